From an optimization exercise on the open Yosys and OpenROAD flow, aimed at small area, a short achievable clock period and few clock cycles; shortcuts taken in it are not production practice.
Where RTL was checked, it was by simulation tests only, not by an equivalence proof against the original.
Runs are listed by start time; runs that overlapped did not see each other's results, and the first one shown may already differ from the original design.
The series may have gaps, and a smaller design here may also do less where the tests do not look.
Only the layout flow was run in runs 2 to 11, 13, 16, 31 to 34, 48, 61 to 63, 67 and 70; the RTL was not checked for function there.

[run.sh]
#!/bin/bash
# synth_recipe.tcl (not shown) runs the flow's synth.tcl, then flattens the netlist and writes it again
# the make line also repeats each setting of config.mk as NAME=value (left out here)
make -C /OpenROAD-flow-scripts/flow DESIGN_CONFIG=/design/flow/config.mk WORK_HOME=/design/flow/orfs CLKGATE_MAP_FILE= SYNTH_SCRIPT=/design/flow/synth_recipe.tcl finish
[config.mk]
export PLATFORM = sky130hd
export DESIGN_NAME = bas
export DESIGN_NICKNAME = bas
export VERILOG_FILES = /design/flow/design.v
export SDC_FILE = /design/flow/constraint.sdc
export NUM_CORES = 8
export LEC_CHECK = 0
export CAP_MARGIN = 20
export CORE_MARGIN = 2
export CORE_UTILIZATION = 45
export SLEW_MARGIN = 20
[constraint.sdc]
create_clock -name core_clock -period 27.0 [get_ports {clock}]
set_input_delay 5.4000 -clock core_clock [delete_from_list [all_inputs] [get_ports {clock}]]
set_output_delay 5.4000 -clock core_clock [all_outputs]
set_load 0.01 [all_outputs]
[design.v]
`timescale 1ns / 1ps
module lfsr(clock,reset,load,seed_x,seed_y,dir_x,dir_y);
input clock,reset,load;
input [8:0] seed_x,seed_y;
output reg [8:0] dir_x,dir_y;
always@(posedge clock)
begin
    if(reset)
    begin
        dir_x<=9'b0;
        dir_y<=9'b0;
    end
    else if(load)
    begin
        dir_x<=seed_x;
        dir_y<=seed_y;
    end
    else
    begin
        dir_x[8:1]<=dir_x[7:0];
        dir_x[0]<= (dir_x[1] ^ dir_x[2]) ^ (dir_x[3] ^ dir_x[7]);
        dir_y[8:1]<=dir_y[8:0];
        dir_y[0]<= (dir_y[1] ^ dir_y[2]) ^ (dir_y[3] ^ dir_y[7]);
    end
 end
 endmodule
`timescale 1ns / 1ps
module beetle_left_antenna(dir_x,dir_y,x,y,sense,x_l,y_l);
input signed [8:0] dir_x,dir_y;
input signed [15:0] x,y;
input signed [13:0] sense;  
output signed [15:0] x_l,y_l; 
wire  signed [22:0] temp_x,temp_y;
assign temp_x=dir_x*sense;
assign temp_y=dir_y*sense;
assign x_l= x + (temp_x>>>8);
assign y_l= y + (temp_y>>>8);
endmodule
`timescale 1ns / 1ps
module beetle_right_antenna(dir_x,dir_y,x,y,sense,x_r,y_r);
input signed [8:0] dir_x,dir_y;
input signed [15:0] x,y;
input  signed [13:0] sense;  
output signed [15:0] x_r,y_r;
wire  signed [22:0] temp_x,temp_y;
assign temp_x=dir_x*sense;
assign temp_y=dir_y*sense;
assign x_r= x - (temp_x>>>8);
assign y_r= y - (temp_y>>>8);
endmodule
`timescale 1ns / 1ps
module beetle_position(move,dir_x,dir_y,odour_left,odour_right,updated_x,updated_y,x,y);
input signed [13:0] move;  
input signed [8:0] dir_x,dir_y;
input signed [15:0] x,y;
input signed [31:0] odour_left,odour_right;
output signed [15:0] updated_x,updated_y;
wire signed [13:0] move_x,move_y;
wire signed [22:0] temp_x,temp_y;
assign temp_x= move*dir_x;
assign temp_y= move*dir_y;
assign move_x= (temp_x>>> 8);
assign move_y=(temp_y >>> 8);
assign updated_x= (odour_left>odour_right)?(x-move_x):(x+move_x);
assign updated_y= (odour_left>odour_right)?(y-move_y):(y+move_y);
endmodule
`timescale 1ns / 1ps
module bas(clock,reset,load, seed_x,seed_y,iterations,x,y,x_extreme,y_extreme,out_value,done );
    input clock,reset,load;
    input [8:0] seed_x,seed_y;
    input [8:0] iterations;
    input [15:0] x,y;
    output signed [15:0] x_extreme,y_extreme;
    output signed [39:0] out_value;
    output reg done;
    wire signed [15:0] x_l,y_l,x_r,y_r;
    wire signed [8:0] dir_x,dir_y;
    reg signed [13:0] sense,move;
    reg  [9:0] count;
    wire signed [8:0] sense_c,move_c;
    wire signed [39:0] odour_left;
    wire signed [39:0] odour_right;
    wire signed [39:0] value;
    reg signed [39:0] value_best;
    reg signed [15:0] x_curr,y_curr,x_best,y_best;
    wire signed[15:0] x_updated,y_updated;
    wire signed [22:0] temp_sense,temp_move;
    assign sense_c=9'h0FF;  
    assign move_c=9'h0FF;   
    assign temp_sense= (sense*sense_c);
    assign temp_move= (move*move_c);
    wire [39:0] temp_value_left1,temp_value_left2,temp_value_left4,temp_value_left5 ;
    wire [39:0] temp_value_left3,temp_value_left6 ;
    assign temp_value_left1=16'sh0200 * y_l;
    assign temp_value_left2=(x_l + (temp_value_left1 >>> 8)-16'sh0700) ;
    assign temp_value_left3= temp_value_left2 * temp_value_left2;
    assign temp_value_left4= 16'sh0200*x_l;
    assign temp_value_left5= ((temp_value_left4>>>8) + y_l -16'sh0500) ;
    assign temp_value_left6= temp_value_left5*temp_value_left5;
    assign odour_left= (temp_value_left3>>>8)  + (temp_value_left6>>>8);
    wire [39:0] temp_value_right1,temp_value_right2,temp_value_right4,temp_value_right5 ;
    wire [39:0] temp_value_right3,temp_value_right6 ;
    assign temp_value_right1=16'sh0200 * y_r;
    assign temp_value_right2=(x_r + (temp_value_right1 >>> 8)-16'sh0700) ;
    assign temp_value_right3= temp_value_right2 * temp_value_right2;
    assign temp_value_right4= 16'sh0200*x_r;
    assign temp_value_right5= ((temp_value_right4>>>8) + y_r -16'sh0500) ; 
    assign temp_value_right6= temp_value_right5*temp_value_right5;
    assign odour_right= (temp_value_right3>>>8)  + (temp_value_right6>>>8);
    wire [39:0] temp_value1,temp_value2,temp_value4,temp_value5;
    wire [39:0] temp_value3,temp_value6 ;
    assign temp_value1= 16'sh0200 * y_curr;
    assign temp_value2= (x_curr + (temp_value1 >>> 8)-16'sh0700) ;
    assign temp_value3= temp_value2*temp_value2;
    assign temp_value4= 16'sh0200*x_curr;
    assign temp_value5= ((temp_value4>>>8) + y_curr -16'sh0500) ;
    assign temp_value6= temp_value5*temp_value5;
    assign value= (temp_value3>>>8)  + (temp_value6>>>8);
    assign x_extreme=x_best;
    assign y_extreme=y_best;
    assign out_value=value_best;
    always@(posedge clock)
    begin
        if(reset)
        begin
            sense<=14'b0;
            move<=14'b0;
            count<=10'b0;
            value_best<=39'h0FFFFFFFFF;
            x_curr<=x; 
            y_curr<=y; 
            x_best<=0;
            y_best<=0;
            done<=0;
        end
        else if(load)
        begin
            sense<=14'h1900;  
            move<=14'h1900;   
            count<=10'b0;
            value_best<=39'h0FFFFFFFFF;  
        end
        else
        begin
            if(count<iterations)
            begin
                sense <= (temp_sense >>>8);
                move <= (temp_move >>> 8);
                count<=count+1;
                x_curr<=x_updated;
                y_curr<=y_updated;
                if(value<value_best)
                begin
                    value_best<=value;
                    x_best<=x_curr;
                    y_best<=y_curr;
                end
            end
            else
            begin
                sense<=14'b0;
                move<=14'b0;
                done<=1'b1;
            end
        end
    end    
    lfsr lfsr1(clock,reset,load,seed_x,seed_y,dir_x,dir_y);
    beetle_left_antenna bla1(dir_x,dir_y,x_curr,y_curr,sense,x_l,y_l);
    beetle_right_antenna bra1(dir_x,dir_y,x_curr,y_curr,sense,x_r,y_r);
    beetle_position bp1 (move,dir_x,dir_y,odour_left,odour_right,x_updated,y_updated,x_curr,y_curr);
endmodule
==> impl_summary.txt, run 1 <==
----------------------------------------------------
[Run status]
  Run status ... finished clean

[Synth]
  Dominant register cell in the synthesized netlist ... dfxtp_1
  Number of instances in the synthesized netlist ... ~18000
  Number of synthesized flops with an enable pin ... 32
  Area contributors post-synth ... fa_1 51%, ha_1 13%, inv_1 13%, xnor2_1 2.9%, nand2_1 2.7%
  Number of flip-flops and latches in the synthesized netlist ... 155
  Average footprint of a synthesized cell ... between 9 and 10 sq um
  Synthesized cell area ... around 160000 sq um
  Cell taking the most area after synthesis ... fa_1
  Library cells used by synthesis ... 95
  Synth warnings ... 4
  Register area share after synthesis ... roughly 2.1%
  Async set-reset flop share out of synthesis ... 0%
  Proportion of netlist area held by the largest area contributor ... around 51%

[Setup path]
  Critical Path Start Type ... flip-flop
  Crit path max-delay cell type ... dfxtp_1
  Critical path launch point ... sense[5]
  CP Capture Type ... flip-flop
  Worst reg-to-reg path cell count ... about 90
  Signal arrival time at the worst endpoint ... 25.63 ns
  Critical setup path kind ... flip-flop to flip-flop
  Largest stage delay on the critical path ... 0.98 ns
  Required time of the critical path ... between 20 and 30 ns
  Highest fanout seen on the critical path ... 52
  FF-to-FF Start ... sense[5]
  CP most frequent cell ... fa_1

[Detailed routing]
  Average wire per cell in the routed design ... 21.5 microns
  Antenna Violating Nets Remaining ... 0
  Drt initial violations ... 8531
  Total routed wirelength ... around 490000 microns
  Per-cell via count in the routed design ... between 5 and 6
  Count of vias placed by the detailed router ... between 100k and 150k
  Number of optimization iterations in the first detailed-route pass ... 6
  DRC violations left ... 0

[Layout]
  Area delta synth->final ... 5.07%
  Ratio of cells with drive above 1 in the final layout ... 2.74%
  Net count reported at finish ... approximately 24000
  Cell area after layout ... between 150000 and 200000 sq um
  Most common cell after layout, fill and taps aside ... inv_1
  Most frequent cells in the layout ... 5504 x inv_1, 4162 x fa_1, 1710 x ha_1

[Floorplan]
  Cell row count ... 222
  Starting Density ... between 40% and 50%
  Top Ports ... around 140
  Full die area ... between 300000 and 400000 sq um
  Floorplan die width ... 609 microns
  Die Y-Extent ... around 610 microns
  Area of the core ... around 360000 sq um

[Clocking]
  Clk latency of the worst-skew pair ... roughly 0.55 ns
  Bufs on Longest Clock Path ... 2
  Clock Tree Root ... clkbuf_16
  Post-cts resize count ... 0
  Number of sinks driven by the clock tree ... approximately 160
  TritonCTS clock tree ... done
  Hold-fix buffer count after cts ... 0
  Register clock-pin slew on the reported worst setup and hold paths ... roughly 0.09 ns
  Post-CTS Setup Bufs ... 0
  Number of levels in the clock H-tree ... 4
  Number of clock buffers inserted by TritonCTS ... 17

[Worst hold path]
  Critical hold path startpoint ... y_best[15]
  Worst Hold Class ... flip-flop to flip-flop
  Worst Hold Path Cells ... 2

[GRT]
  Gr usage total ... between 20% and 30%
  Maximum number of pins on one net before global-route repair ... a little over 70
  Vias in the first global route ... approximately 130k
  Overflow left after global routing ... 0
  First-pass GRT wire length ... 763000 microns
  Antenna violations before repair ... 13

[Timing]
  Unrepaired setup endpoints after global routing ... no
  Achievable Freq ... approximately 39 MHz
  Pins Over Slew Limit ... 0
  Tightest slew margin relative to the limit ... a little under a quarter
  Fin crit period ... about 25 ns
  Final Hold Viols ... 0
  Setup Viol. Count Final ... 0
  Worst path setup slack after routing ... 1.64 ns
  Total negative setup slack ... 0 ns
  Least-Margin Pin Slew ... between 1 and 1.5 ns
  Post-route clock skew ... between 0.03 and 0.04 ns
  Tcrit/Tclk final ... 93.9%

[Placement]
  Dpl ws ... approximately 1.7 ns
  Placed standard-cell area ... between 150000 and 200000 sq um
  Count of buffers inserted at the top-level ports ... 130
  Detailed placement HPWL ... slightly above 400000 microns
  Routability congestion estimate ... 0.960

[Flow run]
  Max Cap Violations ... 0

----------------------------------------------------
## cells in the mapped netlist, types with 33 or more instances
library cell,number
nand3_1,332
nor2_1,1141
nand2b_1,158
o21a_1,110
or3_1,55
nand4_1,49
nor2b_1,85
a21o_1,208
inv_1,5505
or2_2,44
o21bai_1,44
and3_1,92
a31oi_1,33
dfxtp_1,123
clkbuf_1,566
xnor2_1,547
o21ai_0,211
mux2i_1,92
and2_1,343
a21oi_1,313
fa_1,4163
nor3_1,412
ha_1,1712
buf_1,44
xor2_1,188
nand2_1,1183
## flip-flops by register name, indices dropped and copies added, names as in the netlist
name	cells
x_best	16
value_best	34
move	14
count	10
lfsr1.dir_y	9
x_curr	16
y_curr	16
y_best	16
sense	14
done	1
lfsr1.dir_x	9
## final cells by class
| type | instances | area [sq um] |
|---|---|---|
| multi-input combinational | 11800 | 139000 |
| sequential | 155 | 3430 |
| tap | 4816 | 6030 |
| fill | 35400 | 192000 |
| clock inverter | 15 | 168 |
| inverter | 5531 | 20800 |
| antenna | 8 | 20.0 |
| clock buffer | 17 | 425 |
| timing repair buffer | 419 | 3470 |
## routing by layer
metal | share of wire (%) | up-vias | global-route usage (%)
met3 | 8.7 | 828 | 5.21
met2 | 45 | 4387 | 42.4
met1 | 42 | 59700 | 37.6
met5 | 0.020 | - | 0
met4 | 4.4 | 14 | 9.74
li1 | - | 52600 | -
## stage by stage
stage          utilization [%]  std cells  hold slack (ns)
2_1_floorplan                -      18100            0.438
3_5_place_dp              47.2      22800            0.488
4_1_cts                   47.4      22800            0.503
6_report                  47.4      22800            0.500
3_3_place_gp              47.2      22800            0.476
5_1_grt                   47.4      22800            0.536
## worst paths after layout
kind,slack [ns],endpoint
setup reg to reg,1.64,y_curr[14]
hold reg to reg,0.50,y_best[15]
hold / removal,0.50,y_best[15]
setup / recovery,1.64,y_curr[14]
## worst max-delay path: cells and delay by family, from the launching register on
kind                     cells  cell delay (ns)
XOR/XNOR                     7             2.37
buffers and inverters       11             1.75
AO/OA/AOI/OAI               34             6.83
adder cells (fa/ha/maj)     20             9.12
flip-flops                   1             0.98
AND/OR/NAND/NOR             16             3.99
## kinds of logic (layout without fill, tap and decap cells)
group | Yosys count | in the layout | share of synthesized area (%)
buffers and inverters | 6151 | 5982 | 14.0
adder cells (fa/ha/maj) | 5875 | 5875 | 63.7
XOR/XNOR | 740 | 740 | 3.98
AO/OA/AOI/OAI | 1157 | 1157 | 4.61
AND/OR/NAND/NOR | 3962 | 3962 | 11.0
other | 1 | 12 | 0.00228
multiplexers | 96 | 96 | 0.587
flip-flops | 155 | 155 | 2.08
Testbench counts, summed over its fixed seeds: cycles 49,176.
Power of run 1 is left out: the tool's default activity adds up to more than one toggle a clock period on the data nets, which glitch-free logic cannot reach.
==> inputs of run 2 (changes only) <==
==> design.v (replaced) <==
module lfsr(d, n);
input  [8:0] d;
output [8:0] n;
assign n = {d[7:0], d[1] ^ d[2] ^ d[3] ^ d[7]};
endmodule
module beetle_left_antenna(x, y, odour);
input  [15:0] x, y;
output [32:0] odour;
wire signed [17:0] d1 = {2'b00, x} + {y[15], y, 1'b0} - 18'sd1792;
wire signed [17:0] d2 = {x[15], x, 1'b0} + {2'b00, y} - 18'sd1280;
wire [35:0] s1 = d1 * d1;
wire [35:0] s2 = d2 * d2;
wire [31:0] t1 = {6'b0, s1[33:8]} + {(y[15] ? d1[6:0] : 7'd0), 25'd0};
wire [31:0] t2 = {6'b0, s2[33:8]} + {(x[15] ? d2[6:0] : 7'd0), 25'd0};
assign odour = {1'b0, t1} + {1'b0, t2};
endmodule
module beetle_right_antenna(dir, sense, step);
input  signed [8:0]  dir;
input         [12:0] sense;
output signed [13:0] step;
wire signed [22:0] p = dir * $signed({1'b0, sense});
assign step = p[21:8];
endmodule
module beetle_position(x, y, sx, sy, xl, yl, xr, yr, ol, or_, go_right);
input  [15:0] x, y;
input  signed [13:0] sx, sy;
output [15:0] xl, yl, xr, yr;
input  [32:0] ol, or_;
output go_right;
assign xl = x + {{2{sx[13]}}, sx};
assign yl = y + {{2{sy[13]}}, sy};
assign xr = x - {{2{sx[13]}}, sx};
assign yr = y - {{2{sy[13]}}, sy};
assign go_right = $signed(ol[31:0]) > $signed(or_[31:0]);
endmodule
module bas(clock,reset,load, seed_x,seed_y,iterations,x,y,x_extreme,y_extreme,out_value,done );
    input clock,reset,load;
    input [8:0] seed_x,seed_y;
    input [8:0] iterations;
    input [15:0] x,y;
    output signed [15:0] x_extreme,y_extreme;
    output signed [39:0] out_value;
    output reg done;
    reg [15:0] x_curr, y_curr;        
    reg signed [13:0] step_x, step_y;  
    reg [8:0] dir_x, dir_y;           
    reg [12:0] sense;                 
    reg [8:0] remain;                 
    reg run;
    reg [15:0] x_best, y_best;
    reg [32:0] value_best;
    reg value_init;                   
    wire [15:0] x_l, y_l, x_r, y_r;
    wire [32:0] odour_l, odour_r;
    wire go_right;
    beetle_position bp(x_curr, y_curr, step_x, step_y, x_l, y_l, x_r, y_r, odour_l, odour_r, go_right);
    beetle_left_antenna ol(x_l, y_l, odour_l);
    beetle_left_antenna or_(x_r, y_r, odour_r);
    wire [15:0] x_next = go_right ? x_r : x_l;
    wire [15:0] y_next = go_right ? y_r : y_l;
    wire [32:0] v_next = go_right ? odour_r : odour_l;
    wire better = go_right ? (odour_r < value_best) : (odour_l < value_best);
    wire [8:0] dir_x_n, dir_y_n, seed_x_n, seed_y_n;
    lfsr lx(dir_x, dir_x_n);
    lfsr ly(dir_y, dir_y_n);
    lfsr lsx(seed_x, seed_x_n);
    lfsr lsy(seed_y, seed_y_n);
    wire signed [13:0] step_x_n, step_y_n;
    beetle_right_antenna sxn(dir_x, sense, step_x_n);
    beetle_right_antenna syn(dir_y, sense, step_y_n);
    wire first = iterations != 9'd0;
    wire record = load ? first : run;
    assign x_extreme = x_best;
    assign y_extreme = y_best;
    assign out_value = {4'b0, {3{value_init}}, value_best};
    always @(posedge clock) begin
        if (reset) begin
            x_curr <= x;
            y_curr <= y;
            step_x <= 14'd0;
            step_y <= 14'd0;
            run <= 1'b0;
            done <= 1'b0;
            x_best <= 16'd0;
            y_best <= 16'd0;
            value_best <= {33{1'b1}};
            value_init <= 1'b1;
        end else begin
            if (load) begin
                step_x <= $signed(seed_x) * 14'sd25;
                step_y <= $signed(seed_y) * 14'sd25;
                dir_x <= seed_x_n;
                dir_y <= seed_y_n;
                sense <= 13'd6375;
                remain <= iterations - 9'd1;
                run <= iterations > 9'd1;
                done <= iterations <= 9'd1;
            end else if (run) begin
                step_x <= step_x_n;
                step_y <= step_y_n;
                dir_x <= dir_x_n;
                dir_y <= dir_y_n;
                sense <= sense - {8'd0, sense[12:8]} - {12'd0, sense[7:0] != 8'd0};
                remain <= remain - 9'd1;
                if (remain == 9'd1) begin
                    run <= 1'b0;
                    done <= 1'b1;
                end
            end
            if (load | run) begin
                x_curr <= x_next;
                y_curr <= y_next;
            end
            if (record & better) begin
                x_best <= x_next;
                y_best <= y_next;
                value_best <= v_next;
                value_init <= 1'b0;
            end
        end
    end
endmodule
==> run 2 against run 1 <==
Register-to-register slack better by 6.8 ns. First-iteration DRC count down 58%. Count of clock-buffer cells in the layout unchanged. Die area down 59%. Final area down 59%. Critical path depth down 21. Highest routed layer unchanged. Largest cell class unchanged. Synthesized area down 59%. Fmax up 37%. Synthesized cell count down 58%. Clock skew down 0.010 ns. Still clean on timing, DRC and antenna.
==> impl_summary.txt, run 2 <==
----------------------------------------------------
[Run status]
  Run status ... finished clean

[Layout]
  Fillers ... 14400 (-59%)
  Final cell count without fillers ... 9592 (-58%)
  Share of the core filled with cells in the final layout ... 48.1% (+0.68 points)
  Reg with most FFs ... value_best
  Most frequent cells in the layout ... 2000 x inv_1, 1304 x fa_1, 880 x ha_1

[Synth]
  Number of flip-flops and latches in the synthesized netlist ... 168 (+8.4%)
  Largest family of logic cells by synthesized area ... adder cells
  Register area share after synthesis ... 6.06% (+4.0 points)
  Library cells used by synthesis ... 99 (+4.2%)
  Async set-reset flop share out of synthesis ... 0% (unchanged)
  Simple-gate share of the synthesized area ... 11.2% (+0.21 points)
  Number of instances in the synthesized netlist ... 7597 (-58%)
  Compound-Gate Fraction of Synth Area ... 8.80% (+4.2 points)
  Synth warnings ... 1 (-3)
  Area contributors post-synth ... fa_1 39%, ha_1 16%, inv_1 11%, xnor2_1 3.9%, nand2_1 3.4%

[GRT]
  Overflow left after global routing ... 0 (unchanged)
  Gr usage total ... 27.1% (-0.076 points)
  Maximum number of pins on one net before global-route repair ... 61 (-15%)

[Setup path]
  Required time of the critical path ... 27.44 ns (+0.17 ns)
  Signal arrival time at the worst endpoint ... 18.97 ns (-6.66 ns)
  Critical Path Start Type ... flip-flop
  Critical setup path kind ... flip-flop to flip-flop
  FF-to-FF Start ... step_y[1]
  Critical path buffers and inverters ... 9 (-2)
  R2r setup slk ... 8.47 ns (+6.82 ns)
  Crit path max-delay cell type ... a21boi_4

[Clocking]
  Post-cts resize count ... 0 (unchanged)
  Number of clock buffers inserted by TritonCTS ... 17 (unchanged)
  TritonCTS clock tree ... done
  Hold-fix buffer count after cts ... 0 (unchanged)
  Post-CTS Setup Bufs ... 0 (unchanged)

[Detailed routing]
  Count of vias placed by the detailed router ... 51100 (-57%)
  Drt initial violations ... 3604 (-58%)
  Antenna Violating Nets Remaining ... 0 (unchanged)
  Per-cell via count in the routed design ... 5.32 (+3.2%)
  Number of optimization iterations in the first detailed-route pass ... 9 (+3)
  Average wire per cell in the routed design ... 20.8 microns (-2.9%)
  Total routed wirelength ... 200000 microns (-59%)

[Timing]
  Final Hold Viols ... 0 (unchanged)
  Fin crit period ... 18.53 ns (-6.82 ns)
  Tcrit/Tclk final ... 68.6% (-25 points)
  Tightest slew margin relative to the limit ... 24.2% (+0.86 points)

[Placement]
  Routability congestion estimate ... 0.955 (-0.54%)

[Flow run]
  Max Cap Violations ... 0 (unchanged)

[Worst hold path]
  Worst Hold Class ... flip-flop to flip-flop
  Critical hold path startpoint ... x_best[8]

[Floorplan]
  Cell row count ... 142 (-36%)
  Die Y-Extent ... 391 microns (-36%)

----------------------------------------------------
run 2: logic make-up after synthesis:
kind of cell | count (synthesis)
simple gates | 1682
fa+ha+maj | 2184
xor+xnor | 422
flops | 168
buf+inv | 2219
mux | 54
compound gates | 867
other cells | 1
run 2: worst max-delay path by stage:
stage          startpoint             end  slack, ns  cells after the start
2_1_floorplan   x_curr[0]       x_curr[7]      12.34                     67
3_3_place_gp    x_curr[1]  value_best[10]       9.14                     67
3_5_place_dp    x_curr[1]       y_best[8]       8.79                     69
4_1_cts         step_x[1]       y_best[1]       8.72                     70
5_1_grt         step_x[1]       y_best[1]       7.57                     70
6_report        step_y[1]       x_best[1]       8.47                     67
run 2: layout make-up:
class | instances | area, sq um | share of cell area, %
tap | 1944 | 2430 | 3.39
timing repair buffer | 217 | 1960 | 2.73
sequential | 168 | 4080 | 5.69
multi-input combinational | 5213 | 55100 | 76.8
inverter | 2016 | 7570 | 10.6
clock inverter | 15 | 189 | 0.263
clock buffer | 17 | 425 | 0.593
antenna | 2 | 5.00 | 0.00698
run 2: per-layer routing:
layer  wire [microns]  vias to the layer above  global-route usage (%)  share of wire (%)
met4             7520                        4                    9.33                3.8
met1            82800                    25900                    35.4                 41
met2            98200                     1537                    46.6                 49
li1                 -                    23300                       -                  -
met3            11300                      285                    2.77                5.6
met5               17                        -                       0             0.0085
run 2: metrics by stage:
stage	area [sq um]	setup slack (ns)	hold WS, ns
4_1_cts	71700	8.72	0.496
2_1_floorplan	67400	12.34	0.475
3_5_place_dp	71100	8.79	0.475
5_1_grt	71700	7.57	0.506
3_3_place_gp	71100	9.14	0.456
6_report	71700	8.47	0.497
Power of run 2 is left out for the same reason.
## Run 3: large edit since run 2, in outline
design.v: 122 -> 749 lines; modules unchanged: 2
  beetle_left_antenna: edited, 11 -> 615 lines, shown in part
  beetle_position: edited, 12 -> 23 lines
  bas: edited, 87 -> 99 lines, not shown
==> module beetle_left_antenna, changes in run 3, first 37 of 626 lines <==
@@ -1,11 +1,615 @@
-module beetle_left_antenna(x, y, odour);
-input  [15:0] x, y;
-output [32:0] odour;
-wire signed [17:0] d1 = {2'b00, x} + {y[15], y, 1'b0} - 18'sd1792;
-wire signed [17:0] d2 = {x[15], x, 1'b0} + {2'b00, y} - 18'sd1280;
-wire [35:0] s1 = d1 * d1;
-wire [35:0] s2 = d2 * d2;
-wire [31:0] t1 = {6'b0, s1[33:8]} + {(y[15] ? d1[6:0] : 7'd0), 25'd0};
-wire [31:0] t2 = {6'b0, s2[33:8]} + {(x[15] ? d2[6:0] : 7'd0), 25'd0};
-assign odour = {1'b0, t1} + {1'b0, t2};
+module beetle_left_antenna(d1, d2, q1, q2, f);
+input [17:0] d1, d2;
+input q1, q2;
+output [32:0] f;
+wire hs0 = d1[3] ^ (d1[0] & d1[5]);
+wire hk0 = d1[3] & (d1[0] & d1[5]);
+wire hs1 = (d1[0] & d1[6]) ^ (d1[1] & d1[5]);
+wire hk1 = (d1[0] & d1[6]) & (d1[1] & d1[5]);
+wire hs2 = d1[2] ^ (d1[0] & d1[3]);
+wire hk2 = d1[2] & (d1[0] & d1[3]);
+wire hs3 = (d1[0] & d1[4]) ^ (d1[1] & d1[3]);
+wire hk3 = (d1[0] & d1[4]) & (d1[1] & d1[3]);
+wire s0 = (d1[1] & d1[4]) ^ (d1[2] & d1[3]) ^ hs0;
+wire k0 = ((d1[1] & d1[4]) & (d1[2] & d1[3])) | ((d1[1] & d1[4]) & hs0) | ((d1[2] & d1[3]) & hs0);
+wire s1 = (d1[2] & d1[4]) ^ hk0 ^ hs1;
+wire k1 = ((d1[2] & d1[4]) & hk0) | ((d1[2] & d1[4]) & hs1) | (hk0 & hs1);
+wire [8:0] Alo = {1'b0, k0, hk3, hk2, hs2, (d1[0] & d1[2]), d1[1], 1'b0, d1[0]} + {1'b0, s1, s0, hs3, (d1[1] & d1[2]), 1'b0, (d1[0] & d1[1]), 1'b0, 1'b0};
+wire hs4 = d2[3] ^ (d2[0] & d2[5]);
+wire hk4 = d2[3] & (d2[0] & d2[5]);
+wire hs5 = (d2[0] & d2[6]) ^ (d2[1] & d2[5]);
+wire hk5 = (d2[0] & d2[6]) & (d2[1] & d2[5]);
+wire hs6 = d2[2] ^ (d2[0] & d2[3]);
+wire hk6 = d2[2] & (d2[0] & d2[3]);
+wire hs7 = (d2[0] & d2[4]) ^ (d2[1] & d2[3]);
+wire hk7 = (d2[0] & d2[4]) & (d2[1] & d2[3]);
+wire s2 = (d2[1] & d2[4]) ^ (d2[2] & d2[3]) ^ hs4;
==> module beetle_position as of run 3 <==
module beetle_position(x, y, sx, sy, b1, b2, g1, g2, xa, ya, d1, d2);
parameter SUB = 0;    
input  [15:0] x, y;
input  signed [13:0] sx, sy;
input  [17:0] b1, b2;
input  signed [15:0] g1, g2;
output [15:0] xa, ya;
output [17:0] d1, d2;
wire signed [17:0] ux = SUB ? $signed({2'b00, x}) - sx : $signed({2'b00, x}) + sx;   
wire signed [17:0] uy = SUB ? $signed({2'b00, y}) - sy : $signed({2'b00, y}) + sy;
wire signed [17:0] vx = SUB ? $signed({{2{x[15]}}, x}) - sx : $signed({{2{x[15]}}, x}) + sx;   
wire signed [17:0] vy = SUB ? $signed({{2{y[15]}}, y}) - sy : $signed({{2{y[15]}}, y}) + sy;
assign xa = ux[15:0];
assign ya = uy[15:0];
wire [1:0] cux = ux[17] ? 2'd1 : (ux[16] ? 2'd3 : 2'd0);
wire [1:0] cuy = uy[17] ? 2'd1 : (uy[16] ? 2'd3 : 2'd0);
wire ovx = vx[16] != vx[15];
wire ovy = vy[16] != vy[15];
wire [17:0] e1 = SUB ? b1 - {{2{g1[15]}}, g1} : b1 + {{2{g1[15]}}, g1};
wire [17:0] e2 = SUB ? b2 - {{2{g2[15]}}, g2} : b2 + {{2{g2[15]}}, g2};
assign d1 = {e1[17:16] + cux + {ovy, 1'b0}, e1[15:0]};
assign d2 = {e2[17:16] + cuy + {ovx, 1'b0}, e2[15:0]};
endmodule
==> run 3 against run 2 <==
Clock skew rose by 0.019 ns. Fmax rose by 31%. Critical path depth fell by 12. Worst hold slack got worse by 0.035 ns. Count of clock-buffer cells in the layout rose by 35. Worst setup slack improved by 4.4 ns. Flip-flop and latch count rose by 99. Non-clock buffer count fell by 12. Register-to-register slack improved by 4.4 ns. Still clean on timing, DRC and antenna. Global-route usage rose by 0.15 points.
==> impl_summary.txt, run 3 <==
----------------------------------------------------
[Floorplan]
  Tap cell count ... 1403 (-28%)
  Die Y-Extent ... 332 microns (-15%)
  Cell row count ... 120 (-15%)

[Layout]
  Most frequent cells in the layout ... 997 x inv_1, 724 x fa_1, 630 x nor2_1
  Number of clock buffers in the layout ... 52 (+35)
  Data-path buffer share of cell area in the final layout ... 3.58% (+0.85 points)
  Multi-input logic cell count ... 4189 (-20%)
  Num sequential ... 267 (+59%)
  Non-clock inverter total of the final layout ... 1031 (-49%)
  Share of the final layout cell area in sequential cells ... 10.4% (+4.7 points)
  Total of plain and repair buffers excluding clock buffers ... 205 (-5.5%)
  Antenna diode instance count ... 1 (-1)
  Cell type taking the most area ... multi-input gates
  Clock buf/inv share ... 2.33% (+1.5 points)
  Area taken by flip-flops and latches ... 5440 sq um (+33%)

[Setup path]
  Worst setup path end ... x_curr[13]
  Critical setup path kind ... flip-flop to flip-flop
  Critical Path Start Type ... flip-flop
  Signal arrival time at the worst endpoint ... 14.57 ns (-4.40 ns)
  R2r setup slk ... 12.90 ns (+4.43 ns)
  Critical path launch point ... step_x[0]
  FF-to-FF Start ... step_x[0]
  Crit path max-delay cell type ... buf_4
  Required time of the critical path ... 27.47 ns (+0.03 ns)

[Clocking]
  TritonCTS clock tree ... done
  Post-CTS Setup Bufs ... 0 (unchanged)
  Hold-fix buffer count after cts ... 0 (unchanged)
  Number of clock buffers inserted by TritonCTS ... 37 (+20)

[Worst hold path]
  Worst Hold Class ... flip-flop to flip-flop

[Detailed routing]
  Count of vias placed by the detailed router ... 38800 (-24%)
  Number of optimization iterations in the first detailed-route pass ... 5 (-4)
  Average wire per cell in the routed design ... 20.7 microns (-0.49%)
  Total routed wirelength ... 148000 microns (-26%)
  Antenna Violating Nets Remaining ... 0 (unchanged)
  Wire length on met2 ... 66300 microns (-32%)
  WL met1 ... 64000 microns (-23%)

[GRT]
  Busiest layer in global routing ... met2
  Maximum number of pins on one net before global-route repair ... 138 (+130%)
  Met2 usage ... 43.9% (-2.7 points)
  Global routing usage on met3 ... 4.83% (+2.1 points)

[Synth]
  Area contributors post-synth ... fa_1 30%, ha_1 15%, dfxtp_1 11%, inv_1 7.8%, nor2_1 4.9%
  Number of flip-flops and latches in the synthesized netlist ... 267 (+59%)
  Number of instances in the synthesized netlist ... 5703 (-25%)
  Library cells used by synthesis ... 82 (-17%)
  Synth warnings ... 1 (unchanged)

[Timing]
  Tightest slew margin relative to the limit ... 20.0% (-4.2 points)

[Flow run]
  Max Cap Violations ... 0 (unchanged)

[Run status]
  Run status ... finished clean

[Placement]
  Routability congestion estimate ... 0.967 (+1.3%)

----------------------------------------------------
==> run 3: cell types whose count changed in the layout (fill, tap and decap cells not counted), moves of 46 or more <==
| cell | before | now |
|---|---|---|
| nor2_1 | 531 | 630 |
| inv_1 | 2000 | 997 |
| xnor2_1 | 288 | 202 |
| nand2_1 | 617 | 516 |
| o21ai_0 | 147 | 193 |
| fa_1 | 1304 | 724 |
| edfxtp_1 | 72 | 9 |
| xor2_1 | 118 | 67 |
| a21o_1 | 125 | 75 |
| ha_1 | 880 | 597 |
| dfxtp_1 | 96 | 258 |
==> run 3: kinds of logic after synthesis <==
| kind of cell | count (synthesis) | share of synthesized area (%) |
|---|---|---|
| DFF | 267 | 11.3 |
| adders and majority gates | 1321 | 45.5 |
| and+or+nand+nor | 1683 | 15.7 |
| muxes | 74 | 1.60 |
| buffers and inverters | 1250 | 9.85 |
| AOI/OAI and AO/OA | 822 | 10.8 |
| xor gates and xnor gates | 285 | 5.21 |
| other | 1 | 0.00777 |
==> run 3: through the flow <==
step	cells	cell area, sq um	hold WS, ns	worst slack, ns	util (%)
final	7159	52400	0.462	12.90	49.1
after global routing	7158	52400	0.480	12.04	49.1
after CTS	7158	52400	0.467	13.09	49.1
after detailed placement	7095	51200	0.451	13.13	47.9
after global placement	7095	51100	0.452	13.26	47.9
after floorplan	5706	48300	0.426	15.16	-
==> run 3: worst max-delay path: cells and delay by family (launching register included) <==
kind                       cells  cell delay (ns)
AOI/OAI and AO/OA             15             3.73
buffers and inverters          9             2.06
muxes                          3             0.61
and+or+nand+nor               10             1.52
xor gates and xnor gates       7             1.43
DFF                            1             0.37
adders and majority gates     11             4.13
Power of run 3 is left out for the same reason.
--- run 4: outline of the changes from run 3 ---
design.v: 749 -> 920 lines; modules unchanged: 2
  beetle_left_antenna: edited, 615 -> 613 lines, shown in part
  beetle_compare: new, 142 lines, not shown
  beetle_position: edited, 23 -> 17 lines
  bas: edited, 99 -> 136 lines, not shown
==> module beetle_left_antenna as of run 4, first 33 of 613 lines <==
module beetle_left_antenna(d1, d2, q1, q2, ra, rb);
input [17:0] d1, d2;
input q1, q2;
output [32:0] ra, rb;
wire hs0, hk0;
assign {hk0, hs0} = {1'b0, (d1[0] & d1[6])} + {1'b0, (d1[1] & d1[5])};
wire hs1, hk1;
assign {hk1, hs1} = {1'b0, (d1[0] & d1[4])} + {1'b0, (d1[1] & d1[3])};
wire s0, k0;
assign {k0, s0} = {1'b0, (d1[0] & d1[5])} + {1'b0, (d1[1] & d1[4])} + {1'b0, (d1[3] & ~d1[2])};
wire s1, k1;
assign {k1, s1} = {1'b0, (d1[2] & d1[4])} + {1'b0, (d1[3] & d1[2])} + {1'b0, hs0};
wire [8:0] Alo = {1'b0, k0, hk1, hs1, (d1[0] & d1[3]), (d1[0] & d1[2]), (d1[1] & ~d1[0]), 1'b0, d1[0]} + {1'b0, s1, s0, (d1[2] & d1[1]), (d1[2] & ~d1[1]), (d1[1] & d1[0]), 1'b0, 1'b0, 1'b0};
wire hs2, hk2;
assign {hk2, hs2} = {1'b0, (d2[0] & d2[6])} + {1'b0, (d2[1] & d2[5])};
wire hs3, hk3;
assign {hk3, hs3} = {1'b0, (d2[0] & d2[4])} + {1'b0, (d2[1] & d2[3])};
wire s2, k2;
assign {k2, s2} = {1'b0, (d2[0] & d2[5])} + {1'b0, (d2[1] & d2[4])} + {1'b0, (d2[3] & ~d2[2])};
wire s3, k3;
assign {k3, s3} = {1'b0, (d2[2] & d2[4])} + {1'b0, (d2[3] & d2[2])} + {1'b0, hs2};
wire [8:0] Blo = {1'b0, k2, hk3, hs3, (d2[0] & d2[3]), (d2[0] & d2[2]), (d2[1] & ~d2[0]), 1'b0, d2[0]} + {1'b0, s3, s2, (d2[2] & d2[1]), (d2[2] & ~d2[1]), (d2[1] & d2[0]), 1'b0, 1'b0, 1'b0};
wire hs4, hk4;
assign {hk4, hs4} = {1'b0, (d1[0] & d1[7])} + {1'b0, (d1[1] & d1[6])};
wire hs5, hk5;
assign {hk5, hs5} = {1'b0, (d1[0] & d1[12])} + {1'b0, (d1[1] & d1[11])};
wire s4, k4;
assign {k4, s4} = {1'b0, (d1[0] & d1[13])} + {1'b0, (d1[1] & d1[12])} + {1'b0, (d1[2] & d1[11])};
wire s5, k5;
assign {k5, s5} = {1'b0, (d1[0] & d1[14])} + {1'b0, (d1[1] & d1[13])} + {1'b0, (d1[2] & d1[12])};
wire s6, k6;
assign {k6, s6} = {1'b0, (d1[3] & d1[11])} + {1'b0, (d1[4] & d1[10])} + {1'b0, (d1[5] & d1[9])};
wire s7, k7;
==> module beetle_position as of run 4 <==
module beetle_position(x, y, sx, sy, c1, c2, s1, s2);
parameter SUB = 0;
input  [15:0] x, y;
input  signed [13:0] sx, sy;
output [1:0] c1, c2;
output s1, s2;
wire signed [17:0] ux = SUB ? $signed({2'b00, x}) - sx : $signed({2'b00, x}) + sx;
wire signed [17:0] uy = SUB ? $signed({2'b00, y}) - sy : $signed({2'b00, y}) + sy;
wire [1:0] cux = ux[17] ? 2'd1 : (ux[16] ? 2'd3 : 2'd0);
wire [1:0] cuy = uy[17] ? 2'd1 : (uy[16] ? 2'd3 : 2'd0);
wire ovx = SUB ? (x[15] != sx[13]) && (ux[15] != x[15]) : (x[15] == sx[13]) && (ux[15] != x[15]);
wire ovy = SUB ? (y[15] != sy[13]) && (uy[15] != y[15]) : (y[15] == sy[13]) && (uy[15] != y[15]);
assign c1 = cux + {ovy, 1'b0};
assign c2 = cuy + {ovx, 1'b0};
assign s1 = uy[15];
assign s2 = ux[15];
endmodule
==> run 4 against run 3 <==
Fmax increased by 10%. Synthesized area increased by 8.6%. Worst setup slack improved by 1.3 ns. Wire length increased by 12%. Global-route usage increased by 0.91 points. Critical path depth decreased by 15. Die area increased by 8.5%. Count of clock-buffer cells in the layout decreased by 3. First-iteration DRC count decreased by 10%. Via count increased by 7.8%. Synthesized cell count increased by 7.2%.
==> impl_summary.txt, run 4 <==
----------------------------------------------------
[Run status]
  Run status ... finished clean

[Synth]
  Library cells used by synthesis ... 91 (+11%)
  Synth warnings ... 1 (unchanged)
  Number of flip-flops and latches in the synthesized netlist ... 275 (+3.0%)
  Number of instances in the synthesized netlist ... 6116 (+7.2%)
  Average footprint of a synthesized cell ... around 8.6 sq um
  Area contributors post-synth ... fa_1 30%, ha_1 16%, dfxtp_1 10%, inv_1 6.7%, nor2_1 5.6%

[Setup path]
  Critical setup path kind ... flip-flop to flip-flop
  Worst setup path end ... br1[15]
  Required time of the critical path ... 27.53 ns (+0.06 ns)
  Critical Path Start Type ... flip-flop
  Crit path max-delay cell type ... buf_4
  FF-to-FF Start ... br2[0]
  Critical path launch point ... br2[0]
  R2r setup slk ... 14.19 ns (+1.29 ns)
  Signal arrival time at the worst endpoint ... 13.34 ns (-1.23 ns)

[GRT]
  Busiest layer in global routing ... met2
  Global routing usage on met3 ... 3.96% (-0.87 points)
  Vias in the first global route ... ~43000
  Met2 usage ... 47.1% (+3.2 points)
  Maximum number of pins on one net before global-route repair ... 80 (-42%)

[Timing]
  Tcrit/Tclk final ... 47.4%
  Tightest slew margin relative to the limit ... 17.6% (-2.4 points)
  Hold_ws ... 0.455 ns (-0.00676 ns)
  Worst path setup slack after routing ... 14.19 ns (+1.29 ns)
  Total negative setup slack ... 0 ns

[Clocking]
  Hold-fix buffer count after cts ... 0 (unchanged)
  TritonCTS clock tree ... done
  Clk latency of the worst-skew pair ... 0.64 ns
  Post-CTS Setup Bufs ... 0 (unchanged)

[Floorplan]
  Die Y-Extent ... 345 microns (+4.2%)
  Cell row count ... 125 (+4.2%)

[Flow run]
  Max Cap Violations ... 0 (unchanged)

[Detailed routing]
  Average wire per cell in the routed design ... 21.6 microns (+4.0%)
  WL met1 ... 68100 microns (+6.5%)
  Wire length on met2 ... 77300 microns (+17%)
  Total routed wirelength ... 166000 microns (+12%)
  Count of vias placed by the detailed router ... 41900 (+7.8%)
  Number of optimization iterations in the first detailed-route pass ... 5 (unchanged)

[Placement]
  Routability congestion estimate ... 0.980 (+1.4%)
  Placed Instances ... 7638 (+7.7%)
  Placed standard-cell area ... 55700 sq um (+8.9%)
  Count of buffers inserted at the top-level ports ... 130

[Layout]
  Ratio of cells with drive above 1 in the final layout ... roughly 4.8%
  Final cell count without fillers ... 7708 (+7.7%)
  Cell area after layout ... 57100 sq um (+8.9%)
  Most frequent cells in the layout ... 939 x inv_1, 776 x nor2_1, 775 x fa_1
  Share of the core filled with cells in the final layout ... 49.2% (+0.16 points)

[Worst hold path]
  Worst Hold Class ... flip-flop to flip-flop

----------------------------------------------------
==> run 4: critical path: cells and delay by family, from the launching register on <==
| kind | cells | cell delay (ns) |
|---|---|---|
| xor gates and xnor gates | 1 | 0.16 |
| muxes | 3 | 1.02 |
| and+or+nand+nor | 5 | 1.49 |
| AOI/OAI and AO/OA | 15 | 3.41 |
| buffers and inverters | 5 | 1.37 |
| DFF | 1 | 0.34 |
| adders and majority gates | 11 | 4.88 |
==> run 4: worst min path at each step <==
stage | startpoint | to | depth (start not counted)
after floorplan | x_curr[15] | x_best[15] | 2
after CTS | y_best[15] | y_best[15] | 2
final | x_best[14] | x_best[14] | 2
after global routing | x_best[2] | x_best[2] | 2
after detailed placement | x_best[0] | x_best[0] | 2
after global placement | y_best[7] | y_best[7] | 2
==> run 4: cell families after synthesis <==
kind of cell | after synthesis | share of synthesized area [%]
compound gates | 854 | 10.3
xor+xnor | 311 | 5.34
fa+ha+maj | 1442 | 45.5
buf+inv | 1182 | 8.62
flops | 275 | 10.7
mux | 182 | 3.53
other cells | 1 | 0.00715
simple gates | 1869 | 16.1
==> run 4: final cells by class <==
cell class / count / area [sq um] / share of cell area, %
Sequential cell: 275 / 5600 / 9.81
Clock buffer: 49 / 1050 / 1.84
Clock inverter: 20 / 290 / 0.509
Timing Repair Buffer: 234 / 2080 / 3.64
Multi-Input combinational cell: 4662 / 42600 / 74.6
Tap cell: 1524 / 1910 / 3.34
Inverter: 943 / 3550 / 6.22
Antenna cell: 1 / 2.50 / 0.00439
Power of run 4 is left out for the same reason.
==> inputs of run 5 (changes only) <==
==> flow/run.sh (new file) <==
#!/bin/bash
# The standard layout, with timing repair aiming for 17 ns of setup slack
# at the design's clock period (over-fixing, as SETUP_SLACK_MARGIN does).
set -euo pipefail
bash standard.sh SETUP_SLACK_MARGIN=17 finish > orfs_make.log 2>&1
==> standard.sh (new file) <==
#!/bin/bash
# synth_recipe.tcl (not shown) runs the flow's synth.tcl, then flattens the netlist and writes it again
# the make line also repeats each setting of config.mk as NAME=value (left out here)
make -C /OpenROAD-flow-scripts/flow DESIGN_CONFIG=/design/flow/config.mk WORK_HOME=/design/flow/orfs CLKGATE_MAP_FILE= SYNTH_SCRIPT=/design/flow/synth_recipe.tcl "${@:-finish}"
removed: run.sh
==> run 5 against run 4 <==
Non-clock buffer count is 113 higher. Via count increased by 2.4%. Clock skew down 0.021 ns. Cell count increased by 1.5%. Final area is 4.3% higher. Worst hold slack worse by 0.0029 ns. Count of clock-buffer cells in the layout increased by 2. First-iteration DRC count increased by 15%. Die area did not move. Synthesized cell count is the same. Global-route usage is 0.50 points higher. Critical path type unchanged.
==> impl_summary.txt, run 5 <==
----------------------------------------------------
[Setup path]
  Critical Path Start Type ... flip-flop
  Crit path max-delay cell type ... fa_1
  Signal arrival time at the worst endpoint ... 10.61 ns (-2.73 ns)
  Critical setup path kind ... flip-flop to flip-flop
  R2r setup slk ... 16.94 ns (+2.75 ns)
  FF-to-FF Start ... br1[0]

[Layout]
  Num sequential ... 275 (unchanged)
  Share of the final layout cell area in sequential cells ... 9.45% (-0.36 points)
  Most frequent cells in the layout ... 920 x inv_1, 766 x nor2_1, 702 x fa_1
  Cell type taking the most area ... multi-input gates
  Antenna diode instance count ... 0 (-1)
  Share of the core filled with cells in the final layout ... 51.4% (+2.1 points)
  Area taken by flip-flops and latches ... 5630 sq um (+0.54%)
  Cell area after layout ... 59500 sq um (+4.3%)
  Number of clock buffers in the layout ... 51 (+4.1%)
  Ratio of cells with drive above 1 in the final layout ... 10.3% (+5.6 points)
  Clock buf/inv share ... 2.24% (-0.11 points)
  Fraction of standard cell area in multi-input logic ... 73.5% (-1.1 points)
  Total of plain and repair buffers excluding clock buffers ... 347 (+48%)
  Fillers ... 11000
  Data-path buffer share of cell area in the final layout ... 5.62% (+2.0 points)
  Final cell count without fillers ... 7821 (+1.5%)

[GRT]
  Maximum number of pins on one net before global-route repair ... 67 (-16%)
  Vias in the first global route ... 44300 (+1.9%)

[Run status]
  Run status ... finished clean

[Worst hold path]
  Critical hold path startpoint ... y_best[12]
  Worst Hold Class ... flip-flop to flip-flop
  Worst Hold Path Cells ... 2 (unchanged)
  Worst Hold Path EP ... y_best[12]

[Detailed routing]
  Number of optimization iterations in the first detailed-route pass ... 9 (+4)

[Timing]
  Final Hold Viols ... 0
  Total negative setup slack ... 0 ns (unchanged)
  Worst path setup slack after routing ... 16.94 ns (+2.75 ns)
  Tightest slew margin relative to the limit ... 20.5% (+2.8 points)
  Hold_ws ... 0.452 ns (-0.00291 ns)
  Tcrit/Tclk final ... 37.3% (-10 points)

[Floorplan]
  Die Y-Extent ... 345 microns (unchanged)
  Tap cell count ... 1524 (unchanged)

[Placement]
  Placed standard-cell area ... 55700 sq um (about the same)
  Routability congestion estimate ... 0.946 (-3.4%)
  Count of buffers inserted at the top-level ports ... 130 (unchanged)
  Placed Instances ... 7635 (-0.039%)

[Clocking]
  Clk latency of the worst-skew pair ... 0.63 ns (about the same)
  TritonCTS clock tree ... done

[Synth]
  Number of instances in the synthesized netlist ... 6116 (unchanged)
  Area contributors post-synth ... fa_1 30%, ha_1 16%, dfxtp_1 10%, inv_1 6.7%, nor2_1 5.6%
  Library cells used by synthesis ... 91 (unchanged)
  Synth warnings ... 1 (unchanged)

[Flow run]
  Max Cap Violations ... 0 (unchanged)

----------------------------------------------------
## run 5: cell counts after synthesis
Identical to the previous run, type by type.
## run 5: repair_timing
| item | CTS | global route |
|---|---|---|
| endpoints found under the hold margin | 0 | 0 |
| pin swaps | 145 | 157 |
| gates resized for setup | 217 | 156 |
| gates cloned | 7 | 4 |
| setup buffers | 70 | 35 |
| setup endpoints to repair | 105 | 105 |
## run 5: how the worst max path moves through the flow
| stage | start | end | cells past startpoint |
|---|---|---|---|
| after CTS | step_x[0] | br1[15] | 43 |
| after detailed placement | g1[2] | br1[7] | 39 |
| after floorplan | step_y[0] | value_curr[0] | 41 |
| after global routing | br1[0] | br1[15] | 43 |
| after global placement | g1[2] | br1[7] | 39 |
| final | br1[0] | br2[13] | 41 |
## run 5: cell families after synthesis
| group | share of synthesized area (%) |
|---|---|
| other cells | 0.00715 |
| simple gates | 16.1 |
| flops | 10.7 |
| mux | 3.53 |
| xor+xnor | 5.34 |
| compound gates | 10.3 |
| fa+ha+maj | 45.5 |
| buf+inv | 8.62 |
## run 5: worst max-delay path, delay by kind of cell, from the launching register on
kind / cells / cell delay [ns]
mux: 2 / 0.44
fa+ha+maj: 11 / 4.60
simple gates: 6 / 1.27
flops: 1 / 0.35
compound gates: 13 / 2.17
xor+xnor: 1 / 0.18
buf+inv: 8 / 0.97
## run 5: metal layers
layer / up-vias / GRT usage, % / share of wire (%)
met5: - / 0 / 0
met4: 0 / 17.0 / 7.1
met3: 430 / 3.89 / 6.4
met2: 1518 / 47.4 / 47
met1: 21100 / 35.7 / 40
li1: 19800 / - / -
Power of run 5 is left out for the same reason.
==> inputs of run 6 (changes only) <==
==> flow/run.sh (replaced) <==
#!/bin/bash
# The standard layout, with timing repair aiming for 20 ns of setup slack
# at the design's clock period (over-fixing, as SETUP_SLACK_MARGIN does).
set -euo pipefail
bash standard.sh SETUP_SLACK_MARGIN=20 finish > orfs_make.log 2>&1
==> run 6 against run 5 <==
Final area rose by 2.7%. Non-clock buffer count increased by 91. Critical path depth is 2 higher. Fmax shrank 0.57%. Highest routed layer unchanged. Largest cell class unchanged. Critical path type unchanged. Register-to-register slack worse by 0.06 ns. Sequential share of layout area down 0.13 points. Synthesized cell count is the same. Via count increased by 1.7%.
==> impl_summary.txt, run 6 <==
----------------------------------------------------
[Run status]
  Run status ... finished clean

[GRT]
  Vias in the first global route ... 45700 (+3.2%)
  Maximum number of pins on one net before global-route repair ... 70 (+4.5%)
  Busiest layer in global routing ... met2
  Met1 capacity usage during global routing ... 35.8% (+0.039 points)
  Met2 usage ... 47.6% (+0.29 points)
  Global routing usage on met3 ... 4.33% (+0.44 points)

[Layout]
  Fraction of standard cell area in multi-input logic ... 72.3% (-1.2 points)
  Antenna diode instance count ... 1 (+1)
  Data-path buffer share of cell area in the final layout ... 7.13% (+1.5 points)
  Total of plain and repair buffers excluding clock buffers ... 438 (+26%)
  Fillers ... 10700 (-2.7%)
  Cell type taking the most area ... multi-input gates
  Clock buf/inv share ... 2.23% (-0.012 points)
  Share of the final layout cell area in sequential cells ... 9.32% (-0.13 points)
  Ratio of cells with drive above 1 in the final layout ... 13.1% (+2.8 points)
  Number of clock buffers in the layout ... 54 (+5.9%)
  Most frequent cells in the layout ... 904 x inv_1, 765 x nor2_1, 698 x fa_1
  Area taken by flip-flops and latches ... 5700 sq um (+1.3%)
  Most common cell after layout, fill and taps aside ... inv_1

[Setup path]
  Critical path launch point ... step_x[0]
  Signal arrival time at the worst endpoint ... 10.64 ns (+0.03 ns)
  FF-to-FF Start ... step_x[0]
  Top Family by Delay on Critical Path ... adder cells
  Critical Path Start Type ... flip-flop
  Worst setup path end ... br1[15]
  Cell count along the critical path ... 43 (+4.9%)
  Crit path max-delay cell type ... fa_2
  R2r setup slk ... 16.88 ns (-0.06 ns)
  Critical path buffers and inverters ... 8 (unchanged)
  Critical setup path kind ... flip-flop to flip-flop

[Clocking]
  Clk latency of the worst-skew pair ... 0.64 ns (about the same)
  TritonCTS clock tree ... done
  Number of levels in the clock H-tree ... 2

[Placement]
  Count of buffers inserted at the top-level ports ... 130 (unchanged)
  Routability congestion estimate ... 0.954 (+0.80%)

[Timing]
  Final Hold Viols ... 0 (unchanged)
  Tcrit/Tclk final ... 37.5% (+0.21 points)
  Worst path setup slack after routing ... 16.88 ns (-0.0579 ns)
  Tightest slew margin relative to the limit ... 14.1% (-6.3 points)
  Least-Margin Pin Slew ... about 1.3 ns
  Total negative setup slack ... 0 ns (unchanged)

[Synth]
  Synth warnings ... 1 (unchanged)
  Number of instances in the synthesized netlist ... 6116 (unchanged)
  Library cells used by synthesis ... 91 (unchanged)
  Area contributors post-synth ... fa_1 30%, ha_1 16%, dfxtp_1 10%, inv_1 6.7%, nor2_1 5.6%

[Floorplan]
  Die Y-Extent ... 345 microns (unchanged)
  Full die area ... between 100000 and 150000 sq um

[Worst hold path]
  Worst Hold Class ... flip-flop to flip-flop

----------------------------------------------------
run 6: worst min-delay path by stage:
stage	startpoint	to	slack, ns	depth (start not counted)
CTS	y_best[2]	y_best[2]	0.46	2
global placement	x_best[2]	x_best[2]	0.45	2
floorplan	x_curr[15]	x_best[15]	0.45	2
detailed placement	x_best[13]	x_best[13]	0.45	2
finish	y_best[2]	y_best[2]	0.46	2
global route	x_best[15]	x_best[15]	0.48	2
run 6: per-stage QoR:
step | cells | utilization (%) | hold slack [ns] | instance area, sq um
after global placement | 7618 | 48.1 | 0.446 | 55700
final | 7914 | 52.8 | 0.457 | 61200
after global routing | 7913 | 52.8 | 0.476 | 61200
after CTS | 7865 | 51.9 | 0.460 | 60200
after detailed placement | 7618 | 48.1 | 0.446 | 55700
after floorplan | 6119 | - | 0.450 | 52800
run 6: cells by family after synthesis:
family / share of synthesized area, %
other: 0.00715
adder cells (fa/ha/maj): 45.5
flip-flops: 10.7
XOR/XNOR: 5.34
multiplexers: 3.53
AO/OA/AOI/OAI: 10.3
AND/OR/NAND/NOR: 16.1
buffers and inverters: 8.62
run 6: layer usage:
| metal | vias up | routed length [microns] |
|---|---|---|
| li1 | 20000 | - |
| met5 | - | 0 |
| met1 | 21600 | 68500 |
| met4 | 0 | 14400 |
| met3 | 516 | 11600 |
| met2 | 1459 | 79900 |
run 6: repair_timing:
item | in CTS | in global routing
gates resized for setup | 359 | 153
endpoints found under the setup margin | 208 | 170
pin swaps | 201 | 170
endpoints found under the hold margin | 0 | 0
setup buffers | 162 | 44
cloned | 14 | 4
Power of run 6 is left out for the same reason.
==> inputs of run 7 (changes only) <==
--- a/design.v
+++ b/design.v
@@ -765,22 +765,37 @@
 wire signed [22:0] p = dir * $signed({1'b0, sense});
 assign step = p[21:8];
 endmodule
-module beetle_position(x, y, sx, sy, c1, c2, s1, s2);
-parameter SUB = 0;
+module beetle_position(x, y, mx, my, sx, sy, nx, ny, d1, d2, e1, e2, q1, q2);
+parameter MA = 0;
+parameter NB = 0;
 input  [15:0] x, y;
-input  signed [13:0] sx, sy;
-output [1:0] c1, c2;
-output s1, s2;
-wire signed [17:0] ux = SUB ? $signed({2'b00, x}) - sx : $signed({2'b00, x}) + sx;
-wire signed [17:0] uy = SUB ? $signed({2'b00, y}) - sy : $signed({2'b00, y}) + sy;
-wire [1:0] cux = ux[17] ? 2'd1 : (ux[16] ? 2'd3 : 2'd0);
-wire [1:0] cuy = uy[17] ? 2'd1 : (uy[16] ? 2'd3 : 2'd0);
-wire ovx = SUB ? (x[15] != sx[13]) && (ux[15] != x[15]) : (x[15] == sx[13]) && (ux[15] != x[15]);
-wire ovy = SUB ? (y[15] != sy[13]) && (uy[15] != y[15]) : (y[15] == sy[13]) && (uy[15] != y[15]);
-assign c1 = cux + {ovy, 1'b0};
-assign c2 = cuy + {ovx, 1'b0};
-assign s1 = uy[15];
-assign s2 = ux[15];
+input  signed [13:0] sx, sy, nx, ny;
+input  signed [17:0] mx, my;    
+input  [17:0] d1, d2;
+output [17:0] e1, e2;
+output q1, q2;
+wire signed [17:0] rx = NB ? (MA ? $signed({2'b00, x}) - sx - nx : $signed({2'b00, x}) + sx - nx)
+                           : (MA ? $signed({2'b00, x}) - sx + nx : $signed({2'b00, x}) + sx + nx);
+wire signed [17:0] ry = NB ? (MA ? $signed({2'b00, y}) - sy - ny : $signed({2'b00, y}) + sy - ny)
+                           : (MA ? $signed({2'b00, y}) - sy + ny : $signed({2'b00, y}) + sy + ny);
+wire [1:0] wmx = mx[17] ? 2'b11 : (mx[16] ? 2'b01 : 2'b00);
+wire [1:0] wmy = my[17] ? 2'b11 : (my[16] ? 2'b01 : 2'b00);
+wire [2:0] tx = {rx[17:16] - wmx, rx[15]};
+wire [2:0] ty = {ry[17:16] - wmy, ry[15]};
+wire [2:0] ux = {tx[2:1] - {1'b0, mx[15]}, tx[0]};
+wire [2:0] uy = {ty[2:1] - {1'b0, my[15]}, ty[0]};
+wire [1:0] cux = tx[2] ? 2'd1 : (tx[1] ? 2'd3 : 2'd0);
+wire [1:0] cuy = ty[2] ? 2'd1 : (ty[1] ? 2'd3 : 2'd0);
+wire ovx = !(ux == 3'b000 || ux == 3'b111);
+wire ovy = !(uy == 3'b000 || uy == 3'b111);
+wire [17:0] f1 = NB ? d1 - {{4{nx[13]}}, nx} - {{3{ny[13]}}, ny, 1'b0}
+                    : d1 + {{4{nx[13]}}, nx} + {{3{ny[13]}}, ny, 1'b0};
+wire [17:0] f2 = NB ? d2 - {{3{nx[13]}}, nx, 1'b0} - {{4{ny[13]}}, ny}
+                    : d2 + {{3{nx[13]}}, nx, 1'b0} + {{4{ny[13]}}, ny};
+assign e1 = {f1[17:16] + cux + {ovy, 1'b0}, f1[15:0]};
+assign e2 = {f2[17:16] + cuy + {ovx, 1'b0}, f2[15:0]};
+assign q1 = ry[15];
+assign q2 = rx[15];
 endmodule
 module bas(clock,reset,load, seed_x,seed_y,iterations,x,y,x_extreme,y_extreme,out_value,done );
     input clock,reset,load;
@@ -790,46 +805,46 @@
     output signed [15:0] x_extreme,y_extreme;
     output signed [39:0] out_value;
     output reg done;
-    reg [15:0] x_curr, y_curr;         
-    reg [17:0] bl1, bl2, br1, br2;     
-    reg ql1, ql2, qr1, qr2;            
-    reg signed [13:0] step_x, step_y;  
-    reg signed [15:0] g1, g2;          
-    reg [32:0] value_curr;             
-    reg [8:0] dir_x, dir_y;            
-    reg [12:0] sense;                  
-    reg [8:0] remain;
+    reg [15:0] x_curr, y_curr;           
+    reg signed [13:0] step_x, step_y;    
+    reg signed [13:0] step_nx, step_ny;  
+    reg [17:0] dl1, dl2, dr1, dr2;       
+    reg ql1, ql2, qr1, qr2;              
+    reg [32:0] value_curr;               
+    reg [8:0] dir_x, dir_y;              
+    reg [12:0] sense;                    
+    reg [9:0] remain;
     reg run;
     reg [15:0] x_best, y_best;
     reg [32:0] value_best;
-    reg value_init;                    
-    wire [15:0] x_l = x_curr + {{2{step_x[13]}}, step_x};
-    wire [15:0] y_l = y_curr + {{2{step_y[13]}}, step_y};
-    wire [15:0] x_r = x_curr - {{2{step_x[13]}}, step_x};
-    wire [15:0] y_r = y_curr - {{2{step_y[13]}}, step_y};
-    wire [17:0] d1_l = bl1 + {{2{g1[15]}}, g1};
-    wire [17:0] d2_l = bl2 + {{2{g2[15]}}, g2};
-    wire [17:0] d1_r = br1 - {{2{g1[15]}}, g1};
-    wire [17:0] d2_r = br2 - {{2{g2[15]}}, g2};
+    reg value_init;                      
     wire [32:0] al, bl, ar, br;
-    beetle_left_antenna ol(d1_l, d2_l, ql1, ql2, al, bl);
-    beetle_left_antenna or_(d1_r, d2_r, qr1, qr2, ar, br);
+    beetle_left_antenna ol(dl1, dl2, ql1, ql2, al, bl);
+    beetle_left_antenna or_(dr1, dr2, qr1, qr2, ar, br);
     wire go_right;
     beetle_compare cmp(al, bl, ar, br, go_right);
     wire [32:0] odour_l = al + bl;
     wire [32:0] odour_r = ar + br;
-    wire signed [13:0] nstep_x, nstep_y;
-    beetle_right_antenna mulx(dir_x, sense, nstep_x);
-    beetle_right_antenna muly(dir_y, sense, nstep_y);
+    wire signed [17:0] mx_l = $signed({2'b00, x_curr}) + step_x;
+    wire signed [17:0] my_l = $signed({2'b00, y_curr}) + step_y;
+    wire signed [17:0] mx_r = $signed({2'b00, x_curr}) - step_x;
+    wire signed [17:0] my_r = $signed({2'b00, y_curr}) - step_y;
+    wire [15:0] x_l = mx_l[15:0];
+    wire [15:0] y_l = my_l[15:0];
+    wire [15:0] x_r = mx_r[15:0];
+    wire [15:0] y_r = my_r[15:0];
+    wire [17:0] ell1, ell2, elr1, elr2, erl1, erl2, err1, err2;
+    wire qll1, qll2, qlr1, qlr2, qrl1, qrl2, qrr1, qrr2;
+    beetle_position #(0, 0) pll(x_curr, y_curr, mx_l, my_l, step_x, step_y, step_nx, step_ny, dl1, dl2, ell1, ell2, qll1, qll2);
+    beetle_position #(0, 1) plr(x_curr, y_curr, mx_l, my_l, step_x, step_y, step_nx, step_ny, dl1, dl2, elr1, elr2, qlr1, qlr2);
+    beetle_position #(1, 0) prl(x_curr, y_curr, mx_r, my_r, step_x, step_y, step_nx, step_ny, dr1, dr2, erl1, erl2, qrl1, qrl2);
+    beetle_position #(1, 1) prr(x_curr, y_curr, mx_r, my_r, step_x, step_y, step_nx, step_ny, dr1, dr2, err1, err2, qrr1, qrr2);
+    wire signed [13:0] mul_x, mul_y;
+    beetle_right_antenna mulx(dir_x, sense, mul_x);
+    beetle_right_antenna muly(dir_y, sense, mul_y);
     wire [8:0] dir_x_n, dir_y_n;
     lfsr lx(dir_x, dir_x_n);
     lfsr ly(dir_y, dir_y_n);
-    wire [1:0] cll1, cll2, clr1, clr2, crl1, crl2, crr1, crr2;
-    wire sll1, sll2, slr1, slr2, srl1, srl2, srr1, srr2;
-    beetle_position #(0) wll(x_l, y_l, nstep_x, nstep_y, cll1, cll2, sll1, sll2);
-    beetle_position #(1) wlr(x_l, y_l, nstep_x, nstep_y, clr1, clr2, slr1, slr2);
-    beetle_position #(0) wrl(x_r, y_r, nstep_x, nstep_y, crl1, crl2, srl1, srl2);
-    beetle_position #(1) wrr(x_r, y_r, nstep_x, nstep_y, crr1, crr2, srr1, srr2);
     assign x_extreme = x_best;
     assign y_extreme = y_best;
     assign out_value = {4'b0, {3{value_init}}, value_best};
@@ -837,48 +852,48 @@
         if (reset) begin
             x_curr <= x;
             y_curr <= y;
-            bl1 <= {2'b00, x} + {y[15], y, 1'b0} - 18'd1792;
-            bl2 <= {x[15], x, 1'b0} + {2'b00, y} - 18'd1280;
-            br1 <= {2'b00, x} + {y[15], y, 1'b0} - 18'd1792;
-            br2 <= {x[15], x, 1'b0} + {2'b00, y} - 18'd1280;
+            dl1 <= {2'b00, x} + {y[15], y, 1'b0} - 18'd1792;
+            dl2 <= {x[15], x, 1'b0} + {2'b00, y} - 18'd1280;
+            dr1 <= {2'b00, x} + {y[15], y, 1'b0} - 18'd1792;
+            dr2 <= {x[15], x, 1'b0} + {2'b00, y} - 18'd1280;
             ql1 <= y[15];
             ql2 <= x[15];
             qr1 <= y[15];
             qr2 <= x[15];
             step_x <= 14'd0;
             step_y <= 14'd0;
-            g1 <= 16'd0;
-            g2 <= 16'd0;
+            step_nx <= 14'd0;
+            step_ny <= 14'd0;
             dir_x <= 9'd0;
             dir_y <= 9'd0;
         end else begin
             if (go_right) begin
                 x_curr <= x_r;
                 y_curr <= y_r;
-                bl1 <= {d1_r[17:16] + crl1, d1_r[15:0]};
-                bl2 <= {d2_r[17:16] + crl2, d2_r[15:0]};
-                br1 <= {d1_r[17:16] + crr1, d1_r[15:0]};
-                br2 <= {d2_r[17:16] + crr2, d2_r[15:0]};
-                ql1 <= srl1;
-                ql2 <= srl2;
-                qr1 <= srr1;
-                qr2 <= srr2;
+                dl1 <= erl1;
+                dl2 <= erl2;
+                dr1 <= err1;
+                dr2 <= err2;
+                ql1 <= qrl1;
+                ql2 <= qrl2;
+                qr1 <= qrr1;
+                qr2 <= qrr2;
             end else begin
                 x_curr <= x_l;
                 y_curr <= y_l;
-                bl1 <= {d1_l[17:16] + cll1, d1_l[15:0]};
-                bl2 <= {d2_l[17:16] + cll2, d2_l[15:0]};
-                br1 <= {d1_l[17:16] + clr1, d1_l[15:0]};
-                br2 <= {d2_l[17:16] + clr2, d2_l[15:0]};
-                ql1 <= sll1;
-                ql2 <= sll2;
-                qr1 <= slr1;
-                qr2 <= slr2;
+                dl1 <= ell1;
+                dl2 <= ell2;
+                dr1 <= elr1;
+                dr2 <= elr2;
+                ql1 <= qll1;
+                ql2 <= qll2;
+                qr1 <= qlr1;
+                qr2 <= qlr2;
             end
-            step_x <= nstep_x;
-            step_y <= nstep_y;
-            g1 <= {{2{nstep_x[13]}}, nstep_x} + {nstep_y[13], nstep_y, 1'b0};
-            g2 <= {nstep_x[13], nstep_x, 1'b0} + {{2{nstep_y[13]}}, nstep_y};
+            step_x <= step_nx;
+            step_y <= step_ny;
+            step_nx <= mul_x;
+            step_ny <= mul_y;
             if (load) begin
                 dir_x <= seed_x;
                 dir_y <= seed_y;
@@ -900,12 +915,12 @@
             value_best <= {33{1'b1}};
             value_init <= 1'b1;
         end else if (load) begin
-            remain <= iterations;
+            remain <= {1'b0, iterations} + 10'd1;
             run <= iterations != 9'd0;
             done <= iterations == 9'd0;
         end else if (run) begin
-            remain <= remain - 9'd1;
-            if (remain == 9'd0) begin
+            remain <= remain - 10'd1;
+            if (remain == 10'd0) begin
                 run <= 1'b0;
                 done <= 1'b1;
             end
==> flow/run.sh (replaced) <==
#!/bin/bash
# The standard layout, with timing repair aiming for 18 ns of setup slack
# at the design's clock period (over-fixing, as SETUP_SLACK_MARGIN does).
set -euo pipefail
bash standard.sh SETUP_SLACK_MARGIN=18 finish > orfs_make.log 2>&1
==> run 7 against run 6 <==
Flip-flop and latch count rose by 31. Global-route usage fell by 3.0 points. Die area rose by 13%. Worst setup slack improved by 1.3 ns. Synthesized area rose by 13%. Worst hold slack improved by 0.00093 ns. Count of clock-buffer cells in the layout fell by 1. Cell count rose by 6.4%. Synthesized cell count rose by 8.0%. Core utilization fell by 4.0 points.
==> impl_summary.txt, run 7 <==
----------------------------------------------------
[Placement]
  Placed Instances ... 8335 (+9.4%)
  Routability congestion estimate ... 0.944 (-1.0%)
  Count of buffers inserted at the top-level ports ... 130 (unchanged)

[Synth]
  Area share of xor/xnor cells in the synthesized design ... 5.79% (+0.45 points)
  Compound-Gate Fraction of Synth Area ... 11.0% (+0.73 points)
  Simple-gate share of the synthesized area ... 16.4% (+0.29 points)
  Library cells used by synthesis ... 80 (-12%)
  Synth warnings ... 1 (unchanged)
  Adder and majority gate portion of the synthesized area ... 46.3% (+0.78 points)
  Number of instances in the synthesized netlist ... 6607 (+8.0%)
  Largest family of logic cells by synthesized area ... adder cells
  Area contributors post-synth ... fa_1 30%, ha_1 16%, dfxtp_1 10%, inv_1 5.8%, and2_1 5.6%

[Floorplan]
  Full die area ... 134000 sq um (+13%)
  Die Y-Extent ... 367 microns (+6.1%)

[Layout]
  Data-path buffer share of cell area in the final layout ... 3.20% (-3.9 points)
  Clock buf/inv share ... 2.26% (+0.035 points)
  Most frequent cells in the layout ... 913 x inv_1, 901 x fa_1, 745 x ha_1
  Ratio of cells with drive above 1 in the final layout ... 3.47% (-9.6 points)
  Number of clock buffers in the layout ... 53 (-1.9%)
  Share of the core filled with cells in the final layout ... 48.8% (-4.0 points)
  Final cell count without fillers ... 8420 (+6.4%)
  Fraction of standard cell area in multi-input logic ... 76.0% (+3.6 points)
  Antenna diode instance count ... 3 (+2)
  Share of the final layout cell area in sequential cells ... 9.75% (+0.43 points)
  Cell area after layout ... 63900 sq um (+4.5%)

[Timing]
  Tcrit/Tclk final ... 32.6% (-4.8 points)
  Total negative setup slack ... 0 ns (unchanged)
  Hold_ws ... 0.457 ns (+0.000933 ns)
  Worst path setup slack after routing ... 18.19 ns (+1.30 ns)
  Tightest slew margin relative to the limit ... 26.5% (+12 points)
  Final Hold Viols ... 0 (unchanged)

[Setup path]
  Critical Path Start Type ... input port
  Signal arrival time at the worst endpoint ... 9.37 ns (-1.27 ns)
  Critical setup path kind ... input port to flip-flop

[GRT]
  Global routing usage on met3 ... 3.82% (-0.51 points)
  Busiest layer in global routing ... met2
  Vias in the first global route ... 48600 (+6.4%)
  Met2 usage ... 44.4% (-3.2 points)
  Maximum number of pins on one net before global-route repair ... 106 (+51%)
  Met1 capacity usage during global routing ... 34.5% (-1.2 points)

[Detailed routing]
  WL met1 ... 77300 microns (+13%)
  Per-cell via count in the routed design ... between 5 and 6
  Top Metal Used ... met4
  Met3 wire len ... 10600 microns (-8.5%)
  Wire length on met2 ... 82400 microns (+3.1%)

[Clocking]
  TritonCTS clock tree ... done
  Clk latency of the worst-skew pair ... 0.67 ns (+0.03 ns)
  Number of levels in the clock H-tree ... 2 (unchanged)

[Run status]
  Run status ... finished clean

----------------------------------------------------
[run 7: cell types whose count changed after synthesis, moves of 26 or more]
cell     before  now
nor2_1      779  377
ha_1        667  745
inv_1       939  913
nand2_1     505  589
o21ai_1      18   84
dfxtp_1     266  296
xnor2_1     212  250
fa_1        775  901
o21ai_0     171  130
a21oi_1     280  342
and2_1       96  528
or2_2        54   18
nor2b_1      66  101
[run 7: cell families after synthesis]
| group | after synthesis |
|---|---|
| buffers and inverters | 1162 |
| adders and majority gates | 1646 |
| AOI/OAI and AO/OA | 1023 |
| muxes | 146 |
| other | 1 |
| DFF | 306 |
| xor gates and xnor gates | 375 |
| and+or+nand+nor | 1948 |
[run 7: what timing repair did]
item,CTS,global route
setup endpoints to repair,48,106
cloned,2,1
resized for setup,6,4
hold buffers,0,0
endpoints found under the hold margin,0,0
setup buffers,0,3
[run 7: worst paths after layout]
check	from	end	slack, ns	cells after the start
setup / recovery	y[1]	dl1[14]	18.19	15
setup reg to reg	dl1[9]	x_curr[14]	18.49	25
hold / removal	x_best[9]	x_best[9]	0.46	2
hold reg to reg	x_best[9]	x_best[9]	0.46	2
[run 7: worst max-delay path: stages]
cell and delay [ns]:
clkdlybuf4s50_1 0.47, ha_1 0.33, ha_1 0.23, fa_1 0.41, a21o_1 0.21, a21oi_1 0.22
o21bai_1 0.11, a21oi_2 0.30, o21bai_1 0.17, a211o_1 0.36, a2111oi_2 0.46, nor2_1 0.12
xnor2_1 0.26, nor2_1 0.08, a211o_1 0.25
Power of run 7 is left out for the same reason.
==> inputs of run 8 (changes only) <==
==> flow/run.sh (replaced) <==
#!/bin/bash
# The standard layout, with timing repair aiming for 20 ns of setup slack
# at the design's clock period (over-fixing, as SETUP_SLACK_MARGIN does).
set -euo pipefail
bash standard.sh SETUP_SLACK_MARGIN=20 finish > orfs_make.log 2>&1
==> run 8 against run 7 <==
Still clean. Worst setup slack better by 0.88 ns. Final area up 5.1%. Wire length up 7.7%. Clock skew down 0.024 ns. Register-to-register slack better by 0.84 ns. First-iteration DRC count up 11%. Critical path type unchanged. Critical endpoint unchanged.
==> impl_summary.txt, run 8 <==
----------------------------------------------------
[Setup path]
  Largest stage delay on the critical path ... 0.41 ns (-0.06 ns)
  Crit path max-delay cell type ... a2111oi_4
  Critical setup path kind ... input port to flip-flop
  Critical Path, Cell by Cell ... buf_8, ha_4, ha_4, fa_2, a21o_1, a21oi_2, o21bai_2, a21oi_4, o21bai_4, a211o_1, a2111oi_4, nor2_1, xnor2_1, nor2_1, a211o_1
  Signal arrival time at the worst endpoint ... 8.45 ns (-0.92 ns)
  CP Capture Type ... flip-flop
  Critical Path Start Type ... input port

[Placement]
  Routability congestion estimate ... 0.936 (-0.79%)
  Count of buffers inserted at the top-level ports ... 130 (unchanged)
  Detailed placement HPWL ... 144000 microns

[Clocking]
  Clock Tree Root ... clkbuf_16
  Number of levels in the clock H-tree ... 2 (unchanged)
  Post-cts resize count ... 330 (+324)
  Register clock-pin slew on the reported worst setup and hold paths ... roughly 0.060 ns
  Hold-fix buffer count after cts ... 0 (unchanged)
  Post-CTS Setup Bufs ... 36 (+36)
  TritonCTS clock tree ... done
  Clk latency of the worst-skew pair ... 0.65 ns (-0.02 ns)

[Floorplan]
  Area of the core ... roughly 130000 sq um
  Floorplan die width ... ~370 microns
  Full die area ... 134000 sq um (unchanged)
  Die Y-Extent ... 367 microns (unchanged)
  Top Ports ... 135

[Synth]
  Area share of xor/xnor cells in the synthesized design ... 5.79% (unchanged)
  Largest family of logic cells by synthesized area ... adder cells
  Synth warnings ... 1 (unchanged)
  Number of instances in the synthesized netlist ... 6607 (unchanged)
  Compound-Gate Fraction of Synth Area ... 11.0% (unchanged)
  Library cells used by synthesis ... 80 (unchanged)
  Synthesized cell area ... about 59000 sq um
  Adder and majority gate portion of the synthesized area ... 46.3% (unchanged)
  Simple-gate share of the synthesized area ... 16.4% (unchanged)
  Number of flip-flops and latches in the synthesized netlist ... about 310
  Area contributors post-synth ... fa_1 30%, ha_1 16%, dfxtp_1 10%, inv_1 5.8%, and2_1 5.6%

[GRT]
  Gr usage total ... 27.3%
  Maximum number of pins on one net before global-route repair ... 77 (-27%)
  Vias in the first global route ... 48200 (-0.84%)

[Timing]
  Total negative setup slack ... 0 ns (unchanged)
  Tcrit/Tclk final ... 29.4% (-3.3 points)
  Pins Over Slew Limit ... 0
  Setup Viol. Count Final ... 0
  Final Hold Viols ... 0 (unchanged)
  Tightest slew margin relative to the limit ... 22.0% (-4.5 points)

[Detailed routing]
  Per-cell via count in the routed design ... 5.52 (+1.0%)
  Drt initial violations ... 3200
  Total routed wirelength ... roughly 190000 microns

[Layout]
  Ratio of cells with drive above 1 in the final layout ... 8.94% (+5.5 points)
  Most frequent cells in the layout ... 905 x inv_1, 872 x fa_1, 725 x ha_1

[Run status]
  Run status ... finished clean

----------------------------------------------------
run 8: cell counts after synthesis:
Identical to the previous run, type by type.
run 8: worst paths after layout:
| path | startpoint | endpoint | slack, ns | cells past startpoint |
|---|---|---|---|---|
| max reg2reg | dl1[12] | dr2[2] | 19.33 | 27 |
| min | x_best[11] | x_best[11] | 0.46 | 2 |
| max | y[1] | dl1[14] | 19.07 | 15 |
| min reg2reg | x_best[11] | x_best[11] | 0.46 | 2 |
run 8: final cells by class:
cell class,instances,share of cell area [%]
Tap cell,1755,3.27
Clock inverter,22,0.499
Antenna cell,1,0.00373
Multi-Input combinational cell,5142,74.2
Inverter,914,5.12
Timing Repair Buffer,306,5.52
Sequential cell,306,9.51
Clock buffer,58,1.86
run 8: layer usage:
metal	up-vias	track usage [%]	routed length, microns
met5	-	0	0
met4	0	8.90	7360
met3	331	3.24	11900
met2	1563	45.8	88800
met1	23600	36.5	81500
li1	21500	-	-
run 8: through the flow:
step / util [%] / hold WS (ns) / area [sq um] / instances / setup slack (ns)
5_1_grt: 51.3 / 0.473 / 67200 / 8503 / 18.98
3_3_place_gp: 47.7 / 0.444 / 62400 / 8321 / 17.61
6_report: 51.3 / 0.458 / 67200 / 8504 / 19.07
3_5_place_dp: 47.7 / 0.446 / 62400 / 8321 / 17.63
2_1_floorplan: - / 0.455 / 59400 / 6610 / 18.91
4_1_cts: 50.2 / 0.461 / 65700 / 8454 / 19.04
run 8: worst max-delay path: cells and delay by family:
family | cells | cell delay, ns
AOI/OAI and AO/OA | 8 | 1.78
adders and majority gates | 3 | 0.74
xor gates and xnor gates | 1 | 0.27
and+or+nand+nor | 2 | 0.15
buffers and inverters | 1 | 0.10
Power of run 8 is left out for the same reason.
==> inputs of run 9 (changes only) <==
--- a/design.v
+++ b/design.v
@@ -765,37 +765,20 @@
 wire signed [22:0] p = dir * $signed({1'b0, sense});
 assign step = p[21:8];
 endmodule
-module beetle_position(x, y, mx, my, sx, sy, nx, ny, d1, d2, e1, e2, q1, q2);
-parameter MA = 0;
+module beetle_position(mx, my, nx, ny, d1, d2, q1, q2);
 parameter NB = 0;
-input  [15:0] x, y;
-input  signed [13:0] sx, sy, nx, ny;
-input  signed [17:0] mx, my;    
-input  [17:0] d1, d2;
-output [17:0] e1, e2;
+input  [15:0] mx, my;
+input  signed [13:0] nx, ny;
+output [17:0] d1, d2;
 output q1, q2;
-wire signed [17:0] rx = NB ? (MA ? $signed({2'b00, x}) - sx - nx : $signed({2'b00, x}) + sx - nx)
-                           : (MA ? $signed({2'b00, x}) - sx + nx : $signed({2'b00, x}) + sx + nx);
-wire signed [17:0] ry = NB ? (MA ? $signed({2'b00, y}) - sy - ny : $signed({2'b00, y}) + sy - ny)
-                           : (MA ? $signed({2'b00, y}) - sy + ny : $signed({2'b00, y}) + sy + ny);
-wire [1:0] wmx = mx[17] ? 2'b11 : (mx[16] ? 2'b01 : 2'b00);
-wire [1:0] wmy = my[17] ? 2'b11 : (my[16] ? 2'b01 : 2'b00);
-wire [2:0] tx = {rx[17:16] - wmx, rx[15]};
-wire [2:0] ty = {ry[17:16] - wmy, ry[15]};
-wire [2:0] ux = {tx[2:1] - {1'b0, mx[15]}, tx[0]};
-wire [2:0] uy = {ty[2:1] - {1'b0, my[15]}, ty[0]};
-wire [1:0] cux = tx[2] ? 2'd1 : (tx[1] ? 2'd3 : 2'd0);
-wire [1:0] cuy = ty[2] ? 2'd1 : (ty[1] ? 2'd3 : 2'd0);
-wire ovx = !(ux == 3'b000 || ux == 3'b111);
-wire ovy = !(uy == 3'b000 || uy == 3'b111);
-wire [17:0] f1 = NB ? d1 - {{4{nx[13]}}, nx} - {{3{ny[13]}}, ny, 1'b0}
-                    : d1 + {{4{nx[13]}}, nx} + {{3{ny[13]}}, ny, 1'b0};
-wire [17:0] f2 = NB ? d2 - {{3{nx[13]}}, nx, 1'b0} - {{4{ny[13]}}, ny}
-                    : d2 + {{3{nx[13]}}, nx, 1'b0} + {{4{ny[13]}}, ny};
-assign e1 = {f1[17:16] + cux + {ovy, 1'b0}, f1[15:0]};
-assign e2 = {f2[17:16] + cuy + {ovx, 1'b0}, f2[15:0]};
-assign q1 = ry[15];
-assign q2 = rx[15];
+wire [15:0] fx = {{2{nx[13]}}, nx};
+wire [15:0] fy = {{2{ny[13]}}, ny};
+wire [15:0] ax = NB ? mx - fx : mx + fx;
+wire [15:0] ay = NB ? my - fy : my + fy;
+assign d1 = {2'b00, ax} + {ay[15], ay, 1'b0} - 18'd1792;
+assign d2 = {ax[15], ax, 1'b0} + {2'b00, ay} - 18'd1280;
+assign q1 = ay[15];
+assign q2 = ax[15];
 endmodule
 module bas(clock,reset,load, seed_x,seed_y,iterations,x,y,x_extreme,y_extreme,out_value,done );
     input clock,reset,load;
@@ -815,6 +798,7 @@
     reg [12:0] sense;                    
     reg [9:0] remain;
     reg run;
+    reg first;                           
     reg [15:0] x_best, y_best;
     reg [32:0] value_best;
     reg value_init;                      
@@ -825,20 +809,16 @@
     beetle_compare cmp(al, bl, ar, br, go_right);
     wire [32:0] odour_l = al + bl;
     wire [32:0] odour_r = ar + br;
-    wire signed [17:0] mx_l = $signed({2'b00, x_curr}) + step_x;
-    wire signed [17:0] my_l = $signed({2'b00, y_curr}) + step_y;
-    wire signed [17:0] mx_r = $signed({2'b00, x_curr}) - step_x;
-    wire signed [17:0] my_r = $signed({2'b00, y_curr}) - step_y;
-    wire [15:0] x_l = mx_l[15:0];
-    wire [15:0] y_l = my_l[15:0];
-    wire [15:0] x_r = mx_r[15:0];
-    wire [15:0] y_r = my_r[15:0];
+    wire [15:0] x_l = x_curr + {{2{step_x[13]}}, step_x};
+    wire [15:0] y_l = y_curr + {{2{step_y[13]}}, step_y};
+    wire [15:0] x_r = x_curr - {{2{step_x[13]}}, step_x};
+    wire [15:0] y_r = y_curr - {{2{step_y[13]}}, step_y};
     wire [17:0] ell1, ell2, elr1, elr2, erl1, erl2, err1, err2;
     wire qll1, qll2, qlr1, qlr2, qrl1, qrl2, qrr1, qrr2;
-    beetle_position #(0, 0) pll(x_curr, y_curr, mx_l, my_l, step_x, step_y, step_nx, step_ny, dl1, dl2, ell1, ell2, qll1, qll2);
-    beetle_position #(0, 1) plr(x_curr, y_curr, mx_l, my_l, step_x, step_y, step_nx, step_ny, dl1, dl2, elr1, elr2, qlr1, qlr2);
-    beetle_position #(1, 0) prl(x_curr, y_curr, mx_r, my_r, step_x, step_y, step_nx, step_ny, dr1, dr2, erl1, erl2, qrl1, qrl2);
-    beetle_position #(1, 1) prr(x_curr, y_curr, mx_r, my_r, step_x, step_y, step_nx, step_ny, dr1, dr2, err1, err2, qrr1, qrr2);
+    beetle_position #(0) pll(x_l, y_l, step_nx, step_ny, ell1, ell2, qll1, qll2);
+    beetle_position #(1) plr(x_l, y_l, step_nx, step_ny, elr1, elr2, qlr1, qlr2);
+    beetle_position #(0) prl(x_r, y_r, step_nx, step_ny, erl1, erl2, qrl1, qrl2);
+    beetle_position #(1) prr(x_r, y_r, step_nx, step_ny, err1, err2, qrr1, qrr2);
     wire signed [13:0] mul_x, mul_y;
     beetle_right_antenna mulx(dir_x, sense, mul_x);
     beetle_right_antenna muly(dir_y, sense, mul_y);
@@ -852,14 +832,14 @@
         if (reset) begin
             x_curr <= x;
             y_curr <= y;
-            dl1 <= {2'b00, x} + {y[15], y, 1'b0} - 18'd1792;
-            dl2 <= {x[15], x, 1'b0} + {2'b00, y} - 18'd1280;
-            dr1 <= {2'b00, x} + {y[15], y, 1'b0} - 18'd1792;
-            dr2 <= {x[15], x, 1'b0} + {2'b00, y} - 18'd1280;
-            ql1 <= y[15];
-            ql2 <= x[15];
-            qr1 <= y[15];
-            qr2 <= x[15];
+            dl1 <= 18'd0;
+            dl2 <= 18'd0;
+            dr1 <= 18'd0;
+            dr2 <= 18'd0;
+            ql1 <= 1'b0;
+            ql2 <= 1'b0;
+            qr1 <= 1'b0;
+            qr2 <= 1'b0;
             step_x <= 14'd0;
             step_y <= 14'd0;
             step_nx <= 14'd0;
@@ -916,15 +896,17 @@
             value_init <= 1'b1;
         end else if (load) begin
             remain <= {1'b0, iterations} + 10'd1;
+            first <= 1'b1;
             run <= iterations != 9'd0;
             done <= iterations == 9'd0;
         end else if (run) begin
             remain <= remain - 10'd1;
+            first <= 1'b0;
             if (remain == 10'd0) begin
                 run <= 1'b0;
                 done <= 1'b1;
             end
-            if (value_curr < value_best) begin
+            if (!first && value_curr < value_best) begin
                 x_best <= x_curr;
                 y_best <= y_curr;
                 value_best <= value_curr;
==> flow/run.sh (replaced) <==
#!/bin/bash
# The standard layout, with timing repair aiming for 18 ns of setup slack
# at the design's clock period (over-fixing, as SETUP_SLACK_MARGIN does).
set -euo pipefail
bash standard.sh SETUP_SLACK_MARGIN=18 finish > orfs_make.log 2>&1
==> run 9 against run 8 <==
Non-clock buffer count fell by 145. Sequential share of layout area rose by 1.1 points. Synthesized area fell by 6.4%. Core utilization fell by 2.4 points. Worst setup slack got worse by 0.57 ns. Worst hold slack improved by 0.0060 ns. Cell count fell by 5.9%. Wire length fell by 13%. Critical path type is now flip-flop to flip-flop. Fmax fell by 6.7%. Count of clock-buffer cells in the layout fell by 6.
==> impl_summary.txt, run 9 <==
----------------------------------------------------
[Setup path]
  FF-to-FF Start ... dr2[1]
  Critical Path, Cell by Cell ... and2_1, fa_1, inv_1, fa_1, fa_1, fa_1, fa_1, fa_1, fa_1, fa_1, ha_1, a21o_1, a211o_1, nor2_1, nor4b_1, o31ai_1, a21oi_1, xnor2_1, xnor2_2, xor2_4, buf_8, buf_8, mux2i_1, o21ai_1
  Top Family by Delay on Critical Path ... adder cells
  Crit path max-delay cell type ... dfxtp_1
  Signal arrival time at the worst endpoint ... 8.99 ns (+0.54 ns)
  R2r setup slk ... 18.50 ns (-0.83 ns)
  Critical path buffers and inverters ... 3 (+2)
  Critical path launch point ... dr2[1]
  Critical setup path kind ... flip-flop to flip-flop
  R2r endpoint ... y_curr[9]
  Worst reg-to-reg path cell count ... 24 (-11%)
  Largest stage delay on the critical path ... 0.81 ns (+0.40 ns)
  Worst setup path end ... y_curr[9]

[Clocking]
  Post-CTS Setup Bufs ... 0 (-100%)
  Hold-fix buffer count after cts ... 0 (unchanged)
  Clk latency of the worst-skew pair ... 0.65 ns (about the same)
  Clock Tree Root ... clkbuf_16
  TritonCTS clock tree ... done
  Register clock-pin slew on the reported worst setup and hold paths ... 0.07 ns (about the same)

[Synth]
  Simple-gate share of the synthesized area ... 17.1% (+0.66 points)
  Synth warnings ... 1 (unchanged)
  Adder and majority gate portion of the synthesized area ... 44.9% (-1.3 points)
  Area share of xor/xnor cells in the synthesized design ... 5.88% (+0.087 points)
  Compound-Gate Fraction of Synth Area ... 10.9% (-0.12 points)
  Number of flip-flops and latches in the synthesized netlist ... 307 (+0.33%)
  Synthesized cell area ... 55400 sq um (-6.4%)

[Run status]
  Run status ... finished clean

[Layout]
  Ratio of cells with drive above 1 in the final layout ... 3.45% (-5.5 points)
  Most frequent cells in the layout ... 984 x inv_1, 783 x fa_1, 736 x ha_1

[Placement]
  Dpl ws ... 17.63 ns (+0.00560 ns)
  Routability congestion estimate ... 0.913 (-2.5%)
  Detailed placement HPWL ... 134000 microns (-6.8%)

[GRT]
  Gr usage total ... 26.3% (-1.0 points)
  Vias in the first global route ... 43600 (-9.4%)
  Maximum number of pins on one net before global-route repair ... 149 (+94%)

[Detailed routing]
  Per-cell via count in the routed design ... 5.30 (-4.0%)
  Total routed wirelength ... 164000 microns (-13%)
  Drt initial violations ... 2578 (-19%)
  Antenna Violating Nets Remaining ... 0

[Worst hold path]
  Critical hold path startpoint ... value_curr[11]

[Floorplan]
  Area of the core ... 122000 sq um (-6.9%)
  Die Y-Extent ... 355 microns (-3.2%)
  Floorplan die width ... 355 microns (-3.2%)
  Top Ports ... 135 (unchanged)

[Timing]
  Total negative setup slack ... 0 ns (unchanged)
  Final Hold Viols ... 0 (unchanged)
  Setup Viol. Count Final ... 0 (unchanged)
  Hold_ws ... 0.464 ns (+0.00598 ns)
  Worst path setup slack after routing ... 18.50 ns (-0.566 ns)

----------------------------------------------------
run 9: metal layers:
layer  GRT usage (%)  up-vias  routed length (microns)
met2            44.7     1008                    78100
met1            34.8    20900                    71900
met3            2.85      232                     7760
li1                -    20300                        -
met4            8.78        2                     6180
met5               0        -                       19
run 9: worst min path at each step:
stage,end,slack [ns],depth (start not counted)
2_1_floorplan,value_best[10],0.44,1
5_1_grt,value_best[7],0.49,1
4_1_cts,value_best[18],0.47,1
3_3_place_gp,value_best[17],0.45,1
3_5_place_dp,value_best[18],0.46,1
6_report,value_best[11],0.46,1
run 9: area by class of cell:
type	instances	share of cell area, %
clock inverters	23	0.429
repair buffers	161	2.63
diodes	1	0.00420
clock buffers	52	1.95
flip-flops and latches	307	10.6
inverters	984	6.20
well taps	1625	3.41
multi-input cells	4848	74.8
run 9: cell families after synthesis:
kind of cell             Yosys count
AO/OA/AOI/OAI                    955
multiplexers                      86
adder cells (fa/ha/maj)         1519
XOR/XNOR                         369
flip-flops                       307
buffers and inverters           1225
AND/OR/NAND/NOR                 1915
other                              1
run 9: stage by stage:
| stage | std cells | util, % | area [sq um] |
|---|---|---|---|
| floorplan | 6380 | - | 55400 |
| finish | 8001 | 48.9 | 59600 |
| CTS | 8000 | 48.8 | 59500 |
| global placement | 7925 | 47.6 | 58000 |
| global route | 8000 | 48.9 | 59500 |
| detailed placement | 7925 | 47.6 | 58000 |
run 9: timing repair:
action,in CTS,in global routing
endpoints found under the setup margin,44,95
gates resized for setup,3,56
hold endpoints to repair,0,0
Power of run 9 is left out for the same reason.
==> inputs of run 10 (changes only) <==
==> flow/run.sh (replaced) <==
#!/bin/bash
# The standard layout, with timing repair aiming for 21 ns of setup slack
# at the design's clock period (over-fixing, as SETUP_SLACK_MARGIN does).
set -euo pipefail
bash standard.sh SETUP_SLACK_MARGIN=21 finish > orfs_make.log 2>&1
==> run 10 against run 9 <==
Still clean on timing, DRC and antenna. Final area grew 9.0%. Worst setup slack better by 0.84 ns. Synthesized area unchanged. Worst hold slack improved by 0.0047 ns. Core utilization grew 4.4 points. Wire length rose by 5.9%. Global-route usage increased by 0.69 points. Synthesized cell count unchanged.
==> impl_summary.txt, run 10 <==
----------------------------------------------------
[Run status]
  Run status ... finished clean

[Detailed routing]
  Total routed wirelength ... 174000 microns (+5.9%)
  Drt initial violations ... 3080 (+19%)
  Per-cell via count in the routed design ... 5.40 (+1.9%)
  Antenna Violating Nets Remaining ... 0 (unchanged)

[Timing]
  Tightest slew margin relative to the limit ... a little under two fifths
  Worst path setup slack after routing ... 19.34 ns (+0.842 ns)
  Final Hold Viols ... 0 (unchanged)
  Hold_ws ... 0.469 ns (+0.00475 ns)
  Post-route clock skew ... between 0.07 and 0.08 ns
  Total negative setup slack ... 0 ns (unchanged)

[Placement]
  Placed Instances ... 7931 (+0.076%)
  Routability congestion estimate ... 0.958 (+5.0%)
  Placed standard-cell area ... 58400 sq um (+0.55%)
  Detailed placement HPWL ... 126000 microns (-6.1%)

[Setup path]
  Worst reg-to-reg path cell count ... 28 (+17%)
  R2r setup slk ... 19.34 ns (+0.84 ns)
  Largest stage delay on the critical path ... 0.59 ns (-0.22 ns)
  Worst setup path end ... dl2[0]
  Critical path launch point ... dl2[6]
  R2r endpoint ... dl2[0]
  FF-to-FF Start ... dl2[6]
  Signal arrival time at the worst endpoint ... 8.20 ns (-0.79 ns)
  Critical setup path kind ... flip-flop to flip-flop

[GRT]
  Vias in the first global route ... 44900 (+3.0%)
  Maximum number of pins on one net before global-route repair ... 69 (-54%)
  Gr usage total ... 27.0% (+0.69 points)

[Floorplan]
  Die Y-Extent ... 355 microns (unchanged)
  Top Ports ... 135 (unchanged)
  Floorplan die width ... 355 microns (unchanged)

[Clocking]
  Hold-fix buffer count after cts ... 0 (unchanged)
  Clk latency of the worst-skew pair ... 0.66 ns (about the same)
  Clock Tree Root ... clkbuf_16
  TritonCTS clock tree ... done
  Register clock-pin slew on the reported worst setup and hold paths ... 0.06 ns (about the same)

[Synth]
  Area contributors post-synth ... fa_1 28%, ha_1 17%, dfxtp_1 11%, inv_1 6.7%, and2_1 5.8%
  Synth warnings ... 1 (unchanged)
  Most frequent cell after synthesis ... inv_1
  Number of flip-flops and latches in the synthesized netlist ... 307 (unchanged)
  Synthesized cell area ... 55400 sq um (unchanged)

[Worst hold path]
  Critical hold path startpoint ... value_curr[6]
  Worst Hold Path Cells ... 1 (unchanged)
  Worst Hold Path EP ... value_best[6]

[Layout]
  Share of the core filled with cells in the final layout ... 53.3% (+4.4 points)
  Ratio of cells with drive above 1 in the final layout ... 13.7% (+10 points)
  Final cell count without fillers ... 8208 (+2.6%)
  Cell area after layout ... 64900 sq um (+9.0%)
  Antenna diode instance count ... 0 (-1)
  Most frequent cells in the layout ... 971 x inv_1, 733 x fa_1, 732 x ha_1

----------------------------------------------------
[run 10: changes by cell type in the layout (fill, tap and decap cells not counted), moves of 36 or more]
cell	delta
a21oi_1	-70
a21oi_2	+58
buf_4	+75
buf_6	+99
clkdlybuf4s50_1	-77
dfxtp_1	-98
dfxtp_4	+67
fa_1	-50
fa_2	+50
nor2_1	-36
[run 10: cell families after synthesis]
kind of cell | synth area share, %
adder cells (fa/ha/maj) | 44.9
AO/OA/AOI/OAI | 10.9
other | 0.00677
buffers and inverters | 8.40
AND/OR/NAND/NOR | 17.1
multiplexers | 1.56
flip-flops | 11.3
XOR/XNOR | 5.88
[run 10: area by class of cell]
class | count | area [sq um]
Tap cell | 1625 | 2030
Sequential cell | 307 | 6610
Fill cell | 11100 | 57000
Timing Repair Buffer | 363 | 4830
Inverter | 984 | 3710
Multi-Input combinational cell | 4849 | 46200
Clock buffer | 51 | 1160
Clock inverter | 29 | 389
[run 10: critical path, delay by kind of cell, from the launching register on]
family / cells / cell delay [ns]
adder cells (fa/ha/maj): 9 / 4.21
XOR/XNOR: 3 / 0.61
flip-flops: 1 / 0.37
AND/OR/NAND/NOR: 4 / 0.43
buffers and inverters: 7 / 0.98
AO/OA/AOI/OAI: 5 / 0.94
[run 10: timing repair]
action,in CTS,in global routing
buffers inserted,92,55
gates cloned,33,17
endpoints found under the setup margin,345,297
pin swaps,38,79
resized for setup,804,249
[run 10: metal layers]
layer	vias up	GRT usage (%)	part of all wire, %
li1	20700	-	-
met1	21900	36.1	43
met2	1357	45.2	47
met3	329	3.26	5.7
met4	0	8.94	4.5
met5	-	0	0
Power of run 10 is left out for the same reason.
==> inputs of run 11 (changes only) <==
==> flow/run.sh (replaced) <==
#!/bin/bash
# The standard layout, with timing repair aiming for 20 ns of setup slack
# at the design's clock period (over-fixing, as SETUP_SLACK_MARGIN does).
set -euo pipefail
bash standard.sh SETUP_SLACK_MARGIN=20 finish > orfs_make.log 2>&1
==> run 11 against run 10 <==
Flip-flop and latch count unchanged. Worst hold slack worse by 0.0056 ns. Sequential share of layout area about the same. Global-route usage up 0.091 points. Die area unchanged. Via count down 1.4%. Critical path depth down 1. Critical endpoint is now dl2[5]. Register-to-register slack about the same. Wire length down 1.0%. Core utilization down 1.0 points.
==> impl_summary.txt, run 11 <==
----------------------------------------------------
[Run status]
  Run status ... finished clean

[Detailed routing]
  Drt initial violations ... 3018 (-2.0%)
  Antenna Violating Nets Remaining ... 0 (unchanged)
  Total routed wirelength ... 172000 microns (-1.0%)
  Per-cell via count in the routed design ... 5.34 (-1.1%)

[Setup path]
  Critical setup path kind ... flip-flop to flip-flop
  Top Family by Delay on Critical Path ... adder cells
  Largest stage delay on the critical path ... 0.60 ns (about the same)
  Cell count along the critical path ... 27 (-3.6%)
  FF-to-FF Start ... dr2[2]
  Critical path launch point ... dr2[2]
  Worst setup path end ... dl2[5]
  Critical path buffers and inverters ... 8 (+1)
  Signal arrival time at the worst endpoint ... 8.16 ns (-0.04 ns)
  Worst reg-to-reg path cell count ... 27 (-3.6%)
  CP Capture Type ... flip-flop
  R2r endpoint ... dl2[5]
  R2r setup slk ... 19.36 ns (about the same)

[Floorplan]
  Top Ports ... 135 (unchanged)
  Floorplan die width ... 355 microns (unchanged)
  Die Y-Extent ... 355 microns (unchanged)
  Tap cell count ... 1625 (unchanged)

[Synth]
  Synthesized cell area ... 55400 sq um (unchanged)
  Synth warnings ... 1 (unchanged)
  Number of flip-flops and latches in the synthesized netlist ... 307 (unchanged)
  Most frequent cell after synthesis ... inv_1
  Area contributors post-synth ... fa_1 28%, ha_1 17%, dfxtp_1 11%, inv_1 6.7%, and2_1 5.8%

[GRT]
  Gr usage total ... 27.0% (+0.091 points)
  Vias in the first global route ... 44700 (-0.43%)

[Clocking]
  Register clock-pin slew on the reported worst setup and hold paths ... 0.07 ns (about the same)
  Clock Tree Root ... clkbuf_16
  TritonCTS clock tree ... done
  Hold-fix buffer count after cts ... 0 (unchanged)
  Clk latency of the worst-skew pair ... 0.65 ns (about the same)

[Layout]
  Area taken by flip-flops and latches ... 6480 sq um (-2.0%)
  Clock buf/inv share ... 2.01% (-0.37 points)
  Most frequent cells in the layout ... 966 x inv_1, 730 x fa_1, 730 x ha_1
  Data-path buffer share of cell area in the final layout ... 6.61% (-0.82 points)
  Num sequential ... 307 (unchanged)
  Area of the multi-input gates ... 46000 sq um (-0.51%)
  Fillers ... 11300 (+1.9%)
  Ratio of cells with drive above 1 in the final layout ... 10.5% (-3.2 points)
  Total of plain and repair buffers excluding clock buffers ... 353 (-2.8%)
  Final cell count without fillers ... 8187 (-0.26%)

[Worst hold path]
  Critical hold path startpoint ... value_curr[2]
  Worst Hold Path Cells ... 1 (unchanged)

[Timing]
  Final Hold Viols ... 0 (unchanged)
  Post-route clock skew ... 0.0619 ns (-0.0111 ns)

[Placement]
  Count of buffers inserted at the top-level ports ... 130

----------------------------------------------------
[run 11: cell count changes in the layout (fill, tap and decap cells not counted), sizes merged, moves of 2 or more]
| cell | change |
|---|---|
| clkdlybuf4s50 | +67 |
| inv | -7 |
| bufbuf | -5 |
| buf | -69 |
| bufinv | -3 |
| clkbuf | -9 |
| dlygate4sd2 | +7 |
| clkdlybuf4s15 | -2 |
[run 11: repair_timing]
item / in CTS / in global routing
cloned: 24 / 6
buffers inserted: 129 / 27
endpoints found under the hold margin: 0 / 0
pin swaps: 106 / 94
setup endpoints to repair: 215 / 207
gates resized for setup: 406 / 192
[run 11: metrics by stage]
stage | hold WS, ns | setup WS [ns] | instance area, sq um | utilization (%)
after floorplan | 0.440 | 20.00 | 55700 | -
after global placement | 0.452 | 17.66 | 58100 | 47.7
after detailed placement | 0.451 | 17.53 | 58100 | 47.7
after CTS | 0.468 | 19.51 | 62600 | 51.3
after global routing | 0.477 | 19.24 | 63700 | 52.2
final | 0.463 | 19.36 | 63700 | 52.2
[run 11: layer usage]
layer / GRT usage (%) / share of wire, %
met1: 35.7 / 43
met2: 44.8 / 46
met3: 3.37 / 5.6
met4: 11.6 / 5.2
met5: 0 / 0.0076
[run 11: cells by family after synthesis]
logic type	count (synthesis)	synth area share, %
multiplexers	86	1.56
buffers and inverters	1225	8.40
AND/OR/NAND/NOR	1915	17.1
other	1	0.00677
XOR/XNOR	369	5.88
flip-flops	307	11.3
AO/OA/AOI/OAI	955	10.9
adder cells (fa/ha/maj)	1519	44.9
Power of run 11 is left out for the same reason.
==> inputs of run 12 (changes only) <==
--- a/design.v
+++ b/design.v
@@ -762,7 +762,8 @@
 input  signed [8:0]  dir;
 input         [12:0] sense;
 output signed [13:0] step;
-wire signed [22:0] p = dir * $signed({1'b0, sense});
+wire signed [13:0] s = {1'b0, sense};
+wire signed [22:0] p = dir * s;
 assign step = p[21:8];
 endmodule
 module beetle_position(mx, my, nx, ny, d1, d2, q1, q2);
==> flow/run.sh (replaced) <==
#!/bin/bash
# The standard layout, with timing repair aiming for 21 ns of setup slack
# at the design's clock period (over-fixing, as SETUP_SLACK_MARGIN does).
set -euo pipefail
bash standard.sh SETUP_SLACK_MARGIN=21 finish > orfs_make.log 2>&1
==> run 12 against run 11 <==
Highest routed layer is now met4. Worst hold slack better by 0.0056 ns. Synthesized area unchanged. Register-to-register slack is essentially flat. Largest cell class unchanged. Fmax fell by 0.16%. Sequential share of layout area barely moved. Flip-flop and latch count stayed put.
==> impl_summary.txt, run 12 <==
----------------------------------------------------
[Clocking]
  Register clock-pin slew on the reported worst setup and hold paths ... 0.06 ns (about the same)
  Post-cts resize count ... 804 (+98%)
  Clk latency of the worst-skew pair ... 0.66 ns (about the same)
  Hold-fix buffer count after cts ... 0 (unchanged)
  TritonCTS clock tree ... done
  Post-CTS Setup Bufs ... 92 (-29%)
  Clock Tree Root ... clkbuf_16

[Setup path]
  Largest stage delay on the critical path ... 0.59 ns (about the same)
  Top Family by Delay on Critical Path ... adder cells
  Critical Path Start Type ... flip-flop
  CP Capture Type ... flip-flop
  Critical path buffers and inverters ... 7 (-1)
  Critical setup path kind ... flip-flop to flip-flop

[Synth]
  Area share of xor/xnor cells in the synthesized design ... 5.88% (unchanged)
  Adder and majority gate portion of the synthesized area ... 44.9% (unchanged)
  Simple-gate share of the synthesized area ... 17.1% (unchanged)
  Most frequent cell after synthesis ... inv_1
  Mux cell area share after synthesis ... 1.56% (unchanged)
  Synth warnings ... 1 (unchanged)
  Area contributors post-synth ... fa_1 28%, ha_1 17%, dfxtp_1 11%, inv_1 6.7%, and2_1 5.8%
  Largest family of logic cells by synthesized area ... adder cells

[Layout]
  Area delta synth->final ... 17.3%
  Ratio of cells with drive above 1 in the final layout ... 13.7% (+3.2 points)
  Most frequent cells in the layout ... 971 x inv_1, 733 x fa_1, 732 x ha_1

[Detailed routing]
  WL met1 ... 74500 microns (+0.81%)
  Met3 wire len ... 9920 microns (+2.3%)
  Top Metal Used ... met4
  Total routed wirelength ... 174000 microns (+1.0%)
  Wire length on met2 ... 81400 microns (+2.6%)
  Per-cell via count in the routed design ... 5.40 (+1.1%)
  Drt initial violations ... 3080 (+2.1%)

[Timing]
  Pins Over Slew Limit ... 0
  Post-route clock skew ... 0.0730 ns (+0.0111 ns)
  Total negative setup slack ... 0 ns
  Final Hold Viols ... 0 (unchanged)
  Fin crit period ... 7.66 ns

[GRT]
  Antenna violations before repair ... 1
  First-pass GRT wire length ... between 200000 and 300000 microns
  Met2 usage ... 45.2% (+0.43 points)
  Busiest layer in global routing ... met2
  Vias in the first global route ... 44900 (+0.43%)
  Met1 capacity usage during global routing ... 36.1% (+0.47 points)
  Global routing usage on met3 ... 3.26% (-0.12 points)
  Gr usage total ... 27.0% (-0.091 points)

[Floorplan]
  Floorplan die width ... 355 microns (unchanged)
  Top Ports ... 135 (unchanged)
  Die Y-Extent ... 355 microns (unchanged)

[Run status]
  Run status ... finished clean

[Placement]
  Count of buffers inserted at the top-level ports ... 130 (unchanged)

----------------------------------------------------
[run 12: changes by cell type in the layout (fill, tap and decap cells not counted), moves of 19 or more]
cell	before	now
buf_4	121	102
buf_6	26	100
clkdlybuf4s50_1	118	51
dfxtp_1	227	147
dfxtp_2	15	82
nor2_1	332	306
[run 12: cell type report]
type | instances | area (sq um) | share of cell area, %
inverter | 984 | 3710 | 5.72
sequential | 307 | 6610 | 10.2
tap | 1625 | 2030 | 3.13
multi-input combinational | 4849 | 46200 | 71.1
clock buffer | 51 | 1160 | 1.78
clock inverter | 29 | 389 | 0.599
timing repair buffer | 363 | 4830 | 7.44
[run 12: path summary, 6_finish.rpt]
kind | startpoint | end | slack [ns] | cells after the start
hold / removal | value_curr[6] | value_best[6] | 0.47 | 1
setup reg to reg | dl2[6] | dl2[0] | 19.34 | 28
setup / recovery | dl2[6] | dl2[0] | 19.34 | 28
hold reg to reg | value_curr[6] | value_best[6] | 0.47 | 1
[run 12: worst reg2reg max path: cells and delay by family, from the launching register on]
family	cells	cell delay (ns)
fa+ha+maj	9	4.21
simple gates	4	0.44
xor+xnor	3	0.62
compound gates	5	0.95
buf+inv	7	0.98
flops	1	0.37
[run 12: stage by stage]
stage          hold slack [ns]  instances  cell area, sq um  setup slack (ns)
6_report                 0.469       8208             64900             19.34
5_1_grt                  0.481       8208             64900             19.16
4_1_cts                  0.469       8136             63000             19.45
3_5_place_dp             0.456       7931             58400             17.53
3_3_place_gp             0.447       7931             58400             17.66
2_1_floorplan            0.440       6380             56400             20.17
Testbench counts for the RTL of run 12, summed over its fixed seeds: cycles 49,368.
Power of run 12 is left out for the same reason.
==> inputs of run 13 (changes only) <==
--- a/design.v
+++ b/design.v
@@ -625,138 +625,20 @@
 wire [31:0] e = ~br[31:0];
 wire [32:0] tl = {1'b0, a} + {1'b0, b};
 wire [32:0] tr = {1'b0, ~c} + {1'b0, br[31:0]};
-wire xs0, xk0;
-assign {xk0, xs0} = {1'b0, a[0]} + {1'b0, b[0]} + {1'b0, c[0]};
-wire xs1, xk1;
-assign {xk1, xs1} = {1'b0, a[1]} + {1'b0, b[1]} + {1'b0, c[1]};
-wire xs2, xk2;
-assign {xk2, xs2} = {1'b0, a[2]} + {1'b0, b[2]} + {1'b0, c[2]};
-wire xs3, xk3;
-assign {xk3, xs3} = {1'b0, a[3]} + {1'b0, b[3]} + {1'b0, c[3]};
-wire xs4, xk4;
-assign {xk4, xs4} = {1'b0, a[4]} + {1'b0, b[4]} + {1'b0, c[4]};
-wire xs5, xk5;
-assign {xk5, xs5} = {1'b0, a[5]} + {1'b0, b[5]} + {1'b0, c[5]};
-wire xs6, xk6;
-assign {xk6, xs6} = {1'b0, a[6]} + {1'b0, b[6]} + {1'b0, c[6]};
-wire xs7, xk7;
-assign {xk7, xs7} = {1'b0, a[7]} + {1'b0, b[7]} + {1'b0, c[7]};
-wire xs8, xk8;
-assign {xk8, xs8} = {1'b0, a[8]} + {1'b0, b[8]} + {1'b0, c[8]};
-wire xs9, xk9;
-assign {xk9, xs9} = {1'b0, a[9]} + {1'b0, b[9]} + {1'b0, c[9]};
-wire xs10, xk10;
-assign {xk10, xs10} = {1'b0, a[10]} + {1'b0, b[10]} + {1'b0, c[10]};
-wire xs11, xk11;
-assign {xk11, xs11} = {1'b0, a[11]} + {1'b0, b[11]} + {1'b0, c[11]};
-wire xs12, xk12;
-assign {xk12, xs12} = {1'b0, a[12]} + {1'b0, b[12]} + {1'b0, c[12]};
-wire xs13, xk13;
-assign {xk13, xs13} = {1'b0, a[13]} + {1'b0, b[13]} + {1'b0, c[13]};
-wire xs14, xk14;
-assign {xk14, xs14} = {1'b0, a[14]} + {1'b0, b[14]} + {1'b0, c[14]};
-wire xs15, xk15;
-assign {xk15, xs15} = {1'b0, a[15]} + {1'b0, b[15]} + {1'b0, c[15]};
-wire xs16, xk16;
-assign {xk16, xs16} = {1'b0, a[16]} + {1'b0, b[16]} + {1'b0, c[16]};
-wire xs17, xk17;
-assign {xk17, xs17} = {1'b0, a[17]} + {1'b0, b[17]} + {1'b0, c[17]};
-wire xs18, xk18;
-assign {xk18, xs18} = {1'b0, a[18]} + {1'b0, b[18]} + {1'b0, c[18]};
-wire xs19, xk19;
-assign {xk19, xs19} = {1'b0, a[19]} + {1'b0, b[19]} + {1'b0, c[19]};
-wire xs20, xk20;
-assign {xk20, xs20} = {1'b0, a[20]} + {1'b0, b[20]} + {1'b0, c[20]};
-wire xs21, xk21;
-assign {xk21, xs21} = {1'b0, a[21]} + {1'b0, b[21]} + {1'b0, c[21]};
-wire xs22, xk22;
-assign {xk22, xs22} = {1'b0, a[22]} + {1'b0, b[22]} + {1'b0, c[22]};
-wire xs23, xk23;
-assign {xk23, xs23} = {1'b0, a[23]} + {1'b0, b[23]} + {1'b0, c[23]};
-wire xs24, xk24;
-assign {xk24, xs24} = {1'b0, a[24]} + {1'b0, b[24]} + {1'b0, c[24]};
-wire xs25, xk25;
-assign {xk25, xs25} = {1'b0, a[25]} + {1'b0, b[25]} + {1'b0, c[25]};
-wire xs26, xk26;
-assign {xk26, xs26} = {1'b0, a[26]} + {1'b0, b[26]} + {1'b0, c[26]};
-wire xs27, xk27;
-assign {xk27, xs27} = {1'b0, a[27]} + {1'b0, b[27]} + {1'b0, c[27]};
-wire xs28, xk28;
-assign {xk28, xs28} = {1'b0, a[28]} + {1'b0, b[28]} + {1'b0, c[28]};
-wire xs29, xk29;
-assign {xk29, xs29} = {1'b0, a[29]} + {1'b0, b[29]} + {1'b0, c[29]};
-wire xs30, xk30;
-assign {xk30, xs30} = {1'b0, a[30]} + {1'b0, b[30]} + {1'b0, c[30]};
-wire xs31, xk31;
-assign {xk31, xs31} = {1'b0, a[31]} + {1'b0, b[31]} + {1'b0, c[31]};
-wire ys32, yk32;
-assign {yk32, ys32} = {1'b0, xs0} + {1'b0, e[0]} + {1'b0, 1'b1};
-wire ys33, yk33;
-assign {yk33, ys33} = {1'b0, xs1} + {1'b0, e[1]} + {1'b0, xk0};
-wire ys34, yk34;
-assign {yk34, ys34} = {1'b0, xs2} + {1'b0, e[2]} + {1'b0, xk1};
-wire ys35, yk35;
-assign {yk35, ys35} = {1'b0, xs3} + {1'b0, e[3]} + {1'b0, xk2};
-wire ys36, yk36;
-assign {yk36, ys36} = {1'b0, xs4} + {1'b0, e[4]} + {1'b0, xk3};
-wire ys37, yk37;
-assign {yk37, ys37} = {1'b0, xs5} + {1'b0, e[5]} + {1'b0, xk4};
-wire ys38, yk38;
-assign {yk38, ys38} = {1'b0, xs6} + {1'b0, e[6]} + {1'b0, xk5};
-wire ys39, yk39;
-assign {yk39, ys39} = {1'b0, xs7} + {1'b0, e[7]} + {1'b0, xk6};
-wire ys40, yk40;
-assign {yk40, ys40} = {1'b0, xs8} + {1'b0, e[8]} + {1'b0, xk7};
-wire ys41, yk41;
-assign {yk41, ys41} = {1'b0, xs9} + {1'b0, e[9]} + {1'b0, xk8};
-wire ys42, yk42;
-assign {yk42, ys42} = {1'b0, xs10} + {1'b0, e[10]} + {1'b0, xk9};
-wire ys43, yk43;
-assign {yk43, ys43} = {1'b0, xs11} + {1'b0, e[11]} + {1'b0, xk10};
-wire ys44, yk44;
-assign {yk44, ys44} = {1'b0, xs12} + {1'b0, e[12]} + {1'b0, xk11};
-wire ys45, yk45;
-assign {yk45, ys45} = {1'b0, xs13} + {1'b0, e[13]} + {1'b0, xk12};
-wire ys46, yk46;
-assign {yk46, ys46} = {1'b0, xs14} + {1'b0, e[14]} + {1'b0, xk13};
-wire ys47, yk47;
-assign {yk47, ys47} = {1'b0, xs15} + {1'b0, e[15]} + {1'b0, xk14};
-wire ys48, yk48;
-assign {yk48, ys48} = {1'b0, xs16} + {1'b0, e[16]} + {1'b0, xk15};
-wire ys49, yk49;
-assign {yk49, ys49} = {1'b0, xs17} + {1'b0, e[17]} + {1'b0, xk16};
-wire ys50, yk50;
-assign {yk50, ys50} = {1'b0, xs18} + {1'b0, e[18]} + {1'b0, xk17};
-wire ys51, yk51;
-assign {yk51, ys51} = {1'b0, xs19} + {1'b0, e[19]} + {1'b0, xk18};
-wire ys52, yk52;
-assign {yk52, ys52} = {1'b0, xs20} + {1'b0, e[20]} + {1'b0, xk19};
-wire ys53, yk53;
-assign {yk53, ys53} = {1'b0, xs21} + {1'b0, e[21]} + {1'b0, xk20};
-wire ys54, yk54;
-assign {yk54, ys54} = {1'b0, xs22} + {1'b0, e[22]} + {1'b0, xk21};
-wire ys55, yk55;
-assign {yk55, ys55} = {1'b0, xs23} + {1'b0, e[23]} + {1'b0, xk22};
-wire ys56, yk56;
-assign {yk56, ys56} = {1'b0, xs24} + {1'b0, e[24]} + {1'b0, xk23};
-wire ys57, yk57;
-assign {yk57, ys57} = {1'b0, xs25} + {1'b0, e[25]} + {1'b0, xk24};
-wire ys58, yk58;
-assign {yk58, ys58} = {1'b0, xs26} + {1'b0, e[26]} + {1'b0, xk25};
-wire ys59, yk59;
-assign {yk59, ys59} = {1'b0, xs27} + {1'b0, e[27]} + {1'b0, xk26};
-wire ys60, yk60;
-assign {yk60, ys60} = {1'b0, xs28} + {1'b0, e[28]} + {1'b0, xk27};
-wire ys61, yk61;
-assign {yk61, ys61} = {1'b0, xs29} + {1'b0, e[29]} + {1'b0, xk28};
-wire ys62, yk62;
-assign {yk62, ys62} = {1'b0, xs30} + {1'b0, e[30]} + {1'b0, xk29};
-wire ys63, yk63;
-assign {yk63, ys63} = {1'b0, xs31} + {1'b0, e[31]} + {1'b0, xk30};
-wire [31:0] xs = {ys63, ys62, ys61, ys60, ys59, ys58, ys57, ys56, ys55, ys54, ys53, ys52, ys51, ys50, ys49, ys48, ys47, ys46, ys45, ys44, ys43, ys42, ys41, ys40, ys39, ys38, ys37, ys36, ys35, ys34, ys33, ys32};
-wire [31:0] xk = {yk62, yk61, yk60, yk59, yk58, yk57, yk56, yk55, yk54, yk53, yk52, yk51, yk50, yk49, yk48, yk47, yk46, yk45, yk44, yk43, yk42, yk41, yk40, yk39, yk38, yk37, yk36, yk35, yk34, yk33, yk32, 1'b0};
+wire [31:0] x1 = a ^ b;
+wire [31:0] x2 = c ^ e;
+wire [31:0] x = x1 ^ x2;
+wire [31:0] co;
+wire [31:0] ci = {co[30:0], 1'b1};
+genvar i;
+generate for (i = 0; i < 32; i = i + 1) begin : cmp4
+  assign co[i] = x1[i] ? c[i] : a[i];
+end endgenerate
+wire [31:0] xs = x ^ ci;
+wire [31:0] xk = {x[30:0] & ci[30:0] | ~x[30:0] & e[30:0], 1'b0};
+wire k31 = x[31] ? ci[31] : e[31];
 wire [32:0] ts = {1'b0, xs} + {1'b0, xk};
-assign gt = ~(ts[32] ^ xk31 ^ yk63 ^ tl[32] ^ tr[32]);
+assign gt = ~(ts[32] ^ k31 ^ co[31] ^ tl[32] ^ tr[32]);
 endmodule
 module beetle_right_antenna(dir, sense, step);
 input  signed [8:0]  dir;
==> flow/run.sh (replaced) <==
#!/bin/bash
# The standard layout, with timing repair aiming for 20 ns of setup slack
# at the design's clock period (over-fixing, as SETUP_SLACK_MARGIN does).
set -euo pipefail
bash standard.sh SETUP_SLACK_MARGIN=20 finish > orfs_make.log 2>&1
==> run 13 against run 12 <==
First-iteration DRC count grew 5.7%. Worst setup slack gained 0.045 ns. Register-to-register slack gained 0.05 ns. Cell count grew 1.4%. Global-route usage grew 0.27 points. Still clean.
==> impl_summary.txt, run 13 <==
----------------------------------------------------
[Synth]
  Simple-gate share of the synthesized area ... 17.5% (+0.41 points)
  Mux cell area share after synthesis ... 2.82% (+1.3 points)
  Area share of xor/xnor cells in the synthesized design ... 6.87% (+1.0 points)
  Most frequent cell after synthesis ... inv_1
  Largest family of logic cells by synthesized area ... adder cells
  Adder and majority gate portion of the synthesized area ... 42.2% (-2.7 points)
  Synth warnings ... 1 (unchanged)
  Area contributors post-synth ... fa_1 26%, ha_1 16%, dfxtp_1 11%, inv_1 6.6%, and2_1 5.8%

[Setup path]
  Critical setup path kind ... flip-flop to flip-flop
  Largest stage delay on the critical path ... 0.61 ns (+0.02 ns)
  Critical path buffers and inverters ... 9 (+2)
  R2r setup slk ... 19.39 ns (+0.05 ns)
  Worst reg-to-reg path cell count ... 30 (+7.1%)
  Critical Path Start Type ... flip-flop
  FF-to-FF Start ... dr2[5]

[Timing]
  Final Hold Viols ... 0 (unchanged)
  Pins Over Slew Limit ... 0 (unchanged)
  Fin crit period ... 7.61 ns (-0.0452 ns)
  Post-route clock skew ... 0.0620 ns (-0.0110 ns)
  Total negative setup slack ... 0 ns (unchanged)

[Detailed routing]
  Met3 wire len ... 11400 microns (+15%)
  Per-cell via count in the routed design ... 5.40 (about the same)
  Wire length on met2 ... 82400 microns (+1.2%)
  Top Metal Used ... met5
  Drt initial violations ... 3255 (+5.7%)
  Total routed wirelength ... 177000 microns (+2.1%)

[Layout]
  Area of the multi-input gates ... 46900 sq um (+1.6%)
  Multi-input logic cell count ... 4959 (+2.3%)
  Num sequential ... 307 (unchanged)
  Fraction of standard cell area in multi-input logic ... 72.2% (+1.0 points)
  Data-path buffer share of cell area in the final layout ... 6.67% (-0.77 points)
  Ratio of cells with drive above 1 in the final layout ... 11.3% (-2.4 points)
  Share of the final layout cell area in sequential cells ... 9.95% (-0.23 points)
  Area taken by flip-flops and latches ... 6470 sq um (-2.1%)
  Non-clock inverter total of the final layout ... 980 (-0.41%)
  Area delta synth->final ... 16.3%

[Clocking]
  Post-CTS Setup Bufs ... 70 (-24%)
  Post-cts resize count ... 332 (-59%)
  TritonCTS clock tree ... done
  Register clock-pin slew on the reported worst setup and hold paths ... 0.06 ns (about the same)

[GRT]
  Met2 usage ... 45.9% (+0.67 points)
  Met1 capacity usage during global routing ... 36.0% (-0.13 points)
  Antenna violations before repair ... 8 (+7)
  Gr usage total ... 27.2% (+0.27 points)

[Placement]
  Count of buffers inserted at the top-level ports ... 130 (unchanged)

[Run status]
  Run status ... finished clean

[Floorplan]
  Top Ports ... 135 (unchanged)
  Tap cell count ... 1637 (+0.74%)
  Die Y-Extent ... 356 microns (+0.48%)

----------------------------------------------------
-- run 13: changes by cell type in the layout (fill, tap and decap cells not counted), sizes merged, moves of 26 or more --
cell	change
a211o	-26
buf	-67
clkdlybuf4s50	+39
fa	-63
mux2i	+59
nand2b	+58
o21ai	-29
xnor2	+69
-- run 13: through the flow --
| step | setup slack (ns) | util [%] | cells | area, sq um | hold WS, ns |
|---|---|---|---|---|---|
| floorplan | 19.93 | - | 6537 | 56700 | 0.464 |
| detailed placement | 17.49 | 47.7 | 8052 | 58800 | 0.461 |
| global placement | 17.54 | 47.7 | 8052 | 58800 | 0.461 |
| global route | 19.16 | 52.7 | 8325 | 65000 | 0.491 |
| CTS | 19.39 | 50.8 | 8227 | 62700 | 0.475 |
| finish | 19.39 | 52.7 | 8327 | 65000 | 0.471 |
-- run 13: kinds of logic after synthesis --
kind of cell	Yosys count
AOI/OAI and AO/OA	955
xor gates and xnor gates	434
adders and majority gates	1454
buffers and inverters	1271
DFF	307
muxes	156
other	1
and+or+nand+nor	1956
-- run 13: tightest hold or removal path, delay by kind of cell, from the launching register on --
kind	cells	cell delay (ns)
DFF	1	0.31
muxes	1	0.05
and+or+nand+nor	1	0.06
-- run 13: worst max path at each step --
stage                endpoint  cells after the start  slack (ns)  startpoint
6_report       value_curr[24]                     30       19.39      dr2[5]
5_1_grt            x_curr[15]                     30       19.16     dr1[11]
4_1_cts            x_curr[15]                     28       19.39     dr1[13]
3_5_place_dp           dr2[0]                     26       17.49      dl2[6]
3_3_place_gp           dl2[1]                     26       17.54      dl2[6]
2_1_floorplan  value_best[23]                      8       19.93        load
Power of run 13 is left out for the same reason.
==> inputs of run 14 (changes only) <==
==> design.v: back to that of run 12 <==
--- a/config.mk
+++ b/config.mk
@@ -7,5 +7,5 @@
 export LEC_CHECK = 0
 export CAP_MARGIN = 20
 export CORE_MARGIN = 2
-export CORE_UTILIZATION = 45
+export CORE_UTILIZATION = 60
 export SLEW_MARGIN = 20
==> run 14 against run 13 <==
Via count fell by 1.6%. Synthesized area fell by 0.97%. Critical endpoint is now dl1[4]. Still clean. Critical path type unchanged. Final area fell by 3.5%. Core utilization increased by 16 points.
==> impl_summary.txt, run 14 <==
----------------------------------------------------
[Synth]
  Most frequent cell after synthesis ... inv_1
  Area contributors post-synth ... fa_1 28%, ha_1 17%, dfxtp_1 11%, inv_1 6.7%, and2_1 5.8%
  Synth warnings ... 1 (unchanged)
  Synth top cells by count ... 984 x inv_1, 783 x fa_1, 736 x ha_1, 626 x nand2_1, 513 x and2_1
  Register area share after synthesis ... 11.3%
  Library cells used by synthesis ... 83
  Cell taking the most area after synthesis ... fa_1
  Synthesized cell area ... 55400 sq um

[Detailed routing]
  Met3 wire len ... 12000 microns (+5.2%)
  Total routed wirelength ... 171000 microns (-3.5%)
  Top Metal Used ... met4
  Wire length on met2 ... 77300 microns (-6.2%)
  Per-cell via count in the routed design ... 5.73 (+6.1%)

[Floorplan]
  Die Y-Extent ... 308 microns (-14%)
  Top Ports ... 135 (unchanged)

[GRT]
  Met2 usage ... 58.5% (+13 points)
  Gr usage total ... 36.4% (+9.2 points)
  Global routing usage on met3 ... under 10%
  Maximum number of pins on one net before global-route repair ... approximately 110
  Antenna violations before repair ... 3 (-5)
  Met1 capacity usage during global routing ... 46.7% (+11 points)

[Clocking]
  Register clock-pin slew on the reported worst setup and hold paths ... 0.07 ns (about the same)
  Post-cts resize count ... 323 (-2.7%)
  TritonCTS clock tree ... done
  Post-CTS Setup Bufs ... 88 (+26%)

[Setup path]
  Critical setup path kind ... flip-flop to flip-flop
  Critical Path Start Type ... flip-flop
  Largest stage delay on the critical path ... 0.61 ns (about the same)

[Layout]
  Area delta synth->final ... 13.3%
  Cell area after layout ... 62800 sq um (-3.5%)
  Share of the core filled with cells in the final layout ... 68.6% (+16 points)
  Ratio of cells with drive above 1 in the final layout ... 9.29% (-2.0 points)
  Final cell count without fillers ... 7719 (-7.3%)

[Placement]
  Routability congestion estimate ... between 0.9 and 1
  Placed Instances ... 7484 (-7.1%)
  Placed standard-cell area ... 57500 sq um (-2.3%)
  Dpl ws ... 17.80 ns (+0.316 ns)

[Timing]
  Least-Margin Pin Slew ... roughly 0.96 ns
  Final Hold Viols ... 0 (unchanged)
  Total negative setup slack ... 0 ns (unchanged)
  Tcrit/Tclk final ... approximately 29%
  Worst path setup slack after routing ... 19.23 ns (-0.155 ns)
  Fin crit period ... 7.77 ns (+0.155 ns)
  Pins Over Slew Limit ... 0 (unchanged)
  Post-route clock skew ... 0.0449 ns (-0.0171 ns)
  Hold_ws ... 0.463 ns (-0.00772 ns)
  Achievable Freq ... 129 MHz

[Run status]
  Run status ... finished clean

[Flow run]
  Max Cap Violations ... 0

----------------------------------------------------
[run 14: cell count changes after synthesis, sizes merged, moves of 12 or more]
cell / delta
o21a: -12
nor3: +22
xnor2: -70
nand2: +15
o21ai: +29
a211oi: +21
fa: +63
a211o: +26
clkbuf: -39
mux2i: -59
a21o: -22
nand2b: -58
[run 14: final timing paths]
| check | from | end | slack (ns) | depth (start not counted) |
|---|---|---|---|---|
| setup reg to reg | dl1[15] | dl1[4] | 19.23 | 30 |
| hold / removal | value_curr[8] | value_best[8] | 0.46 | 1 |
| hold reg to reg | value_curr[8] | value_best[8] | 0.46 | 1 |
| setup / recovery | dl1[15] | dl1[4] | 19.23 | 30 |
[run 14: cell families after synthesis]
family | count (synthesis) | share of synthesized area, %
DFF | 307 | 11.3
muxes | 86 | 1.56
adders and majority gates | 1519 | 44.9
xor gates and xnor gates | 369 | 5.88
AOI/OAI and AO/OA | 955 | 10.9
other | 1 | 0.00677
and+or+nand+nor | 1915 | 17.1
buffers and inverters | 1225 | 8.40
[run 14: cell type report]
cell class	instances	area, sq um	share of cell area [%]
clock buffer	47	1060	1.69
inverter	984	3700	5.89
timing repair buffer	322	3980	6.34
tap	1186	1480	2.36
clock inverter	24	285	0.455
multi-input combinational	4848	45800	72.9
sequential	307	6480	10.3
antenna	1	2.50	0.00399
[run 14: critical path: cells and delay by family (launching register included)]
family	cells	cell delay (ns)
AOI/OAI and AO/OA	5	0.92
xor gates and xnor gates	3	0.61
adders and majority gates	9	4.28
buffers and inverters	9	0.96
DFF	1	0.37
and+or+nand+nor	4	0.46
Testbench counts for the RTL of run 14, summed over its fixed seeds: cycles 49,368.
Power of run 14 is left out for the same reason.
==> inputs of run 15 (changes only) <==
--- a/config.mk
+++ b/config.mk
@@ -7,5 +7,5 @@
 export LEC_CHECK = 0
 export CAP_MARGIN = 20
 export CORE_MARGIN = 2
-export CORE_UTILIZATION = 60
+export CORE_UTILIZATION = 70
 export SLEW_MARGIN = 20
==> run 15 against run 14 <==
Core utilization up 10 points. Worst hold slack improved by 0.0023 ns. Largest cell class unchanged. Worst setup slack improved by 0.080 ns. Cell count down 1.9%. Flip-flop and latch count did not move. First-iteration DRC count increased by 19%. Via count rose by 2.6%. Sequential share of layout area rose by 0.13 points. Synthesized area unchanged. Wire length decreased by 1.2%.
==> impl_summary.txt, run 15 <==
----------------------------------------------------
[Clocking]
  Post-CTS Setup Bufs ... 97 (+10%)
  Register clock-pin slew on the reported worst setup and hold paths ... 0.08 ns (about the same)
  Post-cts resize count ... 305 (-5.6%)
  TritonCTS clock tree ... done

[GRT]
  Gr usage total ... 41.0% (+4.6 points)
  Antenna violations before repair ... 3 (unchanged)
  Maximum number of pins on one net before global-route repair ... 109 (-1.8%)

[Synth]
  Synth warnings ... 1 (unchanged)
  Most frequent cell after synthesis ... inv_1
  Cell taking the most area after synthesis ... fa_1
  Synthesized cell area ... 55400 sq um (unchanged)
  Register area share after synthesis ... 11.3% (unchanged)
  Area contributors post-synth ... fa_1 28%, ha_1 17%, dfxtp_1 11%, inv_1 6.7%, and2_1 5.8%
  Library cells used by synthesis ... 83 (unchanged)
  Synth top cells by count ... 984 x inv_1, 783 x fa_1, 736 x ha_1, 626 x nand2_1, 513 x and2_1

[Setup path]
  Critical Path Start Type ... flip-flop
  Critical path buffers and inverters ... 8 (-1)
  Largest stage delay on the critical path ... 0.57 ns (-0.04 ns)
  Critical setup path kind ... flip-flop to flip-flop
  Top Family by Delay on Critical Path ... adder cells

[Timing]
  Total negative setup slack ... 0 ns (unchanged)
  Least-Margin Pin Slew ... 0.945 ns (-0.0197 ns)
  Final Hold Viols ... 0 (unchanged)
  Fin crit period ... 7.69 ns (-0.0800 ns)
  Tcrit/Tclk final ... 28.5% (-0.30 points)
  Post-route clock skew ... 0.0438 ns (-0.00109 ns)
  Achievable Freq ... 130 MHz (+1.0%)
  Pins Over Slew Limit ... 0 (unchanged)

[Floorplan]
  Die Y-Extent ... 285 microns (-7.3%)
  Top Ports ... 135 (unchanged)

[Detailed routing]
  Met3 wire len ... 15100 microns (+26%)
  Total routed wirelength ... 169000 microns (-1.2%)
  Top Metal Used ... met5
  Wire length on met2 ... 76400 microns (-1.3%)
  DRC violations left ... 0
  Antenna Violating Nets Remaining ... 0
  Per-cell via count in the routed design ... 5.99 (+4.6%)

[Placement]
  Routability congestion estimate ... 1.02 (+2.5%)
  Count of buffers inserted at the top-level ports ... 130

[Layout]
  Final cell count without fillers ... 7576 (-1.9%)
  Ratio of cells with drive above 1 in the final layout ... 8.87% (-0.42 points)
  Registers with the highest flip-flop counts ... value_best: 33 flops, value_curr: 33 flops
  Area delta synth->final ... 12.0%
  Area taken by flip-flops and latches ... 6480 sq um (about the same)
  Net count reported at finish ... between 8000 and 9000
  Area of the multi-input gates ... 45600 sq um (-0.34%)
  Cell area after layout ... 62000 sq um (-1.2%)

[Run status]
  Run status ... finished clean

[Flow run]
  Max Cap Violations ... 0 (unchanged)

----------------------------------------------------
## run 15: cell count changes in the layout (fill, tap and decap cells not counted), sizes merged
cell           previous run  this run
buf                     181       173
clkdlybuf4s50           119       120
clkinvlp                  6         5
dlygate4sd2               1         2
dlymetal6s2s              8         6
inv                     990       989
xnor2                   260       263
## run 15: final cells by class
class                   count  area share [%]
diodes                      1         0.00403
clock buffers              50            1.79
clock inverters            22           0.470
inverters                 984            5.96
multi-input cells        4851            73.5
well taps                1050            2.12
repair buffers            311            5.67
flip-flops and latches    307            10.5
## run 15: kinds of logic (layout without fill, tap and decap cells)
group           after synthesis  after routing  synth area share (%)
compound gates              955            955                  10.9
other cells                   1              5               0.00677
xor+xnor                    369            372                  5.88
buf+inv                    1225           1367                  8.40
simple gates               1915           1915                  17.1
fa+ha+maj                  1519           1519                  44.9
flops                       307            307                  11.3
mux                          86             86                  1.56
## run 15: through the flow
stage          hold WS (ns)  util (%)  setup slack [ns]
2_1_floorplan         0.440         -             20.00
3_3_place_gp          0.447      72.9             17.71
3_5_place_dp          0.452      72.9             17.57
4_1_cts               0.466      77.5             19.47
5_1_grt               0.475      78.9             19.15
6_report              0.465      78.9             19.31
## run 15: final timing paths
path / depth (start not counted) / slack (ns) / from / to
setup / recovery: 29 / 19.31 / dl1[8] / dl1[13]
hold / removal: 1 / 0.47 / value_curr[11] / value_best[11]
setup reg to reg: 29 / 19.31 / dl1[8] / dl1[13]
hold reg to reg: 1 / 0.47 / value_curr[11] / value_best[11]
## run 15: metal layers
layer	up-vias	GRT usage (%)
met3	632	7.92
li1	20600	-
met4	4	27.1
met2	2107	65.8
met5	-	0
met1	22000	50.6
Power of run 15 is left out for the same reason.
==> inputs of run 16 (changes only) <==
--- a/design.v
+++ b/design.v
@@ -797,7 +797,7 @@
     reg [32:0] value_curr;               
     reg [8:0] dir_x, dir_y;              
     reg [12:0] sense;                    
-    reg [9:0] remain;
+    reg [8:0] remain;
     reg run;
     reg first;                           
     reg [15:0] x_best, y_best;
@@ -823,9 +823,11 @@
     wire signed [13:0] mul_x, mul_y;
     beetle_right_antenna mulx(dir_x, sense, mul_x);
     beetle_right_antenna muly(dir_y, sense, mul_y);
-    wire [8:0] dir_x_n, dir_y_n;
+    wire [8:0] dir_x_n, dir_y_n, seed_x_n, seed_y_n;
     lfsr lx(dir_x, dir_x_n);
     lfsr ly(dir_y, dir_y_n);
+    lfsr lsx(seed_x, seed_x_n);
+    lfsr lsy(seed_y, seed_y_n);
     assign x_extreme = x_best;
     assign y_extreme = y_best;
     assign out_value = {4'b0, {3{value_init}}, value_best};
@@ -873,19 +875,23 @@
             end
             step_x <= step_nx;
             step_y <= step_ny;
-            step_nx <= mul_x;
-            step_ny <= mul_y;
             if (load) begin
-                dir_x <= seed_x;
-                dir_y <= seed_y;
+                step_nx <= {{5{seed_x[8]}}, seed_x} + {{2{seed_x[8]}}, seed_x, 3'b000} + {seed_x[8], seed_x, 4'b0000};
+                step_ny <= {{5{seed_y[8]}}, seed_y} + {{2{seed_y[8]}}, seed_y, 3'b000} + {seed_y[8], seed_y, 4'b0000};
+                dir_x <= seed_x_n;
+                dir_y <= seed_y_n;
             end else begin
+                step_nx <= mul_x;
+                step_ny <= mul_y;
                 dir_x <= dir_x_n;
                 dir_y <= dir_y_n;
             end
         end
         value_curr <= go_right ? odour_r : odour_l;
-        if (reset | load)
+        if (reset)
             sense <= 13'd6400;
+        else if (load)
+            sense <= 13'd6375;
         else
             sense <= sense - {8'd0, sense[12:8]} - {12'd0, sense[7:0] != 8'd0};
         if (reset) begin
@@ -896,14 +902,14 @@
             value_best <= {33{1'b1}};
             value_init <= 1'b1;
         end else if (load) begin
-            remain <= {1'b0, iterations} + 10'd1;
+            remain <= iterations;
             first <= 1'b1;
             run <= iterations != 9'd0;
             done <= iterations == 9'd0;
         end else if (run) begin
-            remain <= remain - 10'd1;
+            remain <= remain - 9'd1;
             first <= 1'b0;
-            if (remain == 10'd0) begin
+            if (remain == 9'd0) begin
                 run <= 1'b0;
                 done <= 1'b1;
             end
--- a/config.mk
+++ b/config.mk
@@ -7,5 +7,5 @@
 export LEC_CHECK = 0
 export CAP_MARGIN = 20
 export CORE_MARGIN = 2
-export CORE_UTILIZATION = 70
+export CORE_UTILIZATION = 45
 export SLEW_MARGIN = 20
==> run 16 against run 15 <==
Fmax increased by 2.9%. Non-clock buffer count up 37. Synthesized cell count rose by 5.7%. Core utilization is 26 points lower.
==> impl_summary.txt, run 16 <==
----------------------------------------------------
[GRT]
  Global routing usage on met3 ... 3.66% (-4.3 points)
  Gr usage total ... 28.5% (-13 points)
  Busiest layer in global routing ... met2
  Antenna violations before repair ... 3 (unchanged)

[Layout]
  Area of the multi-input gates ... 49200 sq um (+7.9%)
  Clock buf/inv share ... 2.33% (+0.070 points)
  Share of the core filled with cells in the final layout ... 52.5% (-26 points)
  Area delta synth->final ... 15.7%
  Total of plain and repair buffers excluding clock buffers ... 348 (+12%)
  Registers with the highest flip-flop counts ... value_best: 33 flops, value_curr: 33 flops
  Fraction of standard cell area in multi-input logic ... 73.4% (-0.14 points)
  Final cell count without fillers ... 8554 (+13%)
  Number of clock buffers in the layout ... 58 (+16%)
  Cell type taking the most area ... multi-input gates
  Ratio of cells with drive above 1 in the final layout ... 11.5% (+2.7 points)
  Data-path buffer share of cell area in the final layout ... 6.05% (+0.38 points)
  Share of the final layout cell area in sequential cells ... 9.58% (-0.88 points)
  Non-clock inverter total of the final layout ... 988 (+0.41%)
  Area taken by flip-flops and latches ... 6420 sq um (-0.97%)

[Floorplan]
  Tap cell count ... 1662 (+58%)
  Die Y-Extent ... 363 microns (+27%)

[Synth]
  Most frequent cell after synthesis ... inv_1
  Area contributors post-synth ... fa_1 28%, ha_1 16%, dfxtp_1 10%, inv_1 6.4%, and2_1 5.4%
  Synth top cells by count ... 987 x inv_1, 799 x fa_1, 754 x ha_1, 654 x nand2_1, 498 x and2_1
  Synth warnings ... 1 (unchanged)
  Register area share after synthesis ... 10.7% (-0.55 points)
  Synthesized cell area ... 57900 sq um (+4.6%)

[Placement]
  Routability congestion estimate ... 0.913 (-11%)
  Count of buffers inserted at the top-level ports ... 130 (unchanged)

[Run status]
  Run status ... finished clean

[Setup path]
  R2r setup slk ... 19.53 ns (+0.22 ns)
  Worst reg-to-reg path cell count ... 25 (-14%)
  Critical path buffers and inverters ... 7 (-1)
  Critical Path Start Type ... flip-flop
  Top Family by Delay on Critical Path ... adder cells
  FF-to-FF Start ... dl1[12]

[Timing]
  Total negative setup slack ... 0 ns (unchanged)
  Post-route clock skew ... 0.0519 ns (+0.00808 ns)
  Hold_ws ... 0.505 ns (+0.0399 ns)
  Least-Margin Pin Slew ... 1.01 ns (+0.0659 ns)
  Final Hold Viols ... 0 (unchanged)

[Clocking]
  Register clock-pin slew on the reported worst setup and hold paths ... 0.06 ns (-0.02 ns)

[Worst hold path]
  Worst Hold Path EP ... run
  Worst Hold Path Cells ... 2 (+1)
  Critical hold path startpoint ... run

[Detailed routing]
  Antenna Violating Nets Remaining ... 0 (unchanged)
  Per-cell via count in the routed design ... 5.56 (-7.2%)
  Total routed wirelength ... 188000 microns (+11%)

[Flow run]
  Max Cap Violations ... 0 (unchanged)

----------------------------------------------------
## run 16: routing by layer
layer  up-vias  wire (microns)
met2      1453           88100
met5         -              13
met3       288           11800
met4         2            6740
met1     23700           81000
li1      22100               -
## run 16: cell families (layout without fill, tap and decap cells)
group	after synthesis	after routing	synth area share [%]
compound gates	1146	1148	12.9
xor+xnor	382	391	5.82
fa+ha+maj	1553	1553	43.9
buf+inv	1278	1416	8.47
flops	306	306	10.7
mux	60	60	1.05
other cells	1	4	0.00647
simple gates	2014	2014	17.1
## run 16: repair_timing
action,in CTS,in global routing
setup buffers,110,33
setup endpoints to repair,201,210
gates resized for setup,635,235
pin swaps,173,114
gates cloned,27,8
endpoints found under the hold margin,0,0
## run 16: worst max-delay path by stage
stage	slack (ns)	startpoint	cells after the start	to
2_1_floorplan	19.45	seed_x[0]	13	step_nx[12]
3_3_place_gp	18.05	dr1[11]	23	dl2[16]
3_5_place_dp	17.95	dl1[6]	25	dl2[16]
4_1_cts	19.75	dl2[6]	26	dl2[16]
5_1_grt	19.36	dl1[12]	25	dl2[16]
6_report	19.53	dl1[12]	25	dl1[16]
## run 16: tightest hold or removal path, stage by stage (launching register included)
cell	delay, ns
dfxtp_1	0.34
nand2_1	0.07
a21oi_1	0.05
## run 16: metrics by stage
| step | worst slack, ns | area (sq um) |
|---|---|---|
| after floorplan | 19.45 | 58000 |
| after global placement | 18.05 | 60600 |
| after detailed placement | 17.95 | 60600 |
| after CTS | 19.75 | 65700 |
| after global routing | 19.36 | 67000 |
| final | 19.53 | 67000 |
Power of run 16 is left out for the same reason.
## Run 17: large edit since run 16, in outline
design.v: 924 -> 834 lines; modules unchanged: 2
  beetle_left_antenna: edited, 613 -> 613 lines, shown in part
  beetle_compare: edited, 142 -> 24 lines
  beetle_right_antenna: edited, 8 -> 21 lines
  beetle_booth_row: new, 14 lines
  bas: edited, 141 -> 142 lines
==> module beetle_left_antenna, changes in run 17, first 30 of 948 lines <==
@@ -2,612 +2,612 @@
 input [17:0] d1, d2;
 input q1, q2;
 output [32:0] ra, rb;
-wire hs0, hk0;
-assign {hk0, hs0} = {1'b0, (d1[0] & d1[6])} + {1'b0, (d1[1] & d1[5])};
-wire hs1, hk1;
-assign {hk1, hs1} = {1'b0, (d1[0] & d1[4])} + {1'b0, (d1[1] & d1[3])};
 wire s0, k0;
-assign {k0, s0} = {1'b0, (d1[0] & d1[5])} + {1'b0, (d1[1] & d1[4])} + {1'b0, (d1[3] & ~d1[2])};
+assign {k0, s0} = {1'b0, ~(d1[0] & d1[6])} + {1'b0, ~(d1[1] & d1[5])} + {1'b0, 1'b1};
 wire s1, k1;
-assign {k1, s1} = {1'b0, (d1[2] & d1[4])} + {1'b0, (d1[3] & d1[2])} + {1'b0, hs0};
-wire [8:0] Alo = {1'b0, k0, hk1, hs1, (d1[0] & d1[3]), (d1[0] & d1[2]), (d1[1] & ~d1[0]), 1'b0, d1[0]} + {1'b0, s1, s0, (d1[2] & d1[1]), (d1[2] & ~d1[1]), (d1[1] & d1[0]), 1'b0, 1'b0, 1'b0};
-wire hs2, hk2;
-assign {hk2, hs2} = {1'b0, (d2[0] & d2[6])} + {1'b0, (d2[1] & d2[5])};
-wire hs3, hk3;
-assign {hk3, hs3} = {1'b0, (d2[0] & d2[4])} + {1'b0, (d2[1] & d2[3])};
+assign {k1, s1} = {1'b0, ~(d1[0] & d1[4])} + {1'b0, ~(d1[1] & d1[3])} + {1'b0, 1'b1};
 wire s2, k2;
-assign {k2, s2} = {1'b0, (d2[0] & d2[5])} + {1'b0, (d2[1] & d2[4])} + {1'b0, (d2[3] & ~d2[2])};
+assign {k2, s2} = {1'b0, ~(d1[0] & d1[5])} + {1'b0, ~(d1[1] & d1[4])} + {1'b0, ~(d1[3] & ~d1[2])};
 wire s3, k3;
-assign {k3, s3} = {1'b0, (d2[2] & d2[4])} + {1'b0, (d2[3] & d2[2])} + {1'b0, hs2};
-wire [8:0] Blo = {1'b0, k2, hk3, hs3, (d2[0] & d2[3]), (d2[0] & d2[2]), (d2[1] & ~d2[0]), 1'b0, d2[0]} + {1'b0, s3, s2, (d2[2] & d2[1]), (d2[2] & ~d2[1]), (d2[1] & d2[0]), 1'b0, 1'b0, 1'b0};
-wire hs4, hk4;
-assign {hk4, hs4} = {1'b0, (d1[0] & d1[7])} + {1'b0, (d1[1] & d1[6])};
-wire hs5, hk5;
-assign {hk5, hs5} = {1'b0, (d1[0] & d1[12])} + {1'b0, (d1[1] & d1[11])};
+assign {k3, s3} = {1'b0, ~(d1[2] & d1[4])} + {1'b0, ~(d1[3] & d1[2])} + {1'b0, s0};
==> module beetle_compare as of run 17 <==
module beetle_compare(al, bl, ar, br, gt);
input [32:0] al, bl, ar, br;
output gt;
wire [31:0] a = {~al[31], al[30:0]};
wire [31:0] b = bl[31:0];
wire [31:0] c = ~{~ar[31], ar[30:0]};
wire [31:0] e = ~br[31:0];
wire [32:0] tl = {1'b0, a} + {1'b0, b};
wire [32:0] tr = {1'b0, ~c} + {1'b0, br[31:0]};
wire [31:0] x1 = a ^ b;
wire [31:0] x2 = c ^ e;
wire [31:0] x = x1 ^ x2;
wire [31:0] co;
wire [31:0] ci = {co[30:0], 1'b1};
genvar i;
generate for (i = 0; i < 32; i = i + 1) begin : cmp4
  assign co[i] = x1[i] ? c[i] : a[i];
end endgenerate
wire [31:0] xs = x ^ ci;
wire [31:0] xk = {x[30:0] & ci[30:0] | ~x[30:0] & e[30:0], 1'b0};
wire k31 = x[31] ? ci[31] : e[31];
wire [32:0] ts = {1'b0, xs} + {1'b0, xk};
assign gt = ~(ts[32] ^ k31 ^ co[31] ^ tl[32] ^ tr[32]);
endmodule
==> module beetle_right_antenna as of run 17 <==
module beetle_right_antenna(dir, sense, s3, step);
input  [8:0]  dir;
input  [12:0] sense;
input  [14:0] s3;
output [13:0] step;
wire [15:0] s1 = {3'b000, sense};
wire [15:0] s2 = {2'b00, sense, 1'b0};
wire [15:0] t3 = {1'b0, s3};
wire [15:0] s4 = {1'b0, sense, 2'b00};
wire [3:0] g0 = {dir[2:0], 1'b0};
wire [3:0] g1 = dir[5:2];
wire [3:0] g2 = dir[8:5];
wire [15:0] r0, r1, r2;
wire n0, n1, n2;
beetle_booth_row b0(g0, s1, s2, t3, s4, r0, n0);
beetle_booth_row b1(g1, s1, s2, t3, s4, r1, n1);
beetle_booth_row b2(g2, s1, s2, t3, s4, r2, n2);
wire [21:0] p = {{6{n0}}, r0} + {{3{n1}}, r1, 3'd0} + {r2, 6'd0}
              + {15'd0, n2, 2'b00, n1, 2'b00, n0};
assign step = p[21:8];
endmodule
==> module beetle_booth_row as of run 17 <==
module beetle_booth_row(g, s1, s2, s3, s4, r, n);
input  [3:0]  g;
input  [15:0] s1, s2, s3, s4;
output [15:0] r;
output n;
wire [2:0] a = g[3] ? ~g[2:0] : g[2:0];
wire m1 = ~a[2] & (a[1] ^ a[0]);
wire m2 = ~a[2] & a[1] & a[0] | a[2] & ~a[1] & ~a[0];
wire m3 = a[2] & (a[1] ^ a[0]);
wire m4 = a[2] & a[1] & a[0];
wire [15:0] mag = {16{m1}} & s1 | {16{m2}} & s2 | {16{m3}} & s3 | {16{m4}} & s4;
assign r = g[3] ? ~mag : mag;
assign n = g[3];
endmodule
==> module bas, changes in run 17 <==
@@ -38,8 +38,9 @@
     beetle_position #(0) prl(x_r, y_r, step_nx, step_ny, erl1, erl2, qrl1, qrl2);
     beetle_position #(1) prr(x_r, y_r, step_nx, step_ny, err1, err2, qrr1, qrr2);
     wire signed [13:0] mul_x, mul_y;
-    beetle_right_antenna mulx(dir_x, sense, mul_x);
-    beetle_right_antenna muly(dir_y, sense, mul_y);
+    wire [14:0] sense3 = {2'b00, sense} + {1'b0, sense, 1'b0};
+    beetle_right_antenna mulx(dir_x, sense, sense3, mul_x);
+    beetle_right_antenna muly(dir_y, sense, sense3, mul_y);
     wire [8:0] dir_x_n, dir_y_n, seed_x_n, seed_y_n;
     lfsr lx(dir_x, dir_x_n);
     lfsr ly(dir_y, dir_y_n);
==> run 17 against run 16 <==
Clock skew is essentially flat. Critical path depth grew 3. Final area shrank 3.3%. Worst hold slack lost 0.033 ns. Still clean. Core utilization grew 0.55 points. Global-route usage grew 0.42 points. Synthesized cell count shrank 3.9%.
==> impl_summary.txt, run 17 <==
----------------------------------------------------
[GRT]
  Vias in the first global route ... between 40000 and 50000
  Antenna violations before repair ... 3 (unchanged)
  Gr usage total ... 28.9% (+0.42 points)

[Clocking]
  Register clock-pin slew on the reported worst setup and hold paths ... 0.06 ns (about the same)
  Number of clock buffers inserted by TritonCTS ... 43
  Hold-fix buffer count after cts ... 0

[Detailed routing]
  Wire length on met2 ... 86300 microns (-2.1%)
  Met3 wire len ... 11600 microns (-1.5%)
  Per-cell via count in the routed design ... 5.60 (+0.85%)
  Antenna Violating Nets Remaining ... 0 (unchanged)
  Top Metal Used ... met5
  Drt initial violations ... between 3000 and 4000
  Total routed wirelength ... 183000 microns (-2.2%)
  WL met1 ... 75200 microns (-7.3%)

[Floorplan]
  Die Y-Extent ... 355 microns (-2.0%)
  Full die area ... 126000 sq um
  Starting Density ... between 40% and 50%

[Timing]
  Hold_ws ... 0.472 ns (-0.0335 ns)
  Least-Margin Pin Slew ... 1.03 ns (+0.0196 ns)
  Post-route clock skew ... 0.0518 ns (-0.000105 ns)
  Unrepaired setup endpoints after global routing ... yes
  Final Hold Viols ... 0 (unchanged)
  Total negative setup slack ... 0 ns (unchanged)
  Tcrit/Tclk final ... approximately 29%

[Layout]
  Final cell count without fillers ... 8274 (-3.3%)
  Registers with the highest flip-flop counts ... value_best: 33 flops, value_curr: 33 flops
  Ratio of cells with drive above 1 in the final layout ... 12.7% (+1.2 points)
  Area delta synth->final ... 16.6%

[Setup path]
  Largest stage delay on the critical path ... just over 0.6 ns
  Required time of the critical path ... 27.49 ns
  Top Family by Delay on Critical Path ... adder cells
  Crit path max-delay cell type ... ha_1
  Critical Path Start Type ... flip-flop
  CP Capture Type ... flip-flop
  Critical path buffers and inverters ... 9 (+2)

[Placement]
  Detailed placement HPWL ... roughly 140000 microns
  Count of buffers inserted at the top-level ports ... 130 (unchanged)
  Routability congestion estimate ... 0.924 (+1.2%)
  Placed Instances ... roughly 8000

[Run status]
  Run status ... finished clean

[Synth]
  Cell taking the most area after synthesis ... fa_1
  Synth top cells by count ... 758 x ha_1, 662 x inv_1, 585 x fa_1, 545 x and2_1, 432 x nand2_1
  Number of flip-flops and latches in the synthesized netlist ... between 300 and 400
  Synthesized cell area ... 55600 sq um (-4.1%)
  Most frequent cell after synthesis ... ha_1
  Area contributors post-synth ... fa_1 21%, ha_1 17%, dfxtp_1 11%, and2_1 6.1%, xnor2_1 5.8%
  Synth warnings ... 1 (unchanged)
  Register area share after synthesis ... 11.2% (+0.46 points)

[Flow run]
  Max Cap Violations ... 0 (unchanged)

----------------------------------------------------
run 17: routing by layer:
metal,vias up,track usage (%)
met2,1402,48.7
met5,-,0
met4,6,14.3
li1,21900,-
met3,340,4.64
met1,22800,35.9
run 17: area by class of cell:
class | instances | area [sq um]
tap | 1625 | 2030
multi-input combinational | 5198 | 47800
timing repair buffer | 400 | 4510
clock inverter | 26 | 328
inverter | 663 | 2500
sequential | 306 | 6460
antenna | 2 | 5.00
clock buffer | 54 | 1190
fill | 11200 | 57400
run 17: kinds of logic after synthesis:
family          synth area share, %
simple gates                   16.5
fa+ha+maj                      38.1
compound gates                 14.7
buf+inv                        6.73
xor+xnor                       9.01
flops                          11.2
mux                            3.74
other cells                 0.00675
run 17: final timing paths:
kind	from	endpoint	slack (ns)	depth (start not counted)
setup / recovery	dl1[15]	dl2[4]	19.28	28
hold / removal	value_curr[0]	value_best[0]	0.47	2
setup reg to reg	dl1[15]	dl2[4]	19.28	28
hold reg to reg	value_curr[0]	value_best[0]	0.47	2
run 17: stage by stage:
stage	util [%]	cell area [sq um]	setup WS [ns]
after floorplan	-	55800	19.52
after global placement	47.6	58200	16.53
after detailed placement	47.6	58200	16.45
after CTS	52.1	63700	19.32
after global routing	53.1	64800	19.06
final	53.1	64800	19.28
run 17: timing repair:
| item | CTS | global route |
|---|---|---|
| resized for setup | 656 | 181 |
| buffers inserted | 161 | 38 |
| pin swaps | 166 | 101 |
| setup endpoints to repair | 235 | 179 |
| gates cloned | 24 | 1 |
Testbench counts for the RTL of run 17, summed over its fixed seeds: cycles 49,176.
Power of run 17 is left out for the same reason.
==> inputs of run 18 (changes only) <==
==> flow/run.sh (replaced) <==
#!/bin/bash
# The standard layout, with timing repair aiming for 21 ns of setup slack
# at the design's clock period (over-fixing, as SETUP_SLACK_MARGIN does).
set -euo pipefail
bash standard.sh SETUP_SLACK_MARGIN=21 finish > orfs_make.log 2>&1
==> run 18 against run 17 <==
Still clean on timing, DRC and antenna. Flip-flop and latch count did not move. Die area did not move. Cell count rose by 1.5%. Worst setup slack improved by 0.24 ns. Worst hold slack improved by 0.0049 ns. First-iteration DRC count rose by 15%. Critical path type unchanged.
==> impl_summary.txt, run 18 <==
----------------------------------------------------
[Worst hold path]
  Worst Hold Path EP ... value_best[8]
  Worst Hold Path Cells ... 2 (unchanged)
  Critical hold path startpoint ... value_curr[8]

[Synth]
  Synthesized cell area ... 55600 sq um (unchanged)
  Cell taking the most area after synthesis ... fa_1
  Synth top cells by count ... 758 x ha_1, 662 x inv_1, 585 x fa_1, 545 x and2_1, 432 x nand2_1
  Register area share after synthesis ... 11.2% (unchanged)
  Number of flip-flops and latches in the synthesized netlist ... 306 (unchanged)
  Area contributors post-synth ... fa_1 21%, ha_1 17%, dfxtp_1 11%, and2_1 6.1%, xnor2_1 5.8%

[Setup path]
  Worst setup path end ... dr2[2]
  Critical path launch point ... dr2[4]
  Required time of the critical path ... 27.43 ns (-0.06 ns)
  Top Family by Delay on Critical Path ... adder cells
  Critical path buffers and inverters ... 7 (-2)
  CP Capture Type ... flip-flop
  FF-to-FF Start ... dr2[4]
  R2r setup slk ... 19.52 ns (+0.24 ns)
  Crit path max-delay cell type ... fa_2
  R2r endpoint ... dr2[2]
  Largest stage delay on the critical path ... 0.62 ns (about the same)

[Timing]
  Tcrit/Tclk final ... 27.7% (-0.89 points)
  Hold_ws ... 0.476 ns (+0.00487 ns)
  Least-Margin Pin Slew ... 0.908 ns (-0.122 ns)
  Total negative setup slack ... 0 ns (unchanged)
  Worst path setup slack after routing ... 19.52 ns (+0.239 ns)
  Final Hold Viols ... 0 (unchanged)

[Detailed routing]
  Antenna Violating Nets Remaining ... 0 (unchanged)
  Per-cell via count in the routed design ... 5.61 (about the same)
  Total routed wirelength ... 190000 microns (+3.6%)

[Layout]
  Area delta synth->final ... 19.9%
  Ratio of cells with drive above 1 in the final layout ... 17.4% (+4.7 points)
  Cell area after layout ... 66700 sq um (+2.8%)
  Share of the core filled with cells in the final layout ... 54.6% (+1.5 points)

[GRT]
  Busiest layer in global routing ... met2
  Met2 usage ... 48.6% (-0.10 points)
  Antenna violations before repair ... 3 (unchanged)
  Global routing usage on met3 ... 3.90% (-0.74 points)
  Gr usage total ... 29.2% (+0.22 points)
  Met1 capacity usage during global routing ... 38.2% (+2.2 points)
  Vias in the first global route ... 47100 (-0.85%)

[Clocking]
  Register clock-pin slew on the reported worst setup and hold paths ... 0.06 ns (about the same)
  Hold-fix buffer count after cts ... 0 (unchanged)

[Placement]
  Detailed placement HPWL ... 136000 microns (-1.5%)
  Placed Instances ... 7961 (-0.088%)
  Dpl ws ... 17.70 ns (+1.25 ns)
  Placed standard-cell area ... 58600 sq um (+0.79%)

[Run status]
  Run status ... finished clean

[Flow run]
  Max Cap Violations ... 0 (unchanged)

[Floorplan]
  Die Y-Extent ... 355 microns (unchanged)

----------------------------------------------------
## run 18: cell count changes in the layout (fill, tap and decap cells not counted), moves of 20 or more
cell	delta
buf_4	+90
buf_6	+93
clkdlybuf4s50_1	-60
dfxtp_1	-75
dfxtp_2	+54
dfxtp_4	+21
ha_1	-20
mux2i_1	+26
mux2i_4	-21
## run 18: cell families (layout without fill, tap and decap cells)
| family | Yosys count | after routing | synth area share [%] |
|---|---|---|---|
| AOI/OAI and AO/OA | 1259 | 1259 | 14.7 |
| xor gates and xnor gates | 566 | 566 | 9.01 |
| adders and majority gates | 1344 | 1344 | 38.1 |
| buffers and inverters | 978 | 1266 | 6.73 |
| DFF | 306 | 306 | 11.2 |
| muxes | 205 | 205 | 3.74 |
| other | 1 | 6 | 0.00675 |
| and+or+nand+nor | 1819 | 1819 | 16.5 |
## run 18: area by class of cell
| class | instances | area, sq um |
|---|---|---|
| antenna | 2 | 5.00 |
| sequential | 306 | 6600 |
| clock inverter | 16 | 216 |
| tap | 1625 | 2030 |
| clock buffer | 55 | 1140 |
| timing repair buffer | 531 | 6030 |
| timing repair inverter | 1 | 8.76 |
| multi-input combinational | 5197 | 48100 |
| inverter | 663 | 2530 |
| fill | 11100 | 55500 |
## run 18: layer usage
metal | share of wire (%) | routed length (microns)
met4 | 4.7 | 8850
met2 | 46 | 88300
met3 | 6.1 | 11600
met5 | 0.0068 | 13
met1 | 43 | 81300
## run 18: repair_timing
action | 4_1_cts | 5_1_grt
gates resized for setup | 1018 | 252
pin swaps | 157 | 138
cloned | 30 | 9
endpoints found under the setup margin | 361 | 317
buffers inserted | 243 | 80
Power of run 18 is left out for the same reason.
==> inputs of run 19 (changes only) <==
==> flow/run.sh (replaced) <==
#!/bin/bash
# The standard layout, with timing repair aiming for 20 ns of setup slack
# at the design's clock period (over-fixing, as SETUP_SLACK_MARGIN does),
# on the worst 20% of endpoints.
set -euo pipefail
bash standard.sh SETUP_SLACK_MARGIN=20 TNS_END_PERCENT=20 finish > orfs_make.log 2>&1
==> run 19 against run 18 <==
Still clean. Via count shrank 1.3%. Worst hold slack got worse by 0.0040 ns. Global-route usage shrank 0.41 points. Die area did not move. Fmax barely moved. Synthesized area unchanged. Critical path depth decreased by 1. Register-to-register slack barely moved. Non-clock buffer count down 122. Core utilization decreased by 2.2 points. Critical endpoint is now dr2[0]. Highest routed layer unchanged.
==> impl_summary.txt, run 19 <==
----------------------------------------------------
[Synth]
  Cell taking the most area after synthesis ... fa_1
  Synth top cells by count ... 758 x ha_1, 662 x inv_1, 585 x fa_1, 545 x and2_1, 432 x nand2_1
  Area share of xor/xnor cells in the synthesized design ... 9.01% (unchanged)
  Number of flip-flops and latches in the synthesized netlist ... 306 (unchanged)
  Register area share after synthesis ... 11.2% (unchanged)
  Mux cell area share after synthesis ... 3.74% (unchanged)
  Area contributors post-synth ... fa_1 21%, ha_1 17%, dfxtp_1 11%, and2_1 6.1%, xnor2_1 5.8%
  Adder and majority gate portion of the synthesized area ... 38.1% (unchanged)
  Compound-Gate Fraction of Synth Area ... 14.7% (unchanged)
  Simple-gate share of the synthesized area ... 16.5% (unchanged)
  Largest family of logic cells by synthesized area ... adder cells
  Dominant register cell in the synthesized netlist ... dfxtp_1
  Synthesized cell area ... 55600 sq um (unchanged)

[GRT]
  Antenna violations before repair ... 3 (unchanged)
  Vias in the first global route ... 46900 (-0.26%)
  Gr usage total ... 28.7% (-0.41 points)

[Setup path]
  Largest stage delay on the critical path ... 0.58 ns (-0.04 ns)
  Worst setup path end ... dr2[0]
  Top Family by Delay on Critical Path ... adder cells
  CP Capture Type ... flip-flop
  FF-to-FF Start ... dr1[11]
  R2r endpoint ... dr2[0]
  Crit path max-delay cell type ... fa_2
  Critical path buffers and inverters ... 6 (-1)
  Required time of the critical path ... 27.54 ns (+0.11 ns)
  Critical path launch point ... dr1[11]
  R2r setup slk ... 19.52 ns (about the same)

[Run status]
  Run status ... finished clean

[Clocking]
  Hold-fix buffer count after cts ... 0 (unchanged)
  Register clock-pin slew on the reported worst setup and hold paths ... 0.06 ns (about the same)
  Post-cts resize count ... 449 (-56%)
  Post-CTS Setup Bufs ... 170 (-30%)

[Timing]
  Unrepaired setup endpoints after global routing ... yes
  Tcrit/Tclk final ... 27.7% (about the same)
  Setup Viol. Count Final ... 0
  Least-Margin Pin Slew ... 1.07 ns (+0.166 ns)
  Final Hold Viols ... 0 (unchanged)
  Total negative setup slack ... 0 ns (unchanged)

[Placement]
  Detailed placement HPWL ... 140000 microns (+3.3%)

[Layout]
  Ratio of cells with drive above 1 in the final layout ... 11.5% (-5.9 points)
  Net count reported at finish ... roughly 8000

[Worst hold path]
  Worst Hold Path Cells ... 2 (unchanged)
  Worst Hold Path EP ... value_best[11]
  Critical hold path startpoint ... value_curr[11]

[Detailed routing]
  Antenna Violating Nets Remaining ... 0 (unchanged)
  Per-cell via count in the routed design ... 5.62 (+0.16%)
  Total routed wirelength ... 186000 microns (-2.3%)

[Flow run]
  Max Cap Violations ... 0 (unchanged)

[Floorplan]
  Die Y-Extent ... 355 microns (unchanged)

----------------------------------------------------
==> run 19: changes by cell type in the layout (fill, tap and decap cells not counted), moves of 35 or more <==
| cell | previous run | this run |
|---|---|---|
| clkdlybuf4s50_1 | 35 | 111 |
| nand2_1 | 396 | 431 |
| o21ai_0 | 196 | 241 |
| buf_4 | 256 | 210 |
| dfxtp_1 | 154 | 230 |
| dfxtp_2 | 62 | 6 |
| buf_6 | 131 | 21 |
==> run 19: metal layers <==
layer  global-route usage [%]  wire, microns  up-vias
met1                     35.8          76400    22700
met5                        0             12        -
met3                     3.97          11700      394
li1                         -              -    21900
met4                     12.6           9690        2
met2                     49.5          88000     1499
==> run 19: area by class of cell <==
class	instances	area (sq um)
Fill cell	11300	58200
Multi-Input combinational cell	5197	47300
Sequential cell	306	6460
Timing Repair Buffer	409	4240
Inverter	663	2490
Tap cell	1625	2030
Clock buffer	52	1190
Clock inverter	24	269
Antenna cell	1	2.50
==> run 19: per-stage QoR <==
| step | instance area [sq um] | worst slack [ns] | util (%) | hold slack (ns) | instances |
|---|---|---|---|---|---|
| 3_3_place_gp | 58100 | 17.53 | 47.6 | 0.466 | 7971 |
| 2_1_floorplan | 55700 | 19.52 | - | 0.436 | 6481 |
| 4_1_cts | 63000 | 19.43 | 51.5 | 0.470 | 8233 |
| 6_report | 64000 | 19.52 | 52.3 | 0.472 | 8277 |
| 5_1_grt | 64000 | 19.39 | 52.3 | 0.472 | 8277 |
| 3_5_place_dp | 58100 | 17.44 | 47.6 | 0.475 | 7971 |
Power of run 19 is left out for the same reason.
==> inputs of run 20 (changes only) <==
==> flow/run.sh (replaced) <==
#!/bin/bash
# The standard layout, with timing repair aiming for 21 ns of setup slack
# at the design's clock period (over-fixing, as SETUP_SLACK_MARGIN does),
# on the worst 20% of endpoints.
set -euo pipefail
bash standard.sh SETUP_SLACK_MARGIN=21 TNS_END_PERCENT=20 finish > orfs_make.log 2>&1
==> run 20 against run 19 <==
Cell count barely moved. Worst setup slack worse by 0.090 ns. Register-to-register slack worse by 0.09 ns. Core utilization increased by 0.17 points. Clock skew is 0.00050 ns lower. Critical path type unchanged. Die area did not move. Sequential share of layout area barely moved. Critical endpoint is now value_curr[30]. Wire length down 0.64%. Synthesized cell count stayed put. Fmax decreased by 1.2%.
==> impl_summary.txt, run 20 <==
----------------------------------------------------
[Placement]
  Placed standard-cell area ... 58400 sq um (+0.45%)
  Dpl ws ... 17.75 ns (+0.303 ns)
  Detailed placement HPWL ... 137000 microns (-2.6%)
  Placed Instances ... 7957 (-0.18%)

[Timing]
  Unrepaired setup endpoints after global routing ... yes
  Least-Margin Pin Slew ... 1.06 ns (-0.0156 ns)
  Tcrit/Tclk final ... 28.0% (+0.33 points)
  Hold_ws ... 0.485 ns (+0.0128 ns)
  Total negative setup slack ... 0 ns (unchanged)
  Setup Viol. Count Final ... 0 (unchanged)
  Final Hold Viols ... 0 (unchanged)
  Worst path setup slack after routing ... 19.43 ns (-0.0899 ns)
  Pins Over Slew Limit ... 0

[Floorplan]
  Full die area ... between 100000 and 150000 sq um
  Die Y-Extent ... 355 microns (unchanged)
  Area of the core ... around 120000 sq um

[Layout]
  Ratio of cells with drive above 1 in the final layout ... 11.9% (+0.35 points)
  Most frequent cells in the layout ... 712 x ha_1, 649 x inv_1, 540 x and2_1
  Antenna diode instance count ... 0 (-1)
  Net count reported at finish ... 8030 (+0.062%)
  Cell area after layout ... 64200 sq um (+0.32%)
  Share of the core filled with cells in the final layout ... 52.5% (+0.17 points)
  Final cell count without fillers ... 8282 (+0.060%)

[GRT]
  Vias in the first global route ... 47100 (+0.38%)
  Gr usage total ... 28.5% (-0.23 points)
  Antenna violations before repair ... 2 (-1)

[Synth]
  Dominant register cell in the synthesized netlist ... dfxtp_1
  Cell taking the most area after synthesis ... fa_1
  Area contributors post-synth ... fa_1 21%, ha_1 17%, dfxtp_1 11%, and2_1 6.1%, xnor2_1 5.8%
  Register area share after synthesis ... 11.2% (unchanged)
  Proportion of netlist area held by the largest area contributor ... 21.1%
  Synth top cells by count ... 758 x ha_1, 662 x inv_1, 585 x fa_1, 545 x and2_1, 432 x nand2_1
  Synthesized cell area ... 55600 sq um (unchanged)
  Number of flip-flops and latches in the synthesized netlist ... 306 (unchanged)

[Clocking]
  Bufs on Longest Clock Path ... 3
  Hold-fix buffer count after cts ... 0 (unchanged)
  TritonCTS clock tree ... done
  Register clock-pin slew on the reported worst setup and hold paths ... 0.06 ns (about the same)

[Setup path]
  R2r setup slk ... 19.43 ns (-0.09 ns)
  CP Capture Type ... flip-flop
  Required time of the critical path ... 27.53 ns (about the same)
  Largest stage delay on the critical path ... 0.61 ns (+0.03 ns)
  Crit path max-delay cell type ... fa_2

[Detailed routing]
  Per-cell via count in the routed design ... 5.63 (+0.13%)
  Antenna Violating Nets Remaining ... 0 (unchanged)
  DRC violations left ... 0
  Total routed wirelength ... 185000 microns (-0.64%)

[Run status]
  Run status ... finished clean

[Flow run]
  Max Cap Violations ... 0 (unchanged)

----------------------------------------------------
==> run 20: logic make-up after synthesis <==
logic type | after synthesis | share of synthesized area [%]
simple gates | 1819 | 16.5
fa+ha+maj | 1344 | 38.1
compound gates | 1259 | 14.7
buf+inv | 978 | 6.73
xor+xnor | 566 | 9.01
flops | 306 | 11.2
mux | 205 | 3.74
other cells | 1 | 0.00675
==> run 20: per-layer routing <==
layer / GRT usage, % / routed length [microns]
met1: 35.3 / 75300
met2: 49.2 / 88500
met3: 3.97 / 11000
met5: 0 / 14
met4: 12.8 / 9780
==> run 20: cell type report <==
type | instances | area [sq um]
Clock buffer | 56 | 1170
Clock inverter | 21 | 274
Fill cell | 11300 | 58000
Inverter | 663 | 2490
Multi-Input combinational cell | 5197 | 47400
Sequential cell | 306 | 6490
Tap cell | 1625 | 2030
Timing Repair Buffer | 414 | 4260
==> run 20: worst paths after layout <==
path	from	end	depth (start not counted)
worst max-delay path	dl1[10]	value_curr[30]	29
worst min-delay path	value_curr[32]	value_best[32]	2
worst max register to register	dl1[10]	value_curr[30]	29
worst min register to register	value_curr[32]	value_best[32]	2
==> run 20: critical path: cells and delay by family (launching register included) <==
family / cells / cell delay (ns)
adder cells (fa/ha/maj): 8 / 3.57
buffers and inverters: 9 / 1.12
AO/OA/AOI/OAI: 4 / 1.05
XOR/XNOR: 4 / 0.76
flip-flops: 1 / 0.41
multiplexers: 1 / 0.33
AND/OR/NAND/NOR: 3 / 0.21
==> run 20: what timing repair did <==
item	in CTS	in global routing
pin swaps	60	116
setup buffers	148	78
gates cloned	13	9
resized for setup	314	238
endpoints found under the setup margin	358	381
Power of run 20 is left out for the same reason.
==> inputs of run 21 (changes only) <==
==> flow/run.sh (replaced) <==
#!/bin/bash
# The standard layout, with timing repair aiming for 20 ns of setup slack
# at the design's clock period (over-fixing, as SETUP_SLACK_MARGIN does),
# on the worst 50% of endpoints.
set -euo pipefail
bash standard.sh SETUP_SLACK_MARGIN=20 TNS_END_PERCENT=50 finish > orfs_make.log 2>&1
==> run 21 against run 20 <==
Synthesized cell count stayed put. Synthesized area stayed put. Non-clock buffer count shrank 18. First-iteration DRC count grew 1.6%. Cell count decreased by 0.16%. Wire length increased by 0.42%. Count of clock-buffer cells in the layout up 1. Global-route usage up 0.47 points. Fmax increased by 0.24%. Still clean on timing, DRC and antenna. Register-to-register slack improved by 0.02 ns.
==> impl_summary.txt, run 21 <==
----------------------------------------------------
[Synth]
  Area contributors post-synth ... fa_1 21%, ha_1 17%, dfxtp_1 11%, and2_1 6.1%, xnor2_1 5.8%
  Synthesized cell area ... 55600 sq um (unchanged)
  Register area share after synthesis ... 11.2% (unchanged)
  Number of flip-flops and latches in the synthesized netlist ... 306 (unchanged)
  Proportion of netlist area held by the largest area contributor ... 21.1% (unchanged)
  Dominant register cell in the synthesized netlist ... dfxtp_1
  Cell taking the most area after synthesis ... fa_1

[Layout]
  Fillers ... 11300 (+0.50%)
  Ratio of cells with drive above 1 in the final layout ... 12.6% (+0.69 points)
  Most frequent cells in the layout ... 718 x ha_1, 644 x inv_1, 534 x and2_1
  Area taken by flip-flops and latches ... 6450 sq um (-0.60%)
  Antenna diode instance count ... 0 (unchanged)
  Final cell count without fillers ... 8269 (-0.16%)
  Share of the core filled with cells in the final layout ... 52.8% (+0.31 points)
  Area of the multi-input gates ... 47600 sq um (+0.33%)

[Timing]
  Least-Margin Pin Slew ... 1.08 ns (+0.0186 ns)
  Pins Over Slew Limit ... 0 (unchanged)
  Total negative setup slack ... 0 ns (unchanged)
  Setup Viol. Count Final ... 0 (unchanged)
  Unrepaired setup endpoints after global routing ... yes

[GRT]
  Global routing usage on met3 ... 4.05% (+0.077 points)
  Gr usage total ... 29.0% (+0.47 points)
  Vias in the first global route ... 47300 (+0.51%)
  Met1 capacity usage during global routing ... 36.0% (+0.68 points)
  Busiest layer in global routing ... met2
  Met2 usage ... 50.3% (+1.1 points)

[Run status]
  Run status ... finished clean

[Clocking]
  Register clock-pin slew on the reported worst setup and hold paths ... 0.06 ns (about the same)
  Hold-fix buffer count after cts ... 0 (unchanged)
  Bufs on Longest Clock Path ... 3 (unchanged)
  TritonCTS clock tree ... done

[Setup path]
  Crit path max-delay cell type ... fa_2
  Worst reg-to-reg path cell count ... 25 (-14%)
  Required time of the critical path ... 27.49 ns (-0.04 ns)
  CP Capture Type ... flip-flop
  Largest stage delay on the critical path ... 0.69 ns (+0.08 ns)

[Worst hold path]
  Worst Hold Path Cells ... 2 (unchanged)

[Detailed routing]
  Antenna Violating Nets Remaining ... 0 (unchanged)
  Met3 wire len ... 11300 microns (+2.6%)
  Top Metal Used ... met4
  Per-cell via count in the routed design ... 5.64 (+0.31%)
  WL met1 ... 75900 microns (+0.81%)
  Total routed wirelength ... 185000 microns (+0.42%)
  DRC violations left ... 0 (unchanged)

[Floorplan]
  Area of the core ... 122000 sq um (unchanged)
  Full die area ... 126000 sq um (unchanged)
  Die Y-Extent ... 355 microns (unchanged)

[Placement]
  Dpl ws ... 17.39 ns (-0.360 ns)
  Detailed placement HPWL ... 136000 microns (-0.11%)

----------------------------------------------------
[run 21: cell counts after synthesis]
Identical to the previous run, type by type.
[run 21: final cells by class]
class                   count  share of cell area (%)
clock buffers              57                    1.91
clock inverters            25                   0.485
inverters                 663                    3.86
multi-input cells        5197                    73.7
flip-flops and latches    306                    10.0
well taps                1625                    3.15
repair buffers            396                    6.86
[run 21: final timing paths]
| check | start | endpoint | slack [ns] |
|---|---|---|---|
| worst min register to register | value_curr[0] | value_best[0] | 0.48 |
| worst max register to register | dr1[12] | y_curr[13] | 19.45 |
| worst min-delay path | value_curr[0] | value_best[0] | 0.48 |
| worst max-delay path | dr1[12] | y_curr[13] | 19.45 |
[run 21: timing repair]
item                       4_1_cts  5_1_grt
setup buffers                  135       48
cloned                          30        1
pin swaps                      146      124
setup endpoints to repair      241      245
resized for setup              478      263
[run 21: critical path, delay by kind of cell, from the launching register on]
family / cells / cell delay (ns)
AOI/OAI and AO/OA: 4 / 0.91
xor gates and xnor gates: 5 / 0.96
adders and majority gates: 8 / 3.72
buffers and inverters: 4 / 0.71
DFF: 1 / 0.42
muxes: 1 / 0.24
and+or+nand+nor: 3 / 0.46
[run 21: cell families after synthesis]
logic type	share of synthesized area (%)
other	0.00675
multiplexers	3.74
adder cells (fa/ha/maj)	38.1
buffers and inverters	6.73
flip-flops	11.2
AO/OA/AOI/OAI	14.7
XOR/XNOR	9.01
AND/OR/NAND/NOR	16.5
[run 21: through the flow]
stage          hold slack, ns  area [sq um]
2_1_floorplan           0.436         55800
3_3_place_gp            0.468         58200
3_5_place_dp            0.473         58200
4_1_cts                 0.489         63300
5_1_grt                 0.514         64500
6_report                0.484         64500
Power of run 21 is left out for the same reason.
==> inputs of run 22 (changes only) <==
==> flow/run.sh (replaced) <==
#!/bin/bash
# The standard layout, with timing repair aiming for 22 ns of setup slack
# at the design's clock period (over-fixing, as SETUP_SLACK_MARGIN does),
# on the worst 10% of endpoints.
set -euo pipefail
bash standard.sh SETUP_SLACK_MARGIN=22 TNS_END_PERCENT=10 finish > orfs_make.log 2>&1
==> run 22 against run 21 <==
Critical path type unchanged. Non-clock buffer count decreased by 62. Flip-flop and latch count unchanged. Register-to-register slack got worse by 0.10 ns.
==> impl_summary.txt, run 22 <==
----------------------------------------------------
[Run status]
  Run status ... finished clean

[Layout]
  Most frequent cells in the layout ... 724 x ha_1, 652 x inv_1, 543 x and2_1
  Area taken by flip-flops and latches ... 6470 sq um (+0.23%)
  Area of the multi-input gates ... 47100 sq um (-1.1%)
  Ratio of cells with drive above 1 in the final layout ... 9.99% (-2.6 points)
  Fillers ... 11500 (+1.3%)

[Setup path]
  Required time of the critical path ... 27.47 ns (-0.02 ns)
  Crit path max-delay cell type ... fa_2
  FF-to-FF Start ... dr1[9]
  Top Family by Delay on Critical Path ... adder cells
  Cell count along the critical path ... 25 (unchanged)
  Worst setup path end ... y_curr[6]
  R2r endpoint ... y_curr[6]
  Critical path launch point ... dr1[9]
  CP Capture Type ... flip-flop
  R2r setup slk ... 19.34 ns (-0.10 ns)
  Largest stage delay on the critical path ... 0.61 ns (-0.08 ns)

[Synth]
  Area share of xor/xnor cells in the synthesized design ... 9.01% (unchanged)
  Number of flip-flops and latches in the synthesized netlist ... 306 (unchanged)
  Adder and majority gate portion of the synthesized area ... 38.1% (unchanged)
  Mux cell area share after synthesis ... 3.74% (unchanged)
  Cell taking the most area after synthesis ... fa_1
  Largest family of logic cells by synthesized area ... adder cells
  Simple-gate share of the synthesized area ... 16.5% (unchanged)
  Register area share after synthesis ... 11.2% (unchanged)
  Synthesized cell area ... 55600 sq um (unchanged)
  Proportion of netlist area held by the largest area contributor ... 21.1% (unchanged)
  Area contributors post-synth ... fa_1 21%, ha_1 17%, dfxtp_1 11%, and2_1 6.1%, xnor2_1 5.8%
  Dominant register cell in the synthesized netlist ... dfxtp_1

[Placement]
  Dpl ws ... 17.65 ns (+0.267 ns)
  Detailed placement HPWL ... 136000 microns (-0.54%)

[Detailed routing]
  Antenna Violating Nets Remaining ... 0 (unchanged)
  Total routed wirelength ... 177000 microns (-4.3%)
  Per-cell via count in the routed design ... 5.59 (-1.0%)
  DRC violations left ... 0 (unchanged)

[GRT]
  Vias in the first global route ... 46500 (-1.8%)

[Clocking]
  TritonCTS clock tree ... done
  Register clock-pin slew on the reported worst setup and hold paths ... 0.06 ns (about the same)
  Hold-fix buffer count after cts ... 0 (unchanged)

[Worst hold path]
  Worst Hold Path EP ... value_best[6]
  Worst Hold Path Cells ... 2 (unchanged)
  Critical hold path startpoint ... value_curr[6]

[Floorplan]
  Floorplan die width ... between 300 and 400 microns
  Full die area ... 126000 sq um (unchanged)
  Area of the core ... 122000 sq um (unchanged)
  Die Y-Extent ... 355 microns (unchanged)

[Timing]
  Setup Viol. Count Final ... 0 (unchanged)
  Total negative setup slack ... 0 ns (unchanged)
  Least-Margin Pin Slew ... 1.02 ns (-0.0564 ns)

----------------------------------------------------
run 22: cell counts after synthesis:
No cell type changed its count.
run 22: final cells by class:
class	count	share of cell area (%)
Clock buffer	52	1.83
Timing Repair Buffer	334	5.54
Tap cell	1625	3.23
Sequential cell	306	10.3
Multi-Input combinational cell	5197	74.7
Inverter	663	3.96
Clock inverter	27	0.449
Antenna cell	1	0.00397
run 22: cell families after synthesis:
logic type               after synthesis
adder cells (fa/ha/maj)             1344
multiplexers                         205
AND/OR/NAND/NOR                     1819
other                                  1
buffers and inverters                978
flip-flops                           306
AO/OA/AOI/OAI                       1259
XOR/XNOR                             566
run 22: metal layers:
metal / up-vias / GRT usage (%) / part of all wire [%]
li1: 21700 / - / -
met1: 22500 / 34.4 / 42
met2: 1261 / 49.2 / 49
met3: 306 / 3.23 / 4.7
met4: 0 / 9.11 / 3.7
met5: - / 0 / 0
run 22: per-stage QoR:
| stage | hold slack [ns] | instances | area (sq um) | utilization, % |
|---|---|---|---|---|
| global route | 0.514 | 8204 | 63000 | 51.5 |
| floorplan | 0.436 | 6481 | 56400 | - |
| detailed placement | 0.481 | 7971 | 58500 | 47.8 |
| finish | 0.467 | 8205 | 63000 | 51.5 |
| CTS | 0.477 | 8147 | 61800 | 50.6 |
| global placement | 0.473 | 7971 | 58500 | 47.8 |
run 22: timing repair:
item	4_1_cts	5_1_grt
setup endpoints to repair	385	385
buffers inserted	86	51
resized for setup	272	168
pin swaps	59	86
cloned	11	6
Power of run 22 is left out for the same reason.
==> inputs of run 23 (changes only) <==
==> flow/run.sh (replaced) <==
#!/bin/bash
# The standard layout, with timing repair aiming for 20 ns of setup slack
# at the design's clock period (over-fixing, as SETUP_SLACK_MARGIN does),
# on the worst 20% of endpoints.
set -euo pipefail
bash standard.sh SETUP_SLACK_MARGIN=20 TNS_END_PERCENT=20 finish > orfs_make.log 2>&1
--- a/config.mk
+++ b/config.mk
@@ -5,6 +5,7 @@
 export SDC_FILE = /design/flow/constraint.sdc
 export NUM_CORES = 8
 export LEC_CHECK = 0
+export ABC_CLOCK_PERIOD_IN_PS = 2000
 export CAP_MARGIN = 20
 export CORE_MARGIN = 2
 export CORE_UTILIZATION = 45
==> run 23 against run 22 <==
Still clean. Sequential share of layout area shrank 0.17 points. Register-to-register slack improved by 0.17 ns. Worst setup slack better by 0.17 ns. Final area increased by 1.5%. Critical path depth increased by 2. Cell count is 0.88% higher. Global-route usage up 1.2 points. Die area unchanged. Count of clock-buffer cells in the layout stayed put. Flip-flop and latch count unchanged.
==> impl_summary.txt, run 23 <==
----------------------------------------------------
[Setup path]
  CP Capture Type ... flip-flop
  Crit path max-delay cell type ... fa_2
  Critical Path Start Type ... flip-flop
  Critical path launch point ... dr1[11]
  Largest stage delay on the critical path ... 0.58 ns (-0.03 ns)
  Top Family by Delay on Critical Path ... adder cells
  Cell count along the critical path ... 27 (+8.0%)
  Required time of the critical path ... 27.54 ns (+0.07 ns)
  FF-to-FF Start ... dr1[11]

[Synth]
  Register area share after synthesis ... 11.2% (unchanged)
  Synthesized cell area ... 55600 sq um (unchanged)
  Area contributors post-synth ... fa_1 21%, ha_1 17%, dfxtp_1 11%, and2_1 6.1%, xnor2_1 5.8%
  Cell taking the most area after synthesis ... fa_1
  Number of flip-flops and latches in the synthesized netlist ... 306 (unchanged)
  Proportion of netlist area held by the largest area contributor ... 21.1% (unchanged)
  Dominant register cell in the synthesized netlist ... dfxtp_1

[Floorplan]
  Full die area ... 126000 sq um (unchanged)
  Starting Density ... between 40% and 50%
  Area of the core ... 122000 sq um (unchanged)
  Die Y-Extent ... 355 microns (unchanged)
  Cell row count ... ~130
  Floorplan die width ... 355 microns (unchanged)

[Worst hold path]
  Worst Hold Path Cells ... 2 (unchanged)
  Critical hold path startpoint ... value_curr[11]

[Detailed routing]
  WL met1 ... 76400 microns (+2.5%)
  Per-cell via count in the routed design ... 5.62 (+0.58%)
  DRC violations left ... 0 (unchanged)
  Total routed wirelength ... 186000 microns (+4.8%)
  Antenna Violating Nets Remaining ... 0 (unchanged)
  Wire length on met2 ... 88000 microns (+0.31%)
  Met3 wire len ... 11700 microns (+38%)
  Top Metal Used ... met5

[Layout]
  Cell area after layout ... 64000 sq um (+1.5%)
  Ratio of cells with drive above 1 in the final layout ... 11.5% (+1.6 points)
  Most frequent cells in the layout ... 716 x ha_1, 649 x inv_1, 539 x and2_1
  Fillers ... 11300 (-1.3%)

[Timing]
  Total negative setup slack ... 0 ns (unchanged)
  Least-Margin Pin Slew ... 1.07 ns (+0.0534 ns)
  Hold_ws ... 0.472 ns (+0.00544 ns)
  Final Hold Viols ... 0
  Setup Viol. Count Final ... 0 (unchanged)

[GRT]
  Vias in the first global route ... 46900 (+0.92%)

[Clocking]
  TritonCTS clock tree ... done
  Post-CTS Setup Bufs ... 170 (+98%)
  Post-cts resize count ... 449 (+65%)
  Register clock-pin slew on the reported worst setup and hold paths ... 0.06 ns (about the same)

[Placement]
  Placed standard-cell area ... 58100 sq um (-0.57%)
  Detailed placement HPWL ... 140000 microns (+3.4%)

[Run status]
  Run status ... finished clean

----------------------------------------------------
==> run 23: changes by cell type in the layout (fill, tap and decap cells not counted), moves of 6 or more <==
cell / previous run / this run
buf_12: 16 / 22
buf_16: 9 / 15
buf_4: 150 / 210
buf_8: 1 / 8
fa_1: 518 / 499
fa_2: 67 / 86
ha_1: 724 / 716
ha_4: 28 / 35
inv_6: 11 / 1
o21ai_1: 14 / 8
==> run 23: layer usage <==
layer | GRT usage, % | vias up
li1 | - | 21900
met1 | 35.8 | 22700
met2 | 49.5 | 1499
met3 | 3.97 | 394
met4 | 12.6 | 2
met5 | 0 | -
==> run 23: path summary, 6_finish.rpt <==
check	to	slack, ns
min	value_best[11]	0.47
max	dr2[0]	19.52
max reg2reg	dr2[0]	19.52
min reg2reg	value_best[11]	0.47
==> run 23: cell type report <==
cell class,count,area [sq um],share of cell area (%)
repair buffers,409,4240,6.63
multi-input cells,5197,47300,73.9
clock inverters,24,269,0.421
clock buffers,52,1190,1.86
flip-flops and latches,306,6460,10.1
well taps,1625,2030,3.18
diodes,1,2.50,0.00391
inverters,663,2490,3.89
==> run 23: through the flow <==
stage,setup WS (ns),util [%],std cells
after floorplan,19.52,-,6481
after global placement,17.53,47.6,7971
after detailed placement,17.44,47.6,7971
after CTS,19.43,51.5,8233
after global routing,19.39,52.3,8277
final,19.52,52.3,8277
==> run 23: logic make-up after synthesis <==
family                     count (synthesis)  share of synthesized area, %
adders and majority gates               1344                          38.1
and+or+nand+nor                         1819                          16.5
buffers and inverters                    978                          6.73
DFF                                      306                          11.2
AOI/OAI and AO/OA                       1259                          14.7
other                                      1                       0.00675
xor gates and xnor gates                 566                          9.01
muxes                                    205                          3.74
Power of run 23 is left out for the same reason.
==> inputs of run 24 (changes only) <==
==> flow/run.sh (replaced) <==
#!/bin/bash
# The standard layout, with timing repair aiming for 19 ns of setup slack
# at the design's clock period (over-fixing, as SETUP_SLACK_MARGIN does),
# on the worst 20% of endpoints.
set -euo pipefail
bash standard.sh SETUP_SLACK_MARGIN=19 TNS_END_PERCENT=20 finish > orfs_make.log 2>&1
--- a/config.mk
+++ b/config.mk
@@ -5,7 +5,7 @@
 export SDC_FILE = /design/flow/constraint.sdc
 export NUM_CORES = 8
 export LEC_CHECK = 0
-export ABC_CLOCK_PERIOD_IN_PS = 2000
+export ABC_AREA = 1
 export CAP_MARGIN = 20
 export CORE_MARGIN = 2
 export CORE_UTILIZATION = 45
==> run 24 against run 23 <==
Still clean on timing, DRC and antenna. Global-route usage is 2.2 points higher. Worst hold slack improved by 0.0028 ns. Wire length grew 11%. Flip-flop and latch count unchanged. Core utilization decreased by 3.9 points. Synthesized area increased by 4.9%. Highest routed layer is now met4.
==> impl_summary.txt, run 24 <==
----------------------------------------------------
[Setup path]
  Critical path launch point ... seed_x[4]
  Required time of the critical path ... 27.55 ns (about the same)
  CP Capture Type ... flip-flop
  FF-to-FF Start ... dl1[13]
  Crit path max-delay cell type ... clkdlybuf4s50_1
  Top Family by Delay on Critical Path ... adder cells
  Largest stage delay on the critical path ... 0.62 ns (+0.04 ns)
  R2r setup slk ... 19.26 ns (-0.26 ns)
  Critical Path Start Type ... input port
  Cell count along the critical path ... 14 (-48%)
  Worst setup path end ... step_nx[12]
  R2r endpoint ... dr1[0]

[Synth]
  Number of flip-flops and latches in the synthesized netlist ... 306 (unchanged)
  Register area share after synthesis ... 10.7% (-0.52 points)
  Area contributors post-synth ... fa_1 20%, ha_1 16%, inv_1 11%, nand2_1 11%, dfxtp_1 10%
  Synthesized cell area ... 58300 sq um (+4.9%)
  Proportion of netlist area held by the largest area contributor ... 20.1% (-0.98 points)
  Dominant register cell in the synthesized netlist ... dfxtp_1
  Cell taking the most area after synthesis ... fa_1

[Timing]
  Least-Margin Pin Slew ... 1.20 ns (+0.129 ns)
  Setup Viol. Count Final ... 0 (unchanged)
  Final Hold Viols ... 0 (unchanged)
  Total negative setup slack ... 0 ns (unchanged)

[Layout]
  Area taken by flip-flops and latches ... 6330 sq um (-2.1%)
  Fillers ... 13200 (+17%)
  Ratio of cells with drive above 1 in the final layout ... 3.07% (-8.5 points)
  Antenna diode instance count ... 0 (-1)
  Area of the multi-input gates ... 44500 sq um (-6.0%)
  Most frequent cells in the layout ... 1680 x inv_1, 1673 x nand2_1, 757 x ha_1
  Final cell count without fillers ... 9892 (+20%)

[Floorplan]
  Area of the core ... 129000 sq um (+5.6%)
  Full die area ... 132000 sq um (+4.8%)
  Die Y-Extent ... 364 microns (+2.4%)
  Starting Density ... 45.2% (-0.29 points)
  Cell row count ... 132 (+3.1%)
  Floorplan die width ... 364 microns (+2.4%)

[Detailed routing]
  DRC violations left ... 0 (unchanged)
  Antenna Violating Nets Remaining ... 0 (unchanged)

[Worst hold path]
  Critical hold path startpoint ... value_init
  Worst Hold Path Cells ... 2 (unchanged)
  Worst Hold Path EP ... value_init

[Placement]
  Detailed placement HPWL ... 167000 microns (+19%)
  Count of buffers inserted at the top-level ports ... between 100 and 150

[Clocking]
  Post-CTS Setup Bufs ... 0 (-100%)
  Post-cts resize count ... 53 (-88%)
  TritonCTS clock tree ... done
  Register clock-pin slew on the reported worst setup and hold paths ... 0.06 ns (about the same)

[GRT]
  Vias in the first global route ... 53500 (+14%)

[Run status]
  Run status ... finished clean

----------------------------------------------------
run 24: changes by cell type after synthesis, sizes merged, moves of 227 or more:
cell | previous run | this run
nand2 | 432 | 1679
inv | 662 | 1691
and2 | 545 | 2
xnor2 | 370 | 113
nand3 | 62 | 293
a21oi | 404 | 631
run 24: stage by stage:
stage	instance area, sq um	worst slack, ns	util, %	hold slack [ns]
2_1_floorplan	58300	19.53	-	0.444
3_3_place_gp	60700	18.30	47.0	0.464
3_5_place_dp	60700	18.17	47.0	0.469
4_1_cts	62200	18.95	48.3	0.481
5_1_grt	62500	18.94	48.5	0.499
6_report	62500	19.14	48.5	0.475
run 24: worst min-delay path, stage by stage (launching register included):
cell and delay, ns:
dfxtp_1 0.33, nand2_1 0.07, nand2_1 0.04
run 24: layout make-up:
class	count	share of cell area [%]
multi-input cells	5897	71.1
inverters	1698	10.2
flip-flops and latches	306	10.1
well taps	1742	3.49
repair buffers	173	2.75
clock buffers	52	1.88
clock inverters	24	0.442
run 24: cell families after synthesis:
family,share of synthesized area [%]
AND/OR/NAND/NOR,18.2
buffers and inverters,13.4
AO/OA/AOI/OAI,13.5
adder cells (fa/ha/maj),36.4
XOR/XNOR,7.69
flip-flops,10.7
multiplexers,0.152
other,0.00643
run 24: metal layers:
layer | vias to the layer above | wire (microns) | share of wire [%] | global-route usage (%)
li1 | 25500 | - | - | -
met1 | 25400 | 85000 | 41 | 38.7
met4 | 0 | 11500 | 5.6 | 14.5
met2 | 1782 | 98900 | 48 | 54.0
met3 | 420 | 11700 | 5.6 | 2.65
met5 | - | 0 | 0 | 0
Power of run 24 is left out for the same reason.
==> inputs of run 25 (changes only) <==
==> flow/run.sh (replaced) <==
#!/bin/bash
# The standard layout, with timing repair aiming for 21 ns of setup slack
# at the design's clock period (over-fixing, as SETUP_SLACK_MARGIN does),
# on the worst 20% of endpoints.
set -euo pipefail
bash standard.sh SETUP_SLACK_MARGIN=21 TNS_END_PERCENT=20 finish > orfs_make.log 2>&1
==> run 25 against run 24 <==
Register-to-register slack gained 0.83 ns. Clock skew shrank 0.00081 ns. Core utilization grew 5.1 points. Global-route usage grew 2.2 points. Worst setup slack gained 0.78 ns. First-iteration DRC count grew 2.7%. Synthesized cell count is the same. Sequential share of layout area shrank 0.70 points. Synthesized area is the same. Wire length grew 8.4%. Non-clock buffer count grew 319. Fmax grew 11%. Critical path type unchanged. Highest routed layer is now met5.
==> impl_summary.txt, run 25 <==
----------------------------------------------------
[Run status]
  Run status ... finished clean

[Setup path]
  R2r setup slk ... 20.09 ns (+0.83 ns)
  Critical Path Start Type ... input port
  Crit path max-delay cell type ... fa_1
  Largest stage delay on the critical path ... 0.50 ns (-0.12 ns)
  CP Capture Type ... flip-flop
  Required time of the critical path ... 27.56 ns (about the same)
  R2r endpoint ... y_curr[8]

[Worst hold path]
  Worst Hold Path Cells ... 2 (unchanged)
  Critical hold path startpoint ... value_init

[Clocking]
  TritonCTS clock tree ... done
  Register clock-pin slew on the reported worst setup and hold paths ... 0.06 ns (about the same)

[Synth]
  Number of flip-flops and latches in the synthesized netlist ... 306 (unchanged)
  Dominant register cell in the synthesized netlist ... dfxtp_1
  Cell taking the most area after synthesis ... fa_1
  Adder and majority gate portion of the synthesized area ... 36.4% (unchanged)
  Area contributors post-synth ... fa_1 20%, ha_1 16%, inv_1 11%, nand2_1 11%, dfxtp_1 10%
  Simple-gate share of the synthesized area ... 18.2% (unchanged)
  Register area share after synthesis ... 10.7% (unchanged)
  Mux cell area share after synthesis ... 0.152% (unchanged)
  Proportion of netlist area held by the largest area contributor ... 20.1% (unchanged)
  Area share of xor/xnor cells in the synthesized design ... 7.69% (unchanged)

[Detailed routing]
  WL met1 ... 90500 microns (+6.5%)
  Top Metal Used ... met5
  Wire length on met2 ... 105000 microns (+6.3%)
  Met3 wire len ... 15400 microns (+32%)
  DRC violations left ... 0 (unchanged)
  Antenna Violating Nets Remaining ... 0 (unchanged)

[Floorplan]
  Floorplan die width ... 364 microns (unchanged)
  Area of the core ... 129000 sq um (unchanged)
  Die Y-Extent ... 364 microns (unchanged)
  Full die area ... 132000 sq um (unchanged)
  Starting Density ... 45.2% (unchanged)

[GRT]
  Met1 capacity usage during global routing ... 40.9% (+2.3 points)
  Busiest layer in global routing ... met2
  Global routing usage on met3 ... 4.90% (+2.3 points)

[Timing]
  Hold_ws ... 0.476 ns (+0.000523 ns)
  Setup Viol. Count Final ... 0 (unchanged)
  Final Hold Viols ... 0 (unchanged)
  Total negative setup slack ... 0 ns (unchanged)
  Least-Margin Pin Slew ... 0.971 ns (-0.233 ns)

[Layout]
  Fillers ... 12500 (-5.6%)
  Most frequent cells in the layout ... 1636 x inv_1, 1586 x nand2_1, 697 x ha_1
  Ratio of cells with drive above 1 in the final layout ... 12.8% (+9.7 points)
  Antenna diode instance count ... 0 (unchanged)
  Share of the core filled with cells in the final layout ... 53.6% (+5.1 points)
  Cell area after layout ... 69100 sq um (+11%)

[Placement]
  Count of buffers inserted at the top-level ports ... 130 (unchanged)
  Placed standard-cell area ... 61000 sq um (+0.52%)

----------------------------------------------------
-- run 25: cell counts after synthesis --
No cell type changed its count.
-- run 25: timing repair --
item / in CTS / in global routing
setup buffers: 201 / 96
hold buffers: 0 / 0
setup endpoints to repair: 354 / 365
gates cloned: 24 / 10
pin swaps: 168 / 185
gates resized for setup: 624 / 392
-- run 25: logic make-up (layout without fill, tap and decap cells) --
family | Yosys count | in the layout
compound gates | 1400 | 1400
xor+xnor | 512 | 512
fa+ha+maj | 1343 | 1343
buf+inv | 2041 | 2277
flops | 306 | 306
mux | 8 | 8
other cells | 1 | 4
simple gates | 2625 | 2628
-- run 25: final cells by class --
class                      count  area, sq um  area share (%)
multi-input combinational   5895        47000            68.0
clock inverter                22          309           0.447
timing repair buffer         492         5320            7.69
timing repair inverter         5         81.3           0.118
clock buffer                  60         1240            1.80
tap                         1742         2180            3.15
inverter                    1698         6460            9.35
sequential                   306         6510            9.42
-- run 25: worst max-delay path by stage --
stage	endpoint	cells past startpoint	from	slack [ns]
floorplan	step_nx[12]	13	seed_x[0]	19.69
global placement	value_curr[2]	32	dl2[4]	18.18
detailed placement	dr2[3]	32	dl2[4]	18.16
CTS	step_nx[11]	16	seed_x[2]	19.96
global route	step_ny[11]	16	seed_y[1]	19.80
finish	step_ny[11]	16	seed_y[1]	19.92
-- run 25: worst max-delay path, delay by kind of cell --
family / cells / cell delay (ns)
AOI/OAI and AO/OA: 7 / 0.96
adders and majority gates: 2 / 0.81
and+or+nand+nor: 4 / 0.29
buffers and inverters: 3 / 0.20
Power of run 25 is left out for the same reason.
==> inputs of run 26 (changes only) <==
==> flow/run.sh (replaced) <==
#!/bin/bash
# The standard layout, with timing repair aiming for 20 ns of setup slack
# at the design's clock period (over-fixing, as SETUP_SLACK_MARGIN does),
# on the worst 20% of endpoints.
set -euo pipefail
bash standard.sh SETUP_SLACK_MARGIN=20 TNS_END_PERCENT=20 finish > orfs_make.log 2>&1
==> run 26 against run 25 <==
Sequential share of layout area up 0.32 points. Die area unchanged. Worst setup slack worse by 0.043 ns. Wire length down 2.2%. Register-to-register slack worse by 0.05 ns. Synthesized cell count unchanged. Core utilization down 2.1 points. Cell count down 0.92%. Non-clock buffer count down 96. Critical endpoint is now step_ny[1]. Largest cell class unchanged.
==> impl_summary.txt, run 26 <==
----------------------------------------------------
[Run status]
  Run status ... finished clean

[Layout]
  Clock buf/inv share ... 2.24% (-0.0047 points)
  Data-path buffer share of cell area in the final layout ... 6.22% (-1.5 points)
  Non-clock inverter total of the final layout ... 1701 (-0.12%)
  Fraction of standard cell area in multi-input logic ... 68.8% (+0.73 points)
  Area taken by flip-flops and latches ... 6460 sq um (-0.69%)
  Cell type taking the most area ... multi-input gates
  Antenna diode instance count ... 0 (unchanged)
  Num sequential ... 306 (unchanged)
  Cell area after layout ... 66300 sq um (-4.0%)
  Total of plain and repair buffers excluding clock buffers ... 396 (-20%)
  Share of the core filled with cells in the final layout ... 51.4% (-2.1 points)
  Multi-input logic cell count ... 5900 (+0.085%)
  Area of the multi-input gates ... 45600 sq um (-3.0%)
  Ratio of cells with drive above 1 in the final layout ... 8.46% (-4.4 points)
  Number of clock buffers in the layout ... 61 (+1.7%)

[Timing]
  Total negative setup slack ... 0 ns (unchanged)
  Least-Margin Pin Slew ... 1.17 ns (+0.195 ns)
  Setup Viol. Count Final ... 0 (unchanged)
  Final Hold Viols ... 0 (unchanged)
  Hold_ws ... 0.478 ns (+0.00170 ns)

[Floorplan]
  Full die area ... 132000 sq um (unchanged)
  Tap cell count ... 1742 (unchanged)
  Area of the core ... 129000 sq um (unchanged)
  Starting Density ... 45.2% (unchanged)
  Die Y-Extent ... 364 microns (unchanged)
  Floorplan die width ... 364 microns (unchanged)

[Detailed routing]
  Antenna Violating Nets Remaining ... 0 (unchanged)
  Count of vias placed by the detailed router ... 54500
  DRC violations left ... 0 (unchanged)

[GRT]
  Global routing usage on met3 ... 3.78% (-1.1 points)
  Busiest layer in global routing ... met2

[Clocking]
  Hold-fix buffer count after cts ... 0 (unchanged)
  Register clock-pin slew on the reported worst setup and hold paths ... 0.06 ns (about the same)
  TritonCTS clock tree ... done

[Setup path]
  Critical path launch point ... load
  FF-to-FF Start ... dl1[9]
  CP Capture Type ... flip-flop
  Critical Path Start Type ... input port
  Required time of the critical path ... 27.52 ns (-0.04 ns)
  Worst setup path end ... step_ny[1]

[Synth]
  Register area share after synthesis ... 10.7% (unchanged)
  Cell taking the most area after synthesis ... fa_1
  Proportion of netlist area held by the largest area contributor ... 20.1% (unchanged)
  Area contributors post-synth ... fa_1 20%, ha_1 16%, inv_1 11%, nand2_1 11%, dfxtp_1 10%
  Number of flip-flops and latches in the synthesized netlist ... 306 (unchanged)
  Dominant register cell in the synthesized netlist ... dfxtp_1

[Placement]
  Count of buffers inserted at the top-level ports ... 130 (unchanged)
  Placed standard-cell area ... 60700 sq um (-0.47%)

----------------------------------------------------
## run 26: cell counts after synthesis
No cell type changed its count.
## run 26: layer usage
| metal | vias to the layer above | share of wire (%) | wire length, microns |
|---|---|---|---|
| li1 | 26000 | - | - |
| met4 | 0 | 6.2 | 13600 |
| met5 | - | 0 | 0 |
| met1 | 26100 | 40 | 87900 |
| met3 | 540 | 6.0 | 13200 |
| met2 | 1896 | 48 | 105000 |
## run 26: cells by family after synthesis
family	after synthesis	share of synthesized area, %
multiplexers	8	0.152
other	1	0.00643
AO/OA/AOI/OAI	1400	13.5
XOR/XNOR	512	7.69
flip-flops	306	10.7
AND/OR/NAND/NOR	2625	18.2
adder cells (fa/ha/maj)	1343	36.4
buffers and inverters	2041	13.4
## run 26: critical path, cell delays in order
cell and delay, ns:
clkdlybuf4s50_1 0.51, buf_12 0.25, clkinvlp_4 0.19, buf_4 0.25, nor2_1 0.15, buf_6 0.26
clkinvlp_4 0.13, buf_4 0.19, o22ai_1 0.28
## run 26: how the worst min path moves through the flow
stage	start	endpoint	slack (ns)	cells after the start
2_1_floorplan	value_curr[0]	value_best[0]	0.44	2
3_3_place_gp	value_curr[1]	value_best[1]	0.46	2
3_5_place_dp	value_curr[7]	value_best[7]	0.46	2
4_1_cts	value_curr[7]	value_best[7]	0.48	2
5_1_grt	y_best[2]	y_best[2]	0.50	2
6_report	value_curr[7]	value_best[7]	0.48	2
## run 26: timing repair
action	in CTS	in global routing
resized for setup	358	247
gates cloned	13	15
setup endpoints to repair	243	233
pin swaps	38	130
setup buffers	110	101
Power of run 26 is left out for the same reason.
==> inputs of run 27 (changes only) <==
==> flow/run.sh (replaced) <==
#!/bin/bash
# The standard layout, with timing repair aiming for 20 ns of setup slack
# at the design's clock period (over-fixing, as SETUP_SLACK_MARGIN does),
# on the worst 10% of endpoints.
set -euo pipefail
bash standard.sh SETUP_SLACK_MARGIN=20 TNS_END_PERCENT=10 finish > orfs_make.log 2>&1
==> run 27 against run 26 <==
Highest routed layer unchanged. Sequential share of layout area is essentially flat. Still clean. Wire length barely moved. Cell count barely moved. Via count hardly changed. Clock skew shrank 0.0041 ns. Register-to-register slack hardly changed. Die area stayed put. Worst hold slack better by 0.0016 ns. Final area is essentially flat.
==> impl_summary.txt, run 27 <==
----------------------------------------------------
[Synth]
  Register area share after synthesis ... 10.7% (unchanged)
  Largest family of logic cells by synthesized area ... adder cells
  Area share of xor/xnor cells in the synthesized design ... 7.69% (unchanged)
  Mux cell area share after synthesis ... 0.152% (unchanged)
  Number of flip-flops and latches in the synthesized netlist ... 306 (unchanged)
  Adder and majority gate portion of the synthesized area ... 36.4% (unchanged)
  Compound-Gate Fraction of Synth Area ... 13.5% (unchanged)
  Simple-gate share of the synthesized area ... 18.2% (unchanged)
  Dominant register cell in the synthesized netlist ... dfxtp_1
  Proportion of netlist area held by the largest area contributor ... 20.1% (unchanged)
  Cell taking the most area after synthesis ... fa_1
  Area contributors post-synth ... fa_1 20%, ha_1 16%, inv_1 11%, nand2_1 11%, dfxtp_1 10%

[Detailed routing]
  WL met1 ... 87200 microns (-0.80%)
  DRC violations left ... 0 (unchanged)
  Wire length on met2 ... 104000 microns (-0.38%)
  Top Metal Used ... met4
  Met3 wire len ... 13800 microns (+4.8%)
  Count of vias placed by the detailed router ... 54500 (-0.028%)
  Antenna Violating Nets Remaining ... 0 (unchanged)

[Floorplan]
  Die Y-Extent ... 364 microns (unchanged)
  Floorplan die width ... 364 microns (unchanged)
  Full die area ... 132000 sq um (unchanged)
  Starting Density ... 45.2% (unchanged)
  Area of the core ... 129000 sq um (unchanged)

[Setup path]
  Critical path buffers and inverters ... 7 (unchanged)
  CP Capture Type ... flip-flop
  Critical Path Start Type ... input port
  Critical Path, Cell by Cell ... clkdlybuf4s50_1, buf_12, clkinvlp_4, buf_4, nor2_1, buf_6, clkinvlp_4, buf_4, o22ai_1
  Required time of the critical path ... 27.51 ns (about the same)
  Largest stage delay on the critical path ... 0.51 ns (about the same)
  Crit path max-delay cell type ... clkdlybuf4s50_1

[Timing]
  Setup Viol. Count Final ... 0 (unchanged)
  Least-Margin Pin Slew ... 1.15 ns (-0.0135 ns)
  Final Hold Viols ... 0 (unchanged)
  Achievable Freq ... between 100 and 150 MHz
  Fin crit period ... 7.14 ns

[Layout]
  Area of the multi-input gates ... 45600 sq um (about the same)
  Area taken by flip-flops and latches ... 6460 sq um (unchanged)
  Ratio of cells with drive above 1 in the final layout ... 8.36% (-0.093 points)

[Clocking]
  Post-CTS Setup Bufs ... 110 (unchanged)
  Register clock-pin slew on the reported worst setup and hold paths ... 0.05 ns (about the same)
  Number of levels in the clock H-tree ... 2
  Post-cts resize count ... 358 (unchanged)
  Hold-fix buffer count after cts ... 0 (unchanged)
  TritonCTS clock tree ... done

[Placement]
  Routability congestion estimate ... just under 1
  Count of buffers inserted at the top-level ports ... 130 (unchanged)

[Run status]
  Run status ... finished clean

[GRT]
  Busiest layer in global routing ... met2

----------------------------------------------------
run 27: cell count changes in the layout (fill, tap and decap cells not counted), moves of 2 or more:
cell	delta
nand2_4	+2
nand2_8	-2
fa_2	-3
fa_1	+3
run 27: path summary, 6_finish.rpt:
kind	startpoint	slack [ns]	cells past startpoint	end
worst max register to register	dl1[11]	20.03	29	value_curr[8]
worst min-delay path	value_curr[3]	0.48	2	value_best[3]
worst min register to register	value_curr[3]	0.48	2	value_best[3]
worst max-delay path	load	19.86	9	step_ny[1]
run 27: kinds of logic after synthesis:
logic type               count (synthesis)
adder cells (fa/ha/maj)               1343
AO/OA/AOI/OAI                         1400
XOR/XNOR                               512
other                                    1
buffers and inverters                 2041
flip-flops                             306
AND/OR/NAND/NOR                       2625
multiplexers                             8
run 27: through the flow:
step                      cells  cell area [sq um]  utilization, %  setup WS [ns]
after floorplan            8239              58300               -          19.69
after global placement     9806              60700            47.1          18.12
after detailed placement   9806              60700            47.1          18.15
after CTS                 10000              64400            49.9          19.90
after global routing      10100              66300            51.4          19.81
final                     10100              66300            51.4          19.86
run 27: area by class of cell:
type / instances / area share, %
sequential: 306 / 9.75
timing repair buffer: 394 / 6.20
clock inverter: 20 / 0.379
antenna: 1 / 0.00378
inverter: 1698 / 9.72
tap: 1742 / 3.29
multi-input combinational: 5900 / 68.8
clock buffer: 61 / 1.86
timing repair inverter: 3 / 0.0396
run 27: worst min-delay path, stage by stage (launching register included):
cell and delay, ns:
dfxtp_1 0.33, a21oi_1 0.06, o21ai_0 0.06
Power of run 27 is left out for the same reason.
==> inputs of run 28 (changes only) <==
==> flow/run.sh (replaced) <==
#!/bin/bash
# The standard layout, with timing repair aiming for 20 ns of setup slack
# at the design's clock period (over-fixing, as SETUP_SLACK_MARGIN does),
# on the worst 20% of endpoints.
set -euo pipefail
bash standard.sh SETUP_SLACK_MARGIN=20 TNS_END_PERCENT=20 finish > orfs_make.log 2>&1
--- a/config.mk
+++ b/config.mk
@@ -8,5 +8,5 @@
 export ABC_AREA = 1
 export CAP_MARGIN = 20
 export CORE_MARGIN = 2
-export CORE_UTILIZATION = 45
+export CORE_UTILIZATION = 60
 export SLEW_MARGIN = 20
==> run 28 against run 27 <==
Still clean on timing, DRC and antenna. Clock skew is 0.016 ns higher. Cell count fell by 4.8%. Global-route usage grew 8.3 points. Flip-flop and latch count stayed put. Critical path type unchanged.
==> impl_summary.txt, run 28 <==
----------------------------------------------------
[Detailed routing]
  Top Metal Used ... met5
  Total routed wirelength ... between 200000 and 250000 microns
  Antenna Violating Nets Remaining ... 0 (unchanged)
  WL met1 ... 81300 microns (-6.7%)
  Met3 wire len ... 21400 microns (+55%)
  DRC violations left ... 0 (unchanged)
  Count of vias placed by the detailed router ... 56000 (+2.9%)
  Wire length on met2 ... 89800 microns (-14%)

[Clocking]
  Post-CTS Setup Bufs ... 56 (-49%)
  Post-cts resize count ... 300 (-16%)
  Number of levels in the clock H-tree ... 2 (unchanged)
  Hold-fix buffer count after cts ... 0 (unchanged)
  Number of clock buffers inserted by TritonCTS ... 39
  Clk latency of the worst-skew pair ... around 0.65 ns
  Register clock-pin slew on the reported worst setup and hold paths ... 0.06 ns (about the same)

[Worst hold path]
  Critical hold path startpoint ... value_init

[Setup path]
  CP Capture Type ... flip-flop
  Critical Path, Cell by Cell ... clkdlybuf4s50_1, buf_4, nor2_1, nand2_1, buf_4, clkinv_2, buf_6, a21oi_1, o21ai_0
  Required time of the critical path ... 27.47 ns (-0.04 ns)
  Largest stage delay on the critical path ... 0.46 ns (-0.05 ns)
  Crit path max-delay cell type ... clkdlybuf4s50_1
  Critical path buffers and inverters ... 5 (-2)
  FF-to-FF Start ... dr1[10]
  Critical path launch point ... load

[Placement]
  Routability congestion estimate ... 1.02 (+4.1%)
  Placed standard-cell area ... 60200 sq um (-0.90%)
  Placed Instances ... 9345 (-4.7%)
  Dpl ws ... 17.70 ns (-0.457 ns)
  Count of buffers inserted at the top-level ports ... 130 (unchanged)

[Layout]
  Ratio of cells with drive above 1 in the final layout ... 8.60% (+0.23 points)
  Cell area after layout ... 65600 sq um (-0.96%)
  Net count reported at finish ... 9739
  Share of the core filled with cells in the final layout ... 68.0% (+17 points)

[Run status]
  Run status ... finished clean

[Synth]
  Area contributors post-synth ... fa_1 20%, ha_1 16%, inv_1 11%, nand2_1 11%, dfxtp_1 10%
  Dominant register cell in the synthesized netlist ... dfxtp_1
  Proportion of netlist area held by the largest area contributor ... 20.1% (unchanged)
  Number of flip-flops and latches in the synthesized netlist ... 306 (unchanged)
  Cell taking the most area after synthesis ... fa_1
  Register area share after synthesis ... 10.7% (unchanged)

[Timing]
  Achievable Freq ... 139 MHz (-0.59%)
  Setup Viol. Count Final ... 0 (unchanged)
  Final Hold Viols ... 0 (unchanged)
  Worst path setup slack after routing ... 19.82 ns (-0.0426 ns)
  Least-Margin Pin Slew ... 1.22 ns (+0.0717 ns)
  Fin crit period ... 7.18 ns (+0.0426 ns)

[GRT]
  Busiest layer in global routing ... met2

[Floorplan]
  Starting Density ... 60.4% (+15 points)
  Full die area ... 99700 sq um (-25%)

----------------------------------------------------
[run 28: cell counts after synthesis]
No cell type changed its count.
[run 28: path summary, 6_finish.rpt]
check                         to  slack (ns)  depth (start not counted)
hold reg to reg       value_init        0.48                          2
setup / recovery  value_best[10]       19.82                          9
hold / removal        value_init        0.48                          2
setup reg to reg  value_curr[21]       20.06                         28
[run 28: logic make-up after synthesis]
kind of cell             count (synthesis)  share of synthesized area, %
XOR/XNOR                               512                          7.69
AO/OA/AOI/OAI                         1400                          13.5
AND/OR/NAND/NOR                       2625                          18.2
adder cells (fa/ha/maj)               1343                          36.4
buffers and inverters                 2041                          13.4
flip-flops                             306                          10.7
other                                    1                       0.00643
multiplexers                             8                         0.152
[run 28: worst reg2reg max path, delay by kind of cell, from the launching register on]
| kind | cells | cell delay (ns) |
|---|---|---|
| muxes | 1 | 0.36 |
| buffers and inverters | 4 | 0.40 |
| AOI/OAI and AO/OA | 4 | 0.92 |
| DFF | 1 | 0.39 |
| adders and majority gates | 8 | 3.46 |
| and+or+nand+nor | 10 | 1.03 |
| xor gates and xnor gates | 1 | 0.20 |
[run 28: area by class of cell]
type / instances / area, sq um / share of cell area, %
multi-input combinational: 5898 / 45800 / 69.7
sequential: 306 / 6450 / 9.82
inverter: 1698 / 6430 / 9.80
timing repair buffer: 391 / 4020 / 6.13
tap: 1276 / 1600 / 2.43
clock buffer: 47 / 1080 / 1.64
clock inverter: 24 / 308 / 0.469
antenna: 2 / 5.00 / 0.00762
Power of run 28 is left out for the same reason.
==> inputs of run 29 (changes only) <==
--- a/config.mk
+++ b/config.mk
@@ -8,5 +8,6 @@
 export ABC_AREA = 1
 export CAP_MARGIN = 20
 export CORE_MARGIN = 2
-export CORE_UTILIZATION = 60
+export CORE_UTILIZATION = 45
+export PLACE_DENSITY = 0.75
 export SLEW_MARGIN = 20
==> run 29 against run 28 <==
Still clean on timing, DRC and antenna. Register-to-register slack improved by 0.04 ns. Wire length increased by 0.85%. Worst hold slack improved by 0.0033 ns. Count of clock-buffer cells in the layout grew 3. Fmax grew 0.60%. Flip-flop and latch count did not move. Synthesized area stayed put. Final area up 0.54%. Worst setup slack improved by 0.043 ns. Sequential share of layout area about the same. Global-route usage fell by 9.9 points. Core utilization fell by 17 points.
==> impl_summary.txt, run 29 <==
----------------------------------------------------
[Setup path]
  Critical path launch point ... seed_x[1]
  Required time of the critical path ... 27.59 ns (+0.12 ns)
  R2r setup slk ... 20.10 ns (+0.04 ns)
  Critical Path, Cell by Cell ... buf_4, fa_1, ha_1, nand2_1, nand2_1, a21oi_2, inv_1, a21oi_1, o21ai_1, nand2_1, inv_1, o21ai_1, nand2_1, a21oi_1, o21ai_1, a21oi_2
  FF-to-FF Start ... dr1[11]
  CP Capture Type ... flip-flop

[Synth]
  Area share of xor/xnor cells in the synthesized design ... 7.69% (unchanged)
  Adder and majority gate portion of the synthesized area ... 36.4% (unchanged)
  Largest family of logic cells by synthesized area ... adder cells
  Simple-gate share of the synthesized area ... 18.2% (unchanged)
  Register area share after synthesis ... 10.7% (unchanged)

[Placement]
  Routability congestion estimate ... 0.994 (-2.3%)
  Placed standard-cell area ... 60600 sq um (+0.80%)

[Layout]
  Antenna diode instance count ... 3 (+1)
  Number of clock buffers in the layout ... 50 (+6.4%)
  Area taken by flip-flops and latches ... 6460 sq um (+0.25%)
  Non-clock inverter total of the final layout ... 1698 (unchanged)
  Multi-input logic cell count ... 5904 (+0.10%)
  Clock buf/inv share ... 2.14% (+0.032 points)
  Area of the multi-input gates ... 45800 sq um (+0.18%)
  Total of plain and repair buffers excluding clock buffers ... 359 (-8.2%)

[Detailed routing]
  Count of vias placed by the detailed router ... 55300 (-1.2%)
  Antenna Violating Nets Remaining ... 0 (unchanged)
  DRC violations left ... 0 (unchanged)

[Floorplan]
  Full die area ... 132000 sq um (+33%)
  Starting Density ... 45.2% (-15 points)
  Tap cell count ... 1742 (+37%)

[Clocking]
  Number of levels in the clock H-tree ... 2 (unchanged)
  Hold-fix buffer count after cts ... 0 (unchanged)

[Run status]
  Run status ... finished clean

[Worst hold path]
  Critical hold path startpoint ... value_curr[29]

[Timing]
  Setup Viol. Count Final ... 0 (unchanged)
  Fin crit period ... 7.14 ns (-0.0427 ns)
  Final Hold Viols ... 0 (unchanged)

----------------------------------------------------
==> run 29: per-layer routing <==
| layer | track usage [%] | vias to the layer above | wire length [microns] |
|---|---|---|---|
| li1 | - | 25900 | - |
| met1 | 37.0 | 26200 | 80900 |
| met2 | 51.0 | 2533 | 96300 |
| met3 | 4.42 | 695 | 17100 |
| met4 | 18.0 | 0 | 15300 |
| met5 | 0 | - | 0 |
==> run 29: through the flow <==
step | utilization, % | cells | setup slack [ns] | hold slack (ns)
3_5_place_dp | 47.0 | 9797 | 17.36 | 0.468
4_1_cts | 49.4 | 9962 | 19.92 | 0.489
6_report | 51.2 | 10100 | 19.86 | 0.482
5_1_grt | 51.2 | 10100 | 19.70 | 0.498
3_3_place_gp | 47.0 | 9797 | 17.41 | 0.462
2_1_floorplan | - | 8239 | 19.69 | 0.444
==> run 29: kinds of logic after synthesis <==
| kind of cell | Yosys count |
|---|---|
| AO/OA/AOI/OAI | 1400 |
| flip-flops | 306 |
| AND/OR/NAND/NOR | 2625 |
| multiplexers | 8 |
| XOR/XNOR | 512 |
| other | 1 |
| adder cells (fa/ha/maj) | 1343 |
| buffers and inverters | 2041 |
==> run 29: timing repair <==
item,in CTS,in global routing
gates cloned,14,12
setup buffers,75,111
pin swaps,22,158
resized for setup,280,344
setup endpoints to repair,232,219
endpoints found under the hold margin,0,0
==> run 29: worst paths after layout <==
kind	cells past startpoint	endpoint
worst max-delay path	16	step_nx[11]
worst min-delay path	2	value_best[29]
worst max register to register	32	dl2[16]
worst min register to register	2	value_best[29]
==> run 29: tightest hold or removal path, stage by stage, from the launching register on <==
cell	delay, ns
dfxtp_1	0.33
a21oi_1	0.06
o21ai_0	0.06
Power of run 29 is left out for the same reason.
==> inputs of run 30 (changes only) <==
==> flow/run.sh (replaced) <==
#!/bin/bash
# The standard layout, with timing repair aiming for 20 ns of setup slack
# at the design's clock period (over-fixing, as SETUP_SLACK_MARGIN does),
# on the worst 20% of endpoints, and buf_4 cells as the port buffers.
set -euo pipefail
bash standard.sh SETUP_SLACK_MARGIN=20 TNS_END_PERCENT=20 "BUFFER_PORTS_ARGS=-buffer_cell sky130_fd_sc_hd__buf_4" finish > orfs_make.log 2>&1
--- a/config.mk
+++ b/config.mk
@@ -9,5 +9,4 @@
 export CAP_MARGIN = 20
 export CORE_MARGIN = 2
 export CORE_UTILIZATION = 45
-export PLACE_DENSITY = 0.75
 export SLEW_MARGIN = 20
==> run 30 against run 29 <==
Still clean on timing, DRC and antenna. Synthesized cell count is the same. Cell count rose by 0.16%. Global-route usage up 1.1 points. Fmax up 0.52%. Register-to-register slack lost 0.04 ns. Worst setup slack better by 0.037 ns. Count of clock-buffer cells in the layout grew 7. Wire length up 3.0%. Critical path depth fell by 2. Core utilization is 0.068 points higher. Sequential share of layout area hardly changed. Clock skew up 0.020 ns.
==> impl_summary.txt, run 30 <==
----------------------------------------------------
[Run status]
  Run status ... finished clean

[Synth]
  Register area share after synthesis ... 10.7% (unchanged)
  Number of synthesized flops with an enable pin ... 10
  Cell taking the most area after synthesis ... fa_1
  Synth top cells by count ... 1680 x inv_1, 1674 x nand2_1, 758 x ha_1, 629 x a21oi_1, 585 x fa_1
  Library cells used by synthesis ... 70

[Layout]
  Ratio of cells with drive above 1 in the final layout ... 9.88%
  Area of the multi-input gates ... 45800 sq um (about the same)
  Share of the core filled with cells in the final layout ... 51.2% (+0.068 points)
  Final cell count without fillers ... 10100 (+0.16%)
  Most frequent cells in the layout ... 1662 x nand2_1, 1662 x inv_1, 710 x ha_1
  Area taken by flip-flops and latches ... 6460 sq um (about the same)

[Floorplan]
  Full die area ... 132000 sq um (unchanged)
  Starting Density ... 45.2% (unchanged)
  Floorplan die width ... about 360 microns

[Timing]
  Setup Viol. Count Final ... 0 (unchanged)
  Worst path setup slack after routing ... 19.90 ns (+0.0370 ns)
  Final Hold Viols ... 0 (unchanged)
  Fin crit period ... 7.10 ns (-0.0370 ns)
  Hold_ws ... 0.480 ns (-0.00244 ns)
  Tcrit/Tclk final ... 26.3%

[Detailed routing]
  Total routed wirelength ... between 200000 and 250000 microns
  Count of vias placed by the detailed router ... 54700 (-1.1%)
  Drt initial violations ... 4497
  Top Metal Used ... met4
  WL met1 ... 86200 microns (+6.6%)
  Wire length on met2 ... 102000 microns (+5.4%)
  Antenna Violating Nets Remaining ... 0 (unchanged)
  DRC violations left ... 0 (unchanged)
  Met3 wire len ... 15000 microns (-12%)

[GRT]
  Vias in the first global route ... between 50000 and 60000

[Setup path]
  Critical Path, Cell by Cell ... buf_12, fa_1, ha_2, inv_2, fa_2, o21ai_2, nand2_1, nand2_2, a21oi_2, nor2_2, o21a_1, o31ai_2, o21bai_4, inv_2
  Largest stage delay on the critical path ... 0.53 ns
  CP Capture Type ... flip-flop
  Critical path launch point ... seed_x[1]
  Critical setup path kind ... input port to flip-flop
  Required time of the critical path ... 27.57 ns (-0.02 ns)
  FF-to-FF Start ... dr1[12]

[Placement]
  Routability congestion estimate ... 0.976 (-1.8%)
  Placed standard-cell area ... 60400 sq um (-0.42%)
  Placed Instances ... 9806 (+0.092%)
  Dpl ws ... 17.96 ns (+0.601 ns)

[Clocking]
  Post-cts resize count ... 250 (-11%)
  Bufs on Longest Clock Path ... 3
  Hold-fix buffer count after cts ... 0 (unchanged)
  Number of levels in the clock H-tree ... 2 (unchanged)
  Post-CTS Setup Bufs ... 83 (+11%)

[Worst hold path]
  Critical hold path startpoint ... value_curr[23]
  Worst Hold Class ... flip-flop to flip-flop

----------------------------------------------------
## run 30: layer usage
layer,GRT usage (%),vias up
li1,-,26000
met1,38.8,26000
met2,54.1,2233
met3,3.72,574
met4,16.2,0
met5,0,-
## run 30: worst register-to-register path, delay by kind of cell (launching register included)
family	cells	cell delay [ns]
XOR/XNOR	1	0.17
AO/OA/AOI/OAI	3	0.45
buffers and inverters	10	1.06
adder cells (fa/ha/maj)	7	3.17
AND/OR/NAND/NOR	13	1.64
flip-flops	1	0.39
## run 30: layout make-up
| type | count | area share [%] |
|---|---|---|
| Multi-Input combinational cell | 5905 | 69.3 |
| Sequential cell | 306 | 9.77 |
| Inverter | 1698 | 9.72 |
| Timing Repair Buffer | 369 | 5.31 |
| Tap cell | 1742 | 3.30 |
| Clock buffer | 57 | 1.88 |
| Clock inverter | 25 | 0.691 |
| Timing Repair inverter | 1 | 0.0133 |
| Antenna cell | 1 | 0.00379 |
## run 30: final timing paths
kind / endpoint / slack [ns] / cells past startpoint
hold / removal: value_best[23] / 0.48 / 2
setup reg to reg: dr1[1] / 20.06 / 34
hold reg to reg: value_best[23] / 0.48 / 2
setup / recovery: step_nx[12] / 19.90 / 14
## run 30: cell families (layout without fill, tap and decap cells)
| family | Yosys count | count (layout) | synth area share (%) |
|---|---|---|---|
| and+or+nand+nor | 2625 | 2638 | 18.2 |
| buffers and inverters | 2041 | 2150 | 13.4 |
| AOI/OAI and AO/OA | 1400 | 1400 | 13.5 |
| adders and majority gates | 1343 | 1343 | 36.4 |
| xor gates and xnor gates | 512 | 512 | 7.69 |
| DFF | 306 | 306 | 10.7 |
| muxes | 8 | 8 | 0.152 |
| other | 1 | 5 | 0.00643 |
Power of run 30 is left out for the same reason.
==> inputs of run 31 (changes only) <==
--- a/design.v
+++ b/design.v
@@ -800,8 +800,6 @@
         value_curr <= go_right ? odour_r : odour_l;
         if (reset)
             sense <= 13'd6400;
-        else if (load)
-            sense <= 13'd6375;
         else
             sense <= sense - {8'd0, sense[12:8]} - {12'd0, sense[7:0] != 8'd0};
         if (reset) begin
==> run 31 against run 30 <==
Via count shrank 1.1%. Register-to-register slack better by 0.08 ns. Global-route usage decreased by 0.44 points. Worst setup slack better by 0.0076 ns. Die area decreased by 0.10%. Cell count decreased by 0.15%. Worst hold slack got worse by 0.0032 ns. Critical path depth fell by 10. Wire length is 2.1% lower. Core utilization up 0.25 points. Highest routed layer unchanged. Clock skew decreased by 0.027 ns. Flip-flop and latch count unchanged.
==> impl_summary.txt, run 31 <==
----------------------------------------------------
[Timing]
  Pins Over Slew Limit ... 0
  Final Hold Viols ... 0 (unchanged)
  Least-Margin Pin Slew ... about 1.2 ns
  Hold_ws ... 0.477 ns (-0.00320 ns)
  Tcrit/Tclk final ... 26.3% (-0.028 points)
  Fin crit period ... 7.10 ns (-0.00760 ns)
  Worst path setup slack after routing ... 19.90 ns (+0.00760 ns)

[Worst hold path]
  Worst Hold Path Cells ... 2 (unchanged)
  Critical hold path startpoint ... value_init
  Worst Hold Class ... flip-flop to flip-flop

[Layout]
  Most frequent cells in the layout ... 1649 x nand2_1, 1642 x inv_1, 717 x ha_1
  Ratio of cells with drive above 1 in the final layout ... 9.40% (-0.48 points)
  Net count reported at finish ... between 9000 and 10000
  Share of the core filled with cells in the final layout ... 51.5% (+0.25 points)
  Final cell count without fillers ... 10100 (-0.15%)
  Registers with the highest flip-flop counts ... value_best: 33 flops, value_curr: 33 flops

[Setup path]
  Critical Path, Cell by Cell ... buf_6, buf_4, buf_4, a21oi_1
  FF-to-FF Start ... dr1[9]
  Critical Path Start Type ... input port
  Critical path launch point ... reset
  Critical setup path kind ... input port to flip-flop
  Worst reg-to-reg path cell count ... 33 (-2.9%)
  CP Capture Type ... flip-flop

[Detailed routing]
  Total routed wirelength ... 211000 microns (-2.1%)
  Count of vias placed by the detailed router ... 54100 (-1.1%)
  DRC violations left ... 0 (unchanged)
  Per-cell via count in the routed design ... 5.37
  Antenna Violating Nets Remaining ... 0 (unchanged)
  Drt initial violations ... 4611 (+2.5%)

[Synth]
  Library cells used by synthesis ... 66 (-5.7%)
  Synth top cells by count ... 1670 x inv_1, 1662 x nand2_1, 758 x ha_1, 655 x a21oi_1, 585 x fa_1
  Number of synthesized flops with an enable pin ... 10 (unchanged)
  Register area share after synthesis ... 10.7% (+0.011 points)
  Cell taking the most area after synthesis ... fa_1

[Placement]
  Placed standard-cell area ... 60300 sq um (about the same)
  Dpl ws ... 17.67 ns (-0.290 ns)
  Placed Instances ... 9811 (+0.051%)
  Routability congestion estimate ... 0.964 (-1.3%)

[Clocking]
  Hold-fix buffer count after cts ... 0 (unchanged)
  Number of clock buffers inserted by TritonCTS ... 44
  Bufs on Longest Clock Path ... 3 (unchanged)
  Post-cts resize count ... 268 (+7.2%)
  Post-CTS Setup Bufs ... 49 (-41%)
  Number of levels in the clock H-tree ... 2 (unchanged)

[Floorplan]
  Floorplan die width ... 364 microns (about the same)
  Full die area ... 132000 sq um (-0.10%)
  Starting Density ... 45.5% (+0.30 points)

[Run status]
  Run status ... finished clean

[GRT]
  Vias in the first global route ... 53800 (-1.3%)

----------------------------------------------------
[run 31: changes by cell type in the layout (fill, tap and decap cells not counted), sizes merged, moves of 7 or more]
cell and delta:
o22ai -18, nand4 -15, o21ai +50, o21bai -24, nor2 +38, inv -20, a22o -7, nor3 +7
a21oi +30, nand3 -36, nand2 -21
[run 31: area by class of cell]
cell class	instances	area, sq um
clock inverters	20	283
well taps	1729	2160
flip-flops and latches	306	6410
inverters	1685	6380
clock buffers	57	1180
multi-input cells	5914	45500
repair inverters	1	5.00
fillers	12600	62100
diodes	1	2.50
repair buffers	376	3960
[run 31: worst max-delay path, delay by kind of cell]
| family | cells | cell delay [ns] |
|---|---|---|
| AOI/OAI and AO/OA | 1 | 0.39 |
| buffers and inverters | 3 | 1.41 |
[run 31: cell families (layout without fill, tap and decap cells)]
logic type,Yosys count,in the layout,synth area share (%)
AND/OR/NAND/NOR,2610,2616,18.0
flip-flops,306,306,10.7
adder cells (fa/ha/maj),1343,1343,36.4
XOR/XNOR,506,506,7.61
other,1,5,0.00644
buffers and inverters,2030,2139,13.4
multiplexers,8,8,0.153
AO/OA/AOI/OAI,1437,1437,13.7
[run 31: worst paths after layout]
| path | slack (ns) | endpoint |
|---|---|---|
| worst max register to register | 20.14 | dr1[1] |
| worst max-delay path | 19.90 | remain[2] |
| worst min-delay path | 0.48 | value_init |
| worst min register to register | 0.48 | value_init |
[run 31: routing by layer]
| layer | track usage (%) | wire length [microns] |
|---|---|---|
| met5 | 0 | 0 |
| met4 | 13.0 | 11000 |
| met3 | 2.94 | 13000 |
| met2 | 54.9 | 101000 |
| met1 | 38.6 | 86000 |
Power of run 31 is left out for the same reason.
==> inputs of run 32 (changes only) <==
--- a/design.v
+++ b/design.v
@@ -725,19 +725,21 @@
     wire [15:0] y_r = y_curr - {{2{step_y[13]}}, step_y};
     wire [17:0] ell1, ell2, elr1, elr2, erl1, erl2, err1, err2;
     wire qll1, qll2, qlr1, qlr2, qrl1, qrl2, qrr1, qrr2;
-    beetle_position #(0) pll(x_l, y_l, step_nx, step_ny, ell1, ell2, qll1, qll2);
-    beetle_position #(1) plr(x_l, y_l, step_nx, step_ny, elr1, elr2, qlr1, qlr2);
-    beetle_position #(0) prl(x_r, y_r, step_nx, step_ny, erl1, erl2, qrl1, qrl2);
-    beetle_position #(1) prr(x_r, y_r, step_nx, step_ny, err1, err2, qrr1, qrr2);
+    wire signed [13:0] first_x = {{5{dir_x[8]}}, dir_x} + {{2{dir_x[8]}}, dir_x, 3'b000} + {dir_x[8], dir_x, 4'b0000};
+    wire signed [13:0] first_y = {{5{dir_y[8]}}, dir_y} + {{2{dir_y[8]}}, dir_y, 3'b000} + {dir_y[8], dir_y, 4'b0000};
+    wire signed [13:0] next_x = first ? first_x : step_nx;
+    wire signed [13:0] next_y = first ? first_y : step_ny;
+    beetle_position #(0) pll(x_l, y_l, next_x, next_y, ell1, ell2, qll1, qll2);
+    beetle_position #(1) plr(x_l, y_l, next_x, next_y, elr1, elr2, qlr1, qlr2);
+    beetle_position #(0) prl(x_r, y_r, next_x, next_y, erl1, erl2, qrl1, qrl2);
+    beetle_position #(1) prr(x_r, y_r, next_x, next_y, err1, err2, qrr1, qrr2);
     wire signed [13:0] mul_x, mul_y;
     wire [14:0] sense3 = {2'b00, sense} + {1'b0, sense, 1'b0};
-    beetle_right_antenna mulx(dir_x, sense, sense3, mul_x);
-    beetle_right_antenna muly(dir_y, sense, sense3, mul_y);
-    wire [8:0] dir_x_n, dir_y_n, seed_x_n, seed_y_n;
+    wire [8:0] dir_x_n, dir_y_n;
     lfsr lx(dir_x, dir_x_n);
     lfsr ly(dir_y, dir_y_n);
-    lfsr lsx(seed_x, seed_x_n);
-    lfsr lsy(seed_y, seed_y_n);
+    beetle_right_antenna mulx(dir_x_n, sense, sense3, mul_x);
+    beetle_right_antenna muly(dir_y_n, sense, sense3, mul_y);
     assign x_extreme = x_best;
     assign y_extreme = y_best;
     assign out_value = {4'b0, {3{value_init}}, value_best};
@@ -783,16 +785,14 @@
                 qr1 <= qlr1;
                 qr2 <= qlr2;
             end
-            step_x <= step_nx;
-            step_y <= step_ny;
+            step_x <= next_x;
+            step_y <= next_y;
+            step_nx <= mul_x;
+            step_ny <= mul_y;
             if (load) begin
-                step_nx <= {{5{seed_x[8]}}, seed_x} + {{2{seed_x[8]}}, seed_x, 3'b000} + {seed_x[8], seed_x, 4'b0000};
-                step_ny <= {{5{seed_y[8]}}, seed_y} + {{2{seed_y[8]}}, seed_y, 3'b000} + {seed_y[8], seed_y, 4'b0000};
-                dir_x <= seed_x_n;
-                dir_y <= seed_y_n;
+                dir_x <= seed_x;
+                dir_y <= seed_y;
             end else begin
-                step_nx <= mul_x;
-                step_ny <= mul_y;
                 dir_x <= dir_x_n;
                 dir_y <= dir_y_n;
             end
@@ -805,6 +805,7 @@
         if (reset) begin
             run <= 1'b0;
             done <= 1'b0;
+            first <= 1'b0;
             x_best <= 16'd0;
             y_best <= 16'd0;
             value_best <= {33{1'b1}};
==> run 32 against run 31 <==
Global-route usage rose by 0.41 points. Die area rose by 0.31%. Clock skew fell by 0.028 ns. Worst hold slack got worse by 0.018 ns. Core utilization rose by 0.39 points. Critical endpoint is now y_best[10]. Critical path type unchanged.
==> impl_summary.txt, run 32 <==
----------------------------------------------------
[Synth]
  Number of synthesized flops with an enable pin ... 9 (-1)
  Register area share after synthesis ... 10.6% (-0.12 points)
  Library cells used by synthesis ... 66 (unchanged)
  Cell taking the most area after synthesis ... fa_1

[Floorplan]
  Starting Density ... 45.2% (-0.26 points)
  Full die area ... 133000 sq um (+0.31%)
  Floorplan die width ... 364 microns (+0.16%)
  Tap cell count ... 1742 (+0.75%)

[Layout]
  Fillers ... 12700 (+0.73%)
  Data-path buffer share of cell area in the final layout ... 6.32% (+0.31 points)
  Share of the final layout cell area in sequential cells ... 9.57% (-0.15 points)
  Area taken by flip-flops and latches ... 6410 sq um (about the same)
  Total of plain and repair buffers excluding clock buffers ... 428 (+14%)
  Antenna diode instance count ... 2 (+1)
  Cell type taking the most area ... multi-input gates
  Ratio of cells with drive above 1 in the final layout ... 11.3% (+1.9 points)
  Number of clock buffers in the layout ... 49 (-14%)
  Most frequent cells in the layout ... 1725 x nand2_1, 1649 x inv_1, 713 x ha_1
  Net count reported at finish ... 9832 (+1.0%)
  Num sequential ... 304 (-0.65%)
  Non-clock inverter total of the final layout ... 1706 (+1.2%)

[Setup path]
  Worst reg-to-reg path cell count ... 31 (-6.1%)
  R2r setup slk ... 20.04 ns (-0.10 ns)
  Signal arrival time at the worst endpoint ... about 7.6 ns
  R2r endpoint ... dr2[3]
  Cell count along the critical path ... 8 (+4)
  CP Capture Type ... flip-flop
  Critical Path Start Type ... input port
  Top Family by Delay on Critical Path ... buffers and inverters
  Critical path launch point ... load
  Critical Path, Cell by Cell ... buf_4, nor2_2, nand2_8, buf_4, clkinv_2, buf_12, nor2_1, nor2_1
  Critical setup path kind ... input port to flip-flop
  FF-to-FF Start ... dr1[14]

[Placement]
  Routability congestion estimate ... 0.997 (+3.5%)

[Detailed routing]
  Per-cell via count in the routed design ... 5.34 (-0.41%)
  Antenna Violating Nets Remaining ... 0 (unchanged)
  Count of vias placed by the detailed router ... 54500 (+0.66%)
  DRC violations left ... 0 (unchanged)
  Total routed wirelength ... 215000 microns (+1.8%)

[Worst hold path]
  Worst Hold Class ... flip-flop to flip-flop

[GRT]
  Vias in the first global route ... 54400 (+1.1%)

[Clocking]
  Number of clock buffers inserted by TritonCTS ... 42 (-4.5%)
  Number of levels in the clock H-tree ... 2 (unchanged)

[Timing]
  Fin crit period ... 6.98 ns (-0.112 ns)
  Pins Over Slew Limit ... 0 (unchanged)
  Hold_ws ... 0.459 ns (-0.0182 ns)
  Tcrit/Tclk final ... 25.9% (-0.42 points)
  Final Hold Viols ... 0 (unchanged)

[Run status]
  Run status ... finished clean

----------------------------------------------------
[run 32: how the worst min path moves through the flow]
stage | cells past startpoint | startpoint | to | slack, ns
after CTS | 2 | value_curr[12] | value_best[12] | 0.46
after global routing | 2 | value_curr[7] | value_best[7] | 0.48
after floorplan | 2 | value_curr[0] | value_best[0] | 0.43
final | 2 | value_curr[12] | value_best[12] | 0.46
after global placement | 2 | value_curr[11] | value_best[11] | 0.44
after detailed placement | 2 | value_curr[12] | value_best[12] | 0.45
[run 32: kinds of logic (layout without fill, tap and decap cells)]
kind of cell,Yosys count,count (layout),synth area share [%]
buf+inv,2052,2212,13.5
other cells,1,6,0.00642
mux,10,10,0.191
xor+xnor,497,497,7.45
flops,304,304,10.6
compound gates,1326,1326,12.9
fa+ha+maj,1351,1351,36.5
simple gates,2743,2749,18.9
[run 32: per-layer routing]
layer	wire length (microns)	share of wire, %	vias up	GRT usage [%]
li1	-	-	26000	-
met5	13	0.0060	-	0
met4	14500	6.7	2	17.8
met1	84900	39	26100	37.1
met3	12500	5.8	516	3.94
met2	103000	48	1824	55.1
[run 32: stage by stage]
| step | setup WS (ns) | instance area, sq um | instances |
|---|---|---|---|
| after floorplan | 20.09 | 58400 | 8287 |
| after CTS | 19.98 | 64800 | 10100 |
| after global placement | 17.40 | 60500 | 9858 |
| after global routing | 19.70 | 67000 | 10200 |
| after detailed placement | 17.34 | 60500 | 9859 |
| final | 20.02 | 67000 | 10200 |
[run 32: what timing repair did]
action	in CTS	in global routing
resized for setup	345	295
endpoints found under the setup margin	205	199
hold buffers	0	0
pin swaps	76	151
gates cloned	15	11
setup buffers	131	101
Power of run 32 is left out for the same reason.
==> inputs of run 33 (changes only) <==
--- a/config.mk
+++ b/config.mk
@@ -8,5 +8,5 @@
 export ABC_AREA = 1
 export CAP_MARGIN = 20
 export CORE_MARGIN = 2
-export CORE_UTILIZATION = 45
+export CORE_UTILIZATION = 65
 export SLEW_MARGIN = 20
==> run 33 against run 32 <==
Sequential share of layout area up 0.27 points. Clock skew rose by 0.028 ns. Cell count down 6.1%. Die area decreased by 30%. Register-to-register slack worse by 0.15 ns. Wire length decreased by 3.5%. Worst setup slack got worse by 0.13 ns. Synthesized area unchanged. Core utilization up 21 points.
==> impl_summary.txt, run 33 <==
----------------------------------------------------
[Setup path]
  Signal arrival time at the worst endpoint ... 7.64 ns (+0.09 ns)
  Worst reg-to-reg path cell count ... 31 (unchanged)
  R2r setup slk ... 19.89 ns (-0.15 ns)
  Critical setup path kind ... flip-flop to flip-flop
  Critical path launch point ... dl1[6]

[Synth]
  Adder and majority gate portion of the synthesized area ... 36.5% (unchanged)
  Compound-Gate Fraction of Synth Area ... 12.9% (unchanged)
  Number of synthesized flops with an enable pin ... 9 (unchanged)
  Largest family of logic cells by synthesized area ... adder cells
  Library cells used by synthesis ... 66 (unchanged)
  Number of flip-flops and latches in the synthesized netlist ... roughly 300
  Register area share after synthesis ... 10.6% (unchanged)
  Area share of xor/xnor cells in the synthesized design ... 7.45% (unchanged)
  Cell taking the most area after synthesis ... fa_1

[GRT]
  Global routing usage on met3 ... 7.63% (+3.7 points)
  Vias in the first global route ... 56100 (+3.1%)
  Met2 usage ... 72.0% (+17 points)
  Met1 capacity usage during global routing ... 47.6% (+10 points)
  Busiest layer in global routing ... met2

[Layout]
  Most frequent cells in the layout ... 1741 x nand2_1, 1668 x inv_1, 720 x ha_1
  Fillers ... 7096 (-44%)
  Registers with the highest flip-flop counts ... value_best: 33 flops, value_curr: 33 flops
  Ratio of cells with drive above 1 in the final layout ... 9.63% (-1.7 points)
  Net count reported at finish ... 9789 (-0.44%)
  Area taken by flip-flops and latches ... 6400 sq um (-0.14%)
  Final cell count without fillers ... 9572 (-6.1%)

[Worst hold path]
  Worst Hold Path Cells ... 2 (unchanged)
  Worst Hold Class ... flip-flop to flip-flop
  Critical hold path startpoint ... value_curr[16]

[Placement]
  Routability congestion estimate ... 1.06 (+5.8%)
  Placed Instances ... 9279 (-5.9%)

[Timing]
  Pins Over Slew Limit ... 0 (unchanged)
  Tcrit/Tclk final ... 26.3% (+0.48 points)
  Final Hold Viols ... 0 (unchanged)
  Fin crit period ... 7.11 ns (+0.129 ns)

[Detailed routing]
  Wire length on met2 ... 94600 microns (-8.4%)
  WL met1 ... 71200 microns (-16%)
  Drt initial violations ... 6005
  Per-cell via count in the routed design ... 5.94 (+11%)
  Total routed wirelength ... 208000 microns (-3.5%)
  Top Metal Used ... met5
  Met3 wire len ... 19400 microns (+56%)
  Antenna Violating Nets Remaining ... 0 (unchanged)
  Count of vias placed by the detailed router ... 56900 (+4.4%)

[Clocking]
  Number of levels in the clock H-tree ... 2 (unchanged)
  Hold-fix buffer count after cts ... 0 (unchanged)

[Run status]
  Run status ... finished clean

[Floorplan]
  Cell row count ... about 110
  Starting Density ... 65.8% (+21 points)

----------------------------------------------------
## run 33: changes by cell type in the layout (fill, tap and decap cells not counted), sizes merged
cell,before,now
inv,1699,1698
nand3,272,275
nand2,1765,1766
bufbuf,4,2
buf,416,372
clkinvlp,13,12
bufinv,7,2
clkbuf,57,58
## run 33: cell families after synthesis
| kind of cell | after synthesis |
|---|---|
| adders and majority gates | 1351 |
| DFF | 304 |
| muxes | 10 |
| other | 1 |
| xor gates and xnor gates | 497 |
| and+or+nand+nor | 2743 |
| buffers and inverters | 2052 |
| AOI/OAI and AO/OA | 1326 |
## run 33: critical path, delay by kind of cell, from the launching register on
family | cells | cell delay, ns
AOI/OAI and AO/OA | 1 | 0.10
and+or+nand+nor | 13 | 2.04
buffers and inverters | 8 | 0.84
xor gates and xnor gates | 1 | 0.16
DFF | 1 | 0.37
adders and majority gates | 8 | 3.41
## run 33: timing repair
action | in CTS | in global routing
cloned | 16 | 9
endpoints found under the hold margin | 0 | 0
endpoints found under the setup margin | 196 | 201
buffers inserted | 92 | 102
pin swaps | 22 | 113
resized for setup | 257 | 245
## run 33: final cells by class
class                      count  area share (%)
clock inverter                22           0.348
antenna                        2         0.00769
tap                         1165            2.24
clock buffer                  50            1.72
inverter                    1705            9.90
timing repair buffer         382            5.52
sequential                   304            9.84
multi-input combinational   5941            70.4
timing repair inverter         1          0.0135
## run 33: through the flow
step / instance area (sq um) / worst slack (ns) / hold WS, ns
final: 65100 / 19.89 / 0.460
after floorplan: 58400 / 20.09 / 0.430
after global routing: 65100 / 19.79 / 0.474
after detailed placement: 59700 / 17.85 / 0.448
after global placement: 59700 / 17.83 / 0.443
after CTS: 63100 / 19.97 / 0.448
Power of run 33 is left out for the same reason.
==> inputs of run 34 (changes only) <==
==> flow/run.sh (replaced) <==
#!/bin/bash
# The standard layout, with timing repair aiming for 20.5 ns of setup slack
# at the design's clock period (over-fixing, as SETUP_SLACK_MARGIN does),
# on the worst 20% of endpoints, and buf_4 cells as the port buffers.
set -euo pipefail
bash standard.sh SETUP_SLACK_MARGIN=20.5 TNS_END_PERCENT=20 "BUFFER_PORTS_ARGS=-buffer_cell sky130_fd_sc_hd__buf_4" finish > orfs_make.log 2>&1
--- a/config.mk
+++ b/config.mk
@@ -8,5 +8,5 @@
 export ABC_AREA = 1
 export CAP_MARGIN = 20
 export CORE_MARGIN = 2
-export CORE_UTILIZATION = 65
+export CORE_UTILIZATION = 45
 export SLEW_MARGIN = 20
==> run 34 against run 33 <==
Critical path depth decreased by 1. Synthesized cell count is the same. Die area is 44% higher. Fmax rose by 4.1%. Count of clock-buffer cells in the layout rose by 4. Worst hold slack gained 0.0022 ns. Final area is 4.6% higher. Critical endpoint is now ql2.
==> impl_summary.txt, run 34 <==
----------------------------------------------------
[Synth]
  Number of flip-flops and latches in the synthesized netlist ... 304 (unchanged)
  Async set-reset flop share out of synthesis ... 0%
  Register area share after synthesis ... 10.6% (unchanged)
  Cell taking the most area after synthesis ... fa_1
  Number of synthesized flops with an enable pin ... 9 (unchanged)
  Library cells used by synthesis ... 66 (unchanged)

[Placement]
  Placed standard-cell area ... 60600 sq um (+1.4%)
  Routability congestion estimate ... 0.997 (-5.5%)

[Run status]
  Run status ... finished clean

[Clocking]
  Number of levels in the clock H-tree ... 2 (unchanged)

[Setup path]
  Signal arrival time at the worst endpoint ... 7.39 ns (-0.25 ns)
  Critical path buffers and inverters ... 8 (unchanged)
  Worst reg-to-reg path cell count ... 30 (-3.2%)
  Top Family by Delay on Critical Path ... adder cells
  Critical setup path kind ... flip-flop to flip-flop
  R2r setup slk ... 20.17 ns (+0.28 ns)
  Crit path max-delay cell type ... fa_2

[Layout]
  Ratio of cells with drive above 1 in the final layout ... 12.5% (+2.9 points)
  Cell area after layout ... 68100 sq um (+4.6%)
  Net count reported at finish ... 9878 (+0.91%)
  Registers with the highest flip-flop counts ... value_best: 33 flops, value_curr: 33 flops

[GRT]
  Met1 capacity usage during global routing ... 36.4% (-11 points)
  Met2 usage ... 55.7% (-16 points)
  Busiest layer in global routing ... met2
  Vias in the first global route ... 55700 (-0.73%)
  Global routing usage on met3 ... 4.65% (-3.0 points)

[Detailed routing]
  Antenna Violating Nets Remaining ... 0 (unchanged)
  Top Metal Used ... met4
  Drt initial violations ... 4579 (-24%)
  Average wire per cell in the routed design ... 21.2 microns
  Wire length on met2 ... 103000 microns (+9.2%)
  Total routed wirelength ... 217000 microns (+4.5%)
  Per-cell via count in the routed design ... 5.40 (-9.2%)
  Count of vias placed by the detailed router ... 55300 (-2.8%)
  Met3 wire len ... 14000 microns (-28%)
  WL met1 ... 82200 microns (+15%)

[Timing]
  Pins Over Slew Limit ... 0 (unchanged)
  Unrepaired setup endpoints after global routing ... yes
  Fin crit period ... 6.83 ns (-0.279 ns)
  Final Hold Viols ... 0 (unchanged)
  Tightest slew margin relative to the limit ... 34.3%
  Tcrit/Tclk final ... 25.3% (-1.0 points)

[Worst hold path]
  Worst Hold Path Cells ... 2 (unchanged)
  Critical hold path startpoint ... value_curr[11]
  Worst Hold Class ... flip-flop to flip-flop

[Floorplan]
  Floorplan die width ... between 300 and 400 microns
  Full die area ... between 100000 and 150000 sq um
  Starting Density ... 45.2% (-21 points)
  Cell row count ... 132 (+21%)

----------------------------------------------------
[run 34: logic make-up after synthesis]
group,after synthesis,share of synthesized area [%]
and+or+nand+nor,2743,18.9
buffers and inverters,2052,13.5
adders and majority gates,1351,36.5
AOI/OAI and AO/OA,1326,12.9
xor gates and xnor gates,497,7.45
DFF,304,10.6
muxes,10,0.191
other,1,0.00642
[run 34: how the worst max path moves through the flow]
stage          startpoint    endpoint  cells past startpoint
2_1_floorplan        load   x_best[0]                      8
6_report          dr1[12]         ql2                     30
4_1_cts           dl1[12]      dr1[1]                     34
5_1_grt           dr1[14]     dl1[15]                     31
3_3_place_gp       dr2[4]   x_curr[6]                     33
3_5_place_dp       dr2[4]  x_curr[10]                     32
[run 34: area by class of cell]
cell class              count  area (sq um)
flip-flops and latches    304          6400
clock inverters            23           265
clock buffers              54          1200
repair buffers            462          4740
inverters                1705          6460
well taps                1742          2180
repair inverters            1          16.3
multi-input cells        5949         46800
diodes                      1          2.50
fillers                 12600         61100
[run 34: what timing repair did]
action | in CTS | in global routing
hold endpoints to repair | 0 | 0
setup buffers | 190 | 70
pin swaps | 133 | 137
gates resized for setup | 498 | 280
cloned | 30 | 10
setup endpoints to repair | 298 | 296
hold buffers | 0 | 0
[run 34: through the flow]
stage	utilization (%)	instances	setup slack (ns)
2_1_floorplan	-	8287	20.35
3_3_place_gp	46.9	9863	17.44
3_5_place_dp	46.9	9863	17.51
4_1_cts	51.3	10200	20.29
5_1_grt	52.7	10200	19.95
6_report	52.7	10200	20.17
Power of run 34 is left out for the same reason.
## Run 35: large edit since run 34, in outline
design.v: 833 -> 833 lines; modules unchanged: 5
  beetle_left_antenna: edited, 613 -> 613 lines, shown in part
  beetle_position: edited, 15 -> 15 lines
==> module beetle_left_antenna, changes in run 35, first 28 of 951 lines <==
@@ -1,613 +1,613 @@
-module beetle_left_antenna(d1, d2, q1, q2, ra, rb);
-input [17:0] d1, d2;
+module beetle_left_antenna(nd1, nd2, q1, q2, ra, rb);
+input [17:0] nd1, nd2;    
 input q1, q2;
 output [32:0] ra, rb;
+wire hs0, hk0;
+assign {hk0, hs0} = {1'b0, (~nd1[0] & ~nd1[6])} + {1'b0, (~nd1[1] & ~nd1[5])};
+wire hs1, hk1;
+assign {hk1, hs1} = {1'b0, (~nd1[0] & ~nd1[4])} + {1'b0, (~nd1[1] & ~nd1[3])};
 wire s0, k0;
-assign {k0, s0} = {1'b0, ~(d1[0] & d1[6])} + {1'b0, ~(d1[1] & d1[5])} + {1'b0, 1'b1};
+assign {k0, s0} = {1'b0, (~nd1[0] & ~nd1[5])} + {1'b0, (~nd1[1] & ~nd1[4])} + {1'b0, (~nd1[3] & nd1[2])};
 wire s1, k1;
-assign {k1, s1} = {1'b0, ~(d1[0] & d1[4])} + {1'b0, ~(d1[1] & d1[3])} + {1'b0, 1'b1};
+assign {k1, s1} = {1'b0, (~nd1[2] & ~nd1[4])} + {1'b0, (~nd1[3] & ~nd1[2])} + {1'b0, hs0};
+wire [8:0] Alo = {1'b0, k0, hk1, hs1, (~nd1[0] & ~nd1[3]), (~nd1[0] & ~nd1[2]), (~nd1[1] & nd1[0]), 1'b0, ~nd1[0]} + {1'b0, s1, s0, (~nd1[2] & ~nd1[1]), (~nd1[2] & nd1[1]), (~nd1[1] & ~nd1[0]), 1'b0, 1'b0, 1'b0};
+wire hs2, hk2;
+assign {hk2, hs2} = {1'b0, (~nd2[0] & ~nd2[6])} + {1'b0, (~nd2[1] & ~nd2[5])};
+wire hs3, hk3;
+assign {hk3, hs3} = {1'b0, (~nd2[0] & ~nd2[4])} + {1'b0, (~nd2[1] & ~nd2[3])};
 wire s2, k2;
-assign {k2, s2} = {1'b0, ~(d1[0] & d1[5])} + {1'b0, ~(d1[1] & d1[4])} + {1'b0, ~(d1[3] & ~d1[2])};
+assign {k2, s2} = {1'b0, (~nd2[0] & ~nd2[5])} + {1'b0, (~nd2[1] & ~nd2[4])} + {1'b0, (~nd2[3] & nd2[2])};
 wire s3, k3;
-assign {k3, s3} = {1'b0, ~(d1[2] & d1[4])} + {1'b0, ~(d1[3] & d1[2])} + {1'b0, s0};
-wire [8:0] Alo = {1'b0, k2, k1, s1, ~(d1[0] & d1[3]), ~(d1[0] & d1[2]), ~(d1[1] & ~d1[0]), 1'b1, ~d1[0]} + {1'b0, s3, s2, ~(d1[2] & d1[1]), ~(d1[2] & ~d1[1]), ~(d1[1] & d1[0]), 1'b1, 1'b1, 1'b1} + 9'd1;
==> module beetle_position as of run 35 <==
module beetle_position(mx, my, nx, ny, d1, d2, q1, q2);
parameter NB = 0;
input  [15:0] mx, my;
input  signed [13:0] nx, ny;
output [17:0] d1, d2;
output q1, q2;
wire [15:0] fx = {{2{nx[13]}}, nx};
wire [15:0] fy = {{2{ny[13]}}, ny};
wire [15:0] ax = NB ? mx - fx : mx + fx;
wire [15:0] ay = NB ? my - fy : my + fy;
assign d1 = 18'd1791 - {2'b00, ax} - {ay[15], ay, 1'b0};
assign d2 = 18'd1279 - {ax[15], ax, 1'b0} - {2'b00, ay};
assign q1 = ay[15];
assign q2 = ax[15];
endmodule
==> run 35 against run 34 <==
Flip-flop and latch count unchanged. Wire length increased by 0.60%. Non-clock buffer count increased by 44. Fmax decreased by 1.9%. First-iteration DRC count increased by 18%. Die area decreased by 3.3%. Synthesized area decreased by 3.3%. Global-route usage increased by 0.82 points. Still clean. Count of clock-buffer cells in the layout decreased by 5.
==> impl_summary.txt, run 35 <==
----------------------------------------------------
[Layout]
  Data-path buffer share of cell area in the final layout ... 7.53% (+0.56 points)
  Num sequential ... 304 (unchanged)
  Ratio of cells with drive above 1 in the final layout ... 14.7% (+2.1 points)
  Share of the final layout cell area in sequential cells ... 9.58% (+0.17 points)
  Cell type taking the most area ... multi-input gates
  Total of plain and repair buffers excluding clock buffers ... 506 (+9.5%)
  Clock buf/inv share ... 2.25% (+0.10 points)
  Area of the multi-input gates ... 46500 sq um (-0.76%)
  Multi-input logic cell count ... 5973 (+0.40%)
  Registers with the highest flip-flop counts ... value_best: 33 flops, value_curr: 33 flops
  Fraction of standard cell area in multi-input logic ... 70.0% (+1.2 points)
  Fillers ... 12000 (-4.8%)
  Non-clock inverter total of the final layout ... 1286 (-25%)
  Antenna diode instance count ... 0 (-1)

[Detailed routing]
  Per-cell via count in the routed design ... 5.58 (+3.3%)
  Count of vias placed by the detailed router ... 54600 (-1.3%)
  Average wire per cell in the routed design ... 22.3 microns (+5.3%)
  Antenna Violating Nets Remaining ... 0 (unchanged)
  Total routed wirelength ... 219000 microns (+0.60%)
  Drt initial violations ... 5414 (+18%)

[Synth]
  Number of synthesized flops with an enable pin ... 9 (unchanged)
  Library cells used by synthesis ... 70 (+6.1%)
  Cell taking the most area after synthesis ... fa_1
  Register area share after synthesis ... 10.9% (+0.36 points)
  Async set-reset flop share out of synthesis ... 0% (unchanged)

[Timing]
  Fin crit period ... 6.97 ns (+0.132 ns)
  Final Hold Viols ... 0 (unchanged)
  Tightest slew margin relative to the limit ... 21.1% (-13 points)
  Tcrit/Tclk final ... 25.8% (+0.49 points)
  Pins Over Slew Limit ... 0 (unchanged)

[Run status]
  Run status ... finished clean

[Setup path]
  Critical path launch point ... load
  Worst reg-to-reg path cell count ... 30 (unchanged)
  Signal arrival time at the worst endpoint ... 7.44 ns (+0.05 ns)
  Critical setup path kind ... input port to flip-flop
  R2r setup slk ... 20.14 ns (-0.03 ns)

[GRT]
  Met1 capacity usage during global routing ... 42.9% (+6.5 points)
  Vias in the first global route ... 53200 (-4.4%)
  Met2 usage ... 52.6% (-3.1 points)
  Busiest layer in global routing ... met2

[Floorplan]
  Full die area ... 128000 sq um (-3.3%)
  Starting Density ... 45.5% (+0.27 points)
  Floorplan die width ... 358 microns (-1.7%)
  Cell row count ... 129 (-2.3%)
  Tap cell count ... 1637 (-6.0%)

[Worst hold path]
  Worst Hold Class ... flip-flop to flip-flop

[Placement]
  Routability congestion estimate ... 1.03 (+3.4%)
  Count of buffers inserted at the top-level ports ... 130

[Clocking]
  Hold-fix buffer count after cts ... 0 (unchanged)

----------------------------------------------------
run 35: critical path, stage by stage:
cell	delay [ns]
buf_4	0.18
nor2_1	0.38
nand2_1	0.32
clkinv_2	0.29
buf_6	0.49
o21ai_0	0.19
run 35: timing repair:
item / 4_1_cts / 5_1_grt
gates resized for setup: 309 / 557
gates cloned: 10 / 25
buffers inserted: 139 / 151
setup endpoints to repair: 314 / 320
pin swaps: 43 / 188
run 35: worst min path at each step:
stage                              start              to  slack (ns)  cells past startpoint
after floorplan            value_curr[0]   value_best[0]        0.44                      2
final                          y_best[9]       y_best[9]        0.49                      2
after CTS                 value_curr[17]  value_best[17]        0.48                      2
after global placement    value_curr[17]  value_best[17]        0.47                      2
after detailed placement  value_curr[17]  value_best[17]        0.47                      2
after global routing           x_best[2]       x_best[2]        0.51                      2
run 35: kinds of logic after synthesis:
family / share of synthesized area (%)
simple gates: 19.3
buf+inv: 10.8
compound gates: 14.1
fa+ha+maj: 36.4
xor+xnor: 8.21
flops: 10.9
mux: 0.124
other cells: 0.00664
run 35: through the flow:
stage                     cell area (sq um)  setup slack [ns]  std cells  utilization (%)  hold slack [ns]
after floorplan                       56600             20.48       7842                -            0.444
after global placement                58700             18.17       9381             47.3            0.469
after detailed placement              58700             18.07       9381             47.3            0.473
after CTS                             62700             20.00       9607             50.5            0.483
after global routing                  66400             19.90       9783             53.5            0.511
final                                 66400             20.03       9783             53.5            0.487
run 35: routing by layer:
layer	up-vias	wire length, microns
met3	561	17700
met1	26000	89900
met4	2	13900
met5	-	14
li1	25500	-
met2	2515	97000
Testbench counts for the RTL of run 35, summed over its fixed seeds: cycles 49,176.
Power of run 35 is left out for the same reason.
==> inputs of run 36 (changes only) <==
--- a/config.mk
+++ b/config.mk
@@ -8,5 +8,5 @@
 export ABC_AREA = 1
 export CAP_MARGIN = 20
 export CORE_MARGIN = 2
-export CORE_UTILIZATION = 45
+export CORE_UTILIZATION = 65
 export SLEW_MARGIN = 20
==> run 36 against run 35 <==
Still clean. Final area fell by 0.79%. Via count grew 7.7%. Wire length up 4.9%. First-iteration DRC count up 43%. Synthesized cell count unchanged. Worst setup slack got worse by 0.96 ns. Critical path type is now flip-flop to flip-flop. Critical endpoint is now dr2[13]. Largest cell class unchanged. Highest routed layer unchanged.
==> impl_summary.txt, run 36 <==
----------------------------------------------------
[GRT]
  Vias in the first global route ... 56200 (+5.6%)
  Antenna violations before repair ... 12

[Layout]
  Area of the multi-input gates ... 46400 sq um (-0.14%)
  Ratio of cells with drive above 1 in the final layout ... 14.7% (+0.065 points)
  Fillers ... 6359 (-47%)
  Final cell count without fillers ... 9296 (-5.0%)
  Registers with the highest flip-flop counts ... value_best: 33 flops, value_curr: 33 flops

[Worst hold path]
  Worst Hold Class ... flip-flop to flip-flop
  Critical hold path startpoint ... value_init

[Setup path]
  Signal arrival time at the worst endpoint ... 8.45 ns (+1.01 ns)
  CP most frequent cell ... ha_1
  Largest stage delay on the critical path ... 0.90 ns (+0.41 ns)
  Critical Path, Cell by Cell ... buf_4, fa_1, ha_1, fa_1, nand2_1, o21ai_0, ha_1, o21ai_0, a221oi_1, nand2_1, xor2_1, ha_1, inv_1, ha_1, nand2_1, inv_1, nand3_1, o211ai_1, a21oi_1, o21ai_0, xor2_1, o21ai_2, nor2_1
  Critical path launch point ... dir_y[4]
  Critical setup path kind ... flip-flop to flip-flop

[Detailed routing]
  Drt initial violations ... 7761 (+43%)
  Total routed wirelength ... 229000 microns (+4.9%)
  Per-cell via count in the routed design ... 6.32 (+13%)
  Count of vias placed by the detailed router ... 58700 (+7.7%)
  Average wire per cell in the routed design ... 24.7 microns (+10%)

[Clocking]
  Register clock-pin slew on the reported worst setup and hold paths ... 0.06 ns
  Number of clock buffers inserted by TritonCTS ... 38
  Hold-fix buffer count after cts ... 0 (unchanged)
  Post-CTS Setup Bufs ... 157 (+13%)
  Post-cts resize count ... 464 (+50%)

[Synth]
  Mux cell area share after synthesis ... 0.124% (unchanged)
  Most frequent cell after synthesis ... nand2_1
  Area contributors post-synth ... fa_1 21%, ha_1 16%, dfxtp_1 10%, nand2_1 8.8%, inv_1 8.4%
  Number of synthesized flops with an enable pin ... 9 (unchanged)
  Compound-Gate Fraction of Synth Area ... 14.1% (unchanged)
  Adder and majority gate portion of the synthesized area ... 36.4% (unchanged)
  Largest family of logic cells by synthesized area ... adder cells
  Area share of xor/xnor cells in the synthesized design ... 8.21% (unchanged)
  Async set-reset flop share out of synthesis ... 0% (unchanged)
  Simple-gate share of the synthesized area ... 19.3% (unchanged)

[Run status]
  Run status ... finished clean

[Timing]
  Pins Over Slew Limit ... 0 (unchanged)
  Fin crit period ... 7.92 ns (+0.955 ns)
  Tightest slew margin relative to the limit ... 13.2% (-7.8 points)
  Tcrit/Tclk final ... 29.3% (+3.5 points)
  Worst path setup slack after routing ... 19.08 ns (-0.955 ns)

[Placement]
  Placed Instances ... 8896 (-5.2%)
  Count of buffers inserted at the top-level ports ... 130 (unchanged)
  Routability congestion estimate ... 1.11 (+7.3%)
  Dpl ws ... 17.97 ns (-0.0998 ns)

[Floorplan]
  Area of the core ... 86500 sq um
  Starting Density ... 65.3% (+20 points)
  Full die area ... 89300 sq um (-30%)
  Cell row count ... 108 (-16%)

----------------------------------------------------
run 36: worst paths after layout:
check	endpoint	slack [ns]	cells past startpoint
setup reg to reg	dr2[13]	19.08	23
hold reg to reg	value_init	0.48	2
hold / removal	value_init	0.48	2
setup / recovery	dr2[13]	19.08	23
run 36: per-layer routing:
metal  routed length [microns]  vias to the layer above  track usage (%)
li1                          -                    25500                -
met3                     31400                     1548             15.3
met4                     23700                       16             35.8
met5                       101                        -                0
met1                     79300                    27200             56.7
met2                     94700                     4424             73.5
run 36: layout make-up:
class                      count  area share, %
clock inverter                19          0.372
antenna                        4         0.0152
inverter                    1286           7.70
timing repair buffer         512           7.92
tap                         1155           2.19
clock buffer                  50           1.75
sequential                   304           9.64
multi-input combinational   5966           70.4
run 36: worst reg2reg max path: stages, from the launching register on:
cell and delay [ns]:
dfxtp_1 0.30, buf_4 0.30, fa_1 0.49, ha_1 0.24, fa_1 0.44, nand2_1 0.08
o21ai_0 0.36, ha_1 0.64, o21ai_0 0.18, a221oi_1 0.26, nand2_1 0.13, xor2_1 0.62
ha_1 0.25, inv_1 0.05, ha_1 0.44, nand2_1 0.16, inv_1 0.18, nand3_1 0.43
o211ai_1 0.56, a21oi_1 0.19, o21ai_0 0.34, xor2_1 0.90, o21ai_2 0.14, nor2_1 0.16
run 36: per-stage QoR:
step                util [%]  area (sq um)
floorplan                  -         56600
global placement        67.2         58100
detailed placement      67.2         58100
CTS                     73.1         63200
global route            76.2         65900
finish                  76.2         65900
Power of run 36 is left out for the same reason.
==> inputs of run 37 (changes only) <==
==> flow/run.sh (replaced) <==
#!/bin/bash
# The standard layout, with timing repair aiming for 21 ns of setup slack
# at the design's clock period (over-fixing, as SETUP_SLACK_MARGIN does),
# on the worst 20% of endpoints, and buf_4 cells as the port buffers.
set -euo pipefail
bash standard.sh SETUP_SLACK_MARGIN=21 TNS_END_PERCENT=20 "BUFFER_PORTS_ARGS=-buffer_cell sky130_fd_sc_hd__buf_4" finish > orfs_make.log 2>&1
--- a/config.mk
+++ b/config.mk
@@ -8,5 +8,5 @@
 export ABC_AREA = 1
 export CAP_MARGIN = 20
 export CORE_MARGIN = 2
-export CORE_UTILIZATION = 65
+export CORE_UTILIZATION = 45
 export SLEW_MARGIN = 20
==> run 37 against run 36 <==
Wire length is 6.2% lower. Count of clock-buffer cells in the layout is 3 higher. Core utilization is 22 points lower. Non-clock buffer count is 23 higher. Fmax is 16% higher. Sequential share of layout area is 0.11 points lower. Critical path type unchanged. Synthesized cell count stayed put. Worst setup slack better by 1.1 ns. First-iteration DRC count is 31% lower. Critical path depth is 6 higher. Worst hold slack better by 0.0015 ns. Flip-flop and latch count stayed put.
==> impl_summary.txt, run 37 <==
----------------------------------------------------
[Floorplan]
  Cell row count ... 129 (+19%)
  Full die area ... 128000 sq um (+44%)
  Area of the core ... 124000 sq um (+44%)
  Floorplan die width ... 358 microns
  Starting Density ... 45.5% (-20 points)

[Layout]
  Fillers ... 11900 (+87%)
  Area of the multi-input gates ... 46800 sq um (+0.95%)
  Ratio of cells with drive above 1 in the final layout ... 15.6% (+0.92 points)
  Cell area after layout ... 67200 sq um (+2.0%)

[Run status]
  Run status ... finished clean

[Timing]
  Pins Over Slew Limit ... 0 (unchanged)
  Tcrit/Tclk final ... 25.3% (-4.0 points)
  Fin crit period ... 6.83 ns (-1.09 ns)

[Setup path]
  Required time of the critical path ... about 28 ns
  CP most frequent cell ... nand2_4
  Cell count along the critical path ... 29 (+26%)
  Signal arrival time at the worst endpoint ... 7.36 ns (-1.09 ns)
  Critical setup path kind ... flip-flop to flip-flop
  Critical path buffers and inverters ... 6
  Largest stage delay on the critical path ... 0.68 ns (-0.22 ns)
  Worst reg-to-reg path cell count ... 29 (+26%)

[Detailed routing]
  Per-cell via count in the routed design ... 5.58 (-12%)
  Top Metal Used ... met4
  WL met1 ... 87800 microns (+11%)
  Drt initial violations ... 5379 (-31%)
  Met3 wire len ... 16800 microns (-46%)
  Average wire per cell in the routed design ... 21.9 microns (-11%)
  Total routed wirelength ... 215000 microns (-6.2%)

[Synth]
  Most frequent cell after synthesis ... nand2_1
  Async set-reset flop share out of synthesis ... 0% (unchanged)
  Average footprint of a synthesized cell ... between 7 and 8 sq um
  Synthesized cell area ... ~56000 sq um
  Number of synthesized flops with an enable pin ... 9 (unchanged)
  Area contributors post-synth ... fa_1 21%, ha_1 16%, dfxtp_1 10%, nand2_1 8.8%, inv_1 8.4%

[GRT]
  Global routing usage on met3 ... 4.48% (-11 points)
  Busiest layer in global routing ... met2
  Met2 usage ... 52.7% (-21 points)
  Antenna violations before repair ... 1 (-11)
  Met1 capacity usage during global routing ... 41.9% (-15 points)
  First-pass GRT wire length ... ~320000 microns
  Vias in the first global route ... 53700 (-4.5%)

[Placement]
  Routability congestion estimate ... 1.02 (-7.5%)
  Placed standard-cell area ... 59000 sq um (+1.5%)
  Count of buffers inserted at the top-level ports ... 130 (unchanged)

[Worst hold path]
  Worst Hold Class ... flip-flop to flip-flop
  Worst Hold Path Cells ... 2 (unchanged)

[Clocking]
  Register clock-pin slew on the reported worst setup and hold paths ... 0.06 ns (about the same)
  Number of clock buffers inserted by TritonCTS ... 42 (+11%)
  Hold-fix buffer count after cts ... 0 (unchanged)

----------------------------------------------------
run 37: per-stage QoR:
step | hold WS [ns] | worst slack (ns) | cells | util [%]
finish | 0.481 | 20.17 | 9803 | 54.1
global route | 0.499 | 20.00 | 9802 | 54.1
CTS | 0.488 | 20.20 | 9644 | 51.5
detailed placement | 0.476 | 18.13 | 9368 | 47.5
global placement | 0.470 | 18.31 | 9368 | 47.5
floorplan | 0.444 | 20.64 | 7842 | -
run 37: cells by family (layout without fill, tap and decap cells):
logic type / Yosys count / in the layout / share of synthesized area [%]
adder cells (fa/ha/maj): 1294 / 1294 / 36.4
AO/OA/AOI/OAI: 1421 / 1421 / 14.1
flip-flops: 304 / 304 / 10.9
AND/OR/NAND/NOR: 2710 / 2714 / 19.3
buffers and inverters: 1576 / 1895 / 10.8
XOR/XNOR: 527 / 527 / 8.21
multiplexers: 6 / 6 / 0.124
other: 1 / 5 / 0.00664
run 37: final timing paths:
kind / from / end / slack, ns
worst max-delay path: dr2[7] / dr1[4] / 20.17
worst min-delay path: value_curr[4] / value_best[4] / 0.48
worst max register to register: dr2[7] / dr1[4] / 20.17
worst min register to register: value_curr[4] / value_best[4] / 0.48
run 37: layout make-up:
type                       instances  area share, %
sequential                       304           9.53
timing repair buffer             535           8.05
multi-input combinational       5966           69.7
inverter                        1286           7.62
clock inverter                    20          0.320
clock buffer                      53           1.72
antenna                            1        0.00372
timing repair inverter             1         0.0112
tap                             1637           3.05
run 37: timing repair:
item / 4_1_cts / 5_1_grt
buffers inserted: 179 / 149
cloned: 24 / 9
pin swaps: 68 / 106
endpoints found under the setup margin: 370 / 378
resized for setup: 422 / 487
Power of run 37 is left out for the same reason.
==> inputs of run 38 (changes only) <==
==> flow/run.sh (replaced) <==
#!/bin/bash
# The standard layout, with timing repair aiming for 20 ns of setup slack
# at the design's clock period (over-fixing, as SETUP_SLACK_MARGIN does),
# on the worst 20% of endpoints, and buf_4 cells as the port buffers.
set -euo pipefail
bash standard.sh SETUP_SLACK_MARGIN=20 TNS_END_PERCENT=20 "BUFFER_PORTS_ARGS=-buffer_cell sky130_fd_sc_hd__buf_4" finish > orfs_make.log 2>&1
==> run 38 against run 37 <==
Synthesized cell count unchanged. Global-route usage down 0.11 points. Fmax down 1.6%. Die area unchanged. Worst hold slack better by 0.0083 ns. Non-clock buffer count down 89. Wire length down 0.92%. Register-to-register slack worse by 0.11 ns. Via count down 1.8%. Sequential share of layout area up 0.27 points. Critical path type unchanged.
==> impl_summary.txt, run 38 <==
----------------------------------------------------
[Clocking]
  Hold-fix buffer count after cts ... 0 (unchanged)
  Register clock-pin slew on the reported worst setup and hold paths ... 0.06 ns (about the same)
  Number of clock buffers inserted by TritonCTS ... 43 (+2.4%)

[Floorplan]
  Starting Density ... 45.5% (unchanged)
  Full die area ... 128000 sq um (unchanged)
  Cell row count ... 129 (unchanged)
  Area of the core ... 124000 sq um (unchanged)
  Floorplan die width ... 358 microns (unchanged)

[Setup path]
  Critical setup path kind ... flip-flop to flip-flop
  R2r setup slk ... 20.05 ns (-0.11 ns)
  R2r endpoint ... y_curr[13]
  Worst reg-to-reg path cell count ... 25 (-14%)
  Cell count along the critical path ... 25 (-14%)
  Critical path launch point ... dr2[2]
  Signal arrival time at the worst endpoint ... 7.44 ns (+0.08 ns)
  Required time of the critical path ... 27.49 ns (-0.04 ns)
  Top Family by Delay on Critical Path ... adder cells
  Critical path buffers and inverters ... 8 (+2)
  FF-to-FF Start ... dr2[2]

[Layout]
  Final cell count without fillers ... 9717 (-0.88%)
  Cell area after layout ... 64800 sq um (-3.6%)
  Share of the core filled with cells in the final layout ... 52.2% (-2.0 points)

[GRT]
  Gr usage total ... around 32%
  Vias in the first global route ... 52400 (-2.3%)
  Antenna violations before repair ... 1 (unchanged)
  First-pass GRT wire length ... 317000 microns (-0.39%)

[Detailed routing]
  Drt initial violations ... 4937 (-8.2%)
  Per-cell via count in the routed design ... 5.53 (-0.92%)
  Count of vias placed by the detailed router ... ~54000
  Average wire per cell in the routed design ... 21.9 microns (about the same)
  Total routed wirelength ... 213000 microns (-0.92%)

[Synth]
  Area contributors post-synth ... fa_1 21%, ha_1 16%, dfxtp_1 10%, nand2_1 8.8%, inv_1 8.4%
  Average footprint of a synthesized cell ... 7.21 sq um (unchanged)
  Number of synthesized flops with an enable pin ... 9 (unchanged)
  Number of flip-flops and latches in the synthesized netlist ... between 300 and 400
  Synthesized cell area ... 56500 sq um (unchanged)
  Most frequent cell after synthesis ... nand2_1
  Async set-reset flop share out of synthesis ... 0% (unchanged)

[Timing]
  Tcrit/Tclk final ... 25.7% (+0.42 points)
  Pins Over Slew Limit ... 0 (unchanged)
  Fin crit period ... 6.95 ns (+0.113 ns)

[Worst hold path]
  Critical hold path startpoint ... y_best[12]
  Worst Hold Path Cells ... 2 (unchanged)
  Worst Hold Class ... flip-flop to flip-flop
  Worst Hold Path EP ... y_best[12]

[Placement]
  Routability congestion estimate ... 0.985 (-3.7%)
  Placed standard-cell area ... 58700 sq um (-0.50%)
  Placed Instances ... 9375 (+0.075%)

[Run status]
  Run status ... finished clean

----------------------------------------------------
run 38: timing repair:
action / 4_1_cts / 5_1_grt
cloned: 9 / 8
buffers inserted: 124 / 123
pin swaps: 28 / 116
endpoints found under the setup margin: 171 / 174
gates resized for setup: 295 / 287
run 38: kinds of logic (layout without fill, tap and decap cells):
family                     count (synthesis)  count (layout)  synth area share [%]
adders and majority gates               1294            1294                  36.4
and+or+nand+nor                         2710            2714                  19.3
DFF                                      304             304                  10.9
other                                      1               6               0.00664
xor gates and xnor gates                 527             527                  8.21
muxes                                      6               6                 0.124
AOI/OAI and AO/OA                       1421            1421                  14.1
buffers and inverters                   1576            1808                  10.8
run 38: stage by stage:
step | hold WS [ns] | setup WS [ns]
6_report | 0.490 | 20.05
5_1_grt | 0.510 | 19.94
4_1_cts | 0.493 | 19.95
3_5_place_dp | 0.478 | 18.09
3_3_place_gp | 0.468 | 18.24
2_1_floorplan | 0.444 | 20.14
run 38: area by class of cell:
type                            count  area [sq um]
Fill cell                       12300         59400
Sequential cell                   304          6350
Timing Repair Buffer              446          4120
Clock inverter                     24           310
Tap cell                         1637          2050
Multi-Input combinational cell   5966         45700
Inverter                         1286          5050
Antenna cell                        2          5.00
Clock buffer                       52          1170
run 38: layer usage:
layer | part of all wire, % | wire length [microns] | GRT usage, % | vias to the layer above
li1 | - | - | - | 25400
met1 | 42 | 89400 | 42.5 | 25600
met2 | 45 | 95100 | 52.8 | 2259
met3 | 7.4 | 15700 | 4.38 | 547
met4 | 6.0 | 12800 | 15.5 | 0
met5 | 0 | 0 | 0 | -
Power of run 38 is left out for the same reason.
==> inputs of run 39 (changes only) <==
==> flow/run.sh (replaced) <==
#!/bin/bash
# The standard layout, with timing repair aiming for 20 ns of setup slack
# at the design's clock period (over-fixing, as SETUP_SLACK_MARGIN does),
# on the worst 10% of endpoints, and sky130_fd_sc_hd__buf_4 cells as the port buffers.
set -euo pipefail
bash standard.sh SETUP_SLACK_MARGIN=20 TNS_END_PERCENT=10 "BUFFER_PORTS_ARGS=-buffer_cell sky130_fd_sc_hd__buf_4" finish > orfs_make.log 2>&1
==> run 39 against run 38 <==
Critical path depth fell by 17. Sequential share of layout area barely moved. Synthesized cell count did not move. Final area fell by 0.41%. Flip-flop and latch count did not move. Count of clock-buffer cells in the layout did not move. Via count fell by 0.38%. Register-to-register slack improved by 0.02 ns. Worst hold slack barely moved. Die area did not move.
==> impl_summary.txt, run 39 <==
----------------------------------------------------
[Detailed routing]
  Per-cell via count in the routed design ... 5.52 (-0.28%)
  WL met1 ... 89600 microns (+0.17%)
  Met3 wire len ... 15500 microns (-1.7%)
  Count of vias placed by the detailed router ... 53600 (-0.38%)
  Wire length on met2 ... 95700 microns (+0.63%)
  Drt initial violations ... 5068 (+2.7%)

[Worst hold path]
  Worst Hold Class ... flip-flop to flip-flop
  Worst Hold Path EP ... y_best[12]
  Worst Hold Path Cells ... 2 (unchanged)
  Critical hold path startpoint ... y_best[12]

[Synth]
  Async set-reset flop share out of synthesis ... 0% (unchanged)
  Number of flip-flops and latches in the synthesized netlist ... 304 (unchanged)
  Area contributors post-synth ... fa_1 21%, ha_1 16%, dfxtp_1 10%, nand2_1 8.8%, inv_1 8.4%
  Synthesized cell area ... 56500 sq um (unchanged)
  Number of synthesized flops with an enable pin ... 9 (unchanged)
  Most frequent cell after synthesis ... nand2_1
  Synth top cells by count ... 1330 x nand2_1, 1267 x inv_1, 959 x nor2_1, 709 x ha_1, 609 x a21oi_1

[Floorplan]
  Starting Density ... 45.5% (unchanged)
  Area of the core ... 124000 sq um (unchanged)
  Cell row count ... 129 (unchanged)
  Floorplan die width ... 358 microns (unchanged)
  Full die area ... 128000 sq um (unchanged)

[Timing]
  Fin crit period ... 6.98 ns (+0.0335 ns)
  Post-route clock skew ... about 0.047 ns
  Pins Over Slew Limit ... 0 (unchanged)
  Hold_ws ... 0.490 ns (-0.0000530 ns)
  Total negative setup slack ... 0 ns

[Run status]
  Run status ... finished clean

[Setup path]
  R2r endpoint ... y_curr[12]
  Critical setup path kind ... input port to flip-flop
  Required time of the critical path ... 27.54 ns (+0.05 ns)
  Worst reg-to-reg path cell count ... 31 (+24%)
  FF-to-FF Start ... dr2[16]
  R2r setup slk ... 20.07 ns (+0.02 ns)
  Signal arrival time at the worst endpoint ... 7.52 ns (+0.08 ns)
  Top Family by Delay on Critical Path ... buffers and inverters
  Critical path launch point ... load

[Placement]
  Placed standard-cell area ... 58700 sq um (unchanged)
  Routability congestion estimate ... 0.985 (unchanged)

[Layout]
  Share of the core filled with cells in the final layout ... 52.0% (-0.21 points)
  Final cell count without fillers ... 9707 (-0.10%)
  Fillers ... 12400 (+0.41%)

[GRT]
  Vias in the first global route ... 52400 (-0.013%)
  Met2 usage ... 52.8% (unchanged)
  First-pass GRT wire length ... 316000 microns (-0.15%)
  Met1 capacity usage during global routing ... 42.5% (about the same)
  Gr usage total ... 32.4% (-0.062 points)
  Busiest layer in global routing ... met2

[Clocking]
  Register clock-pin slew on the reported worst setup and hold paths ... 0.06 ns (about the same)

----------------------------------------------------
[run 39: cell counts after synthesis]
No cell type changed its count.
[run 39: kinds of logic (layout without fill, tap and decap cells)]
kind of cell | after synthesis | count (layout) | share of synthesized area, %
compound gates | 1421 | 1421 | 14.1
xor+xnor | 527 | 527 | 8.21
mux | 6 | 6 | 0.124
flops | 304 | 304 | 10.9
simple gates | 2710 | 2715 | 19.3
other cells | 1 | 7 | 0.00664
fa+ha+maj | 1294 | 1294 | 36.4
buf+inv | 1576 | 1796 | 10.8
[run 39: final cells by class]
| class | instances | area, sq um | area share, % |
|---|---|---|---|
| diodes | 3 | 7.51 | 0.0116 |
| clock buffers | 52 | 1170 | 1.82 |
| flip-flops and latches | 304 | 6340 | 9.84 |
| clock inverters | 24 | 310 | 0.481 |
| inverters | 1286 | 5040 | 7.81 |
| well taps | 1637 | 2050 | 3.18 |
| multi-input cells | 5967 | 45600 | 70.7 |
| repair buffers | 434 | 3950 | 6.13 |
[run 39: timing repair]
| action | in CTS | in global routing |
|---|---|---|
| endpoints found under the setup margin | 171 | 174 |
| hold buffers | 0 | 0 |
| gates cloned | 8 | 8 |
| resized for setup | 285 | 265 |
| pin swaps | 25 | 100 |
| setup buffers | 124 | 113 |
| hold endpoints to repair | 0 | 0 |
[run 39: worst max path at each step]
| stage | to | cells after the start |
|---|---|---|
| floorplan | remain[0] | 4 |
| global placement | y_curr[1] | 29 |
| finish | value_best[4] | 8 |
| global route | y_curr[12] | 34 |
| CTS | dr2[6] | 30 |
| detailed placement | dr1[3] | 29 |
Power of run 39 is left out for the same reason.
==> inputs of run 40 (changes only) <==
==> flow/run.sh (replaced) <==
#!/bin/bash
# The standard layout, with timing repair aiming for 19.5 ns of setup slack
# at the design's clock period (over-fixing, as SETUP_SLACK_MARGIN does),
# on the worst 20% of endpoints, and sky130_fd_sc_hd__buf_4 cells as the port buffers.
set -euo pipefail
bash standard.sh SETUP_SLACK_MARGIN=19.5 TNS_END_PERCENT=20 "BUFFER_PORTS_ARGS=-buffer_cell sky130_fd_sc_hd__buf_4" finish > orfs_make.log 2>&1
==> run 40 against run 39 <==
Non-clock buffer count down 117. Still clean. Die area unchanged. Critical path depth rose by 21. Global-route usage decreased by 0.57 points. Register-to-register slack worse by 0.40 ns. Fmax shrank 4.8%. Synthesized area unchanged. Worst setup slack got worse by 0.35 ns. Largest cell class unchanged.
==> impl_summary.txt, run 40 <==
----------------------------------------------------
[Run status]
  Run status ... finished clean

[Worst hold path]
  Critical hold path startpoint ... y_best[14]
  Worst Hold Path Cells ... 2 (unchanged)
  Worst Hold Path EP ... y_best[14]
  Worst Hold Class ... flip-flop to flip-flop

[Setup path]
  Worst reg-to-reg path cell count ... 29 (-6.5%)
  Worst setup path end ... y_curr[11]
  Critical Path Start Type ... flip-flop
  R2r endpoint ... y_curr[11]
  Highest fanout seen on the critical path ... 14
  Critical setup path kind ... flip-flop to flip-flop
  Signal arrival time at the worst endpoint ... 7.87 ns (+0.35 ns)
  Critical path launch point ... dr2[5]
  Required time of the critical path ... 27.54 ns (about the same)
  R2r setup slk ... 19.67 ns (-0.40 ns)
  FF-to-FF Start ... dr2[5]
  Largest stage delay on the critical path ... ~0.70 ns

[Synth]
  Synth top cells by count ... 1330 x nand2_1, 1267 x inv_1, 959 x nor2_1, 709 x ha_1, 609 x a21oi_1
  Area contributors post-synth ... fa_1 21%, ha_1 16%, dfxtp_1 10%, nand2_1 8.8%, inv_1 8.4%
  Number of instances in the synthesized netlist ... 7839
  Most frequent cell after synthesis ... nand2_1
  Async set-reset flop share out of synthesis ... 0% (unchanged)
  Number of flip-flops and latches in the synthesized netlist ... 304 (unchanged)
  Synthesized cell area ... 56500 sq um (unchanged)
  Number of synthesized flops with an enable pin ... 9 (unchanged)

[Layout]
  Fillers ... 12600 (+1.8%)

[Timing]
  Post-route clock skew ... 0.0527 ns (+0.00576 ns)
  Unrepaired setup endpoints after global routing ... yes
  Total negative setup slack ... 0 ns (unchanged)
  Fin crit period ... 7.33 ns (+0.352 ns)
  Pins Over Slew Limit ... 0 (unchanged)

[GRT]
  Gr usage total ... 31.8% (-0.57 points)
  Vias in the first global route ... 51800 (-1.2%)
  Maximum number of pins on one net before global-route repair ... 76
  First-pass GRT wire length ... 311000 microns (-1.7%)

[Clocking]
  Hold-fix buffer count after cts ... 0 (unchanged)
  Clock Tree Root ... clkbuf_16
  Number of clock buffers inserted by TritonCTS ... 43
  Register clock-pin slew on the reported worst setup and hold paths ... 0.07 ns (about the same)

[Detailed routing]
  Drt initial violations ... 4712 (-7.0%)
  Count of vias placed by the detailed router ... 52800 (-1.3%)
  Per-cell via count in the routed design ... 5.51 (-0.10%)

[Floorplan]
  Area of the core ... 124000 sq um (unchanged)
  Full die area ... 128000 sq um (unchanged)
  Starting Density ... 45.5% (unchanged)
  Cell row count ... 129 (unchanged)
  Floorplan die width ... 358 microns (unchanged)

[Placement]
  Count of buffers inserted at the top-level ports ... 130
  Routability congestion estimate ... 0.985 (unchanged)

----------------------------------------------------
-- run 40: logic make-up after synthesis --
logic type	share of synthesized area, %
other cells	0.00664
simple gates	19.3
xor+xnor	8.21
flops	10.9
fa+ha+maj	36.4
compound gates	14.1
mux	0.124
buf+inv	10.8
-- run 40: critical path, delay by kind of cell (launching register included) --
kind                     cells  cell delay, ns
flip-flops                   1            0.32
AND/OR/NAND/NOR             11            1.21
adder cells (fa/ha/maj)      8            3.72
multiplexers                 1            0.36
XOR/XNOR                     1            0.15
AO/OA/AOI/OAI                3            0.55
buffers and inverters        5            0.91
-- run 40: per-stage QoR --
stage	area [sq um]	util [%]	hold WS, ns	instances	setup WS, ns
4_1_cts	60600	48.8	0.493	9479	19.43
2_1_floorplan	56500	-	0.444	7842	20.14
6_report	62000	50.0	0.488	9588	19.67
3_3_place_gp	58700	47.3	0.468	9375	18.24
5_1_grt	62000	50.0	0.510	9587	19.45
3_5_place_dp	58700	47.3	0.478	9375	18.09
-- run 40: per-layer routing --
metal	vias to the layer above	global-route usage, %	part of all wire (%)
met2	2105	52.2	45
li1	25100	-	-
met4	2	14.5	5.6
met1	25100	41.9	42
met5	-	0	0.0063
met3	465	3.89	6.9
-- run 40: what timing repair did --
item / CTS / global route
pin swaps: 2 / 12
cloned: 5 / 5
gates resized for setup: 75 / 129
buffers inserted: 23 / 103
endpoints found under the setup margin: 136 / 170
-- run 40: layout make-up --
class	instances	area [sq um]	area share, %
timing repair buffer	317	2650	4.28
clock buffer	52	1170	1.89
tap	1637	2050	3.30
inverter	1286	4990	8.05
clock inverter	24	310	0.500
sequential	304	6300	10.2
multi-input combinational	5967	44500	71.8
antenna	1	2.50	0.00403
Power of run 40 is left out for the same reason.
==> inputs of run 41 (changes only) <==
==> flow/run.sh (replaced) <==
#!/bin/bash
# The standard layout, with timing repair aiming for 20 ns of setup slack
# at the design's clock period (over-fixing, as SETUP_SLACK_MARGIN does),
# on the worst 5% of endpoints, and sky130_fd_sc_hd__buf_4 cells as the port buffers.
set -euo pipefail
bash standard.sh SETUP_SLACK_MARGIN=20 TNS_END_PERCENT=5 "BUFFER_PORTS_ARGS=-buffer_cell sky130_fd_sc_hd__buf_4" finish > orfs_make.log 2>&1
==> run 41 against run 40 <==
Still clean. Critical path depth shrank 21. Fmax rose by 5.1%. Die area is the same. Largest cell class unchanged.
==> impl_summary.txt, run 41 <==
----------------------------------------------------
[Setup path]
  Critical setup path kind ... input port to flip-flop
  Largest stage delay on the critical path ... 0.45 ns (-0.25 ns)
  Highest fanout seen on the critical path ... 66 (+52)
  Critical path buffers and inverters ... 4 (-1)
  Required time of the critical path ... 27.54 ns (about the same)
  Signal arrival time at the worst endpoint ... 7.52 ns (-0.35 ns)
  R2r setup slk ... 20.09 ns (+0.42 ns)
  Top Family by Delay on Critical Path ... buffers and inverters

[Synth]
  Number of synthesized flops with an enable pin ... 9 (unchanged)
  Number of flip-flops and latches in the synthesized netlist ... 304 (unchanged)
  Synthesized cell area ... 56500 sq um (unchanged)
  Most frequent cell after synthesis ... nand2_1
  Synth top cells by count ... 1330 x nand2_1, 1267 x inv_1, 959 x nor2_1, 709 x ha_1, 609 x a21oi_1
  Area contributors post-synth ... fa_1 21%, ha_1 16%, dfxtp_1 10%, nand2_1 8.8%, inv_1 8.4%
  Number of instances in the synthesized netlist ... 7839 (unchanged)
  Proportion of netlist area held by the largest area contributor ... around 21%
  Async set-reset flop share out of synthesis ... 0% (unchanged)

[Timing]
  Fin crit period ... 6.98 ns (-0.354 ns)
  Unrepaired setup endpoints after global routing ... yes
  Post-route clock skew ... 0.0504 ns (-0.00234 ns)
  Pins Over Slew Limit ... 0 (unchanged)
  Total negative setup slack ... 0 ns (unchanged)
  Hold_ws ... 0.490 ns (+0.00162 ns)
  Worst path setup slack after routing ... 20.02 ns (+0.354 ns)

[Floorplan]
  Area of the core ... 124000 sq um (unchanged)
  Cell row count ... 129 (unchanged)
  Starting Density ... 45.5% (unchanged)
  Floorplan die width ... 358 microns (unchanged)

[Detailed routing]
  Drt initial violations ... 5028 (+6.7%)
  Antenna Violating Nets Remaining ... 0
  Per-cell via count in the routed design ... 5.53 (+0.40%)

[GRT]
  Vias in the first global route ... 52400 (+1.2%)
  First-pass GRT wire length ... 316000 microns (+1.7%)
  Maximum number of pins on one net before global-route repair ... 76 (unchanged)
  Gr usage total ... 32.4% (+0.57 points)

[Clocking]
  Number of clock buffers inserted by TritonCTS ... 43 (unchanged)
  Hold-fix buffer count after cts ... 0 (unchanged)
  Register clock-pin slew on the reported worst setup and hold paths ... 0.06 ns (about the same)
  Clock Tree Root ... clkbuf_16

[Worst hold path]
  Worst Hold Class ... flip-flop to flip-flop

[Layout]
  Cell area after layout ... 64500 sq um (+4.0%)
  Area taken by flip-flops and latches ... 6340 sq um (+0.66%)
  Area of the multi-input gates ... 45600 sq um (+2.4%)

[Flow run]
  Max Cap Violations ... 0

[Run status]
  Run status ... finished clean

[Placement]
  Routability congestion estimate ... 0.985 (unchanged)
  Count of buffers inserted at the top-level ports ... 130 (unchanged)
  Placed standard-cell area ... 58700 sq um (unchanged)
  Dpl ws ... 18.09 ns (unchanged)

----------------------------------------------------
run 41: final cells by class:
cell class	count	area share [%]
timing repair buffer	433	6.11
antenna	2	0.00776
clock inverter	24	0.481
sequential	304	9.84
inverter	1286	7.82
clock buffer	52	1.82
multi-input combinational	5967	70.7
tap	1637	3.18
run 41: cells by family (layout without fill, tap and decap cells):
kind of cell	after synthesis	after routing	synth area share, %
and+or+nand+nor	2710	2715	19.3
buffers and inverters	1576	1795	10.8
AOI/OAI and AO/OA	1421	1421	14.1
adders and majority gates	1294	1294	36.4
xor gates and xnor gates	527	527	8.21
DFF	304	304	10.9
muxes	6	6	0.124
other	1	6	0.00664
run 41: per-stage QoR:
step / cells / utilization [%]
CTS: 9583 / 50.2
finish: 9705 / 51.9
global placement: 9375 / 47.3
floorplan: 7842 / -
detailed placement: 9375 / 47.3
global route: 9703 / 51.9
run 41: routing by layer:
metal / vias to the layer above / wire (microns) / GRT usage, %
li1: 25400 / - / -
met1: 25600 / 89800 / 42.5
met2: 2228 / 95800 / 52.8
met3: 480 / 15300 / 4.24
met4: 0 / 12100 / 15.3
met5: - / 0 / 0
run 41: worst paths after layout:
kind | cells past startpoint | start | endpoint
setup / recovery | 8 | load | value_best[4]
hold reg to reg | 2 | y_best[12] | y_best[12]
setup reg to reg | 32 | dr1[10] | y_curr[12]
hold / removal | 2 | y_best[12] | y_best[12]
run 41: repair_timing:
item | in CTS | in global routing
setup endpoints to repair | 171 | 174
endpoints found under the hold margin | 0 | 0
cloned | 8 | 8
gates resized for setup | 285 | 260
pin swaps | 25 | 98
buffers inserted | 124 | 112
Power of run 41 is left out for the same reason.
==> inputs of run 42 (changes only) <==
==> flow/run.sh (replaced) <==
#!/bin/bash
# The standard layout, with timing repair aiming for 20 ns of setup slack
# at the design's clock period (over-fixing, as SETUP_SLACK_MARGIN does),
# on the worst 10% of endpoints, and sky130_fd_sc_hd__buf_2 cells as the port buffers.
set -euo pipefail
bash standard.sh SETUP_SLACK_MARGIN=20 TNS_END_PERCENT=10 "BUFFER_PORTS_ARGS=-buffer_cell sky130_fd_sc_hd__buf_2" finish > orfs_make.log 2>&1
==> run 42 against run 41 <==
Fmax increased by 0.36%. Flip-flop and latch count stayed put. Cell count rose by 0.11%. Largest cell class unchanged. Critical path depth is 4 lower. Sequential share of layout area about the same. Core utilization hardly changed. Worst hold slack worse by 0.010 ns. Wire length up 0.15%. Synthesized area is the same. Worst setup slack better by 0.025 ns. Synthesized cell count is the same.
==> impl_summary.txt, run 42 <==
----------------------------------------------------
[Run status]
  Run status ... finished clean

[Synth]
  Largest family of logic cells by synthesized area ... adder cells
  Number of instances in the synthesized netlist ... 7839 (unchanged)
  Area contributors post-synth ... fa_1 21%, ha_1 16%, dfxtp_1 10%, nand2_1 8.8%, inv_1 8.4%
  Synth top cells by count ... 1330 x nand2_1, 1267 x inv_1, 959 x nor2_1, 709 x ha_1, 609 x a21oi_1
  Mux cell area share after synthesis ... 0.124% (unchanged)
  Adder and majority gate portion of the synthesized area ... 36.4% (unchanged)
  Number of flip-flops and latches in the synthesized netlist ... 304 (unchanged)
  Area share of xor/xnor cells in the synthesized design ... 8.21% (unchanged)
  Proportion of netlist area held by the largest area contributor ... 20.7% (unchanged)

[Floorplan]
  Starting Density ... 45.5% (unchanged)
  Cell row count ... 129 (unchanged)
  Area of the core ... 124000 sq um (unchanged)
  Floorplan die width ... 358 microns (unchanged)

[Detailed routing]
  Per-cell via count in the routed design ... 5.56 (+0.39%)
  WL met1 ... 88800 microns (-1.0%)
  Met3 wire len ... 15600 microns (+2.1%)
  Top Metal Used ... met5
  Antenna Violating Nets Remaining ... 0 (unchanged)
  Drt initial violations ... 5094 (+1.3%)

[Setup path]
  Signal arrival time at the worst endpoint ... 7.40 ns (-0.12 ns)
  Required time of the critical path ... 27.45 ns (-0.09 ns)
  Critical setup path kind ... input port to flip-flop

[Timing]
  Hold_ws ... 0.480 ns (-0.0101 ns)
  Total negative setup slack ... 0 ns (unchanged)
  Pins Over Slew Limit ... 0 (unchanged)
  Fin crit period ... 6.95 ns (-0.0248 ns)
  Unrepaired setup endpoints after global routing ... yes
  Post-route clock skew ... 0.0471 ns (-0.00323 ns)

[Layout]
  Area taken by flip-flops and latches ... 6350 sq um (about the same)
  Cell area after layout ... 64400 sq um (about the same)
  Area of the multi-input gates ... 45600 sq um (about the same)

[Clocking]
  Clock Tree Root ... clkbuf_16
  Number of clock buffers inserted by TritonCTS ... 43 (unchanged)
  Register clock-pin slew on the reported worst setup and hold paths ... 0.06 ns (about the same)
  Post-CTS Setup Bufs ... 135 (+8.9%)
  Hold-fix buffer count after cts ... 0 (unchanged)

[Placement]
  Placed Instances ... 9377 (+0.021%)
  Placed standard-cell area ... 58400 sq um (-0.52%)
  Count of buffers inserted at the top-level ports ... 130 (unchanged)

[GRT]
  Busiest layer in global routing ... met2
  Global routing usage on met3 ... 3.64% (-0.60 points)
  Met1 capacity usage during global routing ... 42.6% (+0.14 points)
  Vias in the first global route ... 52900 (+0.96%)
  Gr usage total ... 32.5% (+0.15 points)
  Met2 usage ... 53.5% (+0.77 points)
  Maximum number of pins on one net before global-route repair ... 79 (+3.9%)

[Worst hold path]
  Worst Hold Path Cells ... 2 (unchanged)
  Worst Hold Class ... flip-flop to flip-flop

----------------------------------------------------
==> run 42: changes by cell type in the layout (fill, tap and decap cells not counted), sizes merged, moves of 2 or more <==
| cell | before | now |
|---|---|---|
| buf | 427 | 437 |
| clkinvlp | 51 | 49 |
| bufinv | 6 | 2 |
| clkinv | 18 | 22 |
| clkbuf | 57 | 62 |
==> run 42: cell families after synthesis <==
family                   after synthesis
AND/OR/NAND/NOR                     2710
buffers and inverters               1576
AO/OA/AOI/OAI                       1421
adder cells (fa/ha/maj)             1294
XOR/XNOR                             527
flip-flops                           304
multiplexers                           6
other                                  1
==> run 42: final timing paths <==
kind / end / start / slack (ns)
worst max register to register: dl1[9] / dl1[6] / 20.05
worst max-delay path: step_x[7] / reset / 20.05
worst min-delay path: x_best[7] / x_best[7] / 0.48
worst min register to register: x_best[7] / x_best[7] / 0.48
==> run 42: worst max-delay path: stages <==
cell and delay [ns]:
buf_6 0.28, buf_4 0.57, buf_4 0.78, nor2_1 0.27
==> run 42: cell type report <==
| cell class | count | area share [%] |
|---|---|---|
| inverters | 1286 | 7.83 |
| clock buffers | 57 | 1.93 |
| diodes | 1 | 0.00388 |
| well taps | 1637 | 3.18 |
| flip-flops and latches | 304 | 9.85 |
| multi-input cells | 5966 | 70.7 |
| clock inverters | 21 | 0.322 |
| repair buffers | 444 | 6.14 |
==> run 42: metrics by stage <==
stage          setup WS (ns)  util [%]
2_1_floorplan          20.14         -
3_3_place_gp           18.21      47.0
3_5_place_dp           18.04      47.0
4_1_cts                19.93      50.3
5_1_grt                19.86      51.9
6_report               20.05      51.9
Power of run 42 is left out for the same reason.
==> inputs of run 43 (changes only) <==
--- a/config.mk
+++ b/config.mk
@@ -9,4 +9,5 @@
 export CAP_MARGIN = 20
 export CORE_MARGIN = 2
 export CORE_UTILIZATION = 45
+export CTS_BUF_LIST = sky130_fd_sc_hd__clkbuf_8
 export SLEW_MARGIN = 20
==> run 43 against run 42 <==
Still clean on timing, DRC and antenna. Critical path depth grew 28. Sequential share of layout area barely moved. Fmax about the same. Largest cell class unchanged. Highest routed layer is now met4.
==> impl_summary.txt, run 43 <==
----------------------------------------------------
[Run status]
  Run status ... finished clean

[Timing]
  Pins Over Slew Limit ... 0 (unchanged)
  Fin crit period ... 6.95 ns (-0.00630 ns)
  Post-route clock skew ... 0.0681 ns (+0.0209 ns)
  Hold_ws ... 0.480 ns (+0.000116 ns)
  Unrepaired setup endpoints after global routing ... yes
  Total negative setup slack ... 0 ns (unchanged)

[Setup path]
  FF-to-FF Start ... dr1[7]
  Signal arrival time at the worst endpoint ... 7.57 ns (+0.17 ns)
  Worst setup path end ... value_curr[29]
  Top Family by Delay on Critical Path ... adder cells
  Critical path launch point ... dr1[7]
  R2r setup slk ... 20.05 ns (about the same)
  Cell count along the critical path ... 32 (+28)
  Required time of the critical path ... 27.63 ns (+0.18 ns)
  Crit path max-delay cell type ... fa_2
  Critical setup path kind ... flip-flop to flip-flop
  R2r endpoint ... value_curr[29]
  CP most frequent cell ... fa_2

[GRT]
  Met2 usage ... 53.1% (-0.39 points)
  Busiest layer in global routing ... met2
  Met1 capacity usage during global routing ... 42.3% (-0.33 points)
  Global routing usage on met3 ... 4.35% (+0.70 points)

[Placement]
  Count of buffers inserted at the top-level ports ... 130 (unchanged)
  Placed standard-cell area ... 58400 sq um (unchanged)

[Floorplan]
  Floorplan die width ... 358 microns (unchanged)
  Starting Density ... 45.5% (unchanged)
  Cell row count ... 129 (unchanged)

[Synth]
  Proportion of netlist area held by the largest area contributor ... 20.7% (unchanged)
  Number of flip-flops and latches in the synthesized netlist ... 304 (unchanged)
  Area contributors post-synth ... fa_1 21%, ha_1 16%, dfxtp_1 10%, nand2_1 8.8%, inv_1 8.4%
  Number of instances in the synthesized netlist ... 7839 (unchanged)
  Synth warnings ... 1
  Average footprint of a synthesized cell ... around 7.2 sq um

[Worst hold path]
  Worst Hold Class ... flip-flop to flip-flop

[Clocking]
  Number of sinks driven by the clock tree ... roughly 300
  Clock Tree Root ... clkbuf_8
  Post-CTS Setup Bufs ... 108 (-20%)
  Hold-fix buffer count after cts ... 0 (unchanged)
  Register clock-pin slew on the reported worst setup and hold paths ... 0.06 ns (about the same)

[Detailed routing]
  Per-cell via count in the routed design ... 5.54 (-0.29%)
  Top Metal Used ... met4
  Antenna Violating Nets Remaining ... 0 (unchanged)
  Drt initial violations ... 5180 (+1.7%)
  WL met1 ... 89000 microns (+0.22%)

[Layout]
  Area of the multi-input gates ... 45600 sq um (+0.12%)
  Area taken by flip-flops and latches ... 6350 sq um (+0.12%)
  Share of the core filled with cells in the final layout ... 52.2% (+0.25 points)
  Cell area after layout ... 64700 sq um (+0.48%)

----------------------------------------------------
-- run 43: logic make-up (layout without fill, tap and decap cells) --
| family | Yosys count | after routing | synth area share [%] |
|---|---|---|---|
| AND/OR/NAND/NOR | 2710 | 2715 | 19.3 |
| buffers and inverters | 1576 | 1879 | 10.8 |
| AO/OA/AOI/OAI | 1421 | 1421 | 14.1 |
| adder cells (fa/ha/maj) | 1294 | 1294 | 36.4 |
| XOR/XNOR | 527 | 527 | 8.21 |
| flip-flops | 304 | 304 | 10.9 |
| multiplexers | 6 | 6 | 0.124 |
| other | 1 | 8 | 0.00664 |
-- run 43: through the flow --
step           setup WS, ns  std cells
6_report              20.05       9791
5_1_grt               19.86       9788
4_1_cts               19.93       9616
3_5_place_dp          18.04       9377
3_3_place_gp          18.21       9377
2_1_floorplan         20.14       7842
-- run 43: worst min-delay path, delay by kind of cell, from the launching register on --
family        cells  cell delay [ns]
flops             1             0.32
simple gates      2             0.13
-- run 43: worst min path at each step --
stage | slack, ns | end | start | cells past startpoint
after CTS | 0.49 | value_best[19] | value_curr[19] | 2
final | 0.48 | y_best[12] | y_best[12] | 2
after detailed placement | 0.47 | x_best[3] | x_best[3] | 2
after floorplan | 0.44 | value_best[0] | value_curr[0] | 2
after global placement | 0.46 | y_best[2] | y_best[2] | 2
after global routing | 0.50 | y_best[11] | y_best[11] | 2
-- run 43: cell type report --
cell class	count	share of cell area [%]
clock inverter	44	0.622
clock buffer	76	1.62
timing repair buffer	473	6.46
inverter	1286	7.83
antenna	4	0.0155
multi-input combinational	5967	70.5
sequential	304	9.82
tap	1637	3.16
Power of run 43 is left out for the same reason.
==> inputs of run 44 (changes only) <==
==> flow/run.sh (replaced) <==
#!/bin/bash
# The standard layout, with timing repair aiming for 20 ns of setup slack
# at the design's clock period (over-fixing, as SETUP_SLACK_MARGIN does),
# on the worst 10% of endpoints, and sky130_fd_sc_hd__buf_1 cells as the port buffers.
set -euo pipefail
bash standard.sh SETUP_SLACK_MARGIN=20 TNS_END_PERCENT=10 "BUFFER_PORTS_ARGS=-buffer_cell sky130_fd_sc_hd__buf_1" finish > orfs_make.log 2>&1
--- a/config.mk
+++ b/config.mk
@@ -9,5 +9,4 @@
 export CAP_MARGIN = 20
 export CORE_MARGIN = 2
 export CORE_UTILIZATION = 45
-export CTS_BUF_LIST = sky130_fd_sc_hd__clkbuf_8
 export SLEW_MARGIN = 20
==> run 44 against run 43 <==
Synthesized area is the same. Global-route usage grew 0.19 points. Worst hold slack gained 0.0069 ns. First-iteration DRC count shrank 7.9%. Count of clock-buffer cells in the layout shrank 27. Wire length grew 0.69%. Synthesized cell count is the same. Worst setup slack lost 0.026 ns. Critical path depth shrank 24. Non-clock buffer count grew 4. Cell count shrank 0.46%. Critical endpoint is now value_best[10]. Largest cell class unchanged.
==> impl_summary.txt, run 44 <==
----------------------------------------------------
[Worst hold path]
  Worst Hold Class ... flip-flop to flip-flop
  Critical hold path startpoint ... value_curr[19]

[Detailed routing]
  Top Metal Used ... met5
  Per-cell via count in the routed design ... 5.56 (+0.41%)
  Antenna Violating Nets Remaining ... 0 (unchanged)
  Drt initial violations ... 4770 (-7.9%)
  Count of vias placed by the detailed router ... 54200
  WL met1 ... 90000 microns (+1.1%)

[Synth]
  Number of synthesized flops with an enable pin ... 9
  Area contributors post-synth ... fa_1 21%, ha_1 16%, dfxtp_1 10%, nand2_1 8.8%, inv_1 8.4%
  Async set-reset flop share out of synthesis ... 0%
  Synthesized cell area ... between 50000 and 60000 sq um
  Number of flip-flops and latches in the synthesized netlist ... 304 (unchanged)
  Average footprint of a synthesized cell ... 7.21 sq um (unchanged)
  Synth warnings ... 1 (unchanged)
  Number of instances in the synthesized netlist ... 7839 (unchanged)
  Proportion of netlist area held by the largest area contributor ... 20.7% (unchanged)

[GRT]
  Met2 usage ... 53.3% (+0.18 points)
  Met1 capacity usage during global routing ... 42.4% (+0.11 points)
  Global routing usage on met3 ... 4.20% (-0.14 points)
  Busiest layer in global routing ... met2

[Layout]
  Fillers ... around 12000
  Area taken by flip-flops and latches ... 6320 sq um (-0.47%)
  Area of the multi-input gates ... 45800 sq um (+0.31%)

[Setup path]
  FF-to-FF Start ... dl2[9]
  Worst setup path end ... value_best[10]
  Crit path max-delay cell type ... nor2_1
  R2r setup slk ... 20.06 ns (about the same)
  R2r endpoint ... x_curr[11]
  Cell count along the critical path ... 8 (-75%)
  Top Family by Delay on Critical Path ... buffers and inverters
  CP Capture Type ... flip-flop
  Signal arrival time at the worst endpoint ... 7.52 ns (-0.05 ns)
  Required time of the critical path ... 27.54 ns (-0.09 ns)
  Critical path launch point ... load
  Critical setup path kind ... input port to flip-flop

[Floorplan]
  Floorplan die width ... 358 microns (unchanged)
  Cell row count ... 129 (unchanged)
  Starting Density ... 45.5% (unchanged)

[Timing]
  Total negative setup slack ... 0 ns (unchanged)
  Pins Over Slew Limit ... 0 (unchanged)
  Fin crit period ... 6.97 ns (+0.0264 ns)
  Unrepaired setup endpoints after global routing ... yes

[Clocking]
  Register clock-pin slew on the reported worst setup and hold paths ... 0.06 ns (about the same)
  Bufs on Longest Clock Path ... 3
  Hold-fix buffer count after cts ... 0 (unchanged)
  Clock Tree Root ... clkbuf_16

[Run status]
  Run status ... finished clean

[Placement]
  Count of buffers inserted at the top-level ports ... 130 (unchanged)

----------------------------------------------------
## run 44: cell counts after synthesis
Identical to the previous run, type by type.
## run 44: worst min path at each step
stage | end | slack [ns] | cells after the start
after detailed placement | value_best[19] | 0.46 | 2
after CTS | value_best[19] | 0.48 | 2
after global routing | value_best[19] | 0.50 | 2
after global placement | value_best[22] | 0.46 | 2
final | value_best[19] | 0.49 | 2
after floorplan | value_best[0] | 0.44 | 2
## run 44: area by class of cell
cell class	instances	area share, %
Inverter	1286	7.80
Clock buffer	49	1.73
Timing Repair Buffer	477	6.33
Multi-Input combinational cell	5967	70.7
Tap cell	1637	3.17
Antenna cell	1	0.00387
Clock inverter	25	0.468
Sequential cell	304	9.77
## run 44: cells by family (layout without fill, tap and decap cells)
family	count (synthesis)	in the layout	synth area share, %
DFF	304	304	10.9
AOI/OAI and AO/OA	1421	1421	14.1
xor gates and xnor gates	527	527	8.21
adders and majority gates	1294	1294	36.4
other	1	5	0.00664
muxes	6	6	0.124
and+or+nand+nor	2710	2715	19.3
buffers and inverters	1576	1837	10.8
## run 44: per-stage QoR
stage | hold slack, ns | utilization (%) | worst slack (ns) | instances | instance area (sq um)
finish | 0.487 | 52.1 | 20.03 | 9746 | 64700
global route | 0.503 | 52.1 | 19.89 | 9745 | 64700
CTS | 0.481 | 50.2 | 19.85 | 9606 | 62300
detailed placement | 0.465 | 47.0 | 17.99 | 9389 | 58300
global placement | 0.460 | 47.0 | 18.18 | 9389 | 58300
floorplan | 0.444 | - | 20.14 | 7842 | 56500
## run 44: what timing repair did
item	CTS	global route
gates resized for setup	327	316
setup endpoints to repair	237	209
cloned	15	4
setup buffers	128	135
pin swaps	46	167
Power of run 44 is left out for the same reason.
==> inputs of run 45 (changes only) <==
--- a/design.v
+++ b/design.v
@@ -706,7 +706,7 @@
     reg [32:0] value_curr;               
     reg [8:0] dir_x, dir_y;              
     reg [12:0] sense;                    
-    reg [8:0] remain;
+    reg [9:0] remain;
     reg run;
     reg first;                           
     reg [15:0] x_best, y_best;
@@ -725,21 +725,17 @@
     wire [15:0] y_r = y_curr - {{2{step_y[13]}}, step_y};
     wire [17:0] ell1, ell2, elr1, elr2, erl1, erl2, err1, err2;
     wire qll1, qll2, qlr1, qlr2, qrl1, qrl2, qrr1, qrr2;
-    wire signed [13:0] first_x = {{5{dir_x[8]}}, dir_x} + {{2{dir_x[8]}}, dir_x, 3'b000} + {dir_x[8], dir_x, 4'b0000};
-    wire signed [13:0] first_y = {{5{dir_y[8]}}, dir_y} + {{2{dir_y[8]}}, dir_y, 3'b000} + {dir_y[8], dir_y, 4'b0000};
-    wire signed [13:0] next_x = first ? first_x : step_nx;
-    wire signed [13:0] next_y = first ? first_y : step_ny;
-    beetle_position #(0) pll(x_l, y_l, next_x, next_y, ell1, ell2, qll1, qll2);
-    beetle_position #(1) plr(x_l, y_l, next_x, next_y, elr1, elr2, qlr1, qlr2);
-    beetle_position #(0) prl(x_r, y_r, next_x, next_y, erl1, erl2, qrl1, qrl2);
-    beetle_position #(1) prr(x_r, y_r, next_x, next_y, err1, err2, qrr1, qrr2);
+    beetle_position #(0) pll(x_l, y_l, step_nx, step_ny, ell1, ell2, qll1, qll2);
+    beetle_position #(1) plr(x_l, y_l, step_nx, step_ny, elr1, elr2, qlr1, qlr2);
+    beetle_position #(0) prl(x_r, y_r, step_nx, step_ny, erl1, erl2, qrl1, qrl2);
+    beetle_position #(1) prr(x_r, y_r, step_nx, step_ny, err1, err2, qrr1, qrr2);
     wire signed [13:0] mul_x, mul_y;
     wire [14:0] sense3 = {2'b00, sense} + {1'b0, sense, 1'b0};
     wire [8:0] dir_x_n, dir_y_n;
     lfsr lx(dir_x, dir_x_n);
     lfsr ly(dir_y, dir_y_n);
-    beetle_right_antenna mulx(dir_x_n, sense, sense3, mul_x);
-    beetle_right_antenna muly(dir_y_n, sense, sense3, mul_y);
+    beetle_right_antenna mulx(dir_x, sense, sense3, mul_x);
+    beetle_right_antenna muly(dir_y, sense, sense3, mul_y);
     assign x_extreme = x_best;
     assign y_extreme = y_best;
     assign out_value = {4'b0, {3{value_init}}, value_best};
@@ -785,8 +781,8 @@
                 qr1 <= qlr1;
                 qr2 <= qlr2;
             end
-            step_x <= next_x;
-            step_y <= next_y;
+            step_x <= step_nx;
+            step_y <= step_ny;
             step_nx <= mul_x;
             step_ny <= mul_y;
             if (load) begin
@@ -798,7 +794,7 @@
             end
         end
         value_curr <= go_right ? odour_r : odour_l;
-        if (reset)
+        if (reset | load)
             sense <= 13'd6400;
         else
             sense <= sense - {8'd0, sense[12:8]} - {12'd0, sense[7:0] != 8'd0};
@@ -811,14 +807,14 @@
             value_best <= {33{1'b1}};
             value_init <= 1'b1;
         end else if (load) begin
-            remain <= iterations;
+            remain <= {1'b0, iterations} + 10'd1;
             first <= 1'b1;
             run <= iterations != 9'd0;
             done <= iterations == 9'd0;
         end else if (run) begin
-            remain <= remain - 9'd1;
+            remain <= remain - 10'd1;
             first <= 1'b0;
-            if (remain == 9'd0) begin
+            if (remain == 10'd0) begin
                 run <= 1'b0;
                 done <= 1'b1;
             end
==> flow/run.sh (replaced) <==
#!/bin/bash
# The standard layout, with timing repair aiming for 19.75 ns of setup slack
# at the design's clock period (over-fixing, as SETUP_SLACK_MARGIN does),
# on the worst 10% of endpoints, and sky130_fd_sc_hd__buf_2 cells as the port buffers.
set -euo pipefail
bash standard.sh SETUP_SLACK_MARGIN=19.75 TNS_END_PERCENT=10 "BUFFER_PORTS_ARGS=-buffer_cell sky130_fd_sc_hd__buf_2" finish > orfs_make.log 2>&1
==> run 45 against run 44 <==
Via count fell by 2.4%. Worst hold slack got worse by 0.011 ns. Synthesized cell count fell by 0.93%. Still clean. Largest cell class unchanged.
==> impl_summary.txt, run 45 <==
----------------------------------------------------
[Layout]
  Area taken by flip-flops and latches ... 6460 sq um (+2.2%)
  Area of the multi-input gates ... 44400 sq um (-2.9%)
  Final cell count without fillers ... 9566 (-1.8%)

[Setup path]
  R2r endpoint ... step_ny[13]
  Crit path max-delay cell type ... buf_2
  R2r setup slk ... 19.89 ns (-0.17 ns)
  Top Family by Delay on Critical Path ... buffers and inverters
  Required time of the critical path ... 27.51 ns (-0.03 ns)
  FF-to-FF Start ... sense[2]
  Critical setup path kind ... input port to flip-flop
  CP Capture Type ... flip-flop
  Signal arrival time at the worst endpoint ... 7.85 ns (+0.33 ns)
  Cell count along the critical path ... 8 (unchanged)

[Placement]
  Count of buffers inserted at the top-level ports ... 130 (unchanged)
  Dpl ws ... 17.62 ns (-0.377 ns)
  Placed Instances ... 9269 (-1.3%)
  Placed standard-cell area ... 57500 sq um (-1.3%)

[Timing]
  Hold_ws ... 0.476 ns (-0.0108 ns)
  Fin crit period ... 7.34 ns (+0.362 ns)
  Pins Over Slew Limit ... 0 (unchanged)
  Final Hold Viols ... 0
  Worst path setup slack after routing ... 19.66 ns (-0.362 ns)
  Unrepaired setup endpoints after global routing ... yes

[Run status]
  Run status ... finished clean

[Clocking]
  Hold-fix buffer count after cts ... 0 (unchanged)
  TritonCTS clock tree ... done
  Register clock-pin slew on the reported worst setup and hold paths ... 0.06 ns (about the same)
  Bufs on Longest Clock Path ... 3 (unchanged)

[Synth]
  Number of flip-flops and latches in the synthesized netlist ... 307 (+0.99%)
  Number of instances in the synthesized netlist ... 7766 (-0.93%)
  Largest family of logic cells by synthesized area ... adder cells
  Async set-reset flop share out of synthesis ... 0% (unchanged)
  Simple-gate share of the synthesized area ... 19.0% (-0.28 points)
  Proportion of netlist area held by the largest area contributor ... 20.4% (-0.34 points)
  Average footprint of a synthesized cell ... 7.19 sq um (-0.19%)
  Adder and majority gate portion of the synthesized area ... 35.9% (-0.56 points)
  Synthesized cell area ... 55800 sq um (-1.1%)
  Synth warnings ... 1 (unchanged)
  Area share of xor/xnor cells in the synthesized design ... 8.40% (+0.19 points)
  Compound-Gate Fraction of Synth Area ... 14.2% (+0.019 points)

[Worst hold path]
  Worst Hold Path Cells ... 2 (unchanged)
  Worst Hold Path EP ... value_best[7]
  Critical hold path startpoint ... value_curr[7]
  Worst Hold Class ... flip-flop to flip-flop

[Detailed routing]
  Drt initial violations ... 4701 (-1.4%)
  Per-cell via count in the routed design ... 5.53 (-0.61%)

[Floorplan]
  Floorplan die width ... 356 microns (-0.55%)
  Cell row count ... 129 (unchanged)
  Starting Density ... 45.2% (-0.27 points)

----------------------------------------------------
## run 45: cell types whose count changed after synthesis, moves of 16 or more
cell | previous run | this run
nand3_1 | 238 | 271
ha_1 | 709 | 691
nand2_1 | 1330 | 1249
o21bai_1 | 27 | 59
fa_1 | 585 | 569
inv_1 | 1267 | 1284
o21ai_0 | 443 | 407
## run 45: metal layers
metal  part of all wire, %  track usage (%)
met4                   5.6             14.7
met5                     0                0
met1                    42             42.4
met2                    45             53.7
met3                   7.1             4.42
## run 45: cell type report
class,count,share of cell area [%]
Inverter,1315,8.24
Clock buffer,46,1.71
Tap cell,1637,3.27
Antenna cell,1,0.00399
Timing Repair Buffer,380,4.97
Timing Repair inverter,2,0.0360
Multi-Input combinational cell,5854,70.9
Clock inverter,24,0.537
Sequential cell,307,10.3
## run 45: repair_timing
item	4_1_cts	5_1_grt
gates cloned	9	15
endpoints found under the hold margin	0	0
resized for setup	198	231
buffers inserted	53	149
setup endpoints to repair	182	195
pin swaps	2	80
## run 45: cell families (layout without fill, tap and decap cells)
logic type | count (synthesis) | in the layout
AOI/OAI and AO/OA | 1395 | 1395
xor gates and xnor gates | 535 | 535
adders and majority gates | 1260 | 1260
buffers and inverters | 1615 | 1767
DFF | 307 | 307
muxes | 7 | 7
other | 1 | 5
and+or+nand+nor | 2646 | 2653
## run 45: worst max path at each step
stage | slack, ns | startpoint | to
after CTS | 19.70 | dl1[10] | dr1[11]
after floorplan | 19.95 | load | remain[0]
final | 19.66 | load | value_best[9]
after detailed placement | 17.62 | dr1[6] | value_curr[26]
after global placement | 17.63 | dr1[6] | value_curr[26]
after global routing | 19.44 | load | remain[1]
Testbench counts for the RTL of run 45, summed over its fixed seeds: cycles 49,368.
Power of run 45 is left out for the same reason.
==> inputs of run 46 (changes only) <==
==> flow/run.sh (replaced) <==
#!/bin/bash
# The standard layout, with timing repair aiming for 20.25 ns of setup slack
# at the design's clock period (over-fixing, as SETUP_SLACK_MARGIN does),
# on the worst 10% of endpoints, and sky130_fd_sc_hd__buf_2 cells as the port buffers.
set -euo pipefail
bash standard.sh SETUP_SLACK_MARGIN=20.25 TNS_END_PERCENT=10 "BUFFER_PORTS_ARGS=-buffer_cell sky130_fd_sc_hd__buf_2" finish > orfs_make.log 2>&1
==> run 46 against run 45 <==
Still clean. Clock skew shrank 0.0043 ns. Synthesized cell count unchanged. Count of clock-buffer cells in the layout increased by 1. Cell count up 0.75%. Die area did not move. Flip-flop and latch count is the same. Critical endpoint is now out_value[23].
==> impl_summary.txt, run 46 <==
----------------------------------------------------
[Setup path]
  Crit path max-delay cell type ... dfxtp_1
  Required time of the critical path ... 21.60 ns (-5.91 ns)
  CP Capture Type ... output port
  Signal arrival time at the worst endpoint ... 1.64 ns (-6.21 ns)
  R2r setup slk ... 20.10 ns (+0.21 ns)
  Largest stage delay on the critical path ... roughly 0.74 ns
  R2r endpoint ... dr2[3]
  FF-to-FF Start ... dl1[10]
  Critical setup path kind ... flip-flop to output port
  Top Family by Delay on Critical Path ... flip-flops

[Clocking]
  Hold-fix buffer count after cts ... 0 (unchanged)
  Register clock-pin slew on the reported worst setup and hold paths ... 0.06 ns (about the same)
  Post-cts resize count ... 489 (+150%)
  TritonCTS clock tree ... done
  Bufs on Longest Clock Path ... 3 (unchanged)

[Timing]
  Final Hold Viols ... 0 (unchanged)
  Achievable Freq ... approximately 140 MHz
  Pins Over Slew Limit ... 0 (unchanged)
  Total negative setup slack ... 0 ns
  Fin crit period ... 7.04 ns (-0.295 ns)
  Unrepaired setup endpoints after global routing ... yes

[Worst hold path]
  Worst Hold Class ... flip-flop to flip-flop
  Worst Hold Path Cells ... 2 (unchanged)
  Worst Hold Path EP ... value_init

[Synth]
  Synthesized cell area ... 55800 sq um (unchanged)
  Area share of xor/xnor cells in the synthesized design ... 8.40% (unchanged)
  Compound-Gate Fraction of Synth Area ... 14.2% (unchanged)
  Adder and majority gate portion of the synthesized area ... 35.9% (unchanged)
  Number of flip-flops and latches in the synthesized netlist ... 307 (unchanged)
  Proportion of netlist area held by the largest area contributor ... 20.4% (unchanged)
  Async set-reset flop share out of synthesis ... 0% (unchanged)
  Synth warnings ... 1 (unchanged)
  Number of instances in the synthesized netlist ... 7766 (unchanged)

[GRT]
  First-pass GRT wire length ... between 300000 and 400000 microns
  Vias in the first global route ... about 53000

[Floorplan]
  Floorplan die width ... 356 microns (unchanged)
  Cell row count ... 129 (unchanged)
  Starting Density ... 45.2% (unchanged)

[Detailed routing]
  Drt initial violations ... 4734 (+0.70%)
  Number of optimization iterations in the first detailed-route pass ... 6
  Per-cell via count in the routed design ... 5.57 (+0.74%)

[Layout]
  Area delta synth->final ... 14.8%
  Fillers ... around 12000
  Registers with the highest flip-flop counts ... value_best: 33 flops, value_curr: 33 flops
  Antenna diode instance count ... 0 (-1)
  Area of the multi-input gates ... 45100 sq um (+1.6%)
  Area taken by flip-flops and latches ... 6470 sq um (+0.14%)

[Placement]
  Count of buffers inserted at the top-level ports ... 130 (unchanged)

[Run status]
  Run status ... finished clean

----------------------------------------------------
-- run 46: cell counts after synthesis --
Identical to the previous run, type by type.
-- run 46: layout make-up --
class,instances,area share (%)
tap,1637,3.19
clock inverter,29,0.693
clock buffer,47,1.68
timing repair buffer,447,5.86
inverter,1315,8.07
sequential,307,10.1
timing repair inverter,3,0.0390
multi-input combinational,5853,70.4
-- run 46: kinds of logic after synthesis --
logic type	count (synthesis)
compound gates	1395
simple gates	2646
mux	7
fa+ha+maj	1260
buf+inv	1615
other cells	1
xor+xnor	535
flops	307
-- run 46: how the worst max path moves through the flow --
| stage | depth (start not counted) | startpoint | endpoint |
|---|---|---|---|
| 2_1_floorplan | 7 | load | value_best[0] |
| 5_1_grt | 37 | dl1[7] | dr2[8] |
| 6_report | 1 | value_best[23] | out_value[23] |
| 4_1_cts | 1 | value_best[23] | out_value[23] |
| 3_3_place_gp | 31 | dl1[4] | dr1[1] |
| 3_5_place_dp | 31 | dl1[4] | dr1[1] |
-- run 46: metrics by stage --
stage	worst slack (ns)	area, sq um	hold WS [ns]	utilization (%)	std cells
finish	19.96	64100	0.471	51.9	9638
global route	19.95	64100	0.497	51.9	9638
CTS	19.99	62700	0.475	50.8	9569
detailed placement	17.30	57500	0.462	46.6	9269
global placement	17.38	57500	0.454	46.6	9269
floorplan	20.22	55900	0.444	-	7769
-- run 46: routing by layer --
metal / part of all wire (%) / up-vias / track usage (%)
li1: - / 25100 / -
met1: 41 / 25800 / 43.3
met2: 45 / 2247 / 55.8
met3: 7.3 / 526 / 4.82
met4: 6.2 / 0 / 16.9
met5: 0 / - / 0
Power of run 46 is left out for the same reason.
==> inputs of run 47 (changes only) <==
==> flow/run.sh (replaced) <==
#!/bin/bash
# The standard layout, with timing repair aiming for 20 ns of setup slack
# at the design's clock period (over-fixing, as SETUP_SLACK_MARGIN does),
# on the worst 10% of endpoints, and sky130_fd_sc_hd__buf_2 cells as the port buffers.
set -euo pipefail
bash standard.sh SETUP_SLACK_MARGIN=20 TNS_END_PERCENT=10 "BUFFER_PORTS_ARGS=-buffer_cell sky130_fd_sc_hd__buf_2" finish > orfs_make.log 2>&1
==> run 47 against run 46 <==
Via count fell by 0.20%. Critical path type unchanged. Still clean. Core utilization fell by 0.43 points. Final area fell by 0.83%.
==> impl_summary.txt, run 47 <==
----------------------------------------------------
[Detailed routing]
  Top Metal Used ... met4
  Drt initial violations ... 5172 (+9.3%)
  Wire length on met2 ... 99400 microns (-0.21%)
  Average wire per cell in the routed design ... around 23 microns
  Per-cell via count in the routed design ... 5.55 (-0.35%)
  Number of optimization iterations in the first detailed-route pass ... 9 (+3)
  WL met1 ... 90700 microns (+1.0%)

[Setup path]
  FF-to-FF Start ... dl1[1]
  R2r setup slk ... 20.00 ns (-0.10 ns)
  Signal arrival time at the worst endpoint ... 1.65 ns (about the same)
  Required time of the critical path ... 21.60 ns (about the same)
  CP Capture Type ... output port
  Top Family by Delay on Critical Path ... flip-flops
  Largest stage delay on the critical path ... 0.74 ns (about the same)
  Critical setup path kind ... flip-flop to output port
  R2r endpoint ... dl1[5]

[GRT]
  Vias in the first global route ... 52600 (-1.2%)
  First-pass GRT wire length ... 324000 microns (-0.53%)

[Synth]
  Proportion of netlist area held by the largest area contributor ... 20.4% (unchanged)
  Synthesized cell area ... 55800 sq um (unchanged)
  Synth warnings ... 1 (unchanged)
  Async set-reset flop share out of synthesis ... 0% (unchanged)
  Number of instances in the synthesized netlist ... 7766 (unchanged)
  Number of flip-flops and latches in the synthesized netlist ... 307 (unchanged)

[Layout]
  Final cell count without fillers ... 9652 (+0.15%)
  Area delta synth->final ... 13.8%
  Cell area after layout ... 63600 sq um (-0.83%)
  Registers with the highest flip-flop counts ... value_best: 33 flops, value_curr: 33 flops

[Clocking]
  Hold-fix buffer count after cts ... 0 (unchanged)
  Bufs on Longest Clock Path ... 3 (unchanged)
  TritonCTS clock tree ... done

[Timing]
  Hold_ws ... 0.472 ns (+0.00142 ns)
  Final Hold Viols ... 0 (unchanged)
  Worst path setup slack after routing ... 19.95 ns (-0.0106 ns)
  Fin crit period ... 7.05 ns (+0.0106 ns)
  Achievable Freq ... 142 MHz (-0.15%)
  Unrepaired setup endpoints after global routing ... yes

[Floorplan]
  Floorplan die width ... 356 microns (unchanged)
  Cell row count ... 129 (unchanged)
  Starting Density ... 45.2% (unchanged)

[Placement]
  Dpl ws ... 17.69 ns (+0.385 ns)
  Count of buffers inserted at the top-level ports ... 130 (unchanged)
  Placed standard-cell area ... 57600 sq um (about the same)
  Placed Instances ... 9272 (+0.032%)
  Detailed placement HPWL ... approximately 170000 microns
  Routability congestion estimate ... around 1.0

[Run status]
  Run status ... finished clean

[Worst hold path]
  Worst Hold Class ... flip-flop to flip-flop
  Worst Hold Path EP ... value_init

----------------------------------------------------
-- run 47: cell counts after synthesis --
No cell type changed its count.
-- run 47: area by class of cell --
| class | instances | area (sq um) |
|---|---|---|
| timing repair inverter | 2 | 16.3 |
| timing repair buffer | 460 | 3800 |
| clock inverter | 24 | 262 |
| fill | 12400 | 59900 |
| inverter | 1315 | 5170 |
| clock buffer | 51 | 1120 |
| antenna | 4 | 10.0 |
| tap | 1637 | 2050 |
| multi-input combinational | 5852 | 44700 |
| sequential | 307 | 6460 |
-- run 47: kinds of logic (layout without fill, tap and decap cells) --
family / Yosys count / count (layout) / synth area share (%)
xor+xnor: 535 / 535 / 8.40
buf+inv: 1615 / 1852 / 11.2
simple gates: 2646 / 2651 / 19.0
mux: 7 / 7 / 0.148
fa+ha+maj: 1260 / 1260 / 35.9
other cells: 1 / 8 / 0.00671
compound gates: 1395 / 1395 / 14.2
flops: 307 / 307 / 11.2
-- run 47: repair_timing --
item	CTS	global route
gates resized for setup	388	165
endpoints found under the setup margin	189	220
gates cloned	14	6
pin swaps	65	98
setup buffers	201	80
-- run 47: how the worst max path moves through the flow --
stage / startpoint / end / slack (ns) / cells past startpoint
2_1_floorplan: load / remain[0] / 20.15 / 4
3_3_place_gp: dr1[6] / dl1[15] / 17.69 / 31
3_5_place_dp: dl1[4] / dl1[15] / 17.69 / 30
4_1_cts: load / remain[3] / 19.78 / 3
5_1_grt: dl1[1] / dl1[4] / 19.82 / 35
6_report: value_best[22] / out_value[22] / 19.95 / 1
-- run 47: routing by layer --
metal	up-vias	global-route usage (%)
met5	-	0
met4	0	16.4
met3	527	4.18
met2	2225	55.5
met1	25700	43.6
li1	25100	-
Power of run 47 is left out for the same reason.
==> inputs of run 48 (changes only) <==
--- a/design.v
+++ b/design.v
@@ -616,15 +616,18 @@
 assign ra = {k272, k271, k270, k269, k268, k267, k266, k265, k264, k263, k262, k261, k260, k259, k258, k257, k256, k255, k254, k253, k252, k251, k250, k249, k248, k247, k246, k245, k244, k243, k242, hk27, hs27};
 assign rb = {hs28, s272, s271, s270, s269, s268, s267, s266, s265, s264, s263, s262, s261, s260, s259, s258, s257, s256, s255, s254, s253, s252, s251, s250, s249, s248, s247, s246, s245, s244, s243, s242, hs22};
 endmodule
-module beetle_compare(al, bl, ar, br, gt);
+module beetle_compare(al, bl, ar, br, fl31, fr31, gt);
 input [32:0] al, bl, ar, br;
+input fl31, fr31;
 output gt;
 wire [31:0] a = {~al[31], al[30:0]};
 wire [31:0] b = bl[31:0];
 wire [31:0] c = ~{~ar[31], ar[30:0]};
 wire [31:0] e = ~br[31:0];
-wire [32:0] tl = {1'b0, a} + {1'b0, b};
-wire [32:0] tr = {1'b0, ~c} + {1'b0, br[31:0]};
+wire cl = fl31 ^ al[31] ^ bl[31];
+wire cr = fr31 ^ ar[31] ^ br[31];
+wire kl = a[31] & b[31] | cl & (a[31] | b[31]);
+wire kr = ~c[31] & br[31] | cr & (~c[31] | br[31]);
 wire [31:0] x1 = a ^ b;
 wire [31:0] x2 = c ^ e;
 wire [31:0] x = x1 ^ x2;
@@ -638,7 +641,7 @@
 wire [31:0] xk = {x[30:0] & ci[30:0] | ~x[30:0] & e[30:0], 1'b0};
 wire k31 = x[31] ? ci[31] : e[31];
 wire [32:0] ts = {1'b0, xs} + {1'b0, xk};
-assign gt = ~(ts[32] ^ k31 ^ co[31] ^ tl[32] ^ tr[32]);
+assign gt = ~(ts[32] ^ k31 ^ co[31] ^ kl ^ kr);
 endmodule
 module beetle_right_antenna(dir, sense, s3, step);
 input  [8:0]  dir;
@@ -715,10 +718,10 @@
     wire [32:0] al, bl, ar, br;
     beetle_left_antenna ol(dl1, dl2, ql1, ql2, al, bl);
     beetle_left_antenna or_(dr1, dr2, qr1, qr2, ar, br);
-    wire go_right;
-    beetle_compare cmp(al, bl, ar, br, go_right);
     wire [32:0] odour_l = al + bl;
     wire [32:0] odour_r = ar + br;
+    wire go_right;
+    beetle_compare cmp(al, bl, ar, br, odour_l[31], odour_r[31], go_right);
     wire [15:0] x_l = x_curr + {{2{step_x[13]}}, step_x};
     wire [15:0] y_l = y_curr + {{2{step_y[13]}}, step_y};
     wire [15:0] x_r = x_curr - {{2{step_x[13]}}, step_x};
==> run 48 against run 47 <==
Now fails the layout checks on antenna violations. Sequential share of layout area increased by 0.085 points. Final area decreased by 0.63%. Worst setup slack got worse by 0.049 ns. First-iteration DRC count decreased by 10%. Synthesized area decreased by 0.57%. Via count decreased by 1.0%. Cell count decreased by 0.54%. Worst hold slack improved by 0.0024 ns. Flip-flop and latch count unchanged. Global-route usage decreased by 1.6 points. Clock skew decreased by 0.0013 ns.
==> impl_summary.txt, run 48 <==
----------------------------------------------------
[Timing]
  Achievable Freq ... 141 MHz (-0.68%)
  Hold_ws ... 0.475 ns (+0.00241 ns)
  Unrepaired setup endpoints after global routing ... yes
  Fin crit period ... 7.10 ns (+0.0486 ns)
  Total negative setup slack ... 0 ns
  Worst path setup slack after routing ... 19.90 ns (-0.0486 ns)

[Layout]
  Registers with the highest flip-flop counts ... value_best: 33 flops, value_curr: 33 flops
  Fillers ... 12200 (-1.9%)
  Area delta synth->final ... 13.8% (about the same)

[Synth]
  Largest family of logic cells by synthesized area ... adder cells
  Register area share after synthesis ... 11.2%
  Number of instances in the synthesized netlist ... 7760 (-0.077%)
  Number of flip-flops and latches in the synthesized netlist ... 307 (unchanged)
  Mux cell area share after synthesis ... 0.101% (-0.046 points)
  Adder and majority gate portion of the synthesized area ... 35.9% (+0.072 points)
  Proportion of netlist area held by the largest area contributor ... 20.5% (+0.12 points)
  Area share of xor/xnor cells in the synthesized design ... 8.23% (-0.17 points)
  Synthesized cell area ... 55500 sq um (-0.57%)
  Simple-gate share of the synthesized area ... 19.7% (+0.61 points)

[Flow run]
  Max Cap Violations ... 0

[Placement]
  Detailed placement HPWL ... 163000 microns (-4.7%)
  Dpl ws ... 17.61 ns (-0.0764 ns)
  Placed Instances ... 9259 (-0.14%)
  Placed standard-cell area ... 57200 sq um (-0.63%)
  Count of buffers inserted at the top-level ports ... 130 (unchanged)
  Routability congestion estimate ... 1.01 (-0.45%)

[Floorplan]
  Die Y-Extent ... about 360 microns
  Starting Density ... 45.5% (+0.27 points)
  Cell row count ... 128 (-0.78%)
  Floorplan die width ... 355 microns (-0.28%)

[Clocking]
  Post-cts resize count ... 334 (-14%)
  TritonCTS clock tree ... done
  Hold-fix buffer count after cts ... 0 (unchanged)
  Bufs on Longest Clock Path ... 3 (unchanged)
  Post-CTS Setup Bufs ... 138 (-31%)

[Setup path]
  Crit path max-delay cell type ... fa_2
  CP Capture Type ... flip-flop
  Critical setup path kind ... flip-flop to flip-flop
  Largest stage delay on the critical path ... 0.58 ns (-0.16 ns)
  Signal arrival time at the worst endpoint ... 7.59 ns (+5.94 ns)

[Detailed routing]
  Antenna Violating Nets Remaining ... 1
  Average wire per cell in the routed design ... 21.9 microns (-3.0%)
  Per-cell via count in the routed design ... 5.52 (-0.49%)
  Drt initial violations ... 4656 (-10%)

[Run status]
  Run status ... complete, but fails checks
  Failing Checks ... antenna violations

[Worst hold path]
  Worst Hold Class ... flip-flop to flip-flop

[GRT]
  Vias in the first global route ... 51800 (-1.6%)
  First-pass GRT wire length ... 309000 microns (-4.5%)

----------------------------------------------------
==> run 48: changes by cell type in the layout (fill, tap and decap cells not counted), moves of 9 or more <==
cell	previous run	this run
a211oi_1	4	15
a21o_1	38	17
a31oi_1	36	25
buf_4	272	228
nand2_1	1238	1295
nand2_2	11	28
nand3_1	266	233
nor3_1	69	57
o21a_1	13	22
o21ai_0	393	426
o21bai_1	54	29
xor2_1	399	390
==> run 48: layout make-up <==
class	count	area, sq um	area share [%]
multi-input combinational	5861	44600	70.6
timing repair inverter	1	5.00	0.00792
timing repair buffer	419	3530	5.58
tap	1625	2030	3.22
antenna	6	15.0	0.0238
clock buffer	52	1160	1.84
clock inverter	19	209	0.331
inverter	1310	5130	8.13
sequential	307	6470	10.2
==> run 48: worst max-delay path: cells and delay by family (launching register included) <==
family / cells / cell delay, ns
adders and majority gates: 8 / 3.26
DFF: 1 / 0.39
buffers and inverters: 8 / 0.90
xor gates and xnor gates: 1 / 0.14
and+or+nand+nor: 10 / 1.31
AOI/OAI and AO/OA: 4 / 0.90
==> run 48: final timing paths <==
check	end	slack (ns)	from	cells past startpoint
max	value_curr[23]	19.90	dr1[12]	31
min	value_init	0.47	value_init	2
max reg2reg	value_curr[23]	19.90	dr1[12]	31
min reg2reg	value_init	0.47	value_init	2
==> run 48: per-layer routing <==
metal | global-route usage, % | vias up | part of all wire, %
met2 | 53.1 | 2251 | 46
li1 | - | 24900 | -
met3 | 3.82 | 555 | 6.9
met5 | 0 | - | 0
met4 | 16.7 | 0 | 6.4
met1 | 41.1 | 25300 | 41
Power of run 48 is left out for the same reason.
==> inputs of run 49 (changes only) <==
--- a/design.v
+++ b/design.v
@@ -616,18 +616,15 @@
 assign ra = {k272, k271, k270, k269, k268, k267, k266, k265, k264, k263, k262, k261, k260, k259, k258, k257, k256, k255, k254, k253, k252, k251, k250, k249, k248, k247, k246, k245, k244, k243, k242, hk27, hs27};
 assign rb = {hs28, s272, s271, s270, s269, s268, s267, s266, s265, s264, s263, s262, s261, s260, s259, s258, s257, s256, s255, s254, s253, s252, s251, s250, s249, s248, s247, s246, s245, s244, s243, s242, hs22};
 endmodule
-module beetle_compare(al, bl, ar, br, fl31, fr31, gt);
+module beetle_compare(al, bl, ar, br, gt);
 input [32:0] al, bl, ar, br;
-input fl31, fr31;
 output gt;
 wire [31:0] a = {~al[31], al[30:0]};
 wire [31:0] b = bl[31:0];
 wire [31:0] c = ~{~ar[31], ar[30:0]};
 wire [31:0] e = ~br[31:0];
-wire cl = fl31 ^ al[31] ^ bl[31];
-wire cr = fr31 ^ ar[31] ^ br[31];
-wire kl = a[31] & b[31] | cl & (a[31] | b[31]);
-wire kr = ~c[31] & br[31] | cr & (~c[31] | br[31]);
+wire [32:0] tl = {1'b0, a} + {1'b0, b};
+wire [32:0] tr = {1'b0, ~c} + {1'b0, br[31:0]};
 wire [31:0] x1 = a ^ b;
 wire [31:0] x2 = c ^ e;
 wire [31:0] x = x1 ^ x2;
@@ -641,7 +638,7 @@
 wire [31:0] xk = {x[30:0] & ci[30:0] | ~x[30:0] & e[30:0], 1'b0};
 wire k31 = x[31] ? ci[31] : e[31];
 wire [32:0] ts = {1'b0, xs} + {1'b0, xk};
-assign gt = ~(ts[32] ^ k31 ^ co[31] ^ kl ^ kr);
+assign gt = ~(ts[32] ^ k31 ^ co[31] ^ tl[32] ^ tr[32]);
 endmodule
 module beetle_right_antenna(dir, sense, s3, step);
 input  [8:0]  dir;
@@ -718,10 +715,10 @@
     wire [32:0] al, bl, ar, br;
     beetle_left_antenna ol(dl1, dl2, ql1, ql2, al, bl);
     beetle_left_antenna or_(dr1, dr2, qr1, qr2, ar, br);
+    wire go_right;
+    beetle_compare cmp(al, bl, ar, br, go_right);
     wire [32:0] odour_l = al + bl;
     wire [32:0] odour_r = ar + br;
-    wire go_right;
-    beetle_compare cmp(al, bl, ar, br, odour_l[31], odour_r[31], go_right);
     wire [15:0] x_l = x_curr + {{2{step_x[13]}}, step_x};
     wire [15:0] y_l = y_curr + {{2{step_y[13]}}, step_y};
     wire [15:0] x_r = x_curr - {{2{step_x[13]}}, step_x};
--- a/config.mk
+++ b/config.mk
@@ -8,5 +8,5 @@
 export ABC_AREA = 1
 export CAP_MARGIN = 20
 export CORE_MARGIN = 2
-export CORE_UTILIZATION = 45
+export CORE_UTILIZATION = 52
 export SLEW_MARGIN = 20
==> run 49 against run 48 <==
Now clean on timing, DRC and antenna. Core utilization is 7.7 points higher. Global-route usage rose by 5.0 points. Worst hold slack worse by 0.018 ns. Worst setup slack improved by 0.13 ns. Sequential share of layout area down 0.065 points. Wire length rose by 0.21%. Critical path type unchanged. Via count increased by 0.98%. Largest cell class unchanged. Count of clock-buffer cells in the layout decreased by 2. Die area is 13% lower. Cell count decreased by 2.2%. Fmax rose by 1.8%. Clock skew fell by 0.014 ns.
==> impl_summary.txt, run 49 <==
----------------------------------------------------
[Clocking]
  Clock Tree Root ... clkbuf_16
  Number of clock buffers inserted by TritonCTS ... 40
  TritonCTS clock tree ... done

[Setup path]
  Critical path buffers and inverters ... 7 (-1)
  Critical path launch point ... dr2[2]
  Critical setup path kind ... flip-flop to flip-flop
  Largest stage delay on the critical path ... 0.60 ns (+0.02 ns)
  FF-to-FF Start ... dr2[2]
  CP Capture Type ... flip-flop
  Signal arrival time at the worst endpoint ... 7.45 ns (-0.14 ns)
  Crit path max-delay cell type ... fa_1

[GRT]
  Met1 capacity usage during global routing ... 48.7% (+7.6 points)
  Vias in the first global route ... 51700 (-0.18%)
  Busiest layer in global routing ... met2
  Met2 usage ... 60.3% (+7.2 points)
  Global routing usage on met3 ... 5.43% (+1.6 points)

[Detailed routing]
  Per-cell via count in the routed design ... 5.70 (+3.3%)
  Average wire per cell in the routed design ... 22.4 microns (+2.5%)
  Antenna Violating Nets Remaining ... 0 (-1)
  Drt initial violations ... 5033 (+8.1%)

[Worst hold path]
  Critical hold path startpoint ... value_curr[2]
  Worst Hold Class ... flip-flop to flip-flop

[Floorplan]
  Floorplan die width ... 332 microns (-6.6%)
  Cell row count ... 120 (-6.3%)
  Top Ports ... about 140
  Die Y-Extent ... 332 microns (-6.6%)

[Synth]
  Number of flip-flops and latches in the synthesized netlist ... 307 (unchanged)
  Number of instances in the synthesized netlist ... 7766 (+0.077%)
  Synthesized cell area ... 55800 sq um (+0.58%)
  Proportion of netlist area held by the largest area contributor ... 20.4% (-0.12 points)
  Register area share after synthesis ... 11.2% (-0.065 points)

[Layout]
  Fillers ... 10200 (-16%)
  Registers with the highest flip-flop counts ... value_best: 33 flops, value_curr: 33 flops
  Area delta synth->final ... 13.6%

[Placement]
  Count of buffers inserted at the top-level ports ... 130 (unchanged)
  Placed Instances ... 9041 (-2.4%)
  Placed standard-cell area ... 57300 sq um (+0.17%)
  Dpl ws ... 17.32 ns (-0.285 ns)
  Routability congestion estimate ... 1.02 (+0.93%)
  Detailed placement HPWL ... 163000 microns (-0.16%)

[Timing]
  Hold_ws ... 0.457 ns (-0.0179 ns)
  Total negative setup slack ... 0 ns (unchanged)
  Unrepaired setup endpoints after global routing ... yes
  Achievable Freq ... 143 MHz (+1.8%)
  Worst path setup slack after routing ... 20.03 ns (+0.128 ns)
  Fin crit period ... 6.97 ns (-0.128 ns)
  Tcrit/Tclk final ... about 26%

[Run status]
  Run status ... finished clean

[Flow run]
  Max Cap Violations ... 0 (unchanged)

----------------------------------------------------
run 49: cell type report:
cell class,count,area (sq um),share of cell area [%]
flip-flops and latches,307,6460,10.2
well taps,1403,1760,2.77
clock buffers,50,1090,1.72
inverters,1315,5170,8.15
diodes,2,5.00,0.00789
repair buffers,431,3680,5.81
clock inverters,23,189,0.298
repair inverters,1,8.76,0.0138
multi-input cells,5854,45100,71.1
run 49: final timing paths:
check / cells after the start / slack [ns] / end
worst max-delay path: 33 / 20.03 / value_curr[27]
worst min-delay path: 2 / 0.46 / value_best[2]
worst max register to register: 33 / 20.03 / value_curr[27]
worst min register to register: 2 / 0.46 / value_best[2]
run 49: per-layer routing:
layer | part of all wire (%) | vias to the layer above
li1 | - | 25000
met5 | 0.019 | -
met1 | 41 | 25600
met4 | 5.9 | 6
met2 | 45 | 2402
met3 | 8.0 | 517
run 49: timing repair:
action | in CTS | in global routing
buffers inserted | 99 | 149
cloned | 18 | 4
pin swaps | 15 | 166
resized for setup | 309 | 337
endpoints found under the setup margin | 186 | 191
run 49: cells by family after synthesis:
logic type               after synthesis  share of synthesized area, %
AND/OR/NAND/NOR                     2646                          19.0
buffers and inverters               1615                          11.2
AO/OA/AOI/OAI                       1395                          14.2
adder cells (fa/ha/maj)             1260                          35.9
XOR/XNOR                             535                          8.40
flip-flops                           307                          11.2
multiplexers                           7                         0.148
other                                  1                       0.00671
run 49: worst min-delay path: cells and delay by family (launching register included):
family	cells	cell delay, ns
AOI/OAI and AO/OA	2	0.12
DFF	1	0.33
Testbench counts for the RTL of run 49, summed over its fixed seeds: cycles 49,368.
Power of run 49 is left out for the same reason.
==> inputs of run 50 (changes only) <==
--- a/config.mk
+++ b/config.mk
@@ -8,5 +8,6 @@
 export ABC_AREA = 1
 export CAP_MARGIN = 20
 export CORE_MARGIN = 2
-export CORE_UTILIZATION = 52
+export CORE_UTILIZATION = 45
+export PLACE_DENSITY = 0.7
 export SLEW_MARGIN = 20
==> run 50 against run 49 <==
Still clean on timing, DRC and antenna. Worst setup slack worse by 0.076 ns. Worst hold slack better by 0.020 ns. Non-clock buffer count is 9 higher. Final area is 0.15% higher. Flip-flop and latch count stayed put. Fmax is 1.1% lower. Synthesized cell count stayed put. Cell count is 2.6% higher. Count of clock-buffer cells in the layout stayed put. Critical path depth is 25 lower. Critical endpoint is now value_best[3]. Largest cell class unchanged. Highest routed layer unchanged.
==> impl_summary.txt, run 50 <==
----------------------------------------------------
[Run status]
  Run status ... finished clean

[Layout]
  Area delta synth->final ... 13.8%
  Ratio of cells with drive above 1 in the final layout ... 11.6%
  Registers with the highest flip-flop counts ... value_best: 33 flops, value_curr: 33 flops

[Setup path]
  Largest stage delay on the critical path ... 0.66 ns (+0.06 ns)
  Required time of the critical path ... between 20 and 30 ns
  Worst reg-to-reg path cell count ... 32 (-3.0%)
  Crit path max-delay cell type ... buf_4
  Critical setup path kind ... input port to flip-flop
  Signal arrival time at the worst endpoint ... 7.58 ns (+0.13 ns)
  CP Capture Type ... flip-flop

[Detailed routing]
  Total routed wirelength ... 213000 microns
  DRC violations left ... 0
  Average wire per cell in the routed design ... 22.1 microns (-1.6%)
  Per-cell via count in the routed design ... 5.62 (-1.4%)
  Drt initial violations ... 4924 (-2.2%)
  Antenna Violating Nets Remaining ... 0 (unchanged)
  Number of optimization iterations in the first detailed-route pass ... 6

[Timing]
  Achievable Freq ... 142 MHz (-1.1%)
  Total negative setup slack ... 0 ns (unchanged)
  Worst path setup slack after routing ... 19.95 ns (-0.0757 ns)
  Tcrit/Tclk final ... 26.1% (+0.28 points)
  Fin crit period ... 7.05 ns (+0.0757 ns)
  Unrepaired setup endpoints after global routing ... yes
  Hold_ws ... 0.477 ns (+0.0203 ns)

[Synth]
  Register area share after synthesis ... 11.2% (unchanged)
  Number of flip-flops and latches in the synthesized netlist ... 307 (unchanged)
  Synthesized cell area ... 55800 sq um (unchanged)
  Synth warnings ... 1
  Proportion of netlist area held by the largest area contributor ... 20.4% (unchanged)
  Number of instances in the synthesized netlist ... 7766 (unchanged)

[Placement]
  Routability congestion estimate ... 1.02 (+0.25%)
  Dpl ws ... 16.93 ns (-0.392 ns)
  Placed standard-cell area ... 57500 sq um (+0.38%)
  Count of buffers inserted at the top-level ports ... 130 (unchanged)
  Placed Instances ... 9265 (+2.5%)
  Detailed placement HPWL ... 164000 microns (+0.80%)

[Floorplan]
  Floorplan die width ... 356 microns (+7.4%)
  Top Ports ... 135 (unchanged)
  Cell row count ... 129 (+7.5%)
  Die Y-Extent ... 356 microns (+7.4%)

[Worst hold path]
  Worst Hold Class ... flip-flop to flip-flop
  Worst Hold Path Cells ... 2 (unchanged)

[Clocking]
  TritonCTS clock tree ... done
  Number of clock buffers inserted by TritonCTS ... 42 (+5.0%)
  Register clock-pin slew on the reported worst setup and hold paths ... ~0.060 ns
  Clock Tree Root ... clkbuf_16

[Flow run]
  Max Cap Violations ... 0 (unchanged)

[GRT]
  Vias in the first global route ... 52700 (+2.0%)

----------------------------------------------------
==> run 50: cell types whose count changed in the layout (fill, tap and decap cells not counted), sizes merged <==
cell | before | now
bufbuf | 2 | 4
inv | 1261 | 1266
clkinv | 27 | 20
bufinv | 1 | 2
diode | 2 | 3
buf | 421 | 432
clkinvlp | 50 | 54
clkbuf | 58 | 54
==> run 50: layout make-up <==
| type | instances | area (sq um) |
|---|---|---|
| diodes | 3 | 7.51 |
| clock buffers | 50 | 1160 |
| clock inverters | 26 | 264 |
| fillers | 12100 | 59900 |
| inverters | 1315 | 5170 |
| multi-input cells | 5854 | 44700 |
| flip-flops and latches | 307 | 6460 |
| well taps | 1637 | 2050 |
| repair buffers | 440 | 3750 |
| repair inverters | 1 | 16.3 |
==> run 50: worst paths after layout <==
check        startpoint       endpoint  slack (ns)
max                load  value_best[3]       19.95
min          x_best[13]     x_best[13]        0.48
max reg2reg     dl2[16]      x_curr[5]       20.03
min reg2reg  x_best[13]     x_best[13]        0.48
==> run 50: cells by family after synthesis <==
group                      after synthesis  share of synthesized area, %
and+or+nand+nor                       2646                          19.0
buffers and inverters                 1615                          11.2
AOI/OAI and AO/OA                     1395                          14.2
adders and majority gates             1260                          35.9
xor gates and xnor gates               535                          8.40
DFF                                    307                          11.2
muxes                                    7                         0.148
other                                    1                       0.00671
==> run 50: metal layers <==
layer,track usage (%),part of all wire (%)
met5,0,0.0061
met4,19.2,7.0
met1,39.6,39
met2,53.9,46
met3,5.67,8.5
==> run 50: repair_timing <==
item	4_1_cts	5_1_grt
resized for setup	302	274
setup endpoints to repair	195	218
pin swaps	12	130
gates cloned	14	4
hold endpoints to repair	0	0
buffers inserted	139	132
Power of run 50 is left out for the same reason.
==> inputs of run 51 (changes only) <==
==> flow/run.sh (replaced) <==
#!/bin/bash
# The standard layout: floorplan with the default timing repair, then the rest
# with timing repair aiming for 21 ns of setup slack at the design's clock
# period (over-fixing, as SETUP_SLACK_MARGIN does) on the worst 10% of
# endpoints, and buf_2 cells as the port buffers.
set -euo pipefail
bash standard.sh "BUFFER_PORTS_ARGS=-buffer_cell sky130_fd_sc_hd__buf_2" floorplan > orfs_make_floorplan.log 2>&1
bash standard.sh SETUP_SLACK_MARGIN=21 TNS_END_PERCENT=10 "BUFFER_PORTS_ARGS=-buffer_cell sky130_fd_sc_hd__buf_2" finish > orfs_make.log 2>&1
--- a/config.mk
+++ b/config.mk
@@ -9,5 +9,4 @@
 export CAP_MARGIN = 20
 export CORE_MARGIN = 2
 export CORE_UTILIZATION = 45
-export PLACE_DENSITY = 0.7
 export SLEW_MARGIN = 20
==> run 51 against run 50 <==
Still clean. Final area is 2.9% higher. Wire length is 3.9% higher. Register-to-register slack better by 0.07 ns. Global-route usage is 0.97 points higher. Synthesized cell count stayed put. Synthesized area stayed put. Core utilization is 1.5 points higher. Die area stayed put. Critical path type is now flip-flop to flip-flop. Critical endpoint is now dr1[0].
==> impl_summary.txt, run 51 <==
----------------------------------------------------
[Run status]
  Run status ... finished clean

[Layout]
  Total of plain and repair buffers excluding clock buffers ... 511 (+16%)
  Area taken by flip-flops and latches ... 6500 sq um (+0.60%)
  Multi-input logic cell count ... 5859 (+0.085%)
  Non-clock inverter total of the final layout ... 1320 (+0.30%)
  Fillers ... 12200 (+1.5%)
  Cell type taking the most area ... multi-input gates
  Clock buf/inv share ... 2.16% (-0.089 points)
  Registers with the highest flip-flop counts ... value_best: 33 flops, value_curr: 33 flops
  Area of the multi-input gates ... 45800 sq um (+2.5%)
  Area delta synth->final ... 17.1%
  Number of clock buffers in the layout ... 46 (-8.0%)
  Fraction of standard cell area in multi-input logic ... 70.0% (-0.30 points)

[GRT]
  Vias in the first global route ... 52700 (-0.0076%)

[Timing]
  Fin crit period ... 6.90 ns (-0.145 ns)
  Tcrit/Tclk final ... 25.6% (-0.54 points)
  Achievable Freq ... 145 MHz (+2.1%)
  Total negative setup slack ... 0 ns (unchanged)
  Hold_ws ... 0.476 ns (-0.00125 ns)

[Detailed routing]
  Total routed wirelength ... 221000 microns (+3.9%)
  DRC violations left ... 0 (unchanged)
  Average wire per cell in the routed design ... 22.8 microns (+3.1%)
  Number of optimization iterations in the first detailed-route pass ... 6 (unchanged)
  Per-cell via count in the routed design ... 5.56 (-1.1%)
  Antenna Violating Nets Remaining ... 0 (unchanged)
  Drt initial violations ... 5054 (+2.6%)

[Setup path]
  Signal arrival time at the worst endpoint ... 7.41 ns (-0.17 ns)
  Required time of the critical path ... 27.51 ns (-0.02 ns)
  Critical setup path kind ... flip-flop to flip-flop
  CP Capture Type ... flip-flop

[Placement]
  Placed standard-cell area ... 57500 sq um (about the same)
  Placed Instances ... 9269 (+0.043%)
  Count of buffers inserted at the top-level ports ... 130 (unchanged)

[Flow run]
  Max Cap Violations ... 0 (unchanged)

[Worst hold path]
  Worst Hold Class ... flip-flop to flip-flop

[Floorplan]
  Top Ports ... 135 (unchanged)
  Cell row count ... 129 (unchanged)
  Tap cell count ... 1637 (unchanged)
  Die Y-Extent ... 356 microns (unchanged)
  Floorplan die width ... 356 microns (unchanged)

[Clocking]
  TritonCTS clock tree ... done
  Clock Tree Root ... clkbuf_16
  Number of clock buffers inserted by TritonCTS ... 39 (-7.1%)
  Register clock-pin slew on the reported worst setup and hold paths ... 0.07 ns (about the same)

[Synth]
  Number of flip-flops and latches in the synthesized netlist ... 307 (unchanged)
  Synth warnings ... 1 (unchanged)
  Number of instances in the synthesized netlist ... 7766 (unchanged)
  Synthesized cell area ... 55800 sq um (unchanged)
  Register area share after synthesis ... 11.2% (unchanged)

----------------------------------------------------
==> run 51: cell counts after synthesis <==
Identical to the previous run, type by type.
==> run 51: through the flow <==
step	setup slack, ns	util (%)
after global placement	17.63	46.6
after floorplan	19.95	-
after detailed placement	17.62	46.6
after global routing	19.95	53.0
final	20.10	53.0
after CTS	20.19	50.9
==> run 51: logic make-up (layout without fill, tap and decap cells) <==
family                   Yosys count  count (layout)  share of synthesized area, %
buffers and inverters           1615            1901                          11.2
adder cells (fa/ha/maj)         1260            1260                          35.9
AO/OA/AOI/OAI                   1395            1395                          14.2
AND/OR/NAND/NOR                 2646            2658                          19.0
other                              1               5                       0.00671
XOR/XNOR                         535             535                          8.40
flip-flops                       307             307                          11.2
multiplexers                       7               7                         0.148
==> run 51: metal layers <==
| metal | vias up | wire length, microns | GRT usage, % | share of wire, % |
|---|---|---|---|---|
| met2 | 2304 | 101000 | 55.3 | 46 |
| met3 | 521 | 16600 | 4.73 | 7.5 |
| met5 | - | 0 | 0 | 0 |
| met1 | 25900 | 90300 | 43.0 | 41 |
| li1 | 25300 | - | - | - |
| met4 | 0 | 13200 | 16.6 | 6.0 |
==> run 51: worst paths after layout <==
path / slack, ns / from / to / depth (start not counted)
worst max-delay path: 20.10 / dr1[10] / dr1[0] / 30
worst min register to register: 0.48 / value_curr[7] / value_best[7] / 2
worst min-delay path: 0.48 / value_curr[7] / value_best[7] / 2
worst max register to register: 20.10 / dr1[10] / dr1[0] / 30
==> run 51: what timing repair did <==
item,CTS,global route
buffers inserted,216,112
setup endpoints to repair,349,352
cloned,19,18
resized for setup,542,344
pin swaps,163,152
Power of run 51 is left out for the same reason.
==> inputs of run 52 (changes only) <==
==> design.v: back to that of run 35 <==
==> flow/run.sh (replaced) <==
#!/bin/bash
# The standard layout: floorplan with the default timing repair, then the rest
# with timing repair aiming for 20 ns of setup slack at the design's clock
# period (over-fixing, as SETUP_SLACK_MARGIN does) on the worst 10% of
# endpoints, and buf_2 cells as the port buffers.
set -euo pipefail
bash standard.sh "BUFFER_PORTS_ARGS=-buffer_cell sky130_fd_sc_hd__buf_2" floorplan > orfs_make_floorplan.log 2>&1
bash standard.sh SETUP_SLACK_MARGIN=20 TNS_END_PERCENT=10 "BUFFER_PORTS_ARGS=-buffer_cell sky130_fd_sc_hd__buf_2" finish > orfs_make.log 2>&1
==> run 52 against run 51 <==
Still clean. Non-clock buffer count shrank 67. Worst hold slack improved by 0.0037 ns. Count of clock-buffer cells in the layout increased by 11. Global-route usage down 0.97 points. Fmax shrank 0.73%. Critical path depth down 26. Die area grew 1.1%. Via count barely moved. Cell count rose by 0.11%. Synthesized area grew 1.1%. Wire length is 3.5% lower. Critical endpoint is now step_x[7].
==> impl_summary.txt, run 52 <==
----------------------------------------------------
[Run status]
  Run status ... finished clean

[Layout]
  Ratio of cells with drive above 1 in the final layout ... a little under an eighth
  Most frequent cells in the layout ... 1318 x nand2_1, 1193 x inv_1, 940 x nor2_1
  Fillers ... 12400 (+0.95%)

[Setup path]
  R2r setup slk ... 20.05 ns (-0.05 ns)
  R2r endpoint ... dl1[9]
  FF-to-FF Start ... dl1[6]
  Critical setup path kind ... input port to flip-flop
  Worst setup path end ... step_x[7]
  CP Capture Type ... flip-flop
  Critical path launch point ... reset
  Signal arrival time at the worst endpoint ... 7.40 ns (about the same)
  Required time of the critical path ... 27.45 ns (-0.06 ns)
  Worst reg-to-reg path cell count ... 34 (+13%)

[Synth]
  Synth warnings ... 1 (unchanged)
  Largest family of logic cells by synthesized area ... adder cells
  Synth top cells by count ... 1330 x nand2_1, 1267 x inv_1, 959 x nor2_1, 709 x ha_1, 609 x a21oi_1
  Adder and majority gate portion of the synthesized area ... 36.4% (+0.56 points)
  Mux cell area share after synthesis ... 0.124% (-0.024 points)
  Register area share after synthesis ... 10.9% (-0.25 points)
  Simple-gate share of the synthesized area ... 19.3% (+0.28 points)
  Compound-Gate Fraction of Synth Area ... 14.1% (-0.019 points)
  Most frequent cell after synthesis ... nand2_1
  Synthesized cell area ... 56500 sq um (+1.1%)
  Area share of xor/xnor cells in the synthesized design ... 8.21% (-0.19 points)
  Proportion of netlist area held by the largest area contributor ... 20.7%
  Number of instances in the synthesized netlist ... 7839 (+0.94%)

[Worst hold path]
  Critical hold path startpoint ... x_best[7]
  Worst Hold Path Cells ... 2 (unchanged)
  Worst Hold Path EP ... x_best[7]
  Worst Hold Class ... flip-flop to flip-flop

[Detailed routing]
  Total routed wirelength ... 213000 microns (-3.5%)
  Drt initial violations ... 5094 (+0.79%)
  DRC violations left ... 0 (unchanged)
  Number of optimization iterations in the first detailed-route pass ... 6 (unchanged)
  Per-cell via count in the routed design ... 5.56 (about the same)

[GRT]
  Vias in the first global route ... 52900 (+0.47%)
  Antenna violations before repair ... 2

[Clocking]
  Number of clock buffers inserted by TritonCTS ... 43 (+10%)
  Clock Tree Root ... clkbuf_16
  TritonCTS clock tree ... done
  Register clock-pin slew on the reported worst setup and hold paths ... 0.06 ns (about the same)

[Flow run]
  Max Cap Violations ... 0 (unchanged)

[Timing]
  Achievable Freq ... 144 MHz (-0.73%)
  Tcrit/Tclk final ... 25.8% (+0.19 points)
  Total negative setup slack ... 0 ns (unchanged)
  Fin crit period ... 6.95 ns (+0.0507 ns)

[Floorplan]
  Die Y-Extent ... 358 microns (+0.56%)
  Cell row count ... 129 (unchanged)

----------------------------------------------------
-- run 52: changes by cell type after synthesis, sizes merged, moves of 8 or more --
cell    previous run  this run
clkbuf           226       218
ha               691       709
a221o             12         4
inv             1301      1273
o21bai            59        28
xor2             415       404
nand2           1251      1347
a31oi             37        29
o21ai            441       479
a21oi            601       621
a21o              38        27
a221oi            18        29
nand3            273       245
fa               569       585
-- run 52: worst max-delay path: cells and delay by family --
kind          cells  cell delay, ns
simple gates      1            0.27
buf+inv           3            1.63
-- run 52: routing by layer --
metal	track usage (%)	wire length [microns]	vias to the layer above
met2	53.5	96600	2353
li1	-	-	25400
met5	0	13	-
met3	3.64	15600	499
met4	15.4	12200	2
met1	42.6	88800	25700
-- run 52: metrics by stage --
step / instances / area [sq um] / setup WS, ns / util, % / hold WS, ns
final: 9716 / 64400 / 20.05 / 51.9 / 0.480
after global routing: 9715 / 64400 / 19.86 / 51.9 / 0.501
after CTS: 9603 / 62500 / 19.93 / 50.3 / 0.485
after detailed placement: 9377 / 58400 / 18.04 / 47.0 / 0.472
after global placement: 9377 / 58400 / 18.21 / 47.0 / 0.464
after floorplan: 7842 / 56500 / 20.14 / - / 0.444
-- run 52: timing repair --
item                                    CTS  global route
endpoints found under the setup margin  188           177
setup buffers                           135           108
cloned                                   13             4
pin swaps                                35           107
resized for setup                       337           263
-- run 52: final cells by class --
class	instances	area, sq um	share of cell area, %
repair buffers	444	3960	6.14
diodes	1	2.50	0.00388
clock inverters	21	208	0.322
clock buffers	57	1240	1.93
multi-input cells	5966	45600	70.7
well taps	1637	2050	3.18
inverters	1286	5040	7.83
flip-flops and latches	304	6350	9.85
Testbench counts for the RTL of run 52, summed over its fixed seeds: cycles 49,176.
Power of run 52 is left out for the same reason.
==> inputs of run 53 (changes only) <==
==> design.v: back to that of run 45 <==
==> run 53 against run 52 <==
Still clean on timing, DRC and antenna. Sequential share of layout area is 0.37 points higher. Global-route usage grew 0.44 points. Worst hold slack got worse by 0.0057 ns. Non-clock buffer count down 23. Count of clock-buffer cells in the layout down 11. Fmax is 1.0% lower. Critical path type is now flip-flop to output port. Largest cell class unchanged.
==> impl_summary.txt, run 53 <==
----------------------------------------------------
[Run status]
  Run status ... finished clean

[GRT]
  Vias in the first global route ... 51900 (-2.0%)
  Met2 usage ... 54.3% (+0.77 points)
  Busiest layer in global routing ... met2
  Global routing usage on met3 ... 4.39% (+0.74 points)
  Met1 capacity usage during global routing ... 42.9% (+0.21 points)
  Antenna violations before repair ... 0 (-2)

[Synth]
  Largest family of logic cells by synthesized area ... adder cells
  Synthesized cell area ... 55800 sq um (-1.1%)
  Synth top cells by count ... 1284 x inv_1, 1249 x nand2_1, 952 x nor2_1, 691 x ha_1, 596 x a21oi_1
  Simple-gate share of the synthesized area ... 19.0% (-0.28 points)
  Most frequent cell after synthesis ... inv_1
  Number of instances in the synthesized netlist ... 7766 (-0.93%)
  Area share of xor/xnor cells in the synthesized design ... 8.40% (+0.19 points)
  Adder and majority gate portion of the synthesized area ... 35.9% (-0.56 points)
  Register area share after synthesis ... 11.2% (+0.25 points)
  Mux cell area share after synthesis ... 0.148% (+0.024 points)
  Proportion of netlist area held by the largest area contributor ... 20.4% (-0.34 points)
  Compound-Gate Fraction of Synth Area ... 14.2% (+0.019 points)

[Layout]
  Area delta synth->final ... 13.4%
  Ratio of cells with drive above 1 in the final layout ... 11.4% (-0.33 points)
  Final cell count without fillers ... 9609 (-1.1%)
  Most frequent cells in the layout ... 1233 x nand2_1, 1211 x inv_1, 936 x nor2_1

[Worst hold path]
  Worst Hold Path Cells ... 2 (unchanged)
  Worst Hold Class ... flip-flop to flip-flop
  Worst Hold Path EP ... value_best[1]
  Critical hold path startpoint ... value_curr[1]

[Setup path]
  FF-to-FF Start ... dl1[10]
  Worst setup path end ... out_value[22]
  Critical path launch point ... value_best[22]
  Cell count along the critical path ... 1 (-3)
  Worst reg-to-reg path cell count ... 31 (-8.8%)
  Signal arrival time at the worst endpoint ... 1.63 ns (-5.77 ns)
  Top Family by Delay on Critical Path ... flip-flops
  R2r setup slk ... 20.02 ns (-0.03 ns)
  Required time of the critical path ... 21.60 ns (-5.85 ns)

[Detailed routing]
  Drt initial violations ... 4874 (-4.3%)
  Number of optimization iterations in the first detailed-route pass ... 7 (+1)
  DRC violations left ... 0 (unchanged)
  Total routed wirelength ... 214000 microns (+0.43%)

[Clocking]
  Clock Tree Root ... clkbuf_16
  Register clock-pin slew on the reported worst setup and hold paths ... 0.06 ns (about the same)
  TritonCTS clock tree ... done

[Floorplan]
  Cell row count ... 129 (unchanged)

[Timing]
  Fin crit period ... 7.03 ns (+0.0721 ns)
  Tcrit/Tclk final ... 26.0% (+0.27 points)
  Achievable Freq ... 142 MHz (-1.0%)
  Unrepaired setup endpoints after global routing ... yes

[Placement]
  Placed Instances ... 9269 (-1.2%)

----------------------------------------------------
## run 53: cell types whose count changed after synthesis, moves of 12 or more
cell and delta:
o21ai_0 -36, a21oi_1 -13, nand3_1 +33, nand2_1 -81, ha_1 -18, xor2_1 +12, fa_1 -16, inv_1 +17
o21bai_1 +32, nand2_2 -14
## run 53: kinds of logic (layout without fill, tap and decap cells)
family | after synthesis | in the layout
buf+inv | 1615 | 1808
xor+xnor | 535 | 535
fa+ha+maj | 1260 | 1260
flops | 307 | 307
mux | 7 | 7
compound gates | 1395 | 1395
other cells | 1 | 5
simple gates | 2646 | 2655
## run 53: timing repair
action | 4_1_cts | 5_1_grt
pin swaps | 34 | 135
resized for setup | 327 | 225
gates cloned | 15 | 6
endpoints found under the hold margin | 0 | 0
setup buffers | 116 | 132
endpoints found under the setup margin | 220 | 193
## run 53: stage by stage
step	area, sq um	hold slack, ns	setup slack [ns]	utilization (%)
CTS	61200	0.476	19.75	49.6
global route	63300	0.496	19.87	51.3
finish	63300	0.474	19.97	51.3
detailed placement	57500	0.462	17.62	46.6
global placement	57500	0.457	17.63	46.6
floorplan	55900	0.444	19.95	-
## run 53: area by class of cell
cell class / count / area [sq um]
fill: 12400 / 60200
multi-input combinational: 5856 / 44800
sequential: 307 / 6470
inverter: 1315 / 5170
timing repair buffer: 421 / 3410
tap: 1637 / 2050
clock buffer: 46 / 1070
clock inverter: 24 / 337
timing repair inverter: 2 / 32.5
antenna: 1 / 2.50
## run 53: layer usage
metal	vias to the layer above	wire length (microns)
li1	25000	-
met1	25400	89300
met2	2240	97700
met3	449	15200
met4	0	11900
met5	-	0
Testbench counts for the RTL of run 53, summed over its fixed seeds: cycles 49,368.
Power of run 53 is left out for the same reason.
==> inputs of run 54 (changes only) <==
==> flow/run.sh (replaced) <==
#!/bin/bash
# The standard layout: up to clock tree synthesis with the default timing
# repair, then the rest with timing repair aiming for 20 ns of setup slack at
# the design's clock period (over-fixing, as SETUP_SLACK_MARGIN does) on the
# worst 10% of endpoints; buf_2 cells as the port buffers.
set -euo pipefail
bash standard.sh "BUFFER_PORTS_ARGS=-buffer_cell sky130_fd_sc_hd__buf_2" cts > orfs_make_cts.log 2>&1
bash standard.sh SETUP_SLACK_MARGIN=20 TNS_END_PERCENT=10 "BUFFER_PORTS_ARGS=-buffer_cell sky130_fd_sc_hd__buf_2" finish > orfs_make.log 2>&1
==> run 54 against run 53 <==
Synthesized cell count stayed put. Fmax is 0.60% higher. Via count is 0.94% higher. Count of clock-buffer cells in the layout stayed put. Non-clock buffer count is 66 higher. Wire length is 1.5% higher. Global-route usage is 1.1 points lower. Core utilization is 0.63 points higher. Synthesized area stayed put. Critical path type unchanged.
==> impl_summary.txt, run 54 <==
----------------------------------------------------
[Clocking]
  TritonCTS clock tree ... done
  Clock Tree Root ... clkbuf_16
  Register clock-pin slew on the reported worst setup and hold paths ... 0.06 ns (about the same)
  Clk latency of the worst-skew pair ... ~0.66 ns

[Setup path]
  Top Family by Delay on Critical Path ... flip-flops
  Cell count along the critical path ... 1 (unchanged)
  Signal arrival time at the worst endpoint ... 1.58 ns (-0.05 ns)
  FF-to-FF Start ... dl1[10]
  Worst reg-to-reg path cell count ... 33 (+6.5%)
  Critical path buffers and inverters ... 1
  Required time of the critical path ... 21.60 ns (about the same)
  R2r setup slk ... 20.08 ns (+0.06 ns)

[GRT]
  Busiest layer in global routing ... met2
  Maximum number of pins on one net before global-route repair ... 95
  Met1 capacity usage during global routing ... 41.4% (-1.4 points)
  Antenna violations before repair ... 0 (unchanged)
  Vias in the first global route ... 50800 (-2.1%)
  Met2 usage ... 52.5% (-1.8 points)

[Placement]
  Placed Instances ... 9269 (unchanged)
  Placed standard-cell area ... 57500 sq um (unchanged)
  Dpl ws ... 17.62 ns (unchanged)

[Synth]
  Proportion of netlist area held by the largest area contributor ... 20.4% (unchanged)
  Number of instances in the synthesized netlist ... 7766 (unchanged)
  Synthesized cell area ... 55800 sq um (unchanged)
  Register area share after synthesis ... 11.2% (unchanged)
  Most frequent cell after synthesis ... inv_1
  Synth top cells by count ... 1284 x inv_1, 1249 x nand2_1, 952 x nor2_1, 691 x ha_1, 596 x a21oi_1

[Timing]
  Fin crit period ... 6.98 ns (-0.0418 ns)
  Unrepaired setup endpoints after global routing ... yes
  Hold_ws ... 0.475 ns (+0.000669 ns)
  Worst path setup slack after routing ... 20.02 ns (+0.0418 ns)
  Final Hold Viols ... 0
  Tcrit/Tclk final ... 25.9% (-0.15 points)
  Achievable Freq ... 143 MHz (+0.60%)

[Detailed routing]
  Total routed wirelength ... 217000 microns (+1.5%)
  DRC violations left ... 0 (unchanged)
  Drt initial violations ... 5035 (+3.3%)
  Number of optimization iterations in the first detailed-route pass ... 8 (+1)

[Worst hold path]
  Worst Hold Path Cells ... 2 (unchanged)
  Worst Hold Class ... flip-flop to flip-flop

[Floorplan]
  Starting Density ... 45.2%
  Cell row count ... 129 (unchanged)

[Layout]
  Cell area after layout ... 64100 sq um (+1.2%)
  Most frequent cells in the layout ... 1222 x nand2_1, 1210 x inv_1, 940 x nor2_1
  Share of the core filled with cells in the final layout ... 51.9% (+0.63 points)
  Final cell count without fillers ... 9678 (+0.72%)
  Area delta synth->final ... 14.8%
  Antenna diode instance count ... 0 (-1)

[Run status]
  Run status ... finished clean

----------------------------------------------------
==> run 54: cell counts after synthesis <==
No cell type changed its count.
==> run 54: timing repair <==
| action | CTS | global route |
|---|---|---|
| resized for setup | 0 | 583 |
| buffers inserted | 0 | 310 |
| endpoints found under the setup margin | 0 | 248 |
==> run 54: metal layers <==
metal  up-vias  share of wire, %
li1      25200                 -
met1     25600                41
met2      2325                45
met3       482               7.5
met4         0               5.8
met5         -                 0
==> run 54: worst max path at each step <==
stage | start | to | slack, ns
6_report | value_best[22] | out_value[22] | 20.02
5_1_grt | value_best[22] | out_value[22] | 19.89
4_1_cts | dr1[6] | value_curr[26] | 17.55
3_5_place_dp | dr1[6] | value_curr[26] | 17.62
3_3_place_gp | dr1[6] | value_curr[26] | 17.63
2_1_floorplan | load | remain[0] | 19.95
==> run 54: cell type report <==
class                      count  area, sq um
fill                       12400        59400
timing repair buffer         487         4020
multi-input combinational   5855        44800
clock inverter                24          337
sequential                   307         6480
timing repair inverter         7         92.6
clock buffer                  46         1070
inverter                    1315         5210
tap                         1637         2050
==> run 54: cell families (layout without fill, tap and decap cells) <==
logic type	Yosys count	after routing	share of synthesized area, %
AO/OA/AOI/OAI	1395	1395	14.2
XOR/XNOR	535	535	8.40
adder cells (fa/ha/maj)	1260	1260	35.9
buffers and inverters	1615	1879	11.2
flip-flops	307	307	11.2
multiplexers	7	7	0.148
other	1	4	0.00671
AND/OR/NAND/NOR	2646	2654	19.0
Power of run 54 is left out for the same reason.
==> inputs of run 55 (changes only) <==
==> flow/run.sh (replaced) <==
#!/bin/bash
# The standard layout: floorplan with the default timing repair, then the rest
# with timing repair aiming for 20 ns of setup slack at the design's clock
# period (over-fixing, as SETUP_SLACK_MARGIN does) on the worst 20% of
# endpoints, and buf_2 cells as the port buffers.
set -euo pipefail
bash standard.sh "BUFFER_PORTS_ARGS=-buffer_cell sky130_fd_sc_hd__buf_2" floorplan > orfs_make_floorplan.log 2>&1
bash standard.sh SETUP_SLACK_MARGIN=20 TNS_END_PERCENT=20 "BUFFER_PORTS_ARGS=-buffer_cell sky130_fd_sc_hd__buf_2" finish > orfs_make.log 2>&1
==> run 55 against run 54 <==
Still clean on timing, DRC and antenna. Critical path depth unchanged. Flip-flop and latch count unchanged. Worst setup slack worse by 0.039 ns. Synthesized area unchanged. First-iteration DRC count down 4.9%. Register-to-register slack better by 0.03 ns. Wire length down 0.33%. Sequential share of layout area about the same. Final area down 0.14%. Count of clock-buffer cells in the layout unchanged. Core utilization down 0.072 points. Die area unchanged. Largest cell class unchanged.
==> impl_summary.txt, run 55 <==
----------------------------------------------------
[Worst hold path]
  Worst Hold Path Cells ... 2 (unchanged)
  Worst Hold Class ... flip-flop to flip-flop

[Timing]
  Fin crit period ... 7.02 ns (+0.0391 ns)
  Hold_ws ... 0.475 ns (+0.000495 ns)
  Tcrit/Tclk final ... 26.0% (+0.14 points)
  Final Hold Viols ... 0 (unchanged)
  Achievable Freq ... 142 MHz (-0.56%)
  Unrepaired setup endpoints after global routing ... yes

[Clocking]
  Register clock-pin slew on the reported worst setup and hold paths ... 0.06 ns (about the same)
  TritonCTS clock tree ... done
  Clk latency of the worst-skew pair ... 0.66 ns (about the same)
  Clock Tree Root ... clkbuf_16

[Setup path]
  FF-to-FF Start ... dl1[8]
  Worst reg-to-reg path cell count ... 33 (unchanged)
  Required time of the critical path ... 21.60 ns (about the same)
  R2r setup slk ... 20.11 ns (+0.03 ns)
  Signal arrival time at the worst endpoint ... 1.62 ns (+0.04 ns)
  Cell count along the critical path ... 1 (unchanged)
  Top Family by Delay on Critical Path ... flip-flops
  Critical path buffers and inverters ... 1 (unchanged)
  R2r endpoint ... dl2[0]

[Layout]
  Area delta synth->final ... 14.6%
  Fillers ... 12300 (-0.44%)
  Area taken by flip-flops and latches ... 6470 sq um (about the same)
  Area of the multi-input gates ... 45000 sq um (+0.42%)

[Synth]
  Dominant register cell in the synthesized netlist ... dfxtp_1
  Proportion of netlist area held by the largest area contributor ... 20.4% (unchanged)
  Most frequent cell after synthesis ... inv_1
  Synth top cells by count ... 1284 x inv_1, 1249 x nand2_1, 952 x nor2_1, 691 x ha_1, 596 x a21oi_1
  Register area share after synthesis ... 11.2% (unchanged)
  Number of instances in the synthesized netlist ... 7766 (unchanged)

[Detailed routing]
  DRC violations left ... 0 (unchanged)
  Drt initial violations ... 4790 (-4.9%)
  Total routed wirelength ... 217000 microns (-0.33%)
  WL met1 ... 90100 microns (+0.38%)
  Wire length on met2 ... 98500 microns (-0.29%)
  Top Metal Used ... met4
  Met3 wire len ... 15900 microns (-2.1%)
  Per-cell via count in the routed design ... roughly 5.5
  Number of optimization iterations in the first detailed-route pass ... 8 (unchanged)

[Floorplan]
  Starting Density ... 45.2% (unchanged)
  Full die area ... between 100000 and 150000 sq um

[Run status]
  Run status ... finished clean

[GRT]
  Busiest layer in global routing ... met2
  Maximum number of pins on one net before global-route repair ... 83 (-13%)
  Vias in the first global route ... 52000 (+2.4%)
  Antenna violations before repair ... 1 (+1)
  Met2 usage ... 54.3% (+1.8 points)
  Gr usage total ... approximately a third

----------------------------------------------------
[run 55: cell counts after synthesis]
Identical to the previous run, type by type.
[run 55: how the worst max path moves through the flow]
stage / start / end
after floorplan: load / remain[0]
after global placement: dr1[6] / value_curr[26]
after detailed placement: dr1[6] / value_curr[26]
after CTS: sense[2] / step_ny[13]
after global routing: sense[6] / step_ny[13]
final: value_best[22] / out_value[22]
[run 55: layout make-up]
cell class | instances | area share [%]
inverter | 1315 | 8.08
sequential | 307 | 10.1
clock inverter | 24 | 0.526
multi-input combinational | 5857 | 70.4
timing repair buffer | 453 | 5.98
clock buffer | 46 | 1.68
tap | 1637 | 3.20
antenna | 1 | 0.00391
timing repair inverter | 3 | 0.0645
[run 55: what timing repair did]
| item | CTS | global route |
|---|---|---|
| setup buffers | 125 | 150 |
| setup endpoints to repair | 220 | 193 |
| gates resized for setup | 339 | 296 |
| endpoints found under the hold margin | 0 | 0 |
| pin swaps | 38 | 167 |
| gates cloned | 16 | 12 |
[run 55: cells by family after synthesis]
family / synth area share [%]
AO/OA/AOI/OAI: 14.2
XOR/XNOR: 8.40
adder cells (fa/ha/maj): 35.9
buffers and inverters: 11.2
flip-flops: 11.2
multiplexers: 0.148
other: 0.00671
AND/OR/NAND/NOR: 19.0
[run 55: metrics by stage]
step / instances / instance area (sq um) / worst slack, ns / util, %
global placement: 9269 / 57500 / 17.63 / 46.6
global route: 9642 / 64000 / 19.90 / 51.8
CTS: 9480 / 61400 / 19.75 / 49.7
floorplan: 7769 / 55900 / 19.95 / -
finish: 9643 / 64000 / 19.98 / 51.8
detailed placement: 9269 / 57500 / 17.62 / 46.6
Power of run 55 is left out for the same reason.
==> inputs of run 56 (changes only) <==
==> flow/run.sh (replaced) <==
#!/bin/bash
# The standard layout: floorplan with the default timing repair, then the rest
# with timing repair aiming for 20 ns of setup slack at the design's clock
# period (over-fixing, as SETUP_SLACK_MARGIN does) on the worst 10% of
# endpoints, and buf_2 cells as the port buffers.
set -euo pipefail
bash standard.sh "BUFFER_PORTS_ARGS=-buffer_cell sky130_fd_sc_hd__buf_2" floorplan > orfs_make_floorplan.log 2>&1
bash standard.sh SETUP_SLACK_MARGIN=20 TNS_END_PERCENT=10 "BUFFER_PORTS_ARGS=-buffer_cell sky130_fd_sc_hd__buf_2" finish > orfs_make.log 2>&1
--- a/config.mk
+++ b/config.mk
@@ -8,5 +8,5 @@
 export ABC_AREA = 1
 export CAP_MARGIN = 20
 export CORE_MARGIN = 2
-export CORE_UTILIZATION = 45
+export CORE_UTILIZATION = 50
 export SLEW_MARGIN = 20
==> run 56 against run 55 <==
Flip-flop and latch count unchanged. Synthesized cell count stayed put. Count of clock-buffer cells in the layout up 7. Core utilization grew 5.4 points. Critical path type is now input port to flip-flop. Highest routed layer is now met5.
==> impl_summary.txt, run 56 <==
----------------------------------------------------
[Run status]
  Run status ... finished clean

[GRT]
  Vias in the first global route ... 51900 (-0.11%)
  Gr usage total ... 35.9% (+2.9 points)
  Met2 usage ... 57.9% (+3.6 points)
  Maximum number of pins on one net before global-route repair ... 91 (+9.6%)
  Antenna violations before repair ... 4 (+3)
  Busiest layer in global routing ... met2

[Setup path]
  Worst reg-to-reg path cell count ... 27 (-18%)
  Top Family by Delay on Critical Path ... buffers and inverters
  Signal arrival time at the worst endpoint ... 7.43 ns (+5.81 ns)
  FF-to-FF Start ... dr1[14]
  R2r endpoint ... value_curr[17]
  Critical path buffers and inverters ... 3 (+2)
  Critical path launch point ... load
  Worst setup path end ... value_best[3]

[Timing]
  Final Hold Viols ... 0 (unchanged)
  Fin crit period ... 6.96 ns (-0.0614 ns)
  Tcrit/Tclk final ... 25.8% (-0.23 points)
  Unrepaired setup endpoints after global routing ... yes
  Worst path setup slack after routing ... 20.04 ns (+0.0614 ns)

[Floorplan]
  Full die area ... 114000 sq um (-9.9%)
  Starting Density ... 50.5% (+5.2 points)
  Tap cell count ... 1488 (-9.1%)

[Layout]
  Fillers ... 10800 (-12%)
  Num sequential ... 307 (unchanged)
  Number of clock buffers in the layout ... 53 (+15%)
  Data-path buffer share of cell area in the final layout ... 5.54% (-0.45 points)
  Area delta synth->final ... 13.4%
  Clock buf/inv share ... 2.21% (+0.011 points)
  Total of plain and repair buffers excluding clock buffers ... 422 (-6.8%)
  Cell area after layout ... 63300 sq um (-1.1%)
  Share of the final layout cell area in sequential cells ... 10.2% (+0.11 points)
  Non-clock inverter total of the final layout ... 1316 (-0.15%)
  Area taken by flip-flops and latches ... 6470 sq um (about the same)
  Antenna diode instance count ... 1 (unchanged)
  Area of the multi-input gates ... 44900 sq um (-0.32%)

[Detailed routing]
  Total routed wirelength ... 212000 microns (-2.4%)
  Wire length on met2 ... 94900 microns (-3.8%)
  Drt initial violations ... 4786 (-0.084%)
  Per-cell via count in the routed design ... 5.62 (+1.7%)
  Number of optimization iterations in the first detailed-route pass ... 8 (unchanged)
  Top Metal Used ... met5
  Met3 wire len ... 15400 microns (-3.4%)

[Clocking]
  Clock Tree Root ... clkbuf_16
  TritonCTS clock tree ... done

[Synth]
  Number of instances in the synthesized netlist ... 7766 (unchanged)
  Proportion of netlist area held by the largest area contributor ... 20.4% (unchanged)
  Register area share after synthesis ... 11.2% (unchanged)

[Worst hold path]
  Worst Hold Class ... flip-flop to flip-flop

----------------------------------------------------
run 56: how the worst min path moves through the flow:
stage | from | endpoint | slack (ns) | depth (start not counted)
floorplan | value_curr[0] | value_best[0] | 0.44 | 2
global placement | value_curr[1] | value_best[1] | 0.45 | 2
detailed placement | value_curr[4] | value_best[4] | 0.47 | 2
CTS | y_best[6] | y_best[6] | 0.48 | 2
global route | value_curr[7] | value_best[7] | 0.50 | 2
finish | y_best[9] | y_best[9] | 0.48 | 2
run 56: worst register-to-register path, delay by kind of cell, from the launching register on:
family	cells	cell delay, ns
AND/OR/NAND/NOR	10	0.89
XOR/XNOR	1	0.13
flip-flops	1	0.45
buffers and inverters	4	0.52
multiplexers	1	0.36
adder cells (fa/ha/maj)	8	3.53
AO/OA/AOI/OAI	3	0.88
run 56: cells by family after synthesis:
| family | after synthesis | share of synthesized area [%] |
|---|---|---|
| multiplexers | 7 | 0.148 |
| AND/OR/NAND/NOR | 2646 | 19.0 |
| buffers and inverters | 1615 | 11.2 |
| flip-flops | 307 | 11.2 |
| AO/OA/AOI/OAI | 1395 | 14.2 |
| other | 1 | 0.00671 |
| XOR/XNOR | 535 | 8.40 |
| adder cells (fa/ha/maj) | 1260 | 35.9 |
run 56: repair_timing:
action	4_1_cts	5_1_grt
pin swaps	26	181
gates cloned	13	7
endpoints found under the setup margin	199	220
gates resized for setup	356	274
hold buffers	0	0
buffers inserted	122	123
run 56: per-stage QoR:
step	hold slack, ns	std cells
3_3_place_gp	0.454	9119
5_1_grt	0.503	9458
3_5_place_dp	0.467	9119
4_1_cts	0.482	9327
6_report	0.476	9458
2_1_floorplan	0.444	7769
Power of run 56 is left out for the same reason.
==> inputs of run 57 (changes only) <==
--- a/config.mk
+++ b/config.mk
@@ -8,5 +8,5 @@
 export ABC_AREA = 1
 export CAP_MARGIN = 20
 export CORE_MARGIN = 2
-export CORE_UTILIZATION = 50
+export CORE_UTILIZATION = 55
 export SLEW_MARGIN = 20
==> run 57 against run 56 <==
Wire length fell by 0.24%. Worst hold slack got worse by 0.0023 ns. Synthesized cell count unchanged. Non-clock buffer count up 1. Final area down 0.54%. Sequential share of layout area about the same. Critical path depth increased by 1. Cell count fell by 1.3%. Die area fell by 9.0%. Via count is 1.7% higher. Critical endpoint is now value_best[2].
==> impl_summary.txt, run 57 <==
----------------------------------------------------
[Clocking]
  Register clock-pin slew on the reported worst setup and hold paths ... approximately 0.06 ns
  Hold-fix buffer count after cts ... 0 (unchanged)
  Bufs on Longest Clock Path ... 3
  Clock Tree Root ... clkbuf_16
  Number of clock buffers inserted by TritonCTS ... 40
  TritonCTS clock tree ... done

[Synth]
  Library cells used by synthesis ... 67
  Number of synthesized flops with an enable pin ... 10
  Proportion of netlist area held by the largest area contributor ... 20.4% (unchanged)
  Register area share after synthesis ... 11.2% (unchanged)
  Number of instances in the synthesized netlist ... 7766 (unchanged)

[Layout]
  Cell area after layout ... 63000 sq um (-0.54%)
  Final cell count without fillers ... 9331 (-1.3%)
  Area delta synth->final ... 12.7%
  Share of the core filled with cells in the final layout ... about 63%
  Most common cell after layout, fill and taps aside ... nand2_1
  Fillers ... 9359 (-14%)
  Antenna diode instance count ... 0 (-1)

[Run status]
  Run status ... finished clean

[Timing]
  Hold_ws ... 0.474 ns (-0.00235 ns)
  Tcrit/Tclk final ... 25.9% (+0.10 points)
  Achievable Freq ... about 140 MHz
  Final Hold Viols ... 0 (unchanged)
  Fin crit period ... 6.99 ns (+0.0270 ns)
  Worst path setup slack after routing ... 20.01 ns (-0.0270 ns)
  Post-route clock skew ... between 0.04 and 0.05 ns
  Tightest slew margin relative to the limit ... approximately 30%
  Unrepaired setup endpoints after global routing ... yes

[Floorplan]
  Area of the core ... approximately 100000 sq um
  Full die area ... 104000 sq um (-9.0%)
  Starting Density ... 55.6% (+5.1 points)

[Placement]
  Placed Instances ... 8999 (-1.3%)
  Routability congestion estimate ... around 1.0

[Detailed routing]
  Drt initial violations ... 5415 (+13%)
  Per-cell via count in the routed design ... 5.79 (+3.1%)
  Antenna Violating Nets Remaining ... 0
  Number of optimization iterations in the first detailed-route pass ... 8 (unchanged)
  Average wire per cell in the routed design ... 22.6 microns
  DRC violations left ... 0
  Total routed wirelength ... 211000 microns (-0.24%)

[GRT]
  Maximum number of pins on one net before global-route repair ... 89 (-2.2%)
  Gr usage total ... 39.4% (+3.5 points)
  Antenna violations before repair ... 2 (-2)
  Vias in the first global route ... 52000 (+0.058%)

[Setup path]
  Critical Path Start Type ... input port
  Critical Path, Cell by Cell ... clkbuf_4, nor2_1, nand2_1, buf_6, clkinv_2, buf_6, a21oi_1, o21ai_0
  Crit path max-delay cell type ... buf_6
  Signal arrival time at the worst endpoint ... 7.53 ns (+0.10 ns)

[Worst hold path]
  Worst Hold Class ... flip-flop to flip-flop

----------------------------------------------------
==> run 57: cell counts after synthesis <==
No cell type changed its count.
==> run 57: layout make-up <==
type / count / area, sq um / share of cell area, %
repair buffers: 423 / 3570 / 5.67
multi-input cells: 5856 / 44700 / 70.9
flip-flops and latches: 307 / 6440 / 10.2
clock inverters: 19 / 280 / 0.445
inverters: 1315 / 5160 / 8.20
well taps: 1357 / 1700 / 2.70
clock buffers: 54 / 1150 / 1.82
==> run 57: cell families after synthesis <==
family	synth area share, %
fa+ha+maj	35.9
xor+xnor	8.40
compound gates	14.2
simple gates	19.0
other cells	0.00671
buf+inv	11.2
mux	0.148
flops	11.2
==> run 57: worst max-delay path, delay by kind of cell <==
family / cells / cell delay, ns
compound gates: 2 / 0.28
buf+inv: 4 / 1.19
simple gates: 2 / 0.45
==> run 57: metal layers <==
metal | track usage [%] | vias up | share of wire, %
li1 | - | 25000 | -
met2 | 62.4 | 2642 | 44
met5 | 0 | - | 0.0062
met3 | 7.47 | 658 | 9.1
met1 | 49.9 | 25700 | 40
met4 | 24.1 | 2 | 7.4
==> run 57: what timing repair did <==
item / CTS / global route
setup endpoints to repair: 201 / 223
gates resized for setup: 299 / 197
gates cloned: 12 / 10
hold endpoints to repair: 0 / 0
pin swaps: 25 / 97
setup buffers: 140 / 97
==> run 57: final timing paths <==
kind	start	end	cells after the start
worst min-delay path	y_best[6]	y_best[6]	2
worst max register to register	dr1[9]	dl2[8]	35
worst min register to register	y_best[6]	y_best[6]	2
worst max-delay path	load	value_best[2]	8
Power of run 57 is left out for the same reason.
==> inputs of run 58 (changes only) <==
==> flow/run.sh (replaced) <==
#!/bin/bash
# The standard layout: floorplan with the default timing repair, then the rest
# with timing repair aiming for 20.5 ns of setup slack at the design's clock
# period (over-fixing, as SETUP_SLACK_MARGIN does) on the worst 10% of
# endpoints, and buf_2 cells as the port buffers.
set -euo pipefail
bash standard.sh "BUFFER_PORTS_ARGS=-buffer_cell sky130_fd_sc_hd__buf_2" floorplan > orfs_make_floorplan.log 2>&1
bash standard.sh SETUP_SLACK_MARGIN=20.5 TNS_END_PERCENT=10 "BUFFER_PORTS_ARGS=-buffer_cell sky130_fd_sc_hd__buf_2" finish > orfs_make.log 2>&1
--- a/config.mk
+++ b/config.mk
@@ -8,5 +8,5 @@
 export ABC_AREA = 1
 export CAP_MARGIN = 20
 export CORE_MARGIN = 2
-export CORE_UTILIZATION = 55
+export CORE_UTILIZATION = 50
 export SLEW_MARGIN = 20
==> run 58 against run 57 <==
Critical endpoint is now value_best[3]. Synthesized cell count did not move. Non-clock buffer count rose by 74. Still clean. Critical path depth fell by 1. Largest cell class unchanged. Critical path type unchanged. Worst hold slack improved by 0.0042 ns. Global-route usage fell by 2.4 points. Clock skew rose by 0.0073 ns.
==> impl_summary.txt, run 58 <==
----------------------------------------------------
[Detailed routing]
  Met3 wire len ... 16200 microns (-15%)
  Average wire per cell in the routed design ... 22.7 microns (+0.43%)
  DRC violations left ... 0 (unchanged)
  Wire length on met2 ... 97900 microns (+5.7%)
  WL met1 ... 89900 microns (+7.3%)
  Total routed wirelength ... 217000 microns (+2.7%)
  Number of optimization iterations in the first detailed-route pass ... 8 (unchanged)

[Run status]
  Run status ... finished clean

[Setup path]
  Signal arrival time at the worst endpoint ... 7.36 ns (-0.17 ns)
  Critical Path Start Type ... input port
  Critical path launch point ... load
  FF-to-FF Start ... dr1[10]

[GRT]
  Vias in the first global route ... 53100 (+2.2%)
  Gr usage total ... 37.0% (-2.4 points)
  Met2 usage ... 59.7% (-2.7 points)
  Busiest layer in global routing ... met2
  Met1 capacity usage during global routing ... 47.9% (-1.9 points)
  Maximum number of pins on one net before global-route repair ... 91 (+2.2%)

[Clocking]
  Register clock-pin slew on the reported worst setup and hold paths ... 0.06 ns (about the same)
  TritonCTS clock tree ... done
  Bufs on Longest Clock Path ... 3 (unchanged)
  Clock Tree Root ... clkbuf_16

[Timing]
  Post-route clock skew ... 0.0492 ns (+0.00730 ns)
  Fin crit period ... 6.89 ns (-0.0978 ns)
  Achievable Freq ... 145 MHz (+1.4%)
  Tightest slew margin relative to the limit ... 29.9% (+0.22 points)
  Worst path setup slack after routing ... 20.11 ns (+0.0978 ns)
  Hold_ws ... 0.478 ns (+0.00416 ns)

[Synth]
  Library cells used by synthesis ... 67 (unchanged)
  Number of instances in the synthesized netlist ... 7766 (unchanged)
  Number of synthesized flops with an enable pin ... 10 (unchanged)

[Layout]
  Fillers ... 10700 (+14%)
  Clock buf/inv share ... 2.15% (-0.11 points)
  Cell area after layout ... 65100 sq um (+3.3%)
  Total of plain and repair buffers excluding clock buffers ... 497 (+17%)
  Non-clock inverter total of the final layout ... 1323 (+0.61%)
  Most common cell after layout, fill and taps aside ... inv_1
  Area taken by flip-flops and latches ... 6480 sq um (+0.68%)
  Share of the final layout cell area in sequential cells ... 9.97% (-0.26 points)
  Antenna diode instance count ... 1 (+1)
  Num sequential ... 307 (unchanged)
  Area of the multi-input gates ... 45600 sq um (+2.1%)
  Final cell count without fillers ... 9546 (+2.3%)
  Number of clock buffers in the layout ... 53 (-1.9%)
  Cell type taking the most area ... multi-input gates

[Placement]
  Placed Instances ... 9119 (+1.3%)

[Worst hold path]
  Worst Hold Class ... flip-flop to flip-flop
  Critical hold path startpoint ... y_best[6]

[Floorplan]
  Tap cell count ... 1488 (+9.7%)

----------------------------------------------------
run 58: changes by cell type in the layout (fill, tap and decap cells not counted), moves of 13 or more:
| cell | previous run | this run |
|---|---|---|
| buf_4 | 230 | 282 |
| fa_2 | 57 | 101 |
| nand2_4 | 4 | 21 |
| nor2_1 | 933 | 915 |
| fa_1 | 512 | 468 |
| dfxtp_1 | 243 | 228 |
| o21ai_0 | 394 | 380 |
| nand2_2 | 13 | 50 |
| inv_2 | 30 | 55 |
| nand3_1 | 267 | 249 |
| o21ai_2 | 6 | 19 |
| inv_1 | 1219 | 1191 |
| nand2_1 | 1236 | 1183 |
run 58: kinds of logic after synthesis:
logic type | Yosys count | synth area share (%)
AND/OR/NAND/NOR | 2646 | 19.0
buffers and inverters | 1615 | 11.2
AO/OA/AOI/OAI | 1395 | 14.2
adder cells (fa/ha/maj) | 1260 | 35.9
XOR/XNOR | 535 | 8.40
flip-flops | 307 | 11.2
multiplexers | 7 | 0.148
other | 1 | 0.00671
run 58: final timing paths:
kind	end	slack (ns)	cells after the start
min	y_best[6]	0.48	2
max	value_best[3]	20.11	7
min reg2reg	y_best[6]	0.48	2
max reg2reg	dl2[8]	20.13	35
run 58: repair_timing:
action | 4_1_cts | 5_1_grt
pin swaps | 159 | 100
hold buffers | 0 | 0
endpoints found under the setup margin | 307 | 307
buffers inserted | 257 | 60
gates resized for setup | 617 | 229
cloned | 27 | 9
run 58: critical path, cell delays in order:
cell and delay (ns):
buf_4 0.29, nor2_1 0.13, nand2_1 0.37, clkinv_4 0.33, buf_6 0.32, a21oi_1 0.24
o21ai_0 0.09
Power of run 58 is left out for the same reason.
==> inputs of run 59 (changes only) <==
--- a/design.v
+++ b/design.v
@@ -637,8 +637,72 @@
 wire [31:0] xs = x ^ ci;
 wire [31:0] xk = {x[30:0] & ci[30:0] | ~x[30:0] & e[30:0], 1'b0};
 wire k31 = x[31] ? ci[31] : e[31];
-wire [32:0] ts = {1'b0, xs} + {1'b0, xk};
-assign gt = ~(ts[32] ^ k31 ^ co[31] ^ tl[32] ^ tr[32]);
+wire [31:0] tg = xs & xk;
+wire [31:0] tp = xs | xk;
+wire cg0_0 = tg[1] | tp[1] & tg[0];
+wire cp0_0 = tp[1] & tp[0];
+wire cg0_1 = tg[3] | tp[3] & tg[2];
+wire cp0_1 = tp[3] & tp[2];
+wire cg0_2 = tg[5] | tp[5] & tg[4];
+wire cp0_2 = tp[5] & tp[4];
+wire cg0_3 = tg[7] | tp[7] & tg[6];
+wire cp0_3 = tp[7] & tp[6];
+wire cg0_4 = tg[9] | tp[9] & tg[8];
+wire cp0_4 = tp[9] & tp[8];
+wire cg0_5 = tg[11] | tp[11] & tg[10];
+wire cp0_5 = tp[11] & tp[10];
+wire cg0_6 = tg[13] | tp[13] & tg[12];
+wire cp0_6 = tp[13] & tp[12];
+wire cg0_7 = tg[15] | tp[15] & tg[14];
+wire cp0_7 = tp[15] & tp[14];
+wire cg0_8 = tg[17] | tp[17] & tg[16];
+wire cp0_8 = tp[17] & tp[16];
+wire cg0_9 = tg[19] | tp[19] & tg[18];
+wire cp0_9 = tp[19] & tp[18];
+wire cg0_10 = tg[21] | tp[21] & tg[20];
+wire cp0_10 = tp[21] & tp[20];
+wire cg0_11 = tg[23] | tp[23] & tg[22];
+wire cp0_11 = tp[23] & tp[22];
+wire cg0_12 = tg[25] | tp[25] & tg[24];
+wire cp0_12 = tp[25] & tp[24];
+wire cg0_13 = tg[27] | tp[27] & tg[26];
+wire cp0_13 = tp[27] & tp[26];
+wire cg0_14 = tg[29] | tp[29] & tg[28];
+wire cp0_14 = tp[29] & tp[28];
+wire cg0_15 = tg[31] | tp[31] & tg[30];
+wire cp0_15 = tp[31] & tp[30];
+wire cg1_0 = cg0_1 | cp0_1 & cg0_0;
+wire cp1_0 = cp0_1 & cp0_0;
+wire cg1_1 = cg0_3 | cp0_3 & cg0_2;
+wire cp1_1 = cp0_3 & cp0_2;
+wire cg1_2 = cg0_5 | cp0_5 & cg0_4;
+wire cp1_2 = cp0_5 & cp0_4;
+wire cg1_3 = cg0_7 | cp0_7 & cg0_6;
+wire cp1_3 = cp0_7 & cp0_6;
+wire cg1_4 = cg0_9 | cp0_9 & cg0_8;
+wire cp1_4 = cp0_9 & cp0_8;
+wire cg1_5 = cg0_11 | cp0_11 & cg0_10;
+wire cp1_5 = cp0_11 & cp0_10;
+wire cg1_6 = cg0_13 | cp0_13 & cg0_12;
+wire cp1_6 = cp0_13 & cp0_12;
+wire cg1_7 = cg0_15 | cp0_15 & cg0_14;
+wire cp1_7 = cp0_15 & cp0_14;
+wire cg2_0 = cg1_1 | cp1_1 & cg1_0;
+wire cp2_0 = cp1_1 & cp1_0;
+wire cg2_1 = cg1_3 | cp1_3 & cg1_2;
+wire cp2_1 = cp1_3 & cp1_2;
+wire cg2_2 = cg1_5 | cp1_5 & cg1_4;
+wire cp2_2 = cp1_5 & cp1_4;
+wire cg2_3 = cg1_7 | cp1_7 & cg1_6;
+wire cp2_3 = cp1_7 & cp1_6;
+wire cg3_0 = cg2_1 | cp2_1 & cg2_0;
+wire cp3_0 = cp2_1 & cp2_0;
+wire cg3_1 = cg2_3 | cp2_3 & cg2_2;
+wire cp3_1 = cp2_3 & cp2_2;
+wire cg4_0 = cg3_1 | cp3_1 & cg3_0;
+wire cp4_0 = cp3_1 & cp3_0;
+wire ts32 = cg4_0;
+assign gt = ~(ts32 ^ k31 ^ co[31] ^ tl[32] ^ tr[32]);
 endmodule
 module beetle_right_antenna(dir, sense, s3, step);
 input  [8:0]  dir;
==> flow/run.sh (replaced) <==
#!/bin/bash
# The standard layout: floorplan with the default timing repair, then the rest
# with timing repair aiming for 20 ns of setup slack at the design's clock
# period (over-fixing, as SETUP_SLACK_MARGIN does) on the worst 10% of
# endpoints, and buf_2 cells as the port buffers.
set -euo pipefail
bash standard.sh "BUFFER_PORTS_ARGS=-buffer_cell sky130_fd_sc_hd__buf_2" floorplan > orfs_make_floorplan.log 2>&1
bash standard.sh SETUP_SLACK_MARGIN=20 TNS_END_PERCENT=10 "BUFFER_PORTS_ARGS=-buffer_cell sky130_fd_sc_hd__buf_2" finish > orfs_make.log 2>&1
--- a/config.mk
+++ b/config.mk
@@ -8,5 +8,5 @@
 export ABC_AREA = 1
 export CAP_MARGIN = 20
 export CORE_MARGIN = 2
-export CORE_UTILIZATION = 50
+export CORE_UTILIZATION = 45
 export SLEW_MARGIN = 20
==> run 59 against run 58 <==
Largest cell class unchanged. First-iteration DRC count down 5.0%. Synthesized cell count up 2.4%. Non-clock buffer count down 137. Final area down 4.2%. Register-to-register slack worse by 0.03 ns. Worst setup slack worse by 0.056 ns. Cell count up 2.1%. Highest routed layer is now met4. Count of clock-buffer cells in the layout up 1. Sequential share of layout area up 0.34 points.
==> impl_summary.txt, run 59 <==
----------------------------------------------------
[Timing]
  Fin crit period ... 6.95 ns (+0.0565 ns)
  Post-route clock skew ... 0.0377 ns (-0.0114 ns)
  Tightest slew margin relative to the limit ... 25.3% (-4.6 points)
  Worst path setup slack after routing ... 20.05 ns (-0.0565 ns)
  Hold_ws ... 0.476 ns (-0.00181 ns)
  Total negative setup slack ... 0 ns
  Pins Over Slew Limit ... 0

[GRT]
  First-pass GRT wire length ... 309000 microns
  Maximum number of pins on one net before global-route repair ... 116 (+27%)
  Vias in the first global route ... 51700 (-2.7%)
  Gr usage total ... 31.9% (-5.1 points)

[Synth]
  Synth warnings ... 1
  Library cells used by synthesis ... 65 (-3.0%)
  Most frequent cell after synthesis ... nand2_1
  Proportion of netlist area held by the largest area contributor ... 20.4%
  Number of instances in the synthesized netlist ... 7951 (+2.4%)
  Number of synthesized flops with an enable pin ... 10 (unchanged)

[Detailed routing]
  Average wire per cell in the routed design ... 21.3 microns (-6.1%)
  Number of optimization iterations in the first detailed-route pass ... 8 (unchanged)
  Total routed wirelength ... 208000 microns (-4.1%)
  WL met1 ... 86900 microns (-3.4%)
  Wire length on met2 ... 94700 microns (-3.2%)
  Met3 wire len ... 15600 microns (-4.1%)

[Setup path]
  FF-to-FF Start ... dl2[4]
  Highest fanout seen on the critical path ... 48
  Worst reg-to-reg path cell count ... 28 (-20%)
  Largest stage delay on the critical path ... 0.48 ns (+0.11 ns)
  R2r setup slk ... 20.10 ns (-0.03 ns)
  Critical path buffers and inverters ... 3 (unchanged)
  Critical Path Start Type ... input port
  R2r endpoint ... value_curr[23]
  Critical Path, Cell by Cell ... buf_2, nor4_4, o21ai_1, a21oi_2, nand2_4, bufinv_16, buf_16, nor2_1, nor2_1
  Critical path launch point ... load
  Signal arrival time at the worst endpoint ... 7.50 ns (+0.14 ns)

[Worst hold path]
  Worst Hold Path Cells ... 2 (unchanged)
  Critical hold path startpoint ... value_curr[3]
  Worst Hold Path EP ... value_best[3]
  Worst Hold Class ... flip-flop to flip-flop

[Layout]
  Area delta synth->final ... 11.7%
  Fillers ... 12400 (+17%)
  Final cell count without fillers ... 9751 (+2.1%)
  Cell area after layout ... 62300 sq um (-4.2%)

[Clocking]
  Clock Tree Root ... clkbuf_16
  TritonCTS clock tree ... done
  Register clock-pin slew on the reported worst setup and hold paths ... 0.06 ns (about the same)
  Hold-fix buffer count after cts ... 0 (unchanged)
  Bufs on Longest Clock Path ... 3 (unchanged)

[Run status]
  Run status ... finished clean

[Floorplan]
  Top Ports ... ~140

----------------------------------------------------
==> run 59: repair_timing <==
action | CTS | global route
resized for setup | 224 | 194
pin swaps | 10 | 49
cloned | 14 | 3
setup endpoints to repair | 208 | 190
setup buffers | 44 | 132
==> run 59: kinds of logic (layout without fill, tap and decap cells) <==
kind of cell / Yosys count / in the layout / synth area share (%)
adders and majority gates: 1227 / 1227 / 35.2
xor gates and xnor gates: 484 / 484 / 7.61
DFF: 307 / 307 / 11.2
buffers and inverters: 1653 / 1805 / 11.5
and+or+nand+nor: 2971 / 2978 / 21.3
AOI/OAI and AO/OA: 1308 / 1308 / 13.2
other: 1 / 5 / 0.00672
==> run 59: layer usage <==
layer,global-route usage [%],up-vias
met5,0,-
met4,14.1,0
met3,4.22,432
met2,52.7,2215
met1,41.7,25200
li1,-,25400
==> run 59: cell type report <==
class	count	area [sq um]	area share [%]
multi-input cells	6001	44000	70.6
flip-flops and latches	307	6420	10.3
clock buffers	54	1160	1.86
inverters	1368	5380	8.64
diodes	1	2.50	0.00402
well taps	1637	2050	3.29
repair inverters	1	8.76	0.0141
repair buffers	360	3010	4.84
clock inverters	22	294	0.472
==> run 59: worst max-delay path by stage <==
stage	endpoint	slack [ns]	cells after the start
2_1_floorplan	value_best[3]	20.10	8
3_3_place_gp	dr2[3]	18.29	33
3_5_place_dp	dr2[3]	18.30	33
4_1_cts	x_best[15]	19.90	9
5_1_grt	dl1[0]	19.92	33
6_report	y_best[7]	20.05	9
Testbench counts for the RTL of run 59, summed over its fixed seeds: cycles 49,368.
Power of run 59 is left out for the same reason.
==> inputs of run 60 (changes only) <==
--- a/config.mk
+++ b/config.mk
@@ -8,5 +8,5 @@
 export ABC_AREA = 1
 export CAP_MARGIN = 20
 export CORE_MARGIN = 2
-export CORE_UTILIZATION = 45
+export CORE_UTILIZATION = 50
 export SLEW_MARGIN = 20
==> run 60 against run 59 <==
Highest routed layer is now met5. Core utilization increased by 5.2 points. Count of clock-buffer cells in the layout fell by 1. Fmax up 0.69%.
==> impl_summary.txt, run 60 <==
----------------------------------------------------
[Run status]
  Run status ... finished clean

[Synth]
  Proportion of netlist area held by the largest area contributor ... 20.4% (unchanged)
  Library cells used by synthesis ... 65 (unchanged)
  Most frequent cell after synthesis ... nand2_1
  Synth warnings ... 1 (unchanged)
  Cell taking the most area after synthesis ... fa_1
  Number of synthesized flops with an enable pin ... 10 (unchanged)
  Number of instances in the synthesized netlist ... 7951 (unchanged)

[Clocking]
  Register clock-pin slew on the reported worst setup and hold paths ... 0.06 ns (about the same)
  Hold-fix buffer count after cts ... 0 (unchanged)
  Number of clock buffers inserted by TritonCTS ... 42
  Bufs on Longest Clock Path ... 3 (unchanged)
  Post-CTS Setup Bufs ... 27 (-39%)
  Clock Tree Root ... clkbuf_16
  TritonCTS clock tree ... done
  Post-cts resize count ... 193 (-14%)

[GRT]
  Maximum number of pins on one net before global-route repair ... 82 (-29%)
  First-pass GRT wire length ... 305000 microns (-1.2%)
  Met1 capacity usage during global routing ... 46.0% (+4.3 points)
  Global routing usage on met3 ... 4.06% (-0.16 points)
  Vias in the first global route ... 51000 (-1.5%)
  Gr usage total ... 35.2% (+3.3 points)
  Met2 usage ... 57.7% (+5.0 points)
  Busiest layer in global routing ... met2

[Layout]
  Area delta synth->final ... 10.7%
  Final cell count without fillers ... 9573 (-1.8%)
  Fillers ... 10900 (-12%)

[Timing]
  Tightest slew margin relative to the limit ... 28.3% (+3.0 points)
  Total negative setup slack ... 0 ns (unchanged)
  Fin crit period ... 6.90 ns (-0.0476 ns)
  Hold_ws ... 0.471 ns (-0.00501 ns)
  Post-route clock skew ... 0.0411 ns (+0.00337 ns)
  Pins Over Slew Limit ... 0 (unchanged)

[Detailed routing]
  Antenna Violating Nets Remaining ... 0
  Wire length on met2 ... 91600 microns (-3.4%)
  Drt initial violations ... between 4000 and 5000
  Average wire per cell in the routed design ... 21.4 microns (+0.46%)
  Total routed wirelength ... 205000 microns (-1.4%)
  Count of vias placed by the detailed router ... ~53000
  Number of optimization iterations in the first detailed-route pass ... 6 (-2)

[Floorplan]
  Top Ports ... 135 (unchanged)
  Die Y-Extent ... 338 microns
  Full die area ... around 110000 sq um
  Cell row count ... roughly 120

[Setup path]
  Highest fanout seen on the critical path ... 22 (-54%)
  Worst reg-to-reg path cell count ... 34 (+21%)
  Critical Path Start Type ... input port

[Worst hold path]
  Worst Hold Class ... flip-flop to flip-flop
  Worst Hold Path Cells ... 2 (unchanged)

----------------------------------------------------
-- run 60: stage by stage --
stage                     worst slack, ns  area [sq um]
after floorplan                     20.10         55800
after global placement              17.29         57300
after detailed placement            18.23         57300
after CTS                           19.96         59900
after global routing                19.93         61700
final                               20.10         61700
-- run 60: final cells by class --
cell class                 instances  area [sq um]  area share [%]
antenna                            4          10.0          0.0162
clock buffer                      53          1160            1.89
clock inverter                    24           295           0.478
inverter                        1368          5350            8.67
multi-input combinational       6002         43900            71.1
sequential                       307          6460            10.5
tap                             1488          1860            3.02
timing repair buffer             326          2680            4.34
timing repair inverter             1          8.76          0.0142
-- run 60: cell families (layout without fill, tap and decap cells) --
| group | Yosys count | after routing | synth area share [%] |
|---|---|---|---|
| buffers and inverters | 1653 | 1772 | 11.5 |
| AOI/OAI and AO/OA | 1308 | 1308 | 13.2 |
| adders and majority gates | 1227 | 1227 | 35.2 |
| and+or+nand+nor | 2971 | 2979 | 21.3 |
| xor gates and xnor gates | 484 | 484 | 7.61 |
| other | 1 | 8 | 0.00672 |
| DFF | 307 | 307 | 11.2 |
-- run 60: critical path: stages --
cell and delay, ns:
buf_4 0.22, nor4_2 0.29, buf_4 0.21, o21ai_0 0.11, a21oi_2 0.24, nand2_4 0.23, clkinv_8 0.20, buf_6 0.29
o211ai_1 0.11
-- run 60: final timing paths --
check,slack (ns),to,startpoint
setup / recovery,20.10,value_best[2],load
hold / removal,0.47,value_best[13],value_curr[13]
setup reg to reg,20.13,dr2[2],dr1[11]
hold reg to reg,0.47,value_best[13],value_curr[13]
Power of run 60 is left out for the same reason.
==> inputs of run 61 (changes only) <==
--- a/design.v
+++ b/design.v
@@ -623,8 +623,134 @@
 wire [31:0] b = bl[31:0];
 wire [31:0] c = ~{~ar[31], ar[30:0]};
 wire [31:0] e = ~br[31:0];
-wire [32:0] tl = {1'b0, a} + {1'b0, b};
-wire [32:0] tr = {1'b0, ~c} + {1'b0, br[31:0]};
+wire [31:0] nc = ~c;
+wire [31:0] brl = br[31:0];
+wire [31:0] klg = a & b;
+wire [31:0] klp = a | b;
+wire klg0_0 = klg[1] | klp[1] & klg[0];
+wire klp0_0 = klp[1] & klp[0];
+wire klg0_1 = klg[3] | klp[3] & klg[2];
+wire klp0_1 = klp[3] & klp[2];
+wire klg0_2 = klg[5] | klp[5] & klg[4];
+wire klp0_2 = klp[5] & klp[4];
+wire klg0_3 = klg[7] | klp[7] & klg[6];
+wire klp0_3 = klp[7] & klp[6];
+wire klg0_4 = klg[9] | klp[9] & klg[8];
+wire klp0_4 = klp[9] & klp[8];
+wire klg0_5 = klg[11] | klp[11] & klg[10];
+wire klp0_5 = klp[11] & klp[10];
+wire klg0_6 = klg[13] | klp[13] & klg[12];
+wire klp0_6 = klp[13] & klp[12];
+wire klg0_7 = klg[15] | klp[15] & klg[14];
+wire klp0_7 = klp[15] & klp[14];
+wire klg0_8 = klg[17] | klp[17] & klg[16];
+wire klp0_8 = klp[17] & klp[16];
+wire klg0_9 = klg[19] | klp[19] & klg[18];
+wire klp0_9 = klp[19] & klp[18];
+wire klg0_10 = klg[21] | klp[21] & klg[20];
+wire klp0_10 = klp[21] & klp[20];
+wire klg0_11 = klg[23] | klp[23] & klg[22];
+wire klp0_11 = klp[23] & klp[22];
+wire klg0_12 = klg[25] | klp[25] & klg[24];
+wire klp0_12 = klp[25] & klp[24];
+wire klg0_13 = klg[27] | klp[27] & klg[26];
+wire klp0_13 = klp[27] & klp[26];
+wire klg0_14 = klg[29] | klp[29] & klg[28];
+wire klp0_14 = klp[29] & klp[28];
+wire klg0_15 = klg[31] | klp[31] & klg[30];
+wire klp0_15 = klp[31] & klp[30];
+wire klg1_0 = klg0_1 | klp0_1 & klg0_0;
+wire klp1_0 = klp0_1 & klp0_0;
+wire klg1_1 = klg0_3 | klp0_3 & klg0_2;
+wire klp1_1 = klp0_3 & klp0_2;
+wire klg1_2 = klg0_5 | klp0_5 & klg0_4;
+wire klp1_2 = klp0_5 & klp0_4;
+wire klg1_3 = klg0_7 | klp0_7 & klg0_6;
+wire klp1_3 = klp0_7 & klp0_6;
+wire klg1_4 = klg0_9 | klp0_9 & klg0_8;
+wire klp1_4 = klp0_9 & klp0_8;
+wire klg1_5 = klg0_11 | klp0_11 & klg0_10;
+wire klp1_5 = klp0_11 & klp0_10;
+wire klg1_6 = klg0_13 | klp0_13 & klg0_12;
+wire klp1_6 = klp0_13 & klp0_12;
+wire klg1_7 = klg0_15 | klp0_15 & klg0_14;
+wire klp1_7 = klp0_15 & klp0_14;
+wire klg2_0 = klg1_1 | klp1_1 & klg1_0;
+wire klp2_0 = klp1_1 & klp1_0;
+wire klg2_1 = klg1_3 | klp1_3 & klg1_2;
+wire klp2_1 = klp1_3 & klp1_2;
+wire klg2_2 = klg1_5 | klp1_5 & klg1_4;
+wire klp2_2 = klp1_5 & klp1_4;
+wire klg2_3 = klg1_7 | klp1_7 & klg1_6;
+wire klp2_3 = klp1_7 & klp1_6;
+wire klg3_0 = klg2_1 | klp2_1 & klg2_0;
+wire klp3_0 = klp2_1 & klp2_0;
+wire klg3_1 = klg2_3 | klp2_3 & klg2_2;
+wire klp3_1 = klp2_3 & klp2_2;
+wire klg4_0 = klg3_1 | klp3_1 & klg3_0;
+wire [31:0] krg = nc & brl;
+wire [31:0] krp = nc | brl;
+wire krg0_0 = krg[1] | krp[1] & krg[0];
+wire krp0_0 = krp[1] & krp[0];
+wire krg0_1 = krg[3] | krp[3] & krg[2];
+wire krp0_1 = krp[3] & krp[2];
+wire krg0_2 = krg[5] | krp[5] & krg[4];
+wire krp0_2 = krp[5] & krp[4];
+wire krg0_3 = krg[7] | krp[7] & krg[6];
+wire krp0_3 = krp[7] & krp[6];
+wire krg0_4 = krg[9] | krp[9] & krg[8];
+wire krp0_4 = krp[9] & krp[8];
+wire krg0_5 = krg[11] | krp[11] & krg[10];
+wire krp0_5 = krp[11] & krp[10];
+wire krg0_6 = krg[13] | krp[13] & krg[12];
+wire krp0_6 = krp[13] & krp[12];
+wire krg0_7 = krg[15] | krp[15] & krg[14];
+wire krp0_7 = krp[15] & krp[14];
+wire krg0_8 = krg[17] | krp[17] & krg[16];
+wire krp0_8 = krp[17] & krp[16];
+wire krg0_9 = krg[19] | krp[19] & krg[18];
+wire krp0_9 = krp[19] & krp[18];
+wire krg0_10 = krg[21] | krp[21] & krg[20];
+wire krp0_10 = krp[21] & krp[20];
+wire krg0_11 = krg[23] | krp[23] & krg[22];
+wire krp0_11 = krp[23] & krp[22];
+wire krg0_12 = krg[25] | krp[25] & krg[24];
+wire krp0_12 = krp[25] & krp[24];
+wire krg0_13 = krg[27] | krp[27] & krg[26];
+wire krp0_13 = krp[27] & krp[26];
+wire krg0_14 = krg[29] | krp[29] & krg[28];
+wire krp0_14 = krp[29] & krp[28];
+wire krg0_15 = krg[31] | krp[31] & krg[30];
+wire krp0_15 = krp[31] & krp[30];
+wire krg1_0 = krg0_1 | krp0_1 & krg0_0;
+wire krp1_0 = krp0_1 & krp0_0;
+wire krg1_1 = krg0_3 | krp0_3 & krg0_2;
+wire krp1_1 = krp0_3 & krp0_2;
+wire krg1_2 = krg0_5 | krp0_5 & krg0_4;
+wire krp1_2 = krp0_5 & krp0_4;
+wire krg1_3 = krg0_7 | krp0_7 & krg0_6;
+wire krp1_3 = krp0_7 & krp0_6;
+wire krg1_4 = krg0_9 | krp0_9 & krg0_8;
+wire krp1_4 = krp0_9 & krp0_8;
+wire krg1_5 = krg0_11 | krp0_11 & krg0_10;
+wire krp1_5 = krp0_11 & krp0_10;
+wire krg1_6 = krg0_13 | krp0_13 & krg0_12;
+wire krp1_6 = krp0_13 & krp0_12;
+wire krg1_7 = krg0_15 | krp0_15 & krg0_14;
+wire krp1_7 = krp0_15 & krp0_14;
+wire krg2_0 = krg1_1 | krp1_1 & krg1_0;
+wire krp2_0 = krp1_1 & krp1_0;
+wire krg2_1 = krg1_3 | krp1_3 & krg1_2;
+wire krp2_1 = krp1_3 & krp1_2;
+wire krg2_2 = krg1_5 | krp1_5 & krg1_4;
+wire krp2_2 = krp1_5 & krp1_4;
+wire krg2_3 = krg1_7 | krp1_7 & krg1_6;
+wire krp2_3 = krp1_7 & krp1_6;
+wire krg3_0 = krg2_1 | krp2_1 & krg2_0;
+wire krp3_0 = krp2_1 & krp2_0;
+wire krg3_1 = krg2_3 | krp2_3 & krg2_2;
+wire krp3_1 = krp2_3 & krp2_2;
+wire krg4_0 = krg3_1 | krp3_1 & krg3_0;
 wire [31:0] x1 = a ^ b;
 wire [31:0] x2 = c ^ e;
 wire [31:0] x = x1 ^ x2;
@@ -702,7 +828,7 @@
 wire cg4_0 = cg3_1 | cp3_1 & cg3_0;
 wire cp4_0 = cp3_1 & cp3_0;
 wire ts32 = cg4_0;
-assign gt = ~(ts32 ^ k31 ^ co[31] ^ tl[32] ^ tr[32]);
+assign gt = ~(ts32 ^ k31 ^ co[31] ^ klg4_0 ^ krg4_0);
 endmodule
 module beetle_right_antenna(dir, sense, s3, step);
 input  [8:0]  dir;
==> run 61 against run 60 <==
Synthesized area grew 2.7%. First-iteration DRC count is 8.1% lower. Clock skew grew 0.011 ns. Worst setup slack improved by 0.038 ns. Fmax up 0.55%. Wire length grew 3.4%. Final area is 3.1% higher. Register-to-register slack barely moved. Cell count rose by 2.2%. Worst hold slack improved by 0.0056 ns. Core utilization is 0.051 points higher. Global-route usage shrank 0.083 points.
==> impl_summary.txt, run 61 <==
----------------------------------------------------
[Run status]
  Run status ... finished clean

[Clocking]
  Number of clock buffers inserted by TritonCTS ... 43 (+2.4%)
  Post-CTS Setup Bufs ... 73 (+170%)
  Post-cts resize count ... 219 (+13%)
  Register clock-pin slew on the reported worst setup and hold paths ... 0.06 ns (about the same)
  Clock Tree Root ... clkbuf_16
  TritonCTS clock tree ... done
  Bufs on Longest Clock Path ... 3 (unchanged)
  Hold-fix buffer count after cts ... 0 (unchanged)

[Detailed routing]
  Total routed wirelength ... 212000 microns (+3.4%)
  Average wire per cell in the routed design ... 21.7 microns (+1.2%)
  Drt initial violations ... 4312 (-8.1%)
  Count of vias placed by the detailed router ... 54300 (+2.2%)
  Number of optimization iterations in the first detailed-route pass ... 7 (+1)
  Antenna Violating Nets Remaining ... 0 (unchanged)

[Setup path]
  Critical path buffers and inverters ... 3 (-1)
  Largest stage delay on the critical path ... 0.63 ns (+0.34 ns)
  Top Family by Delay on Critical Path ... buffers and inverters
  Crit path max-delay cell type ... inv_4
  Critical Path Start Type ... input port
  Critical path launch point ... reset
  Worst setup path end ... step_ny[8]
  Highest fanout seen on the critical path ... 80 (+260%)
  R2r setup slk ... 20.14 ns (about the same)
  Cell count along the critical path ... 5 (-4)
  FF-to-FF Start ... dr1[7]
  R2r endpoint ... dl2[7]
  CP most frequent cell ... buf_6

[Layout]
  Cell area after layout ... 63700 sq um (+3.1%)
  Antenna diode instance count ... 0 (-4)
  Final cell count without fillers ... 9783 (+2.2%)

[Timing]
  Worst path setup slack after routing ... 20.14 ns (+0.0380 ns)
  Hold_ws ... 0.477 ns (+0.00563 ns)
  Tightest slew margin relative to the limit ... 27.6% (-0.73 points)
  Fin crit period ... 6.86 ns (-0.0380 ns)
  Total negative setup slack ... 0 ns (unchanged)

[Synth]
  Library cells used by synthesis ... 70 (+7.7%)
  Number of instances in the synthesized netlist ... 8078 (+1.6%)
  Cell taking the most area after synthesis ... fa_1
  Number of synthesized flops with an enable pin ... 10 (unchanged)
  Proportion of netlist area held by the largest area contributor ... 19.9% (-0.54 points)

[Floorplan]
  Top Ports ... 135 (unchanged)
  Cell row count ... 124 (+1.6%)
  Full die area ... 117000 sq um (+2.7%)

[GRT]
  First-pass GRT wire length ... 315000 microns (+3.2%)
  Maximum number of pins on one net before global-route repair ... 81 (-1.2%)

[Worst hold path]
  Worst Hold Class ... flip-flop to flip-flop

[Placement]
  Dpl ws ... 17.74 ns (-0.487 ns)
  Placed standard-cell area ... 58900 sq um (+2.7%)

----------------------------------------------------
## run 61: cell count changes in the layout (fill, tap and decap cells not counted), moves of 14 or more
cell | before | now
ha_1 | 629 | 692
nand3_1 | 282 | 225
buf_4 | 152 | 202
nand2_1 | 1544 | 1499
o21ai_0 | 364 | 406
nand2_2 | 3 | 33
nor2_1 | 957 | 986
inv_1 | 1271 | 1298
o211ai_1 | 44 | 19
a21oi_2 | 10 | 30
inv_2 | 33 | 16
a221o_1 | 8 | 22
xor2_1 | 391 | 405
## run 61: cells by family after synthesis
family	after synthesis	synth area share, %
xor gates and xnor gates	495	7.61
adders and majority gates	1292	35.7
muxes	1	0.0175
DFF	307	10.9
and+or+nand+nor	2942	20.7
buffers and inverters	1664	11.3
AOI/OAI and AO/OA	1376	13.8
other	1	0.00654
## run 61: how the worst min path moves through the flow
stage | startpoint | end | cells past startpoint | slack, ns
5_1_grt | y_best[13] | y_best[13] | 2 | 0.50
4_1_cts | value_init | value_init | 2 | 0.48
3_3_place_gp | value_init | value_init | 2 | 0.46
3_5_place_dp | value_curr[10] | value_best[10] | 2 | 0.47
6_report | value_init | value_init | 2 | 0.48
2_1_floorplan | value_curr[0] | value_best[0] | 2 | 0.44
## run 61: final cells by class
class                           count  area (sq um)
Tap cell                         1512          1890
Multi-Input combinational cell   6120         45400
Clock inverter                     22           283
Fill cell                       11400         50400
Sequential cell                   307          6440
Inverter                         1383          5430
Clock buffer                       56          1200
Timing Repair Buffer              383          3030
## run 61: routing by layer
metal	global-route usage (%)	vias to the layer above	routed length, microns
li1	-	25900	-
met4	16.6	2	11900
met5	0	-	13
met1	45.0	25900	87400
met2	58.9	2093	98200
met3	4.35	459	14500
Power of run 61 is left out for the same reason.
==> inputs of run 62 (changes only) <==
--- a/design.v
+++ b/design.v
@@ -623,134 +623,8 @@
 wire [31:0] b = bl[31:0];
 wire [31:0] c = ~{~ar[31], ar[30:0]};
 wire [31:0] e = ~br[31:0];
-wire [31:0] nc = ~c;
-wire [31:0] brl = br[31:0];
-wire [31:0] klg = a & b;
-wire [31:0] klp = a | b;
-wire klg0_0 = klg[1] | klp[1] & klg[0];
-wire klp0_0 = klp[1] & klp[0];
-wire klg0_1 = klg[3] | klp[3] & klg[2];
-wire klp0_1 = klp[3] & klp[2];
-wire klg0_2 = klg[5] | klp[5] & klg[4];
-wire klp0_2 = klp[5] & klp[4];
-wire klg0_3 = klg[7] | klp[7] & klg[6];
-wire klp0_3 = klp[7] & klp[6];
-wire klg0_4 = klg[9] | klp[9] & klg[8];
-wire klp0_4 = klp[9] & klp[8];
-wire klg0_5 = klg[11] | klp[11] & klg[10];
-wire klp0_5 = klp[11] & klp[10];
-wire klg0_6 = klg[13] | klp[13] & klg[12];
-wire klp0_6 = klp[13] & klp[12];
-wire klg0_7 = klg[15] | klp[15] & klg[14];
-wire klp0_7 = klp[15] & klp[14];
-wire klg0_8 = klg[17] | klp[17] & klg[16];
-wire klp0_8 = klp[17] & klp[16];
-wire klg0_9 = klg[19] | klp[19] & klg[18];
-wire klp0_9 = klp[19] & klp[18];
-wire klg0_10 = klg[21] | klp[21] & klg[20];
-wire klp0_10 = klp[21] & klp[20];
-wire klg0_11 = klg[23] | klp[23] & klg[22];
-wire klp0_11 = klp[23] & klp[22];
-wire klg0_12 = klg[25] | klp[25] & klg[24];
-wire klp0_12 = klp[25] & klp[24];
-wire klg0_13 = klg[27] | klp[27] & klg[26];
-wire klp0_13 = klp[27] & klp[26];
-wire klg0_14 = klg[29] | klp[29] & klg[28];
-wire klp0_14 = klp[29] & klp[28];
-wire klg0_15 = klg[31] | klp[31] & klg[30];
-wire klp0_15 = klp[31] & klp[30];
-wire klg1_0 = klg0_1 | klp0_1 & klg0_0;
-wire klp1_0 = klp0_1 & klp0_0;
-wire klg1_1 = klg0_3 | klp0_3 & klg0_2;
-wire klp1_1 = klp0_3 & klp0_2;
-wire klg1_2 = klg0_5 | klp0_5 & klg0_4;
-wire klp1_2 = klp0_5 & klp0_4;
-wire klg1_3 = klg0_7 | klp0_7 & klg0_6;
-wire klp1_3 = klp0_7 & klp0_6;
-wire klg1_4 = klg0_9 | klp0_9 & klg0_8;
-wire klp1_4 = klp0_9 & klp0_8;
-wire klg1_5 = klg0_11 | klp0_11 & klg0_10;
-wire klp1_5 = klp0_11 & klp0_10;
-wire klg1_6 = klg0_13 | klp0_13 & klg0_12;
-wire klp1_6 = klp0_13 & klp0_12;
-wire klg1_7 = klg0_15 | klp0_15 & klg0_14;
-wire klp1_7 = klp0_15 & klp0_14;
-wire klg2_0 = klg1_1 | klp1_1 & klg1_0;
-wire klp2_0 = klp1_1 & klp1_0;
-wire klg2_1 = klg1_3 | klp1_3 & klg1_2;
-wire klp2_1 = klp1_3 & klp1_2;
-wire klg2_2 = klg1_5 | klp1_5 & klg1_4;
-wire klp2_2 = klp1_5 & klp1_4;
-wire klg2_3 = klg1_7 | klp1_7 & klg1_6;
-wire klp2_3 = klp1_7 & klp1_6;
-wire klg3_0 = klg2_1 | klp2_1 & klg2_0;
-wire klp3_0 = klp2_1 & klp2_0;
-wire klg3_1 = klg2_3 | klp2_3 & klg2_2;
-wire klp3_1 = klp2_3 & klp2_2;
-wire klg4_0 = klg3_1 | klp3_1 & klg3_0;
-wire [31:0] krg = nc & brl;
-wire [31:0] krp = nc | brl;
-wire krg0_0 = krg[1] | krp[1] & krg[0];
-wire krp0_0 = krp[1] & krp[0];
-wire krg0_1 = krg[3] | krp[3] & krg[2];
-wire krp0_1 = krp[3] & krp[2];
-wire krg0_2 = krg[5] | krp[5] & krg[4];
-wire krp0_2 = krp[5] & krp[4];
-wire krg0_3 = krg[7] | krp[7] & krg[6];
-wire krp0_3 = krp[7] & krp[6];
-wire krg0_4 = krg[9] | krp[9] & krg[8];
-wire krp0_4 = krp[9] & krp[8];
-wire krg0_5 = krg[11] | krp[11] & krg[10];
-wire krp0_5 = krp[11] & krp[10];
-wire krg0_6 = krg[13] | krp[13] & krg[12];
-wire krp0_6 = krp[13] & krp[12];
-wire krg0_7 = krg[15] | krp[15] & krg[14];
-wire krp0_7 = krp[15] & krp[14];
-wire krg0_8 = krg[17] | krp[17] & krg[16];
-wire krp0_8 = krp[17] & krp[16];
-wire krg0_9 = krg[19] | krp[19] & krg[18];
-wire krp0_9 = krp[19] & krp[18];
-wire krg0_10 = krg[21] | krp[21] & krg[20];
-wire krp0_10 = krp[21] & krp[20];
-wire krg0_11 = krg[23] | krp[23] & krg[22];
-wire krp0_11 = krp[23] & krp[22];
-wire krg0_12 = krg[25] | krp[25] & krg[24];
-wire krp0_12 = krp[25] & krp[24];
-wire krg0_13 = krg[27] | krp[27] & krg[26];
-wire krp0_13 = krp[27] & krp[26];
-wire krg0_14 = krg[29] | krp[29] & krg[28];
-wire krp0_14 = krp[29] & krp[28];
-wire krg0_15 = krg[31] | krp[31] & krg[30];
-wire krp0_15 = krp[31] & krp[30];
-wire krg1_0 = krg0_1 | krp0_1 & krg0_0;
-wire krp1_0 = krp0_1 & krp0_0;
-wire krg1_1 = krg0_3 | krp0_3 & krg0_2;
-wire krp1_1 = krp0_3 & krp0_2;
-wire krg1_2 = krg0_5 | krp0_5 & krg0_4;
-wire krp1_2 = krp0_5 & krp0_4;
-wire krg1_3 = krg0_7 | krp0_7 & krg0_6;
-wire krp1_3 = krp0_7 & krp0_6;
-wire krg1_4 = krg0_9 | krp0_9 & krg0_8;
-wire krp1_4 = krp0_9 & krp0_8;
-wire krg1_5 = krg0_11 | krp0_11 & krg0_10;
-wire krp1_5 = krp0_11 & krp0_10;
-wire krg1_6 = krg0_13 | krp0_13 & krg0_12;
-wire krp1_6 = krp0_13 & krp0_12;
-wire krg1_7 = krg0_15 | krp0_15 & krg0_14;
-wire krp1_7 = krp0_15 & krp0_14;
-wire krg2_0 = krg1_1 | krp1_1 & krg1_0;
-wire krp2_0 = krp1_1 & krp1_0;
-wire krg2_1 = krg1_3 | krp1_3 & krg1_2;
-wire krp2_1 = krp1_3 & krp1_2;
-wire krg2_2 = krg1_5 | krp1_5 & krg1_4;
-wire krp2_2 = krp1_5 & krp1_4;
-wire krg2_3 = krg1_7 | krp1_7 & krg1_6;
-wire krp2_3 = krp1_7 & krp1_6;
-wire krg3_0 = krg2_1 | krp2_1 & krg2_0;
-wire krp3_0 = krp2_1 & krp2_0;
-wire krg3_1 = krg2_3 | krp2_3 & krg2_2;
-wire krp3_1 = krp2_3 & krp2_2;
-wire krg4_0 = krg3_1 | krp3_1 & krg3_0;
+wire [32:0] tl = {1'b0, a} + {1'b0, b};
+wire [32:0] tr = {1'b0, ~c} + {1'b0, br[31:0]};
 wire [31:0] x1 = a ^ b;
 wire [31:0] x2 = c ^ e;
 wire [31:0] x = x1 ^ x2;
@@ -828,7 +702,7 @@
 wire cg4_0 = cg3_1 | cp3_1 & cg3_0;
 wire cp4_0 = cp3_1 & cp3_0;
 wire ts32 = cg4_0;
-assign gt = ~(ts32 ^ k31 ^ co[31] ^ klg4_0 ^ krg4_0);
+assign gt = ~(ts32 ^ k31 ^ co[31] ^ tl[32] ^ tr[32]);
 endmodule
 module beetle_right_antenna(dir, sense, s3, step);
 input  [8:0]  dir;
@@ -847,8 +721,16 @@
 beetle_booth_row b0(g0, s1, s2, t3, s4, r0, n0);
 beetle_booth_row b1(g1, s1, s2, t3, s4, r1, n1);
 beetle_booth_row b2(g2, s1, s2, t3, s4, r2, n2);
-wire [21:0] p = {{6{n0}}, r0} + {{3{n1}}, r1, 3'd0} + {r2, 6'd0}
-              + {15'd0, n2, 2'b00, n1, 2'b00, n0};
+wire [21:0] ra = {{6{n0}}, r0};
+wire [21:0] rb = {{3{n1}}, r1, 3'd0};
+wire [21:0] rc = {r2, 6'd0};
+wire [21:0] rd = {15'd0, n2, 2'b00, n1, 2'b00, n0};
+wire [21:0] t1 = ra ^ rb ^ rc;
+wire [21:0] c1 = {ra[20:0] & rb[20:0] | ra[20:0] & rc[20:0] | rb[20:0] & rc[20:0], 1'b0};
+wire [21:0] t2 = t1 ^ c1 ^ rd;
+wire [21:0] c2 = {t1[20:0] & c1[20:0] | t1[20:0] & rd[20:0] | c1[20:0] & rd[20:0], 1'b0};
+wire [21:0] p;
+beetle_prefix_add #(22, 5) fin(t2, c2, p);
 assign step = p[21:8];
 endmodule
 module beetle_booth_row(g, s1, s2, s3, s4, r, n);
@@ -865,6 +747,31 @@
 assign r = g[3] ? ~mag : mag;
 assign n = g[3];
 endmodule
+module beetle_prefix_add(a, b, s);
+parameter W = 8;
+parameter L = 3;
+input  [W-1:0] a, b;
+output [W-1:0] s;
+wire [W-1:0] g [0:L];
+wire [W-1:0] p [0:L];
+assign g[0] = a & b;
+assign p[0] = a ^ b;
+genvar l, i;
+generate
+  for (l = 0; l < L; l = l + 1) begin : lv
+    for (i = 0; i < W; i = i + 1) begin : bt
+      if ((i >> l) & 1) begin : cmb
+        assign g[l + 1][i] = g[l][i] | p[l][i] & g[l][((i >> l) << l) - 1];
+        assign p[l + 1][i] = p[l][i] & p[l][((i >> l) << l) - 1];
+      end else begin : pas
+        assign g[l + 1][i] = g[l][i];
+        assign p[l + 1][i] = p[l][i];
+      end
+    end
+  end
+endgenerate
+assign s = p[0] ^ {g[L][W-2:0], 1'b0};
+endmodule
 module beetle_position(mx, my, nx, ny, d1, d2, q1, q2);
 parameter NB = 0;
 input  [15:0] mx, my;
==> run 62 against run 61 <==
Still clean. Die area decreased by 3.8%. Via count decreased by 5.7%. Critical path type is now flip-flop to flip-flop. Count of clock-buffer cells in the layout increased by 3. Wire length decreased by 5.6%. Non-clock buffer count decreased by 63. Final area decreased by 4.8%.
==> impl_summary.txt, run 62 <==
----------------------------------------------------
[Run status]
  Run status ... finished clean

[Synth]
  Proportion of netlist area held by the largest area contributor ... 21.9% (+2.0 points)
  Largest family of logic cells by synthesized area ... adder cells
  Number of instances in the synthesized netlist ... 7716 (-4.5%)
  Compound-Gate Fraction of Synth Area ... 12.3% (-1.5 points)
  Number of synthesized flops with an enable pin ... 10 (unchanged)
  Area share of xor/xnor cells in the synthesized design ... 7.71% (+0.092 points)
  Library cells used by synthesis ... 59 (-16%)
  Simple-gate share of the synthesized area ... 20.6% (-0.11 points)
  Adder and majority gate portion of the synthesized area ... 36.5% (+0.88 points)

[Worst hold path]
  Critical hold path startpoint ... value_curr[10]
  Worst Hold Path EP ... value_best[10]
  Worst Hold Path Cells ... 2 (unchanged)
  Worst Hold Class ... flip-flop to flip-flop

[Floorplan]
  Top Ports ... 135 (unchanged)
  Cell row count ... 121 (-2.4%)
  Full die area ... 113000 sq um (-3.8%)

[Clocking]
  Clock Tree Root ... clkbuf_16
  Bufs on Longest Clock Path ... 3 (unchanged)
  Hold-fix buffer count after cts ... 0 (unchanged)
  Clk latency of the worst-skew pair ... between 0.6 and 0.7 ns
  Register clock-pin slew on the reported worst setup and hold paths ... 0.07 ns (about the same)
  TritonCTS clock tree ... done
  Post-cts resize count ... 220 (+0.46%)
  Post-CTS Setup Bufs ... 76 (+4.1%)
  Number of clock buffers inserted by TritonCTS ... 42 (-2.3%)

[Setup path]
  Largest stage delay on the critical path ... 0.71 ns (+0.08 ns)
  FF-to-FF Start ... dl1[2]
  R2r setup slk ... 20.03 ns (-0.11 ns)
  Critical Path Start Type ... flip-flop
  R2r endpoint ... value_curr[23]
  Crit path max-delay cell type ... fa_1
  Highest fanout seen on the critical path ... 9 (-89%)

[Timing]
  Tcrit/Tclk final ... 25.8%
  Fin crit period ... 6.97 ns (+0.109 ns)
  Hold_ws ... 0.453 ns (-0.0244 ns)
  Total negative setup slack ... 0 ns (unchanged)
  Worst path setup slack after routing ... 20.03 ns (-0.109 ns)

[Detailed routing]
  Antenna Violating Nets Remaining ... 0 (unchanged)
  Number of optimization iterations in the first detailed-route pass ... 6 (-1)
  Count of vias placed by the detailed router ... 51300 (-5.7%)
  Drt initial violations ... 4154 (-3.7%)
  Total routed wirelength ... 200000 microns (-5.6%)

[Placement]
  Placed standard-cell area ... 56600 sq um (-3.9%)
  Dpl ws ... 17.61 ns (-0.129 ns)

[Layout]
  Area of the multi-input gates ... 43200 sq um (-4.8%)
  Area taken by flip-flops and latches ... 6450 sq um (+0.17%)
  Final cell count without fillers ... 9309 (-4.8%)

[GRT]
  Maximum number of pins on one net before global-route repair ... 73 (-9.9%)

----------------------------------------------------
run 62: changes by cell type after synthesis, moves of 28 or more:
cell / before / now
ha_1: 723 / 645
nand2_1: 1505 / 1443
a21oi_1: 552 / 524
fa_1: 569 / 603
o21ai_0: 418 / 356
a21oi_2: 30 / 1
nor2_1: 992 / 958
inv_1: 1357 / 1314
nand3_1: 229 / 276
run 62: routing by layer:
| metal | vias to the layer above | global-route usage [%] | part of all wire [%] |
|---|---|---|---|
| li1 | 24400 | - | - |
| met1 | 24400 | 43.6 | 40 |
| met2 | 2010 | 58.7 | 46 |
| met3 | 495 | 4.58 | 6.8 |
| met4 | 8 | 18.3 | 6.3 |
| met5 | - | 0 | 0.027 |
run 62: cell type report:
type                       count  share of cell area [%]
multi-input combinational   5785                    71.3
sequential                   307                    10.6
inverter                    1342                    8.63
timing repair buffer         320                    4.01
tap                         1476                    3.05
clock buffer                  59                    1.99
clock inverter                19                   0.380
antenna                        1                 0.00413
run 62: worst max-delay path by stage:
stage | slack (ns) | end | from | depth (start not counted)
after floorplan | 20.06 | remain[0] | load | 4
after global placement | 17.63 | dr1[0] | dl2[4] | 31
after detailed placement | 17.61 | dr1[0] | dl1[4] | 31
after CTS | 19.98 | dr2[11] | dl2[12] | 32
after global routing | 19.89 | dl2[16] | step_x[2] | 26
final | 20.03 | value_curr[23] | dl1[2] | 25
run 62: cell families after synthesis:
| logic type | count (synthesis) |
|---|---|
| flip-flops | 307 |
| AND/OR/NAND/NOR | 2829 |
| AO/OA/AOI/OAI | 1210 |
| XOR/XNOR | 484 |
| other | 1 |
| adder cells (fa/ha/maj) | 1248 |
| buffers and inverters | 1637 |
Power of run 62 is left out for the same reason.
==> inputs of run 63 (changes only) <==
--- a/design.v
+++ b/design.v
@@ -814,8 +814,9 @@
     beetle_left_antenna or_(dr1, dr2, qr1, qr2, ar, br);
     wire go_right;
     beetle_compare cmp(al, bl, ar, br, go_right);
-    wire [32:0] odour_l = al + bl;
-    wire [32:0] odour_r = ar + br;
+    wire [32:0] odour_l, odour_r;
+    beetle_prefix_add #(33, 6) suml(al, bl, odour_l);
+    beetle_prefix_add #(33, 6) sumr(ar, br, odour_r);
     wire [15:0] x_l = x_curr + {{2{step_x[13]}}, step_x};
     wire [15:0] y_l = y_curr + {{2{step_y[13]}}, step_y};
     wire [15:0] x_r = x_curr - {{2{step_x[13]}}, step_x};
==> run 63 against run 62 <==
Fmax is 0.83% higher. Synthesized area shrank 2.0%. Critical endpoint is now dr1[2]. Flip-flop and latch count unchanged. Global-route usage is essentially flat. Highest routed layer is now met4. Non-clock buffer count rose by 8. Critical path depth is 20 lower. Core utilization up 0.24 points.
==> impl_summary.txt, run 63 <==
----------------------------------------------------
[Setup path]
  R2r endpoint ... dr1[2]
  Crit path max-delay cell type ... buf_6
  Critical Path Start Type ... input port
  R2r setup slk ... 20.10 ns (+0.07 ns)
  Largest stage delay on the critical path ... 0.50 ns (-0.21 ns)
  FF-to-FF Start ... dr1[10]
  Required time of the critical path ... ~27 ns
  Highest fanout seen on the critical path ... 92 (+83)

[Placement]
  Dpl ws ... 17.41 ns (-0.202 ns)

[Detailed routing]
  Drt initial violations ... 4097 (-1.4%)
  Top Metal Used ... met4
  Total routed wirelength ... 198000 microns (-1.0%)
  Wire length on met2 ... 91100 microns (-1.8%)
  WL met1 ... 80900 microns (-0.14%)
  Count of vias placed by the detailed router ... 50100 (-2.2%)
  Met3 wire len ... 14000 microns (+3.0%)
  Number of optimization iterations in the first detailed-route pass ... 6 (unchanged)

[Synth]
  Proportion of netlist area held by the largest area contributor ... 22.6% (+0.74 points)
  Library cells used by synthesis ... 61 (+3.4%)
  Number of instances in the synthesized netlist ... 7440 (-3.6%)
  Number of synthesized flops with an enable pin ... 10 (unchanged)

[Floorplan]
  Cell row count ... 120 (-0.83%)
  Top Ports ... 135 (unchanged)
  Area of the core ... 107000 sq um
  Full die area ... 111000 sq um (-2.0%)

[Run status]
  Run status ... finished clean

[Worst hold path]
  Worst Hold Class ... flip-flop to flip-flop
  Critical hold path startpoint ... run
  Worst Hold Path Cells ... 2 (unchanged)
  Worst Hold Path EP ... done

[Timing]
  Tightest slew margin relative to the limit ... 25.0%
  Post-route clock skew ... 0.0486 ns
  Worst path setup slack after routing ... 20.09 ns (+0.0575 ns)
  Achievable Freq ... 145 MHz
  Total negative setup slack ... 0 ns (unchanged)
  Fin crit period ... 6.91 ns (-0.0575 ns)
  Final Hold Viols ... 0

[Clocking]
  Bufs on Longest Clock Path ... 3 (unchanged)
  TritonCTS clock tree ... done
  Register clock-pin slew on the reported worst setup and hold paths ... 0.06 ns (about the same)
  Clk latency of the worst-skew pair ... 0.64 ns (about the same)
  Number of clock buffers inserted by TritonCTS ... 40 (-4.8%)
  Clock Tree Root ... clkbuf_16

[Layout]
  Most common cell after layout, fill and taps aside ... nand2_1
  Most frequent cells in the layout ... 1339 x nand2_1, 1180 x inv_1, 964 x nor2_1
  Antenna diode instance count ... 0 (-1)

[GRT]
  Busiest layer in global routing ... met2
  Maximum number of pins on one net before global-route repair ... 93 (+27%)
  Met2 usage ... 58.0% (-0.65 points)

----------------------------------------------------
-- run 63: metrics by stage --
step           hold WS [ns]  area [sq um]
3_3_place_gp          0.463         55500
4_1_cts               0.476         58000
3_5_place_dp          0.465         55500
5_1_grt               0.505         59700
6_report              0.472         59700
2_1_floorplan         0.444         54000
-- run 63: worst max path at each step --
stage	from	to	slack (ns)	cells past startpoint
after CTS	load	remain[3]	19.75	3
after floorplan	load	remain[0]	19.96	4
after global routing	dr1[7]	dr2[12]	19.91	36
final	reset	dr1[2]	20.09	5
after detailed placement	dr1[13]	dr1[2]	17.41	31
after global placement	dl2[4]	dr1[2]	17.48	31
-- run 63: kinds of logic (layout without fill, tap and decap cells) --
kind of cell    count (synthesis)  after routing  synth area share (%)
buf+inv                      1526           1669                  10.9
flops                         307            307                  11.6
simple gates                 2709           2716                  20.0
fa+ha+maj                    1256           1256                  37.6
compound gates               1179           1179                  12.5
other cells                     1              4               0.00694
xor+xnor                      462            462                  7.49
-- run 63: cell type report --
cell class	count	area, sq um
Sequential cell	307	6450
Clock buffer	50	1110
Tap cell	1403	1760
Timing Repair Buffer	328	2620
Inverter	1272	4960
Fill cell	10600	47300
Multi-Input combinational cell	5617	42700
Clock inverter	19	155
-- run 63: tightest hold or removal path, cell delays in order (launching register included) --
cell      delay [ns]
dfxtp_1         0.31
nand2_1         0.06
a211oi_1        0.05
-- run 63: repair_timing --
item                                   in CTS  in global routing
gates cloned                                9                  6
hold buffers                                0                  0
resized for setup                         204                166
pin swaps                                  14                 50
endpoints found under the hold margin       0                  0
setup buffers                              61                103
setup endpoints to repair                 195                202
Power of run 63 is left out for the same reason.
==> inputs of run 64 (changes only) <==
--- a/design.v
+++ b/design.v
@@ -721,16 +721,8 @@
 beetle_booth_row b0(g0, s1, s2, t3, s4, r0, n0);
 beetle_booth_row b1(g1, s1, s2, t3, s4, r1, n1);
 beetle_booth_row b2(g2, s1, s2, t3, s4, r2, n2);
-wire [21:0] ra = {{6{n0}}, r0};
-wire [21:0] rb = {{3{n1}}, r1, 3'd0};
-wire [21:0] rc = {r2, 6'd0};
-wire [21:0] rd = {15'd0, n2, 2'b00, n1, 2'b00, n0};
-wire [21:0] t1 = ra ^ rb ^ rc;
-wire [21:0] c1 = {ra[20:0] & rb[20:0] | ra[20:0] & rc[20:0] | rb[20:0] & rc[20:0], 1'b0};
-wire [21:0] t2 = t1 ^ c1 ^ rd;
-wire [21:0] c2 = {t1[20:0] & c1[20:0] | t1[20:0] & rd[20:0] | c1[20:0] & rd[20:0], 1'b0};
-wire [21:0] p;
-beetle_prefix_add #(22, 5) fin(t2, c2, p);
+wire [21:0] p = {{6{n0}}, r0} + {{3{n1}}, r1, 3'd0} + {r2, 6'd0}
+              + {15'd0, n2, 2'b00, n1, 2'b00, n0};
 assign step = p[21:8];
 endmodule
 module beetle_booth_row(g, s1, s2, s3, s4, r, n);
--- a/config.mk
+++ b/config.mk
@@ -8,5 +8,5 @@
 export ABC_AREA = 1
 export CAP_MARGIN = 20
 export CORE_MARGIN = 2
-export CORE_UTILIZATION = 50
+export CORE_UTILIZATION = 45
 export SLEW_MARGIN = 20
==> run 64 against run 63 <==
Clock skew is essentially flat. Sequential share of layout area down 0.26 points. Critical path depth rose by 2. Critical endpoint is now value_best[20].
==> impl_summary.txt, run 64 <==
----------------------------------------------------
[Synth]
  Simple-gate share of the synthesized area ... 20.9% (+0.82 points)
  Number of synthesized flops with an enable pin ... 10 (unchanged)
  Proportion of netlist area held by the largest area contributor ... 21.0% (-1.6 points)
  Compound-Gate Fraction of Synth Area ... 13.0% (+0.59 points)
  Dominant register cell in the synthesized netlist ... dfxtp_1
  Area share of xor/xnor cells in the synthesized design ... 7.67% (+0.18 points)
  Largest family of logic cells by synthesized area ... adder cells
  Number of instances in the synthesized netlist ... 7711 (+3.6%)
  Adder and majority gate portion of the synthesized area ... 36.1% (-1.5 points)

[GRT]
  Busiest layer in global routing ... met2
  Met2 usage ... 53.0% (-5.0 points)
  Gr usage total ... a little under a third
  Maximum number of pins on one net before global-route repair ... 91 (-2.2%)

[Clocking]
  TritonCTS clock tree ... done
  Clk latency of the worst-skew pair ... 0.64 ns (about the same)
  Hold-fix buffer count after cts ... 0 (unchanged)
  Post-CTS Setup Bufs ... 26 (-57%)
  Bufs on Longest Clock Path ... 3 (unchanged)
  Number of clock buffers inserted by TritonCTS ... 42 (+5.0%)

[Timing]
  Tightest slew margin relative to the limit ... 32.8% (+7.8 points)
  Total negative setup slack ... 0 ns (unchanged)
  Achievable Freq ... 142 MHz (-1.9%)
  Final Hold Viols ... 0 (unchanged)
  Fin crit period ... 7.04 ns (+0.130 ns)
  Post-route clock skew ... 0.0482 ns (-0.000417 ns)

[Setup path]
  Crit path max-delay cell type ... buf_4
  Highest fanout seen on the critical path ... 69 (-25%)
  Largest stage delay on the critical path ... 0.39 ns (-0.11 ns)
  Required time of the critical path ... 27.47 ns (about the same)

[Detailed routing]
  Number of optimization iterations in the first detailed-route pass ... 8 (+2)
  Count of vias placed by the detailed router ... 51600 (+3.0%)
  Drt initial violations ... 4238 (+3.4%)
  Top Metal Used ... met4
  Total routed wirelength ... 202000 microns (+2.0%)
  DRC violations left ... 0
  Met3 wire len ... 13200 microns (-6.0%)
  Wire length on met2 ... 93500 microns (+2.6%)
  WL met1 ... 86200 microns (+6.5%)

[Run status]
  Run status ... finished clean

[Floorplan]
  Floorplan die width ... approximately 350 microns
  Top Ports ... 135 (unchanged)
  Area of the core ... 121000 sq um (+13%)
  Full die area ... 125000 sq um (+13%)
  Cell row count ... 128 (+6.7%)

[Layout]
  Most common cell after layout, fill and taps aside ... nand2_1
  Area taken by flip-flops and latches ... 6450 sq um (about the same)
  Most frequent cells in the layout ... 1484 x nand2_1, 1188 x inv_1, 935 x nor2_1

[Worst hold path]
  Worst Hold Class ... flip-flop to flip-flop

[Placement]
  Count of buffers inserted at the top-level ports ... 130

----------------------------------------------------
[run 64: changes by cell type after synthesis, sizes merged, moves of 8 or more]
cell	delta
o22ai	+8
nand3	+19
o21a	+13
buf	+14
nor2	-29
or2	-8
xor2	+19
ha	+15
fa	-34
nand2	+146
inv	+36
a21oi	+62
o21ai	+22
clkbuf	-10
[run 64: cell type report]
cell class                      instances  area share [%]
Antenna cell                            2         0.00818
Clock buffer                           51            1.91
Clock inverter                         25           0.380
Inverter                             1306            8.40
Multi-Input combinational cell       5848            70.6
Sequential cell                       307            10.5
Tap cell                             1625            3.32
Timing Repair Buffer                  380            4.89
[run 64: path summary, 6_finish.rpt]
path                   start        endpoint  slack, ns  cells after the start
setup / recovery        load  value_best[20]      19.96                      7
hold / removal    value_init      value_init       0.47                      2
setup reg to reg      dr2[0]          dr1[0]      20.20                     29
hold reg to reg   value_init      value_init       0.47                      2
[run 64: cell families after synthesis]
logic type,count (synthesis)
compound gates,1269
xor+xnor,481
fa+ha+maj,1237
buf+inv,1564
flops,307
other cells,1
simple gates,2852
[run 64: metrics by stage]
stage | instances | setup slack, ns | utilization (%) | instance area [sq um] | hold slack [ns]
after floorplan | 7714 | 20.10 | - | 54900 | 0.444
after detailed placement | 9248 | 17.91 | 46.8 | 56800 | 0.470
after CTS | 9355 | 19.87 | 48.4 | 58800 | 0.480
after global routing | 9542 | 19.84 | 50.4 | 61200 | 0.504
final | 9544 | 19.96 | 50.4 | 61200 | 0.472
after global placement | 9248 | 17.88 | 46.8 | 56800 | 0.462
Testbench counts for the RTL of run 64, summed over its fixed seeds: cycles 49,368.
Power of run 64 is left out for the same reason.
==> inputs of run 65 (changes only) <==
--- a/config.mk
+++ b/config.mk
@@ -8,5 +8,5 @@
 export ABC_AREA = 1
 export CAP_MARGIN = 20
 export CORE_MARGIN = 2
-export CORE_UTILIZATION = 45
+export CORE_UTILIZATION = 50
 export SLEW_MARGIN = 20
==> run 65 against run 64 <==
Still clean on timing, DRC and antenna. Via count decreased by 1.1%. Clock skew decreased by 0.018 ns. First-iteration DRC count decreased by 2.3%. Cell count decreased by 3.0%. Non-clock buffer count decreased by 71. Worst setup slack improved by 0.15 ns. Flip-flop and latch count unchanged. Core utilization increased by 5.0 points. Synthesized area unchanged. Wire length decreased by 4.4%. Global-route usage increased by 2.4 points. Critical endpoint is now step_ny[10].
==> impl_summary.txt, run 65 <==
----------------------------------------------------
[Synth]
  Most frequent cell after synthesis ... nand2_1
  Number of synthesized flops with an enable pin ... 10 (unchanged)
  Proportion of netlist area held by the largest area contributor ... 21.0% (unchanged)
  Dominant register cell in the synthesized netlist ... dfxtp_1
  Number of instances in the synthesized netlist ... 7711 (unchanged)

[Timing]
  Final Hold Viols ... 0 (unchanged)
  Worst path setup slack after routing ... 20.10 ns (+0.147 ns)
  Post-route clock skew ... 0.0300 ns (-0.0182 ns)
  Fin crit period ... 6.90 ns (-0.147 ns)
  Tightest slew margin relative to the limit ... 34.9% (+2.0 points)
  Achievable Freq ... 145 MHz (+2.1%)
  Least-Margin Pin Slew ... slightly below 1 ns
  Total negative setup slack ... 0 ns (unchanged)

[GRT]
  Busiest layer in global routing ... met2
  Met2 usage ... 56.3% (+3.3 points)
  Maximum number of pins on one net before global-route repair ... 101 (+11%)
  Met1 capacity usage during global routing ... between 40% and 50%
  Gr usage total ... 33.9% (+2.4 points)

[Detailed routing]
  Drt initial violations ... 4142 (-2.3%)
  Met3 wire len ... 13000 microns (-1.3%)
  Count of vias placed by the detailed router ... 51000 (-1.1%)
  Number of optimization iterations in the first detailed-route pass ... 9 (+1)
  DRC violations left ... 0 (unchanged)
  WL met1 ... 81100 microns (-5.9%)
  Top Metal Used ... met5

[Placement]
  Count of buffers inserted at the top-level ports ... 130 (unchanged)
  Dpl ws ... 18.00 ns (+0.0875 ns)
  Placed standard-cell area ... 56600 sq um (-0.26%)

[Worst hold path]
  Worst Hold Path Cells ... 2 (unchanged)
  Worst Hold Class ... flip-flop to flip-flop

[Clocking]
  TritonCTS clock tree ... done
  Number of clock buffers inserted by TritonCTS ... 41 (-2.4%)
  Clk latency of the worst-skew pair ... 0.62 ns (-0.02 ns)
  Hold-fix buffer count after cts ... 0 (unchanged)
  Bufs on Longest Clock Path ... 3 (unchanged)

[Layout]
  Antenna diode instance count ... 0 (-2)
  Ratio of cells with drive above 1 in the final layout ... ~8%
  Most frequent cells in the layout ... 1481 x nand2_1, 1197 x inv_1, 933 x nor2_1
  Most common cell after layout, fill and taps aside ... nand2_1
  Cell area after layout ... 60300 sq um (-1.4%)

[Floorplan]
  Floorplan die width ... 335 microns (-5.1%)
  Full die area ... 113000 sq um (-9.9%)
  Cell row count ... 121 (-5.5%)
  Area of the core ... 109000 sq um (-10%)
  Top Ports ... 135 (unchanged)

[Setup path]
  Highest fanout seen on the critical path ... 84 (+22%)
  Required time of the critical path ... 27.45 ns (-0.02 ns)
  Worst reg-to-reg path cell count ... 33 (+14%)

[Run status]
  Run status ... finished clean

----------------------------------------------------
[run 65: cell counts after synthesis]
Identical to the previous run, type by type.
[run 65: path summary, 6_finish.rpt]
path / from / end / slack [ns]
worst max-delay path: reset / step_ny[10] / 20.10
worst min-delay path: y_best[14] / y_best[14] / 0.48
worst max register to register: dr2[7] / x_curr[1] / 20.17
worst min register to register: y_best[14] / y_best[14] / 0.48
[run 65: worst max-delay path, stage by stage]
cell	delay (ns)
buf_6	0.22
inv_6	0.53
buf_6	0.58
nand2_1	0.10
nor2_1	0.38
[run 65: logic make-up (layout without fill, tap and decap cells)]
group	after synthesis	after routing	synth area share (%)
flops	307	307	11.4
xor+xnor	481	481	7.67
compound gates	1269	1269	13.0
buf+inv	1564	1689	11.0
simple gates	2852	2857	20.9
fa+ha+maj	1237	1237	36.1
other cells	1	4	0.00683
[run 65: area by class of cell]
cell class	instances	area, sq um
Multi-Input combinational cell	5848	43200
Sequential cell	307	6380
Clock buffer	51	1180
Fill cell	10800	48500
Clock inverter	23	349
Inverter	1306	5100
Tap cell	1414	1770
Timing Repair Buffer	309	2360
[run 65: timing repair]
action,in CTS,in global routing
gates resized for setup,112,175
cloned,6,4
endpoints found under the setup margin,165,198
pin swaps,2,22
buffers inserted,24,97
[run 65: stage by stage]
step | util (%) | hold WS [ns] | instances
after floorplan | - | 0.444 | 7714
after global placement | 52.0 | 0.460 | 9052
after detailed placement | 52.0 | 0.464 | 9052
after CTS | 54.0 | 0.480 | 9156
after global routing | 55.4 | 0.492 | 9258
final | 55.4 | 0.476 | 9258
Power of run 65 is left out for the same reason.
--- run 66: outline of the changes from run 65 ---
design.v: 919 -> 919 lines; modules unchanged: 7
  beetle_left_antenna: edited, 613 -> 613 lines, shown in part
==> module beetle_left_antenna as of run 66, first 28 of 613 lines <==
module beetle_left_antenna(nd1, nd2, q1, q2, ra, rb);
input [17:0] nd1, nd2;    
input q1, q2;
output [32:0] ra, rb;
wire s0, k0;
assign {k0, s0} = {1'b0, ~(~nd1[0] & ~nd1[6])} + {1'b0, ~(~nd1[1] & ~nd1[5])} + {1'b0, 1'b1};
wire s1, k1;
assign {k1, s1} = {1'b0, ~(~nd1[0] & ~nd1[4])} + {1'b0, ~(~nd1[1] & ~nd1[3])} + {1'b0, 1'b1};
wire s2, k2;
assign {k2, s2} = {1'b0, ~(~nd1[0] & ~nd1[5])} + {1'b0, ~(~nd1[1] & ~nd1[4])} + {1'b0, ~(~nd1[3] & nd1[2])};
wire s3, k3;
assign {k3, s3} = {1'b0, ~(~nd1[2] & ~nd1[4])} + {1'b0, ~(~nd1[3] & ~nd1[2])} + {1'b0, s0};
wire [8:0] Alo = {1'b0, k2, k1, s1, ~(~nd1[0] & ~nd1[3]), ~(~nd1[0] & ~nd1[2]), ~(~nd1[1] & nd1[0]), 1'b1, nd1[0]} + {1'b0, s3, s2, ~(~nd1[2] & ~nd1[1]), ~(~nd1[2] & nd1[1]), ~(~nd1[1] & ~nd1[0]), 1'b1, 1'b1, 1'b1} + 9'd1;
wire s4, k4;
assign {k4, s4} = {1'b0, ~(~nd2[0] & ~nd2[6])} + {1'b0, ~(~nd2[1] & ~nd2[5])} + {1'b0, 1'b1};
wire s5, k5;
assign {k5, s5} = {1'b0, ~(~nd2[0] & ~nd2[4])} + {1'b0, ~(~nd2[1] & ~nd2[3])} + {1'b0, 1'b1};
wire s6, k6;
assign {k6, s6} = {1'b0, ~(~nd2[0] & ~nd2[5])} + {1'b0, ~(~nd2[1] & ~nd2[4])} + {1'b0, ~(~nd2[3] & nd2[2])};
wire s7, k7;
assign {k7, s7} = {1'b0, ~(~nd2[2] & ~nd2[4])} + {1'b0, ~(~nd2[3] & ~nd2[2])} + {1'b0, s4};
wire [8:0] Blo = {1'b0, k6, k5, s5, ~(~nd2[0] & ~nd2[3]), ~(~nd2[0] & ~nd2[2]), ~(~nd2[1] & nd2[0]), 1'b1, nd2[0]} + {1'b0, s7, s6, ~(~nd2[2] & ~nd2[1]), ~(~nd2[2] & nd2[1]), ~(~nd2[1] & ~nd2[0]), 1'b1, 1'b1, 1'b1} + 9'd1;
wire s8, k8;
assign {k8, s8} = {1'b0, ~(~nd1[0] & ~nd1[7])} + {1'b0, ~(~nd1[1] & ~nd1[6])} + {1'b0, 1'b1};
wire s9, k9;
assign {k9, s9} = {1'b0, ~(~nd1[0] & ~nd1[12])} + {1'b0, ~(~nd1[1] & ~nd1[11])} + {1'b0, 1'b1};
wire s10, k10;
assign {k10, s10} = {1'b0, ~(~nd1[0] & ~nd1[13])} + {1'b0, ~(~nd1[1] & ~nd1[12])} + {1'b0, ~(~nd1[2] & ~nd1[11])};
==> run 66 against run 65 <==
First-iteration DRC count increased by 4.9%. Sequential share of layout area is 0.27 points higher. Global-route usage grew 0.41 points. Fmax is 0.66% higher. Largest cell class unchanged. Clock skew increased by 0.023 ns. Worst setup slack improved by 0.045 ns.
==> impl_summary.txt, run 66 <==
----------------------------------------------------
[Run status]
  Run status ... finished clean

[Clocking]
  Hold-fix buffer count after cts ... 0 (unchanged)
  Post-cts resize count ... 165 (+47%)
  Bufs on Longest Clock Path ... 3 (unchanged)
  Clk latency of the worst-skew pair ... 0.65 ns (+0.03 ns)
  TritonCTS clock tree ... done
  Post-CTS Setup Bufs ... 46 (+92%)

[Timing]
  Worst path setup slack after routing ... 20.15 ns (+0.0450 ns)
  Achievable Freq ... 146 MHz (+0.66%)
  Tightest slew margin relative to the limit ... 18.4% (-17 points)
  Post-route clock skew ... 0.0535 ns (+0.0235 ns)
  Hold_ws ... 0.468 ns (-0.00837 ns)
  Fin crit period ... 6.85 ns (-0.0450 ns)
  Least-Margin Pin Slew ... 1.22 ns (+0.247 ns)
  Final Hold Viols ... 0 (unchanged)
  Total negative setup slack ... 0 ns (unchanged)

[Layout]
  Most common cell after layout, fill and taps aside ... nand2_1
  Final cell count without fillers ... 9166 (-0.99%)
  Ratio of cells with drive above 1 in the final layout ... 7.75% (-0.48 points)
  Most frequent cells in the layout ... 1385 x nand2_1, 1146 x inv_1, 1048 x nor2_1

[Setup path]
  CP most frequent cell ... nand2_1
  Highest fanout seen on the critical path ... 9 (-89%)
  Required time of the critical path ... 27.57 ns (+0.12 ns)
  Critical path buffers and inverters ... 6 (+3)
  Crit path max-delay cell type ... fa_1
  Top Family by Delay on Critical Path ... adder cells

[Detailed routing]
  Met3 wire len ... 13000 microns (about the same)
  Top Metal Used ... met5
  Count of vias placed by the detailed router ... 51000 (-0.13%)
  Drt initial violations ... 4345 (+4.9%)
  Number of optimization iterations in the first detailed-route pass ... 6 (-3)
  WL met1 ... 77000 microns (-5.0%)

[Floorplan]
  Full die area ... 112000 sq um (-0.44%)
  Area of the core ... 109000 sq um (-0.14%)
  Floorplan die width ... 335 microns (-0.22%)
  Cell row count ... 121 (unchanged)
  Top Ports ... 135 (unchanged)

[Synth]
  Number of flip-flops and latches in the synthesized netlist ... 307
  Number of synthesized flops with an enable pin ... 10 (unchanged)
  Most frequent cell after synthesis ... nand2_1
  Dominant register cell in the synthesized netlist ... dfxtp_1
  Number of instances in the synthesized netlist ... 7667 (-0.57%)
  Proportion of netlist area held by the largest area contributor ... 21.1% (+0.095 points)

[Worst hold path]
  Worst Hold Class ... flip-flop to flip-flop

[GRT]
  Gr usage total ... 34.3% (+0.41 points)
  First-pass GRT wire length ... ~290000 microns
  Maximum number of pins on one net before global-route repair ... 84 (-17%)

[Placement]
  Count of buffers inserted at the top-level ports ... 130 (unchanged)
  Dpl ws ... 17.83 ns (-0.164 ns)

----------------------------------------------------
run 66: per-stage QoR:
step           utilization [%]  cell area, sq um
2_1_floorplan                -             54700
3_3_place_gp              51.6             56000
3_5_place_dp              51.6             56000
4_1_cts                   53.7             58300
5_1_grt                   54.9             59700
6_report                  54.9             59700
run 66: path summary, 6_finish.rpt:
path / startpoint / endpoint / slack (ns) / depth (start not counted)
max: dl1[13] / y_curr[8] / 20.15 / 33
min: value_init / value_init / 0.47 / 2
max reg2reg: dl1[13] / y_curr[8] / 20.15 / 33
min reg2reg: value_init / value_init / 0.47 / 2
run 66: cell families after synthesis:
group | after synthesis | synth area share [%]
compound gates | 1285 | 13.1
xor+xnor | 482 | 7.72
fa+ha+maj | 1239 | 36.3
buf+inv | 1494 | 10.5
flops | 307 | 11.4
mux | 1 | 0.0183
other cells | 1 | 0.00686
simple gates | 2858 | 20.9
run 66: layout make-up:
type	count	area, sq um
multi-input combinational	5873	43200
inverter	1193	4540
clock inverter	24	258
fill	10700	49000
sequential	307	6470
timing repair inverter	1	5.00
clock buffer	53	1160
antenna	1	2.50
tap	1414	1770
timing repair buffer	300	2290
run 66: worst register-to-register path, delay by kind of cell, from the launching register on:
kind / cells / cell delay [ns]
adders and majority gates: 8 / 3.58
AOI/OAI and AO/OA: 2 / 0.17
DFF: 1 / 0.39
and+or+nand+nor: 17 / 1.98
buffers and inverters: 6 / 0.66
run 66: metal layers:
layer  up-vias  GRT usage (%)
met5         -              0
li1      24400              -
met3       479           4.31
met1     24100           41.6
met4         4           18.4
met2      1981           59.3
Testbench counts for the RTL of run 66, summed over its fixed seeds: cycles 49,368.
Power of run 66 is left out for the same reason.
==> inputs of run 67 (changes only) <==
--- a/design.v
+++ b/design.v
@@ -884,18 +884,14 @@
             end
         end
         value_curr <= go_right ? odour_r : odour_l;
-        if (reset | load)
-            sense <= 13'd6400;
+        if (reset)
+            sense <= 13'd6426;
         else
             sense <= sense - {8'd0, sense[12:8]} - {12'd0, sense[7:0] != 8'd0};
         if (reset) begin
             run <= 1'b0;
             done <= 1'b0;
             first <= 1'b0;
-            x_best <= 16'd0;
-            y_best <= 16'd0;
-            value_best <= {33{1'b1}};
-            value_init <= 1'b1;
         end else if (load) begin
             remain <= {1'b0, iterations} + 10'd1;
             first <= 1'b1;
@@ -908,12 +904,17 @@
                 run <= 1'b0;
                 done <= 1'b1;
             end
-            if (!first && value_curr < value_best) begin
-                x_best <= x_curr;
-                y_best <= y_curr;
-                value_best <= value_curr;
-                value_init <= 1'b0;
-            end
+        end
+        if (reset) begin
+            x_best <= 16'd0;
+            y_best <= 16'd0;
+            value_best <= {33{1'b1}};
+            value_init <= 1'b1;
+        end else if (run && !first && value_curr < value_best) begin
+            x_best <= x_curr;
+            y_best <= y_curr;
+            value_best <= value_curr;
+            value_init <= 1'b0;
         end
     end
 endmodule
==> run 67 against run 66 <==
Worst hold slack lost 0.0097 ns. Count of clock-buffer cells in the layout increased by 4. Sequential share of layout area decreased by 0.085 points. Clock skew decreased by 0.012 ns. Global-route usage grew 0.36 points. Register-to-register slack got worse by 0.21 ns. Synthesized cell count increased by 0.44%. Worst setup slack lost 0.21 ns.
==> impl_summary.txt, run 67 <==
----------------------------------------------------
[Run status]
  Run status ... finished clean

[Floorplan]
  Full die area ... 113000 sq um (+0.46%)
  Top Ports ... 135 (unchanged)
  Floorplan die width ... 335 microns (+0.23%)
  Cell row count ... 121 (unchanged)
  Area of the core ... 109000 sq um (+0.14%)

[Detailed routing]
  WL met1 ... 82400 microns (+6.9%)
  Top Metal Used ... met5
  Met3 wire len ... 12400 microns (-4.4%)
  Drt initial violations ... 4408 (+1.4%)
  Number of optimization iterations in the first detailed-route pass ... 6 (unchanged)

[Timing]
  Post-route clock skew ... 0.0411 ns (-0.0123 ns)
  Worst path setup slack after routing ... 19.94 ns (-0.210 ns)
  Achievable Freq ... 142 MHz (-3.0%)
  Tightest slew margin relative to the limit ... 29.6% (+11 points)
  Final Hold Viols ... 0 (unchanged)
  Fin crit period ... 7.06 ns (+0.210 ns)
  Total negative setup slack ... 0 ns (unchanged)
  Setup Viol. Count Final ... 0

[Setup path]
  Required time of the critical path ... 27.49 ns (-0.08 ns)
  Crit path max-delay cell type ... fa_2
  Highest fanout seen on the critical path ... 21 (+12)
  Critical path buffers and inverters ... 6 (unchanged)

[Synth]
  Number of instances in the synthesized netlist ... 7701 (+0.44%)
  Dominant register cell in the synthesized netlist ... dfxtp_1
  Most frequent cell after synthesis ... nand2_1
  Proportion of netlist area held by the largest area contributor ... 21.0% (-0.098 points)
  Number of flip-flops and latches in the synthesized netlist ... 307 (unchanged)

[Layout]
  Most common cell after layout, fill and taps aside ... nand2_1
  Share of the core filled with cells in the final layout ... 54.9% (about the same)
  Most frequent cells in the layout ... 1441 x nand2_1, 1133 x inv_1, 1007 x nor2_1
  Cell area after layout ... 59700 sq um (about the same)
  Final cell count without fillers ... 9160 (-0.065%)
  Ratio of cells with drive above 1 in the final layout ... 7.45% (-0.30 points)
  Fillers ... 10800 (+1.0%)

[Clocking]
  Hold-fix buffer count after cts ... 0 (unchanged)
  Bufs on Longest Clock Path ... 3 (unchanged)
  Clk latency of the worst-skew pair ... 0.64 ns (about the same)

[Placement]
  Placed standard-cell area ... 56300 sq um (+0.46%)
  Dpl ws ... 17.76 ns (-0.0768 ns)
  Count of buffers inserted at the top-level ports ... 130 (unchanged)

[Worst hold path]
  Worst Hold Class ... flip-flop to flip-flop

[GRT]
  Gr usage total ... 34.7% (+0.36 points)
  Busiest layer in global routing ... met2
  Maximum number of pins on one net before global-route repair ... 74 (-12%)
  Met2 usage ... 58.1% (-1.2 points)
  Global routing usage on met3 ... 4.37% (+0.058 points)
  First-pass GRT wire length ... 299000 microns (+1.6%)
  Met1 capacity usage during global routing ... 44.4% (+2.7 points)

----------------------------------------------------
[run 67: changes by cell type after synthesis, moves of 10 or more]
cell,previous run,this run
clkbuf_1,223,233
nand2_1,1396,1453
a21oi_1,568,588
o21ai_0,388,351
o21bai_1,54,36
a21boi_0,20,7
nor2_1,1057,1024
xnor2_1,80,90
a21o_1,19,34
[run 67: cell families (layout without fill, tap and decap cells)]
logic type / Yosys count / count (layout) / synth area share, %
xor+xnor: 486 / 486 / 7.79
flops: 307 / 307 / 11.4
compound gates: 1279 / 1279 / 13.1
fa+ha+maj: 1238 / 1238 / 36.1
simple gates: 2889 / 2896 / 21.0
other cells: 1 / 6 / 0.00683
mux: 2 / 2 / 0.0387
buf+inv: 1499 / 1532 / 10.5
[run 67: final cells by class]
class	count	area (sq um)	area share [%]
Multi-Input combinational cell	5905	43500	72.9
Tap cell	1414	1770	2.96
Antenna cell	2	5.00	0.00838
Timing Repair Buffer	273	2070	3.47
Clock inverter	17	231	0.388
Sequential cell	307	6430	10.8
Timing Repair inverter	1	5.00	0.00838
Inverter	1184	4500	7.54
Clock buffer	57	1180	1.97
[run 67: timing repair]
item	4_1_cts	5_1_grt
setup buffers	50	51
cloned	10	4
pin swaps	12	30
gates resized for setup	163	137
setup endpoints to repair	144	199
[run 67: worst paths after layout]
check                           depth (start not counted)  slack, ns    start     end
worst min-delay path                                    2       0.46    first   first
worst max register to register                         30      19.94  dl1[10]  dr1[2]
worst min register to register                          2       0.46    first   first
worst max-delay path                                   30      19.94  dl1[10]  dr1[2]
Power of run 67 is left out for the same reason.
==> inputs of run 68 (changes only) <==
--- a/design.v
+++ b/design.v
@@ -884,14 +884,18 @@
             end
         end
         value_curr <= go_right ? odour_r : odour_l;
-        if (reset)
-            sense <= 13'd6426;
+        if (reset | load)
+            sense <= 13'd6400;
         else
             sense <= sense - {8'd0, sense[12:8]} - {12'd0, sense[7:0] != 8'd0};
         if (reset) begin
             run <= 1'b0;
             done <= 1'b0;
             first <= 1'b0;
+            x_best <= 16'd0;
+            y_best <= 16'd0;
+            value_best <= {33{1'b1}};
+            value_init <= 1'b1;
         end else if (load) begin
             remain <= {1'b0, iterations} + 10'd1;
             first <= 1'b1;
@@ -904,17 +908,12 @@
                 run <= 1'b0;
                 done <= 1'b1;
             end
-        end
-        if (reset) begin
-            x_best <= 16'd0;
-            y_best <= 16'd0;
-            value_best <= {33{1'b1}};
-            value_init <= 1'b1;
-        end else if (run && !first && value_curr < value_best) begin
-            x_best <= x_curr;
-            y_best <= y_curr;
-            value_best <= value_curr;
-            value_init <= 1'b0;
+            if (!first && value_curr < value_best) begin
+                x_best <= x_curr;
+                y_best <= y_curr;
+                value_best <= value_curr;
+                value_init <= 1'b0;
+            end
         end
     end
 endmodule
--- a/config.mk
+++ b/config.mk
@@ -8,5 +8,5 @@
 export ABC_AREA = 1
 export CAP_MARGIN = 20
 export CORE_MARGIN = 2
-export CORE_UTILIZATION = 50
+export CORE_UTILIZATION = 55
 export SLEW_MARGIN = 20
==> run 68 against run 67 <==
Still clean. Flip-flop and latch count is the same. Worst setup slack gained 0.079 ns. First-iteration DRC count shrank 2.7%. Final area grew 0.14%. Global-route usage grew 3.1 points. Wire length shrank 0.72%. Highest routed layer is now met4.
==> impl_summary.txt, run 68 <==
----------------------------------------------------
[Timing]
  Fin crit period ... 6.98 ns (-0.0788 ns)
  Total negative setup slack ... 0 ns (unchanged)
  Post-route clock skew ... 0.0378 ns (-0.00332 ns)
  Setup Viol. Count Final ... 0 (unchanged)
  Achievable Freq ... 143 MHz (+1.1%)

[Clocking]
  Bufs on Longest Clock Path ... 3 (unchanged)
  Hold-fix buffer count after cts ... 0 (unchanged)
  Post-cts resize count ... 121 (-26%)
  Clk latency of the worst-skew pair ... 0.64 ns (about the same)
  Post-CTS Setup Bufs ... 17 (-66%)

[Detailed routing]
  Number of optimization iterations in the first detailed-route pass ... 6 (unchanged)
  Drt initial violations ... 4289 (-2.7%)

[GRT]
  First-pass GRT wire length ... 294000 microns (-1.5%)
  Gr usage total ... 37.7% (+3.1 points)
  Maximum number of pins on one net before global-route repair ... 92 (+24%)
  Overflow left after global routing ... 0

[Synth]
  Number of instances in the synthesized netlist ... 7667 (-0.44%)
  Compound-Gate Fraction of Synth Area ... 13.1% (about the same)
  Most frequent cell after synthesis ... nand2_1
  Proportion of netlist area held by the largest area contributor ... 21.1% (+0.098 points)
  Dominant register cell in the synthesized netlist ... dfxtp_1
  Simple-gate share of the synthesized area ... 20.9% (-0.16 points)
  Synth warnings ... 2
  Mux cell area share after synthesis ... 0.0183% (-0.020 points)
  Number of flip-flops and latches in the synthesized netlist ... 307 (unchanged)
  Largest family of logic cells by synthesized area ... adder cells
  Area share of xor/xnor cells in the synthesized design ... 7.72% (-0.069 points)

[Layout]
  Most common cell after layout, fill and taps aside ... nand2_1
  Fillers ... 9333 (-13%)
  Ratio of cells with drive above 1 in the final layout ... 7.75% (+0.30 points)
  Cell area after layout ... 59800 sq um (+0.14%)
  Most frequent cells in the layout ... 1385 x nand2_1, 1145 x inv_1, 1035 x nor2_1
  Antenna diode instance count ... 0 (-2)

[Setup path]
  Required time of the critical path ... 27.56 ns (+0.07 ns)
  Worst reg-to-reg path cell count ... 32 (+6.7%)
  Critical Path Start Type ... input port
  Highest fanout seen on the critical path ... 91 (+330%)
  Crit path max-delay cell type ... buf_6
  Cell count along the critical path ... 5 (-83%)
  Critical path buffers and inverters ... 3 (-3)

[Placement]
  Dpl ws ... 17.82 ns (+0.0640 ns)
  Count of buffers inserted at the top-level ports ... 130 (unchanged)
  Placed standard-cell area ... 56000 sq um (-0.51%)

[Worst hold path]
  Worst Hold Class ... flip-flop to flip-flop
  Worst Hold Path Cells ... 2 (unchanged)

[Floorplan]
  Top Ports ... 135 (unchanged)
  Cell row count ... 115 (-5.0%)
  Full die area ... 102000 sq um (-9.4%)

[Run status]
  Run status ... finished clean

----------------------------------------------------
==> run 68: changes by cell type in the layout (fill, tap and decap cells not counted), sizes merged, moves of 9 or more <==
cell,change
a21boi,+9
a21o,-15
a21oi,-21
a221o,-9
buf,+33
inv,+9
nand2,-55
nand3,-10
nor2,+36
o21ai,+32
o21bai,+17
xnor2,-12
==> run 68: final timing paths <==
kind                            slack, ns  startpoint         end
worst min register to register       0.47  x_best[12]  x_best[12]
worst min-delay path                 0.47  x_best[12]  x_best[12]
worst max register to register      20.12     dl1[10]     dr1[17]
worst max-delay path                20.02       reset   x_best[5]
==> run 68: layer usage <==
layer | vias up | part of all wire (%) | track usage, %
met5 | - | 0 | 0
met4 | 0 | 7.8 | 24.9
met3 | 530 | 6.9 | 4.76
met2 | 2036 | 46 | 62.2
met1 | 24300 | 39 | 46.4
li1 | 24400 | - | -
==> run 68: final cells by class <==
cell class | instances | area (sq um) | area share (%)
clock buffer | 56 | 1210 | 2.02
clock inverter | 16 | 270 | 0.452
inverter | 1193 | 4540 | 7.58
multi-input combinational | 5875 | 43200 | 72.3
sequential | 307 | 6420 | 10.7
tap | 1287 | 1610 | 2.69
timing repair buffer | 310 | 2510 | 4.21
==> run 68: kinds of logic (layout without fill, tap and decap cells) <==
family / count (synthesis) / count (layout)
other: 1 / 4
DFF: 307 / 307
muxes: 1 / 1
buffers and inverters: 1494 / 1575
adders and majority gates: 1239 / 1239
xor gates and xnor gates: 482 / 482
and+or+nand+nor: 2858 / 2864
AOI/OAI and AO/OA: 1285 / 1285
Testbench counts for the RTL of run 68, summed over its fixed seeds: cycles 49,368.
Power of run 68 is left out for the same reason.
==> inputs of run 69 (changes only) <==
==> flow/run.sh (replaced) <==
#!/bin/bash
# The standard layout: floorplan with the default timing repair, then the rest
# with timing repair aiming for 20.25 ns of setup slack at the design's clock
# period (over-fixing, as SETUP_SLACK_MARGIN does) on the worst 10% of
# endpoints, and buf_2 cells as the port buffers.
set -euo pipefail
bash standard.sh "BUFFER_PORTS_ARGS=-buffer_cell sky130_fd_sc_hd__buf_2" floorplan > orfs_make_floorplan.log 2>&1
bash standard.sh SETUP_SLACK_MARGIN=20.25 TNS_END_PERCENT=10 "BUFFER_PORTS_ARGS=-buffer_cell sky130_fd_sc_hd__buf_2" finish > orfs_make.log 2>&1
--- a/config.mk
+++ b/config.mk
@@ -8,5 +8,5 @@
 export ABC_AREA = 1
 export CAP_MARGIN = 20
 export CORE_MARGIN = 2
-export CORE_UTILIZATION = 55
+export CORE_UTILIZATION = 50
 export SLEW_MARGIN = 20
==> run 69 against run 68 <==
Register-to-register slack improved by 0.25 ns. Critical path type unchanged. Cell count up 2.5%. First-iteration DRC count increased by 3.7%. Synthesized area is the same. Count of clock-buffer cells in the layout down 3. Die area increased by 9.9%. Flip-flop and latch count unchanged. Via count increased by 0.66%. Wire length increased by 0.77%. Still clean. Final area up 2.9%. Critical endpoint is now y_best[15]. Worst hold slack worse by 0.0065 ns.
==> impl_summary.txt, run 69 <==
----------------------------------------------------
[Worst hold path]
  Worst Hold Path EP ... value_init
  Worst Hold Class ... flip-flop to flip-flop
  Critical hold path startpoint ... value_init

[Synth]
  Proportion of netlist area held by the largest area contributor ... 21.1% (unchanged)
  Synth warnings ... 2 (unchanged)
  Number of flip-flops and latches in the synthesized netlist ... 307 (unchanged)
  Most frequent cell after synthesis ... nand2_1
  Number of instances in the synthesized netlist ... 7667 (unchanged)
  Library cells used by synthesis ... 63

[Setup path]
  Cell count along the critical path ... 6 (+1)
  Highest fanout seen on the critical path ... 83 (-8.8%)
  Worst setup path end ... y_best[15]
  FF-to-FF Start ... dl1[5]
  Required time of the critical path ... 27.58 ns (+0.02 ns)
  R2r setup slk ... 20.37 ns (+0.25 ns)
  R2r endpoint ... dl1[12]
  Worst reg-to-reg path cell count ... 32 (unchanged)
  Critical path buffers and inverters ... 4 (+1)
  Critical Path Start Type ... input port
  Critical setup path kind ... input port to flip-flop
  Crit path max-delay cell type ... buf_6
  Top Family by Delay on Critical Path ... buffers and inverters

[Timing]
  Fin crit period ... 6.72 ns (-0.264 ns)
  Total negative setup slack ... 0 ns (unchanged)
  Post-route clock skew ... 0.0488 ns (+0.0110 ns)
  Setup Viol. Count Final ... 0 (unchanged)
  Achievable Freq ... 149 MHz (+3.9%)

[Clocking]
  Hold-fix buffer count after cts ... 0 (unchanged)
  Post-CTS Setup Bufs ... 117 (+100)
  Post-cts resize count ... 236 (+95%)
  Bufs on Longest Clock Path ... 3 (unchanged)
  Clk latency of the worst-skew pair ... 0.65 ns (about the same)

[Floorplan]
  Cell row count ... 121 (+5.2%)
  Full die area ... 112000 sq um (+9.9%)

[Detailed routing]
  Top Metal Used ... met4
  Drt initial violations ... 4449 (+3.7%)
  Wire length on met2 ... 93000 microns (+3.3%)
  Number of optimization iterations in the first detailed-route pass ... 6 (unchanged)
  DRC violations left ... 0

[GRT]
  Maximum number of pins on one net before global-route repair ... 84 (-8.7%)
  Gr usage total ... 34.7% (-3.0 points)
  Overflow left after global routing ... 0 (unchanged)
  First-pass GRT wire length ... 298000 microns (+1.1%)

[Layout]
  Most frequent cells in the layout ... 1370 x nand2_1, 1121 x inv_1, 1021 x nor2_1
  Ratio of cells with drive above 1 in the final layout ... 10.9% (+3.2 points)
  Fillers ... 10500 (+12%)
  Most common cell after layout, fill and taps aside ... nand2_1

[Placement]
  Count of buffers inserted at the top-level ports ... 130 (unchanged)

[Run status]
  Run status ... finished clean

----------------------------------------------------
==> run 69: metrics by stage <==
step	utilization [%]	hold WS (ns)	cell area, sq um	setup WS [ns]	std cells
after CTS	54.6	0.468	59400	20.19	9145
after floorplan	-	0.444	54700	19.99	7670
after detailed placement	51.6	0.460	56000	17.83	8941
after global routing	56.6	0.497	61500	20.16	9268
after global placement	51.6	0.453	56000	17.94	8941
final	56.6	0.468	61500	20.28	9269
==> run 69: layout make-up <==
class / instances / area (sq um) / share of cell area (%)
Multi-Input combinational cell: 5873 / 43900 / 71.3
Sequential cell: 307 / 6490 / 10.6
Inverter: 1193 / 4560 / 7.41
Timing Repair Buffer: 403 / 3380 / 5.49
Tap cell: 1414 / 1770 / 2.88
Clock buffer: 53 / 1160 / 1.89
Clock inverter: 24 / 258 / 0.419
Timing Repair inverter: 1 / 5.00 / 0.00814
Antenna cell: 1 / 2.50 / 0.00407
==> run 69: logic make-up (layout without fill, tap and decap cells) <==
group | after synthesis | after routing | share of synthesized area (%)
compound gates | 1285 | 1285 | 13.1
mux | 1 | 1 | 0.0183
other cells | 1 | 5 | 0.00686
buf+inv | 1494 | 1674 | 10.5
simple gates | 2858 | 2862 | 20.9
xor+xnor | 482 | 482 | 7.72
fa+ha+maj | 1239 | 1239 | 36.3
flops | 307 | 307 | 11.4
==> run 69: per-layer routing <==
metal / GRT usage (%) / up-vias
met2: 59.7 / 2052
met1: 41.8 / 24500
met3: 4.54 / 502
li1: - / 24600
met4: 19.8 / 0
met5: 0 / -
Power of run 69 is left out for the same reason.
==> inputs of run 70 (changes only) <==
--- a/design.v
+++ b/design.v
@@ -829,10 +829,8 @@
     assign x_extreme = x_best;
     assign y_extreme = y_best;
     assign out_value = {4'b0, {3{value_init}}, value_best};
-    always @(posedge clock) begin
+    always @(posedge clock or posedge reset) begin
         if (reset) begin
-            x_curr <= x;
-            y_curr <= y;
             dl1 <= 18'd0;
             dl2 <= 18'd0;
             dr1 <= 18'd0;
@@ -841,6 +839,30 @@
             ql2 <= 1'b0;
             qr1 <= 1'b0;
             qr2 <= 1'b0;
+        end else if (go_right) begin
+            dl1 <= erl1;
+            dl2 <= erl2;
+            dr1 <= err1;
+            dr2 <= err2;
+            ql1 <= qrl1;
+            ql2 <= qrl2;
+            qr1 <= qrr1;
+            qr2 <= qrr2;
+        end else begin
+            dl1 <= ell1;
+            dl2 <= ell2;
+            dr1 <= elr1;
+            dr2 <= elr2;
+            ql1 <= qll1;
+            ql2 <= qll2;
+            qr1 <= qlr1;
+            qr2 <= qlr2;
+        end
+    end
+    always @(posedge clock) begin
+        if (reset) begin
+            x_curr <= x;
+            y_curr <= y;
             step_x <= 14'd0;
             step_y <= 14'd0;
             step_nx <= 14'd0;
@@ -851,25 +873,9 @@
             if (go_right) begin
                 x_curr <= x_r;
                 y_curr <= y_r;
-                dl1 <= erl1;
-                dl2 <= erl2;
-                dr1 <= err1;
-                dr2 <= err2;
-                ql1 <= qrl1;
-                ql2 <= qrl2;
-                qr1 <= qrr1;
-                qr2 <= qrr2;
             end else begin
                 x_curr <= x_l;
                 y_curr <= y_l;
-                dl1 <= ell1;
-                dl2 <= ell2;
-                dr1 <= elr1;
-                dr2 <= elr2;
-                ql1 <= qll1;
-                ql2 <= qll2;
-                qr1 <= qlr1;
-                qr2 <= qlr2;
             end
             step_x <= step_nx;
             step_y <= step_ny;
==> flow/run.sh (replaced) <==
#!/bin/bash
# The standard layout: floorplan with the default timing repair, then the rest
# with timing repair aiming for 20 ns of setup slack at the design's clock
# period (over-fixing, as SETUP_SLACK_MARGIN does) on the worst 10% of
# endpoints, and buf_2 cells as the port buffers.
set -euo pipefail
bash standard.sh "BUFFER_PORTS_ARGS=-buffer_cell sky130_fd_sc_hd__buf_2" floorplan > orfs_make_floorplan.log 2>&1
bash standard.sh SETUP_SLACK_MARGIN=20 TNS_END_PERCENT=10 "BUFFER_PORTS_ARGS=-buffer_cell sky130_fd_sc_hd__buf_2" finish > orfs_make.log 2>&1
==> run 70 against run 69 <==
First-iteration DRC count decreased by 5.7%. Register-to-register slack worse by 0.21 ns. Count of clock-buffer cells in the layout increased by 1. Critical path type unchanged.
==> impl_summary.txt, run 70 <==
----------------------------------------------------
[GRT]
  Overflow left after global routing ... 0 (unchanged)
  Gr usage total ... 34.8% (+0.062 points)
  Busiest layer in global routing ... met2
  Met2 usage ... 57.5% (-2.3 points)
  First-pass GRT wire length ... 296000 microns (-0.42%)
  Global routing usage on met3 ... 4.61% (+0.070 points)

[Placement]
  Placed standard-cell area ... 56000 sq um (-0.15%)
  Count of buffers inserted at the top-level ports ... 130 (unchanged)
  Placed Instances ... 8809 (-1.5%)

[Setup path]
  Worst reg-to-reg path cell count ... 31 (-3.1%)
  Crit path max-delay cell type ... a31oi_2
  Required time of the critical path ... 27.46 ns (-0.12 ns)
  R2r endpoint ... value_curr[14]
  R2r setup slk ... 20.16 ns (-0.21 ns)
  Highest fanout seen on the critical path ... 64 (-23%)
  FF-to-FF Start ... dl1[9]
  Critical Path Start Type ... input port
  Critical setup path kind ... input port to flip-flop
  Critical path buffers and inverters ... 4 (unchanged)

[Run status]
  Run status ... finished clean

[Clocking]
  Bufs on Longest Clock Path ... 3 (unchanged)
  Clk latency of the worst-skew pair ... 0.63 ns (-0.02 ns)
  Hold-fix buffer count after cts ... 0 (unchanged)

[Worst hold path]
  Critical hold path startpoint ... value_init
  Worst Hold Path EP ... value_init

[Floorplan]
  Full die area ... 112000 sq um (-0.19%)
  Cell row count ... 121 (unchanged)

[Timing]
  Setup Viol. Count Final ... 0 (unchanged)
  Total negative setup slack ... 0 ns (unchanged)
  Hold_ws ... 0.470 ns (+0.00195 ns)

[Layout]
  Ratio of cells with drive above 1 in the final layout ... 10.8% (-0.12 points)
  Most common cell after layout, fill and taps aside ... nand2_1
  Most frequent cells in the layout ... 1353 x nand2_1, 1116 x inv_1, 932 x nor2_1
  Fillers ... 10600 (+1.7%)

[Synth]
  Largest family of logic cells by synthesized area ... adder cells
  Proportion of netlist area held by the largest area contributor ... 21.2% (+0.040 points)
  Number of flip-flops and latches in the synthesized netlist ... 307 (unchanged)
  Simple-gate share of the synthesized area ... 20.6% (-0.29 points)
  Synth warnings ... 2 (unchanged)
  Area share of xor/xnor cells in the synthesized design ... 7.52% (-0.21 points)
  Number of instances in the synthesized netlist ... 7531 (-1.8%)
  Library cells used by synthesis ... 71 (+13%)
  Compound-Gate Fraction of Synth Area ... 12.9% (-0.21 points)
  Mux cell area share after synthesis ... 0.0367% (+0.018 points)
  Adder and majority gate portion of the synthesized area ... 36.3% (+0.046 points)
  Most frequent cell after synthesis ... nand2_1

[Detailed routing]
  Drt initial violations ... 4196 (-5.7%)
  DRC violations left ... 0 (unchanged)
  Number of optimization iterations in the first detailed-route pass ... 9 (+3)

----------------------------------------------------
-- run 70: layout make-up --
class | instances | area, sq um | area share, %
Multi-Input combinational cell | 5759 | 43500 | 71.2
Sequential cell | 307 | 6820 | 11.2
Inverter | 1180 | 4510 | 7.39
Timing Repair Buffer | 371 | 3070 | 5.03
Tap cell | 1414 | 1770 | 2.90
Clock buffer | 54 | 1200 | 1.97
Clock inverter | 23 | 215 | 0.352
Antenna cell | 3 | 7.51 | 0.0123
Timing Repair inverter | 1 | 5.00 | 0.00820
-- run 70: worst max-delay path by stage --
stage | end | slack (ns) | depth (start not counted)
floorplan | dl1[0] | 17.98 | 4
global placement | dl1[4] | 17.86 | 24
detailed placement | dl1[4] | 17.81 | 27
CTS | step_ny[12] | 19.93 | 32
global route | step_ny[13] | 19.90 | 36
finish | value_best[32] | 20.08 | 9
-- run 70: routing by layer --
metal,up-vias,wire length [microns]
met5,-,0
met4,0,12800
met3,488,12900
met2,1924,90600
met1,24300,80800
li1,24200,-
-- run 70: stage by stage --
step                setup slack, ns  utilization, %
finish                        20.08            56.2
global route                  19.90            56.2
CTS                           19.93            54.5
detailed placement            17.81            51.6
global placement              17.86            51.6
floorplan                     17.98               -
-- run 70: cell families after synthesis --
family | Yosys count
AOI/OAI and AO/OA | 1254
xor gates and xnor gates | 465
adders and majority gates | 1238
buffers and inverters | 1479
DFF | 307
muxes | 2
other | 1
and+or+nand+nor | 2785
-- run 70: repair_timing --
action | in CTS | in global routing
setup buffers | 99 | 106
resized for setup | 197 | 288
gates cloned | 17 | 1
pin swaps | 12 | 104
endpoints found under the setup margin | 258 | 183
Power of run 70 is left out for the same reason.
==> inputs of run 71 (changes only) <==
--- a/design.v
+++ b/design.v
@@ -829,8 +829,10 @@
     assign x_extreme = x_best;
     assign y_extreme = y_best;
     assign out_value = {4'b0, {3{value_init}}, value_best};
-    always @(posedge clock or posedge reset) begin
+    always @(posedge clock) begin
         if (reset) begin
+            x_curr <= x;
+            y_curr <= y;
             dl1 <= 18'd0;
             dl2 <= 18'd0;
             dr1 <= 18'd0;
@@ -839,30 +841,6 @@
             ql2 <= 1'b0;
             qr1 <= 1'b0;
             qr2 <= 1'b0;
-        end else if (go_right) begin
-            dl1 <= erl1;
-            dl2 <= erl2;
-            dr1 <= err1;
-            dr2 <= err2;
-            ql1 <= qrl1;
-            ql2 <= qrl2;
-            qr1 <= qrr1;
-            qr2 <= qrr2;
-        end else begin
-            dl1 <= ell1;
-            dl2 <= ell2;
-            dr1 <= elr1;
-            dr2 <= elr2;
-            ql1 <= qll1;
-            ql2 <= qll2;
-            qr1 <= qlr1;
-            qr2 <= qlr2;
-        end
-    end
-    always @(posedge clock) begin
-        if (reset) begin
-            x_curr <= x;
-            y_curr <= y;
             step_x <= 14'd0;
             step_y <= 14'd0;
             step_nx <= 14'd0;
@@ -873,9 +851,25 @@
             if (go_right) begin
                 x_curr <= x_r;
                 y_curr <= y_r;
+                dl1 <= erl1;
+                dl2 <= erl2;
+                dr1 <= err1;
+                dr2 <= err2;
+                ql1 <= qrl1;
+                ql2 <= qrl2;
+                qr1 <= qrr1;
+                qr2 <= qrr2;
             end else begin
                 x_curr <= x_l;
                 y_curr <= y_l;
+                dl1 <= ell1;
+                dl2 <= ell2;
+                dr1 <= elr1;
+                dr2 <= elr2;
+                ql1 <= qll1;
+                ql2 <= qll2;
+                qr1 <= qlr1;
+                qr2 <= qlr2;
             end
             step_x <= step_nx;
             step_y <= step_ny;
--- a/config.mk
+++ b/config.mk
@@ -5,7 +5,6 @@
 export SDC_FILE = /design/flow/constraint.sdc
 export NUM_CORES = 8
 export LEC_CHECK = 0
-export ABC_AREA = 1
 export CAP_MARGIN = 20
 export CORE_MARGIN = 2
 export CORE_UTILIZATION = 50
==> run 71 against run 70 <==
Flip-flop and latch count did not move. Register-to-register slack lost 0.52 ns. Via count shrank 7.6%. Worst hold slack gained 0.0013 ns. First-iteration DRC count decreased by 2.5%. Cell count is 12% lower. Fmax fell by 5.9%. Non-clock buffer count rose by 65. Synthesized area fell by 2.7%. Global-route usage down 0.71 points. Die area fell by 2.7%. Largest cell class unchanged.
==> impl_summary.txt, run 71 <==
----------------------------------------------------
[Detailed routing]
  DRC violations left ... 0 (unchanged)
  Drt initial violations ... 4090 (-2.5%)

[Synth]
  Proportion of netlist area held by the largest area contributor ... 21.8% (+0.59 points)
  Area share of xor/xnor cells in the synthesized design ... 9.08% (+1.6 points)
  Library cells used by synthesis ... 93 (+31%)
  Synth warnings ... 2 (unchanged)
  Async set-reset flop share out of synthesis ... 0%
  Largest family of logic cells by synthesized area ... adder cells
  Compound-Gate Fraction of Synth Area ... 16.7% (+3.8 points)
  Area contributors post-synth ... fa_1 22%, ha_1 16%, dfxtp_1 11%, xnor2_1 5.8%, nor2_1 5.8%
  Mux cell area share after synthesis ... 1.36% (+1.3 points)
  Number of instances in the synthesized netlist ... 6412 (-15%)
  Most frequent cell after synthesis ... nor2_1
  Adder and majority gate portion of the synthesized area ... 37.4% (+1.1 points)
  Simple-gate share of the synthesized area ... 16.3% (-4.3 points)
  Number of flip-flops and latches in the synthesized netlist ... 307 (unchanged)

[Layout]
  Ratio of cells with drive above 1 in the final layout ... 15.3% (+4.5 points)
  Net count reported at finish ... slightly below 8000
  Fillers ... 9505 (-11%)
  Most common cell after layout, fill and taps aside ... nor2_1
  Most frequent cells in the layout ... 787 x nor2_1, 641 x inv_1, 626 x ha_1

[Setup path]
  Critical Path Start Type ... flip-flop
  Crit path max-delay cell type ... fa_1
  Critical path buffers and inverters ... 6 (+2)
  CP Capture Type ... flip-flop
  Critical setup path kind ... flip-flop to flip-flop
  Required time of the critical path ... 27.50 ns (+0.04 ns)
  Highest fanout seen on the critical path ... 8 (-88%)

[GRT]
  Antenna violations before repair ... 9
  Overflow left after global routing ... 0 (unchanged)
  Gr usage total ... 34.1% (-0.71 points)
  Busiest layer in global routing ... met2
  Global routing usage on met3 ... 6.04% (+1.4 points)
  First-pass GRT wire length ... 281000 microns (-5.2%)
  Met2 usage ... 56.9% (-0.58 points)

[Clocking]
  Hold-fix buffer count after cts ... 0 (unchanged)
  Register clock-pin slew on the reported worst setup and hold paths ... roughly 0.060 ns
  Bufs on Longest Clock Path ... 3 (unchanged)
  Number of sinks driven by the clock tree ... approximately 300
  Post-CTS Setup Bufs ... 176 (+78%)
  Post-cts resize count ... 461 (+130%)
  Clk latency of the worst-skew pair ... 0.64 ns (about the same)

[Timing]
  Post-route clock skew ... about 0.022 ns
  Total negative setup slack ... 0 ns (unchanged)

[Placement]
  Count of buffers inserted at the top-level ports ... 130 (unchanged)

[Floorplan]
  Full die area ... 109000 sq um (-2.7%)
  Top Ports ... ~140
  Cell row count ... 119 (-1.7%)

[Run status]
  Run status ... finished clean

----------------------------------------------------
==> run 71: changes by cell type in the layout (fill, tap and decap cells not counted), moves of 77 or more <==
cell and change:
a21oi_1 -115, xor2_1 -189, inv_1 -475, nand2b_1 +93
nor2b_1 +120, nor2_1 -145, nand2_1 -1015, xnor2_1 +242
or2_2 +80, nand3_1 -156, a21o_1 +77
==> run 71: path summary, 6_finish.rpt <==
path	cells past startpoint	from	to	slack (ns)
setup / recovery	26	dl1[1]	dl1[1]	19.64
hold / removal	2	x_best[0]	x_best[0]	0.47
setup reg to reg	26	dl1[1]	dl1[1]	19.64
hold reg to reg	2	x_best[0]	x_best[0]	0.47
==> run 71: final cells by class <==
class,count,area [sq um],area share [%]
Tap cell,1391,1740,2.86
Antenna cell,1,2.50,0.00411
Sequential cell,307,6450,10.6
Clock buffer,52,1120,1.84
Inverter,662,2490,4.09
Timing Repair Buffer,436,4030,6.62
Clock inverter,24,310,0.510
Multi-Input combinational cell,5101,44700,73.5
==> run 71: metrics by stage <==
step	setup slack, ns	std cells	cell area, sq um	utilization, %	hold slack, ns
6_report	19.64	7974	60800	57.8	0.471
5_1_grt	19.53	7973	60800	57.8	0.487
4_1_cts	19.71	7916	59800	56.8	0.471
3_5_place_dp	16.97	7641	54600	51.8	0.459
3_3_place_gp	17.06	7641	54600	51.8	0.457
2_1_floorplan	19.66	6415	53100	-	0.458
==> run 71: per-layer routing <==
metal	vias to the layer above	part of all wire [%]
met4	14	7.1
met3	527	7.4
met2	1886	47
met1	22800	39
met5	-	0.049
li1	21800	-
Testbench counts for the RTL of run 71, summed over its fixed seeds: cycles 49,368.
Power of run 71 is left out for the same reason.

-- what the ideal ports hide --
In the flow no input, the clock included, has a driving cell. The finished layouts below were timed again as built, in two steps.
Step 1 (the two cells are an assumption about what drives the block):
set clk [get_ports {clock}]
set_driving_cell -lib_cell sky130_fd_sc_hd__clkbuf_16 $clk
set_driving_cell -lib_cell sky130_fd_sc_hd__buf_2 [delete_from_list [all_inputs] $clk]
Step 2 times the ports against the registers' clock, not the clock port: input delays grow and output delays shrink by t, the midpoint of the rising clock arrivals with the driver on.
Three values: ideal, step 1, step 2; two values: the first two.
| run | t, ns | setup WS [ns] | hold WS [ns] | worst register clock-pin slew, ns | worst data-port slew with drivers (ns) |
|---|---|---|---|---|---|
| run 1 | 0.598 | 1.643 / 1.643 / 1.643 | 0.500 / 0.500 / 0.500 | 0.09 / 0.09 | 0.09 |
| run 2 | 0.573 | 8.466 / 8.466 / 8.466 | 0.497 / 0.497 / 0.497 | 0.09 / 0.09 | 0.10 |
| run 3 | 0.663 | 12.900 / 12.900 / 12.900 | 0.462 / 0.462 / 0.462 | 0.07 / 0.07 | 0.07 |
| run 4 | 0.680 | 14.191 / 14.191 / 14.191 | 0.455 / 0.455 / 0.455 | 0.07 / 0.07 | 0.04 |
| run 5 | 0.680 | 16.942 / 16.942 / 16.942 | 0.452 / 0.452 / 0.452 | 0.06 / 0.06 | 0.05 |
| run 6 | 0.681 | 16.884 / 16.884 / 16.884 | 0.457 / 0.457 / 0.457 | 0.07 / 0.07 | 0.06 |
| run 7 | 0.718 | 18.185 / 18.243 / 17.526 | 0.457 / 0.457 / 0.457 | 0.07 / 0.07 | 0.04 |
| run 8 | 0.708 | 19.069 / 19.095 / 18.387 | 0.458 / 0.458 / 0.458 | 0.09 / 0.09 | 0.06 |
| run 9 | 0.707 | 18.502 / 18.502 / 18.502 | 0.464 / 0.464 / 0.464 | 0.09 / 0.09 | 0.05 |
| run 10 | 0.705 | 19.344 / 19.344 / 19.344 | 0.469 / 0.469 / 0.469 | 0.07 / 0.07 | 0.20 |
| run 11 | 0.692 | 19.356 / 19.356 / 19.356 | 0.463 / 0.463 / 0.463 | 0.07 / 0.07 | 0.05 |
| run 12 | 0.705 | 19.344 / 19.344 / 19.344 | 0.469 / 0.469 / 0.469 | 0.07 / 0.07 | 0.20 |
| run 13 | 0.705 | 19.389 / 19.389 / 19.389 | 0.471 / 0.471 / 0.471 | 0.07 / 0.07 | 0.05 |
| run 14 | 0.673 | 19.234 / 19.234 / 19.234 | 0.463 / 0.463 / 0.463 | 0.07 / 0.07 | 0.10 |
| run 15 | 0.652 | 19.314 / 19.314 / 19.314 | 0.465 / 0.465 / 0.465 | 0.08 / 0.08 | 0.07 |
| run 16 | 0.704 | 19.534 / 19.534 / 19.212 | 0.505 / 0.505 / 0.505 | 0.07 / 0.07 | 0.07 |
| run 17 | 0.710 | 19.280 / 19.280 / 19.196 | 0.472 / 0.472 / 0.472 | 0.07 / 0.07 | 0.11 |
| run 18 | 0.670 | 19.519 / 19.519 / 19.136 | 0.476 / 0.476 / 0.476 | 0.07 / 0.07 | 0.10 |
| run 19 | 0.713 | 19.518 / 19.518 / 19.045 | 0.472 / 0.472 / 0.472 | 0.07 / 0.07 | 0.05 |
| run 20 | 0.701 | 19.428 / 19.428 / 18.960 | 0.485 / 0.485 / 0.485 | 0.07 / 0.07 | 0.07 |
| run 21 | 0.699 | 19.446 / 19.446 / 18.824 | 0.483 / 0.483 / 0.483 | 0.06 / 0.06 | 0.07 |
| run 22 | 0.688 | 19.344 / 19.344 / 18.931 | 0.467 / 0.467 / 0.467 | 0.07 / 0.07 | 0.08 |
| run 23 | 0.713 | 19.518 / 19.518 / 19.045 | 0.472 / 0.472 / 0.472 | 0.07 / 0.07 | 0.05 |
| run 24 | 0.693 | 19.136 / 19.189 / 18.496 | 0.475 / 0.475 / 0.475 | 0.07 / 0.07 | 0.06 |
| run 25 | 0.712 | 19.918 / 19.917 / 19.231 | 0.476 / 0.476 / 0.476 | 0.07 / 0.07 | 0.08 |
| run 26 | 0.712 | 19.875 / 19.842 / 19.223 | 0.478 / 0.478 / 0.478 | 0.07 / 0.07 | 0.06 |
| run 27 | 0.710 | 19.859 / 19.842 / 19.211 | 0.479 / 0.479 / 0.479 | 0.07 / 0.07 | 0.06 |
| run 28 | 0.702 | 19.816 / 19.802 / 19.169 | 0.479 / 0.479 / 0.479 | 0.09 / 0.09 | 0.04 |
| run 29 | 0.722 | 19.859 / 19.839 / 19.187 | 0.482 / 0.482 / 0.482 | 0.07 / 0.07 | 0.07 |
| run 30 | 0.713 | 19.896 / 19.926 / 19.213 | 0.480 / 0.480 / 0.480 | 0.07 / 0.07 | 0.07 |
| run 31 | 0.704 | 19.904 / 19.947 / 19.244 | 0.477 / 0.477 / 0.477 | 0.07 / 0.07 | 0.09 |
| run 32 | 0.706 | 20.016 / 20.036 / 19.367 | 0.459 / 0.459 / 0.459 | 0.07 / 0.07 | 0.08 |
| run 33 | 0.707 | 19.887 / 19.887 / 19.284 | 0.460 / 0.460 / 0.460 | 0.07 / 0.07 | 0.07 |
| run 34 | 0.703 | 20.166 / 20.166 / 19.613 | 0.462 / 0.462 / 0.462 | 0.08 / 0.08 | 0.05 |
| run 35 | 0.708 | 20.035 / 20.092 / 19.384 | 0.487 / 0.487 / 0.487 | 0.07 / 0.07 | 0.08 |
| run 36 | 0.700 | 19.079 / 19.079 / 19.079 | 0.480 / 0.480 / 0.480 | 0.08 / 0.08 | 0.09 |
| run 37 | 0.697 | 20.167 / 20.167 / 19.730 | 0.481 / 0.481 / 0.481 | 0.06 / 0.06 | 0.06 |
| run 38 | 0.697 | 20.054 / 20.054 / 19.433 | 0.490 / 0.490 / 0.490 | 0.07 / 0.07 | 0.06 |
| run 39 | 0.698 | 20.020 / 20.074 / 19.381 | 0.490 / 0.490 / 0.490 | 0.07 / 0.07 | 0.06 |
| run 40 | 0.702 | 19.668 / 19.668 / 19.092 | 0.488 / 0.488 / 0.488 | 0.07 / 0.07 | 0.06 |
| run 41 | 0.699 | 20.022 / 20.080 / 19.381 | 0.490 / 0.490 / 0.490 | 0.07 / 0.07 | 0.06 |
| run 42 | 0.711 | 20.047 / 20.055 / 19.374 | 0.480 / 0.480 / 0.480 | 0.07 / 0.07 | 0.06 |
| run 43 | 0.829 | 20.053 / 20.053 / 19.367 | 0.480 / 0.480 / 0.480 | 0.08 / 0.08 | 0.06 |
| run 44 | 0.706 | 20.027 / 20.065 / 19.384 | 0.487 / 0.487 / 0.487 | 0.08 / 0.08 | 0.05 |
| run 45 | 0.728 | 19.665 / 19.716 / 18.988 | 0.476 / 0.476 / 0.476 | 0.08 / 0.08 | 0.06 |
| run 46 | 0.728 | 19.960 / 19.877 / 19.465 | 0.471 / 0.471 / 0.471 | 0.08 / 0.08 | 0.05 |
| run 47 | 0.711 | 19.949 / 19.868 / 19.352 | 0.472 / 0.472 / 0.472 | 0.08 / 0.08 | 0.04 |
| run 48 | 0.690 | 19.900 / 19.900 / 19.329 | 0.475 / 0.475 / 0.475 | 0.07 / 0.07 | 0.08 |
| run 49 | 0.697 | 20.028 / 20.028 / 19.382 | 0.457 / 0.457 / 0.457 | 0.09 / 0.09 | 0.07 |
| run 50 | 0.705 | 19.953 / 20.007 / 19.303 | 0.477 / 0.477 / 0.477 | 0.07 / 0.07 | 0.06 |
| run 51 | 0.724 | 20.098 / 20.098 / 19.464 | 0.476 / 0.476 / 0.476 | 0.08 / 0.08 | 0.06 |
| run 52 | 0.711 | 20.047 / 20.055 / 19.374 | 0.480 / 0.480 / 0.480 | 0.07 / 0.07 | 0.06 |
| run 53 | 0.717 | 19.975 / 19.893 / 19.426 | 0.474 / 0.474 / 0.474 | 0.08 / 0.08 | 0.06 |
| run 54 | 0.719 | 20.017 / 19.935 / 19.439 | 0.475 / 0.475 / 0.475 | 0.08 / 0.08 | 0.06 |
| run 55 | 0.720 | 19.978 / 19.895 / 19.440 | 0.475 / 0.475 / 0.475 | 0.08 / 0.08 | 0.06 |
| run 56 | 0.702 | 20.039 / 20.052 / 19.390 | 0.476 / 0.476 / 0.476 | 0.09 / 0.09 | 0.05 |
| run 57 | 0.707 | 20.012 / 20.073 / 19.366 | 0.474 / 0.474 / 0.474 | 0.08 / 0.08 | 0.05 |
| run 58 | 0.701 | 20.110 / 20.126 / 19.461 | 0.478 / 0.478 / 0.478 | 0.09 / 0.09 | 0.05 |
| run 59 | 0.706 | 20.053 / 20.043 / 19.407 | 0.476 / 0.476 / 0.476 | 0.08 / 0.08 | 0.04 |
| run 60 | 0.700 | 20.101 / 20.128 / 19.456 | 0.471 / 0.471 / 0.471 | 0.07 / 0.07 | 0.04 |
| run 61 | 0.720 | 20.139 / 20.145 / 19.469 | 0.477 / 0.477 / 0.477 | 0.08 / 0.08 | 0.05 |
| run 62 | 0.690 | 20.030 / 20.030 / 19.371 | 0.453 / 0.453 / 0.453 | 0.07 / 0.07 | 0.05 |
| run 63 | 0.693 | 20.088 / 20.099 / 19.437 | 0.472 / 0.472 / 0.472 | 0.07 / 0.07 | 0.04 |
| run 64 | 0.698 | 19.957 / 20.014 / 19.316 | 0.472 / 0.472 / 0.472 | 0.08 / 0.08 | 0.07 |
| run 65 | 0.690 | 20.104 / 20.090 / 19.454 | 0.476 / 0.476 / 0.476 | 0.07 / 0.07 | 0.08 |
| run 66 | 0.708 | 20.149 / 20.149 / 19.511 | 0.468 / 0.468 / 0.468 | 0.07 / 0.07 | 0.05 |
| run 67 | 0.704 | 19.939 / 19.939 / 19.296 | 0.458 / 0.458 / 0.458 | 0.07 / 0.07 | 0.12 |
| run 68 | 0.697 | 20.018 / 20.062 / 19.365 | 0.474 / 0.474 / 0.474 | 0.07 / 0.07 | 0.06 |
| run 69 | 0.709 | 20.283 / 20.295 / 19.620 | 0.468 / 0.468 / 0.468 | 0.07 / 0.07 | 0.05 |
| run 70 | 0.696 | 20.077 / 20.136 / 19.441 | 0.470 / 0.470 / 0.470 | 0.07 / 0.07 | 0.05 |
| run 71 | 0.709 | 19.641 / 19.641 / 19.045 | 0.471 / 0.471 / 0.471 | 0.07 / 0.07 | 0.07 |
The setup slack of run 25, which loses most, moves by -0.001 ns with the drivers and by -0.687 ns with both steps.
